Context: an optimization exercise on an open-source flow, tuned for small area, a short achievable clock period and few clock cycles per item. The choices shown serve that exercise and are no tape-out recipe. At most, simulation tests tie the RTL to the original design; equivalence was not proved. Order is by start time. A run may have started before the one above it ended, and the first run may already hold edits. The series may have gaps, and a smaller design here may also do less where the tests do not look. Only the layout flow was run in runs 3 to 8, 12 to 15, 20, 24, 25, 27, 28 and 35; the RTL was not checked for function there.

===== flow/design.v =====
`timescale 1ns/1ns
module deinterlacer_v2 (
	clock,
	reset,
	dout_data,
	dout_ready,
	dout_valid,
	dout_startofpacket,
	dout_endofpacket,
	din_data,
	din_ready,
	din_valid,
	din_startofpacket,
	din_endofpacket
);
parameter  SYMBOLS_PER_BEAT = 3;
parameter  BITS_PER_SYMBOL  = 8;
localparam DATA_WIDTH       = SYMBOLS_PER_BEAT * BITS_PER_SYMBOL;
parameter  WIDTH            = 32;   
localparam PW               = $clog2(WIDTH);
localparam BUFF0_BASE       = 0;      
localparam BUFF1_BASE       = WIDTH;  
input  logic                  clock;
input  logic                  reset;
output logic [DATA_WIDTH-1:0] dout_data;
input  logic                  dout_ready;
output logic                  dout_valid;
output logic                  dout_startofpacket;
output logic                  dout_endofpacket;
input  logic [DATA_WIDTH-1:0] din_data;
output logic                  din_ready;
input  logic                  din_valid;
input  logic                  din_startofpacket;
input  logic                  din_endofpacket;
logic [15:0] width, half_height;          
logic [15:0] s_width, s_half_height;      
logic [15:0] cols, rows;                  
logic [15:0] num_of_pixel_in_line;        
logic [15:0] num_of_line;                 
logic        repeat_line;                 
logic [DATA_WIDTH-1:0] buffs [0:2*WIDTH-1];  
logic        wr_buff, rd_buff;            
logic [1:0]  buff_full;                   
logic        ready_to_send;               
logic [1:0]  beat_index;                  
logic [2:0]  s_beat_index;                
localparam [2:0] send_first_ready    = 3'd0,
                 process_ctrl_packet = 3'd1,
                 init_video_packet   = 3'd2,
                 receive_line        = 3'd3;
logic [2:0] sink_state;
localparam [2:0] wait_for_ready      = 3'd0,
                 form_ctrl_packet    = 3'd1,
                 begin_video_packet  = 3'd2,
                 send_line           = 3'd3;
logic [2:0] source_state;
wire in_fire  = din_valid & din_ready;
wire can_load = ~dout_valid | dout_ready;    
wire [DATA_WIDTH-1:0] rd_data = buffs[{rd_buff, num_of_pixel_in_line[PW-1:0]}];
wire last_pixel = (num_of_pixel_in_line == s_width - 16'd1);
wire last_line  = (num_of_line == s_half_height - 16'd1);
wire src_line_done = (source_state == send_line) && can_load && buff_full[rd_buff]
                     && last_pixel && repeat_line;
always_ff @(posedge clock or posedge reset) begin : sink
	if (reset) begin
		din_ready     <= 0;
		sink_state    <= send_first_ready;
		beat_index    <= 0;
		width         <= 0;
		half_height   <= 0;
		cols          <= 0;
		rows          <= 0;
		wr_buff       <= 0;
		ready_to_send <= 0;
	end else begin
		case (sink_state)
			send_first_ready : begin
				if (!ready_to_send) begin
					din_ready  <= 1;
					beat_index <= 0;
					sink_state <= process_ctrl_packet;
				end
			end
			process_ctrl_packet : begin
				if (in_fire) begin
					beat_index <= beat_index + 2'd1;
					case (beat_index)
						2'd1 : width[15:4] <= {din_data[3:0], din_data[11:8], din_data[19:16]};
						2'd2 : begin
							width[3:0]        <= din_data[3:0];
							half_height[15:8] <= {din_data[11:8], din_data[19:16]};
						end
						2'd3 : half_height[7:0] <= {din_data[3:0], din_data[11:8]};
						default : ;
					endcase
					if (din_endofpacket) begin
						ready_to_send <= 1;
						sink_state    <= init_video_packet;
					end
				end
			end
			init_video_packet : begin
				if (in_fire) begin
					cols       <= 0;
					rows       <= 0;
					sink_state <= receive_line;
					din_ready  <= ~buff_full[wr_buff];
				end
			end
			receive_line : begin
				if (in_fire) begin
					buffs[{wr_buff, cols[PW-1:0]}] <= din_data;
					if (cols == width - 16'd1) begin
						cols    <= 0;
						wr_buff <= ~wr_buff;
						if (rows == half_height - 16'd1) begin
							din_ready  <= 0;
							sink_state <= send_first_ready;
						end else begin
							rows      <= rows + 16'd1;
							din_ready <= ~buff_full[~wr_buff] | (src_line_done && rd_buff == ~wr_buff);
						end
					end else
						cols <= cols + 16'd1;
				end else if (!din_ready)
					din_ready <= ~buff_full[wr_buff] | (src_line_done && rd_buff == wr_buff);
			end
			default : sink_state <= send_first_ready;
		endcase
		if (source_state == wait_for_ready && ready_to_send && can_load)
			ready_to_send <= 0;
	end
end
always_ff @(posedge clock or posedge reset) begin : status
	if (reset)
		buff_full <= 2'b00;
	else begin
		if (sink_state == receive_line && in_fire && cols == width - 16'd1)
			buff_full[wr_buff] <= 1'b1;
		if (src_line_done)
			buff_full[rd_buff] <= 1'b0;
	end
end
always_ff @(posedge clock or posedge reset) begin : source
	if (reset) begin
		dout_valid           <= 0;
		dout_startofpacket   <= 0;
		dout_endofpacket     <= 0;
		dout_data            <= 0;
		source_state         <= wait_for_ready;
		s_beat_index         <= 0;
		s_width              <= 0;
		s_half_height        <= 0;
		num_of_pixel_in_line <= 0;
		num_of_line          <= 0;
		repeat_line          <= 0;
		rd_buff              <= 0;
	end else begin
		if (dout_ready)
			dout_valid <= 0;
		case (source_state)
			wait_for_ready : begin
				if (ready_to_send && can_load) begin
					s_width            <= width;
					s_half_height      <= half_height;
					dout_valid         <= 1;
					dout_startofpacket <= 1;
					dout_endofpacket   <= 0;
					dout_data          <= 24'h00_00_0F;
					s_beat_index       <= 1;
					source_state       <= form_ctrl_packet;
				end
			end
			form_ctrl_packet : begin
				if (can_load) begin
					dout_valid         <= 1;
					dout_startofpacket <= 0;
					s_beat_index       <= s_beat_index + 3'd1;
					case (s_beat_index)
						3'd1 : dout_data <= {4'h0, s_width[7:4], 4'h0, s_width[11:8], 4'h0, s_width[15:12]};
						3'd2 : dout_data <= {4'h0, s_half_height[10:7], 4'h0, s_half_height[14:11], 4'h0, s_width[3:0]};
						default : begin
							dout_data <= {
								4'h0, 4'h2  ,
								4'h0, s_half_height[2:0], 1'b0,
								4'h0, s_half_height[6:3]
							};
							dout_endofpacket <= 1;
							source_state     <= begin_video_packet;
						end
					endcase
				end
			end
			begin_video_packet : begin
				if (can_load) begin
					dout_valid           <= 1;
					dout_startofpacket   <= 1;
					dout_endofpacket     <= 0;
					dout_data            <= 24'h00_00_00;
					num_of_pixel_in_line <= 0;
					num_of_line          <= 0;
					repeat_line          <= 0;
					source_state         <= send_line;
				end
			end
			send_line : begin
				if (can_load && buff_full[rd_buff]) begin
					dout_valid         <= 1;
					dout_startofpacket <= 0;
					dout_endofpacket   <= 0;
					dout_data          <= rd_data;
					if (last_pixel) begin
						num_of_pixel_in_line <= 0;
						repeat_line          <= ~repeat_line;
						if (repeat_line) begin
							rd_buff <= ~rd_buff;
							if (last_line) begin
								dout_endofpacket <= 1;
								source_state     <= wait_for_ready;
							end else
								num_of_line <= num_of_line + 16'd1;
						end
					end else
						num_of_pixel_in_line <= num_of_pixel_in_line + 16'd1;
				end
			end
			default : source_state <= wait_for_ready;
		endcase
	end
end
endmodule

===== flow/run.sh =====
#!/bin/bash
# synth_recipe.tcl (not shown) runs the flow's synth.tcl, then flattens the netlist and writes it again
# the make line also repeats each setting of config.mk as NAME=value (left out here)
make -C /OpenROAD-flow-scripts/flow DESIGN_CONFIG=/design/flow/config.mk WORK_HOME=/design/flow/orfs CLKGATE_MAP_FILE= SYNTH_SCRIPT=/design/flow/synth_recipe.tcl finish

===== flow/config.mk =====
export PLATFORM = sky130hd
export DESIGN_NAME = deinterlacer_v2
export DESIGN_NICKNAME = deinterlacer_v2
export VERILOG_FILES = /design/flow/design.v
export SDC_FILE = /design/flow/constraint.sdc
export NUM_CORES = 4
export LEC_CHECK = 0
export CAP_MARGIN = 20
export CORE_MARGIN = 2
export CORE_UTILIZATION = 30
export SLEW_MARGIN = 20

===== flow/constraint.sdc =====
create_clock -name core_clock -period 8.0 [get_ports {clock}]
set_input_delay 1.6000 -clock core_clock [delete_from_list [all_inputs] [get_ports {clock}]]
set_output_delay 1.6000 -clock core_clock [all_outputs]
set_load 0.01 [all_outputs]

==> results of run 1 <==
-- state kept, by name, summed over array words and instances (netlist names), 2 cells and up --
signal,cells
buffs,1536
dout_data,24
cols,16
half_height,16
num_of_line,16
num_of_pixel_in_line,16
rows,16
s_half_height,16
s_width,16
width,16
s_beat_index,3
beat_index,2
buff_full,2
sink_state,2
source_state,2
-- per-stage QoR --
| step | instance area [sq um] | hold slack (ps) | std cells | setup slack, ps |
|---|---|---|---|---|
| detailed placement | 72170 | 474.0 | 7217 | 2408 |
| global placement | 71890 | 475.8 | 7207 | 2402 |
| global route | 77330 | 528.0 | 7504 | 3111 |
| floorplan | 66410 | 470.8 | 4253 | 1768 |
| finish | 77350 | 496.9 | 7511 | 3143 |
| CTS | 77240 | 499.7 | 7502 | 3246 |
-- layout make-up --
class,count,share of cell area (%)
repair buffers,227,2.562
well taps,2958,4.785
multi-input cells,2279,20.67
clock inverters,81,1.043
inverters,48,0.2426
clock buffers,204,5.511
flip-flops and latches,1707,65.17
diodes,7,0.02265
-- worst max path at each step --
stage / from / endpoint / slack [ps]
detailed placement: din_valid / buffs[57][15]$_DFFE_PP_ / 2410
global route: num_of_pixel_in_line[0]$_DFFE_PP0P_ / dout_data[9]$_DFFE_PP0P_ / 3110
floorplan: reset / beat_index[0]$_DFFE_PP0P_ / 1770
global placement: din_valid / buffs[52][16]$_DFFE_PP_ / 2400
CTS: din_valid / buffs[54][10]$_DFFE_PP_ / 3250
finish: rd_buff$_DFFE_PP0P_ / dout_data[23]$_DFFE_PP0P_ / 3140
-- tightest hold or removal path: stages (launching register included) --
cell	delay, ps
dfrtp_1	350
nand2_1	50
o21ai_0	60
-- cells in the mapped netlist (16+ instances only) --
master       n
a22oi_1    710
a22o_1      17
or3_1       21
nand2b_1    24
mux2_2      62
mux2i_1     43
nor4_1      50
nor2_1     246
o21ai_0     69
nor3_1      76
xor2_1      36
nand2_1    254
nand3_1     99
a21oi_1     70
nand4_1    131
ha_1        30
and3_1      22
xnor2_1     58
edfxtp_1  1536
inv_1       47
dfrtp_1    171
clkbuf_1   199
a221oi_1    16
-- kinds of logic (layout without fill, tap and decap cells) --
kind of cell             after synthesis  count (layout)  share of synthesized area, %
buffers and inverters                267             560                         1.549
flip-flops                          1707            1707                         75.89
multiplexers                         105             105                         1.699
other                                  0               7                             0
AO/OA/AOI/OAI                       1027            1027                         11.32
adder cells (fa/ha/maj)               30              30                        0.5652
AND/OR/NAND/NOR                     1022            1022                         7.698
XOR/XNOR                              95              95                         1.274
-- layer usage --
metal	up-vias	track usage, %	part of all wire (%)
li1	17449	-	-
met4	6	9.207	5.0
met1	22682	30.26	36
met2	3958	32.71	43
met3	729	7.431	16
met5	-	0	0.035
==> run_results.csv, run 1 <==
group,metric,value,unit
yosys,synth_warnings,2,
place,gp_congestion,0.8761,
timing,fin_skew,70.00,ps
setup_path,cpPeakStageDelay,990,ps
setup_path,cp-end-kind,"register",
die,die_w,474.5,microns
finish,nFillCells,20878,
die,start_util,30.20,%
cts,numClockSinks,1707,
global_route,grt.total_usage,22.33,%
cts,cts_setup_buffers,0,
cts,cts.clk_slew.worst_paths,60,ps
setup_path,rr_worst_depth,9,
die,fp-row-count,172,
die,coreArea,0.2199,sq mm
yosys,synth_seq_cells,1707,
timing,rsz0062_at_grt,"false",
detailed_routing,wl,257.4,mm
cts,insertion_delay,840,ps
yosys,syn_inst,4253,
yosys,synth_nets,4313,
global_route,grt_pass1_vias,41215,
setup_path,critical-path-slowest-cell,"a211oi_1",
finish,mostFrequentLayoutCells,"edfxtp_1, a22oi_1, nand2_1",
timing,worst_slew_pin_slew,1215,ps
timing,final.setup.tns,0,ps
finish,layout_commonest_cell,"edfxtp_1",
cts,clock_path_buffers,3,
worst_hold_path,min_to,"dout_data[15]$_DFFE_PP0P_",
detailed_routing,ant_nets,0,
setup_path,critPathArrivalTime,5510,ps
setup_path,reg2reg_to,"dout_data[23]$_DFFE_PP0P_",
yosys,synth_area_per_cell,15.62,sq um
cts,cts_tree,"done",
cts,cts_root_buf,"clkbuf_16",
worst_hold_path,whs_path_depth,2,
detailed_routing,route.detailed.drc,0,
cts,cts_inserted_buffers,161,
finish,multi_input_area,0.01599,sq mm
setup_path,cp-start-kind,"register",
yosys,synthArstFlopShare,10.02,%
yosys,netlist_area,0.06641,sq mm
detailed_routing,drtIter0Drc,9311,
timing,fin_crit,4857,ps
cts,ctsResizeCount,0,
setup_path,r2r_slack,3140,ps
setup_path,cp_top_family,"simple AND/OR/NAND/NOR gates",
timing,slew_headroom,18.81,%
yosys,yosys.area.top_type,"edfxtp_1",
yosys,synth_area_leaders,"edfxtp_1, a22oi_1, dfrtp_1",
timing,finalHoldViolCount,0,
place,port_buffers,56,
die,fp.dieH,474.5,microns
yosys,synth_ff_type,"edfxtp_1",
cts,ctsHoldBuffers,0,
setup_path,cp.depth,9,
global_route,grt_first_pass_wirelength,347.4,mm
timing,slew_viol_final,0,
finish,seq_area,0.05040,sq mm
setup_path,critPathMostFrequentCell,"buf_4",
die,die_area,0.2252,sq mm
detailed_routing,drt_first_pass_iters,9,
outcome,status,"timing/DRC/antenna clean",
detailed_routing,wire_per_inst,34.26,microns
die,ios,58,
setup_path,path_class,"register to register",
job,maxCapViolations,0,
worst_hold_path,hold_path.class,"register to register",
yosys,yosysSeqAreaShare,75.89,%
finish,synthToLayoutAreaGrowth,16.47,%
setup_path,crit_buf_inv,2,
timing,finalSetupViolCount,0,
setup_path,path_cells,"nand3b_1 -> nor2_4 -> buf_4 -> nor4_1 -> nand4_1 -> nor4b_4 -> buf_4 -> a211oi_1 -> o21ai_0",
finish,nets,4484,
yosys,ys_types,92,
timing,fmax,205.9,MHz
setup_path,rr_startpoint,"rd_buff$_DFFE_PP0P_",
yosys,synth_top_area_share,69.45,%
setup_path,crit_fanout,25,
finish,drive_above_1_share,14.14,%
worst_hold_path,hold_start,"dout_data[15]$_DFFE_PP0P_",
global_route,antenna_found_initial,11,
finish,fin_util,35.17,%
yosys,synth-edff-count,1536,
global_route,grt_max_degree,104,
detailed_routing,vias,44824,
timing,fin_crit_sh,60.71,%
global_route,overflow,0,
place,dp_hpwl,147.5,mm
setup_path,critPathRequiredTime,8650,ps
detailed_routing,vias_per_cell,5.968,
cts,cts_htree_levels,4,
Testbench counts, summed over its fixed seeds: cycles 15,398, frames 64.
Power of run 1 is not shown: the default activity estimate is doubtful for this run.
==> run 2, diff against run 1 <==
==> flow/design.v (replaced) <==
`timescale 1ns/1ns
module deinterlacer_v2 (
	clock,
	reset,
	dout_data,
	dout_ready,
	dout_valid,
	dout_startofpacket,
	dout_endofpacket,
	din_data,
	din_ready,
	din_valid,
	din_startofpacket,
	din_endofpacket
);
localparam DW = 24;
input  logic          clock;
input  logic          reset;
output logic [DW-1:0] dout_data;
input  logic          dout_ready;
output logic          dout_valid;
output logic          dout_startofpacket;
output logic          dout_endofpacket;
input  logic [DW-1:0] din_data;
output logic          din_ready;
input  logic          din_valid;
input  logic          din_startofpacket;
input  logic          din_endofpacket;
localparam [2:0] S_C0 = 3'd0, S_C1 = 3'd1, S_C2 = 3'd2, S_C3 = 3'd3,
                 S_HDR = 3'd4, S_PIX = 3'd5;
logic [2:0] ss;                     
localparam [2:0] O_IDLE = 3'd0, O_B1 = 3'd1, O_B2 = 3'd2, O_B3 = 3'd3,
                 O_VHDR = 3'd4, O_PIX = 3'd5;
logic [2:0] so;                     
logic [15:0] cw;                    
logic [14:0] ch;                    
logic [4:0]  wm1;                   
logic        line_active;           
logic        wfull;                 
logic        copy1;                 
logic        lastline;              
logic [4:0]  wp, op;                
logic [4:0]  aw, ao;                
logic [DW-1:0]    r0;
logic [16*DW-1:0] s16;
logic [8*DW-1:0]  s8;
logic [4*DW-1:0]  s4;
logic [2*DW-1:0]  s2;
logic [DW-1:0]    s1;
wire  [DW-1:0] o16 = wm1[4] ? s16[16*DW-1 -: DW] : r0;
wire  [DW-1:0] o8  = wm1[3] ? s8[8*DW-1 -: DW]   : o16;
wire  [DW-1:0] o4  = wm1[2] ? s4[4*DW-1 -: DW]   : o8;
wire  [DW-1:0] o2  = wm1[1] ? s2[2*DW-1 -: DW]   : o4;
wire  [DW-1:0] tap = wm1[0] ? s1                 : o2;
wire pix_mode  = (ss == S_PIX) && (so == O_PIX);
wire wsel      = pix_mode && (!line_active || (!wfull && aw == 5'd0));
assign din_ready = (ss != S_PIX) || wsel;
wire in_fire   = din_valid && din_ready;
wire write_now = din_valid && wsel;
wire can_load  = !dout_valid || dout_ready;
wire line_go   = line_active || write_now;
wire use_din   = !copy1 && !wfull && (wp == op);
wire c0_ok     = copy1 || wfull || (wp != op) || write_now;
wire pix_load  = (so == O_PIX) && line_go && (ao == 5'd0) && c0_ok && can_load;
wire op_last   = (op == wm1);
wire wp_last   = (wp == wm1);
wire retire    = pix_load && copy1 && op_last;
wire cap_ready = (ss == S_HDR) || (ss == S_PIX);
wire [4:0] aw_inc = (aw == wm1) ? 5'd0 : aw + 5'd1;
wire [4:0] ao_inc = (ao == wm1) ? 5'd0 : ao + 5'd1;
always_ff @(posedge clock) begin : loop
	r0  <= wsel ? din_data : tap;
	s16 <= {s16[15*DW-1:0], r0};
	s8  <= {s8[7*DW-1:0], o16};
	s4  <= {s4[3*DW-1:0], o8};
	s2  <= {s2[DW-1:0], o4};
	s1  <= o2;
end
always_ff @(posedge clock or posedge reset) begin : sink
	if (reset)
		ss <= S_C0;
	else if (in_fire) begin
		case (ss)
			S_C0  : ss <= S_C1;
			S_C1  : ss <= S_C2;
			S_C2  : ss <= S_C3;
			S_C3  : ss <= S_HDR;
			S_HDR : ss <= S_PIX;
			default : if (wp_last && din_endofpacket) ss <= S_C0;
		endcase
	end
end
always_ff @(posedge clock) begin : capture
	if (din_valid && ss == S_C1)
		cw[15:4] <= {din_data[3:0], din_data[11:8], din_data[19:16]};
	if (din_valid && ss == S_C2) begin
		cw[3:0]   <= din_data[3:0];
		ch[14:8]  <= {din_data[10:8], din_data[19:16]};
	end
	if (din_valid && ss == S_C3)
		ch[7:0]   <= {din_data[3:0], din_data[11:8]};
	if (so == O_IDLE)
		wm1 <= cw[4:0] - 5'd1;
end
always_ff @(posedge clock or posedge reset) begin : lines
	if (reset) begin
		line_active <= 0;
		wfull       <= 0;
		copy1       <= 0;
		lastline    <= 0;
		wp          <= 0;
		op          <= 0;
		aw          <= 0;
		ao          <= 0;
	end else begin
		if (write_now) begin
			line_active <= 1;
			wp          <= wp_last ? 5'd0 : wp + 5'd1;
			if (wp_last) begin
				wfull    <= 1;
				lastline <= din_endofpacket;
			end
		end else if (line_active && !wfull)
			aw <= aw_inc;
		if (pix_load) begin
			op <= op_last ? 5'd0 : op + 5'd1;
			if (op_last)
				copy1 <= ~copy1;
		end else if (line_go)
			ao <= ao_inc;
		if (retire) begin
			line_active <= 0;
			wfull       <= 0;
			lastline    <= 0;
		end
	end
end
always_ff @(posedge clock or posedge reset) begin : source_ctl
	if (reset) begin
		so         <= O_IDLE;
		dout_valid <= 0;
	end else begin
		if (dout_ready)
			dout_valid <= 0;
		case (so)
			O_IDLE : if (cap_ready && can_load) begin
				dout_valid <= 1;
				so         <= O_B1;
			end
			O_B1, O_B2, O_B3 : if (can_load) begin
				dout_valid <= 1;
				so         <= so + 3'd1;
			end
			O_VHDR : if (can_load) begin
				dout_valid <= 1;
				so         <= O_PIX;
			end
			default : if (pix_load) begin
				dout_valid <= 1;
				if (retire && lastline)
					so <= O_IDLE;
			end
		endcase
	end
end
always_ff @(posedge clock) begin : source_data
	if (can_load) begin
		case (so)
			O_IDLE : begin
				dout_data          <= 24'h00_00_0F;
				dout_startofpacket <= 1;
				dout_endofpacket   <= 0;
			end
			O_B1 : begin
				dout_data          <= {4'h0, cw[7:4], 4'h0, cw[11:8], 4'h0, cw[15:12]};
				dout_startofpacket <= 0;
				dout_endofpacket   <= 0;
			end
			O_B2 : begin
				dout_data          <= {4'h0, ch[10:7], 4'h0, ch[14:11], 4'h0, cw[3:0]};
				dout_startofpacket <= 0;
				dout_endofpacket   <= 0;
			end
			O_B3 : begin
				dout_data          <= {4'h0, 4'h2, 4'h0, ch[2:0], 1'b0, 4'h0, ch[6:3]};
				dout_startofpacket <= 0;
				dout_endofpacket   <= 1;
			end
			O_VHDR : begin
				dout_data          <= 24'h00_00_00;
				dout_startofpacket <= 1;
				dout_endofpacket   <= 0;
			end
			default : begin
				dout_data          <= use_din ? din_data : tap;
				dout_startofpacket <= 0;
				dout_endofpacket   <= copy1 && op_last && lastline;
			end
		endcase
	end
end
endmodule
==> run_results.csv, run 2 <==
group,metric,value,unit
yosys,synth_nets,1516,
die,start_util,30.41,%
timing,final.setup.tns,0,ps
worst_hold_path,hold_path.class,"register to register",
finish,largest_reg_flops,384,
yosys,syn_inst,1475,
yosys,synth-edff-count,62,
setup_path,cp-start-kind,"register",
finish,nets,1612,
timing,slew_headroom,28.83,%
cts,cts_inserted_buffers,75,
yosys,synth_seq_cells,861,
finish,synthToLayoutAreaGrowth,18.94,%
die,die_w,273.7,microns
setup_path,critPathArrivalTime,3770,ps
detailed_routing,drtIter0Drc,765,
timing,fin_crit_sh,67.17,%
cts,insertion_delay,620,ps
die,coreArea,0.07173,sq mm
cts,numClockSinks,861,
yosys,post-synth-top-count-cell,"dfxtp_1",
global_route,grt_max_degree,50,
die,die_area,0.07488,sq mm
global_route,gr-usage-met1,13.21,%
timing,hold_slack,313.7,ps
detailed_routing,ant_nets,0,
die,fp.dieH,273.7,microns
job,maxCapViolations,0,
timing,fin_skew,21.78,ps
setup_path,crit_fanout,49,
die,fp-row-count,98,
global_route,busiest_layer,"met2",
setup_path,cp-end-kind,"primary output",
worst_hold_path,whs_path_depth,0,
finish,drive_above_1_share,12.83,%
cts,clock_path_buffers,3,
timing,rsz0062_at_grt,"false",
yosys,ys_types,58,
timing,worst_slew_pin_slew,1064,ps
cts,cts_root_buf,"clkbuf_16",
yosys,yosys.area.top_type,"dfxtp_1",
cts,cts_tree,"done",
yosys,synthArstFlopShare,3.600,%
setup_path,path_class,"register to primary output",
cts,cts_htree_levels,3,
cts,ctsResizeCount,0,
detailed_routing,wl,36.00,mm
cts,cts.clk_slew.worst_paths,70,ps
global_route,overflow,0,
yosys,synth_common_cells,"dfxtp_1, nor2_1, mux2_2",
detailed_routing,vias,10432,
yosys,synth_ff_type,"dfxtp_1",
finish,layout_commonest_cell,"dfxtp_1",
yosys,synth_warnings,1,
yosys,synth_top_area_share,70.48,%
detailed_routing,vias_per_cell,4.042,
yosys,netlist_area,0.02181,sq mm
detailed_routing,route.detailed.drc,0,
place,port_buffers,56,
timing,slew_viol_final,0,
setup_path,critPathRequiredTime,6400,ps
place,gp_congestion,0.7596,
finish,mostFrequentLayoutCells,"dfxtp_1, nor2_1, clkbuf_16",
global_route,grt_pass1_vias,10520,
yosys,synth_area_per_cell,14.79,sq um
timing,finalHoldViolCount,0,
yosys,yosysSeqAreaShare,82.57,%
cts,cts_setup_buffers,0,
detailed_routing,wire_per_inst,13.95,microns
timing,finalSetupViolCount,0,
global_route,grt_first_pass_wirelength,57.32,mm
global_route,antenna_found_initial,6,
setup_path,rr_worst_depth,6,
detailed_routing,drt_first_pass_iters,5,
yosys,synth_area_leaders,"dfxtp_1, edfxtp_1, mux2_2",
die,ios,58,
cts,ctsHoldBuffers,0,
global_route,met2_usage,14.32,%
timing,fin_crit,5373,ps
outcome,status,"timing/DRC/antenna clean",
place,dp_hpwl,21.52,mm
global_route,grt.total_usage,9.764,%
global_route,use_met3,3.193,%
timing,fmax,186.1,MHz
==> run 2: changes by cell type in the layout (fill, tap and decap cells not counted), sizes merged, moves of 98 or more <==
cell    delta
clkbuf    -98
edfxtp  -1474
nand2    -207
nand4    -129
nor2     -146
a22oi    -703
dfxtp    +768
dfrtp    -140
buf      -188
==> run 2: routing by layer <==
layer	wire [microns]	part of all wire [%]	vias up
met4	1027	2.9	10
met1	17480	49	4957
met3	2142	6.0	79
li1	-	-	5142
met2	15280	42	244
met5	65	0.18	-
==> run 2: final cells by class <==
class                           count  area [sq um]
Tap cell                          950          1189
Sequential cell                   861         18010
Inverter                           32         120.1
Clock buffer                      106          2168
Clock inverter                     29         319.1
Timing Repair Buffer               63         613.1
Multi-Input combinational cell    538          3518
Antenna cell                        2         5.005
Fill cell                        6738         45790
==> run 2: stage by stage <==
step	instances	utilization, %	cell area [sq um]	setup WS, ps
after global placement	2444	32.69	23450	3244
after floorplan	1475	-	21810	4341
after global routing	2579	36.16	25940	2406
after detailed placement	2444	32.69	23450	3279
final	2581	36.17	25940	2627
after CTS	2579	36.16	25930	2563
==> run 2: kinds of logic after synthesis <==
kind of cell / synth area share [%]
AND/OR/NAND/NOR: 4.881
buffers and inverters: 1.359
multiplexers: 3.975
XOR/XNOR: 1.164
adder cells (fa/ha/maj): 0.6309
flip-flops: 82.57
AO/OA/AOI/OAI: 5.415
==> run 2: path summary, 6_finish.rpt <==
path / from / endpoint / slack, ps
min in group asynchronous: reset / wp[2]$_DFFE_PP0P_ / 1420
min: s8[121]$_DFF_P_ / s8[145]$_DFF_P_ / 310
min reg2reg: s8[121]$_DFF_P_ / s8[145]$_DFF_P_ / 310
max in group asynchronous: reset / op[2]$_DFFE_PP0P_ / 6120
max: aw[0]$_DFFE_PP0P_ / din_ready / 2630
max reg2reg: wm1[4]$_DFFE_PP_ / dout_data[20]$_DFFE_PN_ / 5020
==> run 2: worst max-delay path: stages, from the launching register on <==
cell and delay, ps:
dfrtp_1 440, inv_1 90, ha_1 150, nand2b_1 80, o41ai_1 590, nand2_2 800
nand2_1 410, clkdlybuf4s50_1 590
Testbench counts for the RTL of run 2, summed over its fixed seeds: cycles 15,218, frames 64.
Power of run 2 is not shown: the default activity estimate is doubtful for this run.
==> run 3, diff against run 2 <==
--- a/flow/design.v
+++ b/flow/design.v
@@ -54,5 +54,3 @@
 wire  [DW-1:0] tap = wm1[0] ? s1                 : o2;
-wire pix_mode  = (ss == S_PIX) && (so == O_PIX);
-wire wsel      = pix_mode && (!line_active || (!wfull && aw == 5'd0));
-assign din_ready = (ss != S_PIX) || wsel;
+logic wsel;                         
 wire in_fire   = din_valid && din_ready;
@@ -68,6 +66,33 @@
 wire cap_ready = (ss == S_HDR) || (ss == S_PIX);
-wire [4:0] aw_inc = (aw == wm1) ? 5'd0 : aw + 5'd1;
-wire [4:0] ao_inc = (ao == wm1) ? 5'd0 : ao + 5'd1;
+wire aw_wrap   = (aw == wm1);
+wire ao_wrap   = (ao == wm1);
+wire [4:0] aw_inc = aw_wrap ? 5'd0 : aw + 5'd1;
+wire [4:0] ao_inc = ao_wrap ? 5'd0 : ao + 5'd1;
+wire [DW-1:0] r0_d = wsel ? din_data : tap;
+logic [2:0] ss_n, so_n;
+always_comb begin
+	ss_n = ss;
+	if (in_fire)
+		case (ss)
+			S_C0  : ss_n = S_C1;
+			S_C1  : ss_n = S_C2;
+			S_C2  : ss_n = S_C3;
+			S_C3  : ss_n = S_HDR;
+			S_HDR : ss_n = S_PIX;
+			default : if (wp_last && din_endofpacket) ss_n = S_C0;
+		endcase
+	so_n = so;
+	case (so)
+		O_IDLE : if (cap_ready && can_load) so_n = O_B1;
+		O_B1, O_B2, O_B3 : if (can_load) so_n = so + 3'd1;
+		O_VHDR : if (can_load) so_n = O_PIX;
+		default : if (retire && lastline) so_n = O_IDLE;
+	endcase
+end
+wire line_active_n = !retire && (line_active || write_now);
+wire wfull_n       = !retire && (wfull || (write_now && wp_last));
+wire aw_zero_n     = (write_now || !line_active || wfull) ? (aw == 5'd0) : aw_wrap;
+wire wsel_n        = (ss_n == S_PIX) && (so_n == O_PIX) && (!line_active_n || (!wfull_n && aw_zero_n));
 always_ff @(posedge clock) begin : loop
-	r0  <= wsel ? din_data : tap;
+	r0  <= r0_d;
 	s16 <= {s16[15*DW-1:0], r0};
@@ -78,14 +103,13 @@
 end
-always_ff @(posedge clock or posedge reset) begin : sink
-	if (reset)
-		ss <= S_C0;
-	else if (in_fire) begin
-		case (ss)
-			S_C0  : ss <= S_C1;
-			S_C1  : ss <= S_C2;
-			S_C2  : ss <= S_C3;
-			S_C3  : ss <= S_HDR;
-			S_HDR : ss <= S_PIX;
-			default : if (wp_last && din_endofpacket) ss <= S_C0;
-		endcase
+always_ff @(posedge clock or posedge reset) begin : states
+	if (reset) begin
+		ss        <= S_C0;
+		so        <= O_IDLE;
+		wsel      <= 0;
+		din_ready <= 1;
+	end else begin
+		ss        <= ss_n;
+		so        <= so_n;
+		wsel      <= wsel_n;
+		din_ready <= (ss_n != S_PIX) || wsel_n;
 	end
@@ -115,9 +139,8 @@
 	end else begin
+		line_active <= line_active_n;
+		wfull       <= wfull_n;
 		if (write_now) begin
-			line_active <= 1;
-			wp          <= wp_last ? 5'd0 : wp + 5'd1;
-			if (wp_last) begin
-				wfull    <= 1;
+			wp <= wp_last ? 5'd0 : wp + 5'd1;
+			if (wp_last)
 				lastline <= din_endofpacket;
-			end
 		end else if (line_active && !wfull)
@@ -130,7 +153,4 @@
 			ao <= ao_inc;
-		if (retire) begin
-			line_active <= 0;
-			wfull       <= 0;
-			lastline    <= 0;
-		end
+		if (retire)
+			lastline <= 0;
 	end
@@ -138,28 +158,8 @@
 always_ff @(posedge clock or posedge reset) begin : source_ctl
-	if (reset) begin
-		so         <= O_IDLE;
+	if (reset)
 		dout_valid <= 0;
-	end else begin
-		if (dout_ready)
-			dout_valid <= 0;
-		case (so)
-			O_IDLE : if (cap_ready && can_load) begin
-				dout_valid <= 1;
-				so         <= O_B1;
-			end
-			O_B1, O_B2, O_B3 : if (can_load) begin
-				dout_valid <= 1;
-				so         <= so + 3'd1;
-			end
-			O_VHDR : if (can_load) begin
-				dout_valid <= 1;
-				so         <= O_PIX;
-			end
-			default : if (pix_load) begin
-				dout_valid <= 1;
-				if (retire && lastline)
-					so <= O_IDLE;
-			end
-		endcase
-	end
+	else if ((so == O_PIX) ? pix_load : (so_n != so))
+		dout_valid <= 1;
+	else if (dout_ready)
+		dout_valid <= 0;
 end
@@ -194,3 +194,3 @@
 			default : begin
-				dout_data          <= use_din ? din_data : tap;
+				dout_data          <= r0_d;
 				dout_startofpacket <= 0;
--- a/flow/config.mk
+++ b/flow/config.mk
@@ -10,2 +10,3 @@
 export CORE_UTILIZATION = 30
+export SETUP_SLACK_MARGIN = 5
 export SLEW_MARGIN = 20
==> run_results.csv, run 3 <==
group,metric,value,unit
cts,cts_htree_levels,3,
die,start_util,30.32,%
global_route,grt_first_pass_wirelength,56.27,mm
setup_path,critPathArrivalTime,3460,ps
yosys,syn_inst,1373,
setup_path,critPathRequiredTime,8490,ps
place,dp_hpwl,20.98,mm
detailed_routing,ant_nets,0,
setup_path,cp-end-kind,"register",
timing,slew_headroom,33.04,%
yosys,yosys.area.top_type,"dfxtp_1",
timing,fin_skew,19.33,ps
cts,cts_tree,"done",
global_route,antenna_found_initial,9,
die,fp-row-count,98,
setup_path,cp-start-kind,"primary input",
worst_hold_path,hold_path.class,"register to register",
yosys,synth_seq_cells,863,
finish,nFillCells,6624,
die,coreArea,0.07149,sq mm
setup_path,crit_fanout,11,
timing,worst_slew_pin_slew,1001,ps
global_route,grt_pass1_vias,10143,
cts,numClockSinks,863,
cts,cts_root_buf,"clkbuf_16",
global_route,overflow,0,
yosys,synth_ff_type,"dfxtp_1",
global_route,grt_max_degree,40,
timing,fin_crit_sh,37.17,%
detailed_routing,vias_per_cell,3.967,
finish,nets,1534,
yosys,synth_area_leaders,"dfxtp_1, edfxtp_1, dfrtp_1",
finish,largest_reg_flops,384,
die,ios,58,
detailed_routing,vias,9945,
place,port_buffers,56,
yosys,netlist_area,0.02167,sq mm
yosys,post-synth-top-count-cell,"dfxtp_1",
yosys,synth_top_area_share,70.94,%
cts,cts_inserted_buffers,78,
cts,cts.clk_slew.worst_paths,60,ps
timing,finalSetupViolCount,0,
detailed_routing,wl,35.45,mm
yosys,synth_area_per_cell,15.79,sq um
timing,slew_viol_final,0,
place,gp_congestion,0.7571,
yosys,synth_nets,1417,
die,die_area,0.07441,sq mm
finish,drive_above_1_share,16.60,%
detailed_routing,route.detailed.drc,0,
die,fp.dieH,272.8,microns
timing,fin_crit,2973,ps
timing,finalHoldViolCount,0,
outcome,status,"timing/DRC/antenna clean",
yosys,synth_common_cells,"dfxtp_1, mux2_2, edfxtp_1",
yosys,ys_types,54,
timing,rsz0062_at_grt,"false",
detailed_routing,drt_first_pass_iters,5,
timing,fmax,336.3,MHz
die,die_w,272.8,microns
global_route,grt.total_usage,9.702,%
yosys,synthArstFlopShare,3.824,%
job,maxCapViolations,0,
detailed_routing,drtIter0Drc,755,
yosys,synth-edff-count,62,
yosys,yosysSeqAreaShare,83.34,%
yosys,synth_warnings,1,
finish,mostFrequentLayoutCells,"dfxtp_1, clkbuf_16, mux2_2",
cts,clock_path_buffers,3,
setup_path,path_class,"primary input to register",
finish,synthToLayoutAreaGrowth,20.40,%
finish,layout_commonest_cell,"dfxtp_1",
timing,final.setup.tns,0,ps
cts,insertion_delay,610,ps
detailed_routing,wire_per_inst,14.14,microns
-- run 3: cell types whose count changed after synthesis, moves of 14 or more --
cell / delta
nor2_1: -46
a31oi_1: -36
o21ai_0: -26
nand2_1: -20
clkbuf_1: -17
a21oi_1: -16
mux2_4: +15
a21o_1: +14
o31ai_1: +14
-- run 3: worst paths after layout --
kind                                  start                      end  slack (ps)  cells past startpoint
setup reg to reg           wm1[4]$_DFFE_PP_  dout_data[12]$_DFFE_PN_        5150                      7
max in group asynchronous             reset   dout_valid$_DFFE_PP0P_        6180                      3
hold / removal              s8[118]$_DFF_P_          s8[142]$_DFF_P_         310                      0
min in group asynchronous             reset          so[1]$_DFF_PP0_        1480                      3
hold reg to reg             s8[118]$_DFF_P_          s8[142]$_DFF_P_         310                      0
setup / recovery                 dout_ready           wsel$_DFF_PP0_        5030                      7
-- run 3: critical path, stage by stage --
cell and delay (ps):
dlygate4sd2_1 330, nand2b_4 210, nand4_1 160, a211o_4 420
nor2b_2 190, a41oi_2 150, nor4b_1 390
-- run 3: per-layer routing --
metal  GRT usage, %  vias up  wire length, microns
li1               -     4861                     -
met1          13.18     4767                 17430
met2          14.13      209                 14730
met3          3.515      100                  2179
met4          3.528        8                  1050
met5              0        -                    56
-- run 3: cell type report --
cell class                 instances  area [sq um]  area share, %
sequential                       863         18060          69.23
multi-input combinational        457          3462          13.27
clock buffer                     118          2350          9.005
tap                              950          1189          4.555
timing repair buffer              70         615.6          2.359
clock inverter                    26         327.8          1.256
inverter                          20         77.57         0.2973
antenna                            3         7.507        0.02877
-- run 3: metrics by stage --
step           hold WS [ps]  std cells  instance area [sq um]  setup WS, ps  util [%]
3_3_place_gp          310.4       2353                  23370          3983     32.70
5_1_grt               320.8       2505                  26090          5000     36.49
6_report              314.0       2507                  26090          5027     36.50
2_1_floorplan         309.6       1373                  21740          4963         -
4_1_cts               310.3       2503                  26090          5001     36.49
3_5_place_dp          312.1       2353                  23370          3877     32.70
-- run 3: kinds of logic (layout without fill, tap and decap cells) --
kind of cell | Yosys count | after routing | synth area share (%)
flops | 863 | 863 | 83.34
buf+inv | 54 | 234 | 1.131
fa+ha+maj | 14 | 14 | 0.8082
other cells | 0 | 3 | 0
mux | 85 | 85 | 4.682
xor+xnor | 29 | 29 | 1.172
simple gates | 179 | 180 | 4.156
compound gates | 149 | 149 | 4.705
-- run 3: what timing repair did --
action	in CTS	in global routing
endpoints found under the setup margin	60	18
buffers inserted	5	1
cloned	1	0
gates resized for setup	50	8
hold buffers	0	0
Power of run 3 is not shown: the default activity estimate is doubtful for this run.
==> run 4, diff against run 3 <==
--- a/flow/config.mk
+++ b/flow/config.mk
@@ -7,5 +7,6 @@
 export LEC_CHECK = 0
+export ABC_CLOCK_PERIOD_IN_PS = 2500
 export CAP_MARGIN = 20
 export CORE_MARGIN = 2
-export CORE_UTILIZATION = 30
+export CORE_UTILIZATION = 50
 export SETUP_SLACK_MARGIN = 5
==> run_results.csv, run 4 <==
group,metric,value,unit
setup_path,path_cells,"dlygate4sd2_1",
yosys,post-synth-top-count-cell,"dfxtp_1",
timing,fin_crit,2944,ps
die,coreArea,0.04289,sq mm
worst_hold_path,hold_path.class,"register to register",
timing,rsz0062_at_grt,"false",
die,fp-row-count,76,
timing,finalSetupViolCount,0,
place,dp_hpwl,19.26,mm
yosys,synth_common_cells,"dfxtp_1, mux2_2, edfxtp_1",
yosys,synth_area_leaders,"dfxtp_1, edfxtp_1, dfrtp_1",
timing,finalHoldViolCount,0,
place,gp_congestion,0.7633,
global_route,grt_first_pass_wirelength,52.55,mm
cts,cts_root_buf,"clkbuf_16",
setup_path,critical-path-slowest-cell,"edfxtp_1",
setup_path,rr_worst_depth,7,
timing,final.setup.tns,0,ps
global_route,grt_pass1_vias,9867,
yosys,synth_ff_type,"dfxtp_1",
finish,largest_reg_flops,384,
place,placed_area,0.02292,sq mm
global_route,grt.total_usage,15.26,%
detailed_routing,wl,33.13,mm
setup_path,cpPeakStageDelay,430,ps
cts,clock_path_buffers,3,
global_route,grt_max_degree,40,
setup_path,critPathArrivalTime,1340,ps
worst_hold_path,whs_path_depth,0,
finish,synthToLayoutAreaGrowth,17.85,%
finish,design_area,0.02554,sq mm
setup_path,cp_top_family,"flip-flops",
place,port_buffers,56,
detailed_routing,drt_first_pass_iters,5,
outcome,status,"timing/DRC/antenna clean",
die,start_util,50.54,%
yosys,synth_top_area_share,70.94,%
finish,drive_above_1_share,16.13,%
detailed_routing,vias_per_cell,4.586,
detailed_routing,ant_nets,0,
cts,numClockSinks,863,
cts,cts_tree,"done",
finish,layout_commonest_cell,"dfxtp_1",
yosys,synth_nets,1417,
timing,fin_skew,12.26,ps
global_route,antenna_found_initial,3,
setup_path,cp.depth,1,
yosys,ys_types,54,
yosys,synth-edff-count,62,
yosys,synth_area_per_cell,15.79,sq um
setup_path,cp-start-kind,"register",
setup_path,crit_fanout,1,
yosys,yosysSeqAreaShare,83.34,%
timing,fmax,339.6,MHz
die,die_w,212.2,microns
yosys,synth_warnings,1,
cts,cts.clk_slew.worst_paths,60,ps
setup_path,cp-end-kind,"primary output",
cts,cts_inserted_buffers,78,
cts,insertion_delay,600,ps
timing,worst_slew_pin_slew,969.4,ps
yosys,synthArstFlopShare,3.824,%
die,ios,58,
detailed_routing,wire_per_inst,15.51,microns
die,fp.dieH,212.2,microns
detailed_routing,route.detailed.drc,0,
detailed_routing,vias,9795,
timing,slew_headroom,35.24,%
job,maxCapViolations,0,
timing,slew_viol_final,0,
setup_path,crit_buf_inv,1,
timing,fin_crit_sh,36.80,%
global_route,overflow,0,
finish,nets,1532,
yosys,netlist_area,0.02167,sq mm
setup_path,path_class,"register to primary output",
detailed_routing,drtIter0Drc,442,
die,die_area,0.04503,sq mm
cts,cts_htree_levels,3,
yosys,yosys.area.top_type,"dfxtp_1",
setup_path,critPathRequiredTime,6400,ps
yosys,synth_seq_cells,863,
finish,mostFrequentLayoutCells,"dfxtp_1, clkbuf_16, mux2_2",
yosys,syn_inst,1373,
==> run 4: final cells by class <==
| class | instances | area (sq um) |
|---|---|---|
| fillers | 3309 | 17340 |
| multi-input cells | 457 | 3485 |
| well taps | 585 | 732.0 |
| repair buffers | 68 | 615.6 |
| flip-flops and latches | 863 | 18060 |
| clock buffers | 114 | 2292 |
| clock inverters | 28 | 272.8 |
| diodes | 1 | 2.502 |
| inverters | 20 | 77.57 |
==> run 4: what timing repair did <==
action	in CTS	in global routing
pin swaps	0	1
hold buffers	0	0
hold endpoints to repair	0	0
endpoints found under the setup margin	76	4
setup buffers	4	0
gates cloned	1	0
resized for setup	36	8
==> run 4: worst paths after layout <==
kind	startpoint	endpoint	slack, ps
hold reg to reg	s16[238]$_DFF_P_	s16[262]$_DFF_P_	320
setup / recovery	dout_data[2]$_DFFE_PN_	dout_data[2]	5060
setup reg to reg	wm1[2]$_DFFE_PP_	wsel$_DFF_PP0_	5220
hold / removal	s16[238]$_DFF_P_	s16[262]$_DFF_P_	320
min in group asynchronous	reset	wp[3]$_DFFE_PP0P_	1400
max in group asynchronous	reset	dout_valid$_DFFE_PP0P_	6250
==> run 4: cell families after synthesis <==
| group | Yosys count | share of synthesized area, % |
|---|---|---|
| simple gates | 179 | 4.156 |
| mux | 85 | 4.682 |
| compound gates | 149 | 4.705 |
| flops | 863 | 83.34 |
| buf+inv | 54 | 1.131 |
| xor+xnor | 29 | 1.172 |
| fa+ha+maj | 14 | 0.8082 |
==> run 4: layer usage <==
metal  track usage, %  part of all wire (%)  vias up
met5                0                 0.060        -
met1            21.23                    49     4711
met2            22.51                    43      155
li1                 -                     -     4848
met4            7.309                   3.3        4
met3            3.678                   4.0       77
==> run 4: stage by stage <==
step | worst slack [ps] | instances | hold WS [ps] | utilization, %
3_3_place_gp | 3984 | 1988 | 310.5 | 53.43
5_1_grt | 5016 | 2135 | 321.7 | 59.55
3_5_place_dp | 3885 | 1988 | 312.1 | 53.43
4_1_cts | 4921 | 2135 | 322.5 | 59.42
6_report | 5056 | 2136 | 319.3 | 59.56
2_1_floorplan | 4963 | 1373 | 309.6 | -
Power of run 4 is not shown: the default activity estimate is doubtful for this run.
==> run 5, diff against run 4 <==
--- a/flow/design.v
+++ b/flow/design.v
@@ -37,3 +37,5 @@
 logic [4:0]  wm1;                   
-logic        line_active;           
+logic        wsel;                  
+logic        oact;                  
+logic        ahead;                 
 logic        wfull;                 
@@ -42,3 +44,4 @@
 logic [4:0]  wp, op;                
-logic [4:0]  aw, ao;                
+logic [4:0]  aw;                    
+logic [4:0]  ao;                    
 logic [DW-1:0]    r0;
@@ -54,3 +57,10 @@
 wire  [DW-1:0] tap = wm1[0] ? s1                 : o2;
-logic wsel;                         
+always_ff @(posedge clock) begin : loop
+	r0  <= wsel ? din_data : tap;
+	s16 <= {s16[15*DW-1:0], r0};
+	s8  <= {s8[7*DW-1:0], o16};
+	s4  <= {s4[3*DW-1:0], o8};
+	s2  <= {s2[DW-1:0], o4};
+	s1  <= o2;
+end
 wire in_fire   = din_valid && din_ready;
@@ -58,15 +68,11 @@
 wire can_load  = !dout_valid || dout_ready;
-wire line_go   = line_active || write_now;
-wire use_din   = !copy1 && !wfull && (wp == op);
-wire c0_ok     = copy1 || wfull || (wp != op) || write_now;
-wire pix_load  = (so == O_PIX) && line_go && (ao == 5'd0) && c0_ok && can_load;
 wire op_last   = (op == wm1);
 wire wp_last   = (wp == wm1);
+wire [4:0] aw_inc = (aw == wm1) ? 5'd0 : aw + 5'd1;
+wire [4:0] ao_inc = (ao == wm1) ? 5'd0 : ao + 5'd1;
+wire pix_ready = oact && (ao == 5'd0) && (copy1 || ahead || wfull || wp != op);
+wire pix_load  = (so == O_PIX) && pix_ready && can_load;
 wire retire    = pix_load && copy1 && op_last;
+wire start     = write_now && (wp == 5'd0) && (wfull || !oact);    
 wire cap_ready = (ss == S_HDR) || (ss == S_PIX);
-wire aw_wrap   = (aw == wm1);
-wire ao_wrap   = (ao == wm1);
-wire [4:0] aw_inc = aw_wrap ? 5'd0 : aw + 5'd1;
-wire [4:0] ao_inc = ao_wrap ? 5'd0 : ao + 5'd1;
-wire [DW-1:0] r0_d = wsel ? din_data : tap;
 logic [2:0] ss_n, so_n;
@@ -88,17 +94,19 @@
 		O_VHDR : if (can_load) so_n = O_PIX;
-		default : if (retire && lastline) so_n = O_IDLE;
+		default : if (retire && lastline && !ahead) so_n = O_IDLE;
 	endcase
 end
-wire line_active_n = !retire && (line_active || write_now);
-wire wfull_n       = !retire && (wfull || (write_now && wp_last));
-wire aw_zero_n     = (write_now || !line_active || wfull) ? (aw == 5'd0) : aw_wrap;
-wire wsel_n        = (ss_n == S_PIX) && (so_n == O_PIX) && (!line_active_n || (!wfull_n && aw_zero_n));
-always_ff @(posedge clock) begin : loop
-	r0  <= r0_d;
-	s16 <= {s16[15*DW-1:0], r0};
-	s8  <= {s8[7*DW-1:0], o16};
-	s4  <= {s4[3*DW-1:0], o8};
-	s2  <= {s2[DW-1:0], o4};
-	s1  <= o2;
-end
+wire oact_n   = (oact && !(retire && !ahead)) || write_now;
+wire ahead_n  = oact && !retire && (ahead || start);
+wire wfull_n  = write_now ? wp_last : (wfull && !(retire && !ahead));
+wire [4:0] wp_n = write_now ? (wp_last ? 5'd0 : wp + 5'd1) : wp;
+wire [4:0] aw_n = write_now ? 5'd0 : aw_inc;
+wire [4:0] op_n = pix_load ? (op_last ? 5'd0 : op + 5'd1) : op;
+wire copy1_n    = (pix_load && op_last) ? ~copy1 : copy1;
+wire [4:0] ao_n = (!oact || pix_load) ? ao : ao_inc;
+wire lastline_n = (write_now && wp_last) ? din_endofpacket : (lastline && !(retire && !ahead));
+wire pix_mode_n = (ss_n == S_PIX) && (so_n == O_VHDR || so_n == O_PIX);
+wire wsel_n = pix_mode_n &&
+              ((!wfull_n && wp_n != 5'd0 && aw_n == 5'd0 && !ahead_n) ||
+               !oact_n ||
+               (wfull_n && copy1_n && op_n == wm1 && ao_n == 5'd0 && wm1 != 5'd0 && !ahead_n && !lastline_n));
 always_ff @(posedge clock or posedge reset) begin : states
@@ -109,2 +117,11 @@
 		din_ready <= 1;
+		oact      <= 0;
+		ahead     <= 0;
+		wfull     <= 0;
+		copy1     <= 0;
+		lastline  <= 0;
+		wp        <= 0;
+		op        <= 0;
+		aw        <= 0;
+		ao        <= 0;
 	end else begin
@@ -114,2 +131,11 @@
 		din_ready <= (ss_n != S_PIX) || wsel_n;
+		oact      <= oact_n;
+		ahead     <= ahead_n;
+		wfull     <= wfull_n;
+		copy1     <= copy1_n;
+		wp        <= wp_n;
+		op        <= op_n;
+		aw        <= aw_n;
+		ao        <= ao_n;
+		lastline  <= lastline_n;
 	end
@@ -127,31 +153,2 @@
 		wm1 <= cw[4:0] - 5'd1;
-end
-always_ff @(posedge clock or posedge reset) begin : lines
-	if (reset) begin
-		line_active <= 0;
-		wfull       <= 0;
-		copy1       <= 0;
-		lastline    <= 0;
-		wp          <= 0;
-		op          <= 0;
-		aw          <= 0;
-		ao          <= 0;
-	end else begin
-		line_active <= line_active_n;
-		wfull       <= wfull_n;
-		if (write_now) begin
-			wp <= wp_last ? 5'd0 : wp + 5'd1;
-			if (wp_last)
-				lastline <= din_endofpacket;
-		end else if (line_active && !wfull)
-			aw <= aw_inc;
-		if (pix_load) begin
-			op <= op_last ? 5'd0 : op + 5'd1;
-			if (op_last)
-				copy1 <= ~copy1;
-		end else if (line_go)
-			ao <= ao_inc;
-		if (retire)
-			lastline <= 0;
-	end
 end
@@ -194,5 +191,5 @@
 			default : begin
-				dout_data          <= r0_d;
+				dout_data          <= r0;
 				dout_startofpacket <= 0;
-				dout_endofpacket   <= copy1 && op_last && lastline;
+				dout_endofpacket   <= copy1 && op_last && lastline && !ahead;
 			end
==> run_results.csv, run 5 <==
group,metric,value,unit
outcome,status,"timing/DRC/antenna clean",
detailed_routing,ant_nets,0,
setup_path,crit_buf_inv,1,
detailed_routing,drt_first_pass_iters,5,
yosys,netlist_area,0.02185,sq mm
die,die_w,213.1,microns
worst_hold_path,whs_path_depth,0,
yosys,post-synth-top-count-cell,"dfxtp_1",
setup_path,cp_top_family,"flip-flops",
timing,finalHoldViolCount,0,
yosys,synth_top_area_share,70.35,%
die,die_area,0.04539,sq mm
detailed_routing,drtIter0Drc,610,
yosys,synthSimpleGateAreaFrac,4.059,%
yosys,synth_compound_area_share,3.687,%
place,port_buffers,56,
finish,mostFrequentLayoutCells,"dfxtp_1, clkbuf_16, mux2_2",
yosys,yosysSeqAreaShare,82.77,%
yosys,synth_area_per_cell,15.64,sq um
yosys,synthXorXnorAreaFrac,1.403,%
finish,synthToLayoutAreaGrowth,18.38,%
timing,slew_headroom,27.95,%
setup_path,cp.depth,1,
cts,clock_path_buffers,3,
die,fp-row-count,76,
setup_path,critical-path-slowest-cell,"edfxtp_1",
global_route,grt.total_usage,16.24,%
timing,slew_viol_final,0,
timing,fin_skew,13.79,ps
timing,fin_crit,2954,ps
setup_path,rr_worst_depth,10,
detailed_routing,wire_per_inst,16.41,microns
global_route,antenna_found_initial,1,
cts,cts_tree,"done",
yosys,synthAdderAreaFrac,0.7443,%
cts,numClockSinks,864,
detailed_routing,vias,10034,
finish,drive_above_1_share,16.41,%
worst_hold_path,hold_path.class,"register to register",
yosys,synth_seq_cells,864,
yosys,synth.area.mux_share,6.115,%
yosys,synth_common_cells,"dfxtp_1, mux2_2, nand2_1",
setup_path,critPathArrivalTime,1350,ps
yosys,synth_area_leaders,"dfxtp_1, edfxtp_1, dfrtp_1",
job,maxCapViolations,0,
finish,largest_reg_flops,384,
cts,ctsHoldBuffers,0,
place,dp_hpwl,19.74,mm
timing,worst_slew_pin_slew,1079,ps
yosys,synth_ff_type,"dfxtp_1",
finish,nets,1559,
die,ios,58,
cts,insertion_delay,590,ps
yosys,synthArstFlopShare,3.935,%
global_route,grt_max_degree,50,
setup_path,path_class,"register to primary output",
detailed_routing,wl,35.50,mm
setup_path,crit_fanout,1,
cts,cts_inserted_buffers,80,
cts,cts.clk_slew.worst_paths,60,ps
setup_path,path_cells,"dlygate4sd2_1",
timing,rsz0062_at_grt,"true",
detailed_routing,vias_per_cell,4.639,
cts,cts_htree_levels,3,
global_route,grt_first_pass_wirelength,55.92,mm
timing,finalSetupViolCount,0,
global_route,grt_pass1_vias,10053,
yosys,yosys.area.top_type,"dfxtp_1",
finish,layout_commonest_cell,"dfxtp_1",
yosys,syn_inst,1397,
die,fp.dieH,213.1,microns
timing,fmax,338.5,MHz
die,coreArea,0.04308,sq mm
yosys,synth_top_family_by_area,"multiplexers",
setup_path,cp-end-kind,"primary output",
die,start_util,50.73,%
setup_path,cpPeakStageDelay,450,ps
yosys,synth_nets,1440,
cts,cts_root_buf,"clkbuf_16",
detailed_routing,route.detailed.drc,0,
yosys,ys_types,70,
global_route,overflow,0,
yosys,synth-edff-count,62,
setup_path,critPathRequiredTime,6400,ps
timing,final.setup.tns,0,ps
timing,fin_crit_sh,36.93,%
place,gp_congestion,0.8321,
finish,n_antenna_cell,0,
setup_path,cp-start-kind,"register",
yosys,synth_warnings,1,
finish,nFillCells,3288,
## run 5: cell types whose count changed after synthesis, moves of 15 or more
| cell | delta |
|---|---|
| nand2_1 | +36 |
| o21ai_1 | +34 |
| nor2b_1 | -29 |
| mux2_1 | +24 |
| mux2i_1 | +22 |
| nor2_1 | -19 |
| o31ai_1 | -18 |
| o21ai_0 | -17 |
| mux2_4 | -15 |
## run 5: path summary, 6_finish.rpt
kind                                    startpoint                  end  slack, ps
max in group asynchronous                    reset       wsel$_DFF_PP0_       6200
max                        dout_data[17]$_DFFE_PN_        dout_data[17]       5050
max reg2reg                        so[1]$_DFF_PP0_  din_ready$_DFF_PP1_       5210
min                                s8[157]$_DFF_P_      s8[181]$_DFF_P_        320
min reg2reg                        s8[157]$_DFF_P_      s8[181]$_DFF_P_        320
min in group asynchronous                    reset      op[4]$_DFF_PP0_       1440
## run 5: timing repair
action,CTS,global route
cloned,1,0
setup endpoints to repair,51,12
buffers inserted,10,3
resized for setup,45,7
pin swaps,4,5
## run 5: layout make-up
type / count / area [sq um] / share of cell area, %
clock buffer: 109 / 2369 / 9.155
timing repair buffer: 78 / 711.9 / 2.752
tap: 585 / 732.0 / 2.829
clock inverter: 35 / 282.8 / 1.093
multi-input combinational: 468 / 3587 / 13.87
sequential: 864 / 18090 / 69.93
inverter: 24 / 97.59 / 0.3772
## run 5: metal layers
layer / vias up / part of all wire, % / track usage [%]
met2: 182 / 44 / 24.21
met4: 2 / 2.6 / 6.800
met3: 72 / 4.7 / 3.780
met5: - / 0.031 / 0
li1: 4935 / - / -
met1: 4843 / 49 / 22.83
## run 5: metrics by stage
step | hold slack (ps) | utilization [%] | instance area [sq um] | setup slack [ps] | std cells
after floorplan | 309.6 | - | 21900 | 4614 | 1397
after global routing | 324.7 | 60.06 | 25870 | 4978 | 2163
after global placement | 309.7 | 53.56 | 23070 | 3614 | 2005
final | 319.5 | 60.06 | 25870 | 5046 | 2163
after CTS | 321.5 | 59.95 | 25820 | 4975 | 2160
after detailed placement | 312.1 | 53.56 | 23070 | 3526 | 2005
## run 5: logic make-up after synthesis
group           count (synthesis)
flops                         864
simple gates                  176
compound gates                122
mux                           121
buf+inv                        66
xor+xnor                       35
fa+ha+maj                      13
Power of run 5 is not shown: the default activity estimate is doubtful for this run.
==> run 6, diff against run 5 <==
--- a/flow/config.mk
+++ b/flow/config.mk
@@ -11,2 +11,4 @@
 export CORE_UTILIZATION = 50
+export CTS_BUF_LIST = sky130_fd_sc_hd__clkbuf_4 sky130_fd_sc_hd__clkbuf_8
+export CTS_CLUSTER_SIZE = 30
 export SETUP_SLACK_MARGIN = 5
==> run_results.csv, run 6 <==
group,metric,value,unit
place,port_buffers,56,
global_route,antenna_found_initial,0,
cts,cts_htree_levels,4,
die,die_area,0.04539,sq mm
finish,drive_above_1_share,21.85,%
cts,cts.clk_slew.worst_paths,70,ps
timing,fin_crit_sh,37.31,%
cts,ctsHoldBuffers,0,
timing,fin_crit,2985,ps
setup_path,cp.depth,1,
global_route,overflow,0,
job,maxCapViolations,0,
cts,cts_tree,"done",
die,coreArea,0.04308,sq mm
setup_path,endpoint,"din_ready",
yosys,synth-edff-count,62,
setup_path,cp-start-kind,"register",
timing,fmax,335.0,MHz
yosys,synthSimpleGateAreaFrac,4.059,%
detailed_routing,drtIter0Drc,578,
timing,rsz0062_at_grt,"true",
setup_path,cp_top_family,"flip-flops",
yosys,synth_ff_type,"dfxtp_1",
detailed_routing,wl,35.68,mm
detailed_routing,highest_layer,"met4",
timing,worst_slew_pin_slew,1079,ps
detailed_routing,vias,10269,
timing,finalHoldViolCount,0,
yosys,synthAdderAreaFrac,0.7443,%
yosys,synth_warnings,1,
setup_path,critPathRequiredTime,6400,ps
yosys,synth_seq_cells,864,
finish,synthToLayoutAreaGrowth,18.99,%
setup_path,rr_startpoint,"so[1]$_DFF_PP0_",
cts,insertion_delay,680,ps
yosys,synthArstFlopShare,3.935,%
global_route,grt.total_usage,16.41,%
yosys,yosysSeqAreaShare,82.77,%
detailed_routing,drt_first_pass_iters,6,
yosys,netlist_area,0.02185,sq mm
yosys,synth_nets,1440,
yosys,ys_types,70,
yosys,synth_common_cells,"dfxtp_1, mux2_2, nand2_1",
setup_path,cp-end-kind,"primary output",
finish,nets,1606,
setup_path,path_class,"register to primary output",
setup_path,reg2reg_to,"din_ready$_DFF_PP1_",
cts,numClockSinks,864,
finish,largest_reg_flops,384,
setup_path,crit_buf_inv,1,
global_route,grt_first_pass_wirelength,56.25,mm
yosys,synth_top_family_by_area,"multiplexers",
timing,slew_headroom,27.97,%
detailed_routing,wire_per_inst,15.88,microns
timing,finalSetupViolCount,0,
die,fp-row-count,76,
setup_path,critical-path-slowest-cell,"dfstp_2",
setup_path,critPathArrivalTime,1390,ps
detailed_routing,vias_per_cell,4.570,
yosys,synth_top_area_share,70.35,%
die,die_w,213.1,microns
yosys,yosys.area.top_type,"dfxtp_1",
yosys,synthXorXnorAreaFrac,1.403,%
detailed_routing,wl_met2,15.77,mm
yosys,synth_compound_area_share,3.687,%
detailed_routing,ant_nets,0,
finish,layout_commonest_cell,"dfxtp_1",
timing,final.setup.tns,0,ps
setup_path,cpPeakStageDelay,590,ps
global_route,grt_pass1_vias,10488,
setup_path,r2r_slack,5240,ps
yosys,synth_area_per_cell,15.64,sq um
cts,clock_path_buffers,3,
yosys,post-synth-top-count-cell,"dfxtp_1",
outcome,status,"timing/DRC/antenna clean",
global_route,grt_max_degree,50,
cts,cts_root_buf,"clkbuf_8",
setup_path,rr_worst_depth,10,
yosys,synth.area.mux_share,6.115,%
cts,cts_inserted_buffers,130,
finish,mostFrequentLayoutCells,"dfxtp_1, clkbuf_8, mux2_2",
timing,fin_skew,25.55,ps
timing,slew_viol_final,0,
die,ios,58,
yosys,synth_area_leaders,"dfxtp_1, edfxtp_1, dfrtp_1",
worst_hold_path,hold_path.class,"register to register",
die,start_util,50.73,%
setup_path,critPathLaunch,"din_ready$_DFF_PP1_",
place,dp_hpwl,19.74,mm
place,gp_congestion,0.8321,
setup_path,crit_fanout,2,
setup_path,path_cells,"buf_6",
detailed_routing,route.detailed.drc,0,
yosys,syn_inst,1397,
detailed_routing,m1WireLength,17.33,mm
die,fp.dieH,213.1,microns
detailed_routing,wl_met3,1.766,mm
-- run 6: cell counts after synthesis --
Identical to the previous run, type by type.
-- run 6: how the worst min path moves through the flow --
stage	from	endpoint	slack [ps]	cells after the start
global placement	s4[2]$_DFF_P_	s4[26]$_DFF_P_	310	0
detailed placement	s16[19]$_DFF_P_	s16[43]$_DFF_P_	310	0
finish	s4[19]$_DFF_P_	s4[43]$_DFF_P_	310	0
floorplan	s16[76]$_DFF_P_	s16[100]$_DFF_P_	310	0
global route	s8[19]$_DFF_P_	s8[43]$_DFF_P_	320	0
CTS	s4[62]$_DFF_P_	s4[86]$_DFF_P_	310	0
-- run 6: logic make-up (layout without fill, tap and decap cells) --
group / Yosys count / in the layout
AND/OR/NAND/NOR: 176 / 177
other: 0 / 1
flip-flops: 864 / 864
XOR/XNOR: 35 / 35
adder cells (fa/ha/maj): 13 / 13
AO/OA/AOI/OAI: 122 / 122
multiplexers: 121 / 121
buffers and inverters: 66 / 329
-- run 6: per-layer routing --
layer	track usage, %	vias up
met5	0	-
met4	7.837	0
met3	4.251	66
met2	24.35	225
met1	22.49	4927
li1	-	5051
-- run 6: final cells by class --
cell class	instances	area, sq um
Timing Repair Buffer	75	659.4
Clock buffer	201	2504
Inverter	24	97.59
Tap cell	585	732.0
Multi-Input combinational cell	468	3587
Sequential cell	864	18090
Fill cell	3317	17070
Antenna cell	1	2.502
Clock inverter	29	330.3
-- run 6: repair_timing --
item	4_1_cts	5_1_grt
setup endpoints to repair	46	10
cloned	1	0
resized for setup	76	17
setup buffers	8	2
pin swaps	3	5
-- run 6: through the flow --
stage	worst slack, ps	area [sq um]	std cells	hold WS (ps)	util, %
2_1_floorplan	4614	21900	1397	309.6	-
3_3_place_gp	3614	23070	2005	309.7	53.56
3_5_place_dp	3526	23070	2005	312.1	53.56
4_1_cts	4953	25970	2244	306.6	60.29
5_1_grt	4969	26000	2246	316.2	60.36
6_report	5015	26000	2247	309.2	60.37
Power of run 6 is not shown: the default activity estimate is doubtful for this run.
==> run 7, diff against run 6 <==
==> flow/flow/run.sh (new file) <==
#!/bin/bash
# Standard layout, with plain buffers on the ports and no CTS dummy loads.
export BUFFER_PORTS_ARGS="-buffer_cell sky130_fd_sc_hd__buf_2"
export CTS_ARGS="-sink_clustering_enable -repair_clock_nets -dont_use_dummy_load -sink_clustering_size 30 -buf_list {sky130_fd_sc_hd__clkbuf_4 sky130_fd_sc_hd__clkbuf_8}"
bash standard.sh > standard.log 2>&1
==> flow/standard.sh (new file) <==
#!/bin/bash
# synth_recipe.tcl (not shown) runs the flow's synth.tcl, then flattens the netlist and writes it again
# the make line also repeats each setting of config.mk as NAME=value (left out here)
make -C /OpenROAD-flow-scripts/flow DESIGN_CONFIG=/design/flow/config.mk WORK_HOME=/design/flow/orfs CLKGATE_MAP_FILE= SYNTH_SCRIPT=/design/flow/synth_recipe.tcl "${@:-finish}"
removed: flow/run.sh
==> run_results.csv, run 7 <==
group,metric,value,unit
timing,fin_crit,3002,ps
timing,slew_headroom,27.30,%
cts,cts_root_buf,"clkbuf_8",
setup_path,cp-start-kind,"primary input",
detailed_routing,drtIter0Drc,505,
yosys,synth-edff-count,62,
yosys,synthArstFlopShare,3.935,%
yosys,synth_warnings,1,
place,gp_congestion,0.7540,
global_route,grt_first_pass_wirelength,54.79,mm
detailed_routing,wl,34.91,mm
die,die_w,213.1,microns
detailed_routing,route.detailed.drc,0,
yosys,yosysSeqAreaShare,82.77,%
timing,worst_slew_pin_slew,1089,ps
yosys,ys_types,70,
finish,drive_above_1_share,19.29,%
finish,mostFrequentLayoutCells,"dfxtp_1, clkbuf_8, mux2_2",
global_route,grt_max_degree,50,
yosys,synth_area_leaders,"dfxtp_1, edfxtp_1, dfrtp_1",
cts,insertion_delay,690,ps
setup_path,critPathRequiredTime,8560,ps
die,ios,58,
yosys,synthXorXnorAreaFrac,1.403,%
finish,synthToLayoutAreaGrowth,12.78,%
yosys,synth_top_family_by_area,"multiplexers",
timing,fin_crit_sh,37.52,%
cts,cts_inserted_buffers,120,
die,start_util,50.73,%
yosys,yosys.area.top_type,"dfxtp_1",
timing,fmax,333.1,MHz
cts,cts_htree_levels,3,
yosys,post-synth-top-count-cell,"dfxtp_1",
global_route,grt_pass1_vias,10159,
timing,slew_viol_final,0,
detailed_routing,vias,10067,
cts,numClockSinks,864,
die,die_area,0.04539,sq mm
cts,cts_tree,"done",
die,coreArea,0.04308,sq mm
outcome,status,"timing/DRC/antenna clean",
detailed_routing,wire_per_inst,16.31,microns
place,dp_hpwl,19.63,mm
finish,nets,1600,
job,maxCapViolations,0,
die,fp-row-count,76,
finish,largest_reg_flops,384,
yosys,synth_area_per_cell,15.64,sq um
setup_path,critPathArrivalTime,3560,ps
detailed_routing,drt_first_pass_iters,8,
cts,ctsHoldBuffers,0,
yosys,synthSimpleGateAreaFrac,4.059,%
worst_hold_path,whs_path_depth,0,
timing,finalHoldViolCount,0,
timing,fin_skew,92.06,ps
yosys,syn_inst,1397,
yosys,synth_nets,1440,
setup_path,reg2reg_to,"din_ready$_DFF_PP1_",
timing,rsz0062_at_grt,"true",
setup_path,rr_startpoint,"so[1]$_DFF_PP0_",
detailed_routing,vias_per_cell,4.704,
finish,n_antenna_cell,0,
yosys,synth_compound_area_share,3.687,%
finish,layout_commonest_cell,"dfxtp_1",
detailed_routing,ant_nets,0,
setup_path,path_class,"primary input to register",
yosys,synthAdderAreaFrac,0.7443,%
global_route,overflow,0,
worst_hold_path,hold_start,"s16[306]$_DFF_P_",
yosys,synth_top_area_share,70.35,%
yosys,synth_seq_cells,864,
cts,clock_path_buffers,3,
worst_hold_path,hold_path.class,"register to register",
place,port_buffers,56,
global_route,antenna_found_initial,1,
cts,cts.clk_slew.worst_paths,60,ps
setup_path,cp-end-kind,"register",
yosys,synth_ff_type,"dfxtp_1",
global_route,grt.total_usage,15.98,%
timing,final.setup.tns,0,ps
timing,finalSetupViolCount,0,
die,fp.dieH,213.1,microns
yosys,netlist_area,0.02185,sq mm
yosys,synth_common_cells,"dfxtp_1, mux2_2, nand2_1",
setup_path,crit_fanout,4,
setup_path,rr_worst_depth,11,
setup_path,r2r_slack,5160,ps
yosys,synth.area.mux_share,6.115,%
worst_hold_path,min_to,"s16[330]$_DFF_P_",
## run 7: cell types whose count changed in the layout (fill, tap and decap cells not counted), sizes merged
cell           previous run  this run
buf                      29        79
bufinv                    7         0
clkbuf                  204       120
clkdlybuf4s15             9         0
clkdlybuf4s50            26         0
clkinv                   18         0
clkinvlp                  2         0
diode                     1         0
dlygate4sd2               7         0
dlymetal6s2s              1         0
inv                      26        24
## run 7: cell families (layout without fill, tap and decap cells)
group,count (synthesis),after routing
muxes,121,121
AOI/OAI and AO/OA,122,122
xor gates and xnor gates,35,35
DFF,864,864
buffers and inverters,66,223
adders and majority gates,13,13
and+or+nand+nor,176,177
## run 7: cell type report
| class | instances | area [sq um] |
|---|---|---|
| clock buffer | 120 | 1652 |
| sequential | 864 | 18090 |
| inverter | 24 | 97.59 |
| fill | 3389 | 18430 |
| tap | 585 | 732.0 |
| multi-input combinational | 468 | 3601 |
| timing repair buffer | 79 | 474.2 |
## run 7: worst max-delay path, cell delays in order
cell and delay [ps]:
buf_12 70, nand2b_4 160, inv_8 50, nor4b_4 300, o21a_4 200, buf_4 120, nand4b_1 150, and3_4 230
nor4_4 300, nand4_1 190, a22oi_1 180
## run 7: how the worst max path moves through the flow
| stage | start | endpoint | slack, ps |
|---|---|---|---|
| 6_report | dout_ready | din_ready$_DFF_PP1_ | 5000 |
| 2_1_floorplan | dout_ready | din_ready$_DFF_PP1_ | 4610 |
| 3_3_place_gp | dout_ready | din_ready$_DFF_PP1_ | 3880 |
| 4_1_cts | dout_ready | din_ready$_DFF_PP1_ | 4970 |
| 3_5_place_dp | dout_ready | din_ready$_DFF_PP1_ | 3860 |
| 5_1_grt | dout_ready | din_ready$_DFF_PP1_ | 4920 |
## run 7: timing repair
item | CTS | global route
endpoints found under the setup margin | 19 | 3
cloned | 1 | 0
setup buffers | 9 | 6
gates resized for setup | 6 | 10
pin swaps | 2 | 5
hold endpoints to repair | 0 | 0
## run 7: routing by layer
metal / routed length [microns] / track usage [%]
met1: 16830 / 21.79
met3: 1924 / 4.339
met5: 12 / 0
met2: 15340 / 23.87
met4: 794 / 7.282
## run 7: per-stage QoR
stage	util (%)	setup slack [ps]	instance area, sq um	instances	hold WS [ps]
floorplan	-	4614	21900	1397	309.6
global placement	52.89	3883	22780	2004	310.0
detailed placement	52.89	3861	22780	2004	312.1
CTS	56.98	4970	24540	2134	260.8
global route	57.22	4921	24650	2140	269.6
finish	57.22	4998	24650	2140	267.5
Power of run 7 is not shown: the default activity estimate is doubtful for this run.
==> run 8, diff against run 7 <==
--- a/flow/design.v
+++ b/flow/design.v
@@ -44,4 +44,4 @@
 logic [4:0]  wp, op;                
+logic [4:0]  k;                     
 logic [4:0]  aw;                    
-logic [4:0]  ao;                    
 logic [DW-1:0]    r0;
@@ -70,8 +70,10 @@
 wire wp_last   = (wp == wm1);
+wire [4:0] k_p1   = k + 5'd1;
+wire [4:0] k_inc  = (k == wm1) ? 5'd0 : k_p1;
 wire [4:0] aw_inc = (aw == wm1) ? 5'd0 : aw + 5'd1;
-wire [4:0] ao_inc = (ao == wm1) ? 5'd0 : ao + 5'd1;
-wire pix_ready = oact && (ao == 5'd0) && (copy1 || ahead || wfull || wp != op);
+wire pix_ready = oact && (k == op) && (copy1 || ahead || wfull || wp != op);
 wire pix_load  = (so == O_PIX) && pix_ready && can_load;
 wire retire    = pix_load && copy1 && op_last;
-wire start     = write_now && (wp == 5'd0) && (wfull || !oact);    
+wire fresh     = write_now && !oact;                              
+wire start     = write_now && (wp == 5'd0) && (wfull || !oact);   
 wire cap_ready = (ss == S_HDR) || (ss == S_PIX);
@@ -104,9 +106,13 @@
 wire copy1_n    = (pix_load && op_last) ? ~copy1 : copy1;
-wire [4:0] ao_n = (!oact || pix_load) ? ao : ao_inc;
+wire [4:0] k_n  = fresh ? 5'd0 : k_inc;
 wire lastline_n = (write_now && wp_last) ? din_endofpacket : (lastline && !(retire && !ahead));
-wire pix_mode_n = (ss_n == S_PIX) && (so_n == O_VHDR || so_n == O_PIX);
-wire wsel_n = pix_mode_n &&
-              ((!wfull_n && wp_n != 5'd0 && aw_n == 5'd0 && !ahead_n) ||
-               !oact_n ||
-               (wfull_n && copy1_n && op_n == wm1 && ao_n == 5'd0 && wm1 != 5'd0 && !ahead_n && !lastline_n));
+wire sink_pix_n = (ss_n == S_PIX);
+wire src_pix_n  = (so == O_VHDR) ||
+                  (so == O_B3 && can_load) ||
+                  (so == O_PIX && !(lastline && copy1 && op_last && k == op && !ahead));
+wire mid_n   = !wfull_n && wp_n != 5'd0 && aw_n == 5'd0 &&
+               (!(ahead || (start && oact)) || wp_n < op);
+wire fresh_n = !oact && !write_now;
+wire early_n = wfull && copy1 && op != 5'd0 && k_p1 == wm1 && wm1 != 5'd0 && !lastline && !ahead;
+wire wsel_n  = sink_pix_n && src_pix_n && (mid_n || fresh_n || early_n);
 always_ff @(posedge clock or posedge reset) begin : states
@@ -124,4 +130,4 @@
 		op        <= 0;
+		k         <= 0;
 		aw        <= 0;
-		ao        <= 0;
 	end else begin
@@ -130,3 +136,3 @@
 		wsel      <= wsel_n;
-		din_ready <= (ss_n != S_PIX) || wsel_n;
+		din_ready <= !sink_pix_n || wsel_n;
 		oact      <= oact_n;
@@ -135,7 +141,7 @@
 		copy1     <= copy1_n;
+		lastline  <= lastline_n;
 		wp        <= wp_n;
 		op        <= op_n;
+		k         <= k_n;
 		aw        <= aw_n;
-		ao        <= ao_n;
-		lastline  <= lastline_n;
 	end
==> run_results.csv, run 8 <==
group,metric,value,unit
timing,final.setup.tns,0,ps
cts,ctsHoldBuffers,0,
setup_path,critical-path-slowest-cell,"or4_4",
cts,clock_path_buffers,3,
worst_hold_path,hold_start,"s16[184]$_DFF_P_",
detailed_routing,route.detailed.drc,0,
timing,finalSetupViolCount,0,
yosys,synth-edff-count,62,
worst_hold_path,min_to,"s16[208]$_DFF_P_",
die,fp.dieH,213.3,microns
finish,largest_reg_flops,384,
setup_path,reg2reg_to,"din_ready$_DFF_PP1_",
setup_path,critPathMostFrequentCell,"o21ai_2",
outcome,status,"timing/DRC/antenna clean",
place,port_buffers,56,
setup_path,crit_fanout,7,
global_route,antenna_found_initial,2,
detailed_routing,wire_per_inst,16.76,microns
global_route,grt.total_usage,16.32,%
detailed_routing,drtIter0Drc,666,
setup_path,critPathRequiredTime,8610,ps
setup_path,crit_buf_inv,1,
finish,drive_above_1_share,20.72,%
cts,cts_tree,"done",
global_route,grt_max_degree,52,
die,coreArea,0.04317,sq mm
die,ios,58,
detailed_routing,vias_per_cell,4.725,
cts,cts_root_buf,"clkbuf_8",
die,die_w,213.3,microns
setup_path,path_class,"primary input to register",
setup_path,cp_top_family,"simple AND/OR/NAND/NOR gates",
finish,n_antenna_cell,0,
timing,fin_crit_sh,38.34,%
timing,fin_skew,49.85,ps
die,fp-row-count,76,
yosys,netlist_area,0.02191,sq mm
detailed_routing,ant_nets,0,
finish,fin_cells,2139,
finish,design_area,0.02477,sq mm
yosys,synth_top_area_share,70.18,%
timing,hold_slack,276.7,ps
timing,finalHoldViolCount,0,
setup_path,cp-start-kind,"primary input",
setup_path,rr_startpoint,"wp[2]$_DFF_PP0_",
place,dpl.cell_count,2002,
place,gp_congestion,0.8171,
job,maxCapViolations,0,
yosys,yosys.area.top_type,"dfxtp_1",
yosys,synth_nets,1442,
yosys,synth_warnings,1,
yosys,synth_area_leaders,"dfxtp_1, edfxtp_1, mux2_2",
yosys,synth_common_cells,"dfxtp_1, mux2_2, edfxtp_1",
cts,numClockSinks,864,
setup_path,critPathArrivalTime,3680,ps
cts,insertion_delay,710,ps
finish,layout_commonest_cell,"dfxtp_1",
timing,slew_viol_final,0,
cts,cts_htree_levels,4,
yosys,yosysSeqAreaShare,82.57,%
place,dp_hpwl,19.87,mm
yosys,syn_inst,1395,
yosys,post-synth-top-count-cell,"dfxtp_1",
global_route,grt_pass1_vias,10375,
setup_path,rr_worst_depth,12,
global_route,overflow,0,
detailed_routing,drt_first_pass_iters,8,
yosys,synth_area_per_cell,15.70,sq um
die,start_util,50.74,%
finish,synthToLayoutAreaGrowth,13.08,%
setup_path,critPathLaunch,"din_valid",
cts,cts.clk_slew.worst_paths,60,ps
setup_path,cp-end-kind,"register",
timing,worst_slew_pin_slew,1001,ps
global_route,grt_first_pass_wirelength,55.59,mm
worst_hold_path,hold_path.class,"register to register",
setup_path,cpPeakStageDelay,440,ps
yosys,synth_ff_type,"dfxtp_1",
setup_path,r2r_slack,5040,ps
worst_hold_path,whs_path_depth,0,
detailed_routing,wl,35.85,mm
yosys,synth_seq_cells,864,
setup_path,path_cells,"buf_12 -> and2_4 -> o21ai_2 -> nand2_1 -> o21ai_2 -> ha_2 -> or3b_4 -> or4_4 -> a211oi_4 -> o21ai_2 -> o211ai_1",
timing,fin_crit,3067,ps
timing,rsz0062_at_grt,"true",
timing,slew_headroom,33.15,%
timing,fmax,326.0,MHz
yosys,synthArstFlopShare,3.935,%
place,placed_area,0.02287,sq mm
cts,cts_inserted_buffers,130,
yosys,ys_types,62,
die,die_area,0.04551,sq mm
detailed_routing,vias,10106,
finish,nets,1603,
finish,mostFrequentLayoutCells,"dfxtp_1, clkbuf_8, mux2_2",
-- run 8: cells by family (layout without fill, tap and decap cells) --
| logic type | Yosys count | after routing | share of synthesized area [%] |
|---|---|---|---|
| fa+ha+maj | 17 | 17 | 0.9709 |
| simple gates | 160 | 161 | 3.690 |
| buf+inv | 72 | 230 | 1.399 |
| xor+xnor | 44 | 44 | 1.759 |
| mux | 122 | 122 | 6.208 |
| flops | 864 | 864 | 82.57 |
| compound gates | 116 | 116 | 3.404 |
-- run 8: through the flow --
step                      setup WS [ps]  utilization [%]
after floorplan                    4328                -
after global placement             4003            52.97
after detailed placement           3954            52.97
after CTS                          4949            57.29
after global routing               4859            57.38
final                              4933            57.38
-- run 8: layout make-up --
class | count | area, sq um
sequential | 864 | 18090
clock buffer | 130 | 1789
multi-input combinational | 460 | 3631
tap | 585 | 732.0
timing repair buffer | 72 | 425.4
fill | 3473 | 18400
inverter | 28 | 105.1
-- run 8: how the worst max path moves through the flow --
stage	endpoint	slack, ps	cells after the start
2_1_floorplan	din_ready$_DFF_PP1_	4330	11
3_3_place_gp	din_ready$_DFF_PP1_	4000	11
3_5_place_dp	din_ready$_DFF_PP1_	3950	11
4_1_cts	din_ready	4950	1
5_1_grt	din_ready$_DFF_PP1_	4860	11
6_report	din_ready$_DFF_PP1_	4930	11
-- run 8: routing by layer --
layer | up-vias | share of wire, % | track usage [%]
met5 | - | 0.039 | 0
met3 | 79 | 4.2 | 4.177
li1 | 4941 | - | -
met2 | 191 | 44 | 23.96
met4 | 2 | 3.0 | 9.267
met1 | 4893 | 49 | 22.07
-- run 8: what timing repair did --
| action | 4_1_cts | 5_1_grt |
|---|---|---|
| gates resized for setup | 9 | 5 |
| setup buffers | 5 | 1 |
| endpoints found under the setup margin | 3 | 4 |
| pin swaps | 2 | 6 |
| cloned | 0 | 1 |
| hold endpoints to repair | 0 | 0 |
Power of run 8 is not shown: the default activity estimate is doubtful for this run.
==> run 9, diff against run 8 <==
--- a/flow/design.v
+++ b/flow/design.v
@@ -108,11 +108,17 @@
 wire lastline_n = (write_now && wp_last) ? din_endofpacket : (lastline && !(retire && !ahead));
-wire sink_pix_n = (ss_n == S_PIX);
-wire src_pix_n  = (so == O_VHDR) ||
-                  (so == O_B3 && can_load) ||
-                  (so == O_PIX && !(lastline && copy1 && op_last && k == op && !ahead));
-wire mid_n   = !wfull_n && wp_n != 5'd0 && aw_n == 5'd0 &&
-               (!(ahead || (start && oact)) || wp_n < op);
-wire fresh_n = !oact && !write_now;
-wire early_n = wfull && copy1 && op != 5'd0 && k_p1 == wm1 && wm1 != 5'd0 && !lastline && !ahead;
-wire wsel_n  = sink_pix_n && src_pix_n && (mid_n || fresh_n || early_n);
+wire wp_zero   = (wp == 5'd0);
+wire ahead_w   = ahead || (wp_zero && wfull);               
+wire [4:0] wp_p1 = wp + 5'd1;
+wire mid_w     = !wp_last && (!ahead_w || wp_p1 < op);         
+wire mid_nw    = !wfull && !wp_zero && (aw_inc == 5'd0) && (!ahead || wp < op);
+wire early_n   = wfull && copy1 && op != 5'd0 && k_p1 == wm1 && wm1 != 5'd0 && !lastline && !ahead;
+wire src_pix_n = (so == O_VHDR) ||
+                 (so == O_B3 && can_load) ||
+                 (so == O_PIX && !(lastline && copy1 && op_last && k == op && !ahead));
+wire spix_v    = (ss == S_HDR) || (ss == S_PIX && !(wsel && wp_last && din_endofpacket));
+wire spix_nv   = (ss == S_PIX);
+wire wsel_v    = spix_v && src_pix_n && (wsel ? (mid_w || early_n) : (mid_nw || early_n || !oact));
+wire wsel_nv   = spix_nv && src_pix_n && (mid_nw || early_n || !oact);
+wire wsel_n    = din_valid ? wsel_v : wsel_nv;
+wire drdy_n    = din_valid ? (!spix_v || wsel_v) : (!spix_nv || wsel_nv);
 always_ff @(posedge clock or posedge reset) begin : states
@@ -136,3 +142,3 @@
 		wsel      <= wsel_n;
-		din_ready <= !sink_pix_n || wsel_n;
+		din_ready <= drdy_n;
 		oact      <= oact_n;
==> run_results.csv, run 9 <==
group,metric,value,unit
setup_path,critical-path-slowest-cell,"dfrtp_1",
die,fp-row-count,77,
timing,slew_headroom,28.64,%
global_route,grt_first_pass_wirelength,54.14,mm
setup_path,cpPeakStageDelay,520,ps
cts,numClockSinks,864,
global_route,grt_max_degree,49,
setup_path,crit_buf_inv,1,
die,ios,58,
finish,largest_reg_flops,384,
die,fp.dieH,214.6,microns
yosys,synth_nets,1441,
yosys,synth_common_cells,"dfxtp_1, mux2_4, edfxtp_1",
timing,fin_crit,2956,ps
setup_path,rr_worst_depth,7,
cts,cts_tree,"done",
place,port_buffers,56,
finish,design_area,0.02482,sq mm
yosys,post-synth-top-count-cell,"dfxtp_1",
timing,fin_skew,43.95,ps
place,pre_cts_slack,4254,ps
cts,ctsHoldBuffers,0,
die,coreArea,0.04403,sq mm
place,dpl.cell_count,2007,
global_route,grt.total_usage,15.11,%
timing,fmax,338.3,MHz
timing,finalSetupViolCount,0,
finish,n_antenna_cell,0,
timing,fin_crit_sh,36.95,%
detailed_routing,vias,9947,
cts,cts_root_buf,"clkbuf_8",
yosys,synth_warnings,1,
yosys,synthArstFlopShare,3.935,%
cts,cts.clk_slew.worst_paths,60,ps
finish,fin_cells,2130,
worst_hold_path,min_to,"s16[347]$_DFF_P_",
setup_path,rr_startpoint,"so[1]$_DFF_PP0_",
cts,cts_htree_levels,3,
outcome,status,"timing/DRC/antenna clean",
yosys,synth_area_leaders,"dfxtp_1, edfxtp_1, mux2_4",
setup_path,path_cells,"buf_2",
finish,mostFrequentLayoutCells,"dfxtp_1, clkbuf_8, mux2_4",
detailed_routing,route.detailed.drc,0,
worst_hold_path,whs_path_depth,0,
worst_hold_path,hold_start,"s16[323]$_DFF_P_",
detailed_routing,ant_nets,0,
place,dp_hpwl,20.78,mm
detailed_routing,wire_per_inst,15.85,microns
finish,nets,1593,
global_route,antenna_found_initial,1,
finish,drive_above_1_share,19.51,%
timing,final.setup.tns,0,ps
yosys,synth_ff_type,"dfxtp_1",
cts,cts_inserted_buffers,121,
die,die_area,0.04605,sq mm
yosys,yosys.area.top_type,"dfxtp_1",
setup_path,cp-end-kind,"primary output",
cts,clock_path_buffers,3,
timing,worst_slew_pin_slew,1066,ps
yosys,syn_inst,1388,
setup_path,cp-start-kind,"register",
yosys,ys_types,58,
yosys,synth_top_area_share,69.33,%
cts,insertion_delay,680,ps
detailed_routing,drtIter0Drc,530,
yosys,yosysSeqAreaShare,81.57,%
global_route,grt_pass1_vias,10334,
job,maxCapViolations,0,
yosys,synth_seq_cells,864,
finish,synthToLayoutAreaGrowth,11.90,%
timing,slew_viol_final,0,
timing,finalHoldViolCount,0,
yosys,netlist_area,0.02218,sq mm
setup_path,crit_fanout,3,
yosys,synth-edff-count,62,
yosys,synth_area_per_cell,15.98,sq um
worst_hold_path,hold_path.class,"register to register",
setup_path,r2r_slack,5230,ps
detailed_routing,drt_first_pass_iters,4,
setup_path,reg2reg_to,"dout_data[2]$_DFFE_PN_",
timing,timing.final.ws_setup,5044,ps
timing,rsz0062_at_grt,"true",
finish,layout_commonest_cell,"dfxtp_1",
die,start_util,50.37,%
die,die_w,214.6,microns
setup_path,critPathArrivalTime,1360,ps
setup_path,path_class,"register to primary output",
detailed_routing,vias_per_cell,4.670,
setup_path,cp_top_family,"flip-flops",
place,placed_area,0.02313,sq mm
global_route,overflow,0,
detailed_routing,wl,33.76,mm
place,gp_congestion,0.7693,
setup_path,critPathRequiredTime,6400,ps
## run 9: cell count changes after synthesis, sizes merged, moves of 4 or more
cell	previous run	this run
a21o	0	4
ha	17	23
nand3	14	18
nor3	7	11
or4	6	1
clkbuf	26	22
## run 9: worst max path at each step
stage / cells after the start / slack [ps] / end / from
final: 1 / 5040 / dout_valid / dout_valid$_DFFE_PP0P_
after global routing: 1 / 4980 / dout_valid / dout_valid$_DFFE_PP0P_
after CTS: 1 / 5000 / din_ready / din_ready$_DFF_PP1_
after detailed placement: 7 / 4250 / so[1]$_DFF_PP0_ / dout_ready
after global placement: 7 / 4270 / so[1]$_DFF_PP0_ / dout_ready
after floorplan: 10 / 4990 / dout_valid$_DFFE_PP0P_ / dout_ready
## run 9: through the flow
stage | utilization, % | hold WS (ps)
floorplan | - | 309.6
global placement | 52.52 | 309.8
detailed placement | 52.52 | 312.1
CTS | 56.34 | 296.8
global route | 56.36 | 296.3
finish | 56.36 | 301.6
## run 9: area by class of cell
type                       instances  area [sq um]
clock buffer                     121          1665
sequential                       864         18090
inverter                          29         116.4
multi-input combinational        457          3840
fill                            3532         19210
timing repair buffer              67         362.8
tap                              592         740.7
## run 9: metal layers
layer  wire length, microns  GRT usage (%)  up-vias
met5                     10              0        -
met4                    852          6.921        2
met3                   1714          4.043       67
met2                  14890          23.23      182
met1                  16290          20.08     4817
li1                       -              -     4879
## run 9: timing repair
item / 4_1_cts / 5_1_grt
buffers inserted: 1 / 0
cloned: 0 / 1
resized for setup: 1 / 0
setup endpoints to repair: 2 / 1
## run 9: cells by family after synthesis
group | after synthesis | share of synthesized area (%)
compound gates | 110 | 3.143
buf+inv | 68 | 1.354
fa+ha+maj | 23 | 1.298
flops | 864 | 81.57
simple gates | 158 | 3.459
mux | 123 | 7.521
xor+xnor | 42 | 1.659
Testbench counts for the RTL of run 9, summed over its fixed seeds: cycles 15,218, frames 64.
Power of run 9 is not shown: the default activity estimate is doubtful for this run.
==> run 10, diff against run 9 <==
==> flow/flow/run.sh (replaced) <==
#!/bin/bash
# Standard layout, with plain buffers on the ports, no CTS dummy loads and
# larger clock sink clusters.
export BUFFER_PORTS_ARGS="-buffer_cell sky130_fd_sc_hd__buf_2"
export CTS_ARGS="-sink_clustering_enable -repair_clock_nets -dont_use_dummy_load -sink_clustering_size 20 -sink_clustering_max_diameter 60 -sink_buffer_max_cap_derate 0.2 -buf_list {sky130_fd_sc_hd__clkbuf_8 sky130_fd_sc_hd__clkbuf_16}"
bash standard.sh > standard.log 2>&1
==> run_results.csv, run 10 <==
group,metric,value,unit
setup_path,critPathArrivalTime,1330,ps
timing,rsz0062_at_grt,"false",
timing,fmax,341.3,MHz
die,start_util,50.37,%
cts,cts_tree,"done",
yosys,synth_nets,1441,
place,dp_hpwl,20.78,mm
cts,numClockSinks,864,
timing,finalHoldViolCount,0,
yosys,netlist_area,0.02218,sq mm
setup_path,crit_fanout,1,
yosys,yosys.area.top_type,"dfxtp_1",
outcome,status,"timing/DRC/antenna clean",
place,dpl.cell_count,2007,
finish,mostFrequentLayoutCells,"dfxtp_1, mux2_4, edfxtp_1",
global_route,grt_pass1_vias,9665,
cts,clock_path_buffers,3,
yosys,synth_top_area_share,69.33,%
setup_path,critPathRequiredTime,6400,ps
timing,slew_headroom,28.57,%
timing,worst_slew_pin_slew,1067,ps
detailed_routing,ant_nets,0,
timing,slew_viol_final,0,
finish,fin_cells,2060,
detailed_routing,wl,33.11,mm
cts,cts_setup_buffers,0,
yosys,synth_warnings,1,
timing,hold_slack,294.1,ps
die,fp-row-count,77,
global_route,grt_max_degree,49,
yosys,synth_area_leaders,"dfxtp_1, edfxtp_1, mux2_4",
cts,cts_htree_levels,2,
setup_path,cpPeakStageDelay,490,ps
timing,fin_crit_sh,36.62,%
die,ios,58,
detailed_routing,drt_first_pass_iters,5,
yosys,yosysSeqAreaShare,81.57,%
cts,insertion_delay,660,ps
global_route,grt.total_usage,14.60,%
place,gp_congestion,0.7693,
cts,cts.clk_slew.worst_paths,110,ps
timing,finalSetupViolCount,0,
setup_path,critical-path-slowest-cell,"edfxtp_1",
setup_path,path_class,"register to primary output",
timing,final.setup.tns,0,ps
yosys,post-synth-top-count-cell,"dfxtp_1",
timing,fin_skew,61.30,ps
setup_path,crit_buf_inv,1,
die,coreArea,0.04403,sq mm
finish,largest_reg_flops,384,
yosys,synth_common_cells,"dfxtp_1, mux2_4, edfxtp_1",
timing,fin_crit,2930,ps
cts,ctsHoldBuffers,0,
die,fp.dieH,214.6,microns
yosys,syn_inst,1388,
finish,drive_above_1_share,15.67,%
detailed_routing,drtIter0Drc,576,
place,port_buffers,56,
worst_hold_path,hold_path.class,"register to register",
global_route,grt_first_pass_wirelength,52.49,mm
yosys,synth-edff-count,62,
detailed_routing,vias_per_cell,4.655,
setup_path,cp_top_family,"flip-flops",
cts,cts_inserted_buffers,52,
finish,nets,1523,
setup_path,path_cells,"buf_2",
finish,n_antenna_cell,0,
die,die_w,214.6,microns
job,maxCapViolations,0,
setup_path,cp-end-kind,"primary output",
setup_path,cp-start-kind,"register",
finish,layout_commonest_cell,"dfxtp_1",
global_route,antenna_found_initial,1,
yosys,synthArstFlopShare,3.935,%
finish,nFillCells,3595,
cts,cts_root_buf,"clkbuf_8",
detailed_routing,vias,9590,
detailed_routing,wire_per_inst,16.07,microns
detailed_routing,route.detailed.drc,0,
global_route,overflow,0,
yosys,synth_area_per_cell,15.98,sq um
yosys,ys_types,58,
finish,synthToLayoutAreaGrowth,7.583,%
die,die_area,0.04605,sq mm
yosys,synth_seq_cells,864,
yosys,synth_ff_type,"dfxtp_1",
run 10: cell families (layout without fill, tap and decap cells):
group	after synthesis	after routing	share of synthesized area (%)
compound gates	110	110	3.143
xor+xnor	42	42	1.659
fa+ha+maj	23	23	1.298
buf+inv	68	147	1.354
flops	864	864	81.57
mux	123	123	7.521
simple gates	158	159	3.459
run 10: final timing paths:
| path | from | endpoint | slack (ps) | cells after the start |
|---|---|---|---|---|
| hold reg to reg | s8[74]$_DFF_P_ | s8[98]$_DFF_P_ | 290 | 0 |
| hold / removal | s8[74]$_DFF_P_ | s8[98]$_DFF_P_ | 290 | 0 |
| max in group asynchronous | reset | din_ready$_DFF_PP1_ | 6550 | 3 |
| setup reg to reg | so[1]$_DFF_PP0_ | dout_data[2]$_DFFE_PN_ | 5190 | 7 |
| min in group asynchronous | reset | aw[3]$_DFF_PP0_ | 1050 | 3 |
| setup / recovery | dout_data[14]$_DFFE_PN_ | dout_data[14] | 5070 | 1 |
run 10: layout make-up:
cell class	count	area, sq um	share of cell area [%]
well taps	592	740.7	3.105
inverters	29	116.4	0.4877
multi-input cells	457	3840	16.10
clock buffers	52	715.7	3.000
flip-flops and latches	864	18090	75.82
repair buffers	66	355.3	1.489
run 10: timing repair:
action,4_1_cts,5_1_grt
cloned,0,1
endpoints found under the setup margin,2,3
pin swaps,0,0
resized for setup,1,0
run 10: worst reg2reg max path, stage by stage, from the launching register on:
cell and delay, ps:
dfrtp_1 510, inv_1 150, ha_1 310, nor2b_1 170, buf_4 220, or4_1 820
nor2_1 190, a31oi_1 100
run 10: stage by stage:
| step | cell area (sq um) | utilization, % | setup slack, ps |
|---|---|---|---|
| 3_3_place_gp | 23130 | 52.52 | 4266 |
| 6_report | 23860 | 54.19 | 5070 |
| 3_5_place_dp | 23130 | 52.52 | 4254 |
| 5_1_grt | 23860 | 54.19 | 5015 |
| 2_1_floorplan | 22230 | - | 4989 |
| 4_1_cts | 23850 | 54.16 | 5011 |
run 10: per-layer routing:
layer	track usage, %	part of all wire, %	vias to the layer above
met1	20.40	49	4636
met3	2.879	4.5	58
met4	5.023	2.2	2
met2	22.88	44	160
met5	0	0.039	-
li1	-	-	4734
Power of run 10 is not shown: the default activity estimate is doubtful for this run.
==> run 11, diff against run 10 <==
==> flow/flow/run.sh (replaced) <==
#!/bin/bash
# Standard layout with three changes in how it is made:
#  - the synthesized netlist's combinational cells start at their smallest
#    drive strength (repair sizes up what timing needs);
#  - plain buffers on the ports;
#  - no CTS dummy loads, larger clock sink clusters.
set -euo pipefail
export BUFFER_PORTS_ARGS="-buffer_cell sky130_fd_sc_hd__buf_2"
export CTS_ARGS="-sink_clustering_enable -repair_clock_nets -dont_use_dummy_load -sink_clustering_size 20 -sink_clustering_max_diameter 60 -sink_buffer_max_cap_derate 0.2 -buf_list {sky130_fd_sc_hd__clkbuf_8 sky130_fd_sc_hd__clkbuf_16}"
R=orfs/results/sky130hd/deinterlacer_v2/base
bash standard.sh synth > synth.log 2>&1
python3 flow/downsize.py "$FLOW_HOME/platforms/sky130hd/lib/sky130_fd_sc_hd__tt_025C_1v80.lib" "$R/1_2_yosys.v" > downsize.log 2>&1
rm -f "$R/1_synth.odb" "$R/1_synth.sdc"
bash standard.sh > standard.log 2>&1
==> flow/flow/downsize.py (new file) <==
#!/usr/bin/env python3
"""Swap every combinational cell of the synthesized netlist for the smallest
drive strength of the same cell (same function and pins); the layout's
repair steps then size up what timing needs. Flip-flops are left alone."""
import re, sys
lib, net = sys.argv[1], sys.argv[2]
area = {}
cur = None
for line in open(lib):
    m = re.match(r'\s*cell\s*\(\s*"?(sky130_fd_sc_hd__\w+?)"?\s*\)', line)
    if m:
        cur = m.group(1)
        continue
    m = re.match(r'\s*area\s*:\s*([0-9.]+)', line)
    if m and cur:
        area[cur] = float(m.group(1))
        cur = None
dont = set(sys.argv[3].split()) if len(sys.argv) > 3 else set()
best = {}
for c, a in area.items():
    m = re.match(r'(sky130_fd_sc_hd__\w+)_(\d+)$', c)
    if not m or c in dont:
        continue
    base = m.group(1)
    if base not in best or a < area[best[base]]:
        best[base] = c
seq = re.compile(r'sky130_fd_sc_hd__(df|edf|sdf|dl|clk|conb|tap|fill|decap|lpflow|probe)')
text = open(net).read()
swaps = {}
def sub(m):
    c = m.group(0)
    mm = re.match(r'(sky130_fd_sc_hd__\w+)_(\d+)$', c)
    if not mm or seq.match(c):
        return c
    b = best.get(mm.group(1))
    if b and b != c and area[b] < area[c]:
        swaps[c] = swaps.get(c, 0) + 1
        return b
    return c
text = re.sub(r'\bsky130_fd_sc_hd__\w+\b', sub, text)
open(net, 'w').write(text)
for c, n in sorted(swaps.items()):
    print(c, '->', sub(re.match(r'.*', c)) if False else best[re.match(r'(sky130_fd_sc_hd__\w+)_(\d+)$', c).group(1)], n)
==> run_results.csv, run 11 <==
group,metric,value,unit
timing,fmax,338.5,MHz
global_route,antenna_found_initial,3,
global_route,grt_pass1_vias,9378,
die,die_area,0.04530,sq mm
global_route,grt.total_usage,15.07,%
place,port_buffers,56,
yosys,synth_area_per_cell,15.71,sq um
yosys,synth_nets,1441,
cts,cts_tree,"done",
setup_path,critPathArrivalTime,1350,ps
detailed_routing,wl_met2,14.74,mm
detailed_routing,m1WireLength,16.72,mm
finish,drive_above_1_share,10.05,%
timing,worst_slew_pin_slew,885.9,ps
finish,largest_reg_flops,384,
timing,finalSetupViolCount,0,
place,dpl.cell_count,2000,
detailed_routing,wl,33.82,mm
worst_hold_path,hold_path.class,"register to register",
global_route,grt_first_pass_wirelength,51.86,mm
global_route,grt_max_degree,52,
timing,finalHoldViolCount,0,
timing,fin_crit_sh,36.92,%
cts,numClockSinks,864,
detailed_routing,ant_nets,0,
timing,final.setup.tns,0,ps
die,fp-row-count,76,
timing,slew_viol_final,0,
yosys,synth_warnings,1,
finish,n_antenna_cell,0,
place,dp_hpwl,19.69,mm
cts,insertion_delay,680,ps
die,coreArea,0.04308,sq mm
finish,nFillCells,3544,
setup_path,crit_fanout,3,
global_route,overflow,0,
setup_path,crit_buf_inv,1,
timing,fin_skew,70.59,ps
setup_path,cpPeakStageDelay,510,ps
detailed_routing,highest_layer,"met5",
timing,slew_headroom,40.72,%
die,start_util,50.62,%
die,fp.dieH,212.8,microns
finish,multi_input_area,0.003532,sq mm
setup_path,path_cells,"buf_2",
setup_path,cp-end-kind,"primary output",
detailed_routing,route.detailed.drc,0,
timing,fin_crit,2954,ps
finish,nets,1528,
setup_path,cp-start-kind,"register",
setup_path,path_class,"register to primary output",
die,ios,58,
cts,ctsHoldBuffers,0,
detailed_routing,wl_met3,1.462,mm
cts,cts_root_buf,"clkbuf_8",
setup_path,critPathRequiredTime,6400,ps
yosys,syn_inst,1388,
detailed_routing,wire_per_inst,16.44,microns
cts,cts_inserted_buffers,51,
cts,cts_htree_levels,2,
cts,clock_path_buffers,3,
detailed_routing,drtIter0Drc,515,
job,maxCapViolations,0,
setup_path,cp_top_family,"flip-flops",
detailed_routing,vias,9593,
outcome,status,"timing/DRC/antenna clean",
detailed_routing,drt_first_pass_iters,5,
finish,mostFrequentLayoutCells,"dfxtp_1, mux2_1, edfxtp_1",
finish,seq_area,0.01809,sq mm
finish,synthToLayoutAreaGrowth,8.165,%
cts,cts.clk_slew.worst_paths,110,ps
die,die_w,212.8,microns
finish,layout_commonest_cell,"dfxtp_1",
setup_path,critical-path-slowest-cell,"dfrtp_1",
timing,rsz0062_at_grt,"true",
detailed_routing,vias_per_cell,4.661,
yosys,netlist_area,0.02180,sq mm
place,gp_congestion,0.8349,
finish,fin_cells,2058,
[run 11: final cells by class]
| cell class | count | share of cell area, % |
|---|---|---|
| multi-input combinational | 457 | 14.98 |
| timing repair buffer | 72 | 1.751 |
| inverter | 29 | 0.4934 |
| clock buffer | 51 | 2.976 |
| sequential | 864 | 76.70 |
| tap | 585 | 3.103 |
[run 11: worst paths after layout]
check                                       startpoint                      to  slack, ps  depth (start not counted)
worst max-delay path            dout_valid$_DFFE_PP0P_              dout_valid       5050                          1
worst min-delay path                    s4[22]$_DFF_P_          s4[46]$_DFF_P_        300                          0
worst max register to register         so[2]$_DFF_PP0_  dout_data[3]$_DFFE_PN_       5210                          4
worst min register to register          s4[22]$_DFF_P_          s4[46]$_DFF_P_        300                          0
max in group asynchronous                        reset          wsel$_DFF_PP0_       6560                          3
min in group asynchronous                        reset       op[2]$_DFFE_PP0P_       1050                          3
[run 11: metrics by stage]
stage | area [sq um] | hold WS, ps | worst slack (ps) | util, %
4_1_cts | 23530 | 303.2 | 4998 | 54.62
3_3_place_gp | 22800 | 310.4 | 4218 | 52.93
2_1_floorplan | 21850 | 309.6 | 4989 | -
5_1_grt | 23590 | 295.4 | 4946 | 54.75
3_5_place_dp | 22810 | 312.1 | 4157 | 52.94
6_report | 23590 | 300.8 | 5046 | 54.75
[run 11: worst register-to-register path: stages, from the launching register on]
cell	delay (ps)
dfrtp_1	650
inv_1	130
ha_1	420
or4_1	920
a31oi_1	450
[run 11: per-layer routing]
| metal | vias to the layer above | global-route usage [%] |
|---|---|---|
| li1 | 4746 | - |
| met1 | 4638 | 21.42 |
| met2 | 139 | 22.78 |
| met3 | 66 | 3.692 |
| met4 | 4 | 4.775 |
| met5 | - | 0 |
[run 11: timing repair]
item	in CTS	in global routing
pin swaps	0	0
setup endpoints to repair	23	3
gates cloned	0	1
resized for setup	1	0
setup buffers	2	4
Power of run 11 is not shown: the default activity estimate is doubtful for this run.
==> run 12, diff against run 11 <==
--- a/flow/design.v
+++ b/flow/design.v
@@ -65,5 +65,5 @@
 end
-wire in_fire   = din_valid && din_ready;
+wire in_fire   = din_valid && (ss != S_PIX || wsel);
 wire write_now = din_valid && wsel;
-wire can_load  = !dout_valid || dout_ready;
+wire can_load  = ovalid_n || dout_ready;
 wire op_last   = (op == wm1);
@@ -128,3 +128,2 @@
 		wsel      <= 0;
-		din_ready <= 1;
 		oact      <= 0;
@@ -142,3 +141,2 @@
 		wsel      <= wsel_n;
-		din_ready <= drdy_n;
 		oact      <= oact_n;
@@ -154,2 +152,5 @@
 end
+always_ff @(posedge clock) begin : ready_port
+	din_ready <= drdy_n;
+end
 always_ff @(posedge clock) begin : capture
@@ -166,9 +167,49 @@
 end
+logic ovalid_n;
+wire  oload  = (so == O_PIX) ? pix_load : (so_n != so);
+wire  valid_n = oload || (!ovalid_n && !dout_ready);
 always_ff @(posedge clock or posedge reset) begin : source_ctl
-	if (reset)
+	if (reset) begin
 		dout_valid <= 0;
-	else if ((so == O_PIX) ? pix_load : (so_n != so))
-		dout_valid <= 1;
-	else if (dout_ready)
-		dout_valid <= 0;
+		ovalid_n   <= 1;
+	end else begin
+		dout_valid <= valid_n;
+		ovalid_n   <= !valid_n;
+	end
+end
+logic [DW-1:0] odata;
+logic          osop, oeop;
+always_comb begin
+	case (so)
+		O_IDLE : begin
+			odata = 24'h00_00_0F;
+			osop  = 1;
+			oeop  = 0;
+		end
+		O_B1 : begin
+			odata = {4'h0, cw[7:4], 4'h0, cw[11:8], 4'h0, cw[15:12]};
+			osop  = 0;
+			oeop  = 0;
+		end
+		O_B2 : begin
+			odata = {4'h0, ch[10:7], 4'h0, ch[14:11], 4'h0, cw[3:0]};
+			osop  = 0;
+			oeop  = 0;
+		end
+		O_B3 : begin
+			odata = {4'h0, 4'h2, 4'h0, ch[2:0], 1'b0, 4'h0, ch[6:3]};
+			osop  = 0;
+			oeop  = 1;
+		end
+		O_VHDR : begin
+			odata = 24'h00_00_00;
+			osop  = 1;
+			oeop  = 0;
+		end
+		default : begin
+			odata = r0;
+			osop  = 0;
+			oeop  = copy1 && op_last && lastline && !ahead;
+		end
+	endcase
 end
@@ -176,34 +217,5 @@
 	if (can_load) begin
-		case (so)
-			O_IDLE : begin
-				dout_data          <= 24'h00_00_0F;
-				dout_startofpacket <= 1;
-				dout_endofpacket   <= 0;
-			end
-			O_B1 : begin
-				dout_data          <= {4'h0, cw[7:4], 4'h0, cw[11:8], 4'h0, cw[15:12]};
-				dout_startofpacket <= 0;
-				dout_endofpacket   <= 0;
-			end
-			O_B2 : begin
-				dout_data          <= {4'h0, ch[10:7], 4'h0, ch[14:11], 4'h0, cw[3:0]};
-				dout_startofpacket <= 0;
-				dout_endofpacket   <= 0;
-			end
-			O_B3 : begin
-				dout_data          <= {4'h0, 4'h2, 4'h0, ch[2:0], 1'b0, 4'h0, ch[6:3]};
-				dout_startofpacket <= 0;
-				dout_endofpacket   <= 1;
-			end
-			O_VHDR : begin
-				dout_data          <= 24'h00_00_00;
-				dout_startofpacket <= 1;
-				dout_endofpacket   <= 0;
-			end
-			default : begin
-				dout_data          <= r0;
-				dout_startofpacket <= 0;
-				dout_endofpacket   <= copy1 && op_last && lastline && !ahead;
-			end
-		endcase
+		dout_data          <= odata;
+		dout_startofpacket <= osop;
+		dout_endofpacket   <= oeop;
 	end
==> run_results.csv, run 12 <==
group,metric,value,unit
outcome,status,"timing/DRC/antenna clean",
worst_hold_path,min_to,"s16[50]$_DFF_P_",
detailed_routing,drt_first_pass_iters,5,
yosys,synthArstFlopShare,3.931,%
die,die_w,212.9,microns
cts,ctsHoldBuffers,0,
yosys,yosys.area.top_type,"dfxtp_1",
die,fp-row-count,76,
finish,fin_util,54.71,%
finish,largest_reg_flops,384,
die,fp.dieH,212.9,microns
yosys,synth_top_area_share,69.99,%
detailed_routing,vias_per_cell,4.660,
cts,cts_htree_levels,2,
timing,fin_crit,2935,ps
place,dp_hpwl,20.20,mm
yosys,netlist_area,0.02182,sq mm
setup_path,crit_buf_inv,1,
cts,insertion_delay,670,ps
cts,clock_path_buffers,3,
yosys,post-synth-top-count-cell,"dfxtp_1",
setup_path,critPathRequiredTime,6400,ps
detailed_routing,drtIter0Drc,596,
place,gp_congestion,0.8276,
die,start_util,50.65,%
finish,nets,1525,
yosys,synthAdderAreaFrac,1.308,%
die,coreArea,0.04308,sq mm
timing,finalHoldViolCount,0,
cts,cts_inserted_buffers,52,
worst_hold_path,whs_path_depth,0,
yosys,synth.area.mux_share,6.610,%
yosys,synth_warnings,1,
finish,layout_commonest_cell,"dfxtp_1",
detailed_routing,route.detailed.drc,0,
yosys,ys_types,62,
setup_path,rr_worst_depth,7,
die,ios,58,
detailed_routing,wl,33.38,mm
global_route,grt.total_usage,15.12,%
timing,fmax,340.7,MHz
timing,fin_skew,106.9,ps
setup_path,cp-end-kind,"primary output",
setup_path,cp-start-kind,"register",
timing,slew_headroom,50.36,%
yosys,synth_common_cells,"dfxtp_1, mux2_2, edfxtp_1",
global_route,overflow,0,
timing,final.setup.tns,0,ps
worst_hold_path,hold_start,"s16[26]$_DFF_P_",
setup_path,critPathArrivalTime,1340,ps
timing,fin_crit_sh,36.69,%
global_route,antenna_found_initial,2,
cts,cts.clk_slew.worst_paths,120,ps
finish,drive_above_1_share,14.35,%
yosys,synth_nets,1437,
timing,finalSetupViolCount,0,
setup_path,cpPeakStageDelay,490,ps
place,port_buffers,56,
detailed_routing,wire_per_inst,16.23,microns
yosys,synth_top_family_by_area,"multiplexers",
cts,numClockSinks,865,
detailed_routing,ant_nets,0,
setup_path,path_class,"register to primary output",
timing,worst_slew_pin_slew,744.6,ps
global_route,grt_pass1_vias,9372,
yosys,synth-edff-count,62,
yosys,synth_area_per_cell,15.77,sq um
yosys,syn_inst,1384,
detailed_routing,vias,9585,
setup_path,r2r_slack,5360,ps
global_route,grt_max_degree,54,
yosys,synth_area_leaders,"dfxtp_1, edfxtp_1, mux2_2",
cts,cts_root_buf,"clkbuf_8",
setup_path,reg2reg_to,"dout_valid$_DFF_PP0_",
yosys,synth_compound_area_share,3.277,%
setup_path,critical-path-slowest-cell,"edfxtp_1",
yosys,synth_seq_cells,865,
worst_hold_path,hold_path.class,"register to register",
setup_path,path_cells,"buf_2",
job,maxCapViolations,0,
yosys,synth_chip_area,0.02199,sq mm
global_route,grt_first_pass_wirelength,52.01,mm
timing,slew_viol_final,0,
die,die_area,0.04533,sq mm
setup_path,rr_startpoint,"wm1[2]$_DFFE_PP_",
cts,cts_tree,"done",
yosys,synth_ff_type,"dfxtp_1",
timing,rsz0062_at_grt,"false",
setup_path,cp_top_family,"flip-flops",
finish,synthToLayoutAreaGrowth,8.017,%
yosys,synthXorXnorAreaFrac,1.735,%
setup_path,crit_fanout,1,
yosys,synthSimpleGateAreaFrac,3.470,%
yosys,yosysSeqAreaShare,82.33,%
finish,mostFrequentLayoutCells,"dfxtp_1, mux2_2, edfxtp_1",
## run 12: layout make-up
class | instances | area [sq um]
Tap cell | 585 | 732.0
Antenna cell | 2 | 5.005
Sequential cell | 865 | 18110
Timing Repair Buffer | 72 | 400.4
Inverter | 25 | 93.84
Fill cell | 3462 | 19510
Multi-Input combinational cell | 456 | 3512
Clock buffer | 52 | 715.7
## run 12: how the worst max path moves through the flow
stage,endpoint,from,depth (start not counted)
6_report,dout_data[15],dout_data[15]$_DFFE_PN_,1
5_1_grt,lastline$_DFF_PP0_,dout_ready,7
4_1_cts,dout_data[15],dout_data[15]$_DFFE_PN_,1
3_5_place_dp,lastline$_DFF_PP0_,dout_ready,7
3_3_place_gp,lastline$_DFF_PP0_,dout_ready,7
2_1_floorplan,lastline$_DFF_PP0_,dout_ready,8
## run 12: kinds of logic after synthesis
| logic type | after synthesis |
|---|---|
| buffers and inverters | 64 |
| muxes | 124 |
| DFF | 865 |
| adders and majority gates | 23 |
| xor gates and xnor gates | 41 |
| and+or+nand+nor | 158 |
| AOI/OAI and AO/OA | 109 |
## run 12: repair_timing
item                       CTS  global route
setup buffers                3             2
hold endpoints to repair     0             0
resized for setup            1             1
setup endpoints to repair   23             2
pin swaps                    1             0
cloned                       1             0
## run 12: per-layer routing
| metal | global-route usage (%) | wire length [microns] | vias up |
|---|---|---|---|
| li1 | - | - | 4744 |
| met1 | 21.68 | 16690 | 4641 |
| met2 | 22.67 | 14470 | 143 |
| met3 | 3.074 | 1396 | 57 |
| met4 | 5.763 | 827 | 0 |
| met5 | 0 | 0 | - |
## run 12: metrics by stage
stage / setup slack [ps] / hold WS [ps] / instance area, sq um / instances
floorplan: 4727 / 309.6 / 21860 / 1384
global placement: 4090 / 309.8 / 22790 / 1997
detailed placement: 4024 / 312.1 / 22800 / 1997
CTS: 5007 / 260.2 / 23550 / 2053
global route: 5016 / 256.9 / 23570 / 2056
finish: 5065 / 258.8 / 23570 / 2057
Power of run 12 is not shown: the default activity estimate is doubtful for this run.
==> run 13, diff against run 12 <==
--- a/flow/flow/run.sh
+++ b/flow/flow/run.sh
@@ -1,8 +1,4 @@
 #!/bin/bash
-# Standard layout with three changes in how it is made:
-#  - the synthesized netlist's combinational cells start at their smallest
-#    drive strength (repair sizes up what timing needs);
-#  - plain buffers on the ports;
-#  - no CTS dummy loads, larger clock sink clusters.
 set -euo pipefail
+export SETUP_SLACK_MARGIN=5.25
 export BUFFER_PORTS_ARGS="-buffer_cell sky130_fd_sc_hd__buf_2"
--- a/flow/config.mk
+++ b/flow/config.mk
@@ -11,5 +11,2 @@
 export CORE_UTILIZATION = 50
-export CTS_BUF_LIST = sky130_fd_sc_hd__clkbuf_4 sky130_fd_sc_hd__clkbuf_8
-export CTS_CLUSTER_SIZE = 30
-export SETUP_SLACK_MARGIN = 5
 export SLEW_MARGIN = 20
==> run_results.csv, run 13 <==
group,metric,value,unit
cts,cts.clk_slew.worst_paths,110,ps
setup_path,path_class,"register to primary output",
cts,insertion_delay,640,ps
place,dpl.cell_count,1996,
detailed_routing,drt_first_pass_iters,5,
setup_path,path_cells,"buf_2",
die,fp.dieH,212.9,microns
die,die_area,0.04533,sq mm
setup_path,critical-path-slowest-cell,"edfxtp_1",
setup_path,cpPeakStageDelay,460,ps
yosys,synthSimpleGateAreaFrac,3.470,%
finish,seq_area,0.01811,sq mm
detailed_routing,wire_per_inst,16.50,microns
global_route,use_met3,3.265,%
setup_path,critPathArrivalTime,1290,ps
cts,cts_htree_levels,2,
finish,nFillCells,3496,
die,ios,58,
yosys,netlist_area,0.02182,sq mm
place,port_buffers,56,
global_route,grt_pass1_vias,9602,
finish,layout_commonest_cell,"dfxtp_1",
timing,fmax,346.1,MHz
detailed_routing,route.detailed.drc,0,
detailed_routing,ant_nets,0,
finish,multi_input_area,0.003537,sq mm
yosys,synthArstFlopShare,3.931,%
cts,cts_root_buf,"clkbuf_8",
setup_path,cp_top_family,"flip-flops",
yosys,synth_top_area_share,69.99,%
finish,fin_util,54.80,%
place,gp_congestion,0.8465,
cts,cts_inserted_buffers,52,
timing,slew_headroom,51.09,%
timing,fin_crit,2890,ps
die,die_w,212.9,microns
global_route,busiest_layer,"met2",
global_route,grt_first_pass_wirelength,52.94,mm
yosys,synthAdderAreaFrac,1.308,%
worst_hold_path,hold_path.class,"register to register",
yosys,synth-edff-count,62,
finish,nets,1525,
global_route,met2_usage,24.24,%
job,maxCapViolations,0,
setup_path,cp-start-kind,"register",
cts,clock_path_buffers,3,
detailed_routing,vias_per_cell,4.692,
global_route,antenna_found_initial,2,
yosys,synth_compound_area_share,3.277,%
outcome,status,"timing/DRC/antenna clean",
timing,rsz0062_at_grt,"true",
yosys,synth_nets,1437,
die,coreArea,0.04308,sq mm
yosys,syn_inst,1384,
cts,numClockSinks,865,
timing,fin_crit_sh,36.12,%
global_route,grt_max_degree,55,
finish,mostFrequentLayoutCells,"dfxtp_1, mux2_2, edfxtp_1",
yosys,synth.area.mux_share,6.610,%
detailed_routing,drtIter0Drc,607,
finish,fin_cells,2056,
yosys,synth_common_cells,"dfxtp_1, mux2_2, edfxtp_1",
timing,worst_slew_pin_slew,733.7,ps
finish,drive_above_1_share,14.69,%
yosys,post-synth-top-count-cell,"dfxtp_1",
setup_path,cp-end-kind,"primary output",
setup_path,critPathRequiredTime,6400,ps
setup_path,crit_fanout,1,
yosys,synthXorXnorAreaFrac,1.735,%
place,dp_hpwl,20.30,mm
yosys,synth_warnings,1,
yosys,yosys.area.top_type,"dfxtp_1",
yosys,synth_ff_type,"dfxtp_1",
yosys,synth_seq_cells,865,
yosys,synth_top_family_by_area,"multiplexers",
finish,largest_reg_flops,384,
setup_path,crit_buf_inv,1,
yosys,yosysSeqAreaShare,82.33,%
global_route,overflow,0,
timing,slew_viol_final,0,
detailed_routing,wl,33.93,mm
die,start_util,50.65,%
cts,cts_tree,"done",
timing,finalSetupViolCount,0,
yosys,synth_area_per_cell,15.77,sq um
finish,synthToLayoutAreaGrowth,8.183,%
yosys,synth_area_leaders,"dfxtp_1, edfxtp_1, mux2_2",
timing,finalHoldViolCount,0,
global_route,gr-usage-met1,21.21,%
global_route,grt.total_usage,15.44,%
yosys,synth_chip_area,0.02199,sq mm
detailed_routing,vias,9647,
timing,fin_skew,61.64,ps
die,fp-row-count,76,
timing,final.setup.tns,0,ps
yosys,ys_types,62,
-- run 13: cell counts after synthesis --
Identical to the previous run, type by type.
-- run 13: final timing paths --
path                            slack [ps]               startpoint                   end  depth (start not counted)
worst max-delay path                  5110  dout_data[15]$_DFFE_PN_         dout_data[15]                          1
worst min-delay path                   280         s16[287]$_DFF_P_      s16[311]$_DFF_P_                          0
worst max register to register        5440        op[2]$_DFFE_PP0P_  dout_valid$_DFF_PP0_                          8
worst min register to register         280         s16[287]$_DFF_P_      s16[311]$_DFF_P_                          0
max in group asynchronous             6560                    reset     op[0]$_DFFE_PP0P_                          3
min in group asynchronous             1050                    reset       aw[2]$_DFF_PP0_                          3
-- run 13: cell families (layout without fill, tap and decap cells) --
group / count (synthesis) / after routing
buf+inv: 64 / 149
flops: 865 / 865
simple gates: 158 / 159
other cells: 0 / 1
compound gates: 109 / 109
xor+xnor: 41 / 41
mux: 124 / 124
fa+ha+maj: 23 / 23
-- run 13: what timing repair did --
action	in CTS	in global routing
resized for setup	3	11
buffers inserted	5	1
setup endpoints to repair	70	29
cloned	1	0
pin swaps	1	2
hold buffers	0	0
-- run 13: area by class of cell --
class / count / area share (%)
Timing Repair Buffer: 72 / 1.754
Tap cell: 585 / 3.101
Antenna cell: 1 / 0.01060
Clock buffer: 52 / 3.032
Sequential cell: 865 / 76.72
Inverter: 25 / 0.3975
Multi-Input combinational cell: 456 / 14.98
-- run 13: metrics by stage --
step,instance area [sq um],hold slack [ps],setup WS (ps)
floorplan,21860,309.6,4727
global placement,22780,309.6,4096
detailed placement,22780,312.1,4054
CTS,23560,283.4,5026
global route,23600,281.9,5015
finish,23610,280.8,5110
-- run 13: metal layers --
metal | wire length [microns] | vias to the layer above
li1 | - | 4737
met1 | 16480 | 4696
met2 | 15190 | 151
met3 | 1461 | 61
met4 | 802 | 2
met5 | 10 | -
Power of run 13 is not shown: the default activity estimate is doubtful for this run.
==> run 14, diff against run 13 <==
--- a/flow/flow/run.sh
+++ b/flow/flow/run.sh
@@ -2,3 +2,3 @@
 set -euo pipefail
-export SETUP_SLACK_MARGIN=5.25
+export SETUP_SLACK_MARGIN=5.4
 export BUFFER_PORTS_ARGS="-buffer_cell sky130_fd_sc_hd__buf_2"
==> run_results.csv, run 14 <==
group,metric,value,unit
detailed_routing,wire_per_inst,16.37,microns
setup_path,cp_top_family,"flip-flops",
cts,ctsHoldBuffers,0,
setup_path,rr_startpoint,"wm1[4]$_DFFE_PP_",
setup_path,r2r_slack,5600,ps
yosys,yosysSeqAreaShare,82.33,%
finish,drive_above_1_share,15.37,%
setup_path,cp.depth,1,
yosys,syn_inst,1384,
timing,fin_crit_sh,36.10,%
finish,synthToLayoutAreaGrowth,8.756,%
detailed_routing,route.detailed.drc,0,
job,maxCapViolations,0,
yosys,synthArstFlopShare,3.931,%
finish,mostFrequentLayoutCells,"dfxtp_1, mux2_2, edfxtp_1",
setup_path,crit_buf_inv,1,
yosys,synth_chip_area,0.02199,sq mm
yosys,post-synth-top-count-cell,"dfxtp_1",
cts,cts_htree_levels,2,
timing,fin_crit,2888,ps
timing,slew_headroom,43.16,%
global_route,grt_max_degree,54,
setup_path,reg2reg_to,"r0[13]$_DFF_P_",
setup_path,rr_worst_depth,7,
timing,finalSetupViolCount,0,
cts,cts_tree,"done",
detailed_routing,vias_per_cell,4.661,
timing,fin_skew,63.27,ps
global_route,grt_pass1_vias,9352,
die,die_w,212.9,microns
detailed_routing,wl,33.76,mm
timing,rsz0062_at_grt,"true",
worst_hold_path,hold_path.class,"register to register",
yosys,netlist_area,0.02182,sq mm
yosys,synth_ff_type,"dfxtp_1",
worst_hold_path,hold_start,"s16[70]$_DFF_P_",
worst_hold_path,whs_path_depth,0,
setup_path,cpPeakStageDelay,460,ps
setup_path,critical-path-slowest-cell,"edfxtp_1",
detailed_routing,drt_first_pass_iters,6,
timing,worst_slew_pin_slew,846.2,ps
finish,n_antenna_cell,0,
setup_path,path_cells,"buf_2",
cts,insertion_delay,650,ps
yosys,yosys.area.top_type,"dfxtp_1",
yosys,synth-edff-count,62,
yosys,ys_types,62,
timing,slew_viol_final,0,
finish,nets,1532,
outcome,status,"timing/DRC/antenna clean",
setup_path,path_class,"register to primary output",
timing,fmax,346.3,MHz
yosys,synth_common_cells,"dfxtp_1, mux2_2, edfxtp_1",
place,gp_congestion,0.8193,
cts,numClockSinks,865,
die,fp.dieH,212.9,microns
detailed_routing,drtIter0Drc,544,
place,dp_hpwl,19.99,mm
die,coreArea,0.04308,sq mm
global_route,overflow,0,
setup_path,crit_fanout,1,
finish,layout_commonest_cell,"dfxtp_1",
yosys,synth_area_leaders,"dfxtp_1, edfxtp_1, mux2_2",
yosys,synth_warnings,1,
die,die_area,0.04533,sq mm
timing,final.setup.tns,0,ps
place,port_buffers,56,
setup_path,cp-start-kind,"register",
yosys,synth_top_area_share,69.99,%
setup_path,critPathArrivalTime,1290,ps
detailed_routing,ant_nets,0,
cts,clock_path_buffers,3,
cts,cts_root_buf,"clkbuf_8",
timing,finalHoldViolCount,0,
global_route,antenna_found_initial,2,
setup_path,critPathRequiredTime,6400,ps
detailed_routing,vias,9612,
yosys,synth_seq_cells,865,
die,ios,58,
yosys,synth_area_per_cell,15.77,sq um
worst_hold_path,min_to,"s16[94]$_DFF_P_",
die,fp-row-count,76,
finish,largest_reg_flops,384,
cts,cts.clk_slew.worst_paths,110,ps
global_route,grt.total_usage,15.16,%
global_route,grt_first_pass_wirelength,51.85,mm
die,start_util,50.65,%
setup_path,cp-end-kind,"primary output",
cts,cts_inserted_buffers,53,
yosys,synth_nets,1437,
==> run 14: changes by cell type in the layout (fill, tap and decap cells not counted), sizes merged <==
cell / delta
diode: -1
buf: +6
clkbuf: +1
==> run 14: cell type report <==
cell class,count,area (sq um)
Clock buffer,53,729.5
Fill cell,3479,19350
Inverter,25,96.34
Multi-Input combinational cell,456,3572
Sequential cell,865,18110
Tap cell,585,732.0
Timing Repair Buffer,78,489.2
==> run 14: through the flow <==
stage | util [%] | instances | setup WS [ps] | hold slack (ps) | instance area [sq um]
4_1_cts | 54.87 | 2055 | 5055 | 255.2 | 23640
5_1_grt | 55.09 | 2062 | 5041 | 246.7 | 23730
2_1_floorplan | - | 1384 | 4727 | 309.6 | 21870
3_5_place_dp | 52.90 | 1995 | 4013 | 312.1 | 22790
6_report | 55.09 | 2062 | 5112 | 253.7 | 23730
3_3_place_gp | 52.90 | 1995 | 4062 | 309.7 | 22790
==> run 14: metal layers <==
layer | vias up | GRT usage (%) | wire length, microns
met5 | - | 0 | 17
met4 | 2 | 6.704 | 987
met3 | 71 | 3.030 | 1431
met2 | 150 | 23.08 | 14720
met1 | 4630 | 21.08 | 16600
li1 | 4759 | - | -
==> run 14: worst max path at each step <==
stage                         endpoint               startpoint
floorplan           lastline$_DFF_PP0_               dout_ready
global placement    lastline$_DFF_PP0_               dout_ready
detailed placement  lastline$_DFF_PP0_               dout_ready
CTS                      dout_data[14]  dout_data[14]$_DFFE_PN_
global route             dout_data[14]  dout_data[14]$_DFFE_PN_
finish                   dout_data[14]  dout_data[14]$_DFFE_PN_
==> run 14: cell families after synthesis <==
kind of cell | synth area share, %
flops | 82.33
simple gates | 3.470
buf+inv | 1.269
xor+xnor | 1.735
compound gates | 3.277
fa+ha+maj | 1.308
mux | 6.610
==> run 14: what timing repair did <==
item,in CTS,in global routing
endpoints found under the setup margin,87,31
setup buffers,6,7
cloned,1,0
pin swaps,4,4
gates resized for setup,17,9
Power of run 14 is not shown: the default activity estimate is doubtful for this run.
==> run 15, diff against run 14 <==
--- a/flow/design.v
+++ b/flow/design.v
@@ -48,17 +48,17 @@
 logic [16*DW-1:0] s16;
-logic [8*DW-1:0]  s8;
+logic [8*DW-1:0]  s8;               
 logic [4*DW-1:0]  s4;
-logic [2*DW-1:0]  s2;
+logic [2*DW-1:0]  s2;               
 logic [DW-1:0]    s1;
-wire  [DW-1:0] o16 = wm1[4] ? s16[16*DW-1 -: DW] : r0;
-wire  [DW-1:0] o8  = wm1[3] ? s8[8*DW-1 -: DW]   : o16;
-wire  [DW-1:0] o4  = wm1[2] ? s4[4*DW-1 -: DW]   : o8;
-wire  [DW-1:0] o2  = wm1[1] ? s2[2*DW-1 -: DW]   : o4;
-wire  [DW-1:0] tap = wm1[0] ? s1                 : o2;
+wire  [DW-1:0] o16_n = ~(wm1[4] ? s16[16*DW-1 -: DW] : r0);
+wire  [DW-1:0] o8    = ~(wm1[3] ? s8[8*DW-1 -: DW]   : o16_n);
+wire  [DW-1:0] o4_n  = ~(wm1[2] ? s4[4*DW-1 -: DW]   : o8);
+wire  [DW-1:0] o2    = ~(wm1[1] ? s2[2*DW-1 -: DW]   : o4_n);
+wire  [DW-1:0] tap_n = ~(wm1[0] ? s1                 : o2);
 always_ff @(posedge clock) begin : loop
-	r0  <= wsel ? din_data : tap;
+	r0  <= wsel ? din_data : ~tap_n;
 	s16 <= {s16[15*DW-1:0], r0};
-	s8  <= {s8[7*DW-1:0], o16};
+	s8  <= {s8[7*DW-1:0], o16_n};
 	s4  <= {s4[3*DW-1:0], o8};
-	s2  <= {s2[DW-1:0], o4};
+	s2  <= {s2[DW-1:0], o4_n};
 	s1  <= o2;
@@ -109,6 +109,4 @@
 wire wp_zero   = (wp == 5'd0);
-wire ahead_w   = ahead || (wp_zero && wfull);               
-wire [4:0] wp_p1 = wp + 5'd1;
-wire mid_w     = !wp_last && (!ahead_w || wp_p1 < op);         
-wire mid_nw    = !wfull && !wp_zero && (aw_inc == 5'd0) && (!ahead || wp < op);
+wire mid_w     = !wp_last && !ahead && (!(wp_zero && wfull) || op[4:1] != 4'd0);
+wire mid_nw    = !wfull && !wp_zero && (aw_inc == 5'd0) && !ahead;
 wire early_n   = wfull && copy1 && op != 5'd0 && k_p1 == wm1 && wm1 != 5'd0 && !lastline && !ahead;
--- a/flow/flow/run.sh
+++ b/flow/flow/run.sh
@@ -2,3 +2,3 @@
 set -euo pipefail
-export SETUP_SLACK_MARGIN=5.4
+export SETUP_SLACK_MARGIN=5.25
 export BUFFER_PORTS_ARGS="-buffer_cell sky130_fd_sc_hd__buf_2"
==> run_results.csv, run 15 <==
group,metric,value,unit
die,start_util,50.50,%
setup_path,endpoint,"dout_data[12]",
yosys,synth_nets,1431,
place,dp_hpwl,19.79,mm
outcome,status,"timing/DRC/antenna clean",
timing,fin_crit,2913,ps
setup_path,crit_fanout,1,
finish,nets,1512,
timing,fin_crit_sh,36.41,%
setup_path,reg2reg_to,"dout_data[18]$_DFFE_PN_",
die,fp.dieH,212.1,microns
global_route,grt_first_pass_wirelength,52.11,mm
detailed_routing,drtIter0Drc,467,
yosys,synth_area_per_cell,15.61,sq um
die,coreArea,0.04289,sq mm
finish,mostFrequentLayoutCells,"dfxtp_1, mux2i_1, nand2_1",
detailed_routing,wl,32.81,mm
finish,largest_reg_flops,384,
setup_path,cp-start-kind,"register",
cts,cts_inserted_buffers,52,
setup_path,critPathLaunch,"dout_data[12]$_DFFE_PN_",
detailed_routing,wire_per_inst,15.99,microns
finish,design_area,0.02346,sq mm
global_route,grt_pass1_vias,9448,
die,ios,58,
finish,synthToLayoutAreaGrowth,8.325,%
detailed_routing,vias,9600,
place,placed_area,0.02269,sq mm
setup_path,path_class,"register to primary output",
global_route,grt_max_degree,54,
cts,clock_path_buffers,3,
global_route,antenna_found_initial,2,
die,die_area,0.04499,sq mm
timing,slew_headroom,27.39,%
timing,finalSetupViolCount,0,
timing,fin_skew,65.39,ps
cts,cts_tree,"done",
setup_path,path_cells,"buf_2",
setup_path,cp.depth,1,
setup_path,cpPeakStageDelay,460,ps
yosys,netlist_area,0.02166,sq mm
finish,drive_above_1_share,10.16,%
yosys,synth_warnings,1,
timing,final.setup.tns,0,ps
yosys,syn_inst,1387,
setup_path,critPathArrivalTime,1310,ps
die,fp-row-count,76,
setup_path,critPathRequiredTime,6400,ps
cts,cts_root_buf,"clkbuf_8",
job,maxCapViolations,0,
detailed_routing,route.detailed.drc,0,
detailed_routing,ant_nets,0,
cts,numClockSinks,865,
timing,slew_viol_final,0,
global_route,overflow,0,
setup_path,rr_worst_depth,7,
timing,fmax,343.3,MHz
cts,cts_htree_levels,2,
global_route,grt.total_usage,15.11,%
place,port_buffers,56,
timing,rsz0062_at_grt,"true",
setup_path,r2r_slack,5420,ps
detailed_routing,vias_per_cell,4.678,
timing,finalHoldViolCount,0,
cts,insertion_delay,670,ps
worst_hold_path,hold_path.class,"register to register",
detailed_routing,drt_first_pass_iters,4,
place,gp_congestion,0.8386,
finish,layout_commonest_cell,"dfxtp_1",
setup_path,cp-end-kind,"primary output",
setup_path,rr_startpoint,"so[2]$_DFF_PP0_",
setup_path,cp_top_family,"flip-flops",
setup_path,crit_buf_inv,1,
cts,cts.clk_slew.worst_paths,110,ps
die,die_w,212.1,microns
setup_path,critical-path-slowest-cell,"edfxtp_1",
timing,worst_slew_pin_slew,1087,ps
[run 15: stage by stage]
stage / hold slack [ps] / utilization [%] / instances / worst slack [ps]
2_1_floorplan: 309.6 / - / 1387 / 5003
3_3_place_gp: 309.7 / 52.90 / 1995 / 4383
3_5_place_dp: 312.1 / 52.90 / 1995 / 4364
4_1_cts: 284.0 / 54.66 / 2051 / 4999
5_1_grt: 296.4 / 54.70 / 2052 / 5017
6_report: 288.6 / 54.70 / 2052 / 5087
[run 15: worst min-delay path by stage]
| stage | startpoint | endpoint | slack, ps | cells past startpoint |
|---|---|---|---|---|
| after floorplan | s16[76]$_DFF_P_ | s16[100]$_DFF_P_ | 310 | 0 |
| after global placement | s16[346]$_DFF_P_ | s16[370]$_DFF_P_ | 310 | 0 |
| after detailed placement | s16[133]$_DFF_P_ | s16[157]$_DFF_P_ | 310 | 0 |
| after CTS | s16[276]$_DFF_P_ | s16[300]$_DFF_P_ | 280 | 0 |
| after global routing | s16[276]$_DFF_P_ | s16[300]$_DFF_P_ | 300 | 0 |
| final | s16[276]$_DFF_P_ | s16[300]$_DFF_P_ | 290 | 0 |
[run 15: per-layer routing]
| metal | GRT usage [%] | routed length, microns | vias up |
|---|---|---|---|
| met4 | 6.119 | 949 | 2 |
| met2 | 22.79 | 14240 | 158 |
| met1 | 21.40 | 15990 | 4642 |
| met5 | 0 | 13 | - |
| met3 | 3.117 | 1626 | 65 |
| li1 | - | - | 4733 |
[run 15: cell type report]
class	count	area (sq um)
fill	3503	19430
sequential	865	18110
multi-input combinational	457	3415
tap	585	732.0
clock buffer	52	715.7
timing repair buffer	70	391.6
inverter	22	90.09
antenna	1	2.502
[run 15: what timing repair did]
| item | CTS | global route |
|---|---|---|
| setup buffers | 3 | 0 |
| hold buffers | 0 | 0 |
| cloned | 1 | 0 |
| setup endpoints to repair | 39 | 29 |
| gates resized for setup | 3 | 3 |
Power of run 15 is not shown: the default activity estimate is doubtful for this run.
==> run 16, diff against run 15 <==
--- a/flow/design.v
+++ b/flow/design.v
@@ -45,3 +45,2 @@
 logic [4:0]  k;                     
-logic [4:0]  aw;                    
 logic [DW-1:0]    r0;
@@ -72,3 +71,2 @@
 wire [4:0] k_inc  = (k == wm1) ? 5'd0 : k_p1;
-wire [4:0] aw_inc = (aw == wm1) ? 5'd0 : aw + 5'd1;
 wire pix_ready = oact && (k == op) && (copy1 || ahead || wfull || wp != op);
@@ -103,3 +101,2 @@
 wire [4:0] wp_n = write_now ? (wp_last ? 5'd0 : wp + 5'd1) : wp;
-wire [4:0] aw_n = write_now ? 5'd0 : aw_inc;
 wire [4:0] op_n = pix_load ? (op_last ? 5'd0 : op + 5'd1) : op;
@@ -110,3 +107,4 @@
 wire mid_w     = !wp_last && !ahead && (!(wp_zero && wfull) || op[4:1] != 4'd0);
-wire mid_nw    = !wfull && !wp_zero && (aw_inc == 5'd0) && !ahead;
+wire k2_wp     = (k_p1 + 5'd1 == wp) || (k == wm1 && wp == 5'd1);
+wire mid_nw    = !wfull && !wp_zero && k2_wp && !ahead;
 wire early_n   = wfull && copy1 && op != 5'd0 && k_p1 == wm1 && wm1 != 5'd0 && !lastline && !ahead;
@@ -134,3 +132,2 @@
 		k         <= 0;
-		aw        <= 0;
 	end else begin
@@ -147,3 +144,2 @@
 		k         <= k_n;
-		aw        <= aw_n;
 	end
==> run_results.csv, run 16 <==
group,metric,value,unit
detailed_routing,wl,32.77,mm
cts,cts_htree_levels,2,
setup_path,cp-start-kind,"register",
timing,finalHoldViolCount,0,
finish,layout_commonest_cell,"dfxtp_1",
setup_path,critPathArrivalTime,1260,ps
finish,mostFrequentLayoutCells,"dfxtp_1, mux2i_1, nand2_1, edfxtp_1, buf_2",
setup_path,rr_startpoint,"k[1]$_DFF_PP0_",
timing,fmax,350.1,MHz
timing,fin_crit_sh,35.70,%
finish,nFillCells,3418,
detailed_routing,vias,9308,
setup_path,crit_fanout,1,
yosys,synth_top_area_share,71.39,%
yosys,synthArstFlopShare,3.372,%
finish,drive_above_1_share,10.62,%
worst_hold_path,hold_path.class,"register to register",
die,fp-row-count,75,
place,dp_hpwl,18.87,mm
cts,clock_path_buffers,3,
detailed_routing,vias_per_cell,4.701,
global_route,grt_max_degree,56,
yosys,synth_ff_type,"dfxtp_1",
finish,largest_reg_flops,384,
die,ios,58,
setup_path,crit_buf_inv,1,
cts,cts_tree,"done",
yosys,synth_chip_area,0.02156,sq mm
outcome,status,"timing/DRC/antenna clean",
cts,insertion_delay,650,ps
setup_path,cp.depth,1,
die,fp.dieH,211.0,microns
setup_path,cp_top_family,"flip-flops",
global_route,antenna_found_initial,2,
setup_path,cp-end-kind,"primary output",
yosys,netlist_area,0.02143,sq mm
detailed_routing,drtIter0Drc,515,
setup_path,endpoint,"dout_data[17]",
timing,final.setup.tns,0,ps
setup_path,rr_worst_depth,8,
setup_path,path_cells,"buf_6",
cts,cts_inserted_buffers,51,
detailed_routing,drt_first_pass_iters,5,
detailed_routing,ant_nets,0,
finish,seq_area,0.01799,sq mm
cts,numClockSinks,860,
setup_path,critPathRequiredTime,6400,ps
die,start_util,50.87,%
global_route,grt_first_pass_wirelength,51.12,mm
cts,cts_root_buf,"clkbuf_8",
finish,multi_input_area,0.003316,sq mm
finish,synthToLayoutAreaGrowth,8.155,%
cts,cts.clk_slew.worst_paths,100,ps
yosys,synth_common_cells,"dfxtp_1, mux2i_1, nand2_1",
yosys,synth_warnings,1,
global_route,grt.total_usage,14.93,%
yosys,yosysSeqAreaShare,83.39,%
yosys,synth_nets,1408,
setup_path,r2r_slack,5420,ps
timing,finalSetupViolCount,0,
detailed_routing,wire_per_inst,16.55,microns
setup_path,critPathLaunch,"dout_data[17]$_DFFE_PN_",
yosys,syn_inst,1363,
place,gp_congestion,0.7993,
die,die_w,211.0,microns
setup_path,path_class,"register to primary output",
yosys,synth_area_per_cell,15.73,sq um
die,coreArea,0.04213,sq mm
timing,slew_viol_final,0,
yosys,synth_area_leaders,"dfxtp_1, edfxtp_1, mux2i_1",
timing,rsz0062_at_grt,"true",
setup_path,critical-path-slowest-cell,"edfxtp_1",
setup_path,reg2reg_to,"din_ready$_DFF_P_",
yosys,synth_seq_cells,860,
yosys,ys_types,66,
place,port_buffers,56,
finish,nets,1488,
timing,fin_skew,43.86,ps
global_route,grt_pass1_vias,9183,
die,die_area,0.04454,sq mm
timing,worst_slew_pin_slew,719.6,ps
job,maxCapViolations,0,
setup_path,cpPeakStageDelay,460,ps
yosys,yosys.area.top_type,"dfxtp_1",
global_route,overflow,0,
finish,n_antenna_cell,0,
timing,slew_headroom,51.81,%
detailed_routing,route.detailed.drc,0,
yosys,synth-edff-count,62,
yosys,post-synth-top-count-cell,"dfxtp_1",
timing,fin_crit,2856,ps
## run 16: cell types whose count changed in the layout (fill, tap and decap cells not counted), sizes merged, moves of 3 or more
| cell | change |
|---|---|
| xor2 | +8 |
| a21o | -3 |
| nand3b | +3 |
| xnor2 | -10 |
| dfrtp | -5 |
| nand3 | -10 |
| a22o | -3 |
| a21oi | +3 |
| or2 | -4 |
| nand2 | -3 |
## run 16: worst min-delay path by stage
stage                startpoint                to  slack, ps  cells past startpoint
2_1_floorplan   s16[76]$_DFF_P_  s16[100]$_DFF_P_        310                      0
3_3_place_gp      s8[3]$_DFF_P_    s8[27]$_DFF_P_        310                      0
3_5_place_dp    s16[87]$_DFF_P_  s16[111]$_DFF_P_        310                      0
4_1_cts        s16[171]$_DFF_P_  s16[195]$_DFF_P_        280                      0
5_1_grt        s16[171]$_DFF_P_  s16[195]$_DFF_P_        270                      0
6_report       s16[171]$_DFF_P_  s16[195]$_DFF_P_        280                      0
## run 16: cell families (layout without fill, tap and decap cells)
group / after synthesis / after routing / synth area share, %
multiplexers: 121 / 121 / 5.616
buffers and inverters: 67 / 144 / 1.451
XOR/XNOR: 41 / 41 / 1.764
flip-flops: 860 / 860 / 83.39
adder cells (fa/ha/maj): 15 / 15 / 0.8703
AND/OR/NAND/NOR: 154 / 155 / 3.563
AO/OA/AOI/OAI: 105 / 105 / 3.342
## run 16: metrics by stage
stage	setup slack (ps)	std cells	util (%)	hold slack, ps	instance area (sq um)
floorplan	4970	1363	-	309.6	21530
global placement	4580	1920	53.07	310.0	22360
detailed placement	4565	1920	53.08	312.1	22360
CTS	5075	1971	54.80	276.0	23090
global route	5084	1980	55.02	272.4	23180
finish	5144	1980	55.02	281.4	23180
## run 16: timing repair
action                     4_1_cts  5_1_grt
gates resized for setup          7        5
pin swaps                        0        2
setup endpoints to repair       34       32
gates cloned                     0        1
hold buffers                     0        0
setup buffers                    0        8
hold endpoints to repair         0        0
## run 16: final cells by class
cell class,count,share of cell area [%]
clock buffer,51,3.028
sequential,860,77.59
tap,539,2.909
timing repair buffer,72,1.797
inverter,21,0.3724
multi-input combinational,437,14.30
## run 16: per-layer routing
layer | part of all wire (%) | track usage, %
met2 | 42 | 21.84
met4 | 2.4 | 5.051
met5 | 0.055 | 0
met3 | 4.6 | 3.182
met1 | 51 | 22.06
Testbench counts for the RTL of run 16, summed over its fixed seeds: cycles 15,218, frames 64.
Power of run 16 is not shown: the default activity estimate is doubtful for this run.
==> run 17, diff against run 16 <==
--- a/flow/design.v
+++ b/flow/design.v
@@ -34,4 +34,2 @@
 logic [2:0] so;                     
-logic [15:0] cw;                    
-logic [14:0] ch;                    
 logic [4:0]  wm1;                   
@@ -64,4 +62,7 @@
 end
-wire in_fire   = din_valid && (ss != S_PIX || wsel);
+wire sink_ctl  = (ss == S_C1) || (ss == S_C2) || (ss == S_C3);
+wire in_fire   = din_valid && (ss == S_C0 || ss == S_HDR || wsel);
 wire write_now = din_valid && wsel;
+wire pwrite    = write_now && (ss == S_PIX);
+wire cwrite    = write_now && sink_ctl;
 wire can_load  = ovalid_n || dout_ready;
@@ -74,5 +75,9 @@
 wire retire    = pix_load && copy1 && op_last;
-wire fresh     = write_now && !oact;                              
-wire start     = write_now && (wp == 5'd0) && (wfull || !oact);   
-wire cap_ready = (ss == S_HDR) || (ss == S_PIX);
+wire fresh     = pwrite && !oact;                                
+wire start     = pwrite && (wp == 5'd0) && (wfull || !oact);     
+wire b3_in     = (ss == S_HDR) || (ss == S_PIX);
+wire ctl_ready = (so == O_IDLE) ? (ss != S_C0) :
+                 (so == O_B1)   ? ((ss != S_C1) && k == 5'd0) :
+                 (so == O_B2)   ? (b3_in && k == 5'd2) :
+                 (so == O_B3)   ? (k == 5'd0) : 1'b1;
 logic [2:0] ss_n, so_n;
@@ -91,5 +96,3 @@
 	case (so)
-		O_IDLE : if (cap_ready && can_load) so_n = O_B1;
-		O_B1, O_B2, O_B3 : if (can_load) so_n = so + 3'd1;
-		O_VHDR : if (can_load) so_n = O_PIX;
+		O_IDLE, O_B1, O_B2, O_B3, O_VHDR : if (ctl_ready && can_load) so_n = so + 3'd1;
 		default : if (retire && lastline && !ahead) so_n = O_IDLE;
@@ -97,10 +100,10 @@
 end
-wire oact_n   = (oact && !(retire && !ahead)) || write_now;
+wire oact_n   = (oact && !(retire && !ahead)) || pwrite;
 wire ahead_n  = oact && !retire && (ahead || start);
-wire wfull_n  = write_now ? wp_last : (wfull && !(retire && !ahead));
-wire [4:0] wp_n = write_now ? (wp_last ? 5'd0 : wp + 5'd1) : wp;
+wire wfull_n  = pwrite ? wp_last : (wfull && !(retire && !ahead));
+wire [4:0] wp_n = pwrite ? (wp_last ? 5'd0 : wp + 5'd1) : wp;
 wire [4:0] op_n = pix_load ? (op_last ? 5'd0 : op + 5'd1) : op;
 wire copy1_n    = (pix_load && op_last) ? ~copy1 : copy1;
-wire [4:0] k_n  = fresh ? 5'd0 : k_inc;
-wire lastline_n = (write_now && wp_last) ? din_endofpacket : (lastline && !(retire && !ahead));
+wire [4:0] k_n  = (fresh || (cwrite && ss == S_C1)) ? 5'd0 : k_inc;
+wire lastline_n = (pwrite && wp_last) ? din_endofpacket : (lastline && !(retire && !ahead));
 wire wp_zero   = (wp == 5'd0);
@@ -111,3 +114,3 @@
 wire src_pix_n = (so == O_VHDR) ||
-                 (so == O_B3 && can_load) ||
+                 (so == O_B3 && ctl_ready && can_load) ||
                  (so == O_PIX && !(lastline && copy1 && op_last && k == op && !ahead));
@@ -117,4 +120,17 @@
 wire wsel_nv   = spix_nv && src_pix_n && (mid_nw || early_n || !oact);
-wire wsel_n    = din_valid ? wsel_v : wsel_nv;
-wire drdy_n    = din_valid ? (!spix_v || wsel_v) : (!spix_nv || wsel_nv);
+wire src_ctl_n = (so == O_B1) || (so == O_B2) || (so == O_B3) ||
+                 (so == O_IDLE && ss != S_C0 && can_load);
+wire [2:0] ss_v  = (ss == S_C0)  ? S_C1 :
+                   (ss == S_HDR) ? S_PIX :
+                   (ss == S_PIX) ? ((wsel && wp_last && din_endofpacket) ? S_C0 : S_PIX) :
+                   wsel ? ss + 3'd1 : ss;
+wire [4:0] k_cv  = (wsel && ss == S_C1) ? 5'd0 : k_inc;
+wire csel_v    = src_ctl_n && ((ss_v == S_C1) || (ss_v == S_C2 && k_cv == 5'd0) ||
+                               (ss_v == S_C3 && k_cv == 5'd1));
+wire csel_nv   = src_ctl_n && ((ss == S_C1) || (ss == S_C2 && k_inc == 5'd0) ||
+                               (ss == S_C3 && k_inc == 5'd1));
+wire wsel_n    = din_valid ? (wsel_v || csel_v) : (wsel_nv || csel_nv);
+wire drdy_v    = (ss_v == S_C0) || (ss_v == S_HDR) || wsel_v || csel_v;
+wire drdy_nv   = (ss == S_C0) || (ss == S_HDR) || wsel_nv || csel_nv;
+wire drdy_n    = din_valid ? drdy_v : drdy_nv;
 always_ff @(posedge clock or posedge reset) begin : states
@@ -149,16 +165,12 @@
 end
-always_ff @(posedge clock) begin : capture
-	if (din_valid && ss == S_C1)
-		cw[15:4] <= {din_data[3:0], din_data[11:8], din_data[19:16]};
-	if (din_valid && ss == S_C2) begin
-		cw[3:0]   <= din_data[3:0];
-		ch[14:8]  <= {din_data[10:8], din_data[19:16]};
-	end
-	if (din_valid && ss == S_C3)
-		ch[7:0]   <= {din_data[3:0], din_data[11:8]};
-	if (so == O_IDLE)
-		wm1 <= cw[4:0] - 5'd1;
+wire [DW-1:0] cb2 = s16[2*DW-1 -: DW];
+wire [DW-1:0] cb1 = s16[3*DW-1 -: DW];
+always_ff @(posedge clock) begin : loop_length
+	if (so == O_IDLE && ctl_ready && can_load)
+		wm1 <= 5'd2;
+	else if (so == O_B3 && ctl_ready && can_load)
+		wm1 <= {cb1[16], cb2[3:0]} - 5'd1;
 end
 logic ovalid_n;
-wire  oload  = (so == O_PIX) ? pix_load : (so_n != so);
+wire  oload  = (so == O_PIX) ? pix_load : (ctl_ready && can_load);
 wire  valid_n = oload || (!ovalid_n && !dout_ready);
@@ -183,3 +195,3 @@
 		O_B1 : begin
-			odata = {4'h0, cw[7:4], 4'h0, cw[11:8], 4'h0, cw[15:12]};
+			odata = {4'h0, r0[19:16], 4'h0, r0[11:8], 4'h0, r0[3:0]};
 			osop  = 0;
@@ -188,3 +200,3 @@
 		O_B2 : begin
-			odata = {4'h0, ch[10:7], 4'h0, ch[14:11], 4'h0, cw[3:0]};
+			odata = {4'h0, s16[18:16], r0[3], 4'h0, s16[10:8], s16[19], 4'h0, s16[3:0]};
 			osop  = 0;
@@ -193,3 +205,3 @@
 		O_B3 : begin
-			odata = {4'h0, 4'h2, 4'h0, ch[2:0], 1'b0, 4'h0, ch[6:3]};
+			odata = {4'h0, 4'h2, 4'h0, s16[10:8], 1'b0, 4'h0, s16[2:0], s16[11]};
 			osop  = 0;
==> run_results.csv, run 17 <==
group,metric,value,unit
finish,nets,1494,
setup_path,critPathArrivalTime,1280,ps
timing,fin_crit,2877,ps
setup_path,critPathRequiredTime,6400,ps
setup_path,critPathLaunch,"dout_data[19]$_DFFE_PN_",
global_route,grt_pass1_vias,9253,
die,ios,58,
setup_path,crit_fanout,1,
detailed_routing,drt_first_pass_iters,5,
timing,final.setup.tns,0,ps
timing,rsz0062_at_grt,"true",
detailed_routing,vias_per_cell,4.671,
global_route,grt_max_degree,61,
detailed_routing,drtIter0Drc,595,
die,fp.dieH,207.3,microns
cts,cts_tree,"done",
timing,worst_slew_pin_slew,708.0,ps
die,die_area,0.04297,sq mm
yosys,synth_nets,1417,
finish,drive_above_1_share,10.56,%
die,start_util,50.60,%
setup_path,path_class,"register to primary output",
die,coreArea,0.04083,sq mm
cts,cts_inserted_buffers,49,
setup_path,cp_top_family,"flip-flops",
job,maxCapViolations,0,
yosys,synth-edff-count,26,
place,dp_hpwl,18.51,mm
yosys,netlist_area,0.02066,sq mm
die,fp-row-count,74,
detailed_routing,vias,9215,
yosys,yosys.area.top_type,"dfxtp_1",
setup_path,crit_buf_inv,1,
cts,cts.clk_slew.worst_paths,120,ps
yosys,syn_inst,1365,
yosys,synth_seq_cells,829,
place,gp_congestion,0.8155,
timing,finalHoldViolCount,0,
yosys,ys_types,61,
timing,slew_viol_final,0,
detailed_routing,route.detailed.drc,0,
detailed_routing,wl,31.43,mm
setup_path,cpPeakStageDelay,480,ps
yosys,synth_common_cells,"dfxtp_1, mux2i_1, nand2_1",
worst_hold_path,hold_path.class,"register to register",
yosys,synth_area_leaders,"dfxtp_1, mux2i_1, edfxtp_1",
worst_hold_path,hold_start,"s16[186]$_DFF_P_",
cts,cts_root_buf,"clkbuf_8",
cts,ctsHoldBuffers,0,
finish,largest_reg_flops,384,
setup_path,critical-path-slowest-cell,"edfxtp_1",
global_route,antenna_found_initial,1,
timing,fin_skew,59.51,ps
detailed_routing,wire_per_inst,15.93,microns
yosys,synthArstFlopShare,3.498,%
yosys,synth_chip_area,0.02073,sq mm
cts,numClockSinks,829,
finish,mostFrequentLayoutCells,"dfxtp_1, mux2i_1, buf_2",
setup_path,cp-end-kind,"primary output",
setup_path,path_cells,"buf_2",
place,port_buffers,56,
finish,layout_commonest_cell,"dfxtp_1",
outcome,status,"timing/DRC/antenna clean",
timing,slew_headroom,52.80,%
setup_path,rr_startpoint,"k[0]$_DFF_PP0_",
detailed_routing,ant_nets,0,
timing,fin_crit_sh,35.97,%
global_route,grt_first_pass_wirelength,50.92,mm
global_route,overflow,0,
yosys,yosysSeqAreaShare,82.00,%
setup_path,cp-start-kind,"register",
cts,cts_htree_levels,2,
yosys,synth_warnings,1,
cts,insertion_delay,650,ps
yosys,synth_ff_type,"dfxtp_1",
timing,fmax,347.5,MHz
die,die_w,207.3,microns
yosys,synth_area_per_cell,15.14,sq um
global_route,grt.total_usage,15.02,%
finish,synthToLayoutAreaGrowth,8.103,%
cts,clock_path_buffers,3,
timing,finalSetupViolCount,0,
yosys,post-synth-top-count-cell,"dfxtp_1",
yosys,synth_top_area_share,74.73,%
==> run 17: cells by family (layout without fill, tap and decap cells) <==
group / count (synthesis) / in the layout / share of synthesized area, %
fa+ha+maj: 22 / 22 / 1.328
other cells: 0 / 1 / 0
xor+xnor: 38 / 38 / 1.678
buf+inv: 66 / 141 / 1.316
flops: 829 / 829 / 82.00
mux: 125 / 125 / 6.047
simple gates: 171 / 171 / 3.923
compound gates: 114 / 114 / 3.705
==> run 17: metal layers <==
metal	part of all wire (%)	global-route usage (%)	up-vias
met2	42	22.15	146
met5	0	0	-
met3	3.7	2.678	57
met1	52	22.16	4410
met4	2.7	5.616	0
li1	-	-	4602
==> run 17: stage by stage <==
stage                     utilization [%]  hold WS, ps  setup slack (ps)  cell area (sq um)  cells
after floorplan                         -        309.6              4887              20720   1365
after global placement              52.80        309.7              4188              21560   1917
after detailed placement            52.80        312.1              4158              21560   1917
after CTS                           54.53        277.2              5066              22270   1968
after global routing                54.69        276.4              5060              22330   1972
final                               54.70        272.6              5123              22340   1973
==> run 17: path summary, 6_finish.rpt <==
check | endpoint | slack (ps) | depth (start not counted)
worst max-delay path | dout_data[19] | 5120 | 1
worst min-delay path | s16[210]$_DFF_P_ | 270 | 0
worst max register to register | din_ready$_DFF_P_ | 5380 | 9
worst min register to register | s16[210]$_DFF_P_ | 270 | 0
max in group asynchronous | ovalid_n$_DFF_PP1_ | 6600 | 3
min in group asynchronous | k[4]$_DFF_PP0_ | 1030 | 3
==> run 17: cell type report <==
class	count	area (sq um)
Multi-Input combinational cell	470	3492
Sequential cell	829	17020
Timing Repair Buffer	69	391.6
Inverter	22	86.33
Tap cell	532	665.6
Fill cell	3326	18500
Clock buffer	49	674.4
Antenna cell	1	2.502
Timing Repair inverter	1	7.507
==> run 17: what timing repair did <==
action | CTS | global route
gates resized for setup | 7 | 9
gates cloned | 1 | 0
endpoints found under the hold margin | 0 | 0
setup endpoints to repair | 51 | 61
buffers inserted | 1 | 4
Testbench counts for the RTL of run 17, summed over its fixed seeds: cycles 15,322, frames 64.
Power of run 17 is not shown: the default activity estimate is doubtful for this run.
==> run 18, diff against run 17 <==
--- a/flow/config.mk
+++ b/flow/config.mk
@@ -10,3 +10,3 @@
 export CORE_MARGIN = 2
-export CORE_UTILIZATION = 50
+export CORE_UTILIZATION = 70
 export SLEW_MARGIN = 20
==> run_results.csv, run 18 <==
group,metric,value,unit
setup_path,critPathRequiredTime,6400,ps
setup_path,cpPeakStageDelay,480,ps
setup_path,rr_worst_depth,9,
cts,cts_root_buf,"clkbuf_8",
finish,mostFrequentLayoutCells,"dfxtp_1, mux2i_1, buf_2",
detailed_routing,drt_first_pass_iters,7,
yosys,yosysSeqAreaShare,82.00,%
place,dp_hpwl,19.29,mm
setup_path,path_class,"register to primary output",
place,pre_cts_slack,4152,ps
setup_path,path_cells,"buf_2",
outcome,status,"timing/DRC/antenna clean",
worst_hold_path,hold_path.class,"register to register",
timing,worst_slew_pin_slew,825.6,ps
global_route,grt_max_degree,36,
job,maxCapViolations,0,
detailed_routing,wl,32.00,mm
yosys,synth_seq_cells,829,
timing,final.setup.tns,0,ps
setup_path,crit_fanout,1,
setup_path,cp_top_family,"flip-flops",
finish,layout_commonest_cell,"dfxtp_1",
setup_path,rr_startpoint,"k[0]$_DFF_PP0_",
yosys,synth_warnings,1,
cts,cts_inserted_buffers,48,
die,fp.dieH,175.8,microns
yosys,ys_types,61,
timing,finalHoldViolCount,0,
cts,numClockSinks,829,
yosys,synth_area_per_cell,15.14,sq um
yosys,synth-edff-count,26,
global_route,grt_pass1_vias,9366,
timing,fmax,350.1,MHz
yosys,synth_top_area_share,74.73,%
worst_hold_path,min_to,"s16[143]$_DFF_P_",
timing,fin_crit,2857,ps
cts,ctsHoldBuffers,0,
worst_hold_path,hold_start,"s16[119]$_DFF_P_",
yosys,synth_ff_type,"dfxtp_1",
yosys,synth_area_leaders,"dfxtp_1, mux2i_1, edfxtp_1",
die,ios,58,
timing,timing.final.ws_setup,5143,ps
timing,finalSetupViolCount,0,
yosys,post-synth-top-count-cell,"dfxtp_1",
die,fp-row-count,62,
cts,clock_path_buffers,3,
worst_hold_path,whs_path_depth,0,
die,coreArea,0.02886,sq mm
cts,cts.clk_slew.worst_paths,110,ps
yosys,synthArstFlopShare,3.498,%
die,start_util,71.60,%
yosys,synth_common_cells,"dfxtp_1, mux2i_1, nand2_1",
detailed_routing,ant_nets,0,
setup_path,critPathArrivalTime,1260,ps
finish,largest_reg_flops,384,
detailed_routing,route.detailed.drc,0,
detailed_routing,wire_per_inst,17.49,microns
cts,cts_tree,"done",
finish,drive_above_1_share,10.93,%
detailed_routing,vias,9273,
place,gp_congestion,0.8627,
die,die_w,175.8,microns
setup_path,cp-end-kind,"primary output",
global_route,grt.total_usage,21.19,%
cts,insertion_delay,600,ps
yosys,synth_chip_area,0.02073,sq mm
timing,fin_skew,67.25,ps
yosys,netlist_area,0.02066,sq mm
finish,n_antenna_cell,0,
timing,rsz0062_at_grt,"true",
setup_path,reg2reg_to,"din_ready$_DFF_P_",
setup_path,cp-start-kind,"register",
yosys,yosys.area.top_type,"dfxtp_1",
die,die_area,0.03091,sq mm
cts,cts_htree_levels,2,
timing,slew_headroom,44.65,%
place,port_buffers,56,
timing,fin_crit_sh,35.71,%
global_route,grt_first_pass_wirelength,50.71,mm
yosys,synth_nets,1417,
global_route,overflow,0,
global_route,antenna_found_initial,0,
setup_path,r2r_slack,5330,ps
setup_path,critical-path-slowest-cell,"edfxtp_1",
detailed_routing,drtIter0Drc,625,
finish,synthToLayoutAreaGrowth,7.340,%
yosys,syn_inst,1365,
detailed_routing,vias_per_cell,5.070,
finish,nets,1499,
timing,slew_viol_final,0,
setup_path,crit_buf_inv,1,
-- run 18: final cells by class --
| cell class | instances | area [sq um] |
|---|---|---|
| clock buffer | 48 | 660.6 |
| fill | 1715 | 6680 |
| timing repair buffer | 75 | 430.4 |
| sequential | 829 | 17020 |
| inverter | 22 | 86.33 |
| multi-input combinational | 470 | 3500 |
| tap | 384 | 480.5 |
| timing repair inverter | 1 | 5.005 |
-- run 18: per-layer routing --
layer,wire (microns),global-route usage [%]
met1,15850,31.43
met2,14410,33.20
met3,1213,3.268
met4,518,5.269
met5,0,0
-- run 18: how the worst max path moves through the flow --
| stage | slack (ps) | cells past startpoint | from | to |
|---|---|---|---|---|
| final | 5140 | 1 | dout_data[19]$_DFFE_PN_ | dout_data[19] |
| after floorplan | 4890 | 8 | dout_ready | din_ready$_DFF_P_ |
| after detailed placement | 4150 | 9 | dout_ready | din_ready$_DFF_P_ |
| after global placement | 4190 | 9 | dout_ready | din_ready$_DFF_P_ |
| after CTS | 5140 | 1 | dout_data[19]$_DFFE_PN_ | dout_data[19] |
| after global routing | 5120 | 1 | dout_data[19]$_DFFE_PN_ | dout_data[19] |
-- run 18: logic make-up after synthesis --
| family | share of synthesized area (%) |
|---|---|
| xor gates and xnor gates | 1.678 |
| adders and majority gates | 1.328 |
| buffers and inverters | 1.316 |
| muxes | 6.047 |
| DFF | 82.00 |
| AOI/OAI and AO/OA | 3.705 |
| and+or+nand+nor | 3.923 |
-- run 18: what timing repair did --
| item | in CTS | in global routing |
|---|---|---|
| hold endpoints to repair | 0 | 0 |
| cloned | 1 | 0 |
| setup endpoints to repair | 30 | 37 |
| gates resized for setup | 5 | 9 |
| setup buffers | 1 | 11 |
| pin swaps | 0 | 1 |
-- run 18: through the flow --
step	utilization (%)	hold slack [ps]	cells	cell area, sq um
after floorplan	-	309.6	1365	20720
after global placement	74.04	309.9	1768	21370
after detailed placement	74.04	312.1	1768	21370
after CTS	76.41	261.7	1818	22050
after global routing	76.85	251.2	1829	22180
final	76.85	262.4	1829	22180
Power of run 18 is not shown: the default activity estimate is doubtful for this run.
==> run 19, diff against run 18 <==
--- a/flow/config.mk
+++ b/flow/config.mk
@@ -10,3 +10,4 @@
 export CORE_MARGIN = 2
-export CORE_UTILIZATION = 70
+export CORE_UTILIZATION = 60
+export PLACE_DENSITY = 0.8
 export SLEW_MARGIN = 20
==> run_results.csv, run 19 <==
group,metric,value,unit
yosys,yosys.area.top_type,"dfxtp_1",
yosys,synth_area_per_cell,15.14,sq um
setup_path,critPathRequiredTime,6400,ps
finish,fin_cells,1885,
setup_path,cp-end-kind,"primary output",
yosys,synth_warnings,1,
detailed_routing,wl,31.77,mm
yosys,syn_inst,1365,
global_route,grt_first_pass_wirelength,50.74,mm
timing,slew_viol_final,0,
cts,cts_tree,"done",
cts,insertion_delay,630,ps
timing,final.setup.tns,0,ps
finish,nets,1490,
yosys,synth_seq_cells,829,
place,dp_hpwl,19.38,mm
cts,cts_htree_levels,2,
die,die_w,189.6,microns
setup_path,cp_top_family,"flip-flops",
die,fp-row-count,67,
global_route,overflow,0,
detailed_routing,route.detailed.drc,0,
setup_path,path_class,"register to primary output",
yosys,synth_chip_area,0.02073,sq mm
yosys,synth_area_leaders,"dfxtp_1, mux2i_1, edfxtp_1",
job,maxCapViolations,0,
worst_hold_path,hold_path.class,"register to register",
yosys,synth_common_cells,"dfxtp_1, mux2i_1, nand2_1",
yosys,synthArstFlopShare,3.498,%
timing,timing.final.ws_setup,5157,ps
setup_path,r2r_slack,5350,ps
setup_path,critical-path-slowest-cell,"edfxtp_1",
detailed_routing,wire_per_inst,16.85,microns
setup_path,crit_buf_inv,1,
setup_path,critPathArrivalTime,1240,ps
cts,cts_inserted_buffers,49,
die,coreArea,0.03370,sq mm
cts,ctsHoldBuffers,0,
place,dpl.cell_count,1833,
yosys,synthXorXnorAreaFrac,1.678,%
yosys,synth.area.mux_share,6.047,%
finish,mostFrequentLayoutCells,"dfxtp_1, mux2i_1, buf_2",
timing,fin_skew,67.11,ps
die,ios,58,
yosys,synth_compound_area_share,3.705,%
global_route,grt.total_usage,18.07,%
finish,largest_reg_flops,384,
finish,multi_input_area,0.003490,sq mm
cts,clock_path_buffers,3,
yosys,yosysSeqAreaShare,82.00,%
place,gp_congestion,0.8712,
yosys,synth_ff_type,"dfxtp_1",
detailed_routing,ant_nets,0,
cts,numClockSinks,829,
finish,fin_util,65.90,%
finish,nFillCells,2324,
setup_path,path_cells,"buf_2",
timing,slew_headroom,57.29,%
finish,layout_commonest_cell,"dfxtp_1",
yosys,synthSimpleGateAreaFrac,3.923,%
cts,cts_root_buf,"clkbuf_8",
global_route,grt_max_degree,35,
global_route,antenna_found_initial,0,
detailed_routing,vias,9420,
finish,seq_area,0.01702,sq mm
finish,drive_above_1_share,10.45,%
detailed_routing,drtIter0Drc,500,
place,pre_cts_slack,4172,ps
yosys,synthAdderAreaFrac,1.328,%
yosys,synth_nets,1417,
detailed_routing,vias_per_cell,4.997,
timing,rsz0062_at_grt,"true",
setup_path,cpPeakStageDelay,460,ps
outcome,status,"timing/DRC/antenna clean",
timing,fin_crit_sh,35.54,%
yosys,post-synth-top-count-cell,"dfxtp_1",
place,port_buffers,56,
timing,worst_slew_pin_slew,640.6,ps
timing,fin_crit,2843,ps
setup_path,cp-start-kind,"register",
yosys,ys_types,61,
die,die_area,0.03593,sq mm
cts,cts.clk_slew.worst_paths,110,ps
die,start_util,61.31,%
yosys,netlist_area,0.02066,sq mm
timing,finalSetupViolCount,0,
timing,fmax,351.7,MHz
yosys,synth-edff-count,26,
finish,synthToLayoutAreaGrowth,7.491,%
yosys,synth_top_area_share,74.73,%
global_route,grt_pass1_vias,9726,
setup_path,crit_fanout,1,
timing,finalHoldViolCount,0,
die,fp.dieH,189.6,microns
detailed_routing,drt_first_pass_iters,5,
yosys,synth_top_family_by_area,"multiplexers",
-- run 19: cell counts after synthesis --
Identical to the previous run, type by type.
-- run 19: area by class of cell --
cell class                 instances  share of cell area, %
sequential                       829                  76.63
multi-input combinational        470                  15.71
clock buffer                      49                  3.037
tap                              448                  2.524
timing repair buffer              65                  1.662
inverter                          22                 0.3887
timing repair inverter             1                0.03380
antenna                            1                0.01127
-- run 19: logic make-up (layout without fill, tap and decap cells) --
| kind of cell | after synthesis | in the layout |
|---|---|---|
| AO/OA/AOI/OAI | 114 | 114 |
| XOR/XNOR | 38 | 38 |
| flip-flops | 829 | 829 |
| AND/OR/NAND/NOR | 171 | 171 |
| other | 0 | 1 |
| adder cells (fa/ha/maj) | 22 | 22 |
| buffers and inverters | 66 | 137 |
| multiplexers | 125 | 125 |
-- run 19: worst paths after layout --
kind,startpoint,endpoint,cells past startpoint
max,dout_data[11]$_DFFE_PN_,dout_data[11],1
min,s8[26]$_DFF_P_,s8[50]$_DFF_P_,0
max reg2reg,k[0]$_DFF_PP0_,din_ready$_DFF_P_,9
min reg2reg,s8[26]$_DFF_P_,s8[50]$_DFF_P_,0
max in group asynchronous,reset,oact$_DFF_PP0_,3
min in group asynchronous,reset,so[1]$_DFFE_PP0P_,3
-- run 19: through the flow --
stage / area [sq um] / hold slack, ps
global route: 22210 / 282.9
floorplan: 20720 / 309.6
global placement: 21450 / 309.8
detailed placement: 21450 / 312.1
finish: 22210 / 286.9
CTS: 22150 / 286.9
-- run 19: timing repair --
item | CTS | global route
cloned | 1 | 0
setup endpoints to repair | 50 | 56
gates resized for setup | 7 | 14
buffers inserted | 1 | 0
pin swaps | 0 | 1
-- run 19: layer usage --
layer | vias to the layer above | wire (microns) | track usage, %
met5 | - | 0 | 0
met4 | 0 | 785 | 6.261
met3 | 73 | 1406 | 3.191
met2 | 212 | 13960 | 27.88
met1 | 4537 | 15620 | 26.03
li1 | 4598 | - | -
Power of run 19 is not shown: the default activity estimate is doubtful for this run.
==> run 20, diff against run 19 <==
--- a/flow/design.v
+++ b/flow/design.v
@@ -221,4 +221,8 @@
 end
-always_ff @(posedge clock) begin : source_data
-	if (can_load) begin
+always_ff @(posedge clock or posedge reset) begin : source_data
+	if (reset) begin
+		dout_data          <= 0;
+		dout_startofpacket <= 0;
+		dout_endofpacket   <= 0;
+	end else if (can_load) begin
 		dout_data          <= odata;
--- a/flow/config.mk
+++ b/flow/config.mk
@@ -10,4 +10,3 @@
 export CORE_MARGIN = 2
-export CORE_UTILIZATION = 60
-export PLACE_DENSITY = 0.8
+export CORE_UTILIZATION = 50
 export SLEW_MARGIN = 20
==> run_results.csv, run 20 <==
group,metric,value,unit
outcome,status,"timing/DRC/antenna clean",
yosys,netlist_area,0.02074,sq mm
setup_path,cpPeakStageDelay,450,ps
yosys,yosysSeqAreaShare,81.12,%
yosys,ys_types,58,
cts,cts_tree,"done",
finish,drive_above_1_share,10.69,%
timing,fin_crit_sh,35.88,%
setup_path,cp-end-kind,"primary output",
yosys,synth_nets,1470,
global_route,use_met3,3.480,%
worst_hold_path,hold_path.class,"register to register",
timing,finalSetupViolCount,0,
global_route,grt_pass1_vias,9512,
setup_path,critPathRequiredTime,6400,ps
die,die_area,0.04313,sq mm
place,dpl.cell_count,1966,
yosys,synth_area_per_cell,14.63,sq um
finish,fin_util,55.18,%
die,start_util,50.69,%
cts,cts_htree_levels,2,
global_route,grt.total_usage,15.63,%
timing,fin_skew,70.91,ps
cts,ctsHoldBuffers,0,
die,ios,58,
finish,synthToLayoutAreaGrowth,8.867,%
setup_path,cp_top_family,"flip-flops",
global_route,antenna_found_initial,1,
finish,layout_commonest_cell,"dfxtp_1",
global_route,overflow,0,
cts,insertion_delay,650,ps
die,fp-row-count,74,
finish,n_antenna_cell,0,
die,fp.dieH,207.7,microns
finish,nets,1560,
detailed_routing,route.detailed.drc,0,
setup_path,path_class,"register to primary output",
detailed_routing,wire_per_inst,16.24,microns
global_route,met2_usage,23.44,%
timing,slew_headroom,41.84,%
setup_path,critPathArrivalTime,1270,ps
timing,finalHoldViolCount,0,
finish,fin_cells,2038,
cts,cts.clk_slew.worst_paths,110,ps
timing,slew_viol_final,0,
global_route,gr-usage-met1,22.58,%
cts,numClockSinks,829,
global_route,busiest_layer,"met2",
setup_path,cp-start-kind,"register",
yosys,synthArstFlopShare,6.634,%
timing,worst_slew_pin_slew,872.3,ps
yosys,synth_common_cells,"dfxtp_1, mux2i_1, nand2_1",
yosys,syn_inst,1418,
detailed_routing,drt_first_pass_iters,4,
finish,largest_reg_flops,384,
yosys,yosys.area.top_type,"dfxtp_1",
yosys,synth_top_area_share,74.49,%
yosys,synth_warnings,1,
timing,final.setup.tns,0,ps
yosys,synth-edff-count,0,
yosys,synth_chip_area,0.02080,sq mm
finish,seq_area,0.01689,sq mm
yosys,synth_area_leaders,"dfxtp_1, dfrtp_1, mux2i_1",
setup_path,crit_fanout,2,
global_route,grt_max_degree,56,
timing,hold_slack,281.5,ps
timing,fin_crit,2870,ps
detailed_routing,wl,33.10,mm
detailed_routing,drtIter0Drc,494,
yosys,synth_ff_type,"dfxtp_1",
job,maxCapViolations,0,
yosys,synth_seq_cells,829,
setup_path,critical-path-slowest-cell,"dfrtp_1",
timing,fmax,348.4,MHz
finish,nFillCells,3420,
place,gp_congestion,0.8097,
finish,mostFrequentLayoutCells,"dfxtp_1, mux2i_1, nand2_1",
cts,cts_inserted_buffers,49,
setup_path,path_cells,"buf_2",
place,port_buffers,56,
place,dp_hpwl,19.70,mm
timing,rsz0062_at_grt,"true",
die,die_w,207.7,microns
detailed_routing,ant_nets,0,
global_route,grt_first_pass_wirelength,52.63,mm
finish,multi_input_area,0.003696,sq mm
die,coreArea,0.04092,sq mm
cts,clock_path_buffers,3,
setup_path,crit_buf_inv,1,
cts,cts_root_buf,"clkbuf_8",
detailed_routing,vias_per_cell,4.683,
detailed_routing,vias,9543,
yosys,post-synth-top-count-cell,"dfxtp_1",
## run 20: repair_timing
action,CTS,global route
endpoints found under the setup margin,44,48
pin swaps,3,0
buffers inserted,11,11
resized for setup,16,14
gates cloned,1,0
## run 20: final timing paths
check                                               start                        end  slack [ps]  depth (start not counted)
worst max-delay path            dout_data[11]$_DFFE_PP0N_              dout_data[11]        5130                          1
worst min-delay path                       s8[95]$_DFF_P_            s8[119]$_DFF_P_         280                          0
worst max register to register          so[0]$_DFFE_PP0P_          din_ready$_DFF_P_        5240                          9
worst min register to register             s8[95]$_DFF_P_            s8[119]$_DFF_P_         280                          0
max in group asynchronous                           reset             k[0]$_DFF_PP0_        6130                          3
min in group asynchronous                           reset  dout_data[13]$_DFFE_PP0N_        1180                          3
## run 20: cells by family (layout without fill, tap and decap cells)
family	after synthesis	count (layout)	share of synthesized area, %
XOR/XNOR	41	41	1.799
flip-flops	829	829	81.12
AO/OA/AOI/OAI	124	124	3.741
adder cells (fa/ha/maj)	22	22	1.323
AND/OR/NAND/NOR	206	207	4.560
multiplexers	124	124	5.973
buffers and inverters	72	159	1.486
## run 20: per-stage QoR
step	area, sq um	setup WS (ps)
4_1_cts	22430	5073
2_1_floorplan	20780	5095
3_3_place_gp	21610	4082
6_report	22580	5130
5_1_grt	22580	5047
3_5_place_dp	21610	4087
## run 20: cell type report
cell class                      count  share of cell area [%]
Inverter                           23                  0.3989
Sequential cell                   829                   74.80
Tap cell                          532                   2.948
Clock buffer                       49                   2.986
Timing Repair Buffer               87                   2.499
Multi-Input combinational cell    518                   16.37
## run 20: routing by layer
metal | share of wire [%] | wire length (microns) | up-vias
li1 | - | - | 4779
met3 | 4.7 | 1551 | 64
met4 | 2.5 | 821 | 2
met2 | 43 | 14110 | 141
met5 | 0.039 | 13 | -
met1 | 50 | 16600 | 4557
Power of run 20 is not shown: the default activity estimate is doubtful for this run.
==> run 21, diff against run 20 <==
--- a/flow/design.v
+++ b/flow/design.v
@@ -104,3 +104,3 @@
 wire [4:0] wp_n = pwrite ? (wp_last ? 5'd0 : wp + 5'd1) : wp;
-wire [4:0] op_n = pix_load ? (op_last ? 5'd0 : op + 5'd1) : op;
+wire [4:0] op_n = pix_load ? k_inc : op;
 wire copy1_n    = (pix_load && op_last) ? ~copy1 : copy1;
@@ -221,8 +221,4 @@
 end
-always_ff @(posedge clock or posedge reset) begin : source_data
-	if (reset) begin
-		dout_data          <= 0;
-		dout_startofpacket <= 0;
-		dout_endofpacket   <= 0;
-	end else if (can_load) begin
+always_ff @(posedge clock) begin : source_data
+	if (can_load) begin
 		dout_data          <= odata;
--- a/flow/flow/run.sh
+++ b/flow/flow/run.sh
@@ -4,3 +4,3 @@
 export BUFFER_PORTS_ARGS="-buffer_cell sky130_fd_sc_hd__buf_2"
-export CTS_ARGS="-sink_clustering_enable -repair_clock_nets -dont_use_dummy_load -sink_clustering_size 20 -sink_clustering_max_diameter 60 -sink_buffer_max_cap_derate 0.2 -buf_list {sky130_fd_sc_hd__clkbuf_8 sky130_fd_sc_hd__clkbuf_16}"
+export CTS_ARGS="-sink_clustering_enable -repair_clock_nets -dont_use_dummy_load -sink_clustering_size 20 -sink_clustering_max_diameter 60 -sink_buffer_max_cap_derate 0.2 -buf_list {sky130_fd_sc_hd__clkbuf_8 sky130_fd_sc_hd__clkbuf_16} -root_buf sky130_fd_sc_hd__clkbuf_16 -tree_buf sky130_fd_sc_hd__clkbuf_16 -sink_clustering_buffer sky130_fd_sc_hd__clkbuf_8"
 R=orfs/results/sky130hd/deinterlacer_v2/base
--- a/flow/config.mk
+++ b/flow/config.mk
@@ -10,3 +10,4 @@
 export CORE_MARGIN = 2
-export CORE_UTILIZATION = 50
+export CORE_UTILIZATION = 60
+export PLACE_DENSITY = 0.8
 export SLEW_MARGIN = 20
==> run_results.csv, run 21 <==
group,metric,value,unit
outcome,status,"timing/DRC/antenna clean",
place,gp_congestion,0.8649,
yosys,synth_area_leaders,"dfxtp_1, mux2i_1, edfxtp_1",
yosys,ys_types,60,
timing,hold_slack,280.1,ps
finish,layout_commonest_cell,"dfxtp_1",
yosys,synth_chip_area,0.02076,sq mm
finish,drive_above_1_share,10.13,%
place,placed_area,0.02148,sq mm
detailed_routing,wl,32.27,mm
cts,cts_tree,"done",
detailed_routing,wire_per_inst,17.08,microns
timing,fin_crit_sh,34.72,%
timing,fin_skew,50.07,ps
setup_path,cp_top_family,"flip-flops",
setup_path,cpPeakStageDelay,470,ps
yosys,synth_top_area_share,74.64,%
job,maxCapViolations,0,
cts,ctsHoldBuffers,0,
setup_path,crit_fanout,1,
place,dp_hpwl,19.83,mm
timing,finalSetupViolCount,0,
timing,finalHoldViolCount,0,
detailed_routing,drt_first_pass_iters,5,
cts,cts_root_buf,"clkbuf_16",
timing,slew_viol_final,0,
die,start_util,61.38,%
timing,rsz0062_at_grt,"true",
setup_path,critPathRequiredTime,6400,ps
timing,final.setup.tns,0,ps
yosys,post-synth-top-count-cell,"dfxtp_1",
global_route,grt_pass1_vias,9607,
yosys,synth_ff_type,"dfxtp_1",
timing,timing.final.ws_setup,5222,ps
global_route,grt_first_pass_wirelength,51.25,mm
die,fp.dieH,189.7,microns
cts,cts.clk_slew.worst_paths,110,ps
yosys,yosys.area.top_type,"dfxtp_1",
yosys,yosysSeqAreaShare,81.90,%
place,pre_cts_slack,4082,ps
setup_path,path_cells,"buf_6",
place,port_buffers,56,
timing,slew_headroom,44.59,%
finish,largest_reg_flops,384,
cts,cts_inserted_buffers,48,
yosys,syn_inst,1370,
timing,worst_slew_pin_slew,826.6,ps
setup_path,path_class,"register to primary output",
global_route,antenna_found_initial,0,
yosys,synth_common_cells,"dfxtp_1, mux2i_1, nand2_1",
yosys,synth_area_per_cell,15.10,sq um
timing,fmax,360.0,MHz
die,die_area,0.03598,sq mm
detailed_routing,drtIter0Drc,721,
timing,fin_crit,2778,ps
finish,nets,1493,
finish,n_antenna_cell,0,
yosys,synth_warnings,1,
setup_path,critical-path-slowest-cell,"edfxtp_1",
setup_path,cp-end-kind,"primary output",
finish,mostFrequentLayoutCells,"dfxtp_1, mux2i_1, nand2_1",
die,fp-row-count,67,
finish,synthToLayoutAreaGrowth,7.869,%
yosys,synth_nets,1420,
cts,insertion_delay,550,ps
setup_path,cp-start-kind,"register",
cts,cts_htree_levels,2,
detailed_routing,vias_per_cell,5.045,
global_route,overflow,0,
die,coreArea,0.03370,sq mm
die,ios,58,
detailed_routing,route.detailed.drc,0,
die,die_w,189.7,microns
yosys,netlist_area,0.02068,sq mm
setup_path,crit_buf_inv,1,
finish,design_area,0.02231,sq mm
worst_hold_path,hold_path.class,"register to register",
global_route,grt_max_degree,41,
detailed_routing,vias,9530,
cts,clock_path_buffers,3,
setup_path,critPathArrivalTime,1180,ps
yosys,synthArstFlopShare,3.498,%
cts,numClockSinks,829,
detailed_routing,ant_nets,0,
yosys,synth_seq_cells,829,
yosys,synth-edff-count,26,
global_route,grt.total_usage,18.28,%
## run 21: cells by family after synthesis
kind of cell    share of synthesized area, %
flops                                  81.90
simple gates                           3.936
mux                                    6.039
compound gates                         3.869
buf+inv                                1.320
xor+xnor                               1.730
fa+ha+maj                              1.205
## run 21: layout make-up
class	instances	area, sq um
multi-input cells	475	3533
clock buffers	48	716.9
well taps	448	560.5
repair buffers	68	400.4
flip-flops and latches	829	17020
fillers	2347	11390
repair inverters	1	5.005
inverters	20	78.83
## run 21: through the flow
step | utilization [%] | std cells
after floorplan | - | 1370
after global placement | 63.74 | 1836
after detailed placement | 63.74 | 1836
after CTS | 65.97 | 1886
after global routing | 66.21 | 1889
final | 66.21 | 1889
## run 21: timing repair
action	CTS	global route
resized for setup	8	13
gates cloned	1	0
setup buffers	1	3
endpoints found under the setup margin	27	31
## run 21: per-layer routing
metal,wire length (microns),vias up,track usage [%],share of wire (%)
li1,-,4627,-,-
met1,15600,4593,26.50,48
met2,14320,237,28.25,44
met3,1476,73,3.007,4.6
met4,877,0,6.202,2.7
met5,0,-,0,0
## run 21: path summary, 6_finish.rpt
| kind | slack (ps) | end | start | depth (start not counted) |
|---|---|---|---|---|
| max reg2reg | 5330 | dout_data[0]$_DFFE_PN_ | so[0]$_DFFE_PP0P_ | 9 |
| max in group asynchronous | 6490 | k[0]$_DFF_PP0_ | reset | 3 |
| max | 5220 | dout_startofpacket | dout_startofpacket$_DFFE_PN_ | 1 |
| min reg2reg | 280 | s16[338]$_DFF_P_ | s16[314]$_DFF_P_ | 0 |
| min in group asynchronous | 1150 | ss[0]$_DFFE_PP0P_ | reset | 3 |
| min | 280 | s16[338]$_DFF_P_ | s16[314]$_DFF_P_ | 0 |
Testbench counts for the RTL of run 21, summed over its fixed seeds: cycles 15,322, frames 64.
Power of run 21 is not shown: the default activity estimate is doubtful for this run.
==> run 22, diff against run 21 <==
==> flow/flow/run.sh (replaced) <==
#!/bin/bash
set -euo pipefail
export SETUP_SLACK_MARGIN=5.25
export BUFFER_PORTS_ARGS="-buffer_cell sky130_fd_sc_hd__buf_2"
export CTS_ARGS="-sink_clustering_enable -repair_clock_nets -dont_use_dummy_load -sink_clustering_size 20 -sink_clustering_max_diameter 60 -sink_buffer_max_cap_derate 0.2 -buf_list {sky130_fd_sc_hd__clkbuf_8 sky130_fd_sc_hd__clkbuf_16}"
R=orfs/results/sky130hd/deinterlacer_v2/base
bash standard.sh synth > synth.log 2>&1
python3 flow/downsize.py "$FLOW_HOME/platforms/sky130hd/lib/sky130_fd_sc_hd__tt_025C_1v80.lib" "$R/1_2_yosys.v" > downsize.log 2>&1
rm -f "$R/1_synth.odb" "$R/1_synth.sdc"
bash standard.sh > standard.log 2>&1
==> run_results.csv, run 22 <==
group,metric,value,unit
setup_path,cp-start-kind,"register",
cts,insertion_delay,620,ps
cts,cts_root_buf,"clkbuf_8",
setup_path,critical-path-slowest-cell,"edfxtp_1",
cts,cts_tree,"done",
setup_path,crit_buf_inv,1,
yosys,yosysSeqAreaShare,81.90,%
cts,cts_htree_levels,2,
cts,cts_inserted_buffers,48,
finish,fin_util,66.11,%
timing,finalSetupViolCount,0,
setup_path,path_cells,"buf_2",
timing,worst_slew_pin_slew,800.9,ps
detailed_routing,vias,9532,
yosys,yosys.area.top_type,"dfxtp_1",
place,gp_congestion,0.8649,
detailed_routing,wl,32.16,mm
finish,nets,1494,
yosys,syn_inst,1370,
finish,largest_reg_flops,384,
die,coreArea,0.03370,sq mm
die,die_w,189.7,microns
detailed_routing,drtIter0Drc,770,
yosys,synth_area_leaders,"dfxtp_1, mux2i_1, edfxtp_1",
cts,ctsHoldBuffers,0,
timing,final.setup.tns,0,ps
finish,layout_commonest_cell,"dfxtp_1",
detailed_routing,drt_first_pass_iters,10,
timing,rsz0062_at_grt,"true",
yosys,synth_top_family_by_area,"multiplexers",
yosys,ys_types,60,
finish,synthToLayoutAreaGrowth,7.700,%
yosys,synth_area_per_cell,15.10,sq um
yosys,synthXorXnorAreaFrac,1.730,%
detailed_routing,ant_nets,0,
outcome,status,"timing/DRC/antenna clean",
timing,slew_viol_final,0,
timing,fin_crit_sh,35.55,%
finish,seq_area,0.01702,sq mm
finish,n_antenna_cell,0,
setup_path,r2r_slack,5400,ps
yosys,synthAdderAreaFrac,1.205,%
global_route,grt_first_pass_wirelength,50.95,mm
yosys,synth_top_area_share,74.64,%
yosys,synth_warnings,1,
die,die_area,0.03598,sq mm
setup_path,cp_top_family,"flip-flops",
yosys,synth_common_cells,"dfxtp_1, mux2i_1, nand2_1",
yosys,synthArstFlopShare,3.498,%
detailed_routing,wire_per_inst,17.01,microns
yosys,synth_nets,1420,
place,port_buffers,56,
global_route,met2_usage,27.84,%
yosys,synth.area.mux_share,6.039,%
yosys,netlist_area,0.02068,sq mm
yosys,synth_compound_area_share,3.869,%
global_route,grt.total_usage,18.16,%
yosys,synth-edff-count,26,
global_route,grt_max_degree,41,
setup_path,critPathArrivalTime,1240,ps
timing,slew_headroom,46.31,%
finish,drive_above_1_share,10.47,%
finish,mostFrequentLayoutCells,"dfxtp_1, mux2i_1, nand2_1, buf_2, clkbuf_8",
cts,numClockSinks,829,
setup_path,path_class,"register to primary output",
yosys,synth_ff_type,"dfxtp_1",
cts,clock_path_buffers,3,
finish,nFillCells,2367,
detailed_routing,vias_per_cell,5.043,
timing,fin_skew,52.78,ps
yosys,synthSimpleGateAreaFrac,3.936,%
worst_hold_path,hold_path.class,"register to register",
timing,finalHoldViolCount,0,
cts,cts.clk_slew.worst_paths,110,ps
global_route,antenna_found_initial,0,
timing,fin_crit,2844,ps
global_route,grt_pass1_vias,9583,
detailed_routing,route.detailed.drc,0,
finish,multi_input_area,0.003542,sq mm
yosys,post-synth-top-count-cell,"dfxtp_1",
die,fp.dieH,189.7,microns
global_route,busiest_layer,"met2",
die,start_util,61.38,%
global_route,overflow,0,
yosys,synth_chip_area,0.02076,sq mm
yosys,synth_seq_cells,829,
setup_path,crit_fanout,1,
setup_path,cp-end-kind,"primary output",
die,ios,58,
die,fp-row-count,67,
global_route,use_met3,2.951,%
place,dp_hpwl,19.83,mm
global_route,gr-usage-met1,26.42,%
job,maxCapViolations,0,
timing,fmax,351.6,MHz
setup_path,critPathRequiredTime,6400,ps
setup_path,cpPeakStageDelay,470,ps
[run 22: cell types whose count changed in the layout (fill, tap and decap cells not counted), sizes merged]
cell / delta
buf: +1
[run 22: metrics by stage]
step	instances	cell area [sq um]	hold WS, ps	worst slack (ps)
after floorplan	1370	20740	309.6	4837
after global placement	1836	21480	309.9	4153
after detailed placement	1836	21480	312.1	4082
after CTS	1886	22180	279.8	5117
after global routing	1890	22280	273.4	5109
final	1890	22280	280.3	5156
[run 22: cell type report]
type / instances / share of cell area, %
clock buffer: 48 / 2.965
inverter: 20 / 0.3538
multi-input combinational: 475 / 15.90
sequential: 829 / 76.41
tap: 448 / 2.516
timing repair buffer: 69 / 1.831
timing repair inverter: 1 / 0.02247
[run 22: cells by family (layout without fill, tap and decap cells)]
family,count (synthesis),after routing
AOI/OAI and AO/OA,119,119
xor gates and xnor gates,41,41
adders and majority gates,20,20
buffers and inverters,66,138
DFF,829,829
muxes,125,125
and+or+nand+nor,170,170
[run 22: worst reg2reg max path, cell delays in order (launching register included)]
cell and delay (ps):
dfrtp_2 530, inv_1 230, ha_1 510, a21o_1 240, a311oi_4 150, nor2_4 200, o31ai_2 110, a311oi_1 310
a22oi_1 140
[run 22: repair_timing]
action	4_1_cts	5_1_grt
gates resized for setup	9	17
endpoints found under the hold margin	0	0
cloned	1	0
setup buffers	1	4
setup endpoints to repair	39	39
pin swaps	0	1
[run 22: path summary, 6_finish.rpt]
check                                   startpoint                end  cells past startpoint
max reg2reg                      so[2]$_DFFE_PP0P_  din_ready$_DFF_P_                      8
min in group asynchronous                    reset  ss[0]$_DFFE_PP0P_                      3
max                        dout_data[17]$_DFFE_PN_      dout_data[17]                      1
min                               s16[314]$_DFF_P_   s16[338]$_DFF_P_                      0
min reg2reg                       s16[314]$_DFF_P_   s16[338]$_DFF_P_                      0
max in group asynchronous                    reset     k[1]$_DFF_PP0_                      3
[run 22: routing by layer]
layer | up-vias | share of wire, %
li1 | 4626 | -
met1 | 4575 | 48
met2 | 258 | 44
met3 | 73 | 5.5
met4 | 0 | 3.0
met5 | - | 0
Power of run 22 is not shown: the default activity estimate is doubtful for this run.
==> run 23, diff against run 22 <==
--- a/flow/flow/run.sh
+++ b/flow/flow/run.sh
@@ -1,2 +1,8 @@
 #!/bin/bash
+# Standard layout with these changes in how it is made:
+#  - the synthesized netlist's combinational cells start at their smallest
+#    drive strength (repair sizes up what timing needs);
+#  - plain buffers on the ports;
+#  - flip-flops that drive output ports are placed at their port buffers;
+#  - no CTS dummy loads, larger clock sink clusters;
 set -euo pipefail
@@ -4,2 +10,3 @@
 export BUFFER_PORTS_ARGS="-buffer_cell sky130_fd_sc_hd__buf_2"
+export PRE_DETAIL_PLACE_TCL="$PWD/flow/move_oflops.tcl"
 export CTS_ARGS="-sink_clustering_enable -repair_clock_nets -dont_use_dummy_load -sink_clustering_size 20 -sink_clustering_max_diameter 60 -sink_buffer_max_cap_derate 0.2 -buf_list {sky130_fd_sc_hd__clkbuf_8 sky130_fd_sc_hd__clkbuf_16}"
==> flow/flow/move_oflops.tcl (new file) <==
# Before detailed placement: put each flip-flop that drives an output port's
# buffer at that buffer's spot (detailed placement then legalizes both), so
# the flip-flop's output does not cross the die to reach the port.
set block [ord::get_db_block]
set moved 0
foreach bterm [$block getBTerms] {
  if {[$bterm getIoType] != "OUTPUT"} { continue }
  set net [$bterm getNet]
  if {$net == "NULL"} { continue }
  foreach bit [$net getITerms] {
    if {![$bit isOutputSignal]} { continue }
    set buf [$bit getInst]
    foreach in [$buf getITerms] {
      if {![$in isInputSignal]} { continue }
      set inet [$in getNet]
      if {$inet == "NULL"} { continue }
      foreach d [$inet getITerms] {
        if {![$d isOutputSignal]} { continue }
        set ff [$d getInst]
        if {[[$ff getMaster] isSequential]} {
          lassign [$buf getLocation] x y
          $ff setLocation $x $y
          incr moved
        }
      }
    }
  }
}
puts "move_oflops: moved $moved flip-flops next to their output buffers"
==> run_results.csv, run 23 <==
group,metric,value,unit
outcome,status,"timing/DRC/antenna clean",
die,fp-row-count,67,
yosys,synth_nets,1420,
global_route,grt_first_pass_wirelength,52.27,mm
die,ios,58,
timing,fin_crit,2815,ps
timing,fmax,355.3,MHz
setup_path,critPathRequiredTime,8440,ps
setup_path,cp_top_family,"compound AO/OA/AOI/OAI gates",
global_route,grt_max_degree,41,
setup_path,path_cells,"buf_2 -> nor2_4 -> clkinvlp_4 -> nand2_4 -> a311oi_4 -> nor2_4 -> o31ai_2 -> a311oi_1 -> a22oi_2",
cts,numClockSinks,829,
setup_path,critPathArrivalTime,3260,ps
yosys,synth_area_per_cell,15.10,sq um
place,placed_area,0.02148,sq mm
timing,finalSetupViolCount,0,
setup_path,critical-path-slowest-cell,"a311oi_1",
die,start_util,61.38,%
detailed_routing,drtIter0Drc,739,
finish,nFillCells,2362,
timing,worst_slew_pin_slew,675.6,ps
worst_hold_path,hold_path.class,"register to register",
yosys,synth_ff_type,"dfxtp_1",
yosys,synth_common_cells,"dfxtp_1, mux2i_1, nand2_1",
timing,slew_viol_final,0,
finish,largest_reg_flops,384,
setup_path,cp-start-kind,"primary input",
global_route,grt.total_usage,18.57,%
yosys,synthArstFlopShare,3.498,%
cts,insertion_delay,600,ps
global_route,antenna_found_initial,0,
place,dp_hpwl,19.72,mm
timing,slew_headroom,54.96,%
setup_path,path_class,"primary input to register",
detailed_routing,vias,9548,
timing,fin_skew,57.38,ps
detailed_routing,wire_per_inst,17.35,microns
cts,cts_htree_levels,2,
global_route,grt_pass1_vias,9845,
cts,cts_root_buf,"clkbuf_8",
setup_path,cp-end-kind,"register",
die,fp.dieH,189.7,microns
die,die_w,189.7,microns
timing,rsz0062_at_grt,"true",
place,gp_congestion,0.8649,
yosys,synth_area_leaders,"dfxtp_1, mux2i_1, edfxtp_1",
yosys,synth-edff-count,26,
yosys,syn_inst,1370,
cts,clock_path_buffers,3,
detailed_routing,route.detailed.drc,0,
timing,finalHoldViolCount,0,
setup_path,critPathMostFrequentCell,"nor2_4",
yosys,post-synth-top-count-cell,"dfxtp_1",
cts,cts_tree,"done",
cts,ctsHoldBuffers,0,
finish,layout_commonest_cell,"dfxtp_1",
detailed_routing,ant_nets,0,
yosys,synth_warnings,1,
place,port_buffers,56,
cts,cts.clk_slew.worst_paths,110,ps
finish,multi_input_area,0.003547,sq mm
yosys,synth_top_area_share,74.64,%
yosys,yosysSeqAreaShare,81.90,%
die,die_area,0.03598,sq mm
yosys,synth_chip_area,0.02076,sq mm
setup_path,cpPeakStageDelay,350,ps
die,coreArea,0.03370,sq mm
timing,fin_crit_sh,35.19,%
finish,design_area,0.02230,sq mm
finish,seq_area,0.01702,sq mm
detailed_routing,wl,32.86,mm
yosys,yosys.area.top_type,"dfxtp_1",
yosys,ys_types,60,
timing,final.setup.tns,0,ps
global_route,overflow,0,
finish,mostFrequentLayoutCells,"dfxtp_1, mux2i_1, buf_2",
detailed_routing,drt_first_pass_iters,5,
finish,nets,1497,
finish,drive_above_1_share,10.59,%
yosys,synth_seq_cells,829,
detailed_routing,vias_per_cell,5.041,
finish,synthToLayoutAreaGrowth,7.797,%
setup_path,crit_fanout,6,
yosys,netlist_area,0.02068,sq mm
job,maxCapViolations,0,
cts,cts_inserted_buffers,48,
setup_path,crit_buf_inv,2,
-- run 23: per-stage QoR --
stage / utilization [%] / cells / hold slack, ps / setup WS (ps)
after floorplan: - / 1370 / 309.6 / 4837
after global placement: 63.74 / 1836 / 309.9 / 4153
after detailed placement: 63.74 / 1836 / 312.1 / 3962
after CTS: 65.86 / 1886 / 281.4 / 5205
after global routing: 66.16 / 1893 / 283.9 / 5162
final: 66.17 / 1894 / 283.5 / 5185
-- run 23: cell type report --
type / instances / share of cell area (%)
Clock buffer: 48 / 2.963
Multi-Input combinational cell: 475 / 15.91
Inverter: 20 / 0.3535
Antenna cell: 1 / 0.01122
Tap cell: 448 / 2.514
Timing Repair inverter: 1 / 0.03367
Timing Repair Buffer: 72 / 1.874
Sequential cell: 829 / 76.34
-- run 23: kinds of logic after synthesis --
kind of cell	share of synthesized area [%]
DFF	81.90
and+or+nand+nor	3.936
muxes	6.039
AOI/OAI and AO/OA	3.869
buffers and inverters	1.320
xor gates and xnor gates	1.730
adders and majority gates	1.205
-- run 23: routing by layer --
metal  GRT usage (%)  part of all wire (%)  up-vias
met4           6.530                   3.1        0
met5               0                     0        -
li1                -                     -     4636
met3           2.822                   4.5       76
met1           26.96                    49     4605
met2           28.68                    44      231
-- run 23: what timing repair did --
action | 4_1_cts | 5_1_grt
gates resized for setup | 14 | 11
cloned | 1 | 0
setup buffers | 1 | 7
endpoints found under the setup margin | 44 | 52
pin swaps | 0 | 2
-- run 23: final timing paths --
path | startpoint | endpoint | slack [ps] | cells past startpoint
setup / recovery | dout_ready | din_ready$_DFF_P_ | 5190 | 9
hold / removal | s8[53]$_DFF_P_ | s8[77]$_DFF_P_ | 280 | 0
setup reg to reg | k[0]$_DFF_PP0_ | din_ready$_DFF_P_ | 5280 | 9
hold reg to reg | s8[53]$_DFF_P_ | s8[77]$_DFF_P_ | 280 | 0
max in group asynchronous | reset | k[0]$_DFF_PP0_ | 6500 | 3
min in group asynchronous | reset | copy1$_DFFE_PP0P_ | 1110 | 3
Power of run 23 is not shown: the default activity estimate is doubtful for this run.
==> run 24, diff against run 23 <==
--- a/flow/design.v
+++ b/flow/design.v
@@ -113,11 +113,9 @@
 wire early_n   = wfull && copy1 && op != 5'd0 && k_p1 == wm1 && wm1 != 5'd0 && !lastline && !ahead;
-wire src_pix_n = (so == O_VHDR) ||
-                 (so == O_B3 && ctl_ready && can_load) ||
+wire sp0       = (so == O_VHDR) ||
                  (so == O_PIX && !(lastline && copy1 && op_last && k == op && !ahead));
+wire sp1       = (so == O_B3 && ctl_ready);
+wire sc0       = (so == O_B1) || (so == O_B2) || (so == O_B3);
+wire sc1       = (so == O_IDLE && ss != S_C0);
 wire spix_v    = (ss == S_HDR) || (ss == S_PIX && !(wsel && wp_last && din_endofpacket));
 wire spix_nv   = (ss == S_PIX);
-wire wsel_v    = spix_v && src_pix_n && (wsel ? (mid_w || early_n) : (mid_nw || early_n || !oact));
-wire wsel_nv   = spix_nv && src_pix_n && (mid_nw || early_n || !oact);
-wire src_ctl_n = (so == O_B1) || (so == O_B2) || (so == O_B3) ||
-                 (so == O_IDLE && ss != S_C0 && can_load);
 wire [2:0] ss_v  = (ss == S_C0)  ? S_C1 :
@@ -127,10 +125,17 @@
 wire [4:0] k_cv  = (wsel && ss == S_C1) ? 5'd0 : k_inc;
-wire csel_v    = src_ctl_n && ((ss_v == S_C1) || (ss_v == S_C2 && k_cv == 5'd0) ||
-                               (ss_v == S_C3 && k_cv == 5'd1));
-wire csel_nv   = src_ctl_n && ((ss == S_C1) || (ss == S_C2 && k_inc == 5'd0) ||
-                               (ss == S_C3 && k_inc == 5'd1));
-wire wsel_n    = din_valid ? (wsel_v || csel_v) : (wsel_nv || csel_nv);
-wire drdy_v    = (ss_v == S_C0) || (ss_v == S_HDR) || wsel_v || csel_v;
-wire drdy_nv   = (ss == S_C0) || (ss == S_HDR) || wsel_nv || csel_nv;
-wire drdy_n    = din_valid ? drdy_v : drdy_nv;
+logic [3:0] wsel_c, drdy_c;
+for (genvar i = 0; i < 4; i++) begin : nxt
+	wire       dv    = i[0];
+	wire       cl    = i[1] ? 1'b1 : ovalid_n;
+	wire [2:0] ss_x  = dv ? ss_v : ss;
+	wire [4:0] k_x   = dv ? k_cv : k_inc;
+	wire       pix_x = (dv ? spix_v : spix_nv) && (sp0 || (sp1 && cl)) &&
+	                   ((dv && wsel) ? (mid_w || early_n) : (mid_nw || early_n || !oact));
+	wire       ctl_x = (sc0 || (sc1 && cl)) &&
+	                   ((ss_x == S_C1) || (ss_x == S_C2 && k_x == 5'd0) || (ss_x == S_C3 && k_x == 5'd1));
+	assign wsel_c[i] = pix_x || ctl_x;
+	assign drdy_c[i] = (ss_x == S_C0) || (ss_x == S_HDR) || pix_x || ctl_x;
+end
+wire wsel_n = dout_ready ? (din_valid ? wsel_c[3] : wsel_c[2]) : (din_valid ? wsel_c[1] : wsel_c[0]);
+wire drdy_n = dout_ready ? (din_valid ? drdy_c[3] : drdy_c[2]) : (din_valid ? drdy_c[1] : drdy_c[0]);
 always_ff @(posedge clock or posedge reset) begin : states
--- a/flow/flow/run.sh
+++ b/flow/flow/run.sh
@@ -11,3 +11,3 @@
 export PRE_DETAIL_PLACE_TCL="$PWD/flow/move_oflops.tcl"
-export CTS_ARGS="-sink_clustering_enable -repair_clock_nets -dont_use_dummy_load -sink_clustering_size 20 -sink_clustering_max_diameter 60 -sink_buffer_max_cap_derate 0.2 -buf_list {sky130_fd_sc_hd__clkbuf_8 sky130_fd_sc_hd__clkbuf_16}"
+export CTS_ARGS="-sink_clustering_enable -repair_clock_nets -dont_use_dummy_load -sink_clustering_size 20 -sink_clustering_max_diameter 60 -sink_buffer_max_cap_derate 0.2 -buf_list {sky130_fd_sc_hd__clkbuf_8 sky130_fd_sc_hd__clkbuf_16} -root_buf sky130_fd_sc_hd__clkbuf_16 -tree_buf sky130_fd_sc_hd__clkbuf_16 -sink_clustering_buffer sky130_fd_sc_hd__clkbuf_8"
 R=orfs/results/sky130hd/deinterlacer_v2/base
==> run_results.csv, run 24 <==
group,metric,value,unit
outcome,status,"timing/DRC/antenna clean",
setup_path,reg2reg_to,"din_ready$_DFF_P_",
yosys,synth.area.mux_share,6.221,%
place,placed_area,0.02153,sq mm
setup_path,critPathRequiredTime,6400,ps
die,ios,58,
global_route,grt_first_pass_wirelength,53.00,mm
die,die_w,189.9,microns
global_route,antenna_found_initial,1,
setup_path,path_class,"register to primary output",
finish,nets,1508,
setup_path,cp-start-kind,"register",
yosys,synth_top_family_by_area,"multiplexers",
cts,ctsHoldBuffers,0,
detailed_routing,wl_met2,15.65,mm
detailed_routing,ant_nets,0,
yosys,synth_warnings,1,
setup_path,cp-end-kind,"primary output",
detailed_routing,drtIter0Drc,680,
die,coreArea,0.03429,sq mm
timing,fin_crit_sh,34.45,%
cts,insertion_delay,570,ps
yosys,post-synth-top-count-cell,"dfxtp_1",
yosys,synth-edff-count,26,
detailed_routing,highest_layer,"met5",
die,start_util,60.47,%
finish,nFillCells,2343,
global_route,grt_pass1_vias,9698,
yosys,synthAdderAreaFrac,1.197,%
yosys,synth_seq_cells,829,
finish,mostFrequentLayoutCells,"dfxtp_1, mux2i_1, nand2_1, buf_2, o21ai_0",
setup_path,crit_fanout,1,
detailed_routing,wl,34.14,mm
detailed_routing,vias_per_cell,4.997,
yosys,yosysSeqAreaShare,81.36,%
worst_hold_path,min_to,"s16[220]$_DFF_P_",
place,dp_hpwl,20.49,mm
finish,largest_reg_flops,384,
timing,hold_slack,281.6,ps
detailed_routing,wire_per_inst,17.86,microns
yosys,synth_nets,1425,
cts,cts_htree_levels,2,
finish,layout_commonest_cell,"dfxtp_1",
timing,fin_crit,2756,ps
timing,fmax,362.9,MHz
yosys,synth_area_leaders,"dfxtp_1, mux2i_1, edfxtp_1",
job,maxCapViolations,0,
timing,finalSetupViolCount,0,
timing,slew_viol_final,0,
finish,seq_area,0.01702,sq mm
setup_path,rr_worst_depth,8,
timing,rsz0062_at_grt,"true",
setup_path,r2r_slack,5250,ps
detailed_routing,m1WireLength,16.22,mm
cts,cts_tree,"done",
timing,slew_headroom,52.94,%
yosys,ys_types,69,
setup_path,rr_startpoint,"wm1[3]$_SDFFE_PP0P_",
finish,multi_input_area,0.003608,sq mm
setup_path,critPathArrivalTime,1160,ps
yosys,yosys.area.top_type,"dfxtp_1",
yosys,synth_top_area_share,74.15,%
cts,clock_path_buffers,3,
die,fp-row-count,68,
yosys,syn_inst,1375,
yosys,synth_area_per_cell,15.08,sq um
detailed_routing,wl_met3,1.476,mm
timing,fin_skew,93.83,ps
global_route,overflow,0,
cts,cts_inserted_buffers,49,
yosys,synth_common_cells,"dfxtp_1, mux2i_1, nand2_1",
setup_path,cpPeakStageDelay,420,ps
detailed_routing,route.detailed.drc,0,
place,port_buffers,56,
yosys,synthArstFlopShare,3.498,%
finish,design_area,0.02245,sq mm
timing,finalHoldViolCount,0,
place,gp_congestion,0.8587,
yosys,synthSimpleGateAreaFrac,4.179,%
detailed_routing,vias,9554,
yosys,synth_compound_area_share,3.676,%
yosys,netlist_area,0.02073,sq mm
die,fp.dieH,189.9,microns
timing,worst_slew_pin_slew,705.9,ps
setup_path,cp_top_family,"flip-flops",
global_route,grt.total_usage,19.11,%
worst_hold_path,hold_path.class,"register to register",
yosys,synth_ff_type,"dfxtp_1",
cts,cts.clk_slew.worst_paths,120,ps
global_route,grt_max_degree,60,
worst_hold_path,hold_start,"s16[196]$_DFF_P_",
yosys,synth_chip_area,0.02090,sq mm
finish,synthToLayoutAreaGrowth,8.297,%
cts,numClockSinks,829,
cts,cts_root_buf,"clkbuf_16",
setup_path,critical-path-slowest-cell,"edfxtp_1",
setup_path,path_cells,"buf_2",
detailed_routing,drt_first_pass_iters,5,
yosys,synthXorXnorAreaFrac,1.838,%
die,die_area,0.03606,sq mm
finish,drive_above_1_share,11.06,%
setup_path,crit_buf_inv,1,
worst_hold_path,whs_path_depth,0,
timing,final.setup.tns,0,ps
==> run 24: cell types whose count changed after synthesis, sizes merged, moves of 6 or more <==
cell,change
clkbuf,-10
buf,+7
nor3,-7
o21ai,+6
o31ai,-6
==> run 24: final cells by class <==
type / count / area share, %
Inverter: 25 / 0.4346
Timing Repair Buffer: 74 / 1.883
Tap cell: 455 / 2.535
Clock buffer: 49 / 3.254
Timing Repair inverter: 1 / 0.03343
Antenna cell: 1 / 0.01114
Sequential cell: 829 / 75.78
Multi-Input combinational cell: 478 / 16.07
==> run 24: logic make-up after synthesis <==
logic type      Yosys count
flops                   829
simple gates            174
mux                     129
compound gates          112
buf+inv                  68
xor+xnor                 43
fa+ha+maj                20
==> run 24: how the worst max path moves through the flow <==
stage | start | to | slack (ps) | depth (start not counted)
floorplan | dout_ready | so[0]$_DFFE_PP0P_ | 4820 | 7
detailed placement | dout_ready | din_ready$_DFF_P_ | 3870 | 7
CTS | dout_ready | dout_data[18]$_DFFE_PP_ | 5080 | 3
global placement | dout_ready | wsel$_DFF_PP0_ | 4070 | 7
finish | dout_data[12]$_DFFE_PP_ | dout_data[12] | 5240 | 1
global route | wm1[3]$_SDFFE_PP0P_ | din_ready$_DFF_P_ | 5190 | 8
==> run 24: through the flow <==
stage / instances / util [%] / setup WS (ps)
finish: 1912 / 65.49 / 5244
global route: 1911 / 65.48 / 5189
CTS: 1906 / 65.19 / 5080
detailed placement: 1852 / 62.80 / 3869
global placement: 1852 / 62.80 / 4072
floorplan: 1375 / - / 4816
==> run 24: per-layer routing <==
layer | up-vias | GRT usage [%]
met5 | - | 0
li1 | 4655 | -
met4 | 2 | 6.082
met1 | 4632 | 26.67
met3 | 64 | 3.523
met2 | 201 | 30.56
==> run 24: repair_timing <==
item	CTS	global route
pin swaps	2	5
setup endpoints to repair	23	33
gates resized for setup	13	14
gates cloned	1	0
setup buffers	4	5
Power of run 24 is not shown: the default activity estimate is doubtful for this run.
==> run 25, diff against run 24 <==
--- a/flow/flow/run.sh
+++ b/flow/flow/run.sh
@@ -8,3 +8,3 @@
 set -euo pipefail
-export SETUP_SLACK_MARGIN=5.25
+export SETUP_SLACK_MARGIN=5.4
 export BUFFER_PORTS_ARGS="-buffer_cell sky130_fd_sc_hd__buf_2"
==> run_results.csv, run 25 <==
group,metric,value,unit
place,port_buffers,56,
yosys,synth_seq_cells,829,
finish,synthToLayoutAreaGrowth,8.967,%
yosys,synth_common_cells,"dfxtp_1, mux2i_1, nand2_1",
cts,numClockSinks,829,
detailed_routing,wl,34.33,mm
yosys,synth_warnings,1,
finish,nFillCells,2325,
detailed_routing,vias_per_cell,4.989,
setup_path,cp-end-kind,"primary output",
die,ios,58,
cts,insertion_delay,570,ps
yosys,post-synth-top-count-cell,"dfxtp_1",
cts,clock_path_buffers,3,
job,maxCapViolations,0,
setup_path,critical-path-slowest-cell,"edfxtp_1",
yosys,synth-edff-count,26,
finish,multi_input_area,0.003676,sq mm
yosys,synthXorXnorAreaFrac,1.838,%
timing,finalSetupViolCount,0,
yosys,synth.area.mux_share,6.221,%
yosys,synth_top_family_by_area,"multiplexers",
finish,mostFrequentLayoutCells,"dfxtp_1, mux2i_1, nand2_1",
yosys,synthArstFlopShare,3.498,%
yosys,synth_ff_type,"dfxtp_1",
yosys,synth_compound_area_share,3.676,%
global_route,grt.total_usage,19.27,%
setup_path,path_cells,"buf_2",
timing,fmax,362.8,MHz
setup_path,cp_top_family,"flip-flops",
die,coreArea,0.03429,sq mm
die,die_w,189.9,microns
yosys,yosysSeqAreaShare,81.36,%
yosys,netlist_area,0.02073,sq mm
timing,fin_skew,95.84,ps
cts,cts_inserted_buffers,49,
finish,layout_commonest_cell,"dfxtp_1",
yosys,synthAdderAreaFrac,1.197,%
yosys,synth_area_per_cell,15.08,sq um
die,start_util,60.47,%
cts,ctsHoldBuffers,0,
outcome,status,"timing/DRC/antenna clean",
yosys,syn_inst,1375,
timing,fin_crit_sh,34.45,%
cts,cts_tree,"done",
timing,rsz0062_at_grt,"true",
place,dp_hpwl,20.49,mm
setup_path,critPathRequiredTime,6400,ps
yosys,yosys.area.top_type,"dfxtp_1",
yosys,synth_nets,1425,
detailed_routing,route.detailed.drc,0,
cts,cts_htree_levels,2,
timing,worst_slew_pin_slew,708.5,ps
global_route,overflow,0,
global_route,grt_pass1_vias,9843,
setup_path,cpPeakStageDelay,420,ps
yosys,synth_area_leaders,"dfxtp_1, mux2i_1, edfxtp_1",
place,gp_congestion,0.8587,
finish,drive_above_1_share,11.97,%
detailed_routing,drtIter0Drc,599,
cts,cts.clk_slew.worst_paths,120,ps
global_route,antenna_found_initial,1,
worst_hold_path,hold_path.class,"register to register",
yosys,synth_top_area_share,74.15,%
die,fp.dieH,189.9,microns
setup_path,crit_buf_inv,1,
global_route,grt_max_degree,60,
detailed_routing,wire_per_inst,17.90,microns
yosys,synth_chip_area,0.02090,sq mm
setup_path,cp-start-kind,"register",
global_route,grt_first_pass_wirelength,53.46,mm
die,die_area,0.03606,sq mm
detailed_routing,ant_nets,0,
setup_path,path_class,"register to primary output",
yosys,ys_types,69,
finish,seq_area,0.01702,sq mm
setup_path,critPathArrivalTime,1160,ps
die,fp-row-count,68,
timing,slew_viol_final,0,
setup_path,crit_fanout,1,
timing,finalHoldViolCount,0,
finish,largest_reg_flops,384,
timing,final.setup.tns,0,ps
finish,nets,1514,
detailed_routing,vias,9568,
detailed_routing,drt_first_pass_iters,5,
cts,cts_root_buf,"clkbuf_16",
timing,slew_headroom,52.77,%
timing,fin_crit,2756,ps
yosys,synthSimpleGateAreaFrac,4.179,%
==> run 25: path summary, 6_finish.rpt <==
check / start / end / slack [ps] / cells past startpoint
max: dout_data[12]$_DFFE_PP_ / dout_data[12] / 5240 / 1
min: s16[196]$_DFF_P_ / s16[220]$_DFF_P_ / 280 / 0
max reg2reg: wm1[1]$_SDFFE_PP1P_ / din_ready$_DFF_P_ / 5340 / 8
min reg2reg: s16[196]$_DFF_P_ / s16[220]$_DFF_P_ / 280 / 0
max in group asynchronous: reset / ovalid_n$_DFF_PP1_ / 6470 / 3
min in group asynchronous: reset / ahead$_DFF_PP0_ / 1150 / 3
==> run 25: through the flow <==
stage | setup WS (ps) | hold slack, ps | cells | cell area (sq um) | utilization [%]
finish | 5244 | 282.2 | 1918 | 22590 | 65.89
CTS | 5211 | 285.5 | 1914 | 22460 | 65.51
global route | 5190 | 283.4 | 1917 | 22590 | 65.88
global placement | 4072 | 309.8 | 1852 | 21530 | 62.80
detailed placement | 3869 | 312.1 | 1852 | 21530 | 62.80
floorplan | 4816 | 309.6 | 1375 | 20770 | -
==> run 25: logic make-up (layout without fill, tap and decap cells) <==
kind of cell | count (synthesis) | in the layout
flops | 829 | 829
simple gates | 174 | 174
mux | 129 | 129
compound gates | 112 | 112
buf+inv | 68 | 155
xor+xnor | 43 | 43
fa+ha+maj | 20 | 20
other cells | 0 | 1
==> run 25: worst register-to-register path, stage by stage (launching register included) <==
cell and delay (ps):
dfxtp_4 620, buf_4 400, xnor2_1 150, and4_1 250, a222oi_1 400, o211ai_1 130
a32oi_1 260, o211a_1 190, o21ai_1 90
==> run 25: area by class of cell <==
cell class,instances,share of cell area (%)
flip-flops and latches,829,75.32
multi-input cells,478,16.27
clock buffers,49,3.234
well taps,455,2.520
repair buffers,80,2.182
inverters,25,0.4320
repair inverters,1,0.03323
diodes,1,0.01108
==> run 25: metal layers <==
layer  GRT usage [%]  vias up  routed length (microns)
met5               0        -                       16
met3           3.505       75                     1480
met2           30.70      222                    15810
met4           6.708        2                      860
li1                -     4672                        -
met1           26.79     4597                    16160
==> run 25: repair_timing <==
item | in CTS | in global routing
cloned | 2 | 0
pin swaps | 4 | 10
resized for setup | 25 | 21
setup buffers | 11 | 3
setup endpoints to repair | 64 | 49
Power of run 25 is not shown: the default activity estimate is doubtful for this run.
==> run 26, diff against run 25 <==
==> flow/design.v: back to that of run 21 <==
--- a/flow/flow/run.sh
+++ b/flow/flow/run.sh
@@ -8,3 +8,3 @@
 set -euo pipefail
-export SETUP_SLACK_MARGIN=5.4
+export SETUP_SLACK_MARGIN=5.25
 export BUFFER_PORTS_ARGS="-buffer_cell sky130_fd_sc_hd__buf_2"
==> run_results.csv, run 26 <==
group,metric,value,unit
outcome,status,"timing/DRC/antenna clean",
worst_hold_path,hold_path.class,"register to register",
global_route,grt.total_usage,18.65,%
finish,largest_reg_flops,384,
setup_path,r2r_slack,5340,ps
yosys,synth-edff-count,26,
setup_path,path_cells,"buf_2",
die,coreArea,0.03370,sq mm
cts,insertion_delay,540,ps
detailed_routing,ant_nets,0,
die,fp-row-count,67,
global_route,antenna_found_initial,0,
yosys,yosys.area.top_type,"dfxtp_1",
yosys,synth_chip_area,0.02076,sq mm
timing,slew_headroom,55.93,%
detailed_routing,drtIter0Drc,782,
place,pre_cts_slack,3962,ps
timing,fin_skew,53.87,ps
yosys,yosysSeqAreaShare,81.90,%
timing,slew_viol_final,0,
detailed_routing,vias,9551,
finish,n_antenna_cell,0,
cts,clock_path_buffers,3,
yosys,synth_ff_type,"dfxtp_1",
detailed_routing,drt_first_pass_iters,5,
yosys,synth_seq_cells,829,
yosys,netlist_area,0.02068,sq mm
finish,fin_cells,1893,
setup_path,critical-path-slowest-cell,"edfxtp_1",
finish,synthToLayoutAreaGrowth,8.142,%
yosys,ys_types,60,
yosys,synth_common_cells,"dfxtp_1, mux2i_1, nand2_1",
timing,timing.final.ws_setup,5317,ps
place,dpl.cell_count,1836,
place,dp_hpwl,19.72,mm
job,maxCapViolations,0,
timing,fin_crit,2683,ps
timing,fin_crit_sh,33.53,%
setup_path,critPathArrivalTime,1080,ps
place,port_buffers,56,
die,ios,58,
yosys,post-synth-top-count-cell,"dfxtp_1",
setup_path,cp-end-kind,"primary output",
setup_path,critPathRequiredTime,6400,ps
detailed_routing,vias_per_cell,5.045,
cts,numClockSinks,829,
global_route,grt_pass1_vias,9838,
detailed_routing,route.detailed.drc,0,
cts,cts.clk_slew.worst_paths,110,ps
yosys,synth_warnings,1,
timing,worst_slew_pin_slew,661.1,ps
cts,cts_inserted_buffers,48,
setup_path,path_class,"register to primary output",
yosys,synthArstFlopShare,3.498,%
yosys,synth_area_leaders,"dfxtp_1, mux2i_1, edfxtp_1",
timing,fmax,372.8,MHz
die,start_util,61.38,%
finish,drive_above_1_share,10.93,%
cts,cts_htree_levels,2,
setup_path,crit_fanout,1,
setup_path,cp_top_family,"flip-flops",
global_route,grt_first_pass_wirelength,52.44,mm
finish,layout_commonest_cell,"dfxtp_1",
detailed_routing,wire_per_inst,17.45,microns
yosys,synth_area_per_cell,15.10,sq um
finish,mostFrequentLayoutCells,"dfxtp_1, mux2i_1, buf_2",
timing,final.setup.tns,0,ps
detailed_routing,wl,33.04,mm
timing,hold_slack,287.3,ps
yosys,synth_nets,1420,
yosys,syn_inst,1370,
place,gp_congestion,0.8649,
die,die_w,189.7,microns
finish,nets,1497,
setup_path,cpPeakStageDelay,390,ps
die,fp.dieH,189.7,microns
die,die_area,0.03598,sq mm
yosys,synth_top_area_share,74.64,%
global_route,grt_max_degree,41,
setup_path,cp-start-kind,"register",
cts,cts_tree,"done",
timing,finalHoldViolCount,0,
global_route,overflow,0,
cts,cts_root_buf,"clkbuf_16",
timing,finalSetupViolCount,0,
setup_path,crit_buf_inv,1,
timing,rsz0062_at_grt,"true",
cts,ctsHoldBuffers,0,
[run 26: cell types whose count changed in the layout (fill, tap and decap cells not counted), sizes merged, moves of 6 or more]
cell   change
buf        -8
nor3       +7
o21ai      -6
o31ai      +6
[run 26: cell families after synthesis]
family | synth area share, %
DFF | 81.90
and+or+nand+nor | 3.936
muxes | 6.039
AOI/OAI and AO/OA | 3.869
buffers and inverters | 1.320
xor gates and xnor gates | 1.730
adders and majority gates | 1.205
[run 26: stage by stage]
step,utilization [%],area (sq um)
after floorplan,-,20740
after global placement,63.74,21480
after detailed placement,63.74,21480
after CTS,66.01,22250
after global routing,66.38,22370
final,66.38,22370
[run 26: path summary, 6_finish.rpt]
path	startpoint	end	cells past startpoint
worst max-delay path	dout_data[21]$_DFFE_PN_	dout_data[21]	1
worst min-delay path	s8[53]$_DFF_P_	s8[77]$_DFF_P_	0
worst max register to register	k[0]$_DFF_PP0_	din_ready$_DFF_P_	10
worst min register to register	s8[53]$_DFF_P_	s8[77]$_DFF_P_	0
max in group asynchronous	reset	ovalid_n$_DFF_PP1_	3
min in group asynchronous	reset	so[1]$_DFFE_PP0P_	3
[run 26: layout make-up]
type / instances / area [sq um]
flip-flops and latches: 829 / 17020
fillers: 2365 / 11330
multi-input cells: 475 / 3570
clock buffers: 48 / 716.9
well taps: 448 / 560.5
repair buffers: 72 / 411.6
inverters: 20 / 78.83
repair inverters: 1 / 7.507
[run 26: what timing repair did]
item / 4_1_cts / 5_1_grt
buffers inserted: 1 / 7
pin swaps: 0 / 4
endpoints found under the setup margin: 23 / 10
resized for setup: 12 / 18
gates cloned: 1 / 0
[run 26: routing by layer]
| layer | vias to the layer above | wire, microns | track usage, % |
|---|---|---|---|
| li1 | 4637 | - | - |
| met1 | 4602 | 16000 | 27.09 |
| met2 | 241 | 14380 | 28.47 |
| met3 | 71 | 1681 | 3.302 |
| met4 | 0 | 984 | 6.470 |
| met5 | - | 0 | 0 |
Testbench counts for the RTL of run 26, summed over its fixed seeds: cycles 15,322, frames 64.
Power of run 26 is not shown: the default activity estimate is doubtful for this run.
==> run 27, diff against run 26 <==
--- a/flow/design.v
+++ b/flow/design.v
@@ -35,2 +35,3 @@
 logic [4:0]  wm1;                   
+logic [4:0]  lsel_n;                
 logic        wsel;                  
@@ -49,7 +50,7 @@
 logic [DW-1:0]    s1;
-wire  [DW-1:0] o16_n = ~(wm1[4] ? s16[16*DW-1 -: DW] : r0);
-wire  [DW-1:0] o8    = ~(wm1[3] ? s8[8*DW-1 -: DW]   : o16_n);
-wire  [DW-1:0] o4_n  = ~(wm1[2] ? s4[4*DW-1 -: DW]   : o8);
-wire  [DW-1:0] o2    = ~(wm1[1] ? s2[2*DW-1 -: DW]   : o4_n);
-wire  [DW-1:0] tap_n = ~(wm1[0] ? s1                 : o2);
+wire  [DW-1:0] o16_n = ~(!lsel_n[4] ? s16[16*DW-1 -: DW] : r0);
+wire  [DW-1:0] o8    = ~(!lsel_n[3] ? s8[8*DW-1 -: DW]   : o16_n);
+wire  [DW-1:0] o4_n  = ~(!lsel_n[2] ? s4[4*DW-1 -: DW]   : o8);
+wire  [DW-1:0] o2    = ~(!lsel_n[1] ? s2[2*DW-1 -: DW]   : o4_n);
+wire  [DW-1:0] tap_n = ~(!lsel_n[0] ? s1                 : o2);
 always_ff @(posedge clock) begin : loop
@@ -167,7 +168,12 @@
 wire [DW-1:0] cb1 = s16[3*DW-1 -: DW];
+wire [4:0] wm1_ctl = 5'd2;
+wire [4:0] wm1_fld = {cb1[16], cb2[3:0]} - 5'd1;
 always_ff @(posedge clock) begin : loop_length
-	if (so == O_IDLE && ctl_ready && can_load)
-		wm1 <= 5'd2;
-	else if (so == O_B3 && ctl_ready && can_load)
-		wm1 <= {cb1[16], cb2[3:0]} - 5'd1;
+	if (so == O_IDLE && ctl_ready && can_load) begin
+		wm1  <= wm1_ctl;
+		lsel_n <= ~wm1_ctl;
+	end else if (so == O_B3 && ctl_ready && can_load) begin
+		wm1  <= wm1_fld;
+		lsel_n <= ~wm1_fld;
+	end
 end
==> run_results.csv, run 27 <==
group,metric,value,unit
finish,largest_reg_flops,384,
setup_path,critPathRequiredTime,6400,ps
global_route,grt.total_usage,18.44,%
finish,multi_input_area,0.003565,sq mm
global_route,antenna_found_initial,0,
die,fp-row-count,68,
timing,worst_slew_pin_slew,1117,ps
yosys,synth-edff-count,26,
cts,ctsHoldBuffers,0,
place,pre_cts_slack,3766,ps
die,die_area,0.03630,sq mm
yosys,synth_common_cells,"dfxtp_1, mux2i_1, nand2_1",
timing,slew_headroom,25.50,%
setup_path,path_cells,"buf_2",
cts,clock_path_buffers,3,
setup_path,cp_top_family,"flip-flops",
timing,slew_viol_final,0,
finish,synthToLayoutAreaGrowth,7.529,%
timing,timing.final.ws_setup,5271,ps
finish,fin_util,65.30,%
yosys,ys_types,66,
die,die_w,190.5,microns
detailed_routing,vias_per_cell,4.875,
job,maxCapViolations,0,
finish,layout_commonest_cell,"dfxtp_1",
die,fp.dieH,190.5,microns
finish,fin_cells,1912,
setup_path,reg2reg_to,"din_ready$_DFF_P_",
worst_hold_path,whs_path_depth,0,
die,ios,58,
global_route,overflow,0,
setup_path,crit_fanout,1,
timing,finalSetupViolCount,0,
yosys,netlist_area,0.02087,sq mm
setup_path,crit_buf_inv,1,
finish,nFillCells,2392,
timing,finalHoldViolCount,0,
detailed_routing,wire_per_inst,17.10,microns
timing,fmax,366.5,MHz
setup_path,path_class,"register to primary output",
global_route,grt_pass1_vias,9570,
cts,cts_tree,"done",
worst_hold_path,hold_start,"s2[23]$_DFF_P_",
place,gp_congestion,0.8344,
setup_path,cp-start-kind,"register",
yosys,synth_chip_area,0.02101,sq mm
setup_path,critical-path-slowest-cell,"edfxtp_1",
yosys,synth_seq_cells,834,
yosys,synth_top_area_share,74.21,%
yosys,syn_inst,1391,
setup_path,critPathArrivalTime,1130,ps
detailed_routing,wl,32.70,mm
yosys,synth_nets,1440,
yosys,yosysSeqAreaShare,81.39,%
setup_path,rr_startpoint,"so[0]$_DFFE_PP0P_",
finish,n_antenna_cell,0,
cts,cts_htree_levels,2,
die,coreArea,0.03437,sq mm
timing,fin_skew,53.58,ps
detailed_routing,drtIter0Drc,481,
die,start_util,60.72,%
cts,numClockSinks,834,
finish,seq_area,0.01711,sq mm
timing,fin_crit,2729,ps
global_route,grt_max_degree,59,
setup_path,cp-end-kind,"primary output",
yosys,yosys.area.top_type,"dfxtp_1",
place,dp_hpwl,19.46,mm
cts,cts_inserted_buffers,51,
cts,cts_root_buf,"clkbuf_16",
cts,cts.clk_slew.worst_paths,110,ps
yosys,synth_warnings,1,
finish,nets,1508,
detailed_routing,route.detailed.drc,0,
timing,fin_crit_sh,34.11,%
detailed_routing,vias,9321,
yosys,synth_area_per_cell,15.01,sq um
yosys,post-synth-top-count-cell,"dfxtp_1",
setup_path,cpPeakStageDelay,420,ps
finish,mostFrequentLayoutCells,"dfxtp_1, mux2i_1, buf_2",
place,port_buffers,56,
worst_hold_path,hold_path.class,"register to register",
finish,drive_above_1_share,10.16,%
setup_path,rr_worst_depth,9,
global_route,grt_first_pass_wirelength,51.71,mm
worst_hold_path,min_to,"s2[47]$_DFF_P_",
setup_path,r2r_slack,5440,ps
detailed_routing,drt_first_pass_iters,4,
timing,rsz0062_at_grt,"true",
cts,insertion_delay,560,ps
yosys,synth_ff_type,"dfxtp_1",
place,dpl.cell_count,1856,
yosys,synthArstFlopShare,3.477,%
timing,final.setup.tns,0,ps
yosys,synth_area_leaders,"dfxtp_1, mux2i_1, edfxtp_1",
outcome,status,"timing/DRC/antenna clean",
detailed_routing,ant_nets,0,
==> run 27: final cells by class <==
class                   count  share of cell area [%]
clock buffers              51                   3.378
well taps                 455                   2.537
multi-input cells         484                   15.88
repair buffers             64                   1.516
repair inverters            1                 0.03345
flip-flops and latches    834                   76.25
inverters                  23                  0.4014
==> run 27: stage by stage <==
| stage | cell area, sq um | hold slack, ps |
|---|---|---|
| floorplan | 20890 | 309.6 |
| global placement | 21590 | 310.2 |
| detailed placement | 21590 | 312.1 |
| CTS | 22390 | 289.1 |
| global route | 22440 | 280.4 |
| finish | 22440 | 286.2 |
==> run 27: how the worst max path moves through the flow <==
stage	endpoint	slack, ps	startpoint	cells past startpoint
floorplan	din_ready$_DFF_P_	4770	dout_ready	7
global placement	din_ready$_DFF_P_	3910	dout_ready	8
detailed placement	din_ready$_DFF_P_	3770	dout_ready	8
CTS	dout_data[14]	5240	dout_data[14]$_DFFE_PN_	1
global route	din_ready$_DFF_P_	5200	k[1]$_DFF_PP0_	8
finish	dout_data[14]	5270	dout_data[14]$_DFFE_PN_	1
==> run 27: logic make-up after synthesis <==
kind of cell	synth area share, %
xor gates and xnor gates	2.042
AOI/OAI and AO/OA	3.436
DFF	81.39
and+or+nand+nor	4.210
buffers and inverters	1.560
adders and majority gates	1.131
muxes	6.234
==> run 27: what timing repair did <==
item / 4_1_cts / 5_1_grt
buffers inserted: 3 / 1
pin swaps: 1 / 1
cloned: 1 / 0
endpoints found under the setup margin: 13 / 6
resized for setup: 5 / 12
==> run 27: metal layers <==
metal  routed length [microns]  global-route usage [%]
met1                     16110                   26.48
met2                     14380                   28.20
met3                      1178                   3.202
met4                      1030                   6.977
met5                         0                       0
Power of run 27 is not shown: the default activity estimate is doubtful for this run.
==> run 28, diff against run 27 <==
--- a/flow/design.v
+++ b/flow/design.v
@@ -35,3 +35,2 @@
 logic [4:0]  wm1;                   
-logic [4:0]  lsel_n;                
 logic        wsel;                  
@@ -50,7 +49,7 @@
 logic [DW-1:0]    s1;
-wire  [DW-1:0] o16_n = ~(!lsel_n[4] ? s16[16*DW-1 -: DW] : r0);
-wire  [DW-1:0] o8    = ~(!lsel_n[3] ? s8[8*DW-1 -: DW]   : o16_n);
-wire  [DW-1:0] o4_n  = ~(!lsel_n[2] ? s4[4*DW-1 -: DW]   : o8);
-wire  [DW-1:0] o2    = ~(!lsel_n[1] ? s2[2*DW-1 -: DW]   : o4_n);
-wire  [DW-1:0] tap_n = ~(!lsel_n[0] ? s1                 : o2);
+wire  [DW-1:0] o16_n = ~(wm1[4] ? s16[16*DW-1 -: DW] : r0);
+wire  [DW-1:0] o8    = ~(wm1[3] ? s8[8*DW-1 -: DW]   : o16_n);
+wire  [DW-1:0] o4_n  = ~(wm1[2] ? s4[4*DW-1 -: DW]   : o8);
+wire  [DW-1:0] o2    = ~(wm1[1] ? s2[2*DW-1 -: DW]   : o4_n);
+wire  [DW-1:0] tap_n = ~(wm1[0] ? s1                 : o2);
 always_ff @(posedge clock) begin : loop
@@ -121,4 +120,4 @@
 wire wsel_nv   = spix_nv && src_pix_n && (mid_nw || early_n || !oact);
-wire src_ctl_n = (so == O_B1) || (so == O_B2) || (so == O_B3) ||
-                 (so == O_IDLE && ss != S_C0 && can_load);
+wire src_ctl_n = (so == O_IDLE) || (so == O_B1) || (so == O_B2) || (so == O_B3) ||
+                 (so == O_PIX && pix_ready && copy1 && op_last && lastline && !ahead && can_load);
 wire [2:0] ss_v  = (ss == S_C0)  ? S_C1 :
@@ -168,12 +167,7 @@
 wire [DW-1:0] cb1 = s16[3*DW-1 -: DW];
-wire [4:0] wm1_ctl = 5'd2;
-wire [4:0] wm1_fld = {cb1[16], cb2[3:0]} - 5'd1;
 always_ff @(posedge clock) begin : loop_length
-	if (so == O_IDLE && ctl_ready && can_load) begin
-		wm1  <= wm1_ctl;
-		lsel_n <= ~wm1_ctl;
-	end else if (so == O_B3 && ctl_ready && can_load) begin
-		wm1  <= wm1_fld;
-		lsel_n <= ~wm1_fld;
-	end
+	if (so == O_IDLE)
+		wm1 <= 5'd2;
+	else if (so == O_B3 && ctl_ready && can_load)
+		wm1 <= {cb1[16], cb2[3:0]} - 5'd1;
 end
==> run_results.csv, run 28 <==
group,metric,value,unit
yosys,ys_types,65,
setup_path,cp-start-kind,"primary input",
cts,cts_inserted_buffers,49,
yosys,synth_top_area_share,74.59,%
detailed_routing,ant_nets,0,
die,die_w,189.7,microns
cts,cts.clk_slew.worst_paths,110,ps
yosys,syn_inst,1362,
global_route,grt_first_pass_wirelength,51.66,mm
finish,largest_reg_flops,384,
global_route,overflow,0,
setup_path,critPathRequiredTime,8440,ps
finish,synthToLayoutAreaGrowth,8.747,%
setup_path,cpPeakStageDelay,560,ps
setup_path,path_class,"primary input to register",
detailed_routing,route.detailed.drc,0,
yosys,synth_chip_area,0.02077,sq mm
cts,ctsHoldBuffers,0,
timing,worst_slew_pin_slew,994.8,ps
yosys,synth_ff_type,"dfxtp_1",
yosys,synth_seq_cells,829,
detailed_routing,wire_per_inst,17.27,microns
yosys,synth_area_per_cell,15.19,sq um
timing,fmax,365.7,MHz
detailed_routing,drt_first_pass_iters,5,
job,maxCapViolations,0,
yosys,synth_warnings,1,
outcome,status,"timing/DRC/antenna clean",
die,coreArea,0.03370,sq mm
timing,fin_crit_sh,34.18,%
timing,finalSetupViolCount,0,
die,ios,58,
yosys,post-synth-top-count-cell,"dfxtp_1",
setup_path,cp-end-kind,"register",
cts,cts_htree_levels,2,
worst_hold_path,hold_path.class,"register to register",
finish,mostFrequentLayoutCells,"dfxtp_1, mux2i_1, nand2_1",
yosys,netlist_area,0.02068,sq mm
yosys,synth_area_leaders,"dfxtp_1, mux2i_1, edfxtp_1",
finish,n_antenna_cell,0,
yosys,yosys.area.top_type,"dfxtp_1",
detailed_routing,wl,32.74,mm
place,dp_hpwl,19.55,mm
place,port_buffers,56,
setup_path,critPathArrivalTime,3180,ps
detailed_routing,vias,9414,
place,gp_congestion,0.8868,
finish,drive_above_1_share,11.88,%
cts,cts_root_buf,"clkbuf_16",
yosys,synth_nets,1412,
global_route,grt_max_degree,65,
setup_path,crit_fanout,4,
die,die_area,0.03598,sq mm
global_route,grt.total_usage,18.48,%
cts,numClockSinks,829,
die,fp.dieH,189.7,microns
detailed_routing,vias_per_cell,4.965,
detailed_routing,drtIter0Drc,499,
timing,rsz0062_at_grt,"true",
cts,insertion_delay,540,ps
yosys,synth_common_cells,"dfxtp_1, mux2i_1, nand2_1",
timing,finalHoldViolCount,0,
finish,layout_commonest_cell,"dfxtp_1",
timing,fin_skew,65.89,ps
global_route,antenna_found_initial,1,
die,fp-row-count,67,
timing,slew_headroom,33.54,%
yosys,synth-edff-count,26,
yosys,yosysSeqAreaShare,81.85,%
die,start_util,61.38,%
timing,final.setup.tns,0,ps
timing,slew_viol_final,0,
cts,clock_path_buffers,3,
setup_path,critical-path-slowest-cell,"or4_4",
finish,nets,1500,
setup_path,path_cells,"buf_2 -> nor2_4 -> clkinvlp_4 -> nand4_1 -> o31a_1 -> or4_4 -> a41oi_4",
cts,cts_tree,"done",
yosys,synthArstFlopShare,3.498,%
global_route,grt_pass1_vias,9485,
timing,fin_crit,2734,ps
## run 28: cell families (layout without fill, tap and decap cells)
family | after synthesis | after routing | synth area share [%]
muxes | 127 | 127 | 6.137
buffers and inverters | 69 | 155 | 1.427
AOI/OAI and AO/OA | 108 | 108 | 3.451
xor gates and xnor gates | 43 | 43 | 1.921
adders and majority gates | 20 | 20 | 1.205
DFF | 829 | 829 | 81.85
and+or+nand+nor | 166 | 166 | 4.011
## run 28: area by class of cell
cell class	instances	area, sq um
Timing Repair inverter	1	7.507
Inverter	22	90.09
Fill cell	2319	11210
Sequential cell	829	17020
Timing Repair Buffer	83	518.0
Clock buffer	49	730.7
Tap cell	448	560.5
Multi-Input combinational cell	464	3570
## run 28: final timing paths
path                                     start           endpoint  slack [ps]  cells after the start
setup / recovery                    dout_ready  din_ready$_DFF_P_        5270                      7
hold / removal                s16[146]$_DFF_P_   s16[170]$_DFF_P_         270                      0
setup reg to reg           wm1[2]$_SDFFE_PP0P_  din_ready$_DFF_P_        5310                      7
hold reg to reg               s16[146]$_DFF_P_   s16[170]$_DFF_P_         270                      0
max in group asynchronous                reset     k[0]$_DFF_PP0_        6490                      3
min in group asynchronous                reset  so[0]$_DFFE_PP0P_        1150                      3
## run 28: through the flow
step	instances	util, %	hold WS [ps]	worst slack (ps)	area (sq um)
after floorplan	1362	-	309.6	4811	20710
after global placement	1827	63.63	309.7	3876	21440
after detailed placement	1827	63.63	312.1	3482	21440
after CTS	1880	66.06	277.6	5162	22260
after global routing	1896	66.75	283.3	5211	22490
final	1896	66.75	274.8	5266	22490
## run 28: timing repair
item	4_1_cts	5_1_grt
buffers inserted	3	16
endpoints found under the hold margin	0	0
setup endpoints to repair	27	3
pin swaps	1	6
resized for setup	17	25
gates cloned	1	0
## run 28: worst max-delay path: cells and delay by family
kind	cells	cell delay, ps
buf+inv	2	180
compound gates	2	630
simple gates	3	770
## run 28: per-layer routing
metal,up-vias,GRT usage [%],routed length (microns)
met3,70,3.394,1388
met2,206,28.32,14370
met4,0,6.202,903
met1,4518,26.78,16080
li1,4620,-,-
met5,-,0,0
Power of run 28 is not shown: the default activity estimate is doubtful for this run.
==> run 29, diff against run 28 <==
--- a/flow/design.v
+++ b/flow/design.v
@@ -35,2 +35,3 @@
 logic [4:0]  wm1;                   
+logic [4:0]  lsel_n;                
 logic        wsel;                  
@@ -49,7 +50,7 @@
 logic [DW-1:0]    s1;
-wire  [DW-1:0] o16_n = ~(wm1[4] ? s16[16*DW-1 -: DW] : r0);
-wire  [DW-1:0] o8    = ~(wm1[3] ? s8[8*DW-1 -: DW]   : o16_n);
-wire  [DW-1:0] o4_n  = ~(wm1[2] ? s4[4*DW-1 -: DW]   : o8);
-wire  [DW-1:0] o2    = ~(wm1[1] ? s2[2*DW-1 -: DW]   : o4_n);
-wire  [DW-1:0] tap_n = ~(wm1[0] ? s1                 : o2);
+wire  [DW-1:0] o16_n = ~(!lsel_n[4] ? s16[16*DW-1 -: DW] : r0);
+wire  [DW-1:0] o8    = ~(!lsel_n[3] ? s8[8*DW-1 -: DW]   : o16_n);
+wire  [DW-1:0] o4_n  = ~(!lsel_n[2] ? s4[4*DW-1 -: DW]   : o8);
+wire  [DW-1:0] o2    = ~(!lsel_n[1] ? s2[2*DW-1 -: DW]   : o4_n);
+wire  [DW-1:0] tap_n = ~(!lsel_n[0] ? s1                 : o2);
 always_ff @(posedge clock) begin : loop
@@ -113,11 +114,9 @@
 wire early_n   = wfull && copy1 && op != 5'd0 && k_p1 == wm1 && wm1 != 5'd0 && !lastline && !ahead;
-wire src_pix_n = (so == O_VHDR) ||
-                 (so == O_B3 && ctl_ready && can_load) ||
+wire sp0       = (so == O_VHDR) ||
                  (so == O_PIX && !(lastline && copy1 && op_last && k == op && !ahead));
+wire sp1       = (so == O_B3 && ctl_ready);
+wire sc0       = (so == O_IDLE) || (so == O_B1) || (so == O_B2) || (so == O_B3);
+wire sc1       = (so == O_PIX && pix_ready && copy1 && op_last && lastline && !ahead);
 wire spix_v    = (ss == S_HDR) || (ss == S_PIX && !(wsel && wp_last && din_endofpacket));
 wire spix_nv   = (ss == S_PIX);
-wire wsel_v    = spix_v && src_pix_n && (wsel ? (mid_w || early_n) : (mid_nw || early_n || !oact));
-wire wsel_nv   = spix_nv && src_pix_n && (mid_nw || early_n || !oact);
-wire src_ctl_n = (so == O_IDLE) || (so == O_B1) || (so == O_B2) || (so == O_B3) ||
-                 (so == O_PIX && pix_ready && copy1 && op_last && lastline && !ahead && can_load);
 wire [2:0] ss_v  = (ss == S_C0)  ? S_C1 :
@@ -127,10 +126,17 @@
 wire [4:0] k_cv  = (wsel && ss == S_C1) ? 5'd0 : k_inc;
-wire csel_v    = src_ctl_n && ((ss_v == S_C1) || (ss_v == S_C2 && k_cv == 5'd0) ||
-                               (ss_v == S_C3 && k_cv == 5'd1));
-wire csel_nv   = src_ctl_n && ((ss == S_C1) || (ss == S_C2 && k_inc == 5'd0) ||
-                               (ss == S_C3 && k_inc == 5'd1));
-wire wsel_n    = din_valid ? (wsel_v || csel_v) : (wsel_nv || csel_nv);
-wire drdy_v    = (ss_v == S_C0) || (ss_v == S_HDR) || wsel_v || csel_v;
-wire drdy_nv   = (ss == S_C0) || (ss == S_HDR) || wsel_nv || csel_nv;
-wire drdy_n    = din_valid ? drdy_v : drdy_nv;
+logic [3:0] wsel_c, drdy_c;
+for (genvar i = 0; i < 4; i++) begin : nxt
+	wire       dv    = i[0];
+	wire       cl    = i[1] ? 1'b1 : ovalid_n;
+	wire [2:0] ss_x  = dv ? ss_v : ss;
+	wire [4:0] k_x   = dv ? k_cv : k_inc;
+	wire       pix_x = (dv ? spix_v : spix_nv) && (sp0 || (sp1 && cl)) &&
+	                   ((dv && wsel) ? (mid_w || early_n) : (mid_nw || early_n || !oact));
+	wire       ctl_x = (sc0 || (sc1 && cl)) &&
+	                   ((ss_x == S_C1) || (ss_x == S_C2 && k_x == 5'd0) || (ss_x == S_C3 && k_x == 5'd1));
+	assign wsel_c[i] = pix_x || ctl_x;
+	assign drdy_c[i] = (ss_x == S_C0) || (ss_x == S_HDR) || pix_x || ctl_x;
+end
+wire wsel_n = dout_ready ? (din_valid ? wsel_c[3] : wsel_c[2]) : (din_valid ? wsel_c[1] : wsel_c[0]);
+wire drdy_n = dout_ready ? (din_valid ? drdy_c[3] : drdy_c[2]) : (din_valid ? drdy_c[1] : drdy_c[0]);
 always_ff @(posedge clock or posedge reset) begin : states
@@ -167,7 +173,11 @@
 wire [DW-1:0] cb1 = s16[3*DW-1 -: DW];
+wire [4:0] wm1_fld = {cb1[16], cb2[3:0]} - 5'd1;
 always_ff @(posedge clock) begin : loop_length
-	if (so == O_IDLE)
-		wm1 <= 5'd2;
-	else if (so == O_B3 && ctl_ready && can_load)
-		wm1 <= {cb1[16], cb2[3:0]} - 5'd1;
+	if (so == O_IDLE) begin
+		wm1    <= 5'd2;
+		lsel_n <= ~5'd2;
+	end else if (so == O_B3 && ctl_ready && can_load) begin
+		wm1    <= wm1_fld;
+		lsel_n <= ~wm1_fld;
+	end
 end
--- a/flow/flow/run.sh
+++ b/flow/flow/run.sh
@@ -8,3 +8,3 @@
 set -euo pipefail
-export SETUP_SLACK_MARGIN=5.25
+export SETUP_SLACK_MARGIN=5.35
 export BUFFER_PORTS_ARGS="-buffer_cell sky130_fd_sc_hd__buf_2"
==> run_results.csv, run 29 <==
group,metric,value,unit
timing,finalSetupViolCount,0,
yosys,synth_common_cells,"dfxtp_1, mux2i_1, nand2_1",
finish,mostFrequentLayoutCells,"dfxtp_1, mux2i_1, nand2_1",
yosys,synth-edff-count,26,
yosys,synth_area_leaders,"dfxtp_1, mux2i_1, edfxtp_1",
yosys,synth_area_per_cell,15.00,sq um
yosys,syn_inst,1392,
die,die_w,190.6,microns
detailed_routing,wl,32.50,mm
finish,n_antenna_cell,0,
timing,slew_viol_final,0,
finish,synthToLayoutAreaGrowth,7.436,%
place,pre_cts_slack,4702,ps
yosys,synth_seq_cells,834,
die,fp-row-count,68,
outcome,status,"timing/DRC/antenna clean",
detailed_routing,vias,9342,
yosys,synth_ff_type,"dfxtp_1",
timing,fin_skew,67.11,ps
worst_hold_path,hold_path.class,"register to register",
place,gp_congestion,0.8566,
timing,fmax,367.5,MHz
place,port_buffers,56,
die,coreArea,0.03437,sq mm
yosys,synth_chip_area,0.02099,sq mm
global_route,grt.total_usage,18.32,%
global_route,grt_first_pass_wirelength,51.15,mm
cts,cts_htree_levels,2,
timing,fin_crit,2721,ps
global_route,grt_pass1_vias,9565,
timing,slew_headroom,26.13,%
timing,worst_slew_pin_slew,1108,ps
cts,numClockSinks,834,
die,die_area,0.03631,sq mm
die,start_util,60.75,%
yosys,yosysSeqAreaShare,81.48,%
timing,finalHoldViolCount,0,
detailed_routing,ant_nets,0,
yosys,netlist_area,0.02088,sq mm
setup_path,crit_fanout,1,
setup_path,crit_buf_inv,1,
cts,cts.clk_slew.worst_paths,110,ps
cts,cts_root_buf,"clkbuf_16",
timing,final.setup.tns,0,ps
setup_path,critical-path-slowest-cell,"edfxtp_1",
setup_path,cp-start-kind,"register",
timing,timing.final.ws_setup,5279,ps
yosys,synth_warnings,1,
setup_path,r2r_slack,5480,ps
cts,cts_inserted_buffers,49,
global_route,overflow,0,
detailed_routing,route.detailed.drc,0,
setup_path,path_class,"register to primary output",
setup_path,critPathRequiredTime,6400,ps
detailed_routing,drtIter0Drc,356,
finish,largest_reg_flops,384,
finish,nFillCells,2457,
global_route,grt_max_degree,58,
timing,fin_crit_sh,34.01,%
finish,layout_commonest_cell,"dfxtp_1",
yosys,post-synth-top-count-cell,"dfxtp_1",
yosys,ys_types,62,
yosys,synthArstFlopShare,3.477,%
place,dp_hpwl,19.92,mm
finish,nets,1508,
detailed_routing,vias_per_cell,4.889,
yosys,yosys.area.top_type,"dfxtp_1",
setup_path,critPathArrivalTime,1120,ps
cts,insertion_delay,540,ps
setup_path,cp-end-kind,"primary output",
job,maxCapViolations,0,
detailed_routing,drt_first_pass_iters,5,
die,fp.dieH,190.6,microns
detailed_routing,wire_per_inst,17.01,microns
global_route,antenna_found_initial,0,
die,ios,58,
yosys,synth_nets,1442,
yosys,synth_top_area_share,74.30,%
setup_path,path_cells,"buf_2",
setup_path,cpPeakStageDelay,400,ps
setup_path,cp_top_family,"flip-flops",
cts,clock_path_buffers,3,
cts,cts_tree,"done",
timing,rsz0062_at_grt,"true",
finish,drive_above_1_share,10.23,%
-- run 29: final timing paths --
| path | startpoint | endpoint | cells past startpoint |
|---|---|---|---|
| worst max-delay path | dout_startofpacket$_DFFE_PN_ | dout_startofpacket | 1 |
| worst min-delay path | s16[194]$_DFF_P_ | s16[218]$_DFF_P_ | 0 |
| worst max register to register | so[2]$_DFFE_PP0P_ | dout_data[17]$_DFFE_PN_ | 6 |
| worst min register to register | s16[194]$_DFF_P_ | s16[218]$_DFF_P_ | 0 |
| max in group asynchronous | reset | ss[2]$_DFFE_PP0P_ | 2 |
| min in group asynchronous | reset | dout_valid$_DFF_PP0_ | 2 |
-- run 29: through the flow --
stage	cell area, sq um	utilization [%]	hold WS, ps	instances
floorplan	20920	-	309.6	1392
global placement	21600	62.83	310.1	1855
detailed placement	21600	62.83	312.1	1855
CTS	22360	65.06	302.7	1906
global route	22440	65.27	309.4	1911
finish	22440	65.27	305.0	1911
-- run 29: cells by family (layout without fill, tap and decap cells) --
group                    Yosys count  in the layout  share of synthesized area, %
flip-flops                       834            834                         81.48
AND/OR/NAND/NOR                  173            173                         4.197
multiplexers                     125            125                         5.973
AO/OA/AOI/OAI                    119            119                         3.631
buffers and inverters             81            145                         1.854
XOR/XNOR                          40             40                         1.669
adder cells (fa/ha/maj)           20             20                         1.192
-- run 29: timing repair --
action / CTS / global route
setup endpoints to repair: 40 / 38
hold buffers: 0 / 0
cloned: 0 / 0
setup buffers: 2 / 5
gates resized for setup: 6 / 7
-- run 29: routing by layer --
layer / part of all wire [%] / routed length (microns) / track usage [%] / up-vias
li1: - / - / - / 4655
met4: 2.1 / 683 / 5.844 / 0
met5: 0 / 0 / 0 / -
met2: 45 / 14550 / 28.80 / 126
met3: 3.4 / 1115 / 3.423 / 53
met1: 50 / 16150 / 25.89 / 4508
-- run 29: layout make-up --
class	count	area, sq um	share of cell area [%]
Sequential cell	834	17110	76.28
Tap cell	455	569.3	2.538
Inverter	28	105.1	0.4685
Clock buffer	49	730.7	3.257
Multi-Input combinational cell	477	3546	15.81
Timing Repair Buffer	68	370.4	1.651
Testbench counts for the RTL of run 29, summed over its fixed seeds: cycles 15,258, frames 64.
Power of run 29 is not shown: the default activity estimate is doubtful for this run.
==> run 30, diff against run 29 <==
--- a/flow/flow/run.sh
+++ b/flow/flow/run.sh
@@ -8,3 +8,3 @@
 set -euo pipefail
-export SETUP_SLACK_MARGIN=5.35
+export SETUP_SLACK_MARGIN=5.25
 export BUFFER_PORTS_ARGS="-buffer_cell sky130_fd_sc_hd__buf_2"
==> run_results.csv, run 30 <==
group,metric,value,unit
detailed_routing,vias,9375,
setup_path,critical-path-slowest-cell,"edfxtp_1",
detailed_routing,wl,32.45,mm
yosys,synth_area_leaders,"dfxtp_1, mux2i_1, edfxtp_1",
global_route,antenna_found_initial,1,
yosys,post-synth-top-count-cell,"dfxtp_1",
yosys,synth_chip_area,0.02099,sq mm
die,die_w,190.6,microns
setup_path,path_class,"register to primary output",
cts,cts.clk_slew.worst_paths,110,ps
finish,multi_input_area,0.003517,sq mm
global_route,grt_max_degree,50,
detailed_routing,vias_per_cell,4.908,
finish,drive_above_1_share,9.553,%
setup_path,cpPeakStageDelay,400,ps
timing,fin_crit_sh,33.80,%
global_route,grt_pass1_vias,9561,
timing,fin_skew,85.49,ps
timing,fmax,369.8,MHz
yosys,yosysSeqAreaShare,81.48,%
setup_path,crit_fanout,1,
setup_path,cp_top_family,"flip-flops",
timing,rsz0062_at_grt,"true",
yosys,synth_ff_type,"dfxtp_1",
finish,seq_area,0.01711,sq mm
yosys,syn_inst,1392,
cts,cts_root_buf,"clkbuf_16",
setup_path,cp-start-kind,"register",
setup_path,crit_buf_inv,1,
place,port_buffers,56,
timing,finalHoldViolCount,0,
yosys,synth_top_area_share,74.30,%
setup_path,path_cells,"buf_2",
place,dp_hpwl,19.74,mm
cts,cts_tree,"done",
finish,n_antenna_cell,0,
setup_path,cp.depth,1,
worst_hold_path,hold_path.class,"register to register",
timing,slew_viol_final,0,
detailed_routing,drtIter0Drc,364,
die,fp-row-count,68,
place,gp_congestion,0.8997,
setup_path,critPathArrivalTime,1100,ps
global_route,grt.total_usage,18.33,%
timing,fin_crit,2704,ps
outcome,status,"timing/DRC/antenna clean",
die,start_util,60.75,%
finish,mostFrequentLayoutCells,"dfxtp_1, mux2i_1, nand2_1",
setup_path,critPathRequiredTime,6400,ps
setup_path,cp-end-kind,"primary output",
timing,finalSetupViolCount,0,
cts,clock_path_buffers,3,
yosys,synth_warnings,1,
finish,synthToLayoutAreaGrowth,7.286,%
die,ios,58,
yosys,synth_area_per_cell,15.00,sq um
die,fp.dieH,190.6,microns
yosys,netlist_area,0.02088,sq mm
yosys,yosys.area.top_type,"dfxtp_1",
die,coreArea,0.03437,sq mm
detailed_routing,ant_nets,0,
cts,cts_inserted_buffers,49,
finish,layout_commonest_cell,"dfxtp_1",
die,die_area,0.03631,sq mm
cts,insertion_delay,550,ps
global_route,grt_first_pass_wirelength,51.67,mm
detailed_routing,route.detailed.drc,0,
timing,final.setup.tns,0,ps
yosys,synthArstFlopShare,3.477,%
finish,nets,1507,
timing,slew_headroom,28.60,%
yosys,ys_types,62,
global_route,overflow,0,
worst_hold_path,whs_path_depth,0,
cts,cts_htree_levels,2,
detailed_routing,wire_per_inst,16.99,microns
job,maxCapViolations,0,
yosys,synth_nets,1442,
finish,nFillCells,2354,
yosys,synth_common_cells,"dfxtp_1, mux2i_1, nand2_1",
setup_path,rr_worst_depth,8,
cts,numClockSinks,834,
yosys,synth-edff-count,26,
finish,largest_reg_flops,384,
detailed_routing,drt_first_pass_iters,4,
timing,worst_slew_pin_slew,1071,ps
yosys,synth_seq_cells,834,
-- run 30: cell types whose count changed in the layout (fill, tap and decap cells not counted), moves of 2 or more --
cell | previous run | this run
dfrtp_1 | 23 | 25
a21oi_1 | 15 | 17
buf_4 | 12 | 10
dfrtp_2 | 5 | 3
a21oi_2 | 2 | 0
-- run 30: layout make-up --
type	instances	area share, %
clock buffers	49	3.261
inverters	28	0.4691
multi-input cells	477	15.70
flip-flops and latches	834	76.38
well taps	455	2.541
repair buffers	67	1.653
-- run 30: cell families (layout without fill, tap and decap cells) --
kind of cell	Yosys count	after routing	share of synthesized area, %
compound gates	119	119	3.631
xor+xnor	40	40	1.669
fa+ha+maj	20	20	1.192
buf+inv	81	144	1.854
flops	834	834	81.48
mux	125	125	5.973
simple gates	173	173	4.197
-- run 30: metrics by stage --
| step | area, sq um | hold WS (ps) | setup WS [ps] | util [%] | instances |
|---|---|---|---|---|---|
| finish | 22400 | 279.2 | 5296 | 65.18 | 1910 |
| global route | 22400 | 273.7 | 5213 | 65.18 | 1910 |
| CTS | 22330 | 283.1 | 5257 | 64.96 | 1903 |
| detailed placement | 21580 | 312.1 | 4726 | 62.79 | 1854 |
| global placement | 21570 | 310.5 | 4794 | 62.74 | 1853 |
| floorplan | 20890 | 309.6 | 5231 | - | 1392 |
-- run 30: final timing paths --
kind / slack [ps] / to / from
min in group asynchronous: 1080 / dout_valid$_DFF_PP0_ / reset
setup / recovery: 5300 / dout_data[9] / dout_data[9]$_DFFE_PN_
setup reg to reg: 5370 / so[1]$_DFFE_PP0P_ / so[0]$_DFFE_PP0P_
max in group asynchronous: 6380 / k[0]$_DFF_PP0_ / reset
hold reg to reg: 280 / s16[89]$_DFF_P_ / s16[65]$_DFF_P_
hold / removal: 280 / s16[89]$_DFF_P_ / s16[65]$_DFF_P_
-- run 30: per-layer routing --
| layer | vias to the layer above | GRT usage [%] | wire length (microns) |
|---|---|---|---|
| met1 | 4504 | 25.86 | 15920 |
| met4 | 2 | 5.993 | 918 |
| met5 | - | 0 | 11 |
| met2 | 139 | 28.80 | 14390 |
| met3 | 67 | 3.404 | 1207 |
| li1 | 4663 | - | - |
-- run 30: what timing repair did --
| item | CTS | global route |
|---|---|---|
| gates resized for setup | 5 | 4 |
| pin swaps | 0 | 0 |
| hold buffers | 0 | 0 |
| setup buffers | 0 | 7 |
| setup endpoints to repair | 13 | 12 |
Power of run 30 is not shown: the default activity estimate is doubtful for this run.
==> run 31, diff against run 30 <==
--- a/flow/design.v
+++ b/flow/design.v
@@ -28,8 +28,6 @@
 input  logic          din_endofpacket;
-localparam [2:0] S_C0 = 3'd0, S_C1 = 3'd1, S_C2 = 3'd2, S_C3 = 3'd3,
-                 S_HDR = 3'd4, S_PIX = 3'd5;
-logic [2:0] ss;                     
-localparam [2:0] O_IDLE = 3'd0, O_B1 = 3'd1, O_B2 = 3'd2, O_B3 = 3'd3,
-                 O_VHDR = 3'd4, O_PIX = 3'd5;
-logic [2:0] so;                     
+localparam S_C0 = 0, S_C1 = 1, S_C2 = 2, S_C3 = 3, S_HDR = 4, S_PIX = 5;
+logic [5:0] ss;                     
+localparam O_IDLE = 0, O_B1 = 1, O_B2 = 2, O_B3 = 3, O_VHDR = 4, O_PIX = 5;
+logic [5:0] so;                     
 logic [4:0]  wm1;                   
@@ -63,6 +61,6 @@
 end
-wire sink_ctl  = (ss == S_C1) || (ss == S_C2) || (ss == S_C3);
-wire in_fire   = din_valid && (ss == S_C0 || ss == S_HDR || wsel);
+wire sink_ctl  = ss[S_C1] || ss[S_C2] || ss[S_C3];
+wire in_fire   = din_valid && (ss[S_C0] || ss[S_HDR] || wsel);
 wire write_now = din_valid && wsel;
-wire pwrite    = write_now && (ss == S_PIX);
+wire pwrite    = write_now && ss[S_PIX];
 wire cwrite    = write_now && sink_ctl;
@@ -74,3 +72,3 @@
 wire pix_ready = oact && (k == op) && (copy1 || ahead || wfull || wp != op);
-wire pix_load  = (so == O_PIX) && pix_ready && can_load;
+wire pix_load  = so[O_PIX] && pix_ready && can_load;
 wire retire    = pix_load && copy1 && op_last;
@@ -78,25 +76,13 @@
 wire start     = pwrite && (wp == 5'd0) && (wfull || !oact);     
-wire b3_in     = (ss == S_HDR) || (ss == S_PIX);
-wire ctl_ready = (so == O_IDLE) ? (ss != S_C0) :
-                 (so == O_B1)   ? ((ss != S_C1) && k == 5'd0) :
-                 (so == O_B2)   ? (b3_in && k == 5'd2) :
-                 (so == O_B3)   ? (k == 5'd0) : 1'b1;
-logic [2:0] ss_n, so_n;
-always_comb begin
-	ss_n = ss;
-	if (in_fire)
-		case (ss)
-			S_C0  : ss_n = S_C1;
-			S_C1  : ss_n = S_C2;
-			S_C2  : ss_n = S_C3;
-			S_C3  : ss_n = S_HDR;
-			S_HDR : ss_n = S_PIX;
-			default : if (wp_last && din_endofpacket) ss_n = S_C0;
-		endcase
-	so_n = so;
-	case (so)
-		O_IDLE, O_B1, O_B2, O_B3, O_VHDR : if (ctl_ready && can_load) so_n = so + 3'd1;
-		default : if (retire && lastline && !ahead) so_n = O_IDLE;
-	endcase
-end
+wire b3_in     = ss[S_HDR] || ss[S_PIX];
+wire ctl_ready = (so[O_IDLE] && !ss[S_C0]) ||
+                 (so[O_B1] && !ss[S_C1] && k == 5'd0) ||
+                 (so[O_B2] && b3_in && k == 5'd2) ||
+                 (so[O_B3] && k == 5'd0) ||
+                 so[O_VHDR] || so[O_PIX];
+wire [5:0] ss_n = !in_fire ? ss :
+                  ss[S_PIX] ? ((wp_last && din_endofpacket) ? 6'd1 << S_C0 : ss) :
+                  {ss[4:0], 1'b0};
+wire [5:0] so_n = so[O_PIX] ? ((retire && lastline && !ahead) ? 6'd1 << O_IDLE : so) :
+                  (ctl_ready && can_load) ? {so[4:0], 1'b0} : so;
 wire oact_n   = (oact && !(retire && !ahead)) || pwrite;
@@ -107,3 +93,3 @@
 wire copy1_n    = (pix_load && op_last) ? ~copy1 : copy1;
-wire [4:0] k_n  = (fresh || (cwrite && ss == S_C1)) ? 5'd0 : k_inc;
+wire [4:0] k_n  = (fresh || (cwrite && ss[S_C1])) ? 5'd0 : k_inc;
 wire lastline_n = (pwrite && wp_last) ? din_endofpacket : (lastline && !(retire && !ahead));
@@ -114,14 +100,14 @@
 wire early_n   = wfull && copy1 && op != 5'd0 && k_p1 == wm1 && wm1 != 5'd0 && !lastline && !ahead;
-wire sp0       = (so == O_VHDR) ||
-                 (so == O_PIX && !(lastline && copy1 && op_last && k == op && !ahead));
-wire sp1       = (so == O_B3 && ctl_ready);
-wire sc0       = (so == O_IDLE) || (so == O_B1) || (so == O_B2) || (so == O_B3);
-wire sc1       = (so == O_PIX && pix_ready && copy1 && op_last && lastline && !ahead);
-wire spix_v    = (ss == S_HDR) || (ss == S_PIX && !(wsel && wp_last && din_endofpacket));
-wire spix_nv   = (ss == S_PIX);
-wire [2:0] ss_v  = (ss == S_C0)  ? S_C1 :
-                   (ss == S_HDR) ? S_PIX :
-                   (ss == S_PIX) ? ((wsel && wp_last && din_endofpacket) ? S_C0 : S_PIX) :
-                   wsel ? ss + 3'd1 : ss;
-wire [4:0] k_cv  = (wsel && ss == S_C1) ? 5'd0 : k_inc;
+wire sp0       = so[O_VHDR] ||
+                 (so[O_PIX] && !(lastline && copy1 && op_last && k == op && !ahead));
+wire sp1       = (so[O_B3] && ctl_ready);
+wire sc0       = so[O_IDLE] || so[O_B1] || so[O_B2] || so[O_B3];
+wire sc1       = (so[O_PIX] && pix_ready && copy1 && op_last && lastline && !ahead);
+wire spix_v    = ss[S_HDR] || (ss[S_PIX] && !(wsel && wp_last && din_endofpacket));
+wire spix_nv   = ss[S_PIX];
+wire [5:0] ss_v  = ss[S_C0]  ? 6'd1 << S_C1 :
+                   ss[S_HDR] ? 6'd1 << S_PIX :
+                   ss[S_PIX] ? ((wsel && wp_last && din_endofpacket) ? 6'd1 << S_C0 : ss) :
+                   wsel ? {ss[4:0], 1'b0} : ss;
+wire [4:0] k_cv  = (wsel && ss[S_C1]) ? 5'd0 : k_inc;
 logic [3:0] wsel_c, drdy_c;
@@ -130,3 +116,3 @@
 	wire       cl    = i[1] ? 1'b1 : ovalid_n;
-	wire [2:0] ss_x  = dv ? ss_v : ss;
+	wire [5:0] ss_x  = dv ? ss_v : ss;
 	wire [4:0] k_x   = dv ? k_cv : k_inc;
@@ -135,5 +121,5 @@
 	wire       ctl_x = (sc0 || (sc1 && cl)) &&
-	                   ((ss_x == S_C1) || (ss_x == S_C2 && k_x == 5'd0) || (ss_x == S_C3 && k_x == 5'd1));
+	                   (ss_x[S_C1] || (ss_x[S_C2] && k_x == 5'd0) || (ss_x[S_C3] && k_x == 5'd1));
 	assign wsel_c[i] = pix_x || ctl_x;
-	assign drdy_c[i] = (ss_x == S_C0) || (ss_x == S_HDR) || pix_x || ctl_x;
+	assign drdy_c[i] = ss_x[S_C0] || ss_x[S_HDR] || pix_x || ctl_x;
 end
@@ -143,4 +129,4 @@
 	if (reset) begin
-		ss        <= S_C0;
-		so        <= O_IDLE;
+		ss        <= 6'd1 << S_C0;
+		so        <= 6'd1 << O_IDLE;
 		wsel      <= 0;
@@ -175,6 +161,6 @@
 always_ff @(posedge clock) begin : loop_length
-	if (so == O_IDLE) begin
+	if (so[O_IDLE]) begin
 		wm1    <= 5'd2;
 		lsel_n <= ~5'd2;
-	end else if (so == O_B3 && ctl_ready && can_load) begin
+	end else if (so[O_B3] && ctl_ready && can_load) begin
 		wm1    <= wm1_fld;
@@ -184,3 +170,3 @@
 logic ovalid_n;
-wire  oload  = (so == O_PIX) ? pix_load : (ctl_ready && can_load);
+wire  oload  = so[O_PIX] ? pix_load : (ctl_ready && can_load);
 wire  valid_n = oload || (!ovalid_n && !dout_ready);
@@ -195,38 +181,9 @@
 end
-logic [DW-1:0] odata;
-logic          osop, oeop;
-always_comb begin
-	case (so)
-		O_IDLE : begin
-			odata = 24'h00_00_0F;
-			osop  = 1;
-			oeop  = 0;
-		end
-		O_B1 : begin
-			odata = {4'h0, r0[19:16], 4'h0, r0[11:8], 4'h0, r0[3:0]};
-			osop  = 0;
-			oeop  = 0;
-		end
-		O_B2 : begin
-			odata = {4'h0, s16[18:16], r0[3], 4'h0, s16[10:8], s16[19], 4'h0, s16[3:0]};
-			osop  = 0;
-			oeop  = 0;
-		end
-		O_B3 : begin
-			odata = {4'h0, 4'h2, 4'h0, s16[10:8], 1'b0, 4'h0, s16[2:0], s16[11]};
-			osop  = 0;
-			oeop  = 1;
-		end
-		O_VHDR : begin
-			odata = 24'h00_00_00;
-			osop  = 1;
-			oeop  = 0;
-		end
-		default : begin
-			odata = r0;
-			osop  = 0;
-			oeop  = copy1 && op_last && lastline && !ahead;
-		end
-	endcase
-end
+wire [DW-1:0] odata = ({DW{so[O_IDLE]}} & 24'h00_00_0F) |
+                      ({DW{so[O_B1]}}   & {4'h0, r0[19:16], 4'h0, r0[11:8], 4'h0, r0[3:0]}) |
+                      ({DW{so[O_B2]}}   & {4'h0, s16[18:16], r0[3], 4'h0, s16[10:8], s16[19], 4'h0, s16[3:0]}) |
+                      ({DW{so[O_B3]}}   & {4'h0, 4'h2, 4'h0, s16[10:8], 1'b0, 4'h0, s16[2:0], s16[11]}) |
+                      ({DW{so[O_PIX]}}  & r0);
+wire osop = so[O_IDLE] || so[O_VHDR];
+wire oeop = so[O_B3] || (so[O_PIX] && copy1 && op_last && lastline && !ahead);
 always_ff @(posedge clock) begin : source_data
==> run_results.csv, run 31 <==
group,metric,value,unit
global_route,grt_first_pass_wirelength,50.52,mm
setup_path,cp_top_family,"flip-flops",
yosys,synthArstFlopShare,4.167,%
yosys,synthAdderAreaFrac,0.4818,%
worst_hold_path,min_to,"s16[70]$_DFF_P_",
yosys,syn_inst,1357,
yosys,ys_types,58,
detailed_routing,vias_per_cell,4.939,
yosys,synth_warnings,1,
yosys,synthXorXnorAreaFrac,1.771,%
setup_path,critPathArrivalTime,1120,ps
finish,layout_commonest_cell,"dfxtp_1",
yosys,synth_compound_area_share,3.650,%
yosys,synth_ff_type,"dfxtp_1",
setup_path,path_cells,"buf_2",
detailed_routing,wl,31.48,mm
setup_path,rr_startpoint,"k[0]$_DFF_PP0_",
detailed_routing,ant_nets,0,
finish,nFillCells,2414,
die,die_w,189.7,microns
cts,cts_inserted_buffers,50,
timing,worst_slew_pin_slew,1043,ps
setup_path,rr_worst_depth,8,
cts,insertion_delay,560,ps
job,maxCapViolations,0,
yosys,yosys.area.top_type,"dfxtp_1",
timing,fin_crit_sh,33.97,%
timing,finalHoldViolCount,0,
finish,seq_area,0.01727,sq mm
yosys,synth_seq_cells,840,
yosys,synth-edff-count,26,
setup_path,crit_fanout,1,
die,fp-row-count,68,
cts,cts_tree,"done",
finish,drive_above_1_share,9.796,%
setup_path,critPathRequiredTime,6400,ps
worst_hold_path,hold_path.class,"register to register",
yosys,synth_top_family_by_area,"multiplexers",
detailed_routing,route.detailed.drc,0,
detailed_routing,vias,9255,
yosys,synth_common_cells,"dfxtp_1, mux2i_1, nand2_1",
yosys,synth_nets,1395,
die,fp.dieH,189.7,microns
cts,cts_htree_levels,2,
yosys,synth_chip_area,0.02077,sq mm
setup_path,cp-start-kind,"register",
cts,numClockSinks,840,
global_route,grt.total_usage,17.96,%
global_route,grt_max_degree,51,
yosys,netlist_area,0.02070,sq mm
timing,fin_crit,2718,ps
global_route,grt_pass1_vias,9575,
global_route,overflow,0,
cts,cts.clk_slew.worst_paths,110,ps
timing,fin_skew,67.29,ps
timing,fmax,368.0,MHz
global_route,antenna_found_initial,1,
setup_path,reg2reg_to,"din_ready$_DFF_P_",
detailed_routing,wire_per_inst,16.80,microns
finish,nets,1459,
cts,cts_root_buf,"clkbuf_16",
outcome,status,"timing/DRC/antenna clean",
die,die_area,0.03600,sq mm
yosys,synthSimpleGateAreaFrac,3.867,%
setup_path,critical-path-slowest-cell,"edfxtp_1",
die,start_util,60.36,%
cts,ctsHoldBuffers,0,
yosys,synth_area_per_cell,15.25,sq um
place,port_buffers,56,
finish,multi_input_area,0.003249,sq mm
place,gp_congestion,0.8830,
place,dp_hpwl,19.24,mm
timing,final.setup.tns,0,ps
timing,slew_headroom,30.48,%
worst_hold_path,hold_start,"s16[46]$_DFF_P_",
timing,rsz0062_at_grt,"true",
setup_path,r2r_slack,5410,ps
detailed_routing,drtIter0Drc,559,
finish,n_antenna_cell,0,
die,coreArea,0.03429,sq mm
finish,mostFrequentLayoutCells,"dfxtp_1, mux2i_1, nand2_1",
yosys,post-synth-top-count-cell,"dfxtp_1",
detailed_routing,drt_first_pass_iters,7,
yosys,synth.area.mux_share,5.782,%
die,ios,58,
finish,synthToLayoutAreaGrowth,7.345,%
worst_hold_path,whs_path_depth,0,
timing,finalSetupViolCount,0,
setup_path,crit_buf_inv,1,
timing,slew_viol_final,0,
cts,clock_path_buffers,3,
yosys,synth_top_area_share,75.07,%
setup_path,cp-end-kind,"primary output",
setup_path,path_class,"register to primary output",
yosys,synth_area_leaders,"dfxtp_1, mux2i_1, dfrtp_1",
yosys,yosysSeqAreaShare,83.06,%
setup_path,cpPeakStageDelay,400,ps
finish,largest_reg_flops,384,
run 31: cell types whose count changed in the layout (fill, tap and decap cells not counted), sizes merged, moves of 4 or more:
cell	delta
o21ai	-12
buf	-5
inv	-11
nand2	+8
nand2b	-4
a22o	+8
ha	-12
nor2	+8
dfrtp	+4
run 31: repair_timing:
action,4_1_cts,5_1_grt
endpoints found under the setup margin,7,8
gates resized for setup,7,2
setup buffers,0,0
run 31: worst reg2reg max path, stage by stage (launching register included):
cell and delay [ps]:
dfrtp_2 490, ha_2 290, nand3_1 170, xnor2_1 240, or3_1 410, a221oi_2 330, o32ai_2 150, o32ai_2 290
a211o_1 140
run 31: final cells by class:
class / instances / share of cell area [%]
sequential: 840 / 77.71
inverter: 17 / 0.2872
tap: 455 / 2.562
timing repair buffer: 62 / 1.464
clock buffer: 50 / 3.351
multi-input combinational: 450 / 14.63
run 31: worst max-delay path by stage:
stage | from | cells after the start | to | slack (ps)
after floorplan | dout_ready | 8 | din_ready$_DFF_P_ | 5070
after global placement | dout_ready | 8 | din_ready$_DFF_P_ | 4660
after detailed placement | dout_ready | 8 | din_ready$_DFF_P_ | 4600
after CTS | dout_data[8]$_DFFE_PN_ | 1 | dout_data[8] | 5250
after global routing | din_valid | 8 | din_ready$_DFF_P_ | 5200
final | dout_data[15]$_DFFE_PN_ | 1 | dout_data[15] | 5280
run 31: logic make-up after synthesis:
kind of cell             Yosys count
buffers and inverters             67
AO/OA/AOI/OAI                    112
XOR/XNOR                          42
flip-flops                       840
multiplexers                     120
adder cells (fa/ha/maj)            8
AND/OR/NAND/NOR                  168
run 31: stage by stage:
stage | utilization [%] | hold slack, ps | std cells | setup WS (ps) | cell area [sq um]
floorplan | - | 309.6 | 1357 | 5070 | 20740
global placement | 62.53 | 309.9 | 1824 | 4660 | 21440
detailed placement | 62.53 | 312.1 | 1824 | 4598 | 21440
CTS | 64.78 | 270.0 | 1874 | 5247 | 22210
global route | 64.80 | 252.9 | 1874 | 5205 | 22220
finish | 64.80 | 274.3 | 1874 | 5282 | 22220
run 31: metal layers:
| layer | track usage [%] | part of all wire (%) |
|---|---|---|
| met1 | 25.03 | 48 |
| met4 | 7.066 | 3.4 |
| met3 | 3.173 | 3.9 |
| met2 | 28.23 | 44 |
| met5 | 0 | 0 |
Testbench counts for the RTL of run 31, summed over its fixed seeds: cycles 15,258, frames 64.
Power of run 31 is not shown: the default activity estimate is doubtful for this run.
==> run 32, diff against run 31 <==
--- a/flow/flow/run.sh
+++ b/flow/flow/run.sh
@@ -8,3 +8,3 @@
 set -euo pipefail
-export SETUP_SLACK_MARGIN=5.25
+export SETUP_SLACK_MARGIN=5.30
 export BUFFER_PORTS_ARGS="-buffer_cell sky130_fd_sc_hd__buf_2"
==> run_results.csv, run 32 <==
group,metric,value,unit
outcome,status,"timing/DRC/antenna clean",
yosys,synthArstFlopShare,4.167,%
timing,fin_crit,2691,ps
global_route,grt_first_pass_wirelength,50.56,mm
worst_hold_path,hold_path.class,"register to register",
timing,worst_slew_pin_slew,1109,ps
finish,mostFrequentLayoutCells,"dfxtp_1, mux2i_1, nand2_1",
detailed_routing,drtIter0Drc,429,
timing,finalHoldViolCount,0,
job,maxCapViolations,0,
cts,cts_tree,"done",
setup_path,critPathRequiredTime,6400,ps
yosys,yosysSeqAreaShare,83.06,%
timing,final.setup.tns,0,ps
finish,nets,1457,
cts,insertion_delay,540,ps
global_route,gr-usage-met1,24.93,%
die,ios,58,
place,dp_hpwl,19.47,mm
timing,rsz0062_at_grt,"true",
timing,slew_viol_final,0,
die,die_w,189.7,microns
timing,finalSetupViolCount,0,
cts,cts_root_buf,"clkbuf_16",
detailed_routing,ant_nets,0,
place,gp_congestion,0.9003,
finish,n_antenna_cell,0,
finish,drive_above_1_share,9.739,%
finish,seq_area,0.01727,sq mm
global_route,grt_max_degree,46,
yosys,yosys.area.top_type,"dfxtp_1",
global_route,busiest_layer,"met2",
yosys,synth_area_leaders,"dfxtp_1, mux2i_1, dfrtp_1",
setup_path,path_class,"register to primary output",
setup_path,crit_fanout,1,
die,start_util,60.36,%
yosys,ys_types,58,
cts,ctsHoldBuffers,0,
worst_hold_path,hold_start,"s8[142]$_DFF_P_",
setup_path,path_cells,"buf_2",
cts,cts.clk_slew.worst_paths,110,ps
cts,cts_htree_levels,2,
finish,layout_commonest_cell,"dfxtp_1",
setup_path,rr_startpoint,"k[1]$_DFF_PP0_",
detailed_routing,vias_per_cell,4.893,
yosys,synth_area_per_cell,15.25,sq um
global_route,grt.total_usage,17.96,%
yosys,syn_inst,1357,
timing,fmax,371.6,MHz
yosys,synth_ff_type,"dfxtp_1",
finish,synthToLayoutAreaGrowth,7.291,%
yosys,synth_warnings,1,
setup_path,cp_top_family,"flip-flops",
global_route,use_met3,2.804,%
yosys,netlist_area,0.02070,sq mm
yosys,synth_nets,1395,
detailed_routing,vias,9159,
timing,fin_skew,48.52,ps
setup_path,cpPeakStageDelay,390,ps
detailed_routing,wl,31.87,mm
cts,cts_inserted_buffers,49,
global_route,met2_usage,29.81,%
global_route,antenna_found_initial,0,
finish,multi_input_area,0.003249,sq mm
cts,numClockSinks,840,
setup_path,cp-end-kind,"primary output",
cts,cts_setup_buffers,0,
global_route,overflow,0,
place,port_buffers,56,
timing,fin_crit_sh,33.64,%
detailed_routing,drt_first_pass_iters,5,
finish,nFillCells,2373,
global_route,grt_pass1_vias,9533,
cts,clock_path_buffers,3,
die,die_area,0.03600,sq mm
yosys,post-synth-top-count-cell,"dfxtp_1",
yosys,synth_top_area_share,75.07,%
yosys,synth_chip_area,0.02077,sq mm
setup_path,cp-start-kind,"register",
setup_path,crit_buf_inv,1,
timing,hold_slack,305.7,ps
detailed_routing,route.detailed.drc,0,
setup_path,critPathLaunch,"dout_data[19]$_DFFE_PN_",
yosys,synth-edff-count,26,
yosys,synth_seq_cells,840,
setup_path,critPathArrivalTime,1090,ps
yosys,synth_common_cells,"dfxtp_1, mux2i_1, nand2_1",
setup_path,critical-path-slowest-cell,"edfxtp_1",
finish,largest_reg_flops,384,
detailed_routing,wire_per_inst,17.03,microns
timing,slew_headroom,26.07,%
die,fp.dieH,189.7,microns
finish,fin_util,64.76,%
die,fp-row-count,68,
die,coreArea,0.03429,sq mm
==> run 32: cell counts after synthesis <==
Identical to the previous run, type by type.
==> run 32: timing repair <==
item	in CTS	in global routing
endpoints found under the setup margin	11	18
endpoints found under the hold margin	0	0
gates resized for setup	6	5
==> run 32: worst paths after layout <==
check / end / slack, ps / cells past startpoint
min in group asynchronous: k[1]$_DFF_PP0_ / 1170 / 3
max in group asynchronous: wsel$_DFF_PP0_ / 6460 / 3
worst max-delay path: dout_data[19] / 5310 / 1
worst min register to register: s8[166]$_DFF_P_ / 310 / 0
worst max register to register: din_ready$_DFF_P_ / 5380 / 8
worst min-delay path: s8[166]$_DFF_P_ / 310 / 0
==> run 32: final cells by class <==
| class | instances | area share [%] |
|---|---|---|
| timing repair buffer | 61 | 1.459 |
| inverter | 17 | 0.3043 |
| tap | 455 | 2.564 |
| clock buffer | 49 | 3.291 |
| multi-input combinational | 450 | 14.63 |
| sequential | 840 | 77.75 |
==> run 32: cell families after synthesis <==
family,count (synthesis),share of synthesized area [%]
flip-flops,840,83.06
AND/OR/NAND/NOR,168,3.867
multiplexers,120,5.782
AO/OA/AOI/OAI,112,3.650
buffers and inverters,67,1.385
XOR/XNOR,42,1.771
adder cells (fa/ha/maj),8,0.4819
==> run 32: metal layers <==
metal,up-vias,wire length (microns)
li1,4526,-
met1,4427,15390
met2,157,14800
met3,49,1110
met4,0,578
met5,-,0
==> run 32: through the flow <==
stage,instance area [sq um],cells,setup slack [ps]
floorplan,20740,1357,5070
global placement,21430,1823,4637
detailed placement,21430,1823,4643
CTS,22180,1872,5281
global route,22210,1872,5230
finish,22210,1872,5309
==> run 32: worst reg2reg max path, stage by stage (launching register included) <==
cell      delay (ps)
dfrtp_2          490
ha_2             290
nand3_1          140
xnor2_1          260
or3_1            410
a221oi_2         350
a311oi_1         130
o32ai_2          330
a211o_1          140
Power of run 32 is not shown: the default activity estimate is doubtful for this run.
==> run 33, diff against run 32 <==
--- a/flow/flow/run.sh
+++ b/flow/flow/run.sh
@@ -8,3 +8,3 @@
 set -euo pipefail
-export SETUP_SLACK_MARGIN=5.30
+export SETUP_SLACK_MARGIN=5.35
 export BUFFER_PORTS_ARGS="-buffer_cell sky130_fd_sc_hd__buf_2"
==> run_results.csv, run 33 <==
group,metric,value,unit
global_route,antenna_found_initial,0,
cts,ctsHoldBuffers,0,
cts,cts_tree,"done",
yosys,post-synth-top-count-cell,"dfxtp_1",
timing,fin_crit,2699,ps
detailed_routing,drtIter0Drc,593,
finish,nFillCells,2396,
finish,largest_reg_flops,384,
setup_path,critPathRequiredTime,6400,ps
yosys,synth-edff-count,26,
timing,rsz0062_at_grt,"true",
cts,cts_htree_levels,2,
detailed_routing,route.detailed.drc,0,
timing,fmax,370.6,MHz
yosys,synth_ff_type,"dfxtp_1",
cts,cts_root_buf,"clkbuf_16",
yosys,synth_warnings,1,
place,gp_congestion,0.8999,
cts,numClockSinks,840,
die,fp-row-count,68,
timing,fin_skew,60.07,ps
outcome,status,"timing/DRC/antenna clean",
yosys,synthArstFlopShare,4.167,%
global_route,overflow,0,
global_route,grt_first_pass_wirelength,49.89,mm
yosys,synth_top_area_share,75.07,%
global_route,grt_max_degree,51,
yosys,yosysSeqAreaShare,83.06,%
detailed_routing,vias,9171,
setup_path,critical-path-slowest-cell,"edfxtp_1",
setup_path,crit_fanout,1,
cts,clock_path_buffers,3,
place,pre_cts_slack,4584,ps
detailed_routing,wl,31.28,mm
die,fp.dieH,189.7,microns
finish,synthToLayoutAreaGrowth,7.411,%
detailed_routing,ant_nets,0,
finish,n_antenna_cell,0,
yosys,syn_inst,1357,
die,start_util,60.36,%
cts,insertion_delay,540,ps
finish,layout_commonest_cell,"dfxtp_1",
timing,timing.final.ws_setup,5301,ps
die,ios,58,
setup_path,path_class,"register to primary output",
finish,mostFrequentLayoutCells,"dfxtp_1, mux2i_1, nand2_1",
die,die_area,0.03600,sq mm
yosys,synth_chip_area,0.02077,sq mm
timing,worst_slew_pin_slew,1061,ps
detailed_routing,drt_first_pass_iters,5,
die,coreArea,0.03429,sq mm
cts,cts_inserted_buffers,50,
setup_path,path_cells,"buf_2",
setup_path,critPathArrivalTime,1100,ps
global_route,grt_pass1_vias,9401,
cts,cts.clk_slew.worst_paths,110,ps
place,dp_hpwl,19.17,mm
place,port_buffers,56,
die,die_w,189.7,microns
finish,drive_above_1_share,9.873,%
timing,finalSetupViolCount,0,
setup_path,cpPeakStageDelay,400,ps
yosys,yosys.area.top_type,"dfxtp_1",
detailed_routing,wire_per_inst,16.70,microns
setup_path,crit_buf_inv,1,
setup_path,cp-end-kind,"primary output",
timing,slew_viol_final,0,
timing,final.setup.tns,0,ps
yosys,netlist_area,0.02070,sq mm
yosys,synth_common_cells,"dfxtp_1, mux2i_1, nand2_1",
global_route,grt.total_usage,17.72,%
yosys,ys_types,58,
finish,nets,1458,
timing,fin_crit_sh,33.73,%
worst_hold_path,hold_path.class,"register to register",
setup_path,cp-start-kind,"register",
job,maxCapViolations,0,
timing,finalHoldViolCount,0,
yosys,synth_nets,1395,
yosys,synth_seq_cells,840,
yosys,synth_area_per_cell,15.25,sq um
setup_path,cp_top_family,"flip-flops",
timing,slew_headroom,29.24,%
yosys,synth_area_leaders,"dfxtp_1, mux2i_1, dfrtp_1",
detailed_routing,vias_per_cell,4.896,
run 33: layout make-up:
type,count,area [sq um],share of cell area [%]
sequential,840,17270,77.67
multi-input combinational,450,3268,14.70
clock buffer,50,744.5,3.349
tap,455,569.3,2.561
timing repair buffer,61,317.8,1.430
inverter,17,63.81,0.2870
run 33: logic make-up (layout without fill, tap and decap cells):
group	count (synthesis)	count (layout)	share of synthesized area, %
flops	840	840	83.06
simple gates	168	168	3.867
mux	120	120	5.782
compound gates	112	112	3.650
buf+inv	67	128	1.385
xor+xnor	42	42	1.771
fa+ha+maj	8	8	0.4819
run 33: through the flow:
stage	utilization, %	std cells	area, sq um	hold WS, ps
6_report	64.84	1873	22230	268.5
2_1_floorplan	-	1357	20740	309.6
5_1_grt	64.84	1873	22230	266.4
4_1_cts	64.77	1873	22210	267.0
3_5_place_dp	62.51	1823	21430	312.1
3_3_place_gp	62.51	1823	21430	310.3
run 33: repair_timing:
action | in CTS | in global routing
setup buffers | 0 | 0
gates resized for setup | 8 | 5
setup endpoints to repair | 32 | 30
run 33: worst register-to-register path, stage by stage (launching register included):
cell and delay, ps:
dfrtp_2 490, inv_1 250, ha_1 380, xor2_1 210, nand3_1 100, o21ai_0 70, and3_1 170, a311oi_1 420
o32ai_2 170, a211o_1 250
run 33: per-layer routing:
layer | global-route usage [%] | share of wire [%] | vias to the layer above
met5 | 0 | 0 | -
met4 | 5.188 | 2.3 | 0
met3 | 3.007 | 3.7 | 58
met2 | 28.78 | 45 | 162
met1 | 24.74 | 49 | 4429
li1 | - | - | 4522
run 33: final timing paths:
path                       cells past startpoint                     from  slack [ps]                end
max                                            1  dout_data[14]$_DFFE_PN_        5300      dout_data[14]
min                                            0          s16[73]$_DFF_P_         270    s16[97]$_DFF_P_
max reg2reg                                    9           k[0]$_DFF_PP0_        5400  din_ready$_DFF_P_
min reg2reg                                    0          s16[73]$_DFF_P_         270    s16[97]$_DFF_P_
max in group asynchronous                      3                    reset        6450     wsel$_DFF_PP0_
min in group asynchronous                      3                    reset        1140     k[4]$_DFF_PP0_
Power of run 33 is not shown: the default activity estimate is doubtful for this run.
==> run 34, diff against run 33 <==
--- a/flow/flow/run.sh
+++ b/flow/flow/run.sh
@@ -6,3 +6,4 @@
 #  - flip-flops that drive output ports are placed at their port buffers;
-#  - no CTS dummy loads, larger clock sink clusters;
+#  - clock tree: no dummy loads, clusters of up to 20 flip-flops on
+#    clkbuf_8, clkbuf_16 above them;
 set -euo pipefail
==> run_results.csv, run 34 <==
group,metric,value,unit
yosys,synth_area_leaders,"dfxtp_1, mux2i_1, dfrtp_1",
global_route,antenna_found_initial,0,
timing,final.setup.tns,0,ps
die,fp.dieH,189.7,microns
setup_path,critPathArrivalTime,1100,ps
detailed_routing,vias,9171,
finish,nets,1458,
timing,fin_crit,2699,ps
global_route,use_met3,3.007,%
timing,finalSetupViolCount,0,
timing,fin_crit_sh,33.73,%
global_route,grt.total_usage,17.72,%
yosys,yosys.area.top_type,"dfxtp_1",
detailed_routing,wire_per_inst,16.70,microns
setup_path,cp-start-kind,"register",
setup_path,cp_top_family,"flip-flops",
job,maxCapViolations,0,
cts,cts_root_buf,"clkbuf_16",
finish,drive_above_1_share,9.873,%
cts,cts_tree,"done",
timing,rsz0062_at_grt,"true",
yosys,synth_common_cells,"dfxtp_1, mux2i_1, nand2_1",
global_route,grt_max_degree,51,
die,coreArea,0.03429,sq mm
setup_path,path_class,"register to primary output",
cts,numClockSinks,840,
worst_hold_path,hold_path.class,"register to register",
global_route,overflow,0,
timing,finalHoldViolCount,0,
cts,ctsHoldBuffers,0,
detailed_routing,drtIter0Drc,593,
detailed_routing,route.detailed.drc,0,
yosys,yosysSeqAreaShare,83.06,%
yosys,synth_area_per_cell,15.25,sq um
global_route,grt_pass1_vias,9401,
finish,largest_reg_flops,384,
finish,layout_commonest_cell,"dfxtp_1",
place,gp_congestion,0.8999,
global_route,gr-usage-met1,24.74,%
timing,fin_skew,60.07,ps
detailed_routing,vias_per_cell,4.896,
yosys,synth_chip_area,0.02077,sq mm
cts,cts_htree_levels,2,
global_route,grt_first_pass_wirelength,49.89,mm
place,port_buffers,56,
die,ios,58,
setup_path,cp-end-kind,"primary output",
yosys,ys_types,58,
cts,clock_path_buffers,3,
global_route,met2_usage,28.78,%
yosys,synthArstFlopShare,4.167,%
setup_path,crit_fanout,1,
die,fp-row-count,68,
yosys,netlist_area,0.02070,sq mm
die,die_area,0.03600,sq mm
setup_path,cpPeakStageDelay,400,ps
finish,n_antenna_cell,0,
yosys,post-synth-top-count-cell,"dfxtp_1",
cts,cts_inserted_buffers,50,
detailed_routing,ant_nets,0,
finish,nFillCells,2396,
timing,fmax,370.6,MHz
yosys,synth_nets,1395,
yosys,synth_ff_type,"dfxtp_1",
yosys,synth-edff-count,26,
timing,worst_slew_pin_slew,1061,ps
setup_path,critPathRequiredTime,6400,ps
die,die_w,189.7,microns
cts,cts.clk_slew.worst_paths,110,ps
timing,slew_viol_final,0,
detailed_routing,wl,31.28,mm
cts,insertion_delay,540,ps
outcome,status,"timing/DRC/antenna clean",
detailed_routing,drt_first_pass_iters,5,
timing,slew_headroom,29.24,%
yosys,synth_seq_cells,840,
setup_path,crit_buf_inv,1,
setup_path,path_cells,"buf_2",
place,dp_hpwl,19.17,mm
setup_path,critical-path-slowest-cell,"edfxtp_1",
global_route,busiest_layer,"met2",
finish,mostFrequentLayoutCells,"dfxtp_1, mux2i_1, nand2_1",
yosys,synth_warnings,1,
finish,synthToLayoutAreaGrowth,7.411,%
yosys,synth_top_area_share,75.07,%
yosys,syn_inst,1357,
die,start_util,60.36,%
==> run 34: cell counts in the layout (fill, tap and decap cells not counted) <==
No cell type changed its count.
==> run 34: logic make-up after synthesis <==
logic type	share of synthesized area, %
flops	83.06
buf+inv	1.385
xor+xnor	1.771
mux	5.782
compound gates	3.650
simple gates	3.867
fa+ha+maj	0.4819
==> run 34: path summary, 6_finish.rpt <==
kind                                         start                 to  slack, ps  cells after the start
setup / recovery           dout_data[14]$_DFFE_PN_      dout_data[14]       5300                      1
hold / removal                     s16[73]$_DFF_P_    s16[97]$_DFF_P_        270                      0
setup reg to reg                    k[0]$_DFF_PP0_  din_ready$_DFF_P_       5400                      9
hold reg to reg                    s16[73]$_DFF_P_    s16[97]$_DFF_P_        270                      0
max in group asynchronous                    reset     wsel$_DFF_PP0_       6450                      3
min in group asynchronous                    reset     k[4]$_DFF_PP0_       1140                      3
==> run 34: worst register-to-register path, cell delays in order, from the launching register on <==
cell	delay [ps]
dfrtp_2	490
inv_1	250
ha_1	380
xor2_1	210
nand3_1	100
o21ai_0	70
and3_1	170
a311oi_1	420
o32ai_2	170
a211o_1	250
==> run 34: metal layers <==
metal	wire length [microns]	share of wire (%)
met3	1156	3.7
met4	715	2.3
met1	15230	49
met5	0	0
met2	14180	45
==> run 34: timing repair <==
item                       in CTS  in global routing
buffers inserted                0                  0
hold endpoints to repair        0                  0
setup endpoints to repair      32                 30
resized for setup               8                  5
==> run 34: layout make-up <==
type	count	area, sq um	area share, %
clock buffers	50	744.5	3.349
inverters	17	63.81	0.2870
multi-input cells	450	3268	14.70
flip-flops and latches	840	17270	77.67
well taps	455	569.3	2.561
repair buffers	61	317.8	1.430
==> run 34: through the flow <==
step / setup slack, ps / instance area [sq um] / utilization, % / cells / hold slack [ps]
floorplan: 5070 / 20740 / - / 1357 / 309.6
global placement: 4637 / 21430 / 62.51 / 1823 / 310.3
detailed placement: 4584 / 21430 / 62.51 / 1823 / 312.1
CTS: 5283 / 22210 / 64.77 / 1873 / 267.0
global route: 5251 / 22230 / 64.84 / 1873 / 266.4
finish: 5301 / 22230 / 64.84 / 1873 / 268.5
Power of run 34 is not shown: the default activity estimate is doubtful for this run.
==> run 35, diff against run 34 <==
--- a/flow/design.v
+++ b/flow/design.v
@@ -33,3 +33,2 @@
 logic [4:0]  wm1;                   
-logic [4:0]  lsel_n;                
 logic        wsel;                  
@@ -48,7 +47,7 @@
 logic [DW-1:0]    s1;
-wire  [DW-1:0] o16_n = ~(!lsel_n[4] ? s16[16*DW-1 -: DW] : r0);
-wire  [DW-1:0] o8    = ~(!lsel_n[3] ? s8[8*DW-1 -: DW]   : o16_n);
-wire  [DW-1:0] o4_n  = ~(!lsel_n[2] ? s4[4*DW-1 -: DW]   : o8);
-wire  [DW-1:0] o2    = ~(!lsel_n[1] ? s2[2*DW-1 -: DW]   : o4_n);
-wire  [DW-1:0] tap_n = ~(!lsel_n[0] ? s1                 : o2);
+wire  [DW-1:0] o16_n = ~(wm1[4] ? s16[16*DW-1 -: DW] : r0);
+wire  [DW-1:0] o8    = ~(wm1[3] ? s8[8*DW-1 -: DW]   : o16_n);
+wire  [DW-1:0] o4_n  = ~(wm1[2] ? s4[4*DW-1 -: DW]   : o8);
+wire  [DW-1:0] o2    = ~(wm1[1] ? s2[2*DW-1 -: DW]   : o4_n);
+wire  [DW-1:0] tap_n = ~(wm1[0] ? s1                 : o2);
 always_ff @(posedge clock) begin : loop
@@ -161,9 +160,6 @@
 always_ff @(posedge clock) begin : loop_length
-	if (so[O_IDLE]) begin
-		wm1    <= 5'd2;
-		lsel_n <= ~5'd2;
-	end else if (so[O_B3] && ctl_ready && can_load) begin
-		wm1    <= wm1_fld;
-		lsel_n <= ~wm1_fld;
-	end
+	if (so[O_IDLE])
+		wm1 <= 5'd2;
+	else if (so[O_B3] && ctl_ready && can_load)
+		wm1 <= wm1_fld;
 end
==> run_results.csv, run 35 <==
group,metric,value,unit
setup_path,crit_buf_inv,1,
worst_hold_path,hold_path.class,"register to register",
setup_path,path_class,"primary input to register",
timing,fin_skew,26.49,ps
timing,final.setup.tns,0,ps
finish,synthToLayoutAreaGrowth,7.533,%
timing,slew_headroom,46.52,%
job,maxCapViolations,0,
yosys,synth_warnings,1,
global_route,overflow,0,
cts,numClockSinks,835,
global_route,grt_first_pass_wirelength,49.87,mm
detailed_routing,m1WireLength,15.23,mm
timing,fmax,365.8,MHz
setup_path,cp.depth,6,
setup_path,endpoint,"din_ready$_DFF_P_",
detailed_routing,wl,31.40,mm
global_route,grt.total_usage,17.93,%
die,start_util,61.12,%
setup_path,reg2reg_to,"din_ready$_DFF_P_",
timing,worst_slew_pin_slew,791.0,ps
yosys,synth_nets,1376,
setup_path,critPathRequiredTime,8440,ps
yosys,synth_area_leaders,"dfxtp_1, mux2i_1, dfrtp_1",
finish,largest_reg_flops,384,
finish,nets,1446,
setup_path,cpPeakStageDelay,700,ps
yosys,synth_area_per_cell,15.39,sq um
yosys,netlist_area,0.02060,sq mm
detailed_routing,drtIter0Drc,497,
die,die_area,0.03583,sq mm
place,port_buffers,56,
outcome,status,"timing/DRC/antenna clean",
yosys,synth_common_cells,"dfxtp_1, mux2i_1, nand2_1",
yosys,synth_ff_type,"dfxtp_1",
global_route,antenna_found_initial,1,
yosys,yosysSeqAreaShare,82.96,%
detailed_routing,highest_layer,"met4",
detailed_routing,wl_met3,1.347,mm
cts,insertion_delay,550,ps
setup_path,crit_fanout,6,
global_route,grt_pass1_vias,9325,
yosys,synth-edff-count,26,
yosys,synth_seq_cells,835,
setup_path,cp-start-kind,"primary input",
place,gp_congestion,0.8668,
detailed_routing,wl_met2,14.04,mm
timing,finalHoldViolCount,0,
cts,cts_htree_levels,2,
yosys,yosys.area.top_type,"dfxtp_1",
cts,ctsHoldBuffers,0,
place,dp_hpwl,19.00,mm
setup_path,cp_top_family,"simple AND/OR/NAND/NOR gates",
die,die_w,189.3,microns
cts,cts.clk_slew.worst_paths,110,ps
setup_path,cp-end-kind,"register",
timing,rsz0062_at_grt,"true",
setup_path,path_cells,"buf_2 -> nor2_4 -> nor4b_1 -> a2111o_1 -> nand4_1 -> nand4b_1",
timing,slew_viol_final,0,
setup_path,critPathArrivalTime,3170,ps
finish,layout_commonest_cell,"dfxtp_1",
detailed_routing,wire_per_inst,16.92,microns
yosys,synth_chip_area,0.02068,sq mm
setup_path,critPathLaunch,"dout_ready",
yosys,syn_inst,1338,
detailed_routing,route.detailed.drc,0,
cts,cts_tree,"done",
cts,clock_path_buffers,3,
setup_path,critical-path-slowest-cell,"nor4b_1",
timing,fin_crit_sh,34.17,%
die,coreArea,0.03370,sq mm
detailed_routing,vias_per_cell,4.962,
finish,mostFrequentLayoutCells,"dfxtp_1, mux2i_1, buf_2",
global_route,grt_max_degree,53,
yosys,ys_types,66,
finish,drive_above_1_share,9.886,%
detailed_routing,ant_nets,0,
setup_path,rr_worst_depth,8,
yosys,synthArstFlopShare,4.192,%
detailed_routing,vias,9210,
timing,finalSetupViolCount,0,
setup_path,rr_startpoint,"wm1[4]$_SDFFE_PP0P_",
cts,cts_inserted_buffers,47,
detailed_routing,drt_first_pass_iters,5,
yosys,post-synth-top-count-cell,"dfxtp_1",
setup_path,r2r_slack,5400,ps
yosys,synth_top_area_share,74.93,%
die,fp.dieH,189.3,microns
cts,cts_root_buf,"clkbuf_16",
die,fp-row-count,67,
timing,fin_crit,2733,ps
die,ios,58,
## run 35: cell count changes after synthesis, moves of 5 or more
cell	before	now
o21a_1	5	0
dfxtp_1	779	774
o21ai_0	10	40
buf_2	19	9
o31ai_1	2	8
nand2_1	72	53
o21ai_1	32	2
buf_4	3	8
## run 35: logic make-up after synthesis
family | share of synthesized area (%)
compound gates | 3.552
fa+ha+maj | 0.4840
xor+xnor | 1.761
buf+inv | 1.379
simple gates | 4.011
flops | 82.96
mux | 5.857
## run 35: worst min-delay path by stage
stage	slack, ps	cells after the start	end	from
after floorplan	310	0	s16[100]$_DFF_P_	s16[76]$_DFF_P_
after global placement	310	0	s16[297]$_DFF_P_	s16[273]$_DFF_P_
after detailed placement	310	0	s16[158]$_DFF_P_	s16[134]$_DFF_P_
after CTS	330	0	s16[362]$_DFF_P_	s16[338]$_DFF_P_
after global routing	330	0	s16[362]$_DFF_P_	s16[338]$_DFF_P_
final	320	0	s16[362]$_DFF_P_	s16[338]$_DFF_P_
## run 35: metal layers
| metal | up-vias | GRT usage, % |
|---|---|---|
| li1 | 4516 | - |
| met1 | 4440 | 25.51 |
| met2 | 190 | 28.01 |
| met3 | 64 | 3.355 |
| met4 | 0 | 5.903 |
| met5 | - | 0 |
## run 35: what timing repair did
action / 4_1_cts / 5_1_grt
cloned: 1 / 0
setup buffers: 3 / 0
resized for setup: 10 / 8
setup endpoints to repair: 48 / 34
endpoints found under the hold margin: 0 / 0
## run 35: area by class of cell
class                      count  area [sq um]
sequential                   835         17170
fill                        2371         11550
multi-input combinational    441          3259
clock buffer                  47         703.2
tap                          448         560.5
timing repair buffer          66         374.1
inverter                      16         63.81
timing repair inverter         1         7.507
antenna                        2         5.005
## run 35: per-stage QoR
step,hold WS [ps],instance area [sq um],utilization (%),cells,setup WS [ps]
6_report,320.7,22150,65.72,1856,5267
5_1_grt,327.8,22140,65.71,1854,5247
4_1_cts,327.2,22110,65.61,1854,5264
3_5_place_dp,312.1,21350,63.34,1803,4467
3_3_place_gp,309.7,21340,63.32,1803,4586
2_1_floorplan,309.6,20630,-,1338,5277
Power of run 35 is not shown: the default activity estimate is doubtful for this run.
==> run 36, diff against run 35 <==
--- a/flow/design.v
+++ b/flow/design.v
@@ -33,2 +33,3 @@
 logic [4:0]  wm1;                   
+logic [4:0]  lsel_n;                
 logic        wsel;                  
@@ -47,7 +48,7 @@
 logic [DW-1:0]    s1;
-wire  [DW-1:0] o16_n = ~(wm1[4] ? s16[16*DW-1 -: DW] : r0);
-wire  [DW-1:0] o8    = ~(wm1[3] ? s8[8*DW-1 -: DW]   : o16_n);
-wire  [DW-1:0] o4_n  = ~(wm1[2] ? s4[4*DW-1 -: DW]   : o8);
-wire  [DW-1:0] o2    = ~(wm1[1] ? s2[2*DW-1 -: DW]   : o4_n);
-wire  [DW-1:0] tap_n = ~(wm1[0] ? s1                 : o2);
+wire  [DW-1:0] o16_n = ~(!lsel_n[4] ? s16[16*DW-1 -: DW] : r0);
+wire  [DW-1:0] o8    = ~(!lsel_n[3] ? s8[8*DW-1 -: DW]   : o16_n);
+wire  [DW-1:0] o4_n  = ~(!lsel_n[2] ? s4[4*DW-1 -: DW]   : o8);
+wire  [DW-1:0] o2    = ~(!lsel_n[1] ? s2[2*DW-1 -: DW]   : o4_n);
+wire  [DW-1:0] tap_n = ~(!lsel_n[0] ? s1                 : o2);
 always_ff @(posedge clock) begin : loop
@@ -160,6 +161,9 @@
 always_ff @(posedge clock) begin : loop_length
-	if (so[O_IDLE])
-		wm1 <= 5'd2;
-	else if (so[O_B3] && ctl_ready && can_load)
-		wm1 <= wm1_fld;
+	if (so[O_IDLE]) begin
+		wm1    <= 5'd2;
+		lsel_n <= ~5'd2;
+	end else if (so[O_B3] && ctl_ready && can_load) begin
+		wm1    <= wm1_fld;
+		lsel_n <= ~wm1_fld;
+	end
 end
--- a/flow/config.mk
+++ b/flow/config.mk
@@ -10,4 +10,4 @@
 export CORE_MARGIN = 2
-export CORE_UTILIZATION = 60
-export PLACE_DENSITY = 0.8
+export CORE_UTILIZATION = 75
+export PLACE_DENSITY = 0.85
 export SLEW_MARGIN = 20
==> run_results.csv, run 36 <==
group,metric,value,unit
outcome,status,"timing/DRC/antenna clean",
timing,fin_skew,55.20,ps
finish,nFillCells,1351,
detailed_routing,wire_per_inst,19.54,microns
timing,fmax,370.4,MHz
detailed_routing,drtIter0Drc,597,
setup_path,crit_buf_inv,1,
yosys,yosysSeqAreaShare,83.06,%
yosys,synthSimpleGateAreaFrac,3.867,%
place,gp_congestion,0.9049,
yosys,synthAdderAreaFrac,0.4818,%
yosys,synth_compound_area_share,3.650,%
detailed_routing,wl,34.36,mm
yosys,synth_chip_area,0.02077,sq mm
setup_path,critPathRequiredTime,6400,ps
setup_path,cp_top_family,"flip-flops",
cts,insertion_delay,550,ps
timing,fin_crit,2700,ps
place,placed_area,0.02129,sq mm
setup_path,critical-path-slowest-cell,"edfxtp_1",
cts,ctsHoldBuffers,0,
finish,synthToLayoutAreaGrowth,6.565,%
yosys,synthArstFlopShare,4.167,%
job,maxCapViolations,0,
timing,final.setup.tns,0,ps
place,dpl.cell_count,1709,
detailed_routing,route.detailed.drc,0,
detailed_routing,drt_first_pass_iters,5,
timing,worst_slew_pin_slew,1052,ps
yosys,synth_area_leaders,"dfxtp_1, mux2i_1, dfrtp_1",
cts,cts_htree_levels,2,
finish,fin_cells,1758,
setup_path,cpPeakStageDelay,390,ps
cts,cts.clk_slew.worst_paths,120,ps
yosys,synth_warnings,1,
finish,n_antenna_cell,0,
finish,seq_area,0.01727,sq mm
setup_path,path_class,"register to primary output",
cts,cts_root_buf,"clkbuf_16",
cts,cts_inserted_buffers,48,
detailed_routing,vias_per_cell,5.316,
setup_path,cp-end-kind,"primary output",
yosys,synth_common_cells,"dfxtp_1, mux2i_1, nand2_1",
finish,layout_commonest_cell,"dfxtp_1",
yosys,synth_top_family_by_area,"multiplexers",
global_route,grt_pass1_vias,9745,
setup_path,path_cells,"buf_2",
timing,finalHoldViolCount,0,
die,die_w,170.1,microns
die,die_area,0.02894,sq mm
cts,cts_tree,"done",
finish,nets,1457,
setup_path,critPathArrivalTime,1100,ps
global_route,overflow,0,
place,dp_hpwl,20.29,mm
finish,drive_above_1_share,9.809,%
finish,largest_reg_flops,384,
timing,slew_headroom,29.84,%
yosys,synth_nets,1395,
yosys,post-synth-top-count-cell,"dfxtp_1",
cts,clock_path_buffers,3,
yosys,synth_ff_type,"dfxtp_1",
yosys,synthXorXnorAreaFrac,1.771,%
place,port_buffers,56,
setup_path,cp-start-kind,"register",
finish,fin_util,81.61,%
die,fp.dieH,170.1,microns
timing,rsz0062_at_grt,"true",
yosys,synth_top_area_share,75.07,%
yosys,synth_seq_cells,840,
die,fp-row-count,60,
finish,multi_input_area,0.003254,sq mm
finish,mostFrequentLayoutCells,"dfxtp_1, mux2i_1, nand2_1",
die,ios,58,
yosys,synth.area.mux_share,5.782,%
die,start_util,76.58,%
global_route,grt_first_pass_wirelength,53.64,mm
yosys,netlist_area,0.02070,sq mm
global_route,grt_max_degree,52,
timing,slew_viol_final,0,
timing,fin_crit_sh,33.75,%
cts,numClockSinks,840,
yosys,synth_area_per_cell,15.25,sq um
finish,design_area,0.02206,sq mm
detailed_routing,ant_nets,0,
timing,finalSetupViolCount,0,
global_route,grt.total_usage,24.35,%
global_route,antenna_found_initial,0,
yosys,synth-edff-count,26,
detailed_routing,vias,9346,
yosys,yosys.area.top_type,"dfxtp_1",
setup_path,crit_fanout,1,
die,coreArea,0.02703,sq mm
worst_hold_path,hold_path.class,"register to register",
yosys,ys_types,58,
yosys,syn_inst,1357,
## run 36: cell types whose count changed after synthesis, moves of 5 or more
cell     before  now
buf_2         9   19
buf_4         8    3
dfxtp_1     774  779
nand2_1      53   72
o21a_1        0    5
o21ai_0      40   10
o21ai_1       2   32
o31ai_1       8    2
## run 36: per-layer routing
metal | global-route usage, % | part of all wire, %
met4 | 6.838 | 1.9
met1 | 33.88 | 46
met3 | 3.302 | 3.4
met2 | 40.74 | 48
met5 | 0 | 0
## run 36: cell families after synthesis
family	Yosys count
flip-flops	840
buffers and inverters	67
adder cells (fa/ha/maj)	8
AND/OR/NAND/NOR	168
XOR/XNOR	42
multiplexers	120
AO/OA/AOI/OAI	112
## run 36: through the flow
step           hold WS [ps]  worst slack [ps]
3_5_place_dp          312.1              4616
3_3_place_gp          310.3              4664
4_1_cts               303.0              5276
6_report              300.4              5300
5_1_grt               314.6              5269
2_1_floorplan         309.6              5070
## run 36: area by class of cell
class / count / area share, %
sequential: 840 / 78.30
tap: 341 / 1.934
clock buffer: 48 / 3.251
multi-input combinational: 450 / 14.75
timing repair buffer: 62 / 1.475
inverter: 17 / 0.2893
## run 36: repair_timing
item                       CTS  global route
buffers inserted             0             1
gates cloned                 0             0
pin swaps                    0             2
setup endpoints to repair   29            31
resized for setup            9             4
## run 36: path summary, 6_finish.rpt
check	startpoint	slack, ps	endpoint	cells past startpoint
max in group asynchronous	reset	6450	wp[4]$_DFFE_PP0P_	3
worst min register to register	s16[57]$_DFF_P_	300	s16[81]$_DFF_P_	0
worst min-delay path	s16[57]$_DFF_P_	300	s16[81]$_DFF_P_	0
min in group asynchronous	reset	1170	k[3]$_DFF_PP0_	3
worst max-delay path	dout_data[10]$_DFFE_PN_	5300	dout_data[10]	1
worst max register to register	k[0]$_DFF_PP0_	5390	din_ready$_DFF_P_	8
Testbench counts for the RTL of run 36, summed over its fixed seeds: cycles 15,258, frames 64.
Power of run 36 is not shown: the default activity estimate is doubtful for this run.
==> run 37, diff against run 36 <==
--- a/flow/config.mk
+++ b/flow/config.mk
@@ -10,4 +10,4 @@
 export CORE_MARGIN = 2
-export CORE_UTILIZATION = 75
-export PLACE_DENSITY = 0.85
+export CORE_UTILIZATION = 70
+export PLACE_DENSITY = 0.9
 export SLEW_MARGIN = 20
==> run_results.csv, run 37 <==
group,metric,value,unit
die,fp-row-count,62,
setup_path,cp.depth,1,
timing,fin_crit,2780,ps
yosys,synth_area_leaders,"dfxtp_1, mux2i_1, dfrtp_1",
timing,finalSetupViolCount,0,
detailed_routing,vias,9475,
setup_path,crit_buf_inv,1,
setup_path,cp_top_family,"flip-flops",
yosys,synth_area_per_cell,15.25,sq um
die,coreArea,0.02894,sq mm
finish,layout_commonest_cell,"dfxtp_1",
setup_path,r2r_slack,5390,ps
yosys,yosys.area.top_type,"dfxtp_1",
job,maxCapViolations,0,
timing,slew_headroom,27.81,%
yosys,synth_seq_cells,840,
setup_path,cpPeakStageDelay,460,ps
die,die_w,176.0,microns
detailed_routing,drtIter0Drc,704,
setup_path,critPathArrivalTime,1180,ps
yosys,synth_warnings,1,
worst_hold_path,min_to,"s8[136]$_DFF_P_",
place,pre_cts_slack,4598,ps
die,fp.dieH,176.0,microns
yosys,synth-edff-count,26,
place,gp_congestion,0.9086,
cts,cts_tree,"done",
setup_path,path_cells,"buf_2",
yosys,synth_chip_area,0.02077,sq mm
cts,numClockSinks,840,
cts,cts_root_buf,"clkbuf_16",
yosys,ys_types,58,
timing,fin_skew,76.55,ps
yosys,synth_nets,1395,
place,dp_hpwl,21.45,mm
die,start_util,71.53,%
cts,ctsHoldBuffers,0,
global_route,overflow,0,
yosys,synthArstFlopShare,4.167,%
setup_path,cp-end-kind,"primary output",
worst_hold_path,whs_path_depth,0,
detailed_routing,wl,36.21,mm
setup_path,rr_worst_depth,7,
timing,final.setup.tns,0,ps
timing,timing.final.ws_setup,5220,ps
finish,n_antenna_cell,0,
finish,synthToLayoutAreaGrowth,6.958,%
cts,clock_path_buffers,3,
detailed_routing,route.detailed.drc,0,
global_route,grt_first_pass_wirelength,55.79,mm
detailed_routing,ant_nets,0,
yosys,synth_ff_type,"dfxtp_1",
global_route,grt.total_usage,23.73,%
place,port_buffers,56,
cts,cts.clk_slew.worst_paths,110,ps
timing,finalHoldViolCount,0,
timing,fin_crit_sh,34.75,%
yosys,netlist_area,0.02070,sq mm
setup_path,critPathRequiredTime,6400,ps
yosys,yosysSeqAreaShare,83.06,%
yosys,post-synth-top-count-cell,"dfxtp_1",
finish,largest_reg_flops,384,
timing,rsz0062_at_grt,"true",
outcome,status,"timing/DRC/antenna clean",
detailed_routing,drt_first_pass_iters,5,
setup_path,crit_fanout,1,
worst_hold_path,hold_path.class,"register to register",
setup_path,reg2reg_to,"din_ready$_DFF_P_",
yosys,synth_common_cells,"dfxtp_1, mux2i_1, nand2_1",
yosys,syn_inst,1357,
global_route,grt_pass1_vias,9948,
global_route,grt_max_degree,51,
timing,fmax,359.7,MHz
setup_path,critical-path-slowest-cell,"edfxtp_1",
finish,nets,1458,
cts,cts_inserted_buffers,49,
detailed_routing,vias_per_cell,5.258,
setup_path,cp-start-kind,"register",
setup_path,critPathLaunch,"dout_data[14]$_DFFE_PN_",
global_route,antenna_found_initial,0,
timing,slew_viol_final,0,
yosys,synth_top_area_share,75.07,%
die,ios,58,
finish,mostFrequentLayoutCells,"dfxtp_1, mux2i_1, nand2_1",
cts,cts_htree_levels,2,
detailed_routing,wire_per_inst,20.09,microns
die,die_area,0.03096,sq mm
finish,drive_above_1_share,9.803,%
setup_path,rr_startpoint,"wm1[1]$_SDFFE_PP1P_",
setup_path,path_class,"register to primary output",
timing,worst_slew_pin_slew,1083,ps
cts,insertion_delay,540,ps
worst_hold_path,hold_start,"s8[112]$_DFF_P_",
## run 37: how the worst max path moves through the flow
stage	endpoint	slack, ps
6_report	dout_data[14]	5220
5_1_grt	dout_data[14]	5180
4_1_cts	dout_data[14]	5190
3_5_place_dp	din_ready$_DFF_P_	4600
3_3_place_gp	din_ready$_DFF_P_	4660
2_1_floorplan	din_ready$_DFF_P_	5070
## run 37: timing repair
item,4_1_cts,5_1_grt
setup buffers,0,1
pin swaps,0,2
endpoints found under the setup margin,31,31
resized for setup,10,4
## run 37: area by class of cell
type                       instances  area (sq um)
sequential                       840         17270
timing repair buffer              62         337.8
multi-input combinational        450          3256
tap                              384         480.5
inverter                          17         63.81
fill                            1570          6798
clock buffer                      49         730.7
## run 37: worst reg2reg max path: cells and delay by family (launching register included)
family                    cells  cell delay, ps
xor gates and xnor gates      1             170
and+or+nand+nor               3            1200
AOI/OAI and AO/OA             3             570
DFF                           1             590
## run 37: kinds of logic after synthesis
kind of cell,Yosys count,synth area share (%)
xor+xnor,42,1.771
fa+ha+maj,8,0.4819
simple gates,168,3.867
compound gates,112,3.650
mux,120,5.782
buf+inv,67,1.385
flops,840,83.06
## run 37: through the flow
step	hold slack [ps]	cell area [sq um]	util, %	cells
3_3_place_gp	309.8	21350	73.77	1752
5_1_grt	304.9	22140	76.51	1802
6_report	299.2	22140	76.51	1802
4_1_cts	299.0	22110	76.41	1801
3_5_place_dp	312.1	21350	73.77	1752
2_1_floorplan	309.6	20740	-	1357
## run 37: per-layer routing
| layer | GRT usage (%) | wire (microns) | part of all wire, % | vias up |
|---|---|---|---|---|
| li1 | - | - | - | 4527 |
| met1 | 31.14 | 15770 | 44 | 4642 |
| met2 | 41.21 | 17980 | 50 | 232 |
| met3 | 3.402 | 1512 | 4.2 | 74 |
| met4 | 7.541 | 949 | 2.6 | 0 |
| met5 | 0 | 0 | 0 | - |
Power of run 37 is not shown: the default activity estimate is doubtful for this run.

-- static timing again, ports no longer ideal --
How much do the figures lean on ideal ports? The routed layouts below were timed once more, with nothing changed but the port constraints.
Step 1: set_driving_cell puts a clkbuf_16 on clock and a buf_2 on each other input, an assumption about the parent block.
Step 2 times the ports against the registers' clock, not the clock port: input delays grow and output delays shrink by t, the midpoint of the rising clock arrivals with the driver on.
a / b / c = ideal ports / drivers / drivers and shift; a / b = the first two.
run	shift t [ns]	setup slack, ns	worst setup path after step 2	clock arrival spread, ns
run 1	0.895	3.143 / 3.143 / 2.322	input to register	0.071 / 0.071
run 2	0.664	2.627 / 2.568 / 3.232	register to output	0.023 / 0.024
run 3	0.655	5.027 / 4.999 / 4.402	input to register	0.023 / 0.022
run 4	0.645	5.056 / 5.002 / 4.470	input to register	0.019 / 0.019
run 5	0.640	5.046 / 4.988 / 4.458	input to register	0.016 / 0.016
run 6	0.716	5.015 / 4.962 / 4.380	input to register	0.027 / 0.027
run 7	0.694	4.998 / 4.990 / 4.296	input to register	0.092 / 0.092
run 8	0.740	4.933 / 4.885 / 4.145	input to register	0.052 / 0.051
run 9	0.712	5.044 / 4.990 / 4.595	input to register	0.047 / 0.046
run 10	0.677	5.070 / 5.019 / 4.544	input to register	0.064 / 0.064
run 11	0.691	5.046 / 4.994 / 4.494	input to register	0.076 / 0.076
run 12	0.669	5.065 / 5.014 / 4.461	input to register	0.107 / 0.107
run 13	0.670	5.110 / 5.061 / 4.604	input to register	0.082 / 0.082
run 14	0.673	5.112 / 5.062 / 4.751	input to register	0.075 / 0.075
run 15	0.683	5.087 / 5.036 / 4.733	input to register	0.085 / 0.086
run 16	0.672	5.144 / 5.096 / 4.704	input to register	0.049 / 0.049
run 17	0.659	5.123 / 5.073 / 4.780	input to register	0.079 / 0.079
run 18	0.612	5.143 / 5.096 / 4.729	input to register	0.069 / 0.068
run 19	0.641	5.157 / 5.109 / 4.774	input to register	0.079 / 0.079
run 20	0.672	5.130 / 5.077 / 4.555	input to register	0.076 / 0.075
run 21	0.566	5.222 / 5.173 / 4.722	input to register	0.069 / 0.069
run 22	0.627	5.156 / 5.112 / 4.733	input to register	0.072 / 0.072
run 23	0.619	5.185 / 5.207 / 4.588	input to register	0.066 / 0.066
run 24	0.578	5.244 / 5.192 / 4.750	input to register	0.094 / 0.094
run 25	0.576	5.244 / 5.192 / 4.800	input to register	0.096 / 0.096
run 26	0.564	5.317 / 5.266 / 4.803	input to register	0.057 / 0.057
run 27	0.575	5.271 / 5.220 / 4.772	input to register	0.071 / 0.072
run 28	0.560	5.266 / 5.251 / 4.733	input to register	0.067 / 0.067
run 29	0.574	5.279 / 5.226 / 4.947	input to register	0.094 / 0.094
run 30	0.560	5.296 / 5.241 / 4.956	input to register	0.086 / 0.086
run 31	0.570	5.282 / 5.234 / 4.765	input to register	0.081 / 0.081
run 32	0.559	5.309 / 5.258 / 4.781	input to register	0.066 / 0.065
run 33	0.560	5.301 / 5.249 / 4.821	input to register	0.060 / 0.060
run 34	0.560	5.301 / 5.249 / 4.821	input to register	0.060 / 0.060
run 35	0.583	5.267 / 5.270 / 4.690	input to register	0.037 / 0.037
run 36	0.564	5.300 / 5.250 / 4.789	input to register	0.079 / 0.079
run 37	0.553	5.220 / 5.168 / 4.801	input to register	0.083 / 0.083
After both steps every run listed still meets setup and hold. For run 1, which loses most, drivers alone change the setup slack by 0.000 ns; drivers and shift together by -0.821 ns.
